From an optimization exercise on the open Yosys and OpenROAD flow, aimed at small area, a short achievable clock period and few clock cycles per item; shortcuts taken in it are not production practice. At most, simulation tests tie the RTL to the original design; equivalence was not proved. The runs stand in the order in which they began. Some may have run side by side, so a run need not build on the results above it, and the first need not be the original design. The series may have gaps, and a smaller design here may also do less where the tests do not look. Function not checked in runs 2 to 4, 7 to 9, 12, 14 to 16 and 23: the RTL went through the layout flow alone. Power and IR drop assume default switching activity.

### design/flow/run.sh
#!/bin/bash
# synth_recipe.tcl (not shown) runs the flow's synth.tcl, then flattens the netlist and writes it again
# the make line also repeats each setting of config.mk as NAME=value (left out here)
make -C /OpenROAD-flow-scripts/flow DESIGN_CONFIG=/design/flow/config.mk WORK_HOME=/design/flow/orfs CLKGATE_MAP_FILE= SYNTH_SCRIPT=/design/flow/synth_recipe.tcl finish
### design/flow/config.mk
export PLATFORM = sky130hd
export DESIGN_NAME = iir_orde1_axis_wrapper
export DESIGN_NICKNAME = iir_orde1_axis_wrapper
export VERILOG_FILES = /design/flow/design.v
export SDC_FILE = /design/flow/constraint.sdc
export NUM_CORES = 4
export LEC_CHECK = 0
export CAP_MARGIN = 20
export CORE_MARGIN = 2
export CORE_UTILIZATION = 40
export SLEW_MARGIN = 20
### design/flow/constraint.sdc
create_clock -name core_clock -period 15.0 [get_ports {aclk}]
set_input_delay 3.0000 -clock core_clock [delete_from_list [all_inputs] [get_ports {aclk}]]
set_output_delay 3.0000 -clock core_clock [all_outputs]
set_load 0.01 [all_outputs]
### design/flow/design.v
`timescale 1ns / 1ps
module iir_orde1_core #(
    parameter integer ACC_W = 64   
)(
    input  wire clk,
    input  wire rst,          
    input  wire en,           
    input  wire clear_state,  
    input  wire signed [15:0] x_in,   
    output reg  signed [15:0] y_out,  
    input  wire signed [15:0] a0,     
    input  wire signed [15:0] a1,     
    input  wire signed [15:0] b1      
);
    reg signed [15:0] x1;   
    reg signed [15:0] y1;   
    reg signed [ACC_W-1:0] acc_comb;  
    reg signed [15:0]      y_next;    
    always @(posedge clk) begin
        if (rst) begin
            x1    <= 0;
            y1    <= 0;
            y_out <= 0;
        end else if (en) begin
            if (clear_state) begin
                x1    <= 0;
                y1    <= 0;
                y_out <= 0;
            end else begin
                acc_comb = $signed(x_in) * a0 +
                           $signed(x1)   * a1 +
                           $signed(y1)   * b1;
                if ((acc_comb >>> 15) > 32767)
                    y_next = 16'sd32767;
                else if ((acc_comb >>> 15) < -32768)
                    y_next = -16'sd32768;
                else
                    y_next = acc_comb[30:15];
                y_out <= y_next;
                x1    <= x_in;
                y1    <= y_next;
            end
        end
    end
endmodule
`timescale 1ns / 1ps
module iir_orde1_axis_wrapper #(
    parameter integer C_S_AXI_DATA_WIDTH = 32,
    parameter integer C_S_AXI_ADDR_WIDTH = 4,
    parameter integer DATA_WIDTH         = 32   
)(
    input  wire aclk,
    input  wire aresetn,   
    input  wire [DATA_WIDTH-1:0] s_axis_tdata,
    input  wire                  s_axis_tvalid,
    output wire                  s_axis_tready,
    input  wire                  s_axis_tlast,
    output wire [DATA_WIDTH-1:0] m_axis_tdata,
    output reg                   m_axis_tvalid,
    input  wire                  m_axis_tready,
    output reg                   m_axis_tlast,
    input  wire [C_S_AXI_ADDR_WIDTH-1:0] s_axi_awaddr,
    input  wire                          s_axi_awvalid,
    output wire                          s_axi_awready,
    input  wire [C_S_AXI_DATA_WIDTH-1:0] s_axi_wdata,
    input  wire [C_S_AXI_DATA_WIDTH/8-1:0] s_axi_wstrb,
    input  wire                          s_axi_wvalid,
    output wire                          s_axi_wready,
    output wire [1:0]                    s_axi_bresp,
    output wire                          s_axi_bvalid,
    input  wire                          s_axi_bready,
    input  wire [C_S_AXI_ADDR_WIDTH-1:0] s_axi_araddr,
    input  wire                          s_axi_arvalid,
    output wire                          s_axi_arready,
    output wire [C_S_AXI_DATA_WIDTH-1:0] s_axi_rdata,
    output wire [1:0]                    s_axi_rresp,
    output wire                          s_axi_rvalid,
    input  wire                          s_axi_rready
);
    reg [C_S_AXI_DATA_WIDTH-1:0] reg_ctrl;
    reg [C_S_AXI_DATA_WIDTH-1:0] reg_a0;
    reg [C_S_AXI_DATA_WIDTH-1:0] reg_a1;
    reg [C_S_AXI_DATA_WIDTH-1:0] reg_b1;
    reg axi_awready;
    reg axi_wready;
    reg [1:0] axi_bresp;
    reg axi_bvalid;
    reg axi_arready;
    reg [C_S_AXI_DATA_WIDTH-1:0] axi_rdata;
    reg axi_rvalid;
    reg aw_en;   
    assign s_axi_awready = axi_awready;
    assign s_axi_wready  = axi_wready;
    assign s_axi_bresp   = axi_bresp;
    assign s_axi_bvalid  = axi_bvalid;
    assign s_axi_arready = axi_arready;
    assign s_axi_rdata   = axi_rdata;
    assign s_axi_rresp   = 2'b00;   
    assign s_axi_rvalid  = axi_rvalid;
    always @(posedge aclk) begin
        if (!aresetn) begin
            axi_awready <= 1'b0;
            axi_wready  <= 1'b0;
            axi_bvalid  <= 1'b0;
            axi_bresp   <= 2'b0;
            aw_en       <= 1'b1;
            reg_ctrl    <= 32'h0000_0001;  
            reg_a0      <= 32'd0;
            reg_a1      <= 32'd0;
            reg_b1      <= 32'd0;
        end else begin
            if (~axi_awready && s_axi_awvalid && aw_en) begin
                axi_awready <= 1'b1;
                aw_en       <= 1'b0;
            end else begin
                axi_awready <= 1'b0;
            end
            if (~axi_wready && s_axi_wvalid) begin
                axi_wready <= 1'b1;
            end else begin
                axi_wready <= 1'b0;
            end
            if (axi_awready && s_axi_awvalid &&
                axi_wready  && s_axi_wvalid &&
                ~axi_bvalid) begin
                axi_bvalid <= 1'b1;
                axi_bresp  <= 2'b00;
                case (s_axi_awaddr[3:2])
                    2'h0: reg_ctrl <= s_axi_wdata;
                    2'h1: reg_a0   <= s_axi_wdata;
                    2'h2: reg_a1   <= s_axi_wdata;
                    2'h3: reg_b1   <= s_axi_wdata;
                    default: ;
                endcase
            end else if (s_axi_bready && axi_bvalid) begin
                axi_bvalid <= 1'b0;
                aw_en      <= 1'b1;
            end
        end
    end
    always @(posedge aclk) begin
        if (!aresetn) begin
            axi_arready <= 1'b0;
            axi_rvalid  <= 1'b0;
            axi_rdata   <= 32'd0;
        end else begin
            if (~axi_arready && s_axi_arvalid)
                axi_arready <= 1'b1;
            else
                axi_arready <= 1'b0;
            if (axi_arready && s_axi_arvalid && ~axi_rvalid) begin
                axi_rvalid <= 1'b1;
                case (s_axi_araddr[3:2])
                    2'h0: axi_rdata <= reg_ctrl;
                    2'h1: axi_rdata <= reg_a0;
                    2'h2: axi_rdata <= reg_a1;
                    2'h3: axi_rdata <= reg_b1;
                    default: axi_rdata <= 32'd0;
                endcase
            end else if (axi_rvalid && s_axi_rready) begin
                axi_rvalid <= 1'b0;
            end
        end
    end
    wire soft_enable_bit = reg_ctrl[0];
    wire soft_clear      = reg_ctrl[1];
    wire core_reset      = ~aresetn;
    wire axis_handshake_ok =
        s_axis_tvalid && (m_axis_tready || !m_axis_tvalid);
    wire core_enable_signal =
        axis_handshake_ok && soft_enable_bit;
    assign s_axis_tready =
        (m_axis_tready || !m_axis_tvalid) && soft_enable_bit;
    wire signed [15:0] data_in_L = s_axis_tdata[31:16];
    wire signed [15:0] data_in_R = s_axis_tdata[15:0];
    wire signed [15:0] data_out_L;
    wire signed [15:0] data_out_R;
    iir_orde1_core #(.ACC_W(64)) core_left (
        .clk        (aclk),
        .rst        (core_reset),
        .en         (core_enable_signal),
        .clear_state(soft_clear),
        .x_in       (data_in_L),
        .y_out      (data_out_L),
        .a0         (reg_a0[15:0]),
        .a1         (reg_a1[15:0]),
        .b1         (reg_b1[15:0])
    );
    iir_orde1_core #(.ACC_W(64)) core_right (
        .clk        (aclk),
        .rst        (core_reset),
        .en         (core_enable_signal),
        .clear_state(soft_clear),
        .x_in       (data_in_R),
        .y_out      (data_out_R),
        .a0         (reg_a0[15:0]),
        .a1         (reg_a1[15:0]),
        .b1         (reg_b1[15:0])
    );
    always @(posedge aclk) begin
        if (!aresetn) begin
            m_axis_tvalid <= 1'b0;
            m_axis_tlast  <= 1'b0;
        end else if (m_axis_tready || !m_axis_tvalid) begin
            m_axis_tvalid <= s_axis_tvalid && soft_enable_bit;
            m_axis_tlast  <= s_axis_tlast;
        end
    end
    assign m_axis_tdata = {data_out_L, data_out_R};
endmodule
==> results.txt, run 1 <==
The final layout contains 10460 nets. The placement row count is 156. The startpoint identified for the worst register-to-register timing path is reg_a1[7]$_SDFFE_PN0P_. Internal power comes to 1.180 mW. The number of CTS-inserted buffers came out at 31.

CTS built an H-tree with a depth of 1. The buffer type at the clock tree root is sky130_fd_sc_hd__clkbuf_16. The number of flops mapped to enable cells by yosys came out at 0.

The flip-flop and latch count after synthesis is 232. 162 I/O pins were placed. The worst setup skew after layout is 0.03534 ns. The final-report hold violation count came to 0.

Registers take 4649 um^2. The post-place setup slack came out at -0.5928 ns. The first global-routing pass estimated 328.4 mm of wire. The cell count after synthesis is 7893. The achievable clock frequency came out at 0.06800 GHz. The TritonCTS clock tree is done. The die outline height came out at 429.1 um. The final critical path takes up 98.04% of the cycle. The static leakage is 39.58 nW. The path with the worst hold slack has its endpoint at axi_arready$_SDFF_PN0_.

At the pin with the least slew margin, the transition time is 1.215 ns. Buffers placed on the I/O ports in this run total 149. The endpoint required time on the critical path is 15.53 ns. The share of the yosys chip area belonging to registers came out at 6.425%. The path depth of the worst reg2reg path is 43. The weighted congestion reported at the end of routability-driven placement is 0.9218.

The share of total power in the clock network is 46.6%. Entering global routing, the biggest net connects 128 pins. Once detail routing completed, the nets flagged for antenna violations numbered 0. The total power divided by cell area is 21.26 nW/um^2. No sink is reached through more buffers than the 3 on the longest clock path. The routed wire length is 203.3 mm. The smallest setup slack after layout is 0.2946 ns. The flow ran to the end and the layout has no timing, DRC or antenna violations. The cell area that synthesis handed to floorplanning was 72290 um^2. Per report_power, the sequential group accounts for 40.0% of the total. The overall power after layout came out at 1.700 mW. The clock net in this run drives a total of 232 sinks. The repair_antennas step left the layout with diodes totalling 0.

The end of the worst register-to-register path is core_left.y1[9]$_SDFFE_PN0P_. Yosys printed 2 warnings. The full die area came out at 184100 um^2. In this design, the largest share of critical-path delay is due to adder cells. The fraction of layout instances using a drive strength above 1 came out at 6.874%. In this run, distinct cell masters in the synthesized netlist total 83. The delay of the slowest cell on the worst path came out at 0.58 ns. The count of buffering cells on the critical path with inverters included came out at 13.

The highest ir drop seen on vdd is 0.0001020 V. The worst setup path is of the in2reg kind. The worst setup path is launched from a primary input. Summing all multi-input logic gate instances after layout gives 59600 um^2. The launching instance or port of the critical path is s_axis_tdata[29]. The number of DRC markers after the initial detailed-route iteration came out at 3305.

After global routing the overflow that remains totals 0. The internal reg-to-reg setup slack is 1.81 ns. The cell that appears most often on the critical path is sky130_fd_sc_hd__fa_1.

Once detailed placement completed, the half-perimeter wirelength came to 164.6 mm. At the later pin of the worst-skew pair, clock insertion delay measures 0.66 ns. The total count of max-transition violations in the final report came out at 0. The register clock-pin slew on the reported worst setup and hold paths is 0.06 ns. After detailed routing, the average wire length per cell comes to 19.36 um. The path class of the tightest hold or removal check is reg2reg. The worst-case headroom to the max-slew limit is 18.91%. The critical-path maximum fanout is 7.

The hold buffer count at CTS is 0. The initial cell density of the core is 40.13%. After detailed routing, the number of vias per cell comes to 5.057. The setup violation total in the final timing report is 0. The max-capacitance violation count came out at 0. The mean post-synth cell area is 9.159 um^2.

The slowest stage of the critical path is the sky130_fd_sc_hd__fa_1 cell. The number of antenna violations at the first check in global routing is 15. Along the worst hold path, the cell count comes to 1.

The worst hold-check slack is 0.4377 ns. For this run, asynchronously set or reset flops after synthesis account for 0%. The origin of the worst min-delay path is axi_arready$_SDFF_PN0_. Relative to the synthesized area, the layout overhead comes to 10.61%. The routed layout has 53110 vias. The worst setup path is captured at a flop.

The count of filler cells inserted in the layout came out at 17360. The arrival time of data at the critical path endpoint came out at 15.24 ns. From left edge to right edge, the die measures 429.1 um. Global routing consumed, over all layers together, 22.70% of the routing resources. The remaining design rule violation count is 0. The floorplan step defined a core boundary enclosing 180200 um^2. The part of the power in combinational logic is 13.4%. The number of detailed-routing iterations run before antenna repair is 5. The reported net switching power is 0.5197 mW. The number of global-route vias before repair is 58500.

In the synthesized netlist the dominant register cell turns out to be sky130_fd_sc_hd__dfxtp_1. The proportion of total power due to net switching came out at 30.58%. The minimum clock period after layout is 14.71 ns.
==> state kept, by name, indices dropped and copies added, names as in the netlist <==
register,count
core_right.x1,16
axi_rdata,32
reg_a0,32
m_axis_tlast,1
reg_a1,32
core_right.y1,16
reg_b1,32
core_left.y1,16
reg_ctrl,32
axi_wready,1
core_left.x1,16
aw_en,1
axi_bvalid,1
m_axis_tvalid,1
axi_rvalid,1
axi_awready,1
axi_arready,1
==> cell families after synthesis <==
group           Yosys count  synth area share [%]
compound gates          683                 6.513
flops                   232                 6.425
mux                      36                 1.052
other cells               1              0.005187
fa+ha+maj              2266                 57.21
buf+inv                2220                 11.57
simple gates           2288                 15.21
xor+xnor                167                 2.023
==> cells in the mapped netlist, types with 4 or more instances <==
| cell | number | area (um^2) |
|---|---|---|
| sky130_fd_sc_hd__a211oi_1 | 27 | 202.7 |
| sky130_fd_sc_hd__a21boi_0 | 171 | 1284 |
| sky130_fd_sc_hd__a21o_1 | 66 | 495.5 |
| sky130_fd_sc_hd__a21oi_1 | 172 | 860.8 |
| sky130_fd_sc_hd__a221o_1 | 13 | 130.1 |
| sky130_fd_sc_hd__a22oi_1 | 17 | 127.6 |
| sky130_fd_sc_hd__a311oi_1 | 5 | 43.79 |
| sky130_fd_sc_hd__a31o_2 | 7 | 61.31 |
| sky130_fd_sc_hd__a31oi_1 | 13 | 81.33 |
| sky130_fd_sc_hd__and2_1 | 652 | 4079 |
| sky130_fd_sc_hd__and3_1 | 20 | 125.1 |
| sky130_fd_sc_hd__and4_1 | 4 | 35.03 |
| sky130_fd_sc_hd__buf_1 | 7 | 26.28 |
| sky130_fd_sc_hd__buf_4 | 5 | 37.54 |
| sky130_fd_sc_hd__clkbuf_1 | 341 | 1280 |
| sky130_fd_sc_hd__dfxtp_1 | 232 | 4644 |
| sky130_fd_sc_hd__fa_1 | 1732 | 34670 |
| sky130_fd_sc_hd__ha_1 | 534 | 6681 |
| sky130_fd_sc_hd__inv_1 | 1863 | 6993 |
| sky130_fd_sc_hd__mux2i_1 | 4 | 40.04 |
| sky130_fd_sc_hd__mux4_2 | 32 | 720.7 |
| sky130_fd_sc_hd__nand2_1 | 1199 | 4501 |
| sky130_fd_sc_hd__nand2b_1 | 69 | 431.7 |
| sky130_fd_sc_hd__nand3_1 | 27 | 135.1 |
| sky130_fd_sc_hd__nand4_1 | 14 | 87.58 |
| sky130_fd_sc_hd__nor2_1 | 139 | 521.8 |
| sky130_fd_sc_hd__nor2b_1 | 54 | 337.8 |
| sky130_fd_sc_hd__nor3_1 | 31 | 155.2 |
| sky130_fd_sc_hd__nor3b_1 | 35 | 262.8 |
| sky130_fd_sc_hd__nor4_1 | 7 | 43.79 |
| sky130_fd_sc_hd__o2111ai_1 | 5 | 43.79 |
| sky130_fd_sc_hd__o211a_1 | 7 | 70.07 |
| sky130_fd_sc_hd__o211ai_1 | 4 | 30.03 |
| sky130_fd_sc_hd__o21a_1 | 25 | 187.7 |
| sky130_fd_sc_hd__o21ai_0 | 72 | 360.4 |
| sky130_fd_sc_hd__o21ai_1 | 7 | 35.03 |
| sky130_fd_sc_hd__o21bai_1 | 17 | 127.6 |
| sky130_fd_sc_hd__o31ai_1 | 9 | 67.56 |
| sky130_fd_sc_hd__o41ai_1 | 5 | 43.79 |
| sky130_fd_sc_hd__or2_2 | 5 | 31.28 |
| sky130_fd_sc_hd__or3_1 | 14 | 87.58 |
| sky130_fd_sc_hd__or4_1 | 4 | 30.03 |
| sky130_fd_sc_hd__xnor2_1 | 122 | 1069 |
| sky130_fd_sc_hd__xor2_1 | 45 | 394.1 |
==> per-stage QoR <==
step           cell area, um^2  instances  util (%)  setup TNS, ns
6_report                 79960      10500     44.38              0
5_1_grt                  79960      10500     44.38         -1.088
4_1_cts                  79440      10490     44.09              0
3_5_place_dp             78370      10430     43.50         -12.76
3_3_place_gp             78370      10430     43.50         -7.643
2_1_floorplan            72300       7896         -              0
==> worst max-delay path by stage <==
stage | end | slack (ns) | cells past startpoint
after global routing | core_left.y1[8]$_SDFFE_PN0P_ | -0.08 | 44
after detailed placement | core_left.y1[4]$_SDFFE_PN0P_ | -0.59 | 43
after global placement | core_left.y1[1]$_SDFFE_PN0P_ | -0.40 | 44
after CTS | core_left.y1[2]$_SDFFE_PN0P_ | 0.09 | 43
final | core_left.y1[9]$_SDFFE_PN0P_ | 0.29 | 44
after floorplan | core_left.y1[0]$_SDFFE_PN0P_ | 0.79 | 42
==> worst reg2reg max path: cells and delay by family, from the launching register on <==
kind | cells | cell delay, ns
adder cells (fa/ha/maj) | 14 | 6.24
AO/OA/AOI/OAI | 11 | 3.18
flip-flops | 1 | 1.03
buffers and inverters | 12 | 1.39
XOR/XNOR | 2 | 0.35
AND/OR/NAND/NOR | 4 | 0.86
==> final cells by class <==
class                   instances  share of cell area (%)
inverters                    1863                   8.746
clock inverters                17                  0.2206
well taps                    2370                   3.709
flip-flops and latches        232                   5.815
repair buffers                535                   5.860
clock buffers                  41                   1.117
multi-input cells            5444                   74.53
==> cell usage in the layout, fill, tap and decap left out, types with 66 or more instances in the layout <==
cell type                         Yosys  routed
sky130_fd_sc_hd__inv_1             1863    1860
sky130_fd_sc_hd__fa_1              1732    1723
sky130_fd_sc_hd__nand2_1           1199    1196
sky130_fd_sc_hd__and2_1             652     651
sky130_fd_sc_hd__ha_1               534     526
sky130_fd_sc_hd__buf_4                5     364
sky130_fd_sc_hd__dfxtp_1            232     228
sky130_fd_sc_hd__a21boi_0           171     171
sky130_fd_sc_hd__a21oi_1            172     170
sky130_fd_sc_hd__nor2_1             139     136
sky130_fd_sc_hd__clkdlybuf4s50_1      0     136
sky130_fd_sc_hd__xnor2_1            122     120
sky130_fd_sc_hd__o21ai_0             72      71
sky130_fd_sc_hd__nand2b_1            69      69
sky130_fd_sc_hd__a21o_1              66      66
==> repair_timing <==
action,CTS,global route
resized for setup,0,61
endpoints found under the setup margin,0,30
hold endpoints to repair,0,0
buffers inserted,0,13
==> routing by layer <==
metal  share of wire, %  track usage, %  vias up
li1                   -               -    23750
met1                 43           30.22    27450
met2                 47           38.12     1591
met3                7.3           3.972      306
met4                3.2           6.100       16
met5              0.055               0        -
==> power by group through the flow <==
stage	combinational (mW)	clock [mW]	sequential (mW)
floorplan	0.112	0	0.652
global placement	0.217	0	0.692
detailed placement	0.219	0	0.692
CTS	0.220	0.813	0.679
global route	0.244	0.830	0.682
finish	0.227	0.792	0.680
Testbench counts, summed over its fixed seeds: cycles 4,128, items 4,096.
==> run 2: too many edits to list; what changed since run 1 <==
design/flow/design.v: 210 -> 1462 lines; modules unchanged: 0
  iir_orde1_core: edited, 44 -> 1262 lines, shown in part
  iir_orde1_axis_wrapper: edited, 164 -> 198 lines
==> module iir_orde1_core, changes in run 2, first 48 of 1301 lines <==
@@ -1,44 +1,1262 @@
-module iir_orde1_core #(
-    parameter integer ACC_W = 64   
-)(
-    input  wire clk,
-    input  wire rst,          
-    input  wire en,           
-    input  wire clear_state,  
-    input  wire signed [15:0] x_in,   
-    output reg  signed [15:0] y_out,  
-    input  wire signed [15:0] a0,     
-    input  wire signed [15:0] a1,     
-    input  wire signed [15:0] b1      
+module iir_orde1_core (
+    input  wire               clk,
+    input  wire               rst,       
+    input  wire               go,        
+    input  wire               xv,        
+    input  wire               xclr,      
+    input  wire               pv,        
+    input  wire               pclr,      
+    input  wire        [15:0] x_in,      
+    input  wire        [15:0] a0,
+    input  wire        [15:0] a1,
+    input  wire        [15:0] b1,
+    output reg         [15:0] y_out      
 );
-    reg signed [15:0] x1;   
-    reg signed [15:0] y1;   
-    reg signed [ACC_W-1:0] acc_comb;  
-    reg signed [15:0]      y_next;    
+    localparam W = 33;
+    reg  [15:0]  x1;
+    reg  [W-1:0] p;
+    wire a0_neg0 = a0[1];
+    wire a0_one0 = a0[0] ^ 1'b0;
+    wire a0_two0 = (a0[1] & ~a0[0] & ~1'b0) | (~a0[1] & a0[0] & 1'b0);
+    wire a0_neg1 = a0[3];
+    wire a0_one1 = a0[2] ^ a0[1];
+    wire a0_two1 = (a0[3] & ~a0[2] & ~a0[1]) | (~a0[3] & a0[2] & a0[1]);
+    wire a0_neg2 = a0[5];
+    wire a0_one2 = a0[4] ^ a0[3];
+    wire a0_two2 = (a0[5] & ~a0[4] & ~a0[3]) | (~a0[5] & a0[4] & a0[3]);
+    wire a0_neg3 = a0[7];
+    wire a0_one3 = a0[6] ^ a0[5];
+    wire a0_two3 = (a0[7] & ~a0[6] & ~a0[5]) | (~a0[7] & a0[6] & a0[5]);
+    wire a0_neg4 = a0[9];
+    wire a0_one4 = a0[8] ^ a0[7];
==> module iir_orde1_axis_wrapper as of run 2 <==
module iir_orde1_axis_wrapper #(
    parameter integer C_S_AXI_DATA_WIDTH = 32,
    parameter integer C_S_AXI_ADDR_WIDTH = 4,
    parameter integer DATA_WIDTH         = 32   
)(
    input  wire aclk,
    input  wire aresetn,   
    input  wire [DATA_WIDTH-1:0] s_axis_tdata,
    input  wire                  s_axis_tvalid,
    output wire                  s_axis_tready,
    input  wire                  s_axis_tlast,
    output wire [DATA_WIDTH-1:0] m_axis_tdata,
    output reg                   m_axis_tvalid,
    input  wire                  m_axis_tready,
    output reg                   m_axis_tlast,
    input  wire [C_S_AXI_ADDR_WIDTH-1:0] s_axi_awaddr,
    input  wire                          s_axi_awvalid,
    output wire                          s_axi_awready,
    input  wire [C_S_AXI_DATA_WIDTH-1:0] s_axi_wdata,
    input  wire [C_S_AXI_DATA_WIDTH/8-1:0] s_axi_wstrb,
    input  wire                          s_axi_wvalid,
    output wire                          s_axi_wready,
    output wire [1:0]                    s_axi_bresp,
    output wire                          s_axi_bvalid,
    input  wire                          s_axi_bready,
    input  wire [C_S_AXI_ADDR_WIDTH-1:0] s_axi_araddr,
    input  wire                          s_axi_arvalid,
    output wire                          s_axi_arready,
    output wire [C_S_AXI_DATA_WIDTH-1:0] s_axi_rdata,
    output wire [1:0]                    s_axi_rresp,
    output wire                          s_axi_rvalid,
    input  wire                          s_axi_rready
);
    reg [C_S_AXI_DATA_WIDTH-1:0] reg_ctrl;
    reg [C_S_AXI_DATA_WIDTH-1:0] reg_a0;
    reg [C_S_AXI_DATA_WIDTH-1:0] reg_a1;
    reg [C_S_AXI_DATA_WIDTH-1:0] reg_b1;
    reg axi_awready;
    reg axi_wready;
    reg axi_bvalid;
    reg axi_arready;
    reg [C_S_AXI_DATA_WIDTH-1:0] axi_rdata;
    reg axi_rvalid;
    reg aw_en;   
    assign s_axi_awready = axi_awready;
    assign s_axi_wready  = axi_wready;
    assign s_axi_bresp   = 2'b00;   
    assign s_axi_bvalid  = axi_bvalid;
    assign s_axi_arready = axi_arready;
    assign s_axi_rdata   = axi_rdata;
    assign s_axi_rresp   = 2'b00;   
    assign s_axi_rvalid  = axi_rvalid;
    wire reg_write = axi_awready && s_axi_awvalid &&
                     axi_wready  && s_axi_wvalid && ~axi_bvalid;
    always @(posedge aclk) begin
        if (!aresetn) begin
            axi_awready <= 1'b0;
            axi_wready  <= 1'b0;
            axi_bvalid  <= 1'b0;
            aw_en       <= 1'b1;
            reg_ctrl    <= 32'h0000_0001;  
            reg_a0      <= 32'd0;
            reg_a1      <= 32'd0;
            reg_b1      <= 32'd0;
        end else begin
            if (~axi_awready && s_axi_awvalid && aw_en) begin
                axi_awready <= 1'b1;
                aw_en       <= 1'b0;
            end else begin
                axi_awready <= 1'b0;
            end
            if (~axi_wready && s_axi_wvalid) begin
                axi_wready <= 1'b1;
            end else begin
                axi_wready <= 1'b0;
            end
            if (reg_write) begin
                axi_bvalid <= 1'b1;
                case (s_axi_awaddr[3:2])
                    2'h0: reg_ctrl <= s_axi_wdata;
                    2'h1: reg_a0   <= s_axi_wdata;
                    2'h2: reg_a1   <= s_axi_wdata;
                    2'h3: reg_b1   <= s_axi_wdata;
                    default: ;
                endcase
            end else if (s_axi_bready && axi_bvalid) begin
                axi_bvalid <= 1'b0;
                aw_en      <= 1'b1;
            end
        end
    end
    always @(posedge aclk) begin
        if (!aresetn) begin
            axi_arready <= 1'b0;
            axi_rvalid  <= 1'b0;
            axi_rdata   <= 32'd0;
        end else begin
            if (~axi_arready && s_axi_arvalid)
                axi_arready <= 1'b1;
            else
                axi_arready <= 1'b0;
            if (axi_arready && s_axi_arvalid && ~axi_rvalid) begin
                axi_rvalid <= 1'b1;
                case (s_axi_araddr[3:2])
                    2'h0: axi_rdata <= reg_ctrl;
                    2'h1: axi_rdata <= reg_a0;
                    2'h2: axi_rdata <= reg_a1;
                    2'h3: axi_rdata <= reg_b1;
                    default: axi_rdata <= 32'd0;
                endcase
            end else if (axi_rvalid && s_axi_rready) begin
                axi_rvalid <= 1'b0;
            end
        end
    end
    wire go = ~m_axis_tvalid | m_axis_tready;
    reg        rdy;                  
    reg        sk_v, sk_last, sk_clr;
    reg [31:0] sk_d;                 
    reg        x_v, x_last, x_clr;
    reg [31:0] x_d;                  
    reg        p_v, p_last, p_clr;   
    assign s_axis_tready = rdy;
    wire accept = s_axis_tvalid & rdy;
    wire ctrl0_next = (reg_write && s_axi_awaddr[3:2] == 2'h0) ?
                      s_axi_wdata[0] : reg_ctrl[0];
    wire sk_v_next  = ~go & (sk_v | accept);
    always @(posedge aclk) begin
        if (!aresetn) begin
            rdy           <= 1'b1;
            sk_v          <= 1'b0;
            x_v           <= 1'b0;
            p_v           <= 1'b0;
            m_axis_tvalid <= 1'b0;
        end else begin
            rdy  <= ctrl0_next & ~sk_v_next;
            sk_v <= sk_v_next;
            if (go) begin
                x_v           <= sk_v | accept;
                p_v           <= x_v;
                m_axis_tvalid <= p_v;
            end
        end
    end
    always @(posedge aclk) begin
        if (~go & accept) begin
            sk_d    <= s_axis_tdata;
            sk_last <= s_axis_tlast;
            sk_clr  <= reg_ctrl[1];
        end
        if (go) begin
            if (sk_v) begin
                x_d    <= sk_d;
                x_last <= sk_last;
                x_clr  <= sk_clr;
            end else begin
                x_d    <= s_axis_tdata;
                x_last <= s_axis_tlast;
                x_clr  <= reg_ctrl[1];
            end
            p_last       <= x_last;
            p_clr        <= x_clr;
            m_axis_tlast <= p_last;
        end
    end
    wire core_reset = ~aresetn;
    wire [15:0] data_out_L;
    wire [15:0] data_out_R;
    iir_orde1_core core_left (
        .clk   (aclk),
        .rst   (core_reset),
        .go    (go),
        .xv    (x_v),
        .xclr  (x_clr),
        .pv    (p_v),
        .pclr  (p_clr),
        .x_in  (x_d[31:16]),
        .a0    (reg_a0[15:0]),
        .a1    (reg_a1[15:0]),
        .b1    (reg_b1[15:0]),
        .y_out (data_out_L)
    );
    iir_orde1_core core_right (
        .clk   (aclk),
        .rst   (core_reset),
        .go    (go),
        .xv    (x_v),
        .xclr  (x_clr),
        .pv    (p_v),
        .pclr  (p_clr),
        .x_in  (x_d[15:0]),
        .a0    (reg_a0[15:0]),
        .a1    (reg_a1[15:0]),
        .b1    (reg_b1[15:0]),
        .y_out (data_out_R)
    );
    assign m_axis_tdata = {data_out_L, data_out_R};
endmodule
==> run 2 against run 1 <==
  * Still clean
  * Worst setup slack better by 5.3 ns
  * Die area fell by 13%
  * Final area down 17%
  * Core utilization decreased by 1.6 points
  * Clock power is 48% higher
  * Combinational power increased to 3.8 times the previous value
  * Non-clock buffer count fell by 166
==> results.txt, run 2 <==
The proportion of synthesized flip-flops having asynchronous set or reset came out at 0% (unchanged). Status: no timing/DRC/antenna violations (unchanged). The average wire per cell in the routed design was 22.57 um (was 19.36 um).

The worst setup skew after layout was 0.03388 ns (was 0.03534 ns). The hold buffer count at CTS came out at 0 (unchanged). The number of DRC markers after the initial detailed-route iteration is 7473 (was 3305).

The startpoint of the lowest-slack register-to-register path is reg_a0[1]$_SDFFE_PN0P_ (was reg_a1[7]$_SDFFE_PN0P_). The critical setup path kind is reg2reg (was in2reg). The clock latency at the later pin of the worst-skew pair came out at 0.65 ns (was 0.66 ns). The overall overflow remaining after global route came to 0 (unchanged). The layout net count is 9216 (was 10460). The hold-critical path endpoint is m_axis_tlast$_DFFE_PN_ (was axi_arready$_SDFF_PN0_). The dominant cell by count in the synthesized netlist is sky130_fd_sc_hd__nand2_1 (was sky130_fd_sc_hd__inv_1). The non-filler instance count after layout is 10380 (was 10500).

The TritonCTS clock tree was done (unchanged). The total power divided by cell area came to 47.74 nW/um^2 (was 21.26 nW/um^2). The weighted congestion reported at the end of routability-driven placement is 0.9550 (was 0.9218).

The die outline height came out at 399.9 um (was 429.1 um). The end of the worst register-to-register path was core_right.p[31]$_DFFE_PN_ (was core_left.y1[9]$_SDFFE_PN0P_). The initial cell density of the core came out at 40.23% (was 40.13%). The post-synthesis to final-layout area growth came to 6.354% (was 10.61%). The fraction of layout instances using a drive strength above 1 came out at 5.582% (was 6.874%). The area share of the leading cell type in the synthesized netlist came out at 21.07% (was 47.96%). The maximum count of clock buffers along a single path came to 3 (unchanged). The total count of max-transition violations in the final report came to 0 (unchanged).

The number of detailed-routing iterations run before antenna repair is 7 (was 5). The part of the cycle the worst path needs came out at 62.71% (was 98.04%). The endpoint required time on the critical path is 15.36 ns (was 15.53 ns). The origin of the worst min-delay path is p_last$_DFFE_PN_ (was axi_arready$_SDFF_PN0_). The static leakage is 26.18 nW (was 39.58 nW). The flip-flop and latch count after synthesis is 372 (was 232).

The path depth of the worst reg2reg path is 27 (was 43). The worst hold-check slack is 0.4279 ns (was 0.4377 ns). The number of gates resized after cts came out at 0 (unchanged).

Most common library cells after synthesis: sky130_fd_sc_hd__nand2_1, sky130_fd_sc_hd__a21oi_1, sky130_fd_sc_hd__clkbuf_1 (was sky130_fd_sc_hd__inv_1, sky130_fd_sc_hd__fa_1, sky130_fd_sc_hd__nand2_1). The setup violation total in the final timing report came out at 0 (unchanged). The remaining design rule violation count is 0 (unchanged). The total of warnings raised by yosys is 2 (unchanged). The netlist area before placement came out at 62690 um^2 (was 72290 um^2). The minimum clock period after layout is 9.407 ns (was 14.71 ns). The cell taking the most area after synthesis is sky130_fd_sc_hd__fa_1 (unchanged). The count of filler cells inserted in the layout was 15840 (was 17360). The full die area came out at 159900 um^2 (was 184100 um^2).

The final sum of negative setup slack is 0 ns (unchanged). Leading cell types in the layout, fill and taps excluded: sky130_fd_sc_hd__nand2_1, sky130_fd_sc_hd__a21oi_1, sky130_fd_sc_hd__inv_1, sky130_fd_sc_hd__nor2_1, sky130_fd_sc_hd__fa_1 (was sky130_fd_sc_hd__inv_1, sky130_fd_sc_hd__fa_1, sky130_fd_sc_hd__nand2_1, sky130_fd_sc_hd__and2_1, sky130_fd_sc_hd__ha_1). The total I/O pin count was 162 (unchanged). The library cell appearing most often on the critical path is sky130_fd_sc_hd__fa_1 (unchanged). The clock sink count is 372 (was 232). The remaining number of nets flagged by the antenna check after routing came out at 0 (unchanged). The achievable clock frequency came to 0.1063 GHz (was 0.06800 GHz). The global-route usage over all layers is 28.77% (was 22.70%). The overall die width is 399.9 um (was 429.1 um).

The launching instance or port of the critical path was reg_a0[1]$_SDFFE_PN0P_ (was s_axis_tdata[29]). The delay of the slowest cell on the worst path is 0.88 ns (was 0.58 ns). The mean post-synth cell area came out at 7.119 um^2 (was 9.159 um^2). The cell count after synthesis came out at 8806 (was 7893). The number of antenna violations at the first check in global routing is 8 (was 15).

The transition time at the pin with the least slew margin came to 1.149 ns (was 1.215 ns). The critical-path maximum fanout came out at 44 (was 7). The post-CTS setup repair buffer count is 0 (unchanged). The global-route wire length before repair is 355.6 mm (was 328.4 mm). The type of element capturing the critical path is a flop (unchanged). The number of CTS-inserted buffers is 45 (was 31). The average vias per placed instance is 5.990 (was 5.057). The internal reg-to-reg setup slack came out at 5.59 ns (was 1.81 ns). The number of global-route vias before repair came to 58060 (was 58500).

The largest registers in the layout are core_left.p (33), core_right.p (33). The pin count of the biggest net entering global routing came to 141 (was 128). The standard cell with the maximum stage delay on the critical path is sky130_fd_sc_hd__a2111oi_0 (was sky130_fd_sc_hd__fa_1). The highest ir drop seen on vdd is 0.00009108 V (was 0.0001020 V). The number of flops mapped to enable cells by yosys is 137 (was 0). The detailed placer's ending HPWL is 160.9 mm (was 164.6 mm). The count of vias placed by the detailed router is 62160 (was 53110).

The buffer type at the clock tree root is sky130_fd_sc_hd__clkbuf_16 (unchanged). The main flop type after synthesis was sky130_fd_sc_hd__dfxtp_1 (unchanged). The register clock-pin slew on the reported worst setup and hold paths is 0.06 ns (about the same). The final-report hold violation count came to 0 (unchanged).

The worst-case headroom to the max-slew limit came out at 22.60% (was 18.91%). The arrival time of data at the critical path endpoint is 9.77 ns (was 15.24 ns). The routed wire length is 234.2 mm (was 203.3 mm).

The count of different cell masters after synthesis is 82 (was 83). The H-tree depth came out at 2 (was 1). The cell depth of the worst hold path is 0 (was 1).

The startpoint kind of the worst setup timing path is a flop (was primary input). The count of input and output buffers is 149 (unchanged). Cell types occupying the most area after synthesis: sky130_fd_sc_hd__fa_1, sky130_fd_sc_hd__nand2_1, sky130_fd_sc_hd__a21oi_1 (was sky130_fd_sc_hd__fa_1, sky130_fd_sc_hd__inv_1, sky130_fd_sc_hd__ha_1).

The most frequent standard cell in the layout excluding fill and tap cells is sky130_fd_sc_hd__nand2_1 (was sky130_fd_sc_hd__inv_1). The class of the tightest hold or removal check is reg2reg (unchanged). The share of the yosys chip area belonging to registers is 14.07% (was 6.425%). Setup repair after global routing left no endpoint under its margin. The max-capacitance violation count is 0 (unchanged). The number of placed cells counting well taps is 10290 (was 10430).

The placeable core region came to 155800 um^2 (was 180200 um^2). The placement row count came out at 145 (was 156).
[run 2: changes by cell type after synthesis, moves of 165 or more]
cell / change
sky130_fd_sc_hd__maj3_1: +201
sky130_fd_sc_hd__a21oi_1: +831
sky130_fd_sc_hd__inv_1: -1055
sky130_fd_sc_hd__ha_1: -340
sky130_fd_sc_hd__o21ai_0: +535
sky130_fd_sc_hd__and2_1: -619
sky130_fd_sc_hd__fa_1: -1072
sky130_fd_sc_hd__a221oi_1: +298
sky130_fd_sc_hd__a21boi_0: -165
sky130_fd_sc_hd__nor2_1: +551
sky130_fd_sc_hd__nand2_1: +668
sky130_fd_sc_hd__clkbuf_1: +481
[run 2: power by group]
part           switching, mW  internal (mW)
registers             0.0636           1.08
logic                  0.569          0.298
clock network          0.508          0.666
[run 2: worst max path at each step]
| stage | end |
|---|---|
| finish | core_right.p[31]$_DFFE_PN_ |
| global route | core_right.p[31]$_DFFE_PN_ |
| CTS | core_right.p[31]$_DFFE_PN_ |
| detailed placement | core_right.p[31]$_DFFE_PN_ |
| global placement | core_right.p[31]$_DFFE_PN_ |
| floorplan | core_left.y_out[10]$_SDFFE_PN0P_ |
[run 2: through the flow]
step | area, um^2 | util (%) | worst slack, ns | total power, mW
after floorplan | 62710 | - | 7.485 | 1.722
after global placement | 65050 | 41.74 | 5.843 | 1.989
after detailed placement | 65050 | 41.74 | 5.833 | 2.009
after CTS | 66620 | 42.75 | 5.792 | 3.189
after global routing | 66670 | 42.78 | 5.260 | 3.324
final | 66680 | 42.79 | 5.593 | 3.183
[run 2: cell families after synthesis]
group / count (synthesis) / share of synthesized area [%]
and+or+nand+nor: 2786 / 17.59
AOI/OAI and AO/OA: 2513 / 24.22
buffers and inverters: 1761 / 10.60
adders and majority gates: 1055 / 28.16
DFF: 372 / 14.07
xor gates and xnor gates: 217 / 3.032
muxes: 101 / 2.329
other: 1 / 0.005981
[run 2: cell type report]
cell class | instances | area [um^2] | share of cell area [%]
Multi-Input combinational cell | 6676 | 47400 | 71.08
Clock inverter | 27 | 334.1 | 0.5010
Clock buffer | 56 | 1232 | 1.848
Antenna cell | 7 | 17.52 | 0.02627
Timing Repair Buffer | 369 | 3166 | 4.748
Sequential cell | 372 | 8899 | 13.35
Tap cell | 2058 | 2575 | 3.862
Inverter | 812 | 3058 | 4.586
[run 2: worst max-delay path, delay by kind of cell, from the launching register on]
kind	cells	cell delay [ns]
adder cells (fa/ha/maj)	7	3.48
AO/OA/AOI/OAI	8	2.45
buffers and inverters	7	1.22
flip-flops	1	0.69
XOR/XNOR	1	0.51
AND/OR/NAND/NOR	3	0.48
multiplexers	1	0.19
[run 2: layer usage]
metal	vias up	GRT usage, %	wire length (um)
met4	4	15.51	14310
met2	3143	44.90	103300
met5	-	0	30
met1	30110	38.00	94990
li1	28310	-	-
met3	589	4.855	21580
==> run 3: too many edits to list; what changed since run 2 <==
design/flow/design.v: 1462 -> 1449 lines; modules unchanged: 1
  iir_orde1_core: edited, 1262 -> 1249 lines, shown in part
==> module iir_orde1_core, changes in run 3, first 32 of 1799 lines <==
@@ -14,7 +14,9 @@
 );
     localparam W = 33;
     reg  [15:0]  x1;
+    reg  [W-1:0] r;
     reg  [W-1:0] p;
+    wire [15:0]  xm = xv ? (xclr ? 16'd0 : x_in) : x1;
     wire a0_neg0 = a0[1];
     wire a0_one0 = a0[0] ^ 1'b0;
     wire a0_two0 = (a0[1] & ~a0[0] & ~1'b0) | (~a0[1] & a0[0] & 1'b0);
@@ -87,6 +89,363 @@
     wire b1_neg7 = b1[15];
     wire b1_one7 = b1[14] ^ b1[13];
     wire b1_two7 = (b1[15] & ~b1[14] & ~b1[13]) | (~b1[15] & b1[14] & b1[13]);
+    wire nsum14 = a0[15] ^ a1[15] ^ b1[15];
+    wire ncar15 = (a0[15] & a1[15]) | (b1[15] & (a0[15] ^ a1[15]));
+    wire pr_r0_0 = (((a1_one0 & xm[0]) | (a1_two0 & 1'b0)) ^ a1_neg0);
+    wire pr_r0_1 = (((a1_one0 & xm[1]) | (a1_two0 & xm[0])) ^ a1_neg0);
+    wire pr_r0_2 = (((a1_one0 & xm[2]) | (a1_two0 & xm[1])) ^ a1_neg0);
+    wire pr_r0_3 = (((a1_one0 & xm[3]) | (a1_two0 & xm[2])) ^ a1_neg0);
+    wire pr_r0_4 = (((a1_one0 & xm[4]) | (a1_two0 & xm[3])) ^ a1_neg0);
+    wire pr_r0_5 = (((a1_one0 & xm[5]) | (a1_two0 & xm[4])) ^ a1_neg0);
+    wire pr_r0_6 = (((a1_one0 & xm[6]) | (a1_two0 & xm[5])) ^ a1_neg0);
+    wire pr_r0_7 = (((a1_one0 & xm[7]) | (a1_two0 & xm[6])) ^ a1_neg0);
+    wire pr_r0_8 = (((a1_one0 & xm[8]) | (a1_two0 & xm[7])) ^ a1_neg0);
+    wire pr_r0_9 = (((a1_one0 & xm[9]) | (a1_two0 & xm[8])) ^ a1_neg0);
+    wire pr_r0_10 = (((a1_one0 & xm[10]) | (a1_two0 & xm[9])) ^ a1_neg0);
+    wire pr_r0_11 = (((a1_one0 & xm[11]) | (a1_two0 & xm[10])) ^ a1_neg0);
+    wire pr_r0_12 = (((a1_one0 & xm[12]) | (a1_two0 & xm[11])) ^ a1_neg0);
+    wire pr_r0_13 = (((a1_one0 & xm[13]) | (a1_two0 & xm[12])) ^ a1_neg0);
+    wire pr_r0_14 = (((a1_one0 & xm[14]) | (a1_two0 & xm[13])) ^ a1_neg0);
+    wire pr_r0_15 = (((a1_one0 & xm[15]) | (a1_two0 & xm[14])) ^ a1_neg0);
removed: design/flow/run.sh
==> design/flow/flow/run.sh (new file) <==
#!/bin/bash
# Standard layout, with timing repair aimed well below the clock period.
set -o pipefail
export SETUP_SLACK_MARGIN=${SETUP_SLACK_MARGIN_OVERRIDE:-10}
bash standard.sh 2>&1 | tee standard.log
==> design/flow/standard.sh (new file) <==
#!/bin/bash
# synth_recipe.tcl (not shown) runs the flow's synth.tcl, then flattens the netlist and writes it again
# the make line also repeats each setting of config.mk as NAME=value (left out here)
make -C /OpenROAD-flow-scripts/flow DESIGN_CONFIG=/design/flow/config.mk WORK_HOME=/design/flow/orfs CLKGATE_MAP_FILE= SYNTH_SCRIPT=/design/flow/synth_recipe.tcl "${@:-finish}"
==> run 3 against run 2 <==
  * Final cell count is 11% higher
  * Largest power group is now combinational cells
  * Global-route usage is 5.7 points higher
  * Die area is 6.7% higher
  * Critical path type unchanged
  * Sequential share of layout area is 0.85 points lower
  * Clock-buffer cell count is 8 higher
  * First-iteration DRC count is 34% higher
  * Power is 31% higher
  * Critical endpoint is now core_right.r[31]$_DFFE_PP_
  * Combinational power is 63% higher
  * Fmax is 46% higher
==> results.txt, run 3 <==
The register clock-pin slew on the reported worst setup and hold paths is 0.06 ns (about the same). The maximum count of clock buffers along a single path came out at 3 (unchanged). The highest ir drop seen on vdd came out at 0.00007391 V (was 0.00009108 V). The mean post-synth cell area came to 7.443 um^2 (was 7.119 um^2). The netlist area before placement is 66910 um^2 (was 62690 um^2).

The count of different cell masters after synthesis came out at 85 (was 82). The weighted congestion reported at the end of routability-driven placement is 0.9505 (was 0.9550). The number of global-route vias before repair came out at 67930 (was 58060). The number of antenna violations at the first check in global routing came out at 26 (was 8).

The clock sink count was 436 (was 372). The critical setup path kind is reg2reg (unchanged). The worst setup skew after layout came out at 0.07641 ns (was 0.03388 ns). The class of the tightest hold or removal check is reg2reg (unchanged). The total of warnings raised by yosys is 2 (unchanged). The end of the worst register-to-register path is core_right.r[31]$_DFFE_PP_ (was core_right.p[31]$_DFFE_PN_). The count of input and output buffers is 149 (unchanged).

Most common library cells after synthesis: sky130_fd_sc_hd__nand2_1, sky130_fd_sc_hd__a21oi_1, sky130_fd_sc_hd__inv_1 (was sky130_fd_sc_hd__nand2_1, sky130_fd_sc_hd__a21oi_1, sky130_fd_sc_hd__clkbuf_1). The delay of the slowest cell on the worst path came out at 0.57 ns (was 0.88 ns). The die outline height came out at 413.0 um (was 399.9 um).

The part of the cycle the worst path needs came out at 43.01% (was 62.71%). The startpoint of the lowest-slack register-to-register path was x_clr$_DFFE_PN_ (was reg_a0[1]$_SDFFE_PN0P_). The clock latency at the later pin of the worst-skew pair is 0.71 ns (was 0.65 ns). The static leakage is 35.71 nW (was 26.18 nW). The cell count after synthesis is 8989 (was 8806). The number of flops mapped to enable cells by yosys came out at 201 (was 137). Unrepaired setup endpoints after global routing: true (was false).

The placeable core region is 166700 um^2 (was 155800 um^2). The share of total power in the clock network came out at 33.3% (was 36.9%). The count of buffering cells on the critical path with inverters included came out at 12 (was 7). The H-tree depth came out at 2 (unchanged). The total count of max-transition violations in the final report came to 0 (unchanged). The cell area after placement is 71190 um^2 (was 65050 um^2). The family of cells with the greatest summed delay on the critical path is adder cells (unchanged).

The achievable clock frequency came to 0.1550 GHz (was 0.1063 GHz). The proportion of total power due to net switching is 36.76% (was 35.86%). The count of vias placed by the detailed router is 72850 (was 62160).

The path depth of the worst reg2reg path is 30 (was 27). The proportion of synthesized flip-flops having asynchronous set or reset is 0% (unchanged). The routed wire length came out at 307.0 mm (was 234.2 mm). The cell taking the most area after synthesis is sky130_fd_sc_hd__fa_1 (unchanged). The standard cell with the maximum stage delay on the critical path is sky130_fd_sc_hd__fa_1 (was sky130_fd_sc_hd__a2111oi_0). The overall overflow remaining after global route came out at 0 (unchanged). The non-filler instance count after layout came out at 11500 (was 10380). The global-route wire length before repair is 443.9 mm (was 355.6 mm). The remaining number of nets flagged by the antenna check after routing came out at 0 (unchanged). The transition time at the pin with the least slew margin is 1.225 ns (was 1.149 ns). The placement row count is 150 (was 145).

Cell types occupying the most area after synthesis: sky130_fd_sc_hd__fa_1, sky130_fd_sc_hd__nand2_1, sky130_fd_sc_hd__edfxtp_1 (was sky130_fd_sc_hd__fa_1, sky130_fd_sc_hd__nand2_1, sky130_fd_sc_hd__a21oi_1). The TritonCTS clock tree is done (unchanged). The area share of the leading cell type in the synthesized netlist is 18.22% (was 21.07%). The arrival time of data at the critical path endpoint came out at 6.86 ns (was 9.77 ns). The max-capacitance violation count is 0 (unchanged).

The average wire per cell in the routed design came out at 26.70 um (was 22.57 um). The initial cell density of the core came out at 40.15% (was 40.23%). Leading cell types in the layout, fill and taps excluded: sky130_fd_sc_hd__nand2_1, sky130_fd_sc_hd__a21oi_1, sky130_fd_sc_hd__inv_1, sky130_fd_sc_hd__nor2_1, sky130_fd_sc_hd__fa_1 (unchanged).

The utilization after layout is 52.58% (was 42.79%). The setup violation total in the final timing report is 0 (unchanged). The share of total power in sequential cells is 32.9% (was 35.9%). The global-route usage over all layers is 34.47% (was 28.77%). The type of element capturing the critical path was a flop (unchanged). The number of detailed-routing iterations run before antenna repair came out at 13 (was 7). The internal reg-to-reg setup slack is 8.55 ns (was 5.59 ns).

Status: no timing/DRC/antenna violations (unchanged). The final-report hold violation count came out at 0 (unchanged). The flip-flop and latch count after synthesis is 436 (was 372). The total power divided by cell area is 47.72 nW/um^2 (was 47.74 nW/um^2). The share of the yosys chip area belonging to registers is 16.05% (was 14.07%). The detailed placer's ending HPWL was 176.9 mm (was 160.9 mm). The pin count of the biggest net entering global routing came out at 186 (was 141). The critical-path maximum fanout came to 8 (was 44). The number of CTS-inserted buffers came out at 53 (was 45).

The full die area came out at 170600 um^2 (was 159900 um^2). The main flop type after synthesis is sky130_fd_sc_hd__dfxtp_1 (unchanged). The endpoint required time on the critical path was 15.40 ns (was 15.36 ns). The number of DRC markers after the initial detailed-route iteration was 10030 (was 7473). The origin of the worst min-delay path is p_last$_DFFE_PN_ (unchanged).

The most frequent standard cell in the layout excluding fill and tap cells is sky130_fd_sc_hd__nand2_1 (unchanged). The minimum clock period after layout came out at 6.452 ns (was 9.407 ns). The worst hold-check slack is 0.4266 ns (was 0.4279 ns). The fraction of layout instances using a drive strength above 1 is 23.13% (was 5.582%). The post-place setup slack came out at 7.033 ns (was 5.833 ns).

The post-route cell area came to 87620 um^2 (was 66680 um^2). The overall power after layout came out at 4.181 mW (was 3.183 mW). The average vias per placed instance is 6.335 (was 5.990). The cell depth of the worst hold path came out at 0 (unchanged). The internal portion of total power came out at 2.644 mW (was 2.042 mW). The buffer type at the clock tree root is sky130_fd_sc_hd__clkbuf_16 (unchanged). The total I/O pin count is 162 (unchanged). The worst-case headroom to the max-slew limit is 18.34% (was 22.60%). The layout net count is 10240 (was 9216). The final sum of negative setup slack came out at 0 ns (unchanged). Registers with the highest flip-flop counts: core_left.p (33), core_right.p (33) (unchanged). The part of the power in combinational logic was 33.8% (was 27.2%). The smallest setup slack after layout is 8.548 ns (was 5.593 ns). The overall die width came to 413.0 um (was 399.9 um). The reported net switching power came out at 1.537 mW (was 1.141 mW).

The remaining design rule violation count came out at 0 (unchanged). The startpoint kind of the worst setup timing path is a flop (unchanged). The dominant cell by count in the synthesized netlist is sky130_fd_sc_hd__nand2_1 (unchanged).

The number of placed cells counting well taps is 10620 (was 10290). The post-synthesis to final-layout area growth came to 30.96% (was 6.354%). The hold-critical path endpoint is m_axis_tlast$_DFFE_PN_ (unchanged).
[run 3: cell count changes in the layout (fill, tap and decap cells not counted), moves of 91 or more]
| cell | delta |
|---|---|
| sky130_fd_sc_hd__buf_4 | +290 |
| sky130_fd_sc_hd__nand2_1 | -270 |
| sky130_fd_sc_hd__o21ai_0 | -269 |
| sky130_fd_sc_hd__a21oi_1 | -230 |
| sky130_fd_sc_hd__a21boi_0 | +188 |
| sky130_fd_sc_hd__buf_6 | +156 |
| sky130_fd_sc_hd__buf_12 | +127 |
| sky130_fd_sc_hd__a221oi_2 | +126 |
| sky130_fd_sc_hd__a21oi_2 | +91 |
[run 3: cells by family (layout without fill, tap and decap cells)]
group | after synthesis | in the layout | synth area share, %
AO/OA/AOI/OAI | 2588 | 2588 | 24.72
XOR/XNOR | 252 | 252 | 3.310
adder cells (fa/ha/maj) | 1067 | 1067 | 26.17
buffers and inverters | 1729 | 1965 | 9.751
flip-flops | 436 | 436 | 16.05
multiplexers | 166 | 202 | 3.213
other | 1 | 11 | 0.005605
AND/OR/NAND/NOR | 2750 | 2775 | 16.77
[run 3: how the worst max path moves through the flow]
stage	from	end	slack, ns	depth (start not counted)
final	x_clr$_DFFE_PN_	core_right.r[31]$_DFFE_PP_	8.55	30
after CTS	x_clr$_DFFE_PN_	core_left.r[30]$_DFFE_PP_	8.78	23
after global placement	reg_a0[2]$_SDFFE_PN0P_	core_left.p[30]$_DFFE_PN_	7.12	20
after global routing	x_clr$_DFFE_PN_	core_right.r[31]$_DFFE_PP_	8.41	30
after detailed placement	reg_a0[2]$_SDFFE_PN0P_	core_left.p[30]$_DFFE_PN_	7.03	20
after floorplan	x_d[30]$_DFFE_PN_	core_left.r[30]$_DFFE_PP_	9.26	22
[run 3: what timing repair did]
| item | CTS | global route |
|---|---|---|
| setup buffers | 523 | 130 |
| resized for setup | 1104 | 322 |
| pin swaps | 396 | 271 |
| hold buffers | 0 | 0 |
| cloned | 120 | 6 |
| setup endpoints to repair | 244 | 174 |
[run 3: cell type report]
| cell class | instances | area, um^2 |
|---|---|---|
| antenna | 7 | 17.52 |
| clock buffer | 64 | 1420 |
| clock inverter | 34 | 404.1 |
| fill | 15030 | 79040 |
| inverter | 808 | 3047 |
| multi-input combinational | 6888 | 56480 |
| sequential | 436 | 10950 |
| tap | 2204 | 2758 |
| timing repair buffer | 1059 | 12550 |
[run 3: metal layers]
layer / wire (um) / GRT usage, %
met5: 250 / 0
met4: 27580 / 24.05
met3: 38330 / 9.165
met2: 130200 / 51.96
met1: 110600 / 42.79
[run 3: power groups by stage]
stage | Combinational, mW | Sequential, mW | Clock (mW)
after floorplan | 0.755 | 1.35 | 0
after detailed placement | 1.05 | 1.39 | 0
after global placement | 1.03 | 1.39 | 0
after CTS | 1.32 | 1.37 | 1.41
final | 1.41 | 1.38 | 1.39
after global routing | 1.48 | 1.38 | 1.45
## Run 4: large edit since run 3, in outline
design/flow/design.v: 1449 -> 1560 lines; modules unchanged: 0
  iir_orde1_core: edited, 1249 -> 1345 lines, shown in part
  iir_orde1_axis_wrapper: edited, 198 -> 213 lines
==> module iir_orde1_core, changes in run 4, first 48 of 2183 lines <==
@@ -1,22 +1,24 @@
 module iir_orde1_core (
-    input  wire               clk,
-    input  wire               rst,       
-    input  wire               go,        
-    input  wire               xv,        
-    input  wire               xclr,      
-    input  wire               pv,        
-    input  wire               pclr,      
-    input  wire        [15:0] x_in,      
-    input  wire        [15:0] a0,
-    input  wire        [15:0] a1,
-    input  wire        [15:0] b1,
-    output reg         [15:0] y_out      
+    input  wire        clk,
+    input  wire        rst,       
+    input  wire        go,        
+    input  wire        fv,        
+    input  wire        fclr,      
+    input  wire        lbv,       
+    input  wire        lbclr,     
+    input  wire [15:0] x_in,      
+    input  wire [15:0] a0,
+    input  wire [15:0] a1,
+    input  wire [15:0] b1,
+    output wire [15:0] y_new,     
+    output reg  [15:0] ya         
 );
     localparam W = 33;
-    reg  [15:0]  x1;
-    reg  [W-1:0] r;
-    reg  [W-1:0] p;
-    wire [15:0]  xm = xv ? (xclr ? 16'd0 : x_in) : x1;
+    reg  [15:0]  xa, xb;          
+    reg  [15:0]  yb;              
+    reg  [W-1:0] ps, pc;          
+    reg  [17:0]  qs, qc;          
+    reg          qk;
     wire a0_neg0 = a0[1];
     wire a0_one0 = a0[0] ^ 1'b0;
     wire a0_two0 = (a0[1] & ~a0[0] & ~1'b0) | (~a0[1] & a0[0] & 1'b0);
@@ -89,363 +91,6 @@
     wire b1_neg7 = b1[15];
     wire b1_one7 = b1[14] ^ b1[13];
     wire b1_two7 = (b1[15] & ~b1[14] & ~b1[13]) | (~b1[15] & b1[14] & b1[13]);
-    wire nsum14 = a0[15] ^ a1[15] ^ b1[15];
-    wire ncar15 = (a0[15] & a1[15]) | (b1[15] & (a0[15] ^ a1[15]));
-    wire pr_r0_0 = (((a1_one0 & xm[0]) | (a1_two0 & 1'b0)) ^ a1_neg0);
==> module iir_orde1_axis_wrapper, changes in run 4 <==
@@ -114,85 +114,100 @@
         end
     end
     wire go = ~m_axis_tvalid | m_axis_tready;
-    reg        rdy;                  
-    reg        sk_v, sk_last, sk_clr;
-    reg [31:0] sk_d;                 
-    reg        x_v, x_last, x_clr;
-    reg [31:0] x_d;                  
-    reg        p_v, p_last, p_clr;   
+    reg        rdy;                   
+    reg [1:0]  cnt;                   
+    reg [15:0] e0_d, e1_d, e2_d;
+    reg        e0_l, e1_l, e2_l;      
+    reg        e0_c, e1_c, e2_c;      
+    reg        hc;                    
+    reg        ph;                    
     assign s_axis_tready = rdy;
     wire accept = s_axis_tvalid & rdy;
+    wire f_v = (cnt != 2'd0) & (hc == ph);
+    wire pop = go & f_v;
+    wire [1:0] cnt_kept = cnt - {1'b0, pop};
+    wire [1:0] cnt_next = cnt_kept + {accept, 1'b0};
     wire ctrl0_next = (reg_write && s_axi_awaddr[3:2] == 2'h0) ?
                       s_axi_wdata[0] : reg_ctrl[0];
-    wire sk_v_next  = ~go & (sk_v | accept);
-    always @(posedge aclk) begin
-        if (!aresetn) begin
-            rdy           <= 1'b1;
-            sk_v          <= 1'b0;
-            x_v           <= 1'b0;
+    always @(posedge aclk) begin
+        if (!aresetn) begin
+            rdy <= 1'b1;
+            cnt <= 2'd0;
+            hc  <= 1'b0;
+            ph  <= 1'b0;
+        end else begin
+            rdy <= ctrl0_next & (cnt_next <= 2'd1);
+            cnt <= cnt_next;
+            if (pop)
+                hc <= ~hc;
+            if (go)
+                ph <= ~ph;
+        end
+    end
+    always @(posedge aclk) begin
+        if (pop) begin
+            e0_d <= e1_d; e0_l <= e1_l; e0_c <= e1_c;
+            e1_d <= e2_d; e1_l <= e2_l; e1_c <= e2_c;
+        end
+        if (accept) begin
+            if (cnt_kept == 2'd0) begin
+                e0_d <= s_axis_tdata[31:16]; e0_l <= s_axis_tlast; e0_c <= reg_ctrl[1];
+                e1_d <= s_axis_tdata[15:0];  e1_l <= s_axis_tlast; e1_c <= reg_ctrl[1];
+            end else begin
+                e1_d <= s_axis_tdata[31:16]; e1_l <= s_axis_tlast; e1_c <= reg_ctrl[1];
+                e2_d <= s_axis_tdata[15:0];  e2_l <= s_axis_tlast; e2_c <= reg_ctrl[1];
+            end
+        end
+    end
+    reg p_v, p_l, p_c, p_ch;          
+    reg q_v, q_l, q_c, q_ch;          
+    reg [31:0] out_d;
+    wire [15:0] y_new;
+    wire [15:0] y_left;
+    always @(posedge aclk) begin
+        if (!aresetn) begin
             p_v           <= 1'b0;
+            q_v           <= 1'b0;
             m_axis_tvalid <= 1'b0;
         end else begin
-            rdy  <= ctrl0_next & ~sk_v_next;
-            sk_v <= sk_v_next;
             if (go) begin
-                x_v           <= sk_v | accept;
-                p_v           <= x_v;
-                m_axis_tvalid <= p_v;
-            end
-        end
-    end
-    always @(posedge aclk) begin
-        if (~go & accept) begin
-            sk_d    <= s_axis_tdata;
-            sk_last <= s_axis_tlast;
-            sk_clr  <= reg_ctrl[1];
-        end
+                p_v <= f_v;
+                q_v <= p_v;
+            end
+            if (go & q_v & q_ch)
+                m_axis_tvalid <= 1'b1;
+            else if (m_axis_tready)
+                m_axis_tvalid <= 1'b0;
+        end
+    end
+    always @(posedge aclk) begin
         if (go) begin
-            if (sk_v) begin
-                x_d    <= sk_d;
-                x_last <= sk_last;
-                x_clr  <= sk_clr;
-            end else begin
-                x_d    <= s_axis_tdata;
-                x_last <= s_axis_tlast;
-                x_clr  <= reg_ctrl[1];
-            end
-            p_last       <= x_last;
-            p_clr        <= x_clr;
-            m_axis_tlast <= p_last;
-        end
-    end
-    wire core_reset = ~aresetn;
-    wire [15:0] data_out_L;
-    wire [15:0] data_out_R;
-    iir_orde1_core core_left (
+            p_l  <= e0_l;
+            p_c  <= e0_c;
+            p_ch <= hc;
+            q_l  <= p_l;
+            q_c  <= p_c;
+            q_ch <= p_ch;
+        end
+        if (go & q_v & q_ch) begin
+            out_d        <= {y_left, y_new};
+            m_axis_tlast <= q_l;
+        end
+    end
+    assign m_axis_tdata = out_d;
+    iir_orde1_core core (
         .clk   (aclk),
-        .rst   (core_reset),
+        .rst   (~aresetn),
         .go    (go),
-        .xv    (x_v),
-        .xclr  (x_clr),
-        .pv    (p_v),
-        .pclr  (p_clr),
-        .x_in  (x_d[31:16]),
+        .fv    (f_v),
+        .fclr  (e0_c),
+        .lbv   (q_v),
+        .lbclr (q_c),
+        .x_in  (e0_d),
         .a0    (reg_a0[15:0]),
         .a1    (reg_a1[15:0]),
         .b1    (reg_b1[15:0]),
-        .y_out (data_out_L)
+        .y_new (y_new),
+        .ya    (y_left)
     );
-    iir_orde1_core core_right (
-        .clk   (aclk),
-        .rst   (core_reset),
-        .go    (go),
-        .xv    (x_v),
-        .xclr  (x_clr),
-        .pv    (p_v),
-        .pclr  (p_clr),
-        .x_in  (x_d[15:0]),
-        .a0    (reg_a0[15:0]),
-        .a1    (reg_a1[15:0]),
-        .b1    (reg_b1[15:0]),
-        .y_out (data_out_R)
-    );
-    assign m_axis_tdata = {data_out_L, data_out_R};
 endmodule
removed: design/flow/flow/run.sh
removed: design/flow/standard.sh
==> design/flow/run.sh (new file) <==
#!/bin/bash
# synth_recipe.tcl (not shown) runs the flow's synth.tcl, then flattens the netlist and writes it again
# the make line also repeats each setting of config.mk as NAME=value (left out here)
make -C /OpenROAD-flow-scripts/flow DESIGN_CONFIG=/design/flow/config.mk WORK_HOME=/design/flow/orfs CLKGATE_MAP_FILE= SYNTH_SCRIPT=/design/flow/synth_recipe.tcl finish
==> run 4 against run 3 <==
  * Sequential power increased by 4%
  * Still clean
  * Combinational power increased by 13%
  * Final cell count decreased by 41%
==> results.txt, run 4 <==
Status: no timing/DRC/antenna violations (unchanged). Unrepaired setup endpoints after global routing: false (was true). Cell types occupying the most area after synthesis: sky130_fd_sc_hd__fa_1, sky130_fd_sc_hd__edfxtp_1, sky130_fd_sc_hd__dfxtp_1 (was sky130_fd_sc_hd__fa_1, sky130_fd_sc_hd__nand2_1, sky130_fd_sc_hd__edfxtp_1). The total of warnings raised by yosys is 2 (unchanged). The critical-path maximum fanout came to 39 (was 8). The global-route usage over all layers is 24.20% (was 34.47%). The overall die width came out at 329.8 um (was 413.0 um).

The share of total power in the clock network came out at 29.8% (was 33.3%). The hold buffer count at CTS came out at 0 (unchanged). The flip-flop and latch count after synthesis came out at 430 (was 436). The total I/O pin count is 162 (unchanged). The utilization after layout was 43.80% (was 52.58%).

The placement row count came out at 119 (was 150). The part of the power in combinational logic is 36.9% (was 33.8%). The reported net switching power was 1.687 mW (was 1.537 mW).

The post-place setup slack came out at 8.397 ns (was 7.033 ns). The internal portion of total power is 2.641 mW (was 2.644 mW). The clock latency at the later pin of the worst-skew pair came out at 0.64 ns (was 0.71 ns). The number of gates resized after cts is 0 (was 1104). The initial cell density of the core is 40.33% (was 40.15%). The overall overflow remaining after global route came to 0 (unchanged).

The buffer type at the clock tree root is sky130_fd_sc_hd__clkbuf_16 (unchanged). The number of CTS-inserted buffers is 50 (was 53). The average vias per placed instance came out at 5.636 (was 6.335). The post-synthesis to final-layout area growth is 8.621% (was 30.96%). The total power divided by cell area is 93.87 nW/um^2 (was 47.72 nW/um^2). Leading cell types in the layout, fill and taps excluded: sky130_fd_sc_hd__nand2_1, sky130_fd_sc_hd__a21oi_1, sky130_fd_sc_hd__o21ai_0, sky130_fd_sc_hd__nor2_1, sky130_fd_sc_hd__inv_1 (was sky130_fd_sc_hd__nand2_1, sky130_fd_sc_hd__a21oi_1, sky130_fd_sc_hd__inv_1, sky130_fd_sc_hd__nor2_1, sky130_fd_sc_hd__fa_1). The number of flops mapped to enable cells by yosys was 174 (was 201). The share of the yosys chip area belonging to registers was 24.38% (was 16.05%). The weighted congestion reported at the end of routability-driven placement is 0.9095 (was 0.9505). The H-tree depth came out at 2 (unchanged). The global-route wire length before repair came out at 205.6 mm (was 443.9 mm).

The post-route cell area is 46110 um^2 (was 87620 um^2). The total count of max-transition violations in the final report is 0 (unchanged). The cell area after placement came out at 44400 um^2 (was 71190 um^2). The most frequent standard cell in the layout excluding fill and tap cells is sky130_fd_sc_hd__nand2_1 (unchanged). The smallest setup slack after layout came out at 9.072 ns (was 8.548 ns). The pin count of the biggest net entering global routing is 195 (was 186). The remaining number of nets flagged by the antenna check after routing is 0 (unchanged). The netlist area before placement is 42450 um^2 (was 66910 um^2). The number of global-route vias before repair came to 34790 (was 67930). The clock sink count came to 430 (was 436).

The detailed placer's ending HPWL came to 92.81 mm (was 176.9 mm). The proportion of total power due to net switching came out at 38.98% (was 36.76%). Most common library cells after synthesis: sky130_fd_sc_hd__nand2_1, sky130_fd_sc_hd__a21oi_1, sky130_fd_sc_hd__o21ai_0 (was sky130_fd_sc_hd__nand2_1, sky130_fd_sc_hd__a21oi_1, sky130_fd_sc_hd__inv_1). The path depth of the worst reg2reg path is 11 (was 30). The placeable core region is 105300 um^2 (was 166700 um^2).

The cell count after synthesis came out at 5685 (was 8989). The average wire per cell in the routed design came out at 19.58 um (was 26.70 um). The register clock-pin slew on the reported worst setup and hold paths came out at 0.06 ns (about the same). The TritonCTS clock tree was done (unchanged). The final-report hold violation count came out at 0 (unchanged). The number of antenna violations at the first check in global routing came to 0 (was 26). The mean post-synth cell area was 7.467 um^2 (was 7.443 um^2).

The class of the tightest hold or removal check was reg2reg (unchanged). The worst-case headroom to the max-slew limit came to 26.29% (was 18.34%). The die outline height is 329.8 um (was 413.0 um). The remaining design rule violation count is 0 (unchanged). The layout net count is 5921 (was 10240). The count of different cell masters after synthesis came out at 66 (was 85). The transition time at the pin with the least slew margin is 1.106 ns (was 1.225 ns).

The proportion of synthesized flip-flops having asynchronous set or reset is 0% (unchanged). The max-capacitance violation count is 0 (unchanged). The critical setup path kind is in2reg (was reg2reg). The minimum clock period after layout is 5.928 ns (was 6.452 ns). The area share of the leading cell type in the synthesized netlist came out at 17.26% (was 18.22%). The arrival time of data at the critical path endpoint is 6.30 ns (was 6.86 ns). The final sum of negative setup slack came out at 0 ns (unchanged).

The routed wire length came out at 133.8 mm (was 307.0 mm). The post-CTS setup repair buffer count came to 0 (was 523). The number of DRC markers after the initial detailed-route iteration came out at 4016 (was 10030). The endpoint required time on the critical path came out at 15.37 ns (was 15.40 ns). The internal reg-to-reg setup slack came out at 9.36 ns (was 8.55 ns). The achievable clock frequency came out at 0.1687 GHz (was 0.1550 GHz). The number of detailed-routing iterations run before antenna repair came to 6 (was 13). The share of total power in sequential cells is 33.3% (was 32.9%). The cell depth of the worst hold path is 0 (unchanged). The number of diodes is 0 (was 7).

The fraction of layout instances using a drive strength above 1 was 6.026% (was 23.13%). The setup violation total in the final timing report came to 0 (unchanged). The cell taking the most area after synthesis is sky130_fd_sc_hd__fa_1 (unchanged).

The startpoint kind of the worst setup timing path is a primary input (was flop). The full die area is 108700 um^2 (was 170600 um^2). The static leakage came out at 15.95 nW (was 35.71 nW). The highest ir drop seen on vdd is 0.0001254 V (was 0.00007391 V). The maximum count of clock buffers along a single path is 3 (unchanged). The worst setup skew after layout came out at 0.04269 ns (was 0.07641 ns). The part of the cycle the worst path needs is 39.52% (was 43.01%). The count of vias placed by the detailed router came out at 38520 (was 72850). The type of element capturing the critical path is a flop (unchanged). The dominant cell by count in the synthesized netlist was sky130_fd_sc_hd__nand2_1 (unchanged). The count of input and output buffers is 149 (unchanged). The main flop type after synthesis is sky130_fd_sc_hd__dfxtp_1 (unchanged). The overall power after layout came out at 4.329 mW (was 4.181 mW).
==> run 4: changes by cell type after synthesis, sizes merged, moves of 111 or more <==
cell,delta
nor2,-189
clkbuf,-275
o211ai,+125
a21boi,-198
a21oi,-155
fa,-243
o22ai,-184
a221oi,-335
nand2,-532
xnor2,-111
inv,-419
ha,-226
==> run 4: metal layers <==
metal,routed length (um),GRT usage (%),vias up
li1,-,-,18470
met1,58890,33.81,18390
met2,59080,37.55,1440
met3,10890,4.270,216
met4,4920,8.686,0
met5,0,0,-
==> run 4: per-stage QoR <==
step | hold slack [ns] | std cells
floorplan | 0.4003 | 5688
global placement | 0.4018 | 6740
detailed placement | 0.4056 | 6740
CTS | 0.4192 | 6834
global route | 0.4243 | 6834
finish | 0.4172 | 6834
==> run 4: final timing paths <==
| kind | endpoint | start |
|---|---|---|
| hold / removal | q_ch$_DFFE_PN_ | p_ch$_DFFE_PN_ |
| hold reg to reg | q_ch$_DFFE_PN_ | p_ch$_DFFE_PN_ |
| setup / recovery | e1_d[3]$_DFFE_PP_ | m_axis_tready |
| setup reg to reg | core.ps[20]$_DFFE_PN_ | reg_a0[3]$_SDFFE_PN0P_ |
==> run 4: cells by family after synthesis <==
family / after synthesis / share of synthesized area [%]
and+or+nand+nor: 1830 / 17.20
DFF: 430 / 24.38
muxes: 75 / 2.753
adders and majority gates: 535 / 21.65
xor gates and xnor gates: 108 / 2.228
other: 1 / 0.008834
buffers and inverters: 998 / 8.907
AOI/OAI and AO/OA: 1708 / 22.87
==> run 4: cell type report <==
cell class	count	area (um^2)
fillers	10500	59160
multi-input cells	4260	28390
flip-flops and latches	430	10400
repair buffers	270	2407
well taps	1391	1740
inverters	389	1470
clock buffers	62	1359
clock inverters	32	346.6
==> run 4: critical path, cell delays in order <==
cell and delay [ns]:
sky130_fd_sc_hd__clkdlybuf4s50_1 0.45, sky130_fd_sc_hd__nor2b_4 0.11, sky130_fd_sc_hd__buf_4 0.43, sky130_fd_sc_hd__nor2_2 0.08
sky130_fd_sc_hd__buf_4 0.29, sky130_fd_sc_hd__ha_1 0.26, sky130_fd_sc_hd__xnor2_1 0.42, sky130_fd_sc_hd__nand2_1 0.72
sky130_fd_sc_hd__mux2i_1 0.38, sky130_fd_sc_hd__o21ai_0 0.12
==> run 4: power by group through the flow <==
stage	Combinational, mW	Clock (mW)	Sequential (mW)
after global placement	1.55	0	1.47
after CTS	1.59	1.31	1.44
after global routing	1.76	1.35	1.46
final	1.60	1.29	1.44
after detailed placement	1.58	0	1.47
after floorplan	1.14	0	1.45
## Run 5: large edit since run 4, in outline
design/flow/design.v: 1560 -> 1570 lines; modules unchanged: 0
  iir_orde1_core: edited, 1345 -> 1354 lines, shown in part
  iir_orde1_axis_wrapper: edited, 213 -> 214 lines
==> module iir_orde1_core as of run 5, first 46 of 1354 lines <==
module iir_orde1_core (
    input  wire        clk,
    input  wire        rst,       
    input  wire        go,        
    input  wire        fv,        
    input  wire        fclr,      
    input  wire        lbv,       
    input  wire        lbclr,     
    input  wire [15:0] x_in,      
    input  wire [15:0] a0,
    input  wire [15:0] a1,
    input  wire [15:0] b1,
    output wire [15:0] y_new,     
    output reg  [15:0] ya         
);
    localparam W = 33;
    reg  [15:0]  xa, xb;          
    reg  [15:0]  yb;              
    reg  [W-1:0] ps, pc;          
    reg  [17:0]  qs, qc;          
    reg          qk;
    reg [7:0] a0_neg, a0_one, a0_two;
    always @(posedge clk) begin
        a0_neg[0] <= a0[1];
        a0_one[0] <= a0[0] ^ 1'b0;
        a0_two[0] <= (a0[1] & ~a0[0] & ~1'b0) | (~a0[1] & a0[0] & 1'b0);
        a0_neg[1] <= a0[3];
        a0_one[1] <= a0[2] ^ a0[1];
        a0_two[1] <= (a0[3] & ~a0[2] & ~a0[1]) | (~a0[3] & a0[2] & a0[1]);
        a0_neg[2] <= a0[5];
        a0_one[2] <= a0[4] ^ a0[3];
        a0_two[2] <= (a0[5] & ~a0[4] & ~a0[3]) | (~a0[5] & a0[4] & a0[3]);
        a0_neg[3] <= a0[7];
        a0_one[3] <= a0[6] ^ a0[5];
        a0_two[3] <= (a0[7] & ~a0[6] & ~a0[5]) | (~a0[7] & a0[6] & a0[5]);
        a0_neg[4] <= a0[9];
        a0_one[4] <= a0[8] ^ a0[7];
        a0_two[4] <= (a0[9] & ~a0[8] & ~a0[7]) | (~a0[9] & a0[8] & a0[7]);
        a0_neg[5] <= a0[11];
        a0_one[5] <= a0[10] ^ a0[9];
        a0_two[5] <= (a0[11] & ~a0[10] & ~a0[9]) | (~a0[11] & a0[10] & a0[9]);
        a0_neg[6] <= a0[13];
        a0_one[6] <= a0[12] ^ a0[11];
        a0_two[6] <= (a0[13] & ~a0[12] & ~a0[11]) | (~a0[13] & a0[12] & a0[11]);
        a0_neg[7] <= a0[15];
        a0_one[7] <= a0[14] ^ a0[13];
==> module iir_orde1_axis_wrapper, changes in run 5 <==
@@ -121,12 +121,14 @@
     reg        e0_c, e1_c, e2_c;      
     reg        hc;                    
     reg        ph;                    
+    reg        p_v, q_v;              
     assign s_axis_tready = rdy;
     wire accept = s_axis_tvalid & rdy;
+    wire idle = (cnt == 2'd0) & ~p_v & ~q_v;
+    wire adv  = go & ~(idle & ~ph);
     wire f_v = (cnt != 2'd0) & (hc == ph);
-    wire pop = go & f_v;
-    wire [1:0] cnt_kept = cnt - {1'b0, pop};
-    wire [1:0] cnt_next = cnt_kept + {accept, 1'b0};
+    wire pop = adv & f_v;
+    wire [1:0] cnt_next = cnt - {1'b0, pop} + {accept, 1'b0};
     wire ctrl0_next = (reg_write && s_axi_awaddr[3:2] == 2'h0) ?
                       s_axi_wdata[0] : reg_ctrl[0];
     always @(posedge aclk) begin
@@ -140,27 +142,26 @@
             cnt <= cnt_next;
             if (pop)
                 hc <= ~hc;
-            if (go)
+            if (adv)
                 ph <= ~ph;
         end
     end
-    always @(posedge aclk) begin
-        if (pop) begin
-            e0_d <= e1_d; e0_l <= e1_l; e0_c <= e1_c;
-            e1_d <= e2_d; e1_l <= e2_l; e1_c <= e2_c;
-        end
-        if (accept) begin
-            if (cnt_kept == 2'd0) begin
-                e0_d <= s_axis_tdata[31:16]; e0_l <= s_axis_tlast; e0_c <= reg_ctrl[1];
-                e1_d <= s_axis_tdata[15:0];  e1_l <= s_axis_tlast; e1_c <= reg_ctrl[1];
-            end else begin
-                e1_d <= s_axis_tdata[31:16]; e1_l <= s_axis_tlast; e1_c <= reg_ctrl[1];
-                e2_d <= s_axis_tdata[15:0];  e2_l <= s_axis_tlast; e2_c <= reg_ctrl[1];
-            end
-        end
-    end
-    reg p_v, p_l, p_c, p_ch;          
-    reg q_v, q_l, q_c, q_ch;          
+    reg [17:0] v0, v1, v2, v3;
+    wire [17:0] in_l = {s_axis_tlast, reg_ctrl[1], s_axis_tdata[31:16]};
+    wire [17:0] in_r = {s_axis_tlast, reg_ctrl[1], s_axis_tdata[15:0]};
+    always @* begin
+        v0 = (cnt == 2'd0) ? in_l : {e0_l, e0_c, e0_d};
+        v1 = (cnt == 2'd0) ? in_r : (cnt == 2'd1) ? in_l : {e1_l, e1_c, e1_d};
+        v2 = (cnt == 2'd1) ? in_r : (cnt == 2'd2) ? in_l : {e2_l, e2_c, e2_d};
+        v3 = in_r;
+    end
+    always @(posedge aclk) begin
+        {e0_l, e0_c, e0_d} <= pop ? v1 : v0;
+        {e1_l, e1_c, e1_d} <= pop ? v2 : v1;
+        {e2_l, e2_c, e2_d} <= pop ? v3 : v2;
+    end
+    reg p_l, p_c, p_ch;               
+    reg q_l, q_c, q_ch;               
     reg [31:0] out_d;
     wire [15:0] y_new;
     wire [15:0] y_left;
@@ -170,18 +171,18 @@
             q_v           <= 1'b0;
             m_axis_tvalid <= 1'b0;
         end else begin
-            if (go) begin
+            if (adv) begin
                 p_v <= f_v;
                 q_v <= p_v;
             end
-            if (go & q_v & q_ch)
+            if (adv & q_v & q_ch)
                 m_axis_tvalid <= 1'b1;
             else if (m_axis_tready)
                 m_axis_tvalid <= 1'b0;
         end
     end
     always @(posedge aclk) begin
-        if (go) begin
+        if (adv) begin
             p_l  <= e0_l;
             p_c  <= e0_c;
             p_ch <= hc;
@@ -189,7 +190,7 @@
             q_c  <= p_c;
             q_ch <= p_ch;
         end
-        if (go & q_v & q_ch) begin
+        if (adv & q_v & q_ch) begin
             out_d        <= {y_left, y_new};
             m_axis_tlast <= q_l;
         end
@@ -198,7 +199,7 @@
     iir_orde1_core core (
         .clk   (aclk),
         .rst   (~aresetn),
-        .go    (go),
+        .go    (adv),
         .fv    (f_v),
         .fclr  (e0_c),
         .lbv   (q_v),
==> run 5 against run 4 <==
  * Via count shrank 32%
  * Power rose by 27%
  * Fmax rose by 5.7%
  * Sequential cell count rose by 72
  * Non-clock buffer count shrank 68
  * Routed wire length shrank 26%
  * First-iteration DRC count down 50%
  * Synthesized cell count is 34% lower
  * Critical path depth shrank 1
  * Sequential power increased by 51%
  * Sequential share of layout area increased by 6.7 points
  * Largest cell class unchanged
==> results.txt, run 5 <==
The register clock-pin slew on the reported worst setup and hold paths is 0.06 ns (about the same). The initial cell density of the core is 40.50% (was 40.33%). The overall die width came out at 303.6 um (was 329.8 um). The endpoint required time on the critical path was 15.54 ns (was 15.37 ns).

The TritonCTS clock tree was done (unchanged). The internal reg-to-reg setup slack is 9.60 ns (was 9.36 ns). The dominant cell by count in the synthesized netlist was sky130_fd_sc_hd__nand2_1 (unchanged). The number of CTS-inserted buffers is 54 (was 50). The number of gates resized after cts was 0 (unchanged). The highest ir drop seen on vdd is 0.0001222 V (was 0.0001254 V).

The final-report hold violation count came to 0 (unchanged). The global-route wire length before repair is 153.7 mm (was 205.6 mm). The fraction of layout instances using a drive strength above 1 came to 5.739% (was 6.026%).

The transition time at the pin with the least slew margin came out at 1.083 ns (was 1.106 ns). The number of global-route vias before repair came to 25970 (was 34790). The number of DRC markers after the initial detailed-route iteration is 2013 (was 4016). The global-route usage over all layers came out at 21.42% (was 24.20%). The standard cell with the maximum stage delay on the critical path is sky130_fd_sc_hd__buf_4 (was sky130_fd_sc_hd__nand2_1). The count of buffering cells on the critical path with inverters included is 5 (was 3). CP cell instances: clkdlybuf4s50_1 > nand2b_1 > buf_4 > o41ai_4 > buf_4 > inv_6 > buf_4 > o21ai_0 > a311oi_2 (was clkdlybuf4s50_1 > nor2b_4 > buf_4 > nor2_2 > buf_4 > ha_1 > xnor2_1 > nand2_1 > mux2i_1 > o21ai_0). The H-tree depth came to 2 (unchanged). The cell area after placement was 38010 um^2 (was 44400 um^2). The origin of the worst min-delay path is reg_a0[0]$_SDFFE_PN0P_ (was p_ch$_DFFE_PN_).

The minimum clock period after layout came out at 5.609 ns (was 5.928 ns). The delay of the slowest cell on the worst path was 0.77 ns (was 0.72 ns). The average wire per cell in the routed design is 20.25 um (was 19.58 um). Most common library cells after synthesis: sky130_fd_sc_hd__nand2_1, sky130_fd_sc_hd__fa_1, sky130_fd_sc_hd__inv_1 (was sky130_fd_sc_hd__nand2_1, sky130_fd_sc_hd__a21oi_1, sky130_fd_sc_hd__o21ai_0). The total I/O pin count is 162 (unchanged). The overall power after layout came out at 5.496 mW (was 4.329 mW).

The part of the power in combinational logic is 36.2% (was 36.9%). The final sum of negative setup slack came to 0 ns (unchanged). The critical setup path kind is in2reg (unchanged). The full die area came to 92160 um^2 (was 108700 um^2). The detailed placer's ending HPWL is 69.07 mm (was 92.81 mm). The count of input and output buffers is 149 (unchanged). The main flop type after synthesis was sky130_fd_sc_hd__dfxtp_1 (unchanged).

The netlist area before placement came out at 35900 um^2 (was 42450 um^2). The routed wire length came out at 98.41 mm (was 133.8 mm). Unrepaired setup endpoints after global routing: false (unchanged). The count of filler cells inserted in the layout is 8537 (was 10500). The placement row count is 109 (was 119). The worst-case headroom to the max-slew limit came out at 27.81% (was 26.29%). The critical-path maximum fanout is 99 (was 39). The layout net count is 4170 (was 5921). The number of cells on the critical path came out at 9 (was 10). The number of antenna violations at the first check in global routing is 7 (was 0). The area share of the leading cell type in the synthesized netlist was 20.41% (was 17.26%). Leading cell types in the layout, fill and taps excluded: sky130_fd_sc_hd__nand2_1, sky130_fd_sc_hd__fa_1, sky130_fd_sc_hd__inv_1, sky130_fd_sc_hd__a22oi_1, sky130_fd_sc_hd__dfxtp_1 (was sky130_fd_sc_hd__nand2_1, sky130_fd_sc_hd__a21oi_1, sky130_fd_sc_hd__o21ai_0, sky130_fd_sc_hd__nor2_1, sky130_fd_sc_hd__inv_1). The weighted congestion reported at the end of routability-driven placement is 0.9043 (was 0.9095). The end of the worst register-to-register path is core.ps[16]$_DFFE_PP_ (was core.ps[20]$_DFFE_PN_). The max-capacitance violation count is 0 (unchanged).

The die outline height came out at 303.6 um (was 329.8 um). The post-CTS setup repair buffer count came out at 0 (unchanged). The clock latency at the later pin of the worst-skew pair is 0.64 ns (about the same). Cell types occupying the most area after synthesis: sky130_fd_sc_hd__fa_1, sky130_fd_sc_hd__dfxtp_1, sky130_fd_sc_hd__edfxtp_1 (was sky130_fd_sc_hd__fa_1, sky130_fd_sc_hd__edfxtp_1, sky130_fd_sc_hd__dfxtp_1). The launching instance or port of the critical path is m_axis_tready (unchanged). The proportion of synthesized flip-flops having asynchronous set or reset came to 0% (unchanged). The most frequent standard cell in the layout excluding fill and tap cells is sky130_fd_sc_hd__nand2_1 (unchanged).

The clock sink count is 502 (was 430). The total of warnings raised by yosys came out at 2 (unchanged). The type of element capturing the critical path is a flop (unchanged).

The total power divided by cell area came to 138.2 nW/um^2 (was 93.87 nW/um^2). The count of different cell masters after synthesis is 55 (was 66). The worst setup skew after layout was 0.03075 ns (was 0.04269 ns). Status: no timing/DRC/antenna violations (unchanged). The cell count after synthesis came out at 3727 (was 5685).

The buffer type at the clock tree root is sky130_fd_sc_hd__clkbuf_16 (unchanged). The count of vias placed by the detailed router is 26130 (was 38520). The mean post-synth cell area came out at 9.632 um^2 (was 7.467 um^2). The achievable clock frequency is 0.1783 GHz (was 0.1687 GHz). The reported net switching power came out at 2.238 mW (was 1.687 mW). The proportion of total power due to net switching came to 40.72% (was 38.98%). The share of total power in sequential cells came out at 39.5% (was 33.3%). The remaining number of nets flagged by the antenna check after routing came to 0 (unchanged). The path depth of the worst reg2reg path is 9 (was 11). The arrival time of data at the critical path endpoint is 6.15 ns (was 6.30 ns). The termination of the worst setup path is core.ya[12]$_SDFFE_PN0P_ (was e1_d[3]$_DFFE_PP_). The internal portion of total power came out at 3.258 mW (was 2.641 mW). The startpoint of the lowest-slack register-to-register path is core.a1_neg[1]$_DFF_P_ (was reg_a0[3]$_SDFFE_PN0P_). The share of total power in the clock network is 24.3% (was 29.8%). The family of cells with the greatest summed delay on the critical path was buffers and inverters (unchanged). The remaining design rule violation count came out at 0 (unchanged). The share of the yosys chip area belonging to registers came out at 32.34% (was 24.38%). The placeable core region came out at 88650 um^2 (was 105300 um^2). The number of flops mapped to enable cells by yosys is 156 (was 174). The maximum count of clock buffers along a single path is 3 (unchanged). The library cell appearing most often on the critical path is sky130_fd_sc_hd__buf_4 (unchanged). The cell taking the most area after synthesis is sky130_fd_sc_hd__fa_1 (unchanged). The post-route cell area is 39770 um^2 (was 46110 um^2). The overall overflow remaining after global route came out at 0 (unchanged). The post-synthesis to final-layout area growth came out at 10.79% (was 8.621%). The total count of max-transition violations in the final report is 0 (unchanged). The class of the tightest hold or removal check is reg2reg (unchanged).

The hold buffer count at CTS is 0 (unchanged). The pin count of the biggest net entering global routing is 105 (was 195). The startpoint kind of the worst setup timing path is a primary input (unchanged). The flip-flop and latch count after synthesis came to 502 (was 430). The average vias per placed instance is 5.376 (was 5.636). The static leakage is 14.57 nW (was 15.95 nW). The part of the cycle the worst path needs came out at 37.39% (was 39.52%). The setup violation total in the final timing report is 0 (unchanged). The number of detailed-routing iterations run before antenna repair came to 7 (was 6).
## run 5: cell types whose count changed in the layout (fill, tap and decap cells not counted), moves of 175 or more
cell	previous run	this run
sky130_fd_sc_hd__nand2_1	1109	561
sky130_fd_sc_hd__a21oi_1	728	269
sky130_fd_sc_hd__nor2_1	527	74
sky130_fd_sc_hd__o21ai_0	541	105
sky130_fd_sc_hd__a22oi_1	81	360
sky130_fd_sc_hd__xor2_1	60	235
## run 5: worst min-delay path by stage
stage / endpoint / slack [ns] / cells past startpoint
2_1_floorplan: core.a1_one[0]$_DFF_P_ / 0.36 / 0
3_3_place_gp: core.a0_one[0]$_DFF_P_ / 0.37 / 0
3_5_place_dp: core.a0_one[0]$_DFF_P_ / 0.38 / 0
4_1_cts: core.a0_one[0]$_DFF_P_ / 0.39 / 0
5_1_grt: core.a0_one[0]$_DFF_P_ / 0.41 / 0
6_report: core.a0_one[0]$_DFF_P_ / 0.39 / 0
## run 5: metrics by stage
stage,cells,util [%],setup slack (ns),hold WS [ns]
floorplan,3730,-,7.968,0.3612
global placement,4759,42.88,8.762,0.3747
detailed placement,4759,42.88,8.675,0.3800
CTS,4859,44.86,9.340,0.3906
global route,4859,44.86,9.122,0.4096
finish,4860,44.87,9.391,0.3921
## run 5: worst reg2reg max path, stage by stage (launching register included)
cell and delay [ns]:
sky130_fd_sc_hd__dfxtp_1 0.68, sky130_fd_sc_hd__clkinv_1 0.87, sky130_fd_sc_hd__xnor2_1 0.58, sky130_fd_sc_hd__fa_1 0.48, sky130_fd_sc_hd__fa_1 0.47, sky130_fd_sc_hd__fa_1 0.59, sky130_fd_sc_hd__fa_1 0.45, sky130_fd_sc_hd__fa_1 0.54
sky130_fd_sc_hd__inv_1 0.05, sky130_fd_sc_hd__fa_1 0.44
## run 5: area by class of cell
class / instances / area, um^2 / share of cell area (%)
Clock buffer: 79 / 1538 / 3.866
Clock inverter: 21 / 220.2 / 0.5537
Sequential cell: 502 / 11620 / 29.21
Antenna cell: 1 / 2.502 / 0.006292
Tap cell: 1165 / 1458 / 3.665
Timing Repair Buffer: 202 / 1884 / 4.738
Multi-Input combinational cell: 2520 / 21660 / 54.45
Inverter: 370 / 1399 / 3.517
## run 5: power groups by stage
stage          clock (mW)  combinational [mW]  sequential, mW
2_1_floorplan           0                1.63            1.94
3_5_place_dp            0                2.00            2.19
4_1_cts              1.37                2.00            2.16
5_1_grt              1.42                2.26            2.19
3_3_place_gp            0                1.97            2.18
6_report             1.34                1.99            2.17
## run 5: routing by layer
| metal | GRT usage [%] | vias up | wire (um) |
|---|---|---|---|
| li1 | - | 12130 | - |
| met4 | 6.816 | 12 | 2925 |
| met3 | 5.997 | 202 | 9471 |
| met2 | 33.87 | 1056 | 44240 |
| met1 | 28.46 | 12730 | 41700 |
| met5 | 0 | - | 71 |
## run 5: logic make-up (layout without fill, tap and decap cells)
logic type / after synthesis / after routing / share of synthesized area, %
XOR/XNOR: 447 / 447 / 10.91
multiplexers: 76 / 76 / 3.287
flip-flops: 502 / 502 / 32.34
buffers and inverters: 708 / 672 / 7.480
adder cells (fa/ha/maj): 434 / 434 / 22.78
AND/OR/NAND/NOR: 743 / 743 / 8.477
other: 1 / 5 / 0.01045
AO/OA/AOI/OAI: 816 / 816 / 14.72
Testbench counts for the RTL of run 5, summed over its fixed seeds: cycles 8,320, items 4,096.
==> run 6, diff against run 5 <==
==> design/flow/flow/run.sh (new file) <==
#!/bin/bash
# The standard layout (standard.sh, unchanged synthesis), with ORFS's
# timing repair aimed at a slack margin, so it works on the paths that set
# the achieved period. The SDC and every other setting stay as given.
set -o pipefail
export SETUP_SLACK_MARGIN=10.5
bash standard.sh > standard.log 2>&1
==> design/flow/standard.sh (new file) <==
#!/bin/bash
# synth_recipe.tcl (not shown) runs the flow's synth.tcl, then flattens the netlist and writes it again
# the make line also repeats each setting of config.mk as NAME=value (left out here)
make -C /OpenROAD-flow-scripts/flow DESIGN_CONFIG=/design/flow/config.mk WORK_HOME=/design/flow/orfs CLKGATE_MAP_FILE= SYNTH_SCRIPT=/design/flow/synth_recipe.tcl "${@:-finish}"
removed: design/flow/run.sh
==> run 6 against run 5 <==
  * Synthesized cell count is the same
  * Clock power is essentially flat
  * Routed wire length grew 3.8%
  * Sequential share of layout area shrank 0.48 points
  * Non-clock buffer count grew 55
  * First-iteration DRC count grew 12%
  * Clock skew shrank 0.0034 ns
  * Final area grew 2.4%
  * Largest power group is now combinational cells
  * Clock-buffer cell count is the same
  * Still clean
  * Combinational power grew 19%
  * Die area is the same
  * Register-to-register slack gained 0.93 ns
==> results.txt, run 6 <==
Status: no timing/DRC/antenna violations (unchanged). The part of the power in combinational logic came to 41.0% (was 36.2%). The maximum count of clock buffers along a single path came out at 3 (unchanged). The combinational family with the most area after synthesis is adder cells (unchanged).

The count of filler cells inserted in the layout is 8390 (was 8537). The die outline height came out at 303.6 um (unchanged). The initial cell density of the core is 40.50% (unchanged). CP cell instances: buf_4 > a22oi_1 > xnor2_1 > fa_1 > fa_1 > fa_1 > fa_1 > fa_1 > fa_1 > inv_1 (was clkdlybuf4s50_1 > nand2b_1 > buf_4 > o41ai_4 > buf_4 > inv_6 > buf_4 > o21ai_0 > a311oi_2). The type of element capturing the critical path is a flop (unchanged). The number of flops mapped to enable cells by yosys is 156 (unchanged). The setup violation total in the final timing report is 0 (unchanged).

The cell depth of the worst hold path is 0 (unchanged). Unrepaired setup endpoints after global routing: true (was false). The minimum clock period after layout is 4.467 ns (was 5.609 ns). The weighted congestion reported at the end of routability-driven placement came to 0.8901 (was 0.9043). The count of input and output buffers came out at 149 (unchanged). The footprint of the multi-input gates came to 21850 um^2 (was 21660 um^2). The end of the worst register-to-register path was core.ps[14]$_DFFE_PP_ (was core.ps[16]$_DFFE_PP_). The post-synthesis adder-cell area fraction came to 22.78% (unchanged).

The average vias per placed instance was 5.407 (was 5.376). The global-route wire length before repair was 157.1 mm (was 153.7 mm). The cell count after synthesis is 3727 (unchanged). The critical setup path kind was reg2reg (was in2reg). The placeable core region was 88650 um^2 (unchanged). The post-route cell area was 40750 um^2 (was 39770 um^2). The overall overflow remaining after global route came out at 0 (unchanged). The buffer type at the clock tree root is sky130_fd_sc_hd__clkbuf_16 (unchanged).

The share of total power in sequential cells was 35.5% (was 39.5%). The total of warnings raised by yosys was 2 (unchanged). Cell types occupying the most area after synthesis: sky130_fd_sc_hd__fa_1, sky130_fd_sc_hd__dfxtp_1, sky130_fd_sc_hd__edfxtp_1 (unchanged). The non-filler instance count after layout was 4921 (was 4860). The max-capacitance violation count came out at 0 (unchanged). The count of buffering cells on the critical path with inverters included is 2 (was 5). The static leakage is 15.46 nW (was 14.57 nW). The final sum of negative setup slack is 0 ns (unchanged). The main flop type after synthesis was sky130_fd_sc_hd__dfxtp_1 (unchanged). The total power divided by cell area came out at 142.0 nW/um^2 (was 138.2 nW/um^2).

The remaining design rule violation count came out at 0 (unchanged). The pin count of the biggest net entering global routing is 97 (was 105). The clock latency at the later pin of the worst-skew pair is 0.62 ns (was 0.64 ns). The mean post-synth cell area is 9.632 um^2 (unchanged). The post-synthesis to final-layout area growth came out at 13.50% (was 10.79%). The family of cells with the greatest summed delay on the critical path is adder cells (was buffers and inverters). The global-route usage over all layers is 21.96% (was 21.42%). The final-report hold violation count came to 0 (unchanged). The H-tree depth is 2 (unchanged). The TritonCTS clock tree was done (unchanged).

The fraction of layout instances using a drive strength above 1 is 9.481% (was 5.739%). The startpoint of the lowest-slack register-to-register path is core.xa[7]$_SDFFE_PN0P_ (was core.a1_neg[1]$_DFF_P_). The highest ir drop seen on vdd is 0.0001115 V (was 0.0001222 V). The number of CTS-inserted buffers was 54 (unchanged).

The total I/O pin count was 162 (unchanged). The cell area after placement is 38060 um^2 (was 38010 um^2). The number of DRC markers after the initial detailed-route iteration came out at 2260 (was 2013). The origin of the worst min-delay path is reg_a0[0]$_SDFFE_PN0P_ (unchanged). The number of detailed-routing iterations run before antenna repair came out at 6 (was 7).

The hold buffer count at CTS was 0 (unchanged). The number of placed cells counting well taps is 4765 (was 4759). The placement row count is 109 (unchanged). The reported net switching power is 2.348 mW (was 2.238 mW). The number of global-route vias before repair was 26500 (was 25970). The remaining number of nets flagged by the antenna check after routing was 0 (unchanged).

The library cell appearing most often on the critical path is sky130_fd_sc_hd__fa_1 (was sky130_fd_sc_hd__buf_4). The post-place setup slack is 8.416 ns (was 8.675 ns). The routed wire length was 102.2 mm (was 98.41 mm). The clock sink count is 502 (unchanged).

The post-synthesis simple-gate area fraction came out at 8.477% (unchanged). Most common library cells after synthesis: sky130_fd_sc_hd__nand2_1, sky130_fd_sc_hd__fa_1, sky130_fd_sc_hd__inv_1 (unchanged). The transition time at the pin with the least slew margin is 1.028 ns (was 1.083 ns).

The layout net count is 4232 (was 4170). The overall die width came out at 303.6 um (unchanged). The hold-critical path endpoint was core.a0_one[0]$_DFF_P_ (unchanged). The arrival time of data at the critical path endpoint came to 4.83 ns (was 6.15 ns). The startpoint kind of the worst setup timing path is a flop (was primary input). The full die area came to 92160 um^2 (unchanged). The multiplexer area fraction after synthesis was 3.287% (unchanged). The flip-flop and latch count after synthesis came out at 502 (unchanged). The proportion of synthesized flip-flops having asynchronous set or reset is 0% (unchanged). The part of the cycle the worst path needs came to 29.78% (was 37.39%). The proportion of total power due to net switching came to 40.58% (was 40.72%).

The average wire per cell in the routed design came out at 20.76 um (was 20.25 um). The smallest setup slack after layout came to 10.53 ns (was 9.391 ns). The dominant cell by count in the synthesized netlist is sky130_fd_sc_hd__nand2_1 (unchanged).

The cell taking the most area after synthesis is sky130_fd_sc_hd__fa_1 (unchanged). The share of the yosys chip area belonging to registers came out at 32.34% (unchanged). The class of the tightest hold or removal check is reg2reg (unchanged). The worst setup skew after layout came out at 0.02734 ns (was 0.03075 ns).

The number of antenna violations at the first check in global routing came out at 1 (was 7). The most frequent standard cell in the layout excluding fill and tap cells is sky130_fd_sc_hd__nand2_1 (unchanged). The count of vias placed by the detailed router was 26610 (was 26130). The worst hold-check slack is 0.3766 ns (was 0.3921 ns). The worst-case headroom to the max-slew limit came out at 31.37% (was 27.81%).

The overall power after layout came to 5.786 mW (was 5.496 mW). The area share of the leading cell type in the synthesized netlist came out at 20.41% (unchanged). The delay of the slowest cell on the worst path is 0.55 ns (was 0.77 ns).

The xor/xnor cell area share of the yosys netlist came to 10.91% (unchanged). The internal reg-to-reg setup slack came to 10.53 ns (was 9.60 ns). The internal portion of total power is 3.438 mW (was 3.258 mW). The post-synthesis compound-gate area fraction came out at 14.72% (unchanged). The standard cell with the maximum stage delay on the critical path is sky130_fd_sc_hd__dfxtp_1 (was sky130_fd_sc_hd__buf_4). The share of total power in the clock network is 23.6% (was 24.3%).

The utilization after layout came out at 45.96% (was 44.87%). The register clock-pin slew on the reported worst setup and hold paths came out at 0.06 ns (about the same). The area taken by flip-flops and latches came to 11710 um^2 (was 11620 um^2). The critical-path maximum fanout is 12 (was 99). Leading cell types in the layout, fill and taps excluded: sky130_fd_sc_hd__nand2_1, sky130_fd_sc_hd__fa_1, sky130_fd_sc_hd__inv_1, sky130_fd_sc_hd__a22oi_1, sky130_fd_sc_hd__dfxtp_1 (unchanged). The total count of max-transition violations in the final report came out at 0 (unchanged). The netlist area before placement was 35900 um^2 (unchanged).

The detailed placer's ending HPWL was 68.97 mm (was 69.07 mm). The path depth of the worst reg2reg path is 10 (was 9). The count of different cell masters after synthesis came to 55 (unchanged). The achievable clock frequency is 0.2239 GHz (was 0.1783 GHz). The endpoint required time on the critical path is 15.36 ns (was 15.54 ns).
run 6: cell counts after synthesis:
No cell type changed its count.
run 6: how the worst max path moves through the flow:
stage | start | to | slack, ns | depth (start not counted)
after detailed placement | m_axis_tready | core.ya[6]$_SDFFE_PN0P_ | 8.42 | 8
final | core.xa[7]$_SDFFE_PN0P_ | core.ps[14]$_DFFE_PP_ | 10.53 | 10
after floorplan | core.a0_neg[7]$_DFF_P_ | core.ps[14]$_DFFE_PP_ | 10.50 | 10
after global routing | core.ya[13]$_SDFFE_PN0P_ | core.qk$_DFFE_PP_ | 10.37 | 15
after global placement | m_axis_tready | core.ya[12]$_SDFFE_PN0P_ | 8.46 | 8
after CTS | s_axi_wvalid | reg_a0[15]$_SDFFE_PN0P_ | 10.47 | 7
run 6: cell type report:
| type | instances | area share, % |
|---|---|---|
| clock inverter | 20 | 0.5865 |
| antenna | 1 | 0.006142 |
| inverter | 370 | 3.544 |
| timing repair inverter | 2 | 0.04299 |
| timing repair buffer | 257 | 6.031 |
| sequential | 502 | 28.73 |
| tap | 1165 | 3.577 |
| clock buffer | 79 | 3.869 |
| multi-input combinational | 2525 | 53.62 |
run 6: logic make-up after synthesis:
logic type | Yosys count
mux | 76
buf+inv | 708
xor+xnor | 447
simple gates | 743
flops | 502
other cells | 1
fa+ha+maj | 434
compound gates | 816
run 6: routing by layer:
metal,GRT usage [%],wire (um)
met5,0,13
met4,7.120,3506
met3,5.554,9662
met2,34.70,46150
met1,29.52,42840
run 6: worst register-to-register path, stage by stage, from the launching register on:
cell and delay (ns):
sky130_fd_sc_hd__dfxtp_1 0.55, sky130_fd_sc_hd__buf_4 0.31, sky130_fd_sc_hd__a22oi_1 0.12, sky130_fd_sc_hd__xnor2_1 0.23, sky130_fd_sc_hd__fa_1 0.48, sky130_fd_sc_hd__fa_1 0.55
sky130_fd_sc_hd__fa_1 0.45, sky130_fd_sc_hd__fa_1 0.54, sky130_fd_sc_hd__fa_1 0.45, sky130_fd_sc_hd__fa_1 0.52, sky130_fd_sc_hd__inv_1 0.04
run 6: repair_timing:
| item | 4_1_cts | 5_1_grt |
|---|---|---|
| endpoints found under the setup margin | 441 | 215 |
| pin swaps | 7 | 38 |
| gates resized for setup | 132 | 69 |
| gates cloned | 6 | 4 |
| buffers inserted | 38 | 8 |
run 6: power groups by stage:
stage               logic (mW)  clock network (mW)  registers (mW)
floorplan                 1.64                   0            1.91
global placement          1.99                   0            2.16
detailed placement        2.02                   0            2.17
CTS                       2.29                1.40            2.05
global route              2.64                1.45            2.08
finish                    2.37                1.36            2.05
## Run 7: large edit since run 6, in outline
design/flow/design.v: 1570 -> 1609 lines; modules unchanged: 0
  iir_orde1_core: edited, 1354 -> 1379 lines, shown in part
  iir_orde1_axis_wrapper: edited, 214 -> 228 lines
==> module iir_orde1_core, changes in run 7, first 28 of 1807 lines <==
@@ -18,7 +18,7 @@
     reg  [15:0]  yb;              
     reg  [W-1:0] ps, pc;          
     reg  [17:0]  qs, qc;          
-    reg          qk;
+    reg          qa, qb;
     reg [7:0] a0_neg, a0_one, a0_two;
     always @(posedge clk) begin
         a0_neg[0] <= a0[1];
@@ -100,6 +100,9 @@
         b1_one[7] <= b1[14] ^ b1[13];
         b1_two[7] <= (b1[15] & ~b1[14] & ~b1[13]) | (~b1[15] & b1[14] & b1[13]);
     end
+    reg [15:0] ns;
+    always @(posedge clk)
+        ns <= {1'b0, a0[15], 1'b0, a0[13], 1'b0, a0[11], 1'b0, a0[9], 1'b0, a0[7], 1'b0, a0[5], 1'b0, a0[3], 1'b0, a0[1]} + {1'b0, a1[15], 1'b0, a1[13], 1'b0, a1[11], 1'b0, a1[9], 1'b0, a1[7], 1'b0, a1[5], 1'b0, a1[3], 1'b0, a1[1]} + {1'b0, b1[15], 1'b0, b1[13], 1'b0, b1[11], 1'b0, b1[9], 1'b0, b1[7], 1'b0, b1[5], 1'b0, b1[3], 1'b0, b1[1]};
     wire pa_r0_0 = (((a0_one[0] & x_in[0]) | (a0_two[0] & 1'b0)) ^ a0_neg[0]);
     wire pa_r0_1 = (((a0_one[0] & x_in[1]) | (a0_two[0] & x_in[0])) ^ a0_neg[0]);
     wire pa_r0_2 = (((a0_one[0] & x_in[2]) | (a0_two[0] & x_in[1])) ^ a0_neg[0]);
@@ -185,57 +188,6 @@
     wire pa_r4_14 = (((a0_one[4] & x_in[14]) | (a0_two[4] & x_in[13])) ^ a0_neg[4]);
     wire pa_r4_15 = (((a0_one[4] & x_in[15]) | (a0_two[4] & x_in[14])) ^ a0_neg[4]);
     wire pa_r4_16 = ~(((a0_one[4] & x_in[15]) | (a0_two[4] & x_in[15])) ^ a0_neg[4]);
-    wire pa_r5_0 = (((a0_one[5] & x_in[0]) | (a0_two[5] & 1'b0)) ^ a0_neg[5]);
-    wire pa_r5_1 = (((a0_one[5] & x_in[1]) | (a0_two[5] & x_in[0])) ^ a0_neg[5]);
-    wire pa_r5_2 = (((a0_one[5] & x_in[2]) | (a0_two[5] & x_in[1])) ^ a0_neg[5]);
-    wire pa_r5_3 = (((a0_one[5] & x_in[3]) | (a0_two[5] & x_in[2])) ^ a0_neg[5]);
-    wire pa_r5_4 = (((a0_one[5] & x_in[4]) | (a0_two[5] & x_in[3])) ^ a0_neg[5]);
==> module iir_orde1_axis_wrapper, changes in run 7 <==
@@ -113,7 +113,8 @@
             end
         end
     end
-    wire go = ~m_axis_tvalid | m_axis_tready;
+    reg  o2_v;
+    wire go = ~o2_v;
     reg        rdy;                   
     reg [1:0]  cnt;                   
     reg [15:0] e0_d, e1_d, e2_d;
@@ -165,20 +166,29 @@
     reg [31:0] out_d;
     wire [15:0] y_new;
     wire [15:0] y_left;
+    wire        beat   = adv & q_v & q_ch;
+    wire [31:0] beat_d = {y_left, y_new};
+    wire        take   = m_axis_tvalid & m_axis_tready;
+    wire        o_load = ~m_axis_tvalid | m_axis_tready;
+    reg  [31:0] o2_d;
+    reg         o2_l;
     always @(posedge aclk) begin
         if (!aresetn) begin
             p_v           <= 1'b0;
             q_v           <= 1'b0;
             m_axis_tvalid <= 1'b0;
+            o2_v          <= 1'b0;
         end else begin
             if (adv) begin
                 p_v <= f_v;
                 q_v <= p_v;
             end
-            if (adv & q_v & q_ch)
-                m_axis_tvalid <= 1'b1;
-            else if (m_axis_tready)
-                m_axis_tvalid <= 1'b0;
+            if (o_load)
+                m_axis_tvalid <= o2_v | beat;
+            if (o2_v)
+                o2_v <= ~take;
+            else
+                o2_v <= beat & ~o_load;
         end
     end
     always @(posedge aclk) begin
@@ -190,9 +200,13 @@
             q_c  <= p_c;
             q_ch <= p_ch;
         end
-        if (adv & q_v & q_ch) begin
-            out_d        <= {y_left, y_new};
-            m_axis_tlast <= q_l;
+        if (o_load) begin
+            out_d        <= o2_v ? o2_d : beat_d;
+            m_axis_tlast <= o2_v ? o2_l : q_l;
+        end
+        if (~o2_v) begin
+            o2_d <= beat_d;
+            o2_l <= q_l;
         end
     end
     assign m_axis_tdata = out_d;
==> design/flow/flow/run.sh (replaced) <==
#!/bin/bash
# The standard layout (standard.sh, unchanged synthesis), with ORFS's
# timing repair aimed at a slack margin, so it works on the paths that set
# the achieved period. The SDC and every other setting stay as given.
set -o pipefail
export SETUP_SLACK_MARGIN=11.0
bash standard.sh > standard.log 2>&1
==> run 7 against run 6 <==
  * Critical path depth up 6
  * Sequential cell count rose by 49
  * Worst setup slack got worse by 0.080 ns
  * Combinational power is 22% higher
  * Final cell count is 5.8% higher
  * Synthesized cell count rose by 3.6%
  * Non-clock buffer count is 43 higher
  * Register-to-register slack got worse by 0.08 ns
  * Synthesized area increased by 5.9%
==> results.txt, run 7 <==
The fraction of layout instances using a drive strength above 1 was 16.65% (was 9.481%). The die outline height is 312.4 um (was 303.6 um). The placeable core region was 94590 um^2 (was 88650 um^2). The placement row count came out at 113 (was 109). The share of total power in sequential cells is 34.5% (was 35.5%). The total count of max-transition violations in the final report is 0 (unchanged). CP cell instances: buf_12 > a22oi_2 > xnor2_2 > fa_1 > inv_2 > fa_1 > inv_1 > fa_1 > fa_1 > inv_2 > fa_1 > inv_1 > ha_1 > nor2b_1 > o31ai_2 > a21oi_2 (was buf_4 > a22oi_1 > xnor2_1 > fa_1 > fa_1 > fa_1 > fa_1 > fa_1 > fa_1 > inv_1). The worst-case headroom to the max-slew limit came to 33.87% (was 31.37%). The type of element capturing the critical path is a flop (unchanged). The origin of the worst min-delay path is reg_a0[0]$_SDFFE_PN0P_ (unchanged).

The end of the worst register-to-register path is core.qb$_DFFE_PP_ (was core.ps[14]$_DFFE_PP_). The overall overflow remaining after global route is 0 (unchanged). The dominant cell by count in the synthesized netlist is sky130_fd_sc_hd__nand2_1 (unchanged). The flip-flop and latch count after synthesis came out at 551 (was 502). Leading cell types in the layout, fill and taps excluded: sky130_fd_sc_hd__nand2_1, sky130_fd_sc_hd__inv_1, sky130_fd_sc_hd__fa_1, sky130_fd_sc_hd__a22oi_1, sky130_fd_sc_hd__xor2_1 (was sky130_fd_sc_hd__nand2_1, sky130_fd_sc_hd__fa_1, sky130_fd_sc_hd__inv_1, sky130_fd_sc_hd__a22oi_1, sky130_fd_sc_hd__dfxtp_1). The post-synthesis to final-layout area growth came out at 16.30% (was 13.50%). The average vias per placed instance is 5.310 (was 5.407).

The final-report hold violation count was 0 (unchanged). The hold buffer count at CTS is 0 (unchanged). The main flop type after synthesis is sky130_fd_sc_hd__dfxtp_1 (unchanged). The part of the power in combinational logic came to 43.1% (was 41.0%). The final sum of negative setup slack is 0 ns (unchanged). The internal portion of total power came out at 4.000 mW (was 3.438 mW). The standard cell with the maximum stage delay on the critical path is sky130_fd_sc_hd__fa_1 (was sky130_fd_sc_hd__dfxtp_1). The total I/O pin count was 162 (unchanged).

The overall die width is 312.4 um (was 303.6 um). The layout net count is 4426 (was 4232). The cell depth of the worst hold path is 0 (unchanged). The count of input and output buffers was 149 (unchanged). The utilization after layout came out at 46.77% (was 45.96%). The proportion of total power due to net switching is 40.44% (was 40.58%). The share of the yosys chip area belonging to registers is 33.08% (was 32.34%). The reported net switching power was 2.715 mW (was 2.348 mW). The minimum clock period after layout is 4.547 ns (was 4.467 ns).

The number of DRC markers after the initial detailed-route iteration is 2292 (was 2260). The startpoint kind of the worst setup timing path was a flop (unchanged). The global-route usage over all layers came out at 21.46% (was 21.96%).

The TritonCTS clock tree is done (unchanged). Unrepaired setup endpoints after global routing: true (unchanged). The setup violation total in the final timing report came out at 0 (unchanged). The cell count after synthesis is 3863 (was 3727). The critical setup path kind is reg2reg (unchanged). The library cell appearing most often on the critical path is sky130_fd_sc_hd__fa_1 (unchanged). The remaining design rule violation count is 0 (unchanged). The detailed placer's ending HPWL came to 72.81 mm (was 68.97 mm). The initial cell density of the core came to 40.21% (was 40.50%). The achievable clock frequency is 0.2199 GHz (was 0.2239 GHz). The maximum count of clock buffers along a single path is 3 (unchanged). The endpoint required time on the critical path came out at 15.36 ns (about the same). The startpoint of the lowest-slack register-to-register path is core.b1_one[0]$_DFF_P_ (was core.xa[7]$_SDFFE_PN0P_).

The static leakage came out at 16.91 nW (was 15.46 nW). Cell types occupying the most area after synthesis: sky130_fd_sc_hd__dfxtp_1, sky130_fd_sc_hd__fa_1, sky130_fd_sc_hd__edfxtp_1 (was sky130_fd_sc_hd__fa_1, sky130_fd_sc_hd__dfxtp_1, sky130_fd_sc_hd__edfxtp_1). The cell taking the most area after synthesis is sky130_fd_sc_hd__dfxtp_1 (was sky130_fd_sc_hd__fa_1). The arrival time of data at the critical path endpoint came out at 4.90 ns (was 4.83 ns). The register clock-pin slew on the reported worst setup and hold paths is 0.06 ns (about the same). The share of total power in the clock network was 22.4% (was 23.6%). The number of antenna violations at the first check in global routing is 2 (was 1). The remaining number of nets flagged by the antenna check after routing is 0 (unchanged). The area taken by flip-flops and latches came out at 12850 um^2 (was 11710 um^2).

The number of detailed-routing iterations run before antenna repair was 7 (was 6). The total of warnings raised by yosys is 2 (unchanged). The transition time at the pin with the least slew margin is 0.9919 ns (was 1.028 ns). The full die area came out at 97570 um^2 (was 92160 um^2). The count of vias placed by the detailed router came out at 27640 (was 26610).

The average wire per cell in the routed design is 20.46 um (was 20.76 um). The most frequent standard cell in the layout excluding fill and tap cells was sky130_fd_sc_hd__nand2_1 (unchanged). The delay of the slowest cell on the worst path came out at 0.52 ns (was 0.55 ns). The worst setup skew after layout is 0.04225 ns (was 0.02734 ns). The number of global-route vias before repair is 27360 (was 26500). The highest ir drop seen on vdd was 0.0001266 V (was 0.0001115 V). The footprint of the multi-input gates came out at 23380 um^2 (was 21850 um^2).

Most common library cells after synthesis: sky130_fd_sc_hd__nand2_1, sky130_fd_sc_hd__dfxtp_1, sky130_fd_sc_hd__inv_1 (was sky130_fd_sc_hd__nand2_1, sky130_fd_sc_hd__fa_1, sky130_fd_sc_hd__inv_1). The total power divided by cell area was 151.8 nW/um^2 (was 142.0 nW/um^2). The clock latency at the later pin of the worst-skew pair is 0.65 ns (was 0.62 ns).

The proportion of synthesized flip-flops having asynchronous set or reset is 0% (unchanged). The hold-critical path endpoint is core.a0_one[0]$_DFF_P_ (unchanged). The H-tree depth is 2 (unchanged). The area share of the leading cell type in the synthesized netlist came out at 20.84% (was 20.41%). The family of cells with the greatest summed delay on the critical path is adder cells (unchanged). Status: no timing/DRC/antenna violations (unchanged). The pin count of the biggest net entering global routing is 131 (was 97). The critical-path maximum fanout came out at 3 (was 12). The count of buffering cells on the critical path with inverters included came to 5 (was 2). The routed wire length came out at 106.5 mm (was 102.2 mm). The netlist area before placement came out at 38030 um^2 (was 35900 um^2). The path depth of the worst reg2reg path came out at 16 (was 10).

The count of different cell masters after synthesis is 66 (was 55). The count of filler cells inserted in the layout came out at 8753 (was 8390). The internal reg-to-reg setup slack came out at 10.45 ns (was 10.53 ns). The post-place setup slack is 9.637 ns (was 8.416 ns). The smallest setup slack after layout is 10.45 ns (was 10.53 ns). The global-route wire length before repair is 164.2 mm (was 157.1 mm). The weighted congestion reported at the end of routability-driven placement is 0.8622 (was 0.8901). The class of the tightest hold or removal check was reg2reg (unchanged).

The part of the cycle the worst path needs was 30.31% (was 29.78%). The max-capacitance violation count is 0 (unchanged). The number of CTS-inserted buffers is 58 (was 54).

The clock sink count is 551 (was 502). The buffer type at the clock tree root is sky130_fd_sc_hd__clkbuf_16 (unchanged). The mean post-synth cell area came out at 9.845 um^2 (was 9.632 um^2). The number of flops mapped to enable cells by yosys was 155 (was 156).
-- run 7: changes by cell type in the layout (fill, tap and decap cells not counted), moves of 36 or more --
| cell | change |
|---|---|
| sky130_fd_sc_hd__dlygate4sd2_1 | -42 |
| sky130_fd_sc_hd__a21boi_1 | +60 |
| sky130_fd_sc_hd__a21boi_0 | +137 |
| sky130_fd_sc_hd__buf_2 | +36 |
| sky130_fd_sc_hd__xor2_1 | +57 |
| sky130_fd_sc_hd__a22oi_1 | -54 |
| sky130_fd_sc_hd__xnor2_1 | -68 |
| sky130_fd_sc_hd__buf_6 | +50 |
| sky130_fd_sc_hd__a22oi_2 | +55 |
| sky130_fd_sc_hd__dfxtp_2 | +40 |
| sky130_fd_sc_hd__a21oi_1 | -214 |
-- run 7: how the worst max path moves through the flow --
| stage | to | depth (start not counted) | from | slack, ns |
|---|---|---|---|---|
| after floorplan | core.qb$_DFFE_PP_ | 18 | core.b1_one[2]$_DFF_P_ | 10.60 |
| after global placement | reg_a1[25]$_SDFFE_PN0P_ | 8 | s_axi_awvalid | 9.66 |
| after detailed placement | reg_a1[3]$_SDFFE_PN0P_ | 8 | s_axi_awvalid | 9.64 |
| after CTS | core.qb$_DFFE_PP_ | 17 | core.ya[12]$_SDFFE_PN0P_ | 10.51 |
| after global routing | core.qb$_DFFE_PP_ | 16 | core.b1_one[0]$_DFF_P_ | 10.33 |
| final | core.qb$_DFFE_PP_ | 16 | core.b1_one[0]$_DFF_P_ | 10.45 |
-- run 7: area by class of cell --
class	count	area share, %
Multi-Input combinational cell	2591	52.86
Timing Repair Buffer	300	6.684
Antenna cell	1	0.005657
Inverter	387	3.295
Clock inverter	30	0.8005
Tap cell	1265	3.578
Clock buffer	80	3.720
Sequential cell	551	29.06
-- run 7: worst reg2reg max path, delay by kind of cell (launching register included) --
kind / cells / cell delay [ns]
AOI/OAI and AO/OA: 3 / 0.60
xor gates and xnor gates: 1 / 0.09
adders and majority gates: 6 / 2.75
buffers and inverters: 5 / 0.32
DFF: 1 / 0.37
and+or+nand+nor: 1 / 0.15
-- run 7: timing repair --
item / in CTS / in global routing
setup endpoints to repair: 318 / 236
gates resized for setup: 569 / 163
buffers inserted: 68 / 39
pin swaps: 39 / 110
gates cloned: 4 / 3
-- run 7: cell families (layout without fill, tap and decap cells) --
logic type	after synthesis	in the layout	share of synthesized area [%]
AOI/OAI and AO/OA	820	820	15.28
xor gates and xnor gates	443	443	10.20
other	1	5	0.009860
and+or+nand+nor	782	786	8.521
DFF	551	551	33.08
buffers and inverters	729	797	7.359
adders and majority gates	451	451	22.12
muxes	86	87	3.421
-- run 7: metrics by stage --
stage                     power (mW)  instance area, um^2  cells  hold WS [ns]
final                          6.715                44230   5205        0.3753
after global routing           7.159                44230   5204        0.3990
after CTS                      6.530                43200   5162        0.3767
after detailed placement       4.895                40170   4980        0.3776
after global placement         4.855                40170   4980        0.3782
after floorplan                4.089                38520   3866        0.3612
-- run 7: power by group through the flow --
stage	logic [mW]	registers (mW)	clock network [mW]
2_1_floorplan	1.91	2.17	0
3_3_place_gp	2.44	2.42	0
3_5_place_dp	2.47	2.42	0
4_1_cts	2.68	2.32	1.53
5_1_grt	3.22	2.35	1.59
6_report	2.89	2.32	1.50
-- run 7: layer usage --
metal | wire (um) | track usage [%] | vias up
met4 | 3195 | 6.523 | 2
met2 | 47710 | 33.22 | 965
met1 | 47370 | 30.06 | 13700
li1 | - | - | 12800
met5 | 11 | 0 | -
met3 | 8195 | 4.658 | 174
==> run 8, diff against run 7 <==
==> design/flow/flow/run.sh (replaced) <==
#!/bin/bash
# The standard layout (standard.sh, unchanged synthesis), with ORFS's
# timing repair aimed at a slack margin, so it works on the paths that set
# the achieved period. The SDC and every other setting stay as given.
set -o pipefail
export SETUP_SLACK_MARGIN=10.5
bash standard.sh > standard.log 2>&1
==> run 8 against run 7 <==
  * Sequential cell count did not move
  * Routed wire length fell by 3.1%
  * First-iteration DRC count decreased by 0.61%
  * Largest cell class unchanged
  * Still clean
==> results.txt, run 8 <==
The count of different cell masters after synthesis came to 66 (unchanged). Leading cell types in the layout, fill and taps excluded: sky130_fd_sc_hd__nand2_1, sky130_fd_sc_hd__inv_1, sky130_fd_sc_hd__fa_1, sky130_fd_sc_hd__dfxtp_1, sky130_fd_sc_hd__a22oi_1 (was sky130_fd_sc_hd__nand2_1, sky130_fd_sc_hd__inv_1, sky130_fd_sc_hd__fa_1, sky130_fd_sc_hd__a22oi_1, sky130_fd_sc_hd__xor2_1). The pin count of the biggest net entering global routing was 95 (was 131). The critical setup path kind was reg2reg (unchanged). The main flop type after synthesis was sky130_fd_sc_hd__dfxtp_1 (unchanged). The overall overflow remaining after global route is 0 (unchanged). The number of global-route vias before repair is 27020 (was 27360). The global routing usage on met3 came out at 3.942% (was 4.658%). The number of cells on the critical path is 17 (was 16). The worst hold-check slack came out at 0.3884 ns (was 0.3753 ns). The class of the tightest hold or removal check was reg2reg (unchanged).

The placement row count came out at 113 (unchanged). The weighted congestion reported at the end of routability-driven placement was 0.8521 (was 0.8622). The endpoint required time on the critical path is 15.39 ns (was 15.36 ns).

The average vias per placed instance came out at 5.314 (was 5.310). The number of CTS-inserted buffers is 60 (was 58). CP cell instances: buf_12 > a22oi_2 > xnor2_2 > fa_1 > inv_2 > fa_1 > inv_1 > fa_1 > fa_1 > inv_1 > fa_1 > inv_1 > ha_1 > nand3_1 > nor3_1 > o31ai_2 > a21oi_1 (was buf_12 > a22oi_2 > xnor2_2 > fa_1 > inv_2 > fa_1 > inv_1 > fa_1 > fa_1 > inv_2 > fa_1 > inv_1 > ha_1 > nor2b_1 > o31ai_2 > a21oi_2). The most frequent standard cell in the layout excluding fill and tap cells is sky130_fd_sc_hd__nand2_1 (unchanged). The library cell appearing most often on the critical path is sky130_fd_sc_hd__fa_1 (unchanged). The cell taking the most area after synthesis is sky130_fd_sc_hd__dfxtp_1 (unchanged). The number of flops mapped to enable cells by yosys came out at 155 (unchanged).

The cell count after synthesis was 3863 (unchanged). The worst setup skew after layout came to 0.03566 ns (was 0.04225 ns). The part of the cycle the worst path needs came out at 30.50% (was 30.31%).

The minimum clock period after layout is 4.574 ns (was 4.547 ns). The layout net count came out at 4342 (was 4426). The transition time at the pin with the least slew margin is 1.073 ns (was 0.9919 ns). The global-route wire length before repair came out at 162.5 mm (was 164.2 mm).

The non-filler instance count after layout is 5122 (was 5205). The total count of max-transition violations in the final report came out at 0 (unchanged). The die outline height came out at 312.4 um (unchanged). The netlist area before placement came to 38030 um^2 (unchanged).

The register clock-pin slew on the reported worst setup and hold paths is 0.06 ns (about the same). The number of diodes came out at 0 (was 1). The max-capacitance violation count came to 0 (unchanged). Status: no timing/DRC/antenna violations (unchanged). The placeable core region was 94590 um^2 (unchanged).

The final sum of negative setup slack is 0 ns (unchanged). Unrepaired setup endpoints after global routing: true (unchanged). The delay of the slowest cell on the worst path is 0.56 ns (was 0.52 ns). Cell types occupying the most area after synthesis: sky130_fd_sc_hd__dfxtp_1, sky130_fd_sc_hd__fa_1, sky130_fd_sc_hd__edfxtp_1 (unchanged).

The fraction of layout instances using a drive strength above 1 came out at 7.804% (was 16.65%). The remaining number of nets flagged by the antenna check after routing came to 0 (unchanged). The mean post-synth cell area is 9.845 um^2 (unchanged).

The count of vias placed by the detailed router came out at 27220 (was 27640). The worst-case headroom to the max-slew limit was 28.36% (was 33.87%). The detailed placer's ending HPWL came out at 72.67 mm (was 72.81 mm). The static leakage is 16.46 nW (was 16.91 nW). The met2 track demand over resource was 32.38% (was 33.22%). The global-route usage over all layers is 21.13% (was 21.46%). The achievable clock frequency is 0.2186 GHz (was 0.2199 GHz). The standard cell with the maximum stage delay on the critical path is sky130_fd_sc_hd__fa_1 (unchanged). The total power divided by cell area was 152.1 nW/um^2 (was 151.8 nW/um^2). The critical-path maximum fanout came out at 2 (was 3). The global routing usage on met1 is 30.54% (was 30.06%). The area share of the leading cell type in the synthesized netlist is 20.84% (unchanged). The count of buffering cells on the critical path with inverters included is 5 (unchanged). The post-synthesis to final-layout area growth came to 11.97% (was 16.30%).

The path depth of the worst reg2reg path is 17 (was 16). The clock latency at the later pin of the worst-skew pair came out at 0.65 ns (about the same). The initial cell density of the core came out at 40.21% (unchanged). The share of the yosys chip area belonging to registers is 33.08% (unchanged).

The number of detailed-routing iterations run before antenna repair was 5 (was 7). The routed wire length came out at 103.1 mm (was 106.5 mm). The overall power after layout came out at 6.478 mW (was 6.715 mW). The number of placed cells counting well taps came out at 4982 (was 4980). The highest ir drop seen on vdd is 0.0001434 V (was 0.0001266 V). Most common library cells after synthesis: sky130_fd_sc_hd__nand2_1, sky130_fd_sc_hd__dfxtp_1, sky130_fd_sc_hd__inv_1 (unchanged). The maximum count of clock buffers along a single path came out at 3 (unchanged). The TritonCTS clock tree is done (unchanged). The setup violation total in the final timing report came to 0 (unchanged).

The most crowded layer after global routing is met2 (unchanged). The hold buffer count at CTS is 0 (unchanged). The average wire per cell in the routed design was 20.14 um (was 20.46 um).

The proportion of synthesized flip-flops having asynchronous set or reset is 0% (unchanged). The total I/O pin count is 162 (unchanged). The family of cells with the greatest summed delay on the critical path is adder cells (unchanged). The full die area is 97570 um^2 (unchanged).

The flip-flop and latch count after synthesis is 551 (unchanged). The dominant cell by count in the synthesized netlist is sky130_fd_sc_hd__nand2_1 (unchanged). The final-report hold violation count is 0 (unchanged). The H-tree depth is 2 (unchanged).

The count of input and output buffers is 149 (unchanged). The buffer type at the clock tree root is sky130_fd_sc_hd__clkbuf_16 (unchanged). The number of antenna violations at the first check in global routing is 0 (was 2). The number of DRC markers after the initial detailed-route iteration is 2278 (was 2292). The internal reg-to-reg setup slack is 10.43 ns (was 10.45 ns). The utilization after layout was 45.02% (was 46.77%).

The remaining design rule violation count came out at 0 (unchanged). The overall die width is 312.4 um (unchanged). The count of filler cells inserted in the layout came out at 8933 (was 8753).

The arrival time of data at the critical path endpoint was 4.96 ns (was 4.90 ns). The startpoint kind of the worst setup timing path is a flop (unchanged). The type of element capturing the critical path is a flop (unchanged). The clock sink count is 551 (unchanged). The cell depth of the worst hold path is 0 (unchanged). The total of warnings raised by yosys is 2 (unchanged).
-- run 8: cell types whose count changed in the layout (fill, tap and decap cells not counted), sizes merged, moves of 2 or more --
cell           before  now
clkdlybuf4s50      71   75
clkinv             18   20
buf               225   69
or2                 5    3
inv               390  392
dlygate4sd2         1   72
-- run 8: stage by stage --
stage          setup slack, ns  cell area [um^2]
3_3_place_gp             9.668             40130
6_report                 10.43             42580
4_1_cts                  10.34             42460
3_5_place_dp             9.669             40130
2_1_floorplan            10.44             38080
5_1_grt                  10.28             42580
-- run 8: kinds of logic (layout without fill, tap and decap cells) --
group,after synthesis,count (layout),share of synthesized area [%]
compound gates,820,820,15.28
simple gates,782,784,8.521
other cells,1,4,0.009860
xor+xnor,443,443,10.20
flops,551,551,33.08
fa+ha+maj,451,451,22.12
mux,86,87,3.421
buf+inv,729,717,7.359
-- run 8: metal layers --
metal | vias up | share of wire (%)
li1 | 12630 | -
met1 | 13460 | 45
met2 | 961 | 45
met3 | 168 | 7.6
met4 | 0 | 2.7
met5 | - | 0
-- run 8: power breakdown --
group | leakage [nW] | total [mW] | switching (mW) | internal (mW)
clock network | 1.03 | 1.55 | 0.647 | 0.907
logic | 10.6 | 2.56 | 1.66 | 0.900
registers | 4.85 | 2.36 | 0.326 | 2.03
-- run 8: path summary, 6_finish.rpt --
kind	startpoint	endpoint
worst max-delay path	core.b1_one[2]$_DFF_P_	core.qb$_DFFE_PP_
worst min-delay path	reg_a1[0]$_SDFFE_PN0P_	core.a1_one[0]$_DFF_P_
worst max register to register	core.b1_one[2]$_DFF_P_	core.qb$_DFFE_PP_
worst min register to register	reg_a1[0]$_SDFFE_PN0P_	core.a1_one[0]$_DFF_P_
-- run 8: worst register-to-register path, delay by kind of cell (launching register included) --
kind / cells / cell delay, ns
adder cells (fa/ha/maj): 6 / 2.80
AO/OA/AOI/OAI: 3 / 0.60
buffers and inverters: 5 / 0.33
flip-flops: 1 / 0.32
AND/OR/NAND/NOR: 2 / 0.15
XOR/XNOR: 1 / 0.11
-- run 8: repair_timing --
item / in CTS / in global routing
gates cloned: 0 / 3
setup endpoints to repair: 136 / 95
buffers inserted: 21 / 2
gates resized for setup: 133 / 23
pin swaps: 10 / 5
-- run 8: final cells by class --
type	count	area [um^2]	share of cell area (%)
repair buffers	216	1981	4.651
multi-input cells	2589	22820	53.59
clock inverters	33	385.4	0.9050
inverters	387	1458	3.423
well taps	1265	1583	3.717
clock buffers	81	1703	3.999
flip-flops and latches	551	12650	29.71
==> run 9, diff against run 8 <==
==> design/flow/flow/run.sh (replaced) <==
#!/bin/bash
# The standard layout (standard.sh, unchanged synthesis and SDC) with
# two changes to how ORFS builds it:
#  - the port buffers are plain buf_2 cells (ORFS otherwise picks a slow
#    delay-buffer cell for them); every port is still buffered;
#  - timing repair aims at a slack margin, so it works on the paths that
#    set the achieved period.
set -o pipefail
export SETUP_SLACK_MARGIN=10.5
export BUFFER_PORTS_ARGS="-inputs -outputs -buffer_cell sky130_fd_sc_hd__buf_2"
bash standard.sh > standard.log 2>&1
==> run 9 against run 8 <==
  * Synthesized cell count unchanged
  * Hold slack improved by 0.013 ns
  * Worst setup slack improved by 0.13 ns
==> results.txt, run 9 <==
The total I/O pin count came out at 162 (unchanged). The routed wire length was 102.5 mm (was 103.1 mm). The TritonCTS clock tree is done (unchanged). The highest ir drop seen on vdd came out at 0.0001491 V (was 0.0001434 V). CP cell instances: buf_12 > buf_4 > a22oi_1 > xor2_1 > fa_1 > inv_1 > fa_1 > inv_1 > fa_1 > fa_1 > fa_1 > fa_1 > a21oi_2 (was buf_12 > a22oi_2 > xnor2_2 > fa_1 > inv_2 > fa_1 > inv_1 > fa_1 > fa_1 > inv_1 > fa_1 > inv_1 > ha_1 > nand3_1 > nor3_1 > o31ai_2 > a21oi_1). The number of diodes came out at 0 (unchanged). The met2 track demand over resource came out at 31.96% (was 32.38%). The number of detailed-routing iterations run before antenna repair is 5 (unchanged). The fraction of layout instances using a drive strength above 1 came out at 12.14% (was 7.804%). The arrival time of data at the critical path endpoint is 4.82 ns (was 4.96 ns). The static leakage was 16.26 nW (was 16.46 nW). The flip-flop and latch count after synthesis is 551 (unchanged). The final-report hold violation count was 0 (unchanged). Status: no timing/DRC/antenna violations (unchanged). The most frequent standard cell in the layout excluding fill and tap cells was sky130_fd_sc_hd__nand2_1 (unchanged). The proportion of total power due to net switching was 41.04% (was 40.71%). The number of CTS-inserted buffers came out at 57 (was 60).

Cell types occupying the most area after synthesis: sky130_fd_sc_hd__dfxtp_1, sky130_fd_sc_hd__fa_1, sky130_fd_sc_hd__edfxtp_1 (unchanged). The library cell appearing most often on the critical path is sky130_fd_sc_hd__fa_1 (unchanged). The type of element capturing the critical path was a flop (unchanged).

The share of total power in sequential cells is 36.9% (was 36.4%). The part of the power in combinational logic came out at 39.8% (was 39.6%). The cell count after synthesis came out at 3863 (unchanged). The count of different cell masters after synthesis came to 66 (unchanged). The standard cell with the maximum stage delay on the critical path is sky130_fd_sc_hd__fa_1 (unchanged). The transition time at the pin with the least slew margin came out at 1.093 ns (was 1.073 ns).

The worst-case headroom to the max-slew limit came out at 27.05% (was 28.36%). The internal portion of total power is 3.784 mW (was 3.841 mW). The remaining design rule violation count came out at 0 (unchanged). The number of placed cells counting well taps came out at 4977 (was 4982). The placement row count came to 113 (unchanged). The max-capacitance violation count is 0 (unchanged). The count of input and output buffers is 149 (unchanged).

The critical-path maximum fanout is 7 (was 2). The number of antenna violations at the first check in global routing came to 1 (was 0). The proportion of synthesized flip-flops having asynchronous set or reset came out at 0% (unchanged). The cell taking the most area after synthesis is sky130_fd_sc_hd__dfxtp_1 (unchanged). The main flop type after synthesis is sky130_fd_sc_hd__dfxtp_1 (unchanged). The number of DRC markers after the initial detailed-route iteration came to 2232 (was 2278).

The global routing usage on met3 is 3.928% (was 3.942%). The clock sink count is 551 (unchanged). The worst setup skew after layout is 0.01818 ns (was 0.03566 ns). The global-route usage over all layers came out at 20.99% (was 21.13%). The critical setup path kind is reg2reg (unchanged). The family of cells with the greatest summed delay on the critical path is adder cells (unchanged). The initial cell density of the core came out at 40.21% (unchanged). The maximum count of clock buffers along a single path is 3 (unchanged). The global routing usage on met1 is 30.49% (was 30.54%). The area share of the leading cell type in the synthesized netlist was 20.84% (unchanged). The setup violation total in the final timing report came to 0 (unchanged). The remaining number of nets flagged by the antenna check after routing is 0 (unchanged). The mean post-synth cell area came out at 9.845 um^2 (unchanged). The achievable clock frequency is 0.2250 GHz (was 0.2186 GHz). The average wire per cell in the routed design came out at 20.04 um (was 20.14 um). The reported net switching power is 2.635 mW (was 2.637 mW). The total count of max-transition violations in the final report was 0 (unchanged). The dominant cell by count in the synthesized netlist is sky130_fd_sc_hd__nand2_1 (unchanged). The number of flops mapped to enable cells by yosys was 155 (unchanged).

The total power divided by cell area came to 152.9 nW/um^2 (was 152.1 nW/um^2). The share of the yosys chip area belonging to registers came out at 33.08% (unchanged). The non-filler instance count after layout was 5113 (was 5122). The pin count of the biggest net entering global routing is 155 (was 95). The H-tree depth is 2 (unchanged). The die outline height came out at 312.4 um (unchanged). The clock latency at the later pin of the worst-skew pair came out at 0.64 ns (was 0.65 ns). Leading cell types in the layout, fill and taps excluded: sky130_fd_sc_hd__nand2_1, sky130_fd_sc_hd__inv_1, sky130_fd_sc_hd__fa_1, sky130_fd_sc_hd__dfxtp_1, sky130_fd_sc_hd__a22oi_1 (unchanged). The class of the tightest hold or removal check is reg2reg (unchanged). The overall die width came to 312.4 um (unchanged).

The layout net count is 4337 (was 4342). The most crowded layer after global routing was met2 (unchanged). The netlist area before placement came out at 38030 um^2 (unchanged).

The startpoint kind of the worst setup timing path is a flop (unchanged). The part of the cycle the worst path needs was 29.64% (was 30.50%). The startpoint of the lowest-slack register-to-register path was core.ya[11]$_SDFFE_PN0P_ (was core.b1_one[2]$_DFF_P_). Unrepaired setup endpoints after global routing: true (unchanged). The register clock-pin slew on the reported worst setup and hold paths came out at 0.06 ns (about the same). The origin of the worst min-delay path is reg_a1[0]$_SDFFE_PN0P_ (unchanged). The detailed placer's ending HPWL was 72.38 mm (was 72.67 mm). The full die area is 97570 um^2 (unchanged).

The count of buffering cells on the critical path with inverters included came out at 4 (was 5). The share of total power in the clock network is 23.4% (was 24.0%). The minimum clock period after layout came out at 4.445 ns (was 4.574 ns).

The launching instance or port of the critical path was core.ya[11]$_SDFFE_PN0P_ (was core.b1_one[2]$_DFF_P_). The final sum of negative setup slack is 0 ns (unchanged). The hold buffer count at CTS is 0 (unchanged). The post-synthesis to final-layout area growth is 10.35% (was 11.97%). The average vias per placed instance is 5.265 (was 5.314). The number of global-route vias before repair is 26910 (was 27020).

The delay of the slowest cell on the worst path came out at 0.58 ns (was 0.56 ns). Most common library cells after synthesis: sky130_fd_sc_hd__nand2_1, sky130_fd_sc_hd__dfxtp_1, sky130_fd_sc_hd__inv_1 (unchanged). The buffer type at the clock tree root is sky130_fd_sc_hd__clkbuf_16 (unchanged).

The weighted congestion reported at the end of routability-driven placement is 0.8677 (was 0.8521). The count of vias placed by the detailed router is 26920 (was 27220). The global-route wire length before repair is 161.8 mm (was 162.5 mm).

The placeable core region is 94590 um^2 (unchanged). The overall overflow remaining after global route is 0 (unchanged). The endpoint required time on the critical path is 15.37 ns (was 15.39 ns). The total of warnings raised by yosys came out at 2 (unchanged).
## run 9: changes by cell type in the layout (fill, tap and decap cells not counted), sizes merged, moves of 2 or more
cell / delta
clkdlybuf4s50: -75
clkbuf: -6
dlygate4sd2: -72
buf: +148
clkinvlp: +2
clkinv: -5
inv: +3
## run 9: layout make-up
type / count / area (um^2)
clock inverters: 32 / 359.1
clock buffers: 75 / 1618
multi-input cells: 2586 / 22900
well taps: 1265 / 1583
flip-flops and latches: 551 / 12670
fillers: 8989 / 52620
inverters: 387 / 1458
repair buffers: 217 / 1376
## run 9: kinds of logic after synthesis
family / Yosys count / synth area share [%]
buffers and inverters: 729 / 7.359
adders and majority gates: 451 / 22.12
other: 1 / 0.009860
xor gates and xnor gates: 443 / 10.20
AOI/OAI and AO/OA: 820 / 15.28
DFF: 551 / 33.08
muxes: 86 / 3.421
and+or+nand+nor: 782 / 8.521
## run 9: path summary, 6_finish.rpt
| kind | to | slack [ns] | cells after the start |
|---|---|---|---|
| worst max register to register | core.qb$_DFFE_PP_ | 10.55 | 13 |
| worst max-delay path | core.qb$_DFFE_PP_ | 10.55 | 13 |
| worst min-delay path | core.a1_one[0]$_DFF_P_ | 0.40 | 0 |
| worst min register to register | core.a1_one[0]$_DFF_P_ | 0.40 | 0 |
## run 9: layer usage
metal / vias up / wire length (um)
met1: 13250 / 46330
met3: 140 / 7629
met2: 912 / 45780
met4: 0 / 2728
li1: 12620 / -
met5: - / 0
## run 9: power groups by stage
stage / sequential (mW) / combinational [mW] / clock, mW
after detailed placement: 2.40 / 2.45 / 0
after global placement: 2.39 / 2.41 / 0
final: 2.37 / 2.55 / 1.50
after floorplan: 2.19 / 1.90 / 0
after global routing: 2.40 / 2.88 / 1.59
after CTS: 2.36 / 2.50 / 1.53
## run 9: per-stage QoR
stage	setup WS, ns	instance area, um^2	total power, mW	util, %	hold WS (ns)
2_1_floorplan	10.44	38080	4.093	-	0.3612
3_3_place_gp	9.690	39360	4.807	41.61	0.3716
3_5_place_dp	9.678	39360	4.853	41.61	0.3819
4_1_cts	10.36	41610	6.392	43.99	0.3796
5_1_grt	10.40	41970	6.866	44.37	0.4022
6_report	10.55	41970	6.419	44.37	0.4016
## run 9: what timing repair did
item                       CTS  global route
gates resized for setup     57            60
setup endpoints to repair   17            29
pin swaps                    8            27
setup buffers               19            10
==> run 10, diff against run 9 <==
==> design/flow/design.v: back to that of run 5 <==
==> run 10 against run 9 <==
  * Sequential cell count shrank 49
  * Power shrank 11%
  * Clock-buffer cell count grew 5
  * Hold slack lost 0.021 ns
  * Combinational power shrank 9.4%
  * Clock skew grew 0.0030 ns
  * Sequential share of layout area shrank 0.81 points
  * First-iteration DRC count shrank 6.5%
  * Non-clock buffer count grew 29
  * Final cell count shrank 4.1%
  * Routed wire length shrank 2.8%
  * Critical endpoint is now core.ps[13]$_DFFE_PP_
  * Largest cell class unchanged
==> results.txt, run 10 <==
The startpoint kind of the worst setup timing path is a flop (unchanged). The arrival time of data at the critical path endpoint was 4.84 ns (was 4.82 ns). The overall overflow remaining after global route came out at 0 (unchanged). The cell count after synthesis came out at 3727 (was 3863). The remaining number of nets flagged by the antenna check after routing came to 0 (unchanged). The overall die width is 303.6 um (was 312.4 um). The netlist area before placement came out at 35900 um^2 (was 38030 um^2).

The detailed placer's ending HPWL came out at 68.39 mm (was 72.38 mm). The worst-case headroom to the max-slew limit is 32.18% (was 27.05%). The part of the cycle the worst path needs is 29.69% (was 29.64%).

The met2 wire length is 44.81 mm (was 45.78 mm). The non-filler instance count after layout came to 4902 (was 5113). The cell taking the most area after synthesis is sky130_fd_sc_hd__fa_1 (was sky130_fd_sc_hd__dfxtp_1).

The setup violation total in the final timing report came out at 0 (unchanged). The library cell appearing most often on the critical path is sky130_fd_sc_hd__fa_1 (unchanged). The total count of max-transition violations in the final report came out at 0 (unchanged).

The weighted congestion reported at the end of routability-driven placement is 0.8889 (was 0.8677). The class of the tightest hold or removal check is reg2reg (unchanged). The type of element capturing the critical path is a flop (unchanged). The count of vias placed by the detailed router is 26640 (was 26920). The clock sink count is 502 (was 551). The placement row count is 109 (was 113). CP cell instances: buf_4 > a22oi_1 > xnor2_1 > fa_1 > fa_2 > fa_1 > fa_1 > inv_1 > fa_1 > inv_1 > fa_1 > inv_1 (was buf_12 > buf_4 > a22oi_1 > xor2_1 > fa_1 > inv_1 > fa_1 > inv_1 > fa_1 > fa_1 > fa_1 > fa_1 > a21oi_2).

The static leakage came out at 15.03 nW (was 16.26 nW). The post-route cell area came to 39900 um^2 (was 41970 um^2). The transition time at the pin with the least slew margin was 1.017 ns (was 1.093 ns). The count of different cell masters after synthesis came to 55 (was 66). The full die area came to 92160 um^2 (was 97570 um^2). The number of flops mapped to enable cells by yosys came out at 156 (was 155). The post-place setup slack came out at 9.057 ns (was 9.678 ns). The max-capacitance violation count came out at 0 (unchanged).

The area share of the leading cell type in the synthesized netlist is 20.41% (was 20.84%). The layout net count is 4214 (was 4337). The mean post-synth cell area came out at 9.632 um^2 (was 9.845 um^2). The main flop type after synthesis is sky130_fd_sc_hd__dfxtp_1 (unchanged). The number of CTS-inserted buffers came to 54 (was 57).

The hold buffer count at CTS came out at 0 (unchanged). The critical setup path kind was reg2reg (unchanged). The buffer type at the clock tree root was sky130_fd_sc_hd__clkbuf_16 (unchanged). The worst setup skew after layout is 0.02113 ns (was 0.01818 ns). The utilization after layout is 45.00% (was 44.37%). The H-tree depth is 2 (unchanged). The placeable core region is 88650 um^2 (was 94590 um^2). Unrepaired setup endpoints after global routing: true (unchanged). The total met3 wirelength after detailed routing is 9.245 mm (was 7.629 mm). The standard cell with the maximum stage delay on the critical path is sky130_fd_sc_hd__fa_2 (was sky130_fd_sc_hd__fa_1). The pin count of the biggest net entering global routing was 103 (was 155). Cell types occupying the most area after synthesis: sky130_fd_sc_hd__fa_1, sky130_fd_sc_hd__dfxtp_1, sky130_fd_sc_hd__edfxtp_1 (was sky130_fd_sc_hd__dfxtp_1, sky130_fd_sc_hd__fa_1, sky130_fd_sc_hd__edfxtp_1). The total power divided by cell area was 143.5 nW/um^2 (was 152.9 nW/um^2).

The number of detailed-routing iterations run before antenna repair came out at 6 (was 5). The register clock-pin slew on the reported worst setup and hold paths came to 0.06 ns (about the same). Most common library cells after synthesis: sky130_fd_sc_hd__nand2_1, sky130_fd_sc_hd__fa_1, sky130_fd_sc_hd__inv_1 (was sky130_fd_sc_hd__nand2_1, sky130_fd_sc_hd__dfxtp_1, sky130_fd_sc_hd__inv_1). The critical-path maximum fanout came to 4 (was 7). The delay of the slowest cell on the worst path is 0.59 ns (was 0.58 ns). The total I/O pin count came to 162 (unchanged). The fraction of layout instances using a drive strength above 1 came to 13.57% (was 12.14%).

The global-route usage over all layers is 21.37% (was 20.99%). The total of warnings raised by yosys is 2 (unchanged). The number of global-route vias before repair came out at 26130 (was 26910). The number of diodes came out at 0 (unchanged). The most frequent standard cell in the layout excluding fill and tap cells is sky130_fd_sc_hd__nand2_1 (unchanged). The flip-flop and latch count after synthesis came out at 502 (was 551). The count of input and output buffers is 149 (unchanged). The achievable clock frequency is 0.2245 GHz (was 0.2250 GHz). The smallest setup slack after layout is 10.55 ns (about the same).

The clock latency at the later pin of the worst-skew pair is 0.63 ns (was 0.64 ns). The cell area after placement was 37260 um^2 (was 39360 um^2). The initial cell density of the core is 40.50% (was 40.21%).

The final sum of negative setup slack is 0 ns (unchanged). The average wire per cell in the routed design was 20.32 um (was 20.04 um). The post-synthesis to final-layout area growth came to 11.14% (was 10.35%). The die outline height is 303.6 um (was 312.4 um). The number of antenna violations at the first check in global routing came out at 9 (was 1). Leading cell types in the layout, fill and taps excluded: sky130_fd_sc_hd__nand2_1, sky130_fd_sc_hd__fa_1, sky130_fd_sc_hd__inv_1, sky130_fd_sc_hd__a22oi_1, sky130_fd_sc_hd__dfxtp_1 (was sky130_fd_sc_hd__nand2_1, sky130_fd_sc_hd__inv_1, sky130_fd_sc_hd__fa_1, sky130_fd_sc_hd__dfxtp_1, sky130_fd_sc_hd__a22oi_1). The uppermost layer routed is met5 (was met4). The final-report hold violation count came out at 0 (unchanged). The share of the yosys chip area belonging to registers is 32.34% (was 33.08%). The proportion of synthesized flip-flops having asynchronous set or reset is 0% (unchanged). The TritonCTS clock tree is done (unchanged). The endpoint required time on the critical path is 15.38 ns (was 15.37 ns). The minimum clock period after layout is 4.454 ns (was 4.445 ns).

The average vias per placed instance is 5.434 (was 5.265). The dominant cell by count in the synthesized netlist was sky130_fd_sc_hd__nand2_1 (unchanged). The routed wire length is 99.61 mm (was 102.5 mm).

The number of DRC markers after the initial detailed-route iteration is 2086 (was 2232). The remaining design rule violation count is 0 (unchanged). The number of placed cells counting well taps is 4757 (was 4977).

Status: no timing/DRC/antenna violations (unchanged). The global-route wire length before repair is 153.9 mm (was 161.8 mm). The maximum count of clock buffers along a single path came out at 3 (unchanged). The highest ir drop seen on vdd is 0.0001431 V (was 0.0001491 V). The sum of routed wire segments on met1 came out at 42.49 mm (was 46.33 mm).
## run 10: cell count changes after synthesis, sizes merged, moves of 14 or more
cell and change:
inv -22, a211oi +16, nor3b +16, dfxtp -50, mux2 -17, a21boi -197, o311ai -17, xnor2 +66
a21oi +211, o211a -16, xor2 -62, nand2 -18, ha -14
## run 10: where the power goes
group	switching, mW	internal (mW)
combinational	1.52	0.786
sequential	0.230	1.82
clock	0.576	0.796
## run 10: worst max-delay path, delay by kind of cell, from the launching register on
kind                     cells  cell delay, ns
buffers and inverters        4            0.34
flip-flops                   1            0.51
AO/OA/AOI/OAI                1            0.19
adder cells (fa/ha/maj)      6            3.01
XOR/XNOR                     1            0.16
## run 10: logic make-up after synthesis
group | share of synthesized area (%)
buffers and inverters | 7.480
multiplexers | 3.287
AND/OR/NAND/NOR | 8.477
AO/OA/AOI/OAI | 14.72
adder cells (fa/ha/maj) | 22.78
flip-flops | 32.34
XOR/XNOR | 10.91
other | 0.01045
## run 10: stage by stage
stage	hold WS [ns]	power, mW
detailed placement	0.3793	4.158
global placement	0.3744	4.124
finish	0.3809	5.725
CTS	0.3790	5.646
floorplan	0.3612	3.550
global route	0.3963	6.090
## run 10: layer usage
metal / track usage, % / up-vias
li1: - / 12210
met1: 29.06 / 13050
met4: 6.548 / 18
met2: 33.49 / 1125
met3: 5.454 / 235
met5: 0 / -
## run 10: worst paths after layout
path	startpoint	to	slack, ns	depth (start not counted)
worst min register to register	reg_a0[0]$_SDFFE_PN0P_	core.a0_one[0]$_DFF_P_	0.38	0
worst max-delay path	e0_d[11]$_DFFE_PP_	core.ps[13]$_DFFE_PP_	10.55	12
worst min-delay path	reg_a0[0]$_SDFFE_PN0P_	core.a0_one[0]$_DFF_P_	0.38	0
worst max register to register	e0_d[11]$_DFFE_PP_	core.ps[13]$_DFFE_PP_	10.55	12
## run 10: what timing repair did
item                                    in CTS  in global routing
endpoints found under the setup margin     194                129
gates resized for setup                     66                 79
buffers inserted                            36                  8
pin swaps                                    2                 28
cloned                                       0                  2
## run 10: layout make-up
type | count | area, um^2
timing repair buffer | 246 | 1613
fill | 8438 | 48750
multi-input combinational | 2520 | 21830
inverter | 370 | 1443
sequential | 502 | 11720
tap | 1165 | 1458
clock buffer | 80 | 1609
clock inverter | 19 | 215.2
Testbench counts for the RTL of run 10, summed over its fixed seeds: cycles 8,320, items 4,096.
==> run 11, diff against run 10 <==
--- a/design/flow/flow/run.sh
+++ b/design/flow/flow/run.sh
@@ -6,6 +6,6 @@
 #  - timing repair aims at a slack margin, so it works on the paths that
 #    set the achieved period.
 set -o pipefail
-export SETUP_SLACK_MARGIN=10.5
+export SETUP_SLACK_MARGIN=11.0
 export BUFFER_PORTS_ARGS="-inputs -outputs -buffer_cell sky130_fd_sc_hd__buf_2"
 bash standard.sh > standard.log 2>&1
==> run 11 against run 10 <==
  * Core utilization is 1.4 points higher
  * Worst setup slack improved by 0.050 ns
  * Largest cell class unchanged
  * Routed wire length is 7.3% higher
==> results.txt, run 11 <==
The buffer type at the clock tree root was sky130_fd_sc_hd__clkbuf_16 (unchanged). The number of flops mapped to enable cells by yosys is 156 (unchanged). The worst setup skew after layout came out at 0.04188 ns (was 0.02113 ns). The number of DRC markers after the initial detailed-route iteration is 2461 (was 2086).

The total count of max-transition violations in the final report came out at 0 (unchanged). The overall die width is 303.6 um (unchanged). The area taken by flip-flops and latches is 11810 um^2 (was 11720 um^2). The critical-path maximum fanout came to 4 (unchanged). The utilization after layout is 46.45% (was 45.00%). Most common library cells after synthesis: sky130_fd_sc_hd__nand2_1, sky130_fd_sc_hd__fa_1, sky130_fd_sc_hd__inv_1 (unchanged). The final-report hold violation count was 0 (unchanged). The die outline height came out at 303.6 um (unchanged). The clock latency at the later pin of the worst-skew pair came out at 0.62 ns (was 0.63 ns).

The number of global-route vias before repair came out at 27280 (was 26130). The hold-critical path endpoint is core.a0_neg[7]$_DFF_P_ (was core.a0_one[0]$_DFF_P_). The clock sink count is 502 (unchanged). Leading cell types in the layout, fill and taps excluded: sky130_fd_sc_hd__nand2_1, sky130_fd_sc_hd__inv_1, sky130_fd_sc_hd__fa_1, sky130_fd_sc_hd__a22oi_1, sky130_fd_sc_hd__a21oi_1 (was sky130_fd_sc_hd__nand2_1, sky130_fd_sc_hd__fa_1, sky130_fd_sc_hd__inv_1, sky130_fd_sc_hd__a22oi_1, sky130_fd_sc_hd__dfxtp_1).

Unrepaired setup endpoints after global routing: true (unchanged). The sum of routed wire segments on met1 is 44.12 mm (was 42.49 mm). The remaining number of nets flagged by the antenna check after routing came out at 0 (unchanged). The footprint of the multi-input gates came out at 22210 um^2 (was 21830 um^2). The startpoint kind of the worst setup timing path is a flop (unchanged). The post-place setup slack was 9.290 ns (was 9.057 ns). The number of antenna violations at the first check in global routing is 3 (was 9). The TritonCTS clock tree is done (unchanged).

The proportion of total power due to net switching is 40.92% (was 40.66%). Status: no timing/DRC/antenna violations (unchanged). The count of vias placed by the detailed router came out at 27240 (was 26640). The internal reg-to-reg setup slack is 10.60 ns (was 10.55 ns). The endpoint required time on the critical path came out at 15.33 ns (was 15.38 ns). The initial cell density of the core is 40.50% (unchanged). The cell depth of the worst hold path is 0 (unchanged).

The global-route usage over all layers was 22.98% (was 21.37%). The startpoint of the lowest-slack register-to-register path is e0_d[7]$_DFFE_PP_ (was e0_d[11]$_DFFE_PP_). The static leakage is 15.35 nW (was 15.03 nW). The area share of the leading cell type in the synthesized netlist is 20.41% (unchanged). The minimum clock period after layout is 4.403 ns (was 4.454 ns). The mean post-synth cell area came out at 9.632 um^2 (unchanged). The remaining design rule violation count is 0 (unchanged). The share of total power in the clock network came to 22.6% (was 24.0%). The register clock-pin slew on the reported worst setup and hold paths was 0.06 ns (about the same). The netlist area before placement is 35900 um^2 (unchanged). The most frequent standard cell in the layout excluding fill and tap cells is sky130_fd_sc_hd__nand2_1 (unchanged). The total power divided by cell area is 141.3 nW/um^2 (was 143.5 nW/um^2). The average vias per placed instance is 5.511 (was 5.434).

The total met3 wirelength after detailed routing came to 11.12 mm (was 9.245 mm). The max-capacitance violation count is 0 (unchanged). The full die area is 92160 um^2 (unchanged). The cell count after synthesis is 3727 (unchanged). The proportion of synthesized flip-flops having asynchronous set or reset came out at 0% (unchanged). The total of warnings raised by yosys is 2 (unchanged). The routed wire length is 106.9 mm (was 99.61 mm). The maximum count of clock buffers along a single path was 3 (unchanged). The placement row count is 109 (unchanged). The reported net switching power came out at 2.381 mW (was 2.328 mW). Cell types occupying the most area after synthesis: sky130_fd_sc_hd__fa_1, sky130_fd_sc_hd__dfxtp_1, sky130_fd_sc_hd__edfxtp_1 (unchanged).

The H-tree depth is 2 (unchanged). The share of total power in sequential cells came to 34.1% (was 35.7%). The origin of the worst min-delay path is reg_a0[15]$_SDFFE_PN0P_ (was reg_a0[0]$_SDFFE_PN0P_). The weighted congestion reported at the end of routability-driven placement is 0.8949 (was 0.8889). The final sum of negative setup slack is 0 ns (unchanged).

The smallest setup slack after layout is 10.60 ns (was 10.55 ns). The count of input and output buffers is 149 (unchanged). The global-route wire length before repair was 163.4 mm (was 153.9 mm).

The setup violation total in the final timing report came out at 0 (unchanged). The pin count of the biggest net entering global routing is 91 (was 103). The transition time at the pin with the least slew margin was 1.055 ns (was 1.017 ns). The class of the tightest hold or removal check is reg2reg (unchanged).

The share of the yosys chip area belonging to registers came to 32.34% (unchanged). The achievable clock frequency is 0.2271 GHz (was 0.2245 GHz). The uppermost layer routed is met5 (unchanged).

The arrival time of data at the critical path endpoint came out at 4.73 ns (was 4.84 ns). The post-synthesis to final-layout area growth came out at 14.71% (was 11.14%). The path depth of the worst reg2reg path is 10 (was 12). The detailed placer's ending HPWL is 68.69 mm (was 68.39 mm). The worst-case headroom to the max-slew limit is 28.27% (was 32.18%). The average wire per cell in the routed design came out at 21.63 um (was 20.32 um).

The critical setup path kind is reg2reg (unchanged). The fraction of layout instances using a drive strength above 1 is 17.53% (was 13.57%). The flip-flop and latch count after synthesis came out at 502 (unchanged). The met2 wire length came out at 48.08 mm (was 44.81 mm). The cell taking the most area after synthesis was sky130_fd_sc_hd__fa_1 (unchanged). The placeable core region is 88650 um^2 (unchanged). The number of CTS-inserted buffers came out at 54 (unchanged). The layout net count came out at 4252 (was 4214). The count of filler cells inserted in the layout is 8318 (was 8438).

The overall overflow remaining after global route is 0 (unchanged). The part of the cycle the worst path needs came to 29.36% (was 29.69%). The part of the power in combinational logic came out at 43.4% (was 40.3%).

The number of detailed-routing iterations run before antenna repair came out at 10 (was 6). The type of element capturing the critical path is a flop (unchanged). The dominant cell by count in the synthesized netlist is sky130_fd_sc_hd__nand2_1 (unchanged). The internal portion of total power is 3.438 mW (was 3.397 mW). The highest ir drop seen on vdd is 0.0001792 V (was 0.0001431 V). The total I/O pin count is 162 (unchanged). The count of different cell masters after synthesis came to 55 (unchanged). The end of the worst register-to-register path is core.ps[18]$_DFFE_PP_ (was core.ps[13]$_DFFE_PP_).

The main flop type after synthesis is sky130_fd_sc_hd__dfxtp_1 (unchanged).
==> run 11: cell counts after synthesis <==
Identical to the previous run, type by type.
==> run 11: through the flow <==
step           cells  hold WS [ns]  cell area [um^2]  power [mW]
2_1_floorplan   3730        0.3612             36950       3.689
3_3_place_gp    4782        0.3921             37710       4.207
3_5_place_dp    4782        0.3943             37710       4.246
4_1_cts         4926        0.4055             40760       5.735
5_1_grt         4941        0.4187             41180       6.194
6_report        4942        0.4023             41180       5.819
==> run 11: power by group through the flow <==
stage	sequential [mW]	combinational [mW]	clock, mW
finish	1.98	2.52	1.31
global route	2.00	2.80	1.39
CTS	1.98	2.42	1.34
detailed placement	2.06	2.18	0
global placement	2.06	2.15	0
floorplan	1.91	1.77	0
==> run 11: cell families (layout without fill, tap and decap cells) <==
| logic type | count (synthesis) | after routing | synth area share, % |
|---|---|---|---|
| compound gates | 816 | 816 | 14.72 |
| xor+xnor | 447 | 447 | 10.91 |
| simple gates | 743 | 744 | 8.477 |
| fa+ha+maj | 434 | 434 | 22.78 |
| buf+inv | 708 | 752 | 7.480 |
| mux | 76 | 77 | 3.287 |
| other cells | 1 | 5 | 0.01045 |
| flops | 502 | 502 | 32.34 |
==> run 11: worst max path at each step <==
stage,from,to,slack (ns)
after floorplan,m_axis_tready,rdy$_SDFF_PN1_,10.73
after global placement,aresetn,core.xb[2]$_SDFFE_PN0P_,9.27
after detailed placement,aresetn,core.xb[5]$_SDFFE_PN0P_,9.29
after CTS,e0_d[7]$_DFFE_PP_,core.ps[18]$_DFFE_PP_,10.63
after global routing,e0_d[7]$_DFFE_PP_,core.ps[13]$_DFFE_PP_,10.49
final,e0_d[7]$_DFFE_PP_,core.ps[18]$_DFFE_PP_,10.60
==> run 11: critical path, cell delays in order, from the launching register on <==
cell and delay [ns]:
sky130_fd_sc_hd__edfxtp_1 0.52, sky130_fd_sc_hd__buf_6 0.18, sky130_fd_sc_hd__a22oi_1 0.18, sky130_fd_sc_hd__xor2_1 0.20
sky130_fd_sc_hd__fa_1 0.46, sky130_fd_sc_hd__fa_2 0.56, sky130_fd_sc_hd__fa_1 0.44, sky130_fd_sc_hd__fa_2 0.45
sky130_fd_sc_hd__fa_2 0.59, sky130_fd_sc_hd__inv_1 0.06, sky130_fd_sc_hd__fa_1 0.46
==> run 11: cell type report <==
| type | instances | share of cell area [%] |
|---|---|---|
| Multi-Input combinational cell | 2522 | 53.94 |
| Clock inverter | 21 | 0.4740 |
| Clock buffer | 79 | 3.755 |
| Timing Repair Buffer | 280 | 5.983 |
| Antenna cell | 1 | 0.006077 |
| Sequential cell | 502 | 28.67 |
| Tap cell | 1165 | 3.540 |
| Timing Repair inverter | 2 | 0.04254 |
| Inverter | 370 | 3.588 |
==> run 11: what timing repair did <==
action,CTS,global route
buffers inserted,40,11
endpoints found under the setup margin,326,257
hold buffers,0,0
resized for setup,278,66
pin swaps,67,40
hold endpoints to repair,0,0
gates cloned,4,4
==> run 11: layer usage <==
| metal | vias to the layer above | global-route usage [%] |
|---|---|---|
| met2 | 1305 | 35.98 |
| li1 | 12290 | - |
| met1 | 13370 | 31.02 |
| met4 | 6 | 7.306 |
| met5 | - | 0.1553 |
| met3 | 269 | 6.097 |
==> run 12, diff against run 11 <==
--- a/design/flow/design.v
+++ b/design/flow/design.v
@@ -20,84 +20,63 @@
     reg  [W-1:0] ps, pc;          
     reg  [17:0]  qs, qc;          
     reg          qk;
-    reg [7:0] a0_neg, a0_one, a0_two;
+    reg [7:0] a0_one, a0_two;
+    wire [7:0] a0_neg = {a0[15], a0[13], a0[11], a0[9], a0[7], a0[5], a0[3], a0[1]};
     always @(posedge clk) begin
-        a0_neg[0] <= a0[1];
         a0_one[0] <= a0[0] ^ 1'b0;
         a0_two[0] <= (a0[1] & ~a0[0] & ~1'b0) | (~a0[1] & a0[0] & 1'b0);
-        a0_neg[1] <= a0[3];
         a0_one[1] <= a0[2] ^ a0[1];
         a0_two[1] <= (a0[3] & ~a0[2] & ~a0[1]) | (~a0[3] & a0[2] & a0[1]);
-        a0_neg[2] <= a0[5];
         a0_one[2] <= a0[4] ^ a0[3];
         a0_two[2] <= (a0[5] & ~a0[4] & ~a0[3]) | (~a0[5] & a0[4] & a0[3]);
-        a0_neg[3] <= a0[7];
         a0_one[3] <= a0[6] ^ a0[5];
         a0_two[3] <= (a0[7] & ~a0[6] & ~a0[5]) | (~a0[7] & a0[6] & a0[5]);
-        a0_neg[4] <= a0[9];
         a0_one[4] <= a0[8] ^ a0[7];
         a0_two[4] <= (a0[9] & ~a0[8] & ~a0[7]) | (~a0[9] & a0[8] & a0[7]);
-        a0_neg[5] <= a0[11];
         a0_one[5] <= a0[10] ^ a0[9];
         a0_two[5] <= (a0[11] & ~a0[10] & ~a0[9]) | (~a0[11] & a0[10] & a0[9]);
-        a0_neg[6] <= a0[13];
         a0_one[6] <= a0[12] ^ a0[11];
         a0_two[6] <= (a0[13] & ~a0[12] & ~a0[11]) | (~a0[13] & a0[12] & a0[11]);
-        a0_neg[7] <= a0[15];
         a0_one[7] <= a0[14] ^ a0[13];
         a0_two[7] <= (a0[15] & ~a0[14] & ~a0[13]) | (~a0[15] & a0[14] & a0[13]);
     end
-    reg [7:0] a1_neg, a1_one, a1_two;
+    reg [7:0] a1_one, a1_two;
+    wire [7:0] a1_neg = {a1[15], a1[13], a1[11], a1[9], a1[7], a1[5], a1[3], a1[1]};
     always @(posedge clk) begin
-        a1_neg[0] <= a1[1];
         a1_one[0] <= a1[0] ^ 1'b0;
         a1_two[0] <= (a1[1] & ~a1[0] & ~1'b0) | (~a1[1] & a1[0] & 1'b0);
-        a1_neg[1] <= a1[3];
         a1_one[1] <= a1[2] ^ a1[1];
         a1_two[1] <= (a1[3] & ~a1[2] & ~a1[1]) | (~a1[3] & a1[2] & a1[1]);
-        a1_neg[2] <= a1[5];
         a1_one[2] <= a1[4] ^ a1[3];
         a1_two[2] <= (a1[5] & ~a1[4] & ~a1[3]) | (~a1[5] & a1[4] & a1[3]);
-        a1_neg[3] <= a1[7];
         a1_one[3] <= a1[6] ^ a1[5];
         a1_two[3] <= (a1[7] & ~a1[6] & ~a1[5]) | (~a1[7] & a1[6] & a1[5]);
-        a1_neg[4] <= a1[9];
         a1_one[4] <= a1[8] ^ a1[7];
         a1_two[4] <= (a1[9] & ~a1[8] & ~a1[7]) | (~a1[9] & a1[8] & a1[7]);
-        a1_neg[5] <= a1[11];
         a1_one[5] <= a1[10] ^ a1[9];
         a1_two[5] <= (a1[11] & ~a1[10] & ~a1[9]) | (~a1[11] & a1[10] & a1[9]);
-        a1_neg[6] <= a1[13];
         a1_one[6] <= a1[12] ^ a1[11];
         a1_two[6] <= (a1[13] & ~a1[12] & ~a1[11]) | (~a1[13] & a1[12] & a1[11]);
-        a1_neg[7] <= a1[15];
         a1_one[7] <= a1[14] ^ a1[13];
         a1_two[7] <= (a1[15] & ~a1[14] & ~a1[13]) | (~a1[15] & a1[14] & a1[13]);
     end
-    reg [7:0] b1_neg, b1_one, b1_two;
+    reg [7:0] b1_one, b1_two;
+    wire [7:0] b1_neg = {b1[15], b1[13], b1[11], b1[9], b1[7], b1[5], b1[3], b1[1]};
     always @(posedge clk) begin
-        b1_neg[0] <= b1[1];
         b1_one[0] <= b1[0] ^ 1'b0;
         b1_two[0] <= (b1[1] & ~b1[0] & ~1'b0) | (~b1[1] & b1[0] & 1'b0);
-        b1_neg[1] <= b1[3];
         b1_one[1] <= b1[2] ^ b1[1];
         b1_two[1] <= (b1[3] & ~b1[2] & ~b1[1]) | (~b1[3] & b1[2] & b1[1]);
-        b1_neg[2] <= b1[5];
         b1_one[2] <= b1[4] ^ b1[3];
         b1_two[2] <= (b1[5] & ~b1[4] & ~b1[3]) | (~b1[5] & b1[4] & b1[3]);
-        b1_neg[3] <= b1[7];
         b1_one[3] <= b1[6] ^ b1[5];
         b1_two[3] <= (b1[7] & ~b1[6] & ~b1[5]) | (~b1[7] & b1[6] & b1[5]);
-        b1_neg[4] <= b1[9];
         b1_one[4] <= b1[8] ^ b1[7];
         b1_two[4] <= (b1[9] & ~b1[8] & ~b1[7]) | (~b1[9] & b1[8] & b1[7]);
-        b1_neg[5] <= b1[11];
         b1_one[5] <= b1[10] ^ b1[9];
         b1_two[5] <= (b1[11] & ~b1[10] & ~b1[9]) | (~b1[11] & b1[10] & b1[9]);
-        b1_neg[6] <= b1[13];
         b1_one[6] <= b1[12] ^ b1[11];
         b1_two[6] <= (b1[13] & ~b1[12] & ~b1[11]) | (~b1[13] & b1[12] & b1[11]);
-        b1_neg[7] <= b1[15];
         b1_one[7] <= b1[14] ^ b1[13];
         b1_two[7] <= (b1[15] & ~b1[14] & ~b1[13]) | (~b1[15] & b1[14] & b1[13]);
     end
--- a/design/flow/flow/run.sh
+++ b/design/flow/flow/run.sh
@@ -6,6 +6,6 @@
 #  - timing repair aims at a slack margin, so it works on the paths that
 #    set the achieved period.
 set -o pipefail
-export SETUP_SLACK_MARGIN=11.0
+export SETUP_SLACK_MARGIN=10.5
 export BUFFER_PORTS_ARGS="-inputs -outputs -buffer_cell sky130_fd_sc_hd__buf_2"
 bash standard.sh > standard.log 2>&1
==> run 12 against run 11 <==
  * Still clean on timing, DRC and antenna
  * Sequential power about the same
  * Clock power about the same
  * Non-clock buffer count down 17
  * Worst setup slack worse by 0.056 ns
  * Sequential share of layout area down 0.29 points
  * Synthesized area down 0.99%
  * Power down 3.3%
  * Combinational power down 8%
  * Largest cell class unchanged
  * Highest routed layer unchanged
==> results.txt, run 12 <==
The count of different cell masters after synthesis came to 67 (was 55). Unrepaired setup endpoints after global routing: true (unchanged). The die outline height came out at 302.1 um (was 303.6 um). CP cell instances: a22oi_2 > xor2_1 > fa_1 > inv_1 > fa_1 > inv_1 > fa_1 > fa_1 > fa_1 > fa_1 > inv_1 (was buf_6 > a22oi_1 > xor2_1 > fa_1 > fa_2 > fa_1 > fa_2 > fa_2 > inv_1 > fa_1). The arrival time of data at the critical path endpoint came out at 4.84 ns (was 4.73 ns). The average wire per cell in the routed design is 19.92 um (was 21.63 um). The routed wire length came out at 97.49 mm (was 106.9 mm). Counting stages on the worst path, the most repeated cell is sky130_fd_sc_hd__fa_1.

The final-report hold violation count is 0 (unchanged). The cell count after synthesis was 3719 (was 3727). The worst setup skew after layout is 0.05321 ns (was 0.04188 ns). Cell types occupying the most area after synthesis: sky130_fd_sc_hd__fa_1, sky130_fd_sc_hd__dfxtp_1, sky130_fd_sc_hd__edfxtp_1 (unchanged). The utilization after layout was 44.88% (was 46.45%). Most common library cells after synthesis: sky130_fd_sc_hd__nand2_1, sky130_fd_sc_hd__inv_1, sky130_fd_sc_hd__fa_1 (was sky130_fd_sc_hd__nand2_1, sky130_fd_sc_hd__fa_1, sky130_fd_sc_hd__inv_1). The placement row count is 109 (unchanged).

The average vias per placed instance was 5.371 (was 5.511). The flip-flop and latch count after synthesis came to 478 (was 502). The number of global-route vias before repair was 26160 (was 27280). The final sum of negative setup slack is 0 ns (unchanged). The global-route wire length before repair is 153.8 mm (was 163.4 mm). The placeable core region came to 88240 um^2 (was 88650 um^2). The critical setup path kind is reg2reg (unchanged).

The netlist area before placement came out at 35540 um^2 (was 35900 um^2). The total power divided by cell area came out at 142.1 nW/um^2 (was 141.3 nW/um^2). The share of total power in the clock network was 23.8% (was 22.6%).

The part of the cycle the worst path needs is 29.73% (was 29.36%). The post-synthesis to final-layout area growth is 11.42% (was 14.71%). The full die area came out at 91260 um^2 (was 92160 um^2). Leading cell types in the layout, fill and taps excluded: sky130_fd_sc_hd__nand2_1, sky130_fd_sc_hd__inv_1, sky130_fd_sc_hd__fa_1, sky130_fd_sc_hd__a22oi_1, sky130_fd_sc_hd__dfxtp_1 (was sky130_fd_sc_hd__nand2_1, sky130_fd_sc_hd__inv_1, sky130_fd_sc_hd__fa_1, sky130_fd_sc_hd__a22oi_1, sky130_fd_sc_hd__a21oi_1).

The H-tree depth was 2 (unchanged). The layout net count came out at 4204 (was 4252). The static leakage came out at 15.03 nW (was 15.35 nW). The standard cell with the maximum stage delay on the critical path is sky130_fd_sc_hd__fa_1 (was sky130_fd_sc_hd__fa_2). The cell taking the most area after synthesis is sky130_fd_sc_hd__fa_1 (unchanged). The part of the power in combinational logic came out at 41.5% (was 43.4%). The number of detailed-routing iterations run before antenna repair is 6 (was 10). The clock latency at the later pin of the worst-skew pair is 0.65 ns (was 0.62 ns). The total count of max-transition violations in the final report is 0 (unchanged). The initial cell density of the core is 40.28% (was 40.50%). The main flop type after synthesis is sky130_fd_sc_hd__dfxtp_1 (unchanged). The most frequent standard cell in the layout excluding fill and tap cells is sky130_fd_sc_hd__nand2_1 (unchanged).

The remaining design rule violation count came to 0 (unchanged). The class of the tightest hold or removal check is reg2reg (unchanged). The path depth of the worst reg2reg path is 11 (was 10). The total of warnings raised by yosys came to 2 (unchanged). Status: no timing/DRC/antenna violations (unchanged).

The buffer type at the clock tree root is sky130_fd_sc_hd__clkbuf_16 (unchanged). The highest ir drop seen on vdd came out at 0.0001315 V (was 0.0001792 V). The number of flops mapped to enable cells by yosys came out at 156 (unchanged). The non-filler instance count after layout came out at 4893 (was 4942). The number of antenna violations at the first check in global routing is 3 (unchanged). The overall overflow remaining after global route is 0 (unchanged). The count of input and output buffers came out at 149 (unchanged). The register clock-pin slew on the reported worst setup and hold paths is 0.06 ns (about the same). The minimum clock period after layout is 4.460 ns (was 4.403 ns). The share of total power in sequential cells is 34.8% (was 34.1%). The post-place setup slack was 9.623 ns (was 9.290 ns).

The type of element capturing the critical path is a flop (unchanged). The worst-case headroom to the max-slew limit is 32.27% (was 28.27%). The smallest setup slack after layout came out at 10.54 ns (was 10.60 ns). The clock sink count is 478 (was 502).

The reported net switching power came out at 2.271 mW (was 2.381 mW). The global-route usage over all layers is 21.47% (was 22.98%). The proportion of total power due to net switching was 40.36% (was 40.92%).

The max-capacitance violation count came out at 0 (unchanged). The startpoint kind of the worst setup timing path is a flop (unchanged). The critical-path maximum fanout came out at 5 (was 4). The setup violation total in the final timing report came out at 0 (unchanged). The delay of the slowest cell on the worst path was 0.59 ns (about the same).

The number of DRC markers after the initial detailed-route iteration is 2240 (was 2461). The maximum count of clock buffers along a single path is 3 (unchanged). The mean post-synth cell area is 9.557 um^2 (was 9.632 um^2). The transition time at the pin with the least slew margin was 1.016 ns (was 1.055 ns). The dominant cell by count in the synthesized netlist is sky130_fd_sc_hd__nand2_1 (unchanged).

The TritonCTS clock tree is done (unchanged). The overall die width is 302.1 um (was 303.6 um). The proportion of synthesized flip-flops having asynchronous set or reset is 0% (unchanged). The weighted congestion reported at the end of routability-driven placement is 0.9124 (was 0.8949). The area share of the leading cell type in the synthesized netlist came out at 20.61% (was 20.41%). The share of the yosys chip area belonging to registers came to 31.32% (was 32.34%). The number of placed cells counting well taps came out at 4746 (was 4782). The total I/O pin count came out at 162 (unchanged). The pin count of the biggest net entering global routing came out at 112 (was 91). The internal portion of total power came to 3.355 mW (was 3.438 mW). The detailed placer's ending HPWL came out at 67.77 mm (was 68.69 mm). The endpoint required time on the critical path came to 15.38 ns (was 15.33 ns). The count of vias placed by the detailed router is 26280 (was 27240). The fraction of layout instances using a drive strength above 1 came out at 13.37% (was 17.53%). The number of CTS-inserted buffers came out at 54 (unchanged).

The achievable clock frequency came to 0.2242 GHz (was 0.2271 GHz). The remaining number of nets flagged by the antenna check after routing is 0 (unchanged). The cell depth of the worst hold path came out at 0 (unchanged).
[run 12: cell count changes after synthesis, moves of 7 or more]
cell,before,now
sky130_fd_sc_hd__a311oi_2,9,2
sky130_fd_sc_hd__a21oi_1,269,255
sky130_fd_sc_hd__nand2_1,563,549
sky130_fd_sc_hd__clkbuf_1,285,297
sky130_fd_sc_hd__or3_1,16,23
sky130_fd_sc_hd__dfxtp_1,346,322
sky130_fd_sc_hd__nor2_1,76,62
sky130_fd_sc_hd__a21boi_0,0,12
[run 12: power groups by stage]
| stage | sequential [mW] | combinational [mW] | clock (mW) |
|---|---|---|---|
| finish | 1.96 | 2.33 | 1.34 |
| detailed placement | 2.09 | 2.05 | 0 |
| CTS | 1.96 | 2.30 | 1.37 |
| global placement | 2.08 | 2.02 | 0 |
| global route | 1.99 | 2.63 | 1.42 |
| floorplan | 1.85 | 1.71 | 0 |
[run 12: metal layers]
metal / GRT usage [%] / share of wire, %
met1: 30.24 / 45
met5: 0 / 0.011
met4: 6.377 / 2.5
met3: 3.620 / 7.4
met2: 33.94 / 45
[run 12: what timing repair did]
item / CTS / global route
buffers inserted: 39 / 8
pin swaps: 0 / 25
hold buffers: 0 / 0
gates resized for setup: 57 / 69
cloned: 0 / 0
endpoints found under the setup margin: 87 / 75
[run 12: per-stage QoR]
stage | hold WS, ns | power (mW) | instance area, um^2
after detailed placement | 0.3964 | 4.147 | 36930
after global placement | 0.3965 | 4.109 | 36930
after global routing | 0.4108 | 6.037 | 39600
after floorplan | 0.3612 | 3.560 | 35630
after CTS | 0.3955 | 5.636 | 39300
final | 0.3956 | 5.626 | 39600
[run 12: layout make-up]
cell class | count | area [um^2]
Fill cell | 8449 | 48640
Multi-Input combinational cell | 2511 | 21790
Sequential cell | 478 | 11240
Timing Repair Buffer | 263 | 1805
Clock buffer | 71 | 1548
Inverter | 376 | 1471
Tap cell | 1165 | 1458
Clock inverter | 26 | 287.8
Antenna cell | 3 | 7.507
[run 12: critical path, delay by kind of cell (launching register included)]
kind | cells | cell delay, ns
AO/OA/AOI/OAI | 1 | 0.23
flip-flops | 1 | 0.55
adder cells (fa/ha/maj) | 6 | 3.19
buffers and inverters | 3 | 0.15
XOR/XNOR | 1 | 0.11
[run 12: worst paths after layout]
kind	startpoint	to	slack (ns)
worst max-delay path	e0_d[14]$_DFFE_PP_	core.ps[14]$_DFFE_PP_	10.54
worst min-delay path	reg_a0[0]$_SDFFE_PN0P_	core.a0_one[0]$_DFF_P_	0.40
worst max register to register	e0_d[14]$_DFFE_PP_	core.ps[14]$_DFFE_PP_	10.54
worst min register to register	reg_a0[0]$_SDFFE_PN0P_	core.a0_one[0]$_DFF_P_	0.40
[run 12: kinds of logic after synthesis]
| kind of cell | after synthesis | share of synthesized area, % |
|---|---|---|
| fa+ha+maj | 434 | 23.01 |
| xor+xnor | 445 | 10.99 |
| simple gates | 732 | 8.597 |
| buf+inv | 733 | 7.854 |
| compound gates | 821 | 14.97 |
| other cells | 1 | 0.01055 |
| flops | 478 | 31.32 |
| mux | 75 | 3.256 |
==> run 13, diff against run 12 <==
==> design/flow/design.v: back to that of run 5 <==
--- a/design/flow/config.mk
+++ b/design/flow/config.mk
@@ -7,5 +7,7 @@
 export LEC_CHECK = 0
 export CAP_MARGIN = 20
 export CORE_MARGIN = 2
-export CORE_UTILIZATION = 40
+export CORE_UTILIZATION = 55
+export CTS_CLUSTER_DIAMETER = 60
+export CTS_CLUSTER_SIZE = 30
 export SLEW_MARGIN = 20
==> run 13 against run 12 <==
  * Core utilization grew 16 points
  * Largest power group unchanged
  * First-iteration DRC count grew 20%
  * Sequential cell count grew 24
  * Critical endpoint is now core.ps[13]$_DFFE_PP_
  * Largest cell class unchanged
  * Via count grew 3.5%
  * Global-route usage grew 9.9 points
  * Register-to-register slack is essentially flat
  * Routed wire length grew 8.0%
  * Critical path depth shrank 1
  * Still clean on timing, DRC and antenna
  * Synthesized area grew 1.0%
  * Clock power shrank 9%
==> results.txt, run 13 <==
The count of input and output buffers is 149 (unchanged). The placement row count is 93 (was 109). The detailed placer's ending HPWL is 72.09 mm (was 67.77 mm). The total I/O pin count was 162 (unchanged). The full die area came out at 67330 um^2 (was 91260 um^2). The class of the tightest hold or removal check is reg2reg (unchanged).

The number of detailed-routing iterations run before antenna repair came out at 6 (unchanged). The clock sink count is 502 (was 478). The initial cell density of the core is 55.69% (was 40.28%). The startpoint kind of the worst setup timing path is a flop (unchanged).

The critical setup path kind is reg2reg (unchanged). The final-report hold violation count came to 0 (unchanged). The arrival time of data at the critical path endpoint came out at 4.81 ns (was 4.84 ns).

The remaining design rule violation count was 0 (unchanged). The max-capacitance violation count is 0 (unchanged). The library cell appearing most often on the critical path is sky130_fd_sc_hd__fa_1 (unchanged). The total count of max-transition violations in the final report is 0 (unchanged). Unrepaired setup endpoints after global routing: true (unchanged). The number of CTS-inserted buffers is 41 (was 54).

The non-filler instance count after layout is 4577 (was 4893). The count of different cell masters after synthesis came to 55 (was 67). Status: no timing/DRC/antenna violations (unchanged).

The mean post-synth cell area is 9.632 um^2 (was 9.557 um^2). The total power divided by cell area is 143.1 nW/um^2 (was 142.1 nW/um^2). The buffer type at the clock tree root is sky130_fd_sc_hd__clkbuf_16 (unchanged). The count of buffering cells on the critical path with inverters included is 4 (was 3). The average vias per placed instance is 5.942 (was 5.371). The average wire per cell in the routed design came out at 23.01 um (was 19.92 um). The netlist area before placement is 35900 um^2 (was 35540 um^2). The cell taking the most area after synthesis is sky130_fd_sc_hd__fa_1 (unchanged). The standard cell with the maximum stage delay on the critical path is sky130_fd_sc_hd__dfxtp_1 (was sky130_fd_sc_hd__fa_1). The static leakage came out at 14.97 nW (was 15.03 nW). The register clock-pin slew on the reported worst setup and hold paths came out at 0.10 ns (was 0.06 ns). The hold-critical path endpoint was core.a0_one[0]$_DFF_P_ (unchanged). The share of the yosys chip area belonging to registers was 32.34% (was 31.32%). Most common library cells after synthesis: sky130_fd_sc_hd__nand2_1, sky130_fd_sc_hd__fa_1, sky130_fd_sc_hd__inv_1 (was sky130_fd_sc_hd__nand2_1, sky130_fd_sc_hd__inv_1, sky130_fd_sc_hd__fa_1). The family of cells with the greatest summed delay on the critical path was adder cells (unchanged). The number of DRC markers after the initial detailed-route iteration was 2683 (was 2240). The global-route usage over all layers is 31.34% (was 21.47%). The achievable clock frequency came out at 0.2237 GHz (was 0.2242 GHz). The overall overflow remaining after global route came out at 0 (unchanged).

The minimum clock period after layout is 4.471 ns (was 4.460 ns). The maximum count of clock buffers along a single path came out at 3 (unchanged). The area share of the leading cell type in the synthesized netlist is 20.41% (was 20.61%). The layout net count came out at 4209 (was 4204). The cell depth of the worst hold path came out at 0 (unchanged). The count of vias placed by the detailed router came to 27200 (was 26280). The routed wire length is 105.3 mm (was 97.49 mm). The main flop type after synthesis is sky130_fd_sc_hd__dfxtp_1 (unchanged).

The most frequent standard cell in the layout excluding fill and tap cells is sky130_fd_sc_hd__nand2_1 (unchanged). The number of flops mapped to enable cells by yosys came out at 156 (unchanged). The startpoint of the lowest-slack register-to-register path is core.a1_neg[6]$_DFF_P_ (was e0_d[14]$_DFFE_PP_). The fraction of layout instances using a drive strength above 1 is 13.57% (was 13.37%). The global-route wire length before repair came to 162.0 mm (was 153.8 mm). The hold buffer count at CTS came out at 0 (unchanged).

The origin of the worst min-delay path is reg_a0[0]$_SDFFE_PN0P_ (unchanged). The TritonCTS clock tree is done (unchanged). The end of the worst register-to-register path is core.ps[13]$_DFFE_PP_ (was core.ps[14]$_DFFE_PP_). The count of filler cells inserted in the layout came out at 5513 (was 8449). The placeable core region came out at 64460 um^2 (was 88240 um^2). The critical-path maximum fanout came out at 14 (was 5).

The die outline height is 259.5 um (was 302.1 um). The type of element capturing the critical path is a flop (unchanged). The post-synthesis to final-layout area growth is 9.916% (was 11.42%). The pin count of the biggest net entering global routing is 111 (was 112).

The clock latency at the later pin of the worst-skew pair is 0.61 ns (was 0.65 ns). The internal reg-to-reg setup slack came out at 10.53 ns (was 10.54 ns). The utilization after layout came out at 61.21% (was 44.88%). The number of placed cells counting well taps came out at 4455 (was 4746).

The transition time at the pin with the least slew margin is 1.005 ns (was 1.016 ns). The worst setup skew after layout is 0.04180 ns (was 0.05321 ns). The weighted congestion reported at the end of routability-driven placement came out at 0.9303 (was 0.9124). The proportion of synthesized flip-flops having asynchronous set or reset came out at 0% (unchanged). The number of global-route vias before repair is 27670 (was 26160). The endpoint required time on the critical path came out at 15.34 ns (was 15.38 ns). The cell count after synthesis came out at 3727 (was 3719). The number of antenna violations at the first check in global routing is 7 (was 3). The setup violation total in the final timing report was 0 (unchanged). The launching instance or port of the critical path is core.a1_neg[6]$_DFF_P_ (was e0_d[14]$_DFFE_PP_). The overall die width is 259.5 um (was 302.1 um). The worst-case headroom to the max-slew limit came to 32.89% (was 32.27%).

The flip-flop and latch count after synthesis is 502 (was 478). The total of warnings raised by yosys is 2 (unchanged). The H-tree depth came out at 2 (unchanged).

Leading cell types in the layout, fill and taps excluded: sky130_fd_sc_hd__nand2_1, sky130_fd_sc_hd__inv_1, sky130_fd_sc_hd__fa_1, sky130_fd_sc_hd__a22oi_1, sky130_fd_sc_hd__dfxtp_1 (unchanged). The delay of the slowest cell on the worst path came to 0.80 ns (was 0.59 ns). The path depth of the worst reg2reg path was 10 (was 11). The part of the cycle the worst path needs came out at 29.81% (was 29.73%).

The final sum of negative setup slack came to 0 ns (unchanged). CP cell instances: clkinv_4 > xnor2_1 > fa_1 > fa_1 > fa_1 > inv_1 > fa_1 > inv_1 > fa_1 > inv_1 (was a22oi_2 > xor2_1 > fa_1 > inv_1 > fa_1 > inv_1 > fa_1 > fa_1 > fa_1 > fa_1 > inv_1). The overall power after layout is 5.648 mW (was 5.626 mW). The highest ir drop seen on vdd came out at 0.0001429 V (was 0.0001315 V). The dominant cell by count in the synthesized netlist is sky130_fd_sc_hd__nand2_1 (unchanged). The remaining number of nets flagged by the antenna check after routing came out at 0 (unchanged). Cell types occupying the most area after synthesis: sky130_fd_sc_hd__fa_1, sky130_fd_sc_hd__dfxtp_1, sky130_fd_sc_hd__edfxtp_1 (unchanged).
## run 13: cell types whose count changed in the layout (fill, tap and decap cells not counted), moves of 12 or more
cell                        previous run  this run
sky130_fd_sc_hd__a21boi_0             12         0
sky130_fd_sc_hd__buf_4                92        76
sky130_fd_sc_hd__clkinv_2             14         1
sky130_fd_sc_hd__a21oi_1             254       269
sky130_fd_sc_hd__nor2_1               60        74
sky130_fd_sc_hd__clkbuf_16            56        43
sky130_fd_sc_hd__nand2_1             548       560
sky130_fd_sc_hd__dfxtp_1             276       291
## run 13: report_power, final
group          switching (mW)  total [mW]  internal [mW]
Combinational            1.62        2.44          0.816
Sequential              0.180        1.99           1.81
Clock                   0.628        1.22          0.591
Total                    2.43        5.65           3.22
## run 13: cell families (layout without fill, tap and decap cells)
logic type	Yosys count	in the layout	synth area share (%)
buffers and inverters	708	697	7.480
other	1	5	0.01045
multiplexers	76	76	3.287
flip-flops	502	502	32.34
XOR/XNOR	447	447	10.91
adder cells (fa/ha/maj)	434	434	22.78
AO/OA/AOI/OAI	816	816	14.72
AND/OR/NAND/NOR	743	745	8.477
## run 13: worst max path at each step
stage                                  endpoint  cells past startpoint  slack, ns
final                     core.ps[13]$_DFFE_PP_                     10      10.53
after global routing          core.qk$_DFFE_PP_                     15      10.37
after CTS                     core.qk$_DFFE_PP_                     13      10.47
after detailed placement         rdy$_SDFF_PN1_                      9       8.77
after global placement           rdy$_SDFF_PN1_                      9       8.89
after floorplan           core.ps[14]$_DFFE_PP_                     10      10.50
## run 13: area by class of cell
class | instances | area, um^2 | share of cell area (%)
clock inverters | 30 | 469.2 | 1.189
inverters | 370 | 1460 | 3.701
flip-flops and latches | 502 | 11740 | 29.76
multi-input cells | 2522 | 21890 | 55.48
well taps | 855 | 1070 | 2.711
clock buffers | 45 | 1085 | 2.749
repair buffers | 252 | 1738 | 4.405
diodes | 1 | 2.502 | 0.006342
## run 13: stage by stage
step                      instance area [um^2]  hold slack [ns]  setup WS, ns
final                                    39460           0.3741         10.53
after global placement                   36930           0.3832         8.891
after floorplan                          35960           0.3612         10.50
after global routing                     39460           0.3961         10.37
after CTS                                39020           0.3869         10.47
after detailed placement                 36930           0.3870         8.772
## run 13: per-layer routing
metal / track usage (%) / vias up / part of all wire (%)
li1: - / 12200 / -
met1: 41.33 / 13380 / 41
met2: 50.71 / 1282 / 46
met3: 6.815 / 319 / 8.8
met4: 11.96 / 8 / 4.1
met5: 0 / - / 0.047
## run 13: what timing repair did
item | in CTS | in global routing
setup buffers | 36 | 8
setup endpoints to repair | 271 | 50
pin swaps | 9 | 47
gates resized for setup | 71 | 103
gates cloned | 2 | 0
Testbench counts for the RTL of run 13, summed over its fixed seeds: cycles 8,320, items 4,096.
==> run 14, diff against run 13 <==
==> design/flow/design.v: back to that of run 12 <==
--- a/design/flow/flow/run.sh
+++ b/design/flow/flow/run.sh
@@ -6,6 +6,6 @@
 #  - timing repair aims at a slack margin, so it works on the paths that
 #    set the achieved period.
 set -o pipefail
-export SETUP_SLACK_MARGIN=10.5
+export SETUP_SLACK_MARGIN=10.0
 export BUFFER_PORTS_ARGS="-inputs -outputs -buffer_cell sky130_fd_sc_hd__buf_2"
 bash standard.sh > standard.log 2>&1
--- a/design/flow/config.mk
+++ b/design/flow/config.mk
@@ -7,7 +7,5 @@
 export LEC_CHECK = 0
 export CAP_MARGIN = 20
 export CORE_MARGIN = 2
-export CORE_UTILIZATION = 55
-export CTS_CLUSTER_DIAMETER = 60
-export CTS_CLUSTER_SIZE = 30
+export CORE_UTILIZATION = 40
 export SLEW_MARGIN = 20
==> run 14 against run 13 <==
  * Core utilization decreased by 17 points
  * Routed wire length decreased by 8.2%
  * Still clean
  * Critical path depth increased by 1
  * Final cell count increased by 6.1%
  * Largest power group unchanged
  * Synthesized area decreased by 0.99%
  * Power decreased by 1.2%
  * Fmax decreased by 9.7%
  * Clock-buffer cell count increased by 26
==> results.txt, run 14 <==
The cell count after synthesis came out at 3719 (was 3727). The met2 track demand over resource is 32.96% (was 50.71%). The number of detailed-routing iterations run before antenna repair is 8 (was 6). The hold buffer count at CTS came out at 0 (unchanged).

The end of the worst register-to-register path is core.ps[14]$_DFFE_PP_ (was core.ps[13]$_DFFE_PP_). The global routing usage on met1 came out at 29.88% (was 41.33%). The remaining design rule violation count came out at 0 (unchanged). The maximum count of clock buffers along a single path came out at 3 (unchanged). The type of element capturing the critical path is a flop (unchanged). The path depth of the worst reg2reg path came out at 11 (was 10). The proportion of synthesized flip-flops having asynchronous set or reset is 0% (unchanged). The clock latency at the later pin of the worst-skew pair is 0.66 ns (was 0.61 ns). The count of input and output buffers came out at 149 (unchanged). The count of different cell masters after synthesis was 67 (was 55).

The post-synthesis adder-cell area fraction came out at 23.01% (was 22.78%). The number of DRC markers after the initial detailed-route iteration is 2420 (was 2683). The weighted congestion reported at the end of routability-driven placement came to 0.8881 (was 0.9303). The transition time at the pin with the least slew margin is 1.084 ns (was 1.005 ns). The cell taking the most area after synthesis is sky130_fd_sc_hd__fa_1 (unchanged). The H-tree depth is 2 (unchanged). The pin count of the biggest net entering global routing was 116 (was 111). The total count of max-transition violations in the final report came out at 0 (unchanged). The post-synthesis to final-layout area growth came out at 9.695% (was 9.916%). The multiplexer area fraction after synthesis is 3.256% (was 3.287%).

The achievable clock frequency came out at 0.2019 GHz (was 0.2237 GHz). The startpoint of the lowest-slack register-to-register path is e0_d[7]$_DFFE_PP_ (was core.a1_neg[6]$_DFF_P_). The xor/xnor cell area share of the yosys netlist is 10.99% (was 10.91%).

The die outline height came to 302.1 um (was 259.5 um). The netlist area before placement is 35540 um^2 (was 35900 um^2). The count of vias placed by the detailed router came out at 26230 (was 27200). The detailed placer's ending HPWL came to 67.54 mm (was 72.09 mm).

The average wire per cell in the routed design is 19.91 um (was 23.01 um). The area share of the leading cell type in the synthesized netlist is 20.61% (was 20.41%). The max-capacitance violation count is 0 (unchanged). The clock sink count is 478 (was 502).

Leading cell types in the layout, fill and taps excluded: sky130_fd_sc_hd__nand2_1, sky130_fd_sc_hd__inv_1, sky130_fd_sc_hd__fa_1, sky130_fd_sc_hd__a22oi_1, sky130_fd_sc_hd__dfxtp_1 (unchanged). The remaining number of nets flagged by the antenna check after routing came out at 0 (unchanged). The full die area came out at 91260 um^2 (was 67330 um^2). The dominant cell by count in the synthesized netlist was sky130_fd_sc_hd__nand2_1 (unchanged).

The register clock-pin slew on the reported worst setup and hold paths was 0.06 ns (was 0.10 ns). The main flop type after synthesis is sky130_fd_sc_hd__dfxtp_1 (unchanged). The fraction of layout instances using a drive strength above 1 is 10.65% (was 13.57%). The placeable core region is 88240 um^2 (was 64460 um^2). The layout net count is 4162 (was 4209). Unrepaired setup endpoints after global routing: true (unchanged).

The launching instance or port of the critical path is e0_d[7]$_DFFE_PP_ (was core.a1_neg[6]$_DFF_P_). The class of the tightest hold or removal check is reg2reg (unchanged). The mean post-synth cell area is 9.557 um^2 (was 9.632 um^2). Most common library cells after synthesis: sky130_fd_sc_hd__nand2_1, sky130_fd_sc_hd__inv_1, sky130_fd_sc_hd__fa_1 (was sky130_fd_sc_hd__nand2_1, sky130_fd_sc_hd__fa_1, sky130_fd_sc_hd__inv_1). The number of flops mapped to enable cells by yosys is 156 (unchanged). The static leakage is 14.78 nW (was 14.97 nW).

The most crowded layer after global routing is met2 (unchanged). The worst-case headroom to the max-slew limit came out at 27.66% (was 32.89%). The buffer type at the clock tree root is sky130_fd_sc_hd__clkbuf_16 (unchanged). The post-synthesis compound-gate area fraction came out at 14.97% (was 14.72%).

The global routing usage on met3 is 4.015% (was 6.815%). The post-synthesis simple-gate area fraction is 8.596% (was 8.477%). The flip-flop and latch count after synthesis is 478 (was 502).

The critical setup path kind is reg2reg (unchanged). The placement row count is 109 (was 93). The TritonCTS clock tree is done (unchanged). The total power divided by cell area is 143.1 nW/um^2 (about the same). The internal reg-to-reg setup slack is 10.05 ns (was 10.53 ns). The overall die width was 302.1 um (was 259.5 um).

Status: no timing/DRC/antenna violations (unchanged). The worst setup skew after layout came out at 0.06581 ns (was 0.04180 ns). The number of CTS-inserted buffers was 55 (was 41). The critical-path maximum fanout is 17 (was 14). The average vias per placed instance is 5.402 (was 5.942). The routed wire length came to 96.67 mm (was 105.3 mm). The number of global-route vias before repair came to 26130 (was 27670). The overall overflow remaining after global route is 0 (unchanged). The total of warnings raised by yosys was 2 (unchanged). The utilization after layout came to 44.19% (was 61.21%). The share of the yosys chip area belonging to registers is 31.32% (was 32.34%). The termination of the worst setup path was core.ps[14]$_DFFE_PP_ (was core.ps[13]$_DFFE_PP_). The overall power after layout is 5.581 mW (was 5.648 mW). The final-report hold violation count came to 0 (unchanged). Cell types occupying the most area after synthesis: sky130_fd_sc_hd__fa_1, sky130_fd_sc_hd__dfxtp_1, sky130_fd_sc_hd__edfxtp_1 (unchanged). The total I/O pin count came to 162 (unchanged). The startpoint kind of the worst setup timing path was a flop (unchanged). The minimum clock period after layout came out at 4.953 ns (was 4.471 ns).

The number of antenna violations at the first check in global routing is 4 (was 7). The combinational family with the most area after synthesis is adder cells (unchanged). The initial cell density of the core came out at 40.28% (was 55.69%). The arrival time of data at the critical path endpoint is 5.31 ns (was 4.81 ns). The cell area after placement came to 36890 um^2 (was 36930 um^2). The count of filler cells inserted in the layout is 8479 (was 5513). The final sum of negative setup slack is 0 ns (unchanged).

The endpoint required time on the critical path came out at 15.36 ns (was 15.34 ns). The highest ir drop seen on vdd came out at 0.0001758 V (was 0.0001429 V). The global-route usage over all layers is 21.24% (was 31.34%). The setup violation total in the final timing report came out at 0 (unchanged). The post-route cell area is 38990 um^2 (was 39460 um^2). The part of the cycle the worst path needs was 33.02% (was 29.81%). The global-route wire length before repair is 152.5 mm (was 162.0 mm).

The most frequent standard cell in the layout excluding fill and tap cells is sky130_fd_sc_hd__nand2_1 (unchanged).
-- run 14: cell types whose count changed after synthesis, moves of 12 or more --
cell	change
sky130_fd_sc_hd__a21boi_0	+12
sky130_fd_sc_hd__a21oi_1	-14
sky130_fd_sc_hd__clkbuf_1	+12
sky130_fd_sc_hd__dfxtp_1	-24
sky130_fd_sc_hd__nand2_1	-14
sky130_fd_sc_hd__nor2_1	-14
-- run 14: timing repair --
| action | CTS | global route |
|---|---|---|
| gates cloned | 0 | 0 |
| pin swaps | 0 | 0 |
| resized for setup | 8 | 4 |
| setup buffers | 0 | 9 |
| setup endpoints to repair | 50 | 128 |
-- run 14: per-stage QoR --
stage / worst slack (ns) / hold WS (ns) / cells
after floorplan: 10.02 / 0.3612 / 3722
after global placement: 9.370 / 0.3851 / 4740
after detailed placement: 9.355 / 0.3911 / 4740
after CTS: 10.05 / 0.4067 / 4844
after global routing: 9.931 / 0.4292 / 4855
final: 10.05 / 0.4062 / 4855
-- run 14: cell type report --
type                       instances  area, um^2  share of cell area, %
sequential                       478       11140                  28.57
antenna                            1       2.502               0.006418
tap                             1165        1458                  3.739
inverter                         376        1441                  3.697
multi-input combinational       2511       21670                  55.57
timing repair buffer             220        1331                  3.415
clock buffer                      71        1538                  3.944
clock inverter                    33       410.4                  1.053
-- run 14: kinds of logic after synthesis --
| family | Yosys count |
|---|---|
| other | 1 |
| adders and majority gates | 434 |
| xor gates and xnor gates | 445 |
| muxes | 75 |
| buffers and inverters | 733 |
| AOI/OAI and AO/OA | 821 |
| and+or+nand+nor | 732 |
| DFF | 478 |
-- run 14: worst min path at each step --
stage | from | endpoint | slack [ns] | cells after the start
after floorplan | reg_a1[0]$_SDFFE_PN0P_ | core.a1_one[0]$_DFF_P_ | 0.36 | 0
after global placement | reg_a0[0]$_SDFFE_PN0P_ | core.a0_one[0]$_DFF_P_ | 0.39 | 0
after detailed placement | reg_a0[0]$_SDFFE_PN0P_ | core.a0_one[0]$_DFF_P_ | 0.39 | 0
after CTS | reg_a0[0]$_SDFFE_PN0P_ | core.a0_one[0]$_DFF_P_ | 0.41 | 0
after global routing | reg_a0[0]$_SDFFE_PN0P_ | core.a0_one[0]$_DFF_P_ | 0.43 | 0
final | reg_a0[0]$_SDFFE_PN0P_ | core.a0_one[0]$_DFF_P_ | 0.41 | 0
-- run 14: worst max-delay path, stage by stage (launching register included) --
cell and delay [ns]:
sky130_fd_sc_hd__edfxtp_1 0.91, sky130_fd_sc_hd__a22oi_1 0.18, sky130_fd_sc_hd__xor2_1 0.21, sky130_fd_sc_hd__fa_1 0.58, sky130_fd_sc_hd__inv_1 0.06, sky130_fd_sc_hd__fa_1 0.50
sky130_fd_sc_hd__inv_1 0.06, sky130_fd_sc_hd__fa_1 0.62, sky130_fd_sc_hd__fa_1 0.46, sky130_fd_sc_hd__fa_1 0.52, sky130_fd_sc_hd__fa_1 0.51, sky130_fd_sc_hd__inv_1 0.04
-- run 14: routing by layer --
| layer | up-vias | wire length, um |
|---|---|---|
| li1 | 12090 | - |
| met1 | 12950 | 42770 |
| met2 | 995 | 43260 |
| met3 | 193 | 7520 |
| met4 | 4 | 3102 |
| met5 | - | 21 |
-- run 14: power by group --
group / total [mW] / switching [mW] / internal (mW) / leakage, nW
sequential: 2.03 / 0.268 / 1.76 / 4.19
clock: 1.42 / 0.579 / 0.837 / 0.950
combinational: 2.13 / 1.40 / 0.737 / 9.65
==> run 15, diff against run 14 <==
--- a/design/flow/flow/run.sh
+++ b/design/flow/flow/run.sh
@@ -6,6 +6,6 @@
 #  - timing repair aims at a slack margin, so it works on the paths that
 #    set the achieved period.
 set -o pipefail
-export SETUP_SLACK_MARGIN=10.0
+export SETUP_SLACK_MARGIN=10.3
 export BUFFER_PORTS_ARGS="-inputs -outputs -buffer_cell sky130_fd_sc_hd__buf_2"
 bash standard.sh > standard.log 2>&1
==> run 15 against run 14 <==
  * Sequential power is 5% lower
  * Non-clock buffer count rose by 43
  * Still clean
  * Global-route usage grew 0.24 points
  * Register-to-register slack gained 0.37 ns
  * Critical path depth is the same
==> results.txt, run 15 <==
The sum of routed wire segments on met1 was 42.82 mm (was 42.77 mm). The TritonCTS clock tree is done (unchanged). Status: no timing/DRC/antenna violations (unchanged).

The full die area came out at 91260 um^2 (unchanged). The final sum of negative setup slack was 0 ns (unchanged). The number of placed cells counting well taps is 4742 (was 4740).

The mean post-synth cell area is 9.557 um^2 (unchanged). The number of CTS-inserted buffers came out at 54 (was 55). The area taken by flip-flops and latches came out at 11190 um^2 (was 11140 um^2). The launching instance or port of the critical path is reg_a0[3]$_SDFFE_PN0P_ (was e0_d[7]$_DFFE_PP_).

The met2 wire length came out at 43.36 mm (was 43.26 mm). The total power divided by cell area is 145.2 nW/um^2 (was 143.1 nW/um^2). The post-synthesis simple-gate area fraction came out at 8.596% (unchanged). The final-report hold violation count came out at 0 (unchanged). The worst setup skew after layout is 0.06300 ns (was 0.06581 ns). The origin of the worst min-delay path is reg_a0[0]$_SDFFE_PN0P_ (unchanged). The weighted congestion reported at the end of routability-driven placement is 0.9014 (was 0.8881). The placeable core region came out at 88240 um^2 (unchanged). The type of element capturing the critical path is a flop (unchanged). The flip-flop and latch count after synthesis is 478 (unchanged).

The startpoint of the lowest-slack register-to-register path is reg_a0[3]$_SDFFE_PN0P_ (was e0_d[7]$_DFFE_PP_). The arrival time of data at the critical path endpoint came out at 4.94 ns (was 5.31 ns). The netlist area before placement came out at 35540 um^2 (unchanged). The footprint of the multi-input gates is 21670 um^2 (about the same). The smallest setup slack after layout came out at 10.42 ns (was 10.05 ns). The end of the worst register-to-register path is core.ps[13]$_DFFE_PP_ (was core.ps[14]$_DFFE_PP_). The class of the tightest hold or removal check is reg2reg (unchanged).

The cell count after synthesis came out at 3719 (unchanged). The buffer type at the clock tree root is sky130_fd_sc_hd__clkbuf_16 (unchanged). The routed wire length came out at 97.27 mm (was 96.67 mm). Unrepaired setup endpoints after global routing: true (unchanged). CP cell instances: clkinv_4 > xnor2_1 > fa_1 > fa_1 > fa_1 > fa_1 > inv_1 > fa_1 > inv_1 > fa_1 > inv_1 (was a22oi_1 > xor2_1 > fa_1 > inv_1 > fa_1 > inv_1 > fa_1 > fa_1 > fa_1 > fa_1 > inv_1).

The hold-critical path endpoint was core.a0_one[0]$_DFF_P_ (unchanged). The most frequent standard cell in the layout excluding fill and tap cells is sky130_fd_sc_hd__nand2_1 (unchanged). The post-synthesis compound-gate area fraction is 14.97% (unchanged). The area share of the leading cell type in the synthesized netlist is 20.61% (unchanged).

The number of detailed-routing iterations run before antenna repair came out at 5 (was 8). The overall power after layout is 5.737 mW (was 5.581 mW). The count of filler cells inserted in the layout is 8341 (was 8479). The combinational family with the most area after synthesis is adder cells (unchanged).

The total I/O pin count came to 162 (unchanged). The post-synthesis adder-cell area fraction came out at 23.01% (unchanged). The utilization after layout is 44.78% (was 44.19%).

The pin count of the biggest net entering global routing came to 115 (was 116). The post-place setup slack is 9.367 ns (was 9.355 ns). The global-route wire length before repair came to 154.1 mm (was 152.5 mm). The internal reg-to-reg setup slack is 10.42 ns (was 10.05 ns).

The critical-path maximum fanout came out at 15 (was 17). The part of the cycle the worst path needs is 30.53% (was 33.02%). The number of DRC markers after the initial detailed-route iteration was 2329 (was 2420). The count of vias placed by the detailed router is 26400 (was 26230).

The count of input and output buffers came out at 149 (unchanged). The xor/xnor cell area share of the yosys netlist came out at 10.99% (unchanged). The detailed placer's ending HPWL is 66.73 mm (was 67.54 mm). The non-filler instance count after layout came to 4897 (was 4855). The clock latency at the later pin of the worst-skew pair came out at 0.65 ns (was 0.66 ns). Most common library cells after synthesis: sky130_fd_sc_hd__nand2_1, sky130_fd_sc_hd__inv_1, sky130_fd_sc_hd__fa_1 (unchanged).

The setup violation total in the final timing report came to 0 (unchanged). The number of global-route vias before repair is 26660 (was 26130). The max-capacitance violation count is 0 (unchanged). The register clock-pin slew on the reported worst setup and hold paths came out at 0.07 ns (was 0.06 ns). The remaining number of nets flagged by the antenna check after routing came out at 0 (unchanged).

The average vias per placed instance is 5.390 (was 5.402). The total of warnings raised by yosys was 2 (unchanged). The average wire per cell in the routed design came to 19.86 um (was 19.91 um). The uppermost layer routed is met5 (unchanged). The worst-case headroom to the max-slew limit is 30.47% (was 27.66%). The layout net count is 4204 (was 4162).

The startpoint kind of the worst setup timing path was a flop (unchanged). The overall overflow remaining after global route was 0 (unchanged). Cell types occupying the most area after synthesis: sky130_fd_sc_hd__fa_1, sky130_fd_sc_hd__dfxtp_1, sky130_fd_sc_hd__edfxtp_1 (unchanged). The achievable clock frequency is 0.2184 GHz (was 0.2019 GHz). The share of the yosys chip area belonging to registers came out at 31.32% (unchanged). The dominant cell by count in the synthesized netlist is sky130_fd_sc_hd__nand2_1 (unchanged). The count of different cell masters after synthesis came out at 67 (unchanged).

The maximum count of clock buffers along a single path is 3 (unchanged). The main flop type after synthesis is sky130_fd_sc_hd__dfxtp_1 (unchanged). The remaining design rule violation count came out at 0 (unchanged). The critical setup path kind is reg2reg (unchanged).

The standard cell with the maximum stage delay on the critical path is sky130_fd_sc_hd__fa_1 (was sky130_fd_sc_hd__edfxtp_1). The highest ir drop seen on vdd came out at 0.0001538 V (was 0.0001758 V). The clock sink count came out at 478 (unchanged). The total count of max-transition violations in the final report is 0 (unchanged). The post-synthesis to final-layout area growth is 11.16% (was 9.695%).

The proportion of synthesized flip-flops having asynchronous set or reset is 0% (unchanged). The delay of the slowest cell on the worst path is 0.61 ns (was 0.91 ns). Leading cell types in the layout, fill and taps excluded: sky130_fd_sc_hd__nand2_1, sky130_fd_sc_hd__inv_1, sky130_fd_sc_hd__fa_1, sky130_fd_sc_hd__a22oi_1, sky130_fd_sc_hd__dfxtp_1 (unchanged). The static leakage came out at 15.07 nW (was 14.78 nW). The placement row count came to 109 (unchanged). The number of flops mapped to enable cells by yosys came out at 156 (unchanged).

The cell depth of the worst hold path came out at 0 (unchanged). The initial cell density of the core is 40.28% (unchanged). The endpoint required time on the critical path is 15.36 ns (about the same). The die outline height came to 302.1 um (unchanged). The library cell appearing most often on the critical path is sky130_fd_sc_hd__fa_1 (unchanged). The path depth of the worst reg2reg path came out at 11 (unchanged). The overall die width is 302.1 um (unchanged). The multiplexer area fraction after synthesis is 3.256% (unchanged). The cell taking the most area after synthesis was sky130_fd_sc_hd__fa_1 (unchanged). The hold buffer count at CTS came out at 0 (unchanged). The number of antenna violations at the first check in global routing came out at 5 (was 4). The minimum clock period after layout is 4.579 ns (was 4.953 ns). The global-route usage over all layers is 21.48% (was 21.24%). The fraction of layout instances using a drive strength above 1 was 12.65% (was 10.65%). The H-tree depth came out at 2 (unchanged). The transition time at the pin with the least slew margin came out at 1.043 ns (was 1.084 ns). The total met3 wirelength after detailed routing is 7.315 mm (was 7.520 mm).
==> run 15: cell count changes in the layout (fill, tap and decap cells not counted), sizes merged <==
cell,delta
buf,+43
clkinv,-8
inv,+5
clkbuf,+2
clkinvlp,-1
diode,+1
==> run 15: worst max path at each step <==
stage / end / cells past startpoint
6_report: core.ps[13]$_DFFE_PP_ / 11
5_1_grt: core.ps[13]$_DFFE_PP_ / 12
4_1_cts: core.ps[13]$_DFFE_PP_ / 11
3_5_place_dp: reg_a0[8]$_SDFFE_PN0P_ / 6
3_3_place_gp: reg_b1[3]$_SDFFE_PN0P_ / 6
2_1_floorplan: core.pc[0]$_DFFE_PP_ / 6
==> run 15: cell type report <==
class / count / area share (%)
Timing Repair Buffer: 263 / 4.424
Clock buffer: 73 / 4.072
Clock inverter: 29 / 0.9659
Inverter: 376 / 3.658
Tap cell: 1165 / 3.689
Sequential cell: 478 / 28.32
Antenna cell: 2 / 0.01267
Multi-Input combinational cell: 2511 / 54.86
==> run 15: critical path: cells and delay by family (launching register included) <==
kind                     cells  cell delay, ns
adder cells (fa/ha/maj)      6            3.13
XOR/XNOR                     1            0.29
flip-flops                   1            0.48
buffers and inverters        4            0.38
==> run 15: metal layers <==
| metal | up-vias | GRT usage [%] |
|---|---|---|
| met5 | - | 0 |
| met4 | 6 | 8.369 |
| met3 | 246 | 4.353 |
| met2 | 1031 | 33.27 |
| met1 | 12930 | 29.58 |
| li1 | 12190 | - |
==> run 15: logic make-up (layout without fill, tap and decap cells) <==
logic type | Yosys count | in the layout
AO/OA/AOI/OAI | 821 | 821
buffers and inverters | 733 | 741
other | 1 | 6
adder cells (fa/ha/maj) | 434 | 434
AND/OR/NAND/NOR | 732 | 732
flip-flops | 478 | 478
multiplexers | 75 | 75
XOR/XNOR | 445 | 445
==> run 15: timing repair <==
item / in CTS / in global routing
pin swaps: 0 / 2
gates cloned: 0 / 0
setup buffers: 49 / 1
endpoints found under the setup margin: 103 / 71
resized for setup: 26 / 37
==> run 15: through the flow <==
step | cell area, um^2 | hold WS [ns]
2_1_floorplan | 35570 | 0.3612
6_report | 39510 | 0.3896
3_3_place_gp | 36900 | 0.3886
4_1_cts | 39400 | 0.3945
5_1_grt | 39510 | 0.3985
3_5_place_dp | 36900 | 0.3915
==> run 15: where the power goes <==
| group | internal [mW] | switching, mW | total (mW) |
|---|---|---|---|
| Clock | 0.867 | 0.591 | 1.46 |
| Combinational | 0.825 | 1.52 | 2.35 |
| Sequential | 1.76 | 0.173 | 1.93 |
| Total | 3.45 | 2.28 | 5.74 |
==> run 16, diff against run 15 <==
--- a/design/flow/design.v
+++ b/design/flow/design.v
@@ -20,66 +20,81 @@
     reg  [W-1:0] ps, pc;          
     reg  [17:0]  qs, qc;          
     reg          qk;
-    reg [7:0] a0_one, a0_two;
-    wire [7:0] a0_neg = {a0[15], a0[13], a0[11], a0[9], a0[7], a0[5], a0[3], a0[1]};
-    always @(posedge clk) begin
-        a0_one[0] <= a0[0] ^ 1'b0;
-        a0_two[0] <= (a0[1] & ~a0[0] & ~1'b0) | (~a0[1] & a0[0] & 1'b0);
-        a0_one[1] <= a0[2] ^ a0[1];
-        a0_two[1] <= (a0[3] & ~a0[2] & ~a0[1]) | (~a0[3] & a0[2] & a0[1]);
-        a0_one[2] <= a0[4] ^ a0[3];
-        a0_two[2] <= (a0[5] & ~a0[4] & ~a0[3]) | (~a0[5] & a0[4] & a0[3]);
-        a0_one[3] <= a0[6] ^ a0[5];
-        a0_two[3] <= (a0[7] & ~a0[6] & ~a0[5]) | (~a0[7] & a0[6] & a0[5]);
-        a0_one[4] <= a0[8] ^ a0[7];
-        a0_two[4] <= (a0[9] & ~a0[8] & ~a0[7]) | (~a0[9] & a0[8] & a0[7]);
-        a0_one[5] <= a0[10] ^ a0[9];
-        a0_two[5] <= (a0[11] & ~a0[10] & ~a0[9]) | (~a0[11] & a0[10] & a0[9]);
-        a0_one[6] <= a0[12] ^ a0[11];
-        a0_two[6] <= (a0[13] & ~a0[12] & ~a0[11]) | (~a0[13] & a0[12] & a0[11]);
-        a0_one[7] <= a0[14] ^ a0[13];
-        a0_two[7] <= (a0[15] & ~a0[14] & ~a0[13]) | (~a0[15] & a0[14] & a0[13]);
-    end
-    reg [7:0] a1_one, a1_two;
-    wire [7:0] a1_neg = {a1[15], a1[13], a1[11], a1[9], a1[7], a1[5], a1[3], a1[1]};
-    always @(posedge clk) begin
-        a1_one[0] <= a1[0] ^ 1'b0;
-        a1_two[0] <= (a1[1] & ~a1[0] & ~1'b0) | (~a1[1] & a1[0] & 1'b0);
-        a1_one[1] <= a1[2] ^ a1[1];
-        a1_two[1] <= (a1[3] & ~a1[2] & ~a1[1]) | (~a1[3] & a1[2] & a1[1]);
-        a1_one[2] <= a1[4] ^ a1[3];
-        a1_two[2] <= (a1[5] & ~a1[4] & ~a1[3]) | (~a1[5] & a1[4] & a1[3]);
-        a1_one[3] <= a1[6] ^ a1[5];
-        a1_two[3] <= (a1[7] & ~a1[6] & ~a1[5]) | (~a1[7] & a1[6] & a1[5]);
-        a1_one[4] <= a1[8] ^ a1[7];
-        a1_two[4] <= (a1[9] & ~a1[8] & ~a1[7]) | (~a1[9] & a1[8] & a1[7]);
-        a1_one[5] <= a1[10] ^ a1[9];
-        a1_two[5] <= (a1[11] & ~a1[10] & ~a1[9]) | (~a1[11] & a1[10] & a1[9]);
-        a1_one[6] <= a1[12] ^ a1[11];
-        a1_two[6] <= (a1[13] & ~a1[12] & ~a1[11]) | (~a1[13] & a1[12] & a1[11]);
-        a1_one[7] <= a1[14] ^ a1[13];
-        a1_two[7] <= (a1[15] & ~a1[14] & ~a1[13]) | (~a1[15] & a1[14] & a1[13]);
-    end
-    reg [7:0] b1_one, b1_two;
-    wire [7:0] b1_neg = {b1[15], b1[13], b1[11], b1[9], b1[7], b1[5], b1[3], b1[1]};
-    always @(posedge clk) begin
-        b1_one[0] <= b1[0] ^ 1'b0;
-        b1_two[0] <= (b1[1] & ~b1[0] & ~1'b0) | (~b1[1] & b1[0] & 1'b0);
-        b1_one[1] <= b1[2] ^ b1[1];
-        b1_two[1] <= (b1[3] & ~b1[2] & ~b1[1]) | (~b1[3] & b1[2] & b1[1]);
-        b1_one[2] <= b1[4] ^ b1[3];
-        b1_two[2] <= (b1[5] & ~b1[4] & ~b1[3]) | (~b1[5] & b1[4] & b1[3]);
-        b1_one[3] <= b1[6] ^ b1[5];
-        b1_two[3] <= (b1[7] & ~b1[6] & ~b1[5]) | (~b1[7] & b1[6] & b1[5]);
-        b1_one[4] <= b1[8] ^ b1[7];
-        b1_two[4] <= (b1[9] & ~b1[8] & ~b1[7]) | (~b1[9] & b1[8] & b1[7]);
-        b1_one[5] <= b1[10] ^ b1[9];
-        b1_two[5] <= (b1[11] & ~b1[10] & ~b1[9]) | (~b1[11] & b1[10] & b1[9]);
-        b1_one[6] <= b1[12] ^ b1[11];
-        b1_two[6] <= (b1[13] & ~b1[12] & ~b1[11]) | (~b1[13] & b1[12] & b1[11]);
-        b1_one[7] <= b1[14] ^ b1[13];
-        b1_two[7] <= (b1[15] & ~b1[14] & ~b1[13]) | (~b1[15] & b1[14] & b1[13]);
-    end
+    wire [7:0] a0_neg, a0_one, a0_two;
+    assign a0_neg[0] = a0[1];
+    assign a0_one[0] = a0[0] ^ 1'b0;
+    assign a0_two[0] = (a0[1] & ~a0[0] & ~1'b0) | (~a0[1] & a0[0] & 1'b0);
+    assign a0_neg[1] = a0[3];
+    assign a0_one[1] = a0[2] ^ a0[1];
+    assign a0_two[1] = (a0[3] & ~a0[2] & ~a0[1]) | (~a0[3] & a0[2] & a0[1]);
+    assign a0_neg[2] = a0[5];
+    assign a0_one[2] = a0[4] ^ a0[3];
+    assign a0_two[2] = (a0[5] & ~a0[4] & ~a0[3]) | (~a0[5] & a0[4] & a0[3]);
+    assign a0_neg[3] = a0[7];
+    assign a0_one[3] = a0[6] ^ a0[5];
+    assign a0_two[3] = (a0[7] & ~a0[6] & ~a0[5]) | (~a0[7] & a0[6] & a0[5]);
+    assign a0_neg[4] = a0[9];
+    assign a0_one[4] = a0[8] ^ a0[7];
+    assign a0_two[4] = (a0[9] & ~a0[8] & ~a0[7]) | (~a0[9] & a0[8] & a0[7]);
+    assign a0_neg[5] = a0[11];
+    assign a0_one[5] = a0[10] ^ a0[9];
+    assign a0_two[5] = (a0[11] & ~a0[10] & ~a0[9]) | (~a0[11] & a0[10] & a0[9]);
+    assign a0_neg[6] = a0[13];
+    assign a0_one[6] = a0[12] ^ a0[11];
+    assign a0_two[6] = (a0[13] & ~a0[12] & ~a0[11]) | (~a0[13] & a0[12] & a0[11]);
+    assign a0_neg[7] = a0[15];
+    assign a0_one[7] = a0[14] ^ a0[13];
+    assign a0_two[7] = (a0[15] & ~a0[14] & ~a0[13]) | (~a0[15] & a0[14] & a0[13]);
+    wire [7:0] a1_neg, a1_one, a1_two;
+    assign a1_neg[0] = a1[1];
+    assign a1_one[0] = a1[0] ^ 1'b0;
+    assign a1_two[0] = (a1[1] & ~a1[0] & ~1'b0) | (~a1[1] & a1[0] & 1'b0);
+    assign a1_neg[1] = a1[3];
+    assign a1_one[1] = a1[2] ^ a1[1];
+    assign a1_two[1] = (a1[3] & ~a1[2] & ~a1[1]) | (~a1[3] & a1[2] & a1[1]);
+    assign a1_neg[2] = a1[5];
+    assign a1_one[2] = a1[4] ^ a1[3];
+    assign a1_two[2] = (a1[5] & ~a1[4] & ~a1[3]) | (~a1[5] & a1[4] & a1[3]);
+    assign a1_neg[3] = a1[7];
+    assign a1_one[3] = a1[6] ^ a1[5];
+    assign a1_two[3] = (a1[7] & ~a1[6] & ~a1[5]) | (~a1[7] & a1[6] & a1[5]);
+    assign a1_neg[4] = a1[9];
+    assign a1_one[4] = a1[8] ^ a1[7];
+    assign a1_two[4] = (a1[9] & ~a1[8] & ~a1[7]) | (~a1[9] & a1[8] & a1[7]);
+    assign a1_neg[5] = a1[11];
+    assign a1_one[5] = a1[10] ^ a1[9];
+    assign a1_two[5] = (a1[11] & ~a1[10] & ~a1[9]) | (~a1[11] & a1[10] & a1[9]);
+    assign a1_neg[6] = a1[13];
+    assign a1_one[6] = a1[12] ^ a1[11];
+    assign a1_two[6] = (a1[13] & ~a1[12] & ~a1[11]) | (~a1[13] & a1[12] & a1[11]);
+    assign a1_neg[7] = a1[15];
+    assign a1_one[7] = a1[14] ^ a1[13];
+    assign a1_two[7] = (a1[15] & ~a1[14] & ~a1[13]) | (~a1[15] & a1[14] & a1[13]);
+    wire [7:0] b1_neg, b1_one, b1_two;
+    assign b1_neg[0] = b1[1];
+    assign b1_one[0] = b1[0] ^ 1'b0;
+    assign b1_two[0] = (b1[1] & ~b1[0] & ~1'b0) | (~b1[1] & b1[0] & 1'b0);
+    assign b1_neg[1] = b1[3];
+    assign b1_one[1] = b1[2] ^ b1[1];
+    assign b1_two[1] = (b1[3] & ~b1[2] & ~b1[1]) | (~b1[3] & b1[2] & b1[1]);
+    assign b1_neg[2] = b1[5];
+    assign b1_one[2] = b1[4] ^ b1[3];
+    assign b1_two[2] = (b1[5] & ~b1[4] & ~b1[3]) | (~b1[5] & b1[4] & b1[3]);
+    assign b1_neg[3] = b1[7];
+    assign b1_one[3] = b1[6] ^ b1[5];
+    assign b1_two[3] = (b1[7] & ~b1[6] & ~b1[5]) | (~b1[7] & b1[6] & b1[5]);
+    assign b1_neg[4] = b1[9];
+    assign b1_one[4] = b1[8] ^ b1[7];
+    assign b1_two[4] = (b1[9] & ~b1[8] & ~b1[7]) | (~b1[9] & b1[8] & b1[7]);
+    assign b1_neg[5] = b1[11];
+    assign b1_one[5] = b1[10] ^ b1[9];
+    assign b1_two[5] = (b1[11] & ~b1[10] & ~b1[9]) | (~b1[11] & b1[10] & b1[9]);
+    assign b1_neg[6] = b1[13];
+    assign b1_one[6] = b1[12] ^ b1[11];
+    assign b1_two[6] = (b1[13] & ~b1[12] & ~b1[11]) | (~b1[13] & b1[12] & b1[11]);
+    assign b1_neg[7] = b1[15];
+    assign b1_one[7] = b1[14] ^ b1[13];
+    assign b1_two[7] = (b1[15] & ~b1[14] & ~b1[13]) | (~b1[15] & b1[14] & b1[13]);
     wire pa_r0_0 = (((a0_one[0] & x_in[0]) | (a0_two[0] & 1'b0)) ^ a0_neg[0]);
     wire pa_r0_1 = (((a0_one[0] & x_in[1]) | (a0_two[0] & x_in[0])) ^ a0_neg[0]);
     wire pa_r0_2 = (((a0_one[0] & x_in[2]) | (a0_two[0] & x_in[1])) ^ a0_neg[0]);
@@ -1451,9 +1466,9 @@
     wire go = ~m_axis_tvalid | m_axis_tready;
     reg        rdy;                   
     reg [1:0]  cnt;                   
-    reg [15:0] e0_d, e1_d, e2_d;
-    reg        e0_l, e1_l, e2_l;      
-    reg        e0_c, e1_c, e2_c;      
+    reg [15:0] e0_d, e1_d;
+    reg        e0_l, e1_l;            
+    reg        e0_c, e1_c;            
     reg        hc;                    
     reg        ph;                    
     reg        p_v, q_v;              
@@ -1464,6 +1479,9 @@
     wire f_v = (cnt != 2'd0) & (hc == ph);
     wire pop = adv & f_v;
     wire [1:0] cnt_next = cnt - {1'b0, pop} + {accept, 1'b0};
+    wire tvalid_next = (adv & q_v & q_ch) | (m_axis_tvalid & ~m_axis_tready);
+    wire ph_next     = ph ^ adv;
+    wire hc_next     = hc ^ pop;
     wire ctrl0_next = (reg_write && s_axi_awaddr[3:2] == 2'h0) ?
                       s_axi_wdata[0] : reg_ctrl[0];
     always @(posedge aclk) begin
@@ -1473,7 +1491,9 @@
             hc  <= 1'b0;
             ph  <= 1'b0;
         end else begin
-            rdy <= ctrl0_next & (cnt_next <= 2'd1);
+            rdy <= ctrl0_next & ~tvalid_next &
+                   ((cnt_next == 2'd0) |
+                    ((cnt_next == 2'd1) & (ph_next == hc_next)));
             cnt <= cnt_next;
             if (pop)
                 hc <= ~hc;
@@ -1481,19 +1501,13 @@
                 ph <= ~ph;
         end
     end
-    reg [17:0] v0, v1, v2, v3;
-    wire [17:0] in_l = {s_axis_tlast, reg_ctrl[1], s_axis_tdata[31:16]};
-    wire [17:0] in_r = {s_axis_tlast, reg_ctrl[1], s_axis_tdata[15:0]};
-    always @* begin
-        v0 = (cnt == 2'd0) ? in_l : {e0_l, e0_c, e0_d};
-        v1 = (cnt == 2'd0) ? in_r : (cnt == 2'd1) ? in_l : {e1_l, e1_c, e1_d};
-        v2 = (cnt == 2'd1) ? in_r : (cnt == 2'd2) ? in_l : {e2_l, e2_c, e2_d};
-        v3 = in_r;
-    end
     always @(posedge aclk) begin
-        {e0_l, e0_c, e0_d} <= pop ? v1 : v0;
-        {e1_l, e1_c, e1_d} <= pop ? v2 : v1;
-        {e2_l, e2_c, e2_d} <= pop ? v3 : v2;
+        if (accept) begin
+            {e0_l, e0_c, e0_d} <= {s_axis_tlast, reg_ctrl[1], s_axis_tdata[31:16]};
+            {e1_l, e1_c, e1_d} <= {s_axis_tlast, reg_ctrl[1], s_axis_tdata[15:0]};
+        end else if (pop) begin
+            {e0_l, e0_c, e0_d} <= {e1_l, e1_c, e1_d};
+        end
     end
     reg p_l, p_c, p_ch;               
     reg q_l, q_c, q_ch;               
--- a/design/flow/flow/run.sh
+++ b/design/flow/flow/run.sh
@@ -6,6 +6,6 @@
 #  - timing repair aims at a slack margin, so it works on the paths that
 #    set the achieved period.
 set -o pipefail
-export SETUP_SLACK_MARGIN=10.3
+export SETUP_SLACK_MARGIN=10.5
 export BUFFER_PORTS_ARGS="-inputs -outputs -buffer_cell sky130_fd_sc_hd__buf_2"
 bash standard.sh > standard.log 2>&1
==> run 16 against run 15 <==
  * Sequential share of layout area shrank 6.0 points
  * Clock-buffer cell count is 10 lower
  * Clock power is 23% lower
  * Final cell count is 29% higher
  * Sequential power is 16% lower
  * Highest routed layer unchanged
  * Largest cell class unchanged
  * Critical endpoint is now core.ps[14]$_DFFE_PP_
  * Power fell by 4.9%
==> results.txt, run 16 <==
The proportion of total power due to net switching came out at 42.91% (was 39.82%). The overall overflow remaining after global route came to 0 (unchanged). The internal reg-to-reg setup slack came to 10.39 ns (was 10.42 ns). The highest ir drop seen on vdd came out at 0.0001628 V (was 0.0001538 V). The total I/O pin count came out at 162 (unchanged). The post-place setup slack came out at 9.355 ns (was 9.367 ns). The achievable clock frequency is 0.2167 GHz (was 0.2184 GHz).

The global-route usage over all layers came to 25.76% (was 21.48%). The cell area after placement came out at 40350 um^2 (was 36900 um^2). The count of input and output buffers was 149 (unchanged). The number of placed cells counting well taps came to 6080 (was 4742). The maximum count of clock buffers along a single path came to 3 (unchanged).

The transition time at the pin with the least slew margin is 1.145 ns (was 1.043 ns). The number of detailed-routing iterations run before antenna repair is 6 (was 5). The count of different cell masters after synthesis came out at 68 (was 67). Status: no timing/DRC/antenna violations (unchanged). The part of the cycle the worst path needs is 30.76% (was 30.53%). The area taken by flip-flops and latches came out at 10110 um^2 (was 11190 um^2). The H-tree depth was 2 (unchanged). The worst-case headroom to the max-slew limit came to 23.57% (was 30.47%). The main flop type after synthesis is sky130_fd_sc_hd__dfxtp_1 (unchanged). The type of element capturing the critical path is a flop (unchanged). The flip-flop and latch count after synthesis was 412 (was 478). The critical-path maximum fanout came out at 7 (was 15). The footprint of the multi-input gates is 26420 um^2 (was 21670 um^2). The overall power after layout came to 5.455 mW (was 5.737 mW). The register clock-pin slew on the reported worst setup and hold paths is 0.06 ns (was 0.07 ns). The die outline height was 316.8 um (was 302.1 um).

The reported net switching power came to 2.341 mW (was 2.284 mW). The dominant cell by count in the synthesized netlist was sky130_fd_sc_hd__nand2_1 (unchanged). The setup violation total in the final timing report came out at 0 (unchanged). The internal portion of total power came out at 3.114 mW (was 3.452 mW). The cell taking the most area after synthesis is sky130_fd_sc_hd__fa_1 (unchanged). The number of CTS-inserted buffers came to 46 (was 54). The share of total power in sequential cells is 29.8% (was 33.7%). Unrepaired setup endpoints after global routing: true (unchanged). The startpoint kind of the worst setup timing path was a flop (unchanged).

The average vias per placed instance came to 5.744 (was 5.390). The critical setup path kind is reg2reg (unchanged). Cell types occupying the most area after synthesis: sky130_fd_sc_hd__fa_1, sky130_fd_sc_hd__edfxtp_1, sky130_fd_sc_hd__dfxtp_1 (was sky130_fd_sc_hd__fa_1, sky130_fd_sc_hd__dfxtp_1, sky130_fd_sc_hd__edfxtp_1). The routed wire length is 134.2 mm (was 97.27 mm). The share of the yosys chip area belonging to registers came out at 25.52% (was 31.32%). The number of antenna violations at the first check in global routing is 5 (unchanged). The max-capacitance violation count came out at 0 (unchanged).

The mean post-synth cell area is 7.681 um^2 (was 9.557 um^2). The smallest setup slack after layout came out at 10.39 ns (was 10.42 ns). The final sum of negative setup slack is 0 ns (unchanged). The clock latency at the later pin of the worst-skew pair is 0.62 ns (was 0.65 ns). The initial cell density of the core came to 40.41% (was 40.28%).

The post-synthesis to final-layout area growth was 15.65% (was 11.16%). The TritonCTS clock tree is done (unchanged). The utilization after layout is 46.74% (was 44.78%). The netlist area before placement came out at 39140 um^2 (was 35540 um^2).

The hold buffer count at CTS is 0 (unchanged). The minimum clock period after layout is 4.614 ns (was 4.579 ns). The non-filler instance count after layout is 6312 (was 4897).

The worst hold-check slack came to 0.4224 ns (was 0.3896 ns). Leading cell types in the layout, fill and taps excluded: sky130_fd_sc_hd__nand2_1, sky130_fd_sc_hd__a21oi_1, sky130_fd_sc_hd__inv_1, sky130_fd_sc_hd__nor2_1, sky130_fd_sc_hd__fa_1 (was sky130_fd_sc_hd__nand2_1, sky130_fd_sc_hd__inv_1, sky130_fd_sc_hd__fa_1, sky130_fd_sc_hd__a22oi_1, sky130_fd_sc_hd__dfxtp_1). The placeable core region is 96850 um^2 (was 88240 um^2). The number of DRC markers after the initial detailed-route iteration is 4540 (was 2329).

The number of flops mapped to enable cells by yosys is 174 (was 156). The remaining design rule violation count came out at 0 (unchanged). The layout net count came out at 5517 (was 4204). The share of total power in the clock network came out at 20.7% (was 25.4%). The final-report hold violation count is 0 (unchanged).

The total count of max-transition violations in the final report is 0 (unchanged). The placement row count came to 114 (was 109). The static leakage came out at 16.33 nW (was 15.07 nW).

The class of the tightest hold or removal check was reg2reg (unchanged). The pin count of the biggest net entering global routing came out at 94 (was 115). The remaining number of nets flagged by the antenna check after routing came out at 0 (unchanged). The proportion of synthesized flip-flops having asynchronous set or reset is 0% (unchanged).

The overall die width is 316.8 um (was 302.1 um). The total power divided by cell area is 120.5 nW/um^2 (was 145.2 nW/um^2). The part of the power in combinational logic came out at 49.5% (was 40.9%). The weighted congestion reported at the end of routability-driven placement came out at 0.8993 (was 0.9014). The fraction of layout instances using a drive strength above 1 is 15.61% (was 12.65%). The full die area is 100400 um^2 (was 91260 um^2).

The post-route cell area came out at 45270 um^2 (was 39510 um^2). The endpoint required time on the critical path came out at 15.37 ns (was 15.36 ns). The count of vias placed by the detailed router came out at 36260 (was 26400). The buffer type at the clock tree root is sky130_fd_sc_hd__clkbuf_16 (unchanged). The number of global-route vias before repair is 32880 (was 26660). The area share of the leading cell type in the synthesized netlist came out at 18.72% (was 20.61%).

Most common library cells after synthesis: sky130_fd_sc_hd__nand2_1, sky130_fd_sc_hd__a21oi_1, sky130_fd_sc_hd__clkbuf_1 (was sky130_fd_sc_hd__nand2_1, sky130_fd_sc_hd__inv_1, sky130_fd_sc_hd__fa_1). The worst setup skew after layout was 0.04374 ns (was 0.06300 ns). The global-route wire length before repair is 200.9 mm (was 154.1 mm). The arrival time of data at the critical path endpoint was 4.98 ns (was 4.94 ns). The most frequent standard cell in the layout excluding fill and tap cells was sky130_fd_sc_hd__nand2_1 (unchanged). The total of warnings raised by yosys came out at 2 (unchanged). The detailed placer's ending HPWL came to 84.57 mm (was 66.73 mm).

The clock sink count is 412 (was 478). The count of filler cells inserted in the layout is 9363 (was 8341). The average wire per cell in the routed design came out at 21.27 um (was 19.86 um). The cell count after synthesis is 5096 (was 3719).
-- run 16: worst paths after layout --
| path | from | end | cells past startpoint |
|---|---|---|---|
| setup / recovery | e0_d[10]$_DFFE_PP_ | core.ps[14]$_DFFE_PP_ | 14 |
| hold / removal | p_ch$_DFFE_PP_ | q_ch$_DFFE_PP_ | 0 |
| setup reg to reg | e0_d[10]$_DFFE_PP_ | core.ps[14]$_DFFE_PP_ | 14 |
| hold reg to reg | p_ch$_DFFE_PP_ | q_ch$_DFFE_PP_ | 0 |
-- run 16: area by class of cell --
| cell class | instances | area share [%] |
|---|---|---|
| inverters | 387 | 3.264 |
| repair buffers | 395 | 9.213 |
| multi-input cells | 3755 | 58.36 |
| diodes | 2 | 0.01106 |
| well taps | 1276 | 3.527 |
| flip-flops and latches | 412 | 22.33 |
| clock buffers | 63 | 2.825 |
| clock inverters | 22 | 0.4699 |
-- run 16: cell families after synthesis --
| group | synth area share, % |
|---|---|
| AOI/OAI and AO/OA | 21.63 |
| xor gates and xnor gates | 2.436 |
| adders and majority gates | 22.15 |
| buffers and inverters | 9.037 |
| DFF | 25.52 |
| muxes | 2.839 |
| other | 0.009581 |
| and+or+nand+nor | 16.38 |
-- run 16: power groups by stage --
stage | clock (mW) | sequential (mW) | combinational, mW
floorplan | 0 | 1.62 | 1.66
global placement | 0 | 1.63 | 2.30
detailed placement | 0 | 1.64 | 2.34
CTS | 1.15 | 1.62 | 2.55
global route | 1.19 | 1.65 | 2.98
finish | 1.13 | 1.63 | 2.70
-- run 16: critical path, stage by stage (launching register included) --
cell and delay, ns:
sky130_fd_sc_hd__edfxtp_1 0.44, sky130_fd_sc_hd__buf_12 0.15, sky130_fd_sc_hd__buf_16 0.14, sky130_fd_sc_hd__a21oi_1 0.07, sky130_fd_sc_hd__nor2_1 0.15, sky130_fd_sc_hd__o21ai_2 0.09
sky130_fd_sc_hd__fa_1 0.51, sky130_fd_sc_hd__inv_2 0.06, sky130_fd_sc_hd__fa_1 0.52, sky130_fd_sc_hd__inv_1 0.05, sky130_fd_sc_hd__fa_1 0.48, sky130_fd_sc_hd__fa_1 0.58
sky130_fd_sc_hd__fa_1 0.46, sky130_fd_sc_hd__fa_2 0.62, sky130_fd_sc_hd__inv_2 0.04
-- run 16: repair_timing --
| action | CTS | global route |
|---|---|---|
| pin swaps | 76 | 67 |
| endpoints found under the setup margin | 217 | 60 |
| gates cloned | 26 | 14 |
| setup buffers | 77 | 28 |
| gates resized for setup | 334 | 161 |
| endpoints found under the hold margin | 0 | 0 |
-- run 16: routing by layer --
layer	wire, um	GRT usage, %	vias to the layer above	share of wire (%)
met5	13	0	-	0.0097
met4	5211	9.230	2	3.9
met3	12120	4.141	251	9.0
met2	58790	39.15	1665	44
met1	58110	37.01	17560	43
li1	-	-	16780	-
==> run 17, diff against run 16 <==
--- a/design/flow/design.v
+++ b/design/flow/design.v
@@ -20,81 +20,66 @@
     reg  [W-1:0] ps, pc;          
     reg  [17:0]  qs, qc;          
     reg          qk;
-    wire [7:0] a0_neg, a0_one, a0_two;
-    assign a0_neg[0] = a0[1];
-    assign a0_one[0] = a0[0] ^ 1'b0;
-    assign a0_two[0] = (a0[1] & ~a0[0] & ~1'b0) | (~a0[1] & a0[0] & 1'b0);
-    assign a0_neg[1] = a0[3];
-    assign a0_one[1] = a0[2] ^ a0[1];
-    assign a0_two[1] = (a0[3] & ~a0[2] & ~a0[1]) | (~a0[3] & a0[2] & a0[1]);
-    assign a0_neg[2] = a0[5];
-    assign a0_one[2] = a0[4] ^ a0[3];
-    assign a0_two[2] = (a0[5] & ~a0[4] & ~a0[3]) | (~a0[5] & a0[4] & a0[3]);
-    assign a0_neg[3] = a0[7];
-    assign a0_one[3] = a0[6] ^ a0[5];
-    assign a0_two[3] = (a0[7] & ~a0[6] & ~a0[5]) | (~a0[7] & a0[6] & a0[5]);
-    assign a0_neg[4] = a0[9];
-    assign a0_one[4] = a0[8] ^ a0[7];
-    assign a0_two[4] = (a0[9] & ~a0[8] & ~a0[7]) | (~a0[9] & a0[8] & a0[7]);
-    assign a0_neg[5] = a0[11];
-    assign a0_one[5] = a0[10] ^ a0[9];
-    assign a0_two[5] = (a0[11] & ~a0[10] & ~a0[9]) | (~a0[11] & a0[10] & a0[9]);
-    assign a0_neg[6] = a0[13];
-    assign a0_one[6] = a0[12] ^ a0[11];
-    assign a0_two[6] = (a0[13] & ~a0[12] & ~a0[11]) | (~a0[13] & a0[12] & a0[11]);
-    assign a0_neg[7] = a0[15];
-    assign a0_one[7] = a0[14] ^ a0[13];
-    assign a0_two[7] = (a0[15] & ~a0[14] & ~a0[13]) | (~a0[15] & a0[14] & a0[13]);
-    wire [7:0] a1_neg, a1_one, a1_two;
-    assign a1_neg[0] = a1[1];
-    assign a1_one[0] = a1[0] ^ 1'b0;
-    assign a1_two[0] = (a1[1] & ~a1[0] & ~1'b0) | (~a1[1] & a1[0] & 1'b0);
-    assign a1_neg[1] = a1[3];
-    assign a1_one[1] = a1[2] ^ a1[1];
-    assign a1_two[1] = (a1[3] & ~a1[2] & ~a1[1]) | (~a1[3] & a1[2] & a1[1]);
-    assign a1_neg[2] = a1[5];
-    assign a1_one[2] = a1[4] ^ a1[3];
-    assign a1_two[2] = (a1[5] & ~a1[4] & ~a1[3]) | (~a1[5] & a1[4] & a1[3]);
-    assign a1_neg[3] = a1[7];
-    assign a1_one[3] = a1[6] ^ a1[5];
-    assign a1_two[3] = (a1[7] & ~a1[6] & ~a1[5]) | (~a1[7] & a1[6] & a1[5]);
-    assign a1_neg[4] = a1[9];
-    assign a1_one[4] = a1[8] ^ a1[7];
-    assign a1_two[4] = (a1[9] & ~a1[8] & ~a1[7]) | (~a1[9] & a1[8] & a1[7]);
-    assign a1_neg[5] = a1[11];
-    assign a1_one[5] = a1[10] ^ a1[9];
-    assign a1_two[5] = (a1[11] & ~a1[10] & ~a1[9]) | (~a1[11] & a1[10] & a1[9]);
-    assign a1_neg[6] = a1[13];
-    assign a1_one[6] = a1[12] ^ a1[11];
-    assign a1_two[6] = (a1[13] & ~a1[12] & ~a1[11]) | (~a1[13] & a1[12] & a1[11]);
-    assign a1_neg[7] = a1[15];
-    assign a1_one[7] = a1[14] ^ a1[13];
-    assign a1_two[7] = (a1[15] & ~a1[14] & ~a1[13]) | (~a1[15] & a1[14] & a1[13]);
-    wire [7:0] b1_neg, b1_one, b1_two;
-    assign b1_neg[0] = b1[1];
-    assign b1_one[0] = b1[0] ^ 1'b0;
-    assign b1_two[0] = (b1[1] & ~b1[0] & ~1'b0) | (~b1[1] & b1[0] & 1'b0);
-    assign b1_neg[1] = b1[3];
-    assign b1_one[1] = b1[2] ^ b1[1];
-    assign b1_two[1] = (b1[3] & ~b1[2] & ~b1[1]) | (~b1[3] & b1[2] & b1[1]);
-    assign b1_neg[2] = b1[5];
-    assign b1_one[2] = b1[4] ^ b1[3];
-    assign b1_two[2] = (b1[5] & ~b1[4] & ~b1[3]) | (~b1[5] & b1[4] & b1[3]);
-    assign b1_neg[3] = b1[7];
-    assign b1_one[3] = b1[6] ^ b1[5];
-    assign b1_two[3] = (b1[7] & ~b1[6] & ~b1[5]) | (~b1[7] & b1[6] & b1[5]);
-    assign b1_neg[4] = b1[9];
-    assign b1_one[4] = b1[8] ^ b1[7];
-    assign b1_two[4] = (b1[9] & ~b1[8] & ~b1[7]) | (~b1[9] & b1[8] & b1[7]);
-    assign b1_neg[5] = b1[11];
-    assign b1_one[5] = b1[10] ^ b1[9];
-    assign b1_two[5] = (b1[11] & ~b1[10] & ~b1[9]) | (~b1[11] & b1[10] & b1[9]);
-    assign b1_neg[6] = b1[13];
-    assign b1_one[6] = b1[12] ^ b1[11];
-    assign b1_two[6] = (b1[13] & ~b1[12] & ~b1[11]) | (~b1[13] & b1[12] & b1[11]);
-    assign b1_neg[7] = b1[15];
-    assign b1_one[7] = b1[14] ^ b1[13];
-    assign b1_two[7] = (b1[15] & ~b1[14] & ~b1[13]) | (~b1[15] & b1[14] & b1[13]);
+    reg [7:0] a0_one, a0_two;
+    wire [7:0] a0_neg = {a0[15], a0[13], a0[11], a0[9], a0[7], a0[5], a0[3], a0[1]};
+    always @(posedge clk) begin
+        a0_one[0] <= a0[0] ^ 1'b0;
+        a0_two[0] <= (a0[1] & ~a0[0] & ~1'b0) | (~a0[1] & a0[0] & 1'b0);
+        a0_one[1] <= a0[2] ^ a0[1];
+        a0_two[1] <= (a0[3] & ~a0[2] & ~a0[1]) | (~a0[3] & a0[2] & a0[1]);
+        a0_one[2] <= a0[4] ^ a0[3];
+        a0_two[2] <= (a0[5] & ~a0[4] & ~a0[3]) | (~a0[5] & a0[4] & a0[3]);
+        a0_one[3] <= a0[6] ^ a0[5];
+        a0_two[3] <= (a0[7] & ~a0[6] & ~a0[5]) | (~a0[7] & a0[6] & a0[5]);
+        a0_one[4] <= a0[8] ^ a0[7];
+        a0_two[4] <= (a0[9] & ~a0[8] & ~a0[7]) | (~a0[9] & a0[8] & a0[7]);
+        a0_one[5] <= a0[10] ^ a0[9];
+        a0_two[5] <= (a0[11] & ~a0[10] & ~a0[9]) | (~a0[11] & a0[10] & a0[9]);
+        a0_one[6] <= a0[12] ^ a0[11];
+        a0_two[6] <= (a0[13] & ~a0[12] & ~a0[11]) | (~a0[13] & a0[12] & a0[11]);
+        a0_one[7] <= a0[14] ^ a0[13];
+        a0_two[7] <= (a0[15] & ~a0[14] & ~a0[13]) | (~a0[15] & a0[14] & a0[13]);
+    end
+    reg [7:0] a1_one, a1_two;
+    wire [7:0] a1_neg = {a1[15], a1[13], a1[11], a1[9], a1[7], a1[5], a1[3], a1[1]};
+    always @(posedge clk) begin
+        a1_one[0] <= a1[0] ^ 1'b0;
+        a1_two[0] <= (a1[1] & ~a1[0] & ~1'b0) | (~a1[1] & a1[0] & 1'b0);
+        a1_one[1] <= a1[2] ^ a1[1];
+        a1_two[1] <= (a1[3] & ~a1[2] & ~a1[1]) | (~a1[3] & a1[2] & a1[1]);
+        a1_one[2] <= a1[4] ^ a1[3];
+        a1_two[2] <= (a1[5] & ~a1[4] & ~a1[3]) | (~a1[5] & a1[4] & a1[3]);
+        a1_one[3] <= a1[6] ^ a1[5];
+        a1_two[3] <= (a1[7] & ~a1[6] & ~a1[5]) | (~a1[7] & a1[6] & a1[5]);
+        a1_one[4] <= a1[8] ^ a1[7];
+        a1_two[4] <= (a1[9] & ~a1[8] & ~a1[7]) | (~a1[9] & a1[8] & a1[7]);
+        a1_one[5] <= a1[10] ^ a1[9];
+        a1_two[5] <= (a1[11] & ~a1[10] & ~a1[9]) | (~a1[11] & a1[10] & a1[9]);
+        a1_one[6] <= a1[12] ^ a1[11];
+        a1_two[6] <= (a1[13] & ~a1[12] & ~a1[11]) | (~a1[13] & a1[12] & a1[11]);
+        a1_one[7] <= a1[14] ^ a1[13];
+        a1_two[7] <= (a1[15] & ~a1[14] & ~a1[13]) | (~a1[15] & a1[14] & a1[13]);
+    end
+    reg [7:0] b1_one, b1_two;
+    wire [7:0] b1_neg = {b1[15], b1[13], b1[11], b1[9], b1[7], b1[5], b1[3], b1[1]};
+    always @(posedge clk) begin
+        b1_one[0] <= b1[0] ^ 1'b0;
+        b1_two[0] <= (b1[1] & ~b1[0] & ~1'b0) | (~b1[1] & b1[0] & 1'b0);
+        b1_one[1] <= b1[2] ^ b1[1];
+        b1_two[1] <= (b1[3] & ~b1[2] & ~b1[1]) | (~b1[3] & b1[2] & b1[1]);
+        b1_one[2] <= b1[4] ^ b1[3];
+        b1_two[2] <= (b1[5] & ~b1[4] & ~b1[3]) | (~b1[5] & b1[4] & b1[3]);
+        b1_one[3] <= b1[6] ^ b1[5];
+        b1_two[3] <= (b1[7] & ~b1[6] & ~b1[5]) | (~b1[7] & b1[6] & b1[5]);
+        b1_one[4] <= b1[8] ^ b1[7];
+        b1_two[4] <= (b1[9] & ~b1[8] & ~b1[7]) | (~b1[9] & b1[8] & b1[7]);
+        b1_one[5] <= b1[10] ^ b1[9];
+        b1_two[5] <= (b1[11] & ~b1[10] & ~b1[9]) | (~b1[11] & b1[10] & b1[9]);
+        b1_one[6] <= b1[12] ^ b1[11];
+        b1_two[6] <= (b1[13] & ~b1[12] & ~b1[11]) | (~b1[13] & b1[12] & b1[11]);
+        b1_one[7] <= b1[14] ^ b1[13];
+        b1_two[7] <= (b1[15] & ~b1[14] & ~b1[13]) | (~b1[15] & b1[14] & b1[13]);
+    end
     wire pa_r0_0 = (((a0_one[0] & x_in[0]) | (a0_two[0] & 1'b0)) ^ a0_neg[0]);
     wire pa_r0_1 = (((a0_one[0] & x_in[1]) | (a0_two[0] & x_in[0])) ^ a0_neg[0]);
     wire pa_r0_2 = (((a0_one[0] & x_in[2]) | (a0_two[0] & x_in[1])) ^ a0_neg[0]);
==> run 17 against run 16 <==
  * Sequential power grew about 10%
  * Final area shrank 14%
  * Via count shrank 31%
  * Highest routed layer is now met4
  * Core utilization shrank 1.6 points
  * First-iteration DRC count shrank 50%
==> results.txt, run 17 <==
Status: no timing/DRC/antenna violations (unchanged). The buffer type at the clock tree root is sky130_fd_sc_hd__clkbuf_16 (unchanged). The count of input and output buffers came out at 149 (unchanged).

The cell taking the most area after synthesis is sky130_fd_sc_hd__fa_1 (unchanged). The routed wire length came to 99.27 mm (was 134.2 mm). The main flop type after synthesis is sky130_fd_sc_hd__dfxtp_1 (unchanged). The endpoint required time on the critical path is 15.32 ns (was 15.37 ns). The global-route wire length before repair is 154.5 mm (was 200.9 mm). The area share of the leading cell type in the synthesized netlist is 21.05% (was 18.72%).

The highest ir drop seen on vdd came to 0.0001429 V (was 0.0001628 V). The number of DRC markers after the initial detailed-route iteration came out at 2261 (was 4540). The placeable core region came out at 86480 um^2 (was 96850 um^2). The mean post-synth cell area is 10.02 um^2 (was 7.681 um^2).

The maximum count of clock buffers along a single path came to 3 (unchanged). The most frequent standard cell in the layout excluding fill and tap cells was sky130_fd_sc_hd__nand2_1 (unchanged). The share of the yosys chip area belonging to registers came out at 31.46% (was 25.52%).

The number of global-route vias before repair came to 25780 (was 32880). The startpoint of the lowest-slack register-to-register path is core.a0_two[2]$_DFF_P_ (was e0_d[10]$_DFFE_PP_). The origin of the worst min-delay path is reg_a1[0]$_SDFFE_PN0P_ (was p_ch$_DFFE_PP_). The global-route usage over all layers is 22.22% (was 25.76%).

Most common library cells after synthesis: sky130_fd_sc_hd__nand2_1, sky130_fd_sc_hd__inv_1, sky130_fd_sc_hd__fa_1 (was sky130_fd_sc_hd__nand2_1, sky130_fd_sc_hd__a21oi_1, sky130_fd_sc_hd__clkbuf_1). The netlist area before placement came out at 34810 um^2 (was 39140 um^2). The minimum clock period after layout is 4.444 ns (was 4.614 ns).

Leading cell types in the layout, fill and taps excluded: sky130_fd_sc_hd__nand2_1, sky130_fd_sc_hd__inv_1, sky130_fd_sc_hd__fa_1, sky130_fd_sc_hd__a22oi_1, sky130_fd_sc_hd__dfxtp_1 (was sky130_fd_sc_hd__nand2_1, sky130_fd_sc_hd__a21oi_1, sky130_fd_sc_hd__inv_1, sky130_fd_sc_hd__nor2_1, sky130_fd_sc_hd__fa_1). The number of CTS-inserted buffers is 54 (was 46). The remaining design rule violation count is 0 (unchanged). The path depth of the worst reg2reg path is 10 (was 14). The met2 track demand over resource came out at 35.71% (was 39.15%). The clock latency at the later pin of the worst-skew pair came out at 0.65 ns (was 0.62 ns).

The number of antenna violations at the first check in global routing is 3 (was 5). The count of filler cells inserted in the layout came out at 8216 (was 9363). The achievable clock frequency came to 0.2250 GHz (was 0.2167 GHz). Cell types occupying the most area after synthesis: sky130_fd_sc_hd__fa_1, sky130_fd_sc_hd__dfxtp_1, sky130_fd_sc_hd__edfxtp_1 (was sky130_fd_sc_hd__fa_1, sky130_fd_sc_hd__edfxtp_1, sky130_fd_sc_hd__dfxtp_1). The internal reg-to-reg setup slack was 10.56 ns (was 10.39 ns). The type of element capturing the critical path is a flop (unchanged). The total I/O pin count is 162 (unchanged).

The die outline height came to 299.0 um (was 316.8 um). The post-synthesis to final-layout area growth came out at 12.02% (was 15.65%). The pin count of the biggest net entering global routing was 117 (was 94). The worst setup skew after layout came out at 0.06345 ns (was 0.04374 ns). The H-tree depth came out at 2 (unchanged). The delay of the slowest cell on the worst path came out at 0.58 ns (was 0.62 ns). The weighted congestion reported at the end of routability-driven placement is 0.8971 (was 0.8993).

The average wire per cell in the routed design is 21.31 um (was 21.27 um). The count of different cell masters after synthesis is 71 (was 68). The worst hold-check slack came out at 0.3893 ns (was 0.4224 ns). The static leakage was 14.75 nW (was 16.33 nW). The setup violation total in the final timing report is 0 (unchanged). The flip-flop and latch count after synthesis came to 460 (was 412).

The non-filler instance count after layout was 4659 (was 6312). The register clock-pin slew on the reported worst setup and hold paths was 0.07 ns (was 0.06 ns). The total of warnings raised by yosys was 2 (unchanged). The standard cell with the maximum stage delay on the critical path was sky130_fd_sc_hd__dfxtp_2 (was sky130_fd_sc_hd__fa_2). The clock sink count came out at 460 (was 412).

The global routing usage on met3 came out at 5.016% (was 4.141%). The critical setup path kind is reg2reg (unchanged). The arrival time of data at the critical path endpoint came out at 4.76 ns (was 4.98 ns). The TritonCTS clock tree is done (unchanged). The final-report hold violation count came out at 0 (unchanged). The overall die width came out at 299.0 um (was 316.8 um). The cell depth of the worst hold path came out at 0 (unchanged). The fraction of layout instances using a drive strength above 1 is 14.67% (was 15.61%). The transition time at the pin with the least slew margin is 1.108 ns (was 1.145 ns). The most crowded layer after global routing was met2 (unchanged). The final sum of negative setup slack is 0 ns (unchanged).

The detailed placer's ending HPWL came out at 66.79 mm (was 84.57 mm). The proportion of synthesized flip-flops having asynchronous set or reset is 0% (unchanged). The worst-case headroom to the max-slew limit is 24.21% (was 23.57%). The remaining number of nets flagged by the antenna check after routing came out at 0 (unchanged).

The class of the tightest hold or removal check is reg2reg (unchanged). Unrepaired setup endpoints after global routing: true (unchanged). CP cell instances: a22oi_1 > xnor2_1 > ha_1 > inv_1 > fa_1 > fa_1 > fa_1 > fa_1 > inv_1 > fa_1 (was buf_12 > buf_16 > a21oi_1 > nor2_1 > o21ai_2 > fa_1 > inv_2 > fa_1 > inv_1 > fa_1 > fa_1 > fa_1 > fa_2 > inv_2). The hold-critical path endpoint is core.a1_one[0]$_DFF_P_ (was q_ch$_DFFE_PP_). The layout net count is 3979 (was 5517). The startpoint kind of the worst setup timing path is a flop (unchanged). The end of the worst register-to-register path is core.ps[19]$_DFFE_PP_ (was core.ps[14]$_DFFE_PP_).

The initial cell density of the core came out at 40.25% (was 40.41%). The global routing usage on met1 was 29.53% (was 37.01%). The dominant cell by count in the synthesized netlist is sky130_fd_sc_hd__nand2_1 (unchanged).

The cell count after synthesis is 3475 (was 5096). The total power divided by cell area came out at 134.6 nW/um^2 (was 120.5 nW/um^2). The total count of max-transition violations in the final report was 0 (unchanged). The part of the cycle the worst path needs came out at 29.63% (was 30.76%). The number of placed cells counting well taps is 4529 (was 6080). The placement row count is 108 (was 114). The overall overflow remaining after global route came out at 0 (unchanged).

The max-capacitance violation count is 0 (unchanged). The number of flops mapped to enable cells by yosys is 174 (unchanged). The critical-path maximum fanout came out at 16 (was 7). The full die area was 89400 um^2 (was 100400 um^2). The library cell appearing most often on the critical path is sky130_fd_sc_hd__fa_1 (unchanged).

The count of vias placed by the detailed router came out at 25130 (was 36260). The average vias per placed instance came out at 5.395 (was 5.744). The number of detailed-routing iterations run before antenna repair was 6 (unchanged).
[run 17: critical path: cells and delay by family (launching register included)]
family / cells / cell delay (ns)
fa+ha+maj: 6 / 2.82
flops: 1 / 0.58
xor+xnor: 1 / 0.40
compound gates: 1 / 0.18
buf+inv: 2 / 0.13
[run 17: repair_timing]
| item | 4_1_cts | 5_1_grt |
|---|---|---|
| pin swaps | 3 | 36 |
| buffers inserted | 27 | 0 |
| hold buffers | 0 | 0 |
| resized for setup | 61 | 75 |
| setup endpoints to repair | 114 | 26 |
| gates cloned | 1 | 0 |
[run 17: layer usage]
| layer | share of wire (%) | up-vias |
|---|---|---|
| met1 | 41 | 12350 |
| li1 | - | 11410 |
| met4 | 3.5 | 0 |
| met2 | 46 | 1148 |
| met3 | 9.1 | 222 |
| met5 | 0 | - |
[run 17: layout make-up]
| class | count | area, um^2 | share of cell area (%) |
|---|---|---|---|
| diodes | 1 | 2.502 | 0.006417 |
| clock buffers | 73 | 1577 | 4.043 |
| clock inverters | 27 | 342.8 | 0.8791 |
| inverters | 392 | 1503 | 3.853 |
| multi-input cells | 2295 | 21280 | 54.57 |
| flip-flops and latches | 460 | 11070 | 28.38 |
| well taps | 1155 | 1445 | 3.706 |
| repair buffers | 255 | 1769 | 4.537 |
| repair inverters | 1 | 8.758 | 0.02246 |
[run 17: worst max path at each step]
stage,startpoint,end,slack [ns],cells after the start
2_1_floorplan,e0_d[10]$_DFFE_PP_,core.ps[13]$_DFFE_PP_,10.51,13
3_3_place_gp,m_axis_tready,core.xb[3]$_SDFFE_PN0P_,8.86,8
3_5_place_dp,m_axis_tready,core.xb[8]$_SDFFE_PN0P_,8.71,8
4_1_cts,e0_d[11]$_DFFE_PP_,core.ps[18]$_DFFE_PP_,10.50,11
5_1_grt,core.ya[5]$_SDFFE_PN0P_,core.qk$_DFFE_PP_,10.43,15
6_report,core.a0_two[2]$_DFF_P_,core.ps[19]$_DFFE_PP_,10.56,10
[run 17: through the flow]
| stage | area [um^2] | total power [mW] | worst slack, ns | utilization (%) |
|---|---|---|---|---|
| finish | 39000 | 5.248 | 10.56 | 45.09 |
| global route | 38990 | 5.591 | 10.43 | 45.09 |
| CTS | 38730 | 5.262 | 10.50 | 44.78 |
| detailed placement | 36370 | 3.763 | 8.712 | 42.06 |
| global placement | 36370 | 3.733 | 8.860 | 42.06 |
| floorplan | 34870 | 3.173 | 10.51 | - |
[run 17: logic make-up after synthesis]
family,synth area share (%)
xor+xnor,11.12
mux,2.922
buf+inv,7.918
flops,31.46
other cells,0.01077
fa+ha+maj,23.49
compound gates,16.04
simple gates,7.034
[run 17: power breakdown]
| part | switching, mW | internal, mW | total [mW] |
|---|---|---|---|
| Combinational | 1.36 | 0.699 | 2.06 |
| Clock | 0.561 | 0.832 | 1.39 |
| Sequential | 0.135 | 1.66 | 1.80 |
| Total | 2.06 | 3.19 | 5.25 |
Testbench counts for the RTL of run 17, summed over its fixed seeds: cycles 8,320, items 4,096.
==> run 18, diff against run 17 <==
--- a/design/flow/config.mk
+++ b/design/flow/config.mk
@@ -8,4 +8,5 @@
 export CAP_MARGIN = 20
 export CORE_MARGIN = 2
 export CORE_UTILIZATION = 40
+export CTS_BUF_LIST = sky130_fd_sc_hd__clkbuf_8
 export SLEW_MARGIN = 20
==> run 18 against run 17 <==
  * Die area stayed put
  * Worst setup slack improved by 0.018 ns
  * Fmax grew 0.41%
  * Sequential cell count is the same
  * Power decreased by 1.9%
  * Synthesized area is the same
  * Critical path depth decreased by 1
  * Critical path type unchanged
  * Highest routed layer is now met5
==> results.txt, run 18 <==
Status: no timing/DRC/antenna violations (unchanged). Most common library cells after synthesis: sky130_fd_sc_hd__nand2_1, sky130_fd_sc_hd__inv_1, sky130_fd_sc_hd__fa_1 (unchanged). The proportion of synthesized flip-flops having asynchronous set or reset is 0% (unchanged).

The count of different cell masters after synthesis came to 71 (unchanged). The endpoint required time on the critical path is 15.41 ns (was 15.32 ns). The hold buffer count at CTS is 0 (unchanged). The layout net count is 4021 (was 3979). The startpoint kind of the worst setup timing path is a flop (unchanged).

The post-synthesis adder-cell area fraction came out at 23.49% (unchanged). The critical setup path kind is reg2reg (unchanged). The worst-case headroom to the max-slew limit came out at 22.13% (was 24.21%). The non-filler instance count after layout came out at 4726 (was 4659).

The most frequent standard cell in the layout excluding fill and tap cells was sky130_fd_sc_hd__nand2_1 (unchanged). The number of CTS-inserted buffers came out at 85 (was 54). The static leakage came out at 14.89 nW (was 14.75 nW). Cell types occupying the most area after synthesis: sky130_fd_sc_hd__fa_1, sky130_fd_sc_hd__dfxtp_1, sky130_fd_sc_hd__edfxtp_1 (unchanged).

The area share of the leading cell type in the synthesized netlist came out at 21.05% (unchanged). The multiplexer area fraction after synthesis came out at 2.922% (unchanged). The dominant cell by count in the synthesized netlist is sky130_fd_sc_hd__nand2_1 (unchanged).

The H-tree depth came out at 3 (was 2). The xor/xnor cell area share of the yosys netlist came to 11.12% (unchanged). The pin count of the biggest net entering global routing was 117 (unchanged). The arrival time of data at the critical path endpoint came to 4.84 ns (was 4.76 ns).

The global-route wire length before repair was 154.8 mm (was 154.5 mm). The cell count after synthesis is 3475 (unchanged). The remaining number of nets flagged by the antenna check after routing is 0 (unchanged). The total I/O pin count is 162 (unchanged). The post-place setup slack came to 8.712 ns (unchanged). The TritonCTS clock tree was done (unchanged). The smallest setup slack after layout is 10.57 ns (was 10.56 ns). The placement row count came out at 108 (unchanged). The clock sink count came out at 460 (unchanged).

The remaining design rule violation count is 0 (unchanged). The cell taking the most area after synthesis is sky130_fd_sc_hd__fa_1 (unchanged). The netlist area before placement came to 34810 um^2 (unchanged). The max-capacitance violation count came out at 0 (unchanged). Leading cell types in the layout, fill and taps excluded: sky130_fd_sc_hd__nand2_1, sky130_fd_sc_hd__inv_1, sky130_fd_sc_hd__fa_1, sky130_fd_sc_hd__a22oi_1, sky130_fd_sc_hd__dfxtp_1 (unchanged). The number of antenna violations at the first check in global routing is 4 (was 3). The routed wire length came out at 100.2 mm (was 99.27 mm).

The register clock-pin slew on the reported worst setup and hold paths came out at 0.06 ns (was 0.07 ns). The count of vias placed by the detailed router was 25490 (was 25130). The class of the tightest hold or removal check is reg2reg (unchanged). The maximum count of clock buffers along a single path came out at 3 (unchanged).

The total power divided by cell area is 131.9 nW/um^2 (was 134.6 nW/um^2). The critical-path maximum fanout is 16 (unchanged). The number of flops mapped to enable cells by yosys came out at 174 (unchanged). The highest ir drop seen on vdd is 0.0001460 V (was 0.0001429 V). The final sum of negative setup slack came out at 0 ns (unchanged). The global-route usage over all layers is 22.32% (was 22.22%). The worst setup skew after layout is 0.07219 ns (was 0.06345 ns). The count of input and output buffers came to 149 (unchanged).

The average wire per cell in the routed design is 21.21 um (was 21.31 um). The full die area is 89400 um^2 (unchanged). The main flop type after synthesis was sky130_fd_sc_hd__dfxtp_1 (unchanged). The setup violation total in the final timing report was 0 (unchanged). The worst hold-check slack was 0.3884 ns (was 0.3893 ns).

The placeable core region is 86480 um^2 (unchanged). The number of placed cells counting well taps is 4529 (unchanged). The number of DRC markers after the initial detailed-route iteration came to 2120 (was 2261). The average vias per placed instance came out at 5.393 (was 5.395).

Unrepaired setup endpoints after global routing: true (unchanged). The die outline height is 299.0 um (unchanged). The buffer type at the clock tree root is sky130_fd_sc_hd__clkbuf_8 (was sky130_fd_sc_hd__clkbuf_16). The minimum clock period after layout was 4.426 ns (was 4.444 ns). The final-report hold violation count was 0 (unchanged). The overall power after layout came to 5.151 mW (was 5.248 mW). The number of detailed-routing iterations run before antenna repair is 6 (unchanged). The post-synthesis to final-layout area growth is 12.18% (was 12.02%). The fraction of layout instances using a drive strength above 1 came out at 15.66% (was 14.67%). The cell area after placement came out at 36370 um^2 (unchanged). The type of element capturing the critical path is a flop (unchanged).

The part of the cycle the worst path needs was 29.51% (was 29.63%). The post-route cell area came out at 39050 um^2 (was 39000 um^2). The flip-flop and latch count after synthesis came out at 460 (unchanged). The detailed placer's ending HPWL is 66.79 mm (unchanged). The combinational family with the most area after synthesis was adder cells (unchanged). The post-synthesis compound-gate area fraction is 16.04% (unchanged).

The overall overflow remaining after global route came out at 0 (unchanged). The number of global-route vias before repair came to 26010 (was 25780). The post-synthesis simple-gate area fraction is 7.034% (unchanged).

The achievable clock frequency came out at 0.2259 GHz (was 0.2250 GHz). The count of filler cells inserted in the layout is 8270 (was 8216). The clock latency at the later pin of the worst-skew pair is 0.71 ns (was 0.65 ns).

The total count of max-transition violations in the final report came out at 0 (unchanged). The share of the yosys chip area belonging to registers came to 31.46% (unchanged). The total of warnings raised by yosys came out at 2 (unchanged). The transition time at the pin with the least slew margin is 1.139 ns (was 1.108 ns).

The utilization after layout came out at 45.15% (was 45.09%). The overall die width came out at 299.0 um (unchanged). The initial cell density of the core is 40.25% (unchanged).

The mean post-synth cell area is 10.02 um^2 (unchanged). The weighted congestion reported at the end of routability-driven placement is 0.8971 (unchanged).
-- run 18: cell counts after synthesis --
No cell type changed its count.
-- run 18: layout make-up --
cell class	instances	area [um^2]	share of cell area, %
diodes	1	2.502	0.006408
well taps	1155	1445	3.701
multi-input cells	2295	21300	54.53
clock inverters	51	375.4	0.9612
clock buffers	105	1445	3.701
inverters	392	1500	3.842
flip-flops and latches	460	11060	28.33
repair buffers	267	1926	4.931
-- run 18: worst max-delay path: stages, from the launching register on --
cell and delay [ns]:
sky130_fd_sc_hd__dfxtp_2 0.63, sky130_fd_sc_hd__a22oi_1 0.15, sky130_fd_sc_hd__xor2_1 0.19, sky130_fd_sc_hd__fa_1 0.57, sky130_fd_sc_hd__fa_1 0.47, sky130_fd_sc_hd__fa_1 0.60
sky130_fd_sc_hd__fa_1 0.48, sky130_fd_sc_hd__fa_1 0.55, sky130_fd_sc_hd__inv_1 0.05, sky130_fd_sc_hd__fa_1 0.43
-- run 18: repair_timing --
action                     in CTS  in global routing
pin swaps                       4                 34
setup endpoints to repair     105                 34
cloned                          0                  2
hold endpoints to repair        0                  0
gates resized for setup        55                 85
setup buffers                  29                  8
-- run 18: logic make-up (layout without fill, tap and decap cells) --
family,after synthesis,in the layout
xor+xnor,442,442
simple gates,595,595
mux,59,59
buf+inv,723,815
other cells,1,5
flops,460,460
fa+ha+maj,434,434
compound gates,761,761
-- run 18: worst paths after layout --
check	cells after the start	to	slack [ns]	start
hold / removal	0	core.a1_one[0]$_DFF_P_	0.39	reg_a1[0]$_SDFFE_PN0P_
hold reg to reg	0	core.a1_one[0]$_DFF_P_	0.39	reg_a1[0]$_SDFFE_PN0P_
setup reg to reg	9	core.ps[15]$_DFFE_PP_	10.57	core.a0_two[6]$_DFF_P_
setup / recovery	9	core.ps[15]$_DFFE_PP_	10.57	core.a0_two[6]$_DFF_P_
-- run 18: per-layer routing --
metal,global-route usage (%),wire length (um)
met3,5.205,8946
met1,29.57,41790
met5,0,7
met2,35.38,45810
met4,8.833,3679
-- run 18: report_power, final --
part / leakage [nW] / switching [mW] / internal [mW]
registers: 4.03 / 0.136 / 1.66
logic: 9.85 / 1.36 / 0.716
clock network: 1.01 / 0.567 / 0.709
==> run 19, diff against run 18 <==
--- a/design/flow/flow/run.sh
+++ b/design/flow/flow/run.sh
@@ -6,6 +6,6 @@
 #  - timing repair aims at a slack margin, so it works on the paths that
 #    set the achieved period.
 set -o pipefail
-export SETUP_SLACK_MARGIN=10.5
+export SETUP_SLACK_MARGIN=10.6
 export BUFFER_PORTS_ARGS="-inputs -outputs -buffer_cell sky130_fd_sc_hd__buf_2"
 bash standard.sh > standard.log 2>&1
--- a/design/flow/config.mk
+++ b/design/flow/config.mk
@@ -8,5 +8,4 @@
 export CAP_MARGIN = 20
 export CORE_MARGIN = 2
 export CORE_UTILIZATION = 40
-export CTS_BUF_LIST = sky130_fd_sc_hd__clkbuf_8
 export SLEW_MARGIN = 20
==> run 19 against run 18 <==
  * Die area is the same
  * Clock power about the same
  * Sequential power hardly changed
  * Non-clock buffer count shrank 5
  * Final cell count shrank 1.4%
  * Fmax is 0.23% lower
  * Power rose by 1.4%
  * Register-to-register slack about the same
  * Final area shrank 0.13%
  * Highest routed layer unchanged
==> results.txt, run 19 <==
Status: no timing/DRC/antenna violations (unchanged). The area taken by flip-flops and latches came out at 11040 um^2 (was 11060 um^2). The number of antenna violations at the first check in global routing came out at 6 (was 4). The minimum clock period after layout was 4.437 ns (was 4.426 ns). The remaining design rule violation count is 0 (unchanged). The overall die width is 299.0 um (unchanged). The part of the cycle the worst path needs came to 29.58% (was 29.51%). The H-tree depth is 2 (was 3).

The final-report hold violation count is 0 (unchanged). The count of vias placed by the detailed router came out at 25240 (was 25490). The achievable clock frequency is 0.2254 GHz (was 0.2259 GHz). The detailed placer's ending HPWL was 65.42 mm (was 66.79 mm). The arrival time of data at the critical path endpoint is 4.79 ns (was 4.84 ns). The non-filler instance count after layout is 4661 (was 4726).

The initial cell density of the core is 40.25% (unchanged). The total power divided by cell area is 134.0 nW/um^2 (was 131.9 nW/um^2). The remaining number of nets flagged by the antenna check after routing came out at 0 (unchanged). The die outline height came out at 299.0 um (unchanged). The mean post-synth cell area came out at 10.02 um^2 (unchanged). The overall power after layout came out at 5.224 mW (was 5.151 mW).

The number of placed cells counting well taps is 4528 (was 4529). The total of warnings raised by yosys is 2 (unchanged). The placeable core region is 86480 um^2 (unchanged).

The main flop type after synthesis was sky130_fd_sc_hd__dfxtp_1 (unchanged). The placement row count is 108 (unchanged). Cell types occupying the most area after synthesis: sky130_fd_sc_hd__fa_1, sky130_fd_sc_hd__dfxtp_1, sky130_fd_sc_hd__edfxtp_1 (unchanged). The transition time at the pin with the least slew margin came out at 0.9951 ns (was 1.139 ns).

The startpoint kind of the worst setup timing path is a flop (unchanged). The share of the yosys chip area belonging to registers came out at 31.46% (unchanged). The count of input and output buffers is 149 (unchanged). The type of element capturing the critical path was a flop (unchanged). The max-capacitance violation count is 0 (unchanged). The worst-case headroom to the max-slew limit is 33.66% (was 22.13%). The total I/O pin count came out at 162 (unchanged). The average wire per cell in the routed design came to 21.30 um (was 21.21 um).

The footprint of the multi-input gates is 21380 um^2 (was 21300 um^2). The TritonCTS clock tree is done (unchanged). The static leakage is 14.70 nW (was 14.89 nW). The class of the tightest hold or removal check is reg2reg (unchanged). The clock latency at the later pin of the worst-skew pair came out at 0.63 ns (was 0.71 ns). The count of filler cells inserted in the layout is 8226 (was 8270). The clock sink count came out at 460 (unchanged). The critical setup path kind is reg2reg (unchanged).

The post-synthesis to final-layout area growth came out at 12.03% (was 12.18%). The overall overflow remaining after global route came out at 0 (unchanged). The count of different cell masters after synthesis came to 71 (unchanged). The number of CTS-inserted buffers is 52 (was 85). The reported net switching power came out at 2.081 mW (was 2.064 mW). The most frequent standard cell in the layout excluding fill and tap cells is sky130_fd_sc_hd__nand2_1 (unchanged). The layout net count is 3983 (was 4021).

The post-route cell area came out at 39000 um^2 (was 39050 um^2). The number of DRC markers after the initial detailed-route iteration came out at 2327 (was 2120). The global-route usage over all layers came out at 22.02% (was 22.32%).

The cell taking the most area after synthesis is sky130_fd_sc_hd__fa_1 (unchanged). The maximum count of clock buffers along a single path is 3 (unchanged). The share of total power in sequential cells is 34.5% (was 34.9%). Most common library cells after synthesis: sky130_fd_sc_hd__nand2_1, sky130_fd_sc_hd__inv_1, sky130_fd_sc_hd__fa_1 (unchanged). The setup violation total in the final timing report came out at 0 (unchanged). The number of flops mapped to enable cells by yosys is 174 (unchanged). The critical-path maximum fanout came to 7 (was 16). The part of the power in combinational logic came out at 41.0% (was 40.3%).

The highest ir drop seen on vdd is 0.0001214 V (was 0.0001460 V). The number of detailed-routing iterations run before antenna repair is 6 (unchanged). The netlist area before placement is 34810 um^2 (unchanged). The number of global-route vias before repair came out at 25650 (was 26010). The final sum of negative setup slack came out at 0 ns (unchanged). The fraction of layout instances using a drive strength above 1 is 15.29% (was 15.66%). Unrepaired setup endpoints after global routing: true (unchanged). Leading cell types in the layout, fill and taps excluded: sky130_fd_sc_hd__nand2_1, sky130_fd_sc_hd__inv_1, sky130_fd_sc_hd__fa_1, sky130_fd_sc_hd__a22oi_1, sky130_fd_sc_hd__dfxtp_1 (unchanged). The proportion of total power due to net switching is 39.84% (was 40.07%). The average vias per placed instance came to 5.415 (was 5.393). The cell count after synthesis was 3475 (unchanged). The full die area was 89400 um^2 (unchanged). The area share of the leading cell type in the synthesized netlist is 21.05% (unchanged). The register clock-pin slew on the reported worst setup and hold paths came out at 0.06 ns (about the same). The proportion of synthesized flip-flops having asynchronous set or reset was 0% (unchanged). The routed wire length came to 99.27 mm (was 100.2 mm). The worst setup skew after layout is 0.04307 ns (was 0.07219 ns).

The cell area after placement was 36380 um^2 (was 36370 um^2). The global-route wire length before repair is 153.2 mm (was 154.8 mm). The weighted congestion reported at the end of routability-driven placement came out at 0.8945 (was 0.8971). The utilization after layout is 45.10% (was 45.15%).

The share of total power in the clock network is 24.5% (was 24.8%). The internal portion of total power is 3.143 mW (was 3.087 mW). The buffer type at the clock tree root is sky130_fd_sc_hd__clkbuf_16 (was sky130_fd_sc_hd__clkbuf_8). The flip-flop and latch count after synthesis came to 460 (unchanged). The pin count of the biggest net entering global routing is 136 (was 117). The dominant cell by count in the synthesized netlist is sky130_fd_sc_hd__nand2_1 (unchanged). The endpoint required time on the critical path is 15.35 ns (was 15.41 ns). The hold buffer count at CTS is 0 (unchanged). The total count of max-transition violations in the final report came out at 0 (unchanged).
[run 19: critical path, cell delays in order (launching register included)]
cell and delay, ns:
sky130_fd_sc_hd__edfxtp_1 0.41, sky130_fd_sc_hd__buf_12 0.16, sky130_fd_sc_hd__buf_4 0.13, sky130_fd_sc_hd__a22oi_2 0.15
sky130_fd_sc_hd__xor2_1 0.20, sky130_fd_sc_hd__fa_1 0.48, sky130_fd_sc_hd__fa_1 0.60, sky130_fd_sc_hd__fa_1 0.45
sky130_fd_sc_hd__fa_1 0.51, sky130_fd_sc_hd__inv_2 0.04, sky130_fd_sc_hd__fa_1 0.47, sky130_fd_sc_hd__inv_1 0.05
sky130_fd_sc_hd__fa_1 0.47, sky130_fd_sc_hd__inv_1 0.03
[run 19: per-stage QoR]
step | hold WS [ns] | setup WS, ns
after CTS | 0.3864 | 10.57
after global placement | 0.3819 | 9.442
final | 0.3852 | 10.56
after detailed placement | 0.3840 | 9.441
after global routing | 0.3982 | 10.46
after floorplan | 0.3612 | 10.60
[run 19: per-layer routing]
layer	routed length, um	part of all wire, %	vias up	track usage, %
li1	-	-	11410	-
met1	41930	42	12470	29.59
met2	44910	45	1144	34.67
met3	9160	9.2	206	5.169
met4	3212	3.2	10	8.048
met5	57	0.057	-	0.1587
[run 19: cell type report]
type	count	share of cell area (%)
Clock inverter	28	0.8053
Inverter	392	3.853
Antenna cell	1	0.006416
Tap cell	1155	3.705
Sequential cell	460	28.31
Clock buffer	68	3.645
Multi-Input combinational cell	2295	54.82
Timing Repair Buffer	262	4.860
[run 19: kinds of logic after synthesis]
family,after synthesis,synth area share (%)
multiplexers,59,2.922
buffers and inverters,723,7.918
XOR/XNOR,442,11.12
adder cells (fa/ha/maj),434,23.49
flip-flops,460,31.46
other,1,0.01077
AND/OR/NAND/NOR,595,7.034
AO/OA/AOI/OAI,761,16.04
[run 19: power by group through the flow]
stage | clock [mW] | combinational (mW) | sequential, mW
after floorplan | 0 | 1.43 | 1.75
after global placement | 0 | 1.87 | 1.88
after detailed placement | 0 | 1.89 | 1.89
after CTS | 1.32 | 2.05 | 1.80
after global routing | 1.37 | 2.38 | 1.82
final | 1.28 | 2.14 | 1.80
[run 19: path summary, 6_finish.rpt]
kind	startpoint	end	slack (ns)	cells past startpoint
worst max-delay path	e0_d[12]$_DFFE_PP_	core.ps[13]$_DFFE_PP_	10.56	13
worst min-delay path	reg_a0[0]$_SDFFE_PN0P_	core.a0_one[0]$_DFF_P_	0.39	0
worst max register to register	e0_d[12]$_DFFE_PP_	core.ps[13]$_DFFE_PP_	10.56	13
worst min register to register	reg_a0[0]$_SDFFE_PN0P_	core.a0_one[0]$_DFF_P_	0.39	0
[run 19: timing repair]
| item | in CTS | in global routing |
|---|---|---|
| pin swaps | 31 | 38 |
| endpoints found under the setup margin | 135 | 59 |
| gates cloned | 0 | 2 |
| setup buffers | 29 | 5 |
| resized for setup | 79 | 79 |
==> run 20, diff against run 19 <==
--- a/design/flow/design.v
+++ b/design/flow/design.v
@@ -1428,24 +1428,25 @@
         if (!aresetn) begin
             axi_arready <= 1'b0;
             axi_rvalid  <= 1'b0;
-            axi_rdata   <= 32'd0;
         end else begin
             if (~axi_arready && s_axi_arvalid)
                 axi_arready <= 1'b1;
             else
                 axi_arready <= 1'b0;
-            if (axi_arready && s_axi_arvalid && ~axi_rvalid) begin
+            if (axi_arready && s_axi_arvalid && ~axi_rvalid)
                 axi_rvalid <= 1'b1;
-                case (s_axi_araddr[3:2])
-                    2'h0: axi_rdata <= reg_ctrl;
-                    2'h1: axi_rdata <= reg_a0;
-                    2'h2: axi_rdata <= reg_a1;
-                    2'h3: axi_rdata <= reg_b1;
-                    default: axi_rdata <= 32'd0;
-                endcase
-            end else if (axi_rvalid && s_axi_rready) begin
+            else if (axi_rvalid && s_axi_rready)
                 axi_rvalid <= 1'b0;
-            end
+        end
+    end
+    always @(posedge aclk) begin
+        if (~axi_rvalid) begin
+            case (s_axi_araddr[3:2])
+                2'h0: axi_rdata <= reg_ctrl;
+                2'h1: axi_rdata <= reg_a0;
+                2'h2: axi_rdata <= reg_a1;
+                default: axi_rdata <= reg_b1;
+            endcase
         end
     end
     wire go = ~m_axis_tvalid | m_axis_tready;
--- a/design/flow/flow/run.sh
+++ b/design/flow/flow/run.sh
@@ -6,6 +6,7 @@
 #  - timing repair aims at a slack margin, so it works on the paths that
 #    set the achieved period.
 set -o pipefail
-export SETUP_SLACK_MARGIN=10.6
+export SETUP_SLACK_MARGIN=10.5
+export MATCH_CELL_FOOTPRINT=0
 export BUFFER_PORTS_ARGS="-inputs -outputs -buffer_cell sky130_fd_sc_hd__buf_2"
 bash standard.sh > standard.log 2>&1
==> run 20 against run 19 <==
  * Clock-buffer cell count rose by 7
  * Routed wire length decreased by 3.4%
  * Via count decreased by 3.1%
  * Sequential power barely moved
  * Largest power group unchanged
  * Fmax is essentially flat
  * Core utilization grew 0.36 points
  * Highest routed layer is now met4
  * Final cell count down 2.2%
  * Final area decreased by 0.45%
  * Critical path depth fell by 4
  * Sequential cell count unchanged
==> results.txt, run 20 <==
The average vias per placed instance came to 5.365 (was 5.415). The average wire per cell in the routed design was 21.03 um (was 21.30 um). Status: no timing/DRC/antenna violations (unchanged). The weighted congestion reported at the end of routability-driven placement came out at 0.8833 (was 0.8945). The worst-case headroom to the max-slew limit came out at 32.51% (was 33.66%). The launching instance or port of the critical path was reg_a1[7]$_SDFFE_PN0P_ (was e0_d[12]$_DFFE_PP_).

The final-report hold violation count is 0 (unchanged). The routed wire length came out at 95.89 mm (was 99.27 mm). The startpoint kind of the worst setup timing path is a flop (unchanged). The minimum clock period after layout came out at 4.435 ns (was 4.437 ns). The overall die width is 298.1 um (was 299.0 um). The setup violation total in the final timing report is 0 (unchanged). The remaining design rule violation count is 0 (unchanged). The part of the cycle the worst path needs is 29.57% (was 29.58%). CP cell instances: inv_4 > xnor2_1 > fa_1 > fa_1 > fa_1 > fa_1 > fa_1 > inv_1 > fa_1 (was buf_12 > buf_4 > a22oi_2 > xor2_1 > fa_1 > fa_1 > fa_1 > fa_1 > inv_2 > fa_1 > inv_1 > fa_1 > inv_1).

The global-route usage over all layers is 21.30% (was 22.02%). The number of CTS-inserted buffers is 53 (was 52). The part of the power in combinational logic is 39.7% (was 41.0%).

The fraction of layout instances using a drive strength above 1 came out at 15.34% (was 15.29%). The final sum of negative setup slack is 0 ns (unchanged). The buffer type at the clock tree root is sky130_fd_sc_hd__clkbuf_16 (unchanged). The static leakage is 14.77 nW (was 14.70 nW).

The placement row count was 107 (was 108). The critical-path maximum fanout is 16 (was 7). The count of vias placed by the detailed router came out at 24460 (was 25240). The proportion of synthesized flip-flops having asynchronous set or reset was 0% (unchanged).

The dominant cell by count in the synthesized netlist was sky130_fd_sc_hd__nand2_1 (unchanged). The class of the tightest hold or removal check is reg2reg (unchanged). The netlist area before placement came out at 34610 um^2 (was 34810 um^2).

The total count of max-transition violations in the final report came out at 0 (unchanged). The number of cells on the critical path is 9 (was 13). The die outline height was 298.1 um (was 299.0 um). The origin of the worst min-delay path is reg_a1[0]$_SDFFE_PN0P_ (was reg_a0[0]$_SDFFE_PN0P_).

The area share of the leading cell type in the synthesized netlist came out at 21.17% (was 21.05%). The internal portion of total power came to 3.183 mW (was 3.143 mW). Unrepaired setup endpoints after global routing: true (unchanged). The TritonCTS clock tree is done (unchanged).

The non-filler instance count after layout came out at 4560 (was 4661). The global routing usage on met1 is 30.03% (was 29.59%). The number of global-route vias before repair came out at 24510 (was 25650). The H-tree depth is 2 (unchanged). The reported net switching power is 2.041 mW (was 2.081 mW). The endpoint required time on the critical path came to 15.33 ns (was 15.35 ns).

The layout net count came out at 3890 (was 3983). The full die area is 88890 um^2 (was 89400 um^2). The library cell appearing most often on the critical path is sky130_fd_sc_hd__fa_1 (unchanged).

The startpoint of the lowest-slack register-to-register path is reg_a1[7]$_SDFFE_PN0P_ (was e0_d[12]$_DFFE_PP_). The total I/O pin count came out at 162 (unchanged). The register clock-pin slew on the reported worst setup and hold paths came out at 0.06 ns (about the same). The global routing usage on met3 is 4.463% (was 5.169%). The count of buffering cells on the critical path with inverters included is 2 (was 5). The flip-flop and latch count after synthesis came out at 460 (unchanged). Leading cell types in the layout, fill and taps excluded: sky130_fd_sc_hd__nand2_1, sky130_fd_sc_hd__inv_1, sky130_fd_sc_hd__fa_1, sky130_fd_sc_hd__a22oi_1, sky130_fd_sc_hd__xor2_1 (was sky130_fd_sc_hd__nand2_1, sky130_fd_sc_hd__inv_1, sky130_fd_sc_hd__fa_1, sky130_fd_sc_hd__a22oi_1, sky130_fd_sc_hd__dfxtp_1).

The most crowded layer after global routing was met2 (unchanged). The end of the worst register-to-register path is core.ps[16]$_DFFE_PP_ (was core.ps[13]$_DFFE_PP_). The placeable core region is 85410 um^2 (was 86480 um^2). The worst hold-check slack is 0.3924 ns (was 0.3852 ns). The met2 track demand over resource came out at 32.84% (was 34.67%). The detailed placer's ending HPWL was 64.59 mm (was 65.42 mm). The share of total power in the clock network is 25.4% (was 24.5%). The overall overflow remaining after global route came to 0 (unchanged).

The utilization after layout came out at 45.45% (was 45.10%). The cell taking the most area after synthesis is sky130_fd_sc_hd__fa_1 (unchanged). The transition time at the pin with the least slew margin came out at 0.9868 ns (was 0.9951 ns).

The number of detailed-routing iterations run before antenna repair is 5 (was 6). The standard cell with the maximum stage delay on the critical path is sky130_fd_sc_hd__fa_1 (unchanged). The clock latency at the later pin of the worst-skew pair is 0.65 ns (was 0.63 ns).

The share of the yosys chip area belonging to registers was 32.57% (was 31.46%). The clock sink count is 460 (unchanged). The initial cell density of the core is 40.52% (was 40.25%).

The maximum count of clock buffers along a single path came out at 3 (unchanged). The delay of the slowest cell on the worst path is 0.58 ns (was 0.60 ns). The number of flops mapped to enable cells by yosys is 206 (was 174).

The arrival time of data at the critical path endpoint is 4.76 ns (was 4.79 ns). The cell area after placement is 36120 um^2 (was 36380 um^2). The family of cells with the greatest summed delay on the critical path is adder cells (unchanged).

The global-route wire length before repair is 148.0 mm (was 153.2 mm). The critical setup path kind is reg2reg (unchanged). The number of antenna violations at the first check in global routing is 2 (was 6). The post-synthesis to final-layout area growth is 12.18% (was 12.03%). The mean post-synth cell area came out at 10.28 um^2 (was 10.02 um^2). The share of total power in sequential cells came out at 34.9% (was 34.5%). The termination of the worst setup path is core.ps[16]$_DFFE_PP_ (was core.ps[13]$_DFFE_PP_). The most frequent standard cell in the layout excluding fill and tap cells was sky130_fd_sc_hd__nand2_1 (unchanged). The hold buffer count at CTS came out at 0 (unchanged).

The number of DRC markers after the initial detailed-route iteration is 2066 (was 2327). The internal reg-to-reg setup slack came out at 10.57 ns (was 10.56 ns). The max-capacitance violation count is 0 (unchanged). The total of warnings raised by yosys came out at 2 (unchanged). Cell types occupying the most area after synthesis: sky130_fd_sc_hd__fa_1, sky130_fd_sc_hd__edfxtp_1, sky130_fd_sc_hd__dfxtp_1 (was sky130_fd_sc_hd__fa_1, sky130_fd_sc_hd__dfxtp_1, sky130_fd_sc_hd__edfxtp_1). The remaining number of nets flagged by the antenna check after routing came out at 0 (unchanged). Most common library cells after synthesis: sky130_fd_sc_hd__nand2_1, sky130_fd_sc_hd__inv_1, sky130_fd_sc_hd__fa_1 (unchanged). The post-route cell area was 38820 um^2 (was 39000 um^2). The proportion of total power due to net switching came out at 39.07% (was 39.84%). The achievable clock frequency was 0.2255 GHz (was 0.2254 GHz).

The pin count of the biggest net entering global routing came to 129 (was 136). The number of placed cells counting well taps came out at 4410 (was 4528). The worst setup skew after layout came out at 0.06147 ns (was 0.04307 ns). The type of element capturing the critical path is a flop (unchanged).

The path depth of the worst reg2reg path came out at 9 (was 13). The main flop type after synthesis is sky130_fd_sc_hd__dfxtp_1 (unchanged). The count of input and output buffers is 149 (unchanged). The cell count after synthesis came to 3367 (was 3475).

The total power divided by cell area is 134.5 nW/um^2 (was 134.0 nW/um^2). The highest ir drop seen on vdd is 0.0001407 V (was 0.0001214 V). The count of different cell masters after synthesis is 70 (was 71).
## run 20: cell types whose count changed after synthesis, sizes merged, moves of 3 or more
cell,delta
a21boi,-33
buf,-9
dfxtp,-32
edfxtp,+32
nand2,-66
nor2b,+3
## run 20: area by class of cell
type,count,area [um^2]
repair inverters,1,11.26
diodes,1,2.502
well taps,1144,1431
fillers,8194,46590
inverters,393,1518
flip-flops and latches,460,11360
repair buffers,264,1807
clock buffers,75,1521
multi-input cells,2197,20880
clock inverters,25,295.3
## run 20: worst reg2reg max path, stage by stage (launching register included)
cell and delay (ns):
sky130_fd_sc_hd__dfxtp_2 0.52, sky130_fd_sc_hd__inv_4 0.22, sky130_fd_sc_hd__xnor2_1 0.29, sky130_fd_sc_hd__fa_1 0.47, sky130_fd_sc_hd__fa_1 0.54, sky130_fd_sc_hd__fa_1 0.58
sky130_fd_sc_hd__fa_1 0.46, sky130_fd_sc_hd__fa_1 0.54, sky130_fd_sc_hd__inv_1 0.05, sky130_fd_sc_hd__fa_1 0.45
## run 20: per-stage QoR
stage	power [mW]	setup slack [ns]
5_1_grt	5.568	10.44
3_5_place_dp	3.763	9.007
6_report	5.223	10.57
3_3_place_gp	3.738	9.019
2_1_floorplan	3.184	10.43
4_1_cts	5.196	10.51
## run 20: power groups by stage
| stage | combinational [mW] | sequential [mW] | clock (mW) |
|---|---|---|---|
| floorplan | 1.41 | 1.78 | 0 |
| detailed placement | 1.83 | 1.94 | 0 |
| global placement | 1.81 | 1.93 | 0 |
| finish | 2.07 | 1.82 | 1.33 |
| CTS | 2.01 | 1.82 | 1.36 |
| global route | 2.31 | 1.85 | 1.41 |
## run 20: cells by family (layout without fill, tap and decap cells)
family          count (synthesis)  in the layout  synth area share, %
buf+inv                       713            758                7.831
xor+xnor                      442            442                11.19
flops                         460            460                32.57
other cells                     1              5              0.01084
compound gates                728            728                15.46
fa+ha+maj                     434            434                23.63
mux                            59             59                2.939
simple gates                  530            530                6.374
## run 20: worst min-delay path by stage
| stage | end | cells past startpoint |
|---|---|---|
| floorplan | core.a1_one[0]$_DFF_P_ | 0 |
| global placement | core.a0_one[0]$_DFF_P_ | 0 |
| detailed placement | core.a0_one[0]$_DFF_P_ | 0 |
| CTS | core.a0_one[0]$_DFF_P_ | 0 |
| global route | core.a1_one[0]$_DFF_P_ | 0 |
| finish | core.a1_one[0]$_DFF_P_ | 0 |
## run 20: repair_timing
item,CTS,global route
setup endpoints to repair,113,19
pin swaps,6,50
cloned,0,2
resized for setup,48,86
setup buffers,41,6
## run 20: routing by layer
| layer | vias up | share of wire, % | wire [um] |
|---|---|---|---|
| met2 | 1042 | 44 | 42490 |
| met4 | 0 | 2.9 | 2812 |
| met3 | 178 | 8.4 | 8052 |
| li1 | 11120 | - | - |
| met5 | - | 0 | 0 |
| met1 | 12120 | 44 | 42530 |
Testbench counts for the RTL of run 20, summed over its fixed seeds: cycles 8,320, items 4,096.
==> run 21, diff against run 20 <==
--- a/design/flow/flow/run.sh
+++ b/design/flow/flow/run.sh
@@ -6,7 +6,7 @@
 #  - timing repair aims at a slack margin, so it works on the paths that
 #    set the achieved period.
 set -o pipefail
-export SETUP_SLACK_MARGIN=10.5
+export SETUP_SLACK_MARGIN=10.8
 export MATCH_CELL_FOOTPRINT=0
 export BUFFER_PORTS_ARGS="-inputs -outputs -buffer_cell sky130_fd_sc_hd__buf_2"
 bash standard.sh > standard.log 2>&1
==> run 21 against run 20 <==
  * Critical path depth increased by 2
  * Final area is 2.4% higher
  * Via count grew 1.5%
  * Routed wire length up 4.2%
  * Fmax grew 1.3%
  * Hold slack improved by 0.0079 ns
  * Power rose by 3.7%
  * Register-to-register slack gained 0.06 ns
  * Die area unchanged
  * Combinational power up 11%
  * Sequential cell count unchanged
  * Clock-buffer cell count up 4
  * Largest power group unchanged
==> results.txt, run 21 <==
The most frequent standard cell in the layout excluding fill and tap cells is sky130_fd_sc_hd__nand2_1 (unchanged). The cell count after synthesis is 3367 (unchanged). The global-route usage over all layers came out at 22.04% (was 21.30%).

The number of detailed-routing iterations run before antenna repair came out at 6 (was 5). The cell taking the most area after synthesis is sky130_fd_sc_hd__fa_1 (unchanged). The layout net count came to 3926 (was 3890). The buffer type at the clock tree root is sky130_fd_sc_hd__clkbuf_16 (unchanged). The number of antenna violations at the first check in global routing came out at 4 (was 2). The end of the worst register-to-register path is core.ps[12]$_DFFE_PP_ (was core.ps[16]$_DFFE_PP_). Unrepaired setup endpoints after global routing: true (unchanged). The remaining design rule violation count is 0 (unchanged).

Status: no timing/DRC/antenna violations (unchanged). The termination of the worst setup path is core.ps[12]$_DFFE_PP_ (was core.ps[16]$_DFFE_PP_). The count of input and output buffers came to 149 (unchanged). The number of DRC markers after the initial detailed-route iteration came out at 2134 (was 2066). The share of total power in the clock network is 23.8% (was 25.4%). The startpoint of the lowest-slack register-to-register path is e0_d[10]$_DFFE_PP_ (was reg_a1[7]$_SDFFE_PN0P_). The weighted congestion reported at the end of routability-driven placement is 0.8740 (was 0.8833).

The die outline height is 298.1 um (unchanged). The part of the power in combinational logic came to 42.2% (was 39.7%). The startpoint kind of the worst setup timing path was a flop (unchanged).

The launching instance or port of the critical path was e0_d[10]$_DFFE_PP_ (was reg_a1[7]$_SDFFE_PN0P_). The total count of max-transition violations in the final report is 0 (unchanged). The worst-case headroom to the max-slew limit is 33.16% (was 32.51%).

The internal portion of total power came out at 3.304 mW (was 3.183 mW). The clock sink count came out at 460 (unchanged). The detailed placer's ending HPWL came out at 66.09 mm (was 64.59 mm). The area share of the leading cell type in the synthesized netlist was 21.17% (unchanged). The proportion of total power due to net switching is 39.03% (was 39.07%). The total power divided by cell area came out at 136.3 nW/um^2 (was 134.5 nW/um^2). The mean post-synth cell area is 10.28 um^2 (unchanged). The final sum of negative setup slack is 0 ns (unchanged). The footprint of the multi-input gates is 21140 um^2 (was 20880 um^2).

The count of filler cells inserted in the layout came out at 8045 (was 8194). The area taken by flip-flops and latches came out at 11410 um^2 (was 11360 um^2). The total I/O pin count came to 162 (unchanged). Cell types occupying the most area after synthesis: sky130_fd_sc_hd__fa_1, sky130_fd_sc_hd__edfxtp_1, sky130_fd_sc_hd__dfxtp_1 (unchanged). The number of CTS-inserted buffers is 51 (was 53).

The worst hold-check slack is 0.4003 ns (was 0.3924 ns). The flip-flop and latch count after synthesis came out at 460 (unchanged). The share of total power in sequential cells came out at 33.9% (was 34.9%). The highest ir drop seen on vdd is 0.0001405 V (was 0.0001407 V). The final-report hold violation count came to 0 (unchanged). The transition time at the pin with the least slew margin is 0.9773 ns (was 0.9868 ns). The placeable core region is 85410 um^2 (unchanged).

The maximum count of clock buffers along a single path is 3 (unchanged). The overall overflow remaining after global route is 0 (unchanged). The non-filler instance count after layout came out at 4593 (was 4560). The minimum clock period after layout is 4.380 ns (was 4.435 ns). The static leakage was 15.09 nW (was 14.77 nW). The post-synthesis to final-layout area growth is 14.87% (was 12.18%). The reported net switching power was 2.115 mW (was 2.041 mW). The share of the yosys chip area belonging to registers is 32.57% (unchanged). The arrival time of data at the critical path endpoint is 4.76 ns (about the same). The routed wire length came to 99.93 mm (was 95.89 mm). The main flop type after synthesis is sky130_fd_sc_hd__dfxtp_1 (unchanged). The TritonCTS clock tree is done (unchanged).

The critical setup path kind is reg2reg (unchanged). The number of flops mapped to enable cells by yosys is 206 (unchanged). The endpoint required time on the critical path is 15.38 ns (was 15.33 ns).

The average vias per placed instance came to 5.406 (was 5.365). The part of the cycle the worst path needs was 29.20% (was 29.57%). The internal reg-to-reg setup slack came out at 10.62 ns (was 10.57 ns). The H-tree depth was 2 (unchanged). The dominant cell by count in the synthesized netlist is sky130_fd_sc_hd__nand2_1 (unchanged). The fraction of layout instances using a drive strength above 1 came out at 18.39% (was 15.34%). The number of placed cells counting well taps is 4417 (was 4410). The register clock-pin slew on the reported worst setup and hold paths was 0.07 ns (was 0.06 ns).

The achievable clock frequency is 0.2283 GHz (was 0.2255 GHz). The number of global-route vias before repair came out at 25140 (was 24510). The placement row count is 107 (unchanged).

Leading cell types in the layout, fill and taps excluded: sky130_fd_sc_hd__nand2_1, sky130_fd_sc_hd__inv_1, sky130_fd_sc_hd__fa_1, sky130_fd_sc_hd__a22oi_1, sky130_fd_sc_hd__xor2_1 (unchanged). The smallest setup slack after layout came out at 10.62 ns (was 10.57 ns). The path depth of the worst reg2reg path came out at 11 (was 9). The max-capacitance violation count came to 0 (unchanged). The average wire per cell in the routed design is 21.76 um (was 21.03 um). The pin count of the biggest net entering global routing is 96 (was 129).

The post-place setup slack is 9.220 ns (was 9.007 ns). The full die area came out at 88890 um^2 (unchanged). The count of different cell masters after synthesis came out at 70 (unchanged). The proportion of synthesized flip-flops having asynchronous set or reset came to 0% (unchanged). The count of vias placed by the detailed router is 24830 (was 24460). The cell depth of the worst hold path is 0 (unchanged).

The worst setup skew after layout came out at 0.03862 ns (was 0.06147 ns). The utilization after layout is 46.54% (was 45.45%). The remaining number of nets flagged by the antenna check after routing is 0 (unchanged).

The class of the tightest hold or removal check is reg2reg (unchanged). The initial cell density of the core came to 40.52% (unchanged). The netlist area before placement came to 34610 um^2 (unchanged). The type of element capturing the critical path is a flop (unchanged). The clock latency at the later pin of the worst-skew pair is 0.63 ns (was 0.65 ns). The critical-path maximum fanout is 8 (was 16).

The global-route wire length before repair came out at 153.1 mm (was 148.0 mm). The overall die width came out at 298.1 um (unchanged). Most common library cells after synthesis: sky130_fd_sc_hd__nand2_1, sky130_fd_sc_hd__inv_1, sky130_fd_sc_hd__fa_1 (unchanged). The total of warnings raised by yosys is 2 (unchanged). The setup violation total in the final timing report is 0 (unchanged).
-- run 21: worst min-delay path by stage --
stage	startpoint	end	slack, ns
after floorplan	reg_a1[0]$_SDFFE_PN0P_	core.a1_one[0]$_DFF_P_	0.36
after global placement	reg_a0[0]$_SDFFE_PN0P_	core.a0_one[0]$_DFF_P_	0.40
after detailed placement	reg_a0[0]$_SDFFE_PN0P_	core.a0_one[0]$_DFF_P_	0.39
after CTS	reg_a0[0]$_SDFFE_PN0P_	core.a0_one[0]$_DFF_P_	0.40
after global routing	reg_a0[0]$_SDFFE_PN0P_	core.a0_one[0]$_DFF_P_	0.41
final	reg_a0[0]$_SDFFE_PN0P_	core.a0_one[0]$_DFF_P_	0.40
-- run 21: cell families after synthesis --
| group | share of synthesized area (%) |
|---|---|
| AOI/OAI and AO/OA | 15.46 |
| and+or+nand+nor | 6.374 |
| other | 0.01084 |
| muxes | 2.939 |
| DFF | 32.57 |
| xor gates and xnor gates | 11.19 |
| adders and majority gates | 23.63 |
| buffers and inverters | 7.831 |
-- run 21: timing repair --
action,CTS,global route
pin swaps,22,54
gates cloned,1,6
hold buffers,0,0
resized for setup,128,138
setup endpoints to repair,139,60
buffers inserted,50,23
-- run 21: area by class of cell --
class	count	share of cell area, %
clock inverters	16	0.5665
diodes	1	0.006295
multi-input cells	2197	53.17
well taps	1144	3.601
repair buffers	301	6.226
inverters	393	3.827
flip-flops and latches	460	28.70
repair inverters	2	0.04406
clock buffers	79	3.862
-- run 21: critical path: stages, from the launching register on --
cell,delay [ns]
sky130_fd_sc_hd__edfxtp_1,0.42
sky130_fd_sc_hd__buf_12,0.17
sky130_fd_sc_hd__buf_6,0.12
sky130_fd_sc_hd__a22oi_2,0.22
sky130_fd_sc_hd__xnor2_2,0.15
sky130_fd_sc_hd__fa_2,0.51
sky130_fd_sc_hd__fa_2,0.56
sky130_fd_sc_hd__fa_2,0.44
sky130_fd_sc_hd__fa_1,0.53
sky130_fd_sc_hd__inv_2,0.04
sky130_fd_sc_hd__fa_1,0.56
sky130_fd_sc_hd__fa_2,0.43
-- run 21: through the flow --
step / area, um^2 / power [mW]
after floorplan: 35120 / 3.248
after global placement: 36280 / 3.752
after detailed placement: 36280 / 3.790
after CTS: 38910 / 5.264
after global routing: 39750 / 5.776
final: 39750 / 5.419
-- run 21: power by group through the flow --
stage	clock network, mW	logic, mW	registers, mW
2_1_floorplan	0	1.47	1.78
3_3_place_gp	0	1.80	1.95
3_5_place_dp	0	1.84	1.95
4_1_cts	1.32	2.11	1.83
5_1_grt	1.37	2.54	1.86
6_report	1.29	2.29	1.84
-- run 21: per-layer routing --
| metal | track usage [%] | up-vias | routed length (um) |
|---|---|---|---|
| met3 | 5.039 | 200 | 9210 |
| li1 | - | 11210 | - |
| met1 | 30.77 | 12240 | 43230 |
| met4 | 6.329 | 2 | 2868 |
| met2 | 34.21 | 1173 | 44610 |
| met5 | 0 | - | 11 |
==> run 22, diff against run 21 <==
--- a/design/flow/flow/run.sh
+++ b/design/flow/flow/run.sh
@@ -6,7 +6,6 @@
 #  - timing repair aims at a slack margin, so it works on the paths that
 #    set the achieved period.
 set -o pipefail
-export SETUP_SLACK_MARGIN=10.8
-export MATCH_CELL_FOOTPRINT=0
+export SETUP_SLACK_MARGIN=10.5
 export BUFFER_PORTS_ARGS="-inputs -outputs -buffer_cell sky130_fd_sc_hd__buf_2"
 bash standard.sh > standard.log 2>&1
==> run 22 against run 21 <==
  * Power down 3.6%
  * Register-to-register slack worse by 0.06 ns
  * Highest routed layer is now met4
  * Final cell count is 0.72% lower
  * Critical path type unchanged
  * Sequential cell count did not move
  * Fmax is 1.2% lower
  * Synthesized cell count is the same
  * Critical path depth decreased by 2
  * Sequential power about the same
  * Core utilization fell by 1.1 points
==> results.txt, run 22 <==
Status: no timing/DRC/antenna violations (unchanged). The worst hold-check slack is 0.3924 ns (was 0.4003 ns). The overall power after layout is 5.223 mW (was 5.419 mW).

The cell taking the most area after synthesis is sky130_fd_sc_hd__fa_1 (unchanged). The average vias per placed instance is 5.365 (was 5.406). The internal portion of total power came to 3.183 mW (was 3.304 mW). The placement row count is 107 (unchanged). The weighted congestion reported at the end of routability-driven placement came to 0.8833 (was 0.8740). The maximum count of clock buffers along a single path came out at 3 (unchanged).

The global-route wire length before repair is 148.0 mm (was 153.1 mm). The number of DRC markers after the initial detailed-route iteration came to 2066 (was 2134). The worst setup skew after layout came to 0.06147 ns (was 0.03862 ns). The transition time at the pin with the least slew margin is 0.9868 ns (was 0.9773 ns). The critical-path maximum fanout came to 16 (was 8). The reported net switching power came out at 2.041 mW (was 2.115 mW). The layout net count came out at 3890 (was 3926). The pin count of the biggest net entering global routing is 129 (was 96). The flip-flop and latch count after synthesis is 460 (unchanged). The total I/O pin count came out at 162 (unchanged).

The class of the tightest hold or removal check was reg2reg (unchanged). The arrival time of data at the critical path endpoint came out at 4.76 ns (about the same). The smallest setup slack after layout came out at 10.57 ns (was 10.62 ns). The post-place setup slack came out at 9.007 ns (was 9.220 ns). Unrepaired setup endpoints after global routing: true (unchanged). The global-route usage over all layers came out at 21.30% (was 22.04%). The static leakage is 14.77 nW (was 15.09 nW). The number of CTS-inserted buffers came out at 53 (was 51). The cell area after placement is 36120 um^2 (was 36280 um^2). The TritonCTS clock tree is done (unchanged). The non-filler instance count after layout is 4560 (was 4593). The area share of the leading cell type in the synthesized netlist came to 21.17% (unchanged). The H-tree depth came out at 2 (unchanged). The average wire per cell in the routed design came to 21.03 um (was 21.76 um).

The total power divided by cell area came to 134.5 nW/um^2 (was 136.3 nW/um^2). The number of flops mapped to enable cells by yosys came out at 206 (unchanged). The part of the power in combinational logic was 39.7% (was 42.2%). The number of global-route vias before repair came to 24510 (was 25140). The library cell appearing most often on the critical path is sky130_fd_sc_hd__fa_1 (was sky130_fd_sc_hd__fa_2). The die outline height is 298.1 um (unchanged).

The part of the cycle the worst path needs came out at 29.57% (was 29.20%). The count of vias placed by the detailed router came out at 24460 (was 24830). The cell count after synthesis is 3367 (unchanged).

The number of placed cells counting well taps came to 4410 (was 4417). The main flop type after synthesis is sky130_fd_sc_hd__dfxtp_1 (unchanged). The total of warnings raised by yosys is 2 (unchanged). The proportion of total power due to net switching came out at 39.07% (was 39.03%).

The mean post-synth cell area came out at 10.28 um^2 (unchanged). The share of the yosys chip area belonging to registers came out at 32.57% (unchanged). The post-route cell area is 38820 um^2 (was 39750 um^2). The number of detailed-routing iterations run before antenna repair came to 5 (was 6).

The final-report hold violation count came out at 0 (unchanged). The setup violation total in the final timing report is 0 (unchanged). The share of total power in sequential cells is 34.9% (was 33.9%). The placeable core region came to 85410 um^2 (unchanged).

The worst-case headroom to the max-slew limit came to 32.51% (was 33.16%). The hold buffer count at CTS is 0 (unchanged). The endpoint required time on the critical path came out at 15.33 ns (was 15.38 ns). The count of input and output buffers came to 149 (unchanged). The clock latency at the later pin of the worst-skew pair is 0.65 ns (was 0.63 ns). The clock sink count is 460 (unchanged). The netlist area before placement came to 34610 um^2 (unchanged). Most common library cells after synthesis: sky130_fd_sc_hd__nand2_1, sky130_fd_sc_hd__inv_1, sky130_fd_sc_hd__fa_1 (unchanged). The detailed placer's ending HPWL came out at 64.59 mm (was 66.09 mm). The routed wire length came out at 95.89 mm (was 99.93 mm). The register clock-pin slew on the reported worst setup and hold paths was 0.06 ns (was 0.07 ns). The critical setup path kind was reg2reg (unchanged). The overall die width is 298.1 um (unchanged). The proportion of synthesized flip-flops having asynchronous set or reset was 0% (unchanged).

The total count of max-transition violations in the final report is 0 (unchanged). The count of buffering cells on the critical path with inverters included is 2 (was 3). The full die area is 88890 um^2 (unchanged). The startpoint kind of the worst setup timing path is a flop (unchanged). The utilization after layout is 45.45% (was 46.54%). The initial cell density of the core came out at 40.52% (unchanged). The remaining number of nets flagged by the antenna check after routing is 0 (unchanged).

The number of antenna violations at the first check in global routing came out at 2 (was 4). The buffer type at the clock tree root is sky130_fd_sc_hd__clkbuf_16 (unchanged). The overall overflow remaining after global route came to 0 (unchanged). The delay of the slowest cell on the worst path is 0.58 ns (was 0.56 ns). CP cell instances: inv_4 > xnor2_1 > fa_1 > fa_1 > fa_1 > fa_1 > fa_1 > inv_1 > fa_1 (was buf_12 > buf_6 > a22oi_2 > xnor2_2 > fa_2 > fa_2 > fa_2 > fa_1 > inv_2 > fa_1 > fa_2). The final sum of negative setup slack was 0 ns (unchanged). The achievable clock frequency came out at 0.2255 GHz (was 0.2283 GHz). The post-synthesis to final-layout area growth came out at 12.18% (was 14.87%). The count of different cell masters after synthesis was 70 (unchanged). The share of total power in the clock network came out at 25.4% (was 23.8%). The dominant cell by count in the synthesized netlist is sky130_fd_sc_hd__nand2_1 (unchanged). The minimum clock period after layout came out at 4.435 ns (was 4.380 ns). The highest ir drop seen on vdd is 0.0001407 V (was 0.0001405 V). The remaining design rule violation count is 0 (unchanged). The max-capacitance violation count came to 0 (unchanged). Cell types occupying the most area after synthesis: sky130_fd_sc_hd__fa_1, sky130_fd_sc_hd__edfxtp_1, sky130_fd_sc_hd__dfxtp_1 (unchanged). Leading cell types in the layout, fill and taps excluded: sky130_fd_sc_hd__nand2_1, sky130_fd_sc_hd__inv_1, sky130_fd_sc_hd__fa_1, sky130_fd_sc_hd__a22oi_1, sky130_fd_sc_hd__xor2_1 (unchanged). The type of element capturing the critical path is a flop (unchanged). The family of cells with the greatest summed delay on the critical path was adder cells (unchanged).

The fraction of layout instances using a drive strength above 1 came out at 15.34% (was 18.39%). The standard cell with the maximum stage delay on the critical path is sky130_fd_sc_hd__fa_1 (was sky130_fd_sc_hd__fa_2). The most frequent standard cell in the layout excluding fill and tap cells is sky130_fd_sc_hd__nand2_1 (unchanged).
-- run 22: cell counts after synthesis --
No cell type changed its count.
-- run 22: repair_timing --
| item | CTS | global route |
|---|---|---|
| resized for setup | 48 | 86 |
| buffers inserted | 41 | 6 |
| cloned | 0 | 2 |
| pin swaps | 6 | 50 |
| endpoints found under the setup margin | 113 | 19 |
-- run 22: worst register-to-register path, delay by kind of cell (launching register included) --
kind	cells	cell delay [ns]
adder cells (fa/ha/maj)	6	3.04
flip-flops	1	0.52
XOR/XNOR	1	0.29
buffers and inverters	2	0.27
-- run 22: final cells by class --
type	instances	area, um^2
tap	1144	1431
clock buffer	75	1521
fill	8194	46590
inverter	393	1518
clock inverter	25	295.3
antenna	1	2.502
timing repair buffer	264	1807
timing repair inverter	1	11.26
sequential	460	11360
multi-input combinational	2197	20880
-- run 22: final timing paths --
kind                          startpoint                      to  slack, ns  depth (start not counted)
hold reg to reg   reg_a1[0]$_SDFFE_PN0P_  core.a1_one[0]$_DFF_P_       0.39                          0
setup reg to reg  reg_a1[7]$_SDFFE_PN0P_   core.ps[16]$_DFFE_PP_      10.57                          9
hold / removal    reg_a1[0]$_SDFFE_PN0P_  core.a1_one[0]$_DFF_P_       0.39                          0
setup / recovery  reg_a1[7]$_SDFFE_PN0P_   core.ps[16]$_DFFE_PP_      10.57                          9
-- run 22: cell families (layout without fill, tap and decap cells) --
group / count (synthesis) / after routing / share of synthesized area, %
buffers and inverters: 713 / 758 / 7.831
other: 1 / 5 / 0.01084
adder cells (fa/ha/maj): 434 / 434 / 23.63
flip-flops: 460 / 460 / 32.57
multiplexers: 59 / 59 / 2.939
XOR/XNOR: 442 / 442 / 11.19
AO/OA/AOI/OAI: 728 / 728 / 15.46
AND/OR/NAND/NOR: 530 / 530 / 6.374
-- run 22: routing by layer --
| layer | vias to the layer above | wire length, um | share of wire (%) | track usage (%) |
|---|---|---|---|---|
| li1 | 11120 | - | - | - |
| met1 | 12120 | 42530 | 44 | 30.03 |
| met2 | 1042 | 42490 | 44 | 32.84 |
| met3 | 178 | 8052 | 8.4 | 4.463 |
| met4 | 0 | 2812 | 2.9 | 6.497 |
| met5 | - | 0 | 0 | 0 |
-- run 22: power by group through the flow --
stage	Combinational (mW)	Sequential, mW	Clock, mW
floorplan	1.41	1.78	0
global placement	1.81	1.93	0
detailed placement	1.83	1.94	0
CTS	2.01	1.82	1.36
global route	2.31	1.85	1.41
finish	2.07	1.82	1.33
==> run 23, diff against run 22 <==
--- a/design/flow/design.v
+++ b/design/flow/design.v
@@ -1453,8 +1453,8 @@
     reg        rdy;                   
     reg [1:0]  cnt;                   
     reg [15:0] e0_d, e1_d;
-    reg        e0_l, e1_l;            
-    reg        e0_c, e1_c;            
+    reg        e_l;                   
+    reg        e_c;                   
     reg        hc;                    
     reg        ph;                    
     reg        p_v, q_v;              
@@ -1489,14 +1489,17 @@
     end
     always @(posedge aclk) begin
         if (accept) begin
-            {e0_l, e0_c, e0_d} <= {s_axis_tlast, reg_ctrl[1], s_axis_tdata[31:16]};
-            {e1_l, e1_c, e1_d} <= {s_axis_tlast, reg_ctrl[1], s_axis_tdata[15:0]};
+            e_l  <= s_axis_tlast;
+            e_c  <= reg_ctrl[1];
+            e0_d <= s_axis_tdata[31:16];
+            e1_d <= s_axis_tdata[15:0];
         end else if (pop) begin
-            {e0_l, e0_c, e0_d} <= {e1_l, e1_c, e1_d};
+            e0_d <= e1_d;
         end
     end
-    reg p_l, p_c, p_ch;               
-    reg q_l, q_c, q_ch;               
+    reg p_l, p_c;                     
+    reg q_l, q_c;                     
+    wire q_ch = ph;
     reg [31:0] out_d;
     wire [15:0] y_new;
     wire [15:0] y_left;
@@ -1518,12 +1521,10 @@
     end
     always @(posedge aclk) begin
         if (adv) begin
-            p_l  <= e0_l;
-            p_c  <= e0_c;
-            p_ch <= hc;
+            p_l  <= e_l;
+            p_c  <= e_c;
             q_l  <= p_l;
             q_c  <= p_c;
-            q_ch <= p_ch;
         end
         if (adv & q_v & q_ch) begin
             out_d        <= {y_left, y_new};
@@ -1536,7 +1537,7 @@
         .rst   (~aresetn),
         .go    (adv),
         .fv    (f_v),
-        .fclr  (e0_c),
+        .fclr  (e_c),
         .lbv   (q_v),
         .lbclr (q_c),
         .x_in  (e0_d),
==> run 23 against run 22 <==
  * Still clean on timing, DRC and antenna
  * Non-clock buffer count is 4 higher
  * Register-to-register slack worse by 0.07 ns
  * Core utilization decreased by 0.30 points
  * Combinational power decreased by 9%
  * Clock skew shrank 0.040 ns
  * Power decreased by 3.4%
  * Hold slack worse by 0.016 ns
  * Die area fell by 0.83%
  * Final cell count is 0.57% lower
  * First-iteration DRC count down 4.0%
  * Routed wire length is 0.45% lower
  * Sequential power fell by 2%
  * Critical endpoint is now core.ps[14]$_DFFE_PP_
==> results.txt, run 23 <==
The cell taking the most area after synthesis is sky130_fd_sc_hd__fa_1 (unchanged). The register clock-pin slew on the reported worst setup and hold paths is 0.06 ns (about the same). The main flop type after synthesis is sky130_fd_sc_hd__dfxtp_1 (unchanged).

The type of element capturing the critical path was a flop (unchanged). The startpoint kind of the worst setup timing path is a flop (unchanged). The total I/O pin count is 162 (unchanged). The placement row count came out at 107 (unchanged).

The die outline height came out at 296.9 um (was 298.1 um). The overall die width came out at 296.9 um (was 298.1 um). The worst-case headroom to the max-slew limit came to 30.55% (was 32.51%). The global-route usage over all layers came to 21.54% (was 21.30%).

The initial cell density of the core came out at 40.30% (was 40.52%). The full die area is 88150 um^2 (was 88890 um^2). Cell types occupying the most area after synthesis: sky130_fd_sc_hd__fa_1, sky130_fd_sc_hd__edfxtp_1, sky130_fd_sc_hd__dfxtp_1 (unchanged). The part of the cycle the worst path needs came out at 30.06% (was 29.57%). The share of the yosys chip area belonging to registers came to 32.49% (was 32.57%). The H-tree depth is 2 (unchanged).

Status: no timing/DRC/antenna violations (unchanged). The highest ir drop seen on vdd is 0.0001219 V (was 0.0001407 V). The placeable core region is 85150 um^2 (was 85410 um^2). The achievable clock frequency is 0.2218 GHz (was 0.2255 GHz). The overall power after layout is 5.048 mW (was 5.223 mW). The post-synthesis to final-layout area growth came out at 12.04% (was 12.18%). The detailed placer's ending HPWL was 64.84 mm (was 64.59 mm).

The path depth of the worst reg2reg path is 12 (was 9). The clock latency at the later pin of the worst-skew pair is 0.62 ns (was 0.65 ns). The launching instance or port of the critical path is e0_d[14]$_DFFE_PP_ (was reg_a1[7]$_SDFFE_PN0P_). The mean post-synth cell area came to 10.28 um^2 (about the same). The buffer type at the clock tree root is sky130_fd_sc_hd__clkbuf_16 (unchanged). The number of global-route vias before repair is 24620 (was 24510). The area share of the leading cell type in the synthesized netlist came out at 21.35% (was 21.17%). The maximum count of clock buffers along a single path is 3 (unchanged).

The overall overflow remaining after global route is 0 (unchanged). The final-report hold violation count came out at 0 (unchanged). The total count of max-transition violations in the final report came to 0 (unchanged).

The minimum clock period after layout came out at 4.509 ns (was 4.435 ns). The number of CTS-inserted buffers came to 52 (was 53). The number of flops mapped to enable cells by yosys is 202 (was 206). The weighted congestion reported at the end of routability-driven placement came out at 0.9081 (was 0.8833). The layout net count is 3865 (was 3890). The static leakage is 14.67 nW (was 14.77 nW). The total power divided by cell area came to 131.3 nW/um^2 (was 134.5 nW/um^2). The netlist area before placement came to 34320 um^2 (was 34610 um^2). The worst setup skew after layout came to 0.02196 ns (was 0.06147 ns). The pin count of the biggest net entering global routing is 113 (was 129). The count of filler cells inserted in the layout came out at 8105 (was 8194). The critical setup path kind is reg2reg (unchanged). Unrepaired setup endpoints after global routing: true (unchanged). The transition time at the pin with the least slew margin was 1.042 ns (was 0.9868 ns). The cell count after synthesis is 3339 (was 3367). The flip-flop and latch count after synthesis is 456 (was 460). The remaining design rule violation count is 0 (unchanged). The count of vias placed by the detailed router is 24220 (was 24460). The count of different cell masters after synthesis is 64 (was 70). The critical-path maximum fanout came to 4 (was 16). The dominant cell by count in the synthesized netlist was sky130_fd_sc_hd__nand2_1 (unchanged).

The most frequent standard cell in the layout excluding fill and tap cells is sky130_fd_sc_hd__nand2_1 (unchanged). The average vias per placed instance came out at 5.341 (was 5.365). The endpoint required time on the critical path was 15.37 ns (was 15.33 ns). The clock sink count is 456 (was 460). The TritonCTS clock tree is done (unchanged). The max-capacitance violation count came to 0 (unchanged).

The startpoint of the lowest-slack register-to-register path is e0_d[14]$_DFFE_PP_ (was reg_a1[7]$_SDFFE_PN0P_). The number of detailed-routing iterations run before antenna repair is 6 (was 5). Most common library cells after synthesis: sky130_fd_sc_hd__nand2_1, sky130_fd_sc_hd__inv_1, sky130_fd_sc_hd__fa_1 (unchanged). The number of antenna violations at the first check in global routing was 3 (was 2). The routed wire length came out at 95.46 mm (was 95.89 mm).

The internal reg-to-reg setup slack came out at 10.49 ns (was 10.57 ns). The remaining number of nets flagged by the antenna check after routing came out at 0 (unchanged). The fraction of layout instances using a drive strength above 1 came to 15.02% (was 15.34%). The termination of the worst setup path was core.ps[14]$_DFFE_PP_ (was core.ps[16]$_DFFE_PP_). The final sum of negative setup slack came out at 0 ns (unchanged).

The total of warnings raised by yosys came out at 2 (unchanged). The number of DRC markers after the initial detailed-route iteration came out at 1984 (was 2066). Leading cell types in the layout, fill and taps excluded: sky130_fd_sc_hd__nand2_1, sky130_fd_sc_hd__inv_1, sky130_fd_sc_hd__fa_1, sky130_fd_sc_hd__a22oi_1, sky130_fd_sc_hd__xor2_1 (unchanged). The global-route wire length before repair was 149.0 mm (was 148.0 mm). The end of the worst register-to-register path was core.ps[14]$_DFFE_PP_ (was core.ps[16]$_DFFE_PP_). The count of input and output buffers came out at 149 (unchanged).

The arrival time of data at the critical path endpoint is 4.88 ns (was 4.76 ns). The class of the tightest hold or removal check was reg2reg (unchanged). The setup violation total in the final timing report came out at 0 (unchanged).

The average wire per cell in the routed design came out at 21.05 um (was 21.03 um). The proportion of synthesized flip-flops having asynchronous set or reset is 0% (unchanged).
-- run 23: how the worst min path moves through the flow --
stage,from,endpoint,slack (ns),cells past startpoint
floorplan,reg_a1[0]$_SDFFE_PN0P_,core.a1_one[0]$_DFF_P_,0.36,0
global placement,reg_a1[0]$_SDFFE_PN0P_,core.a1_one[0]$_DFF_P_,0.37,0
detailed placement,reg_a0[0]$_SDFFE_PN0P_,core.a0_one[0]$_DFF_P_,0.38,0
CTS,reg_a1[0]$_SDFFE_PN0P_,core.a1_one[0]$_DFF_P_,0.38,0
global route,reg_a1[0]$_SDFFE_PN0P_,core.a1_one[0]$_DFF_P_,0.39,0
finish,reg_a1[0]$_SDFFE_PN0P_,core.a1_one[0]$_DFF_P_,0.38,0
-- run 23: cell type report --
class | instances | area (um^2) | area share, %
inverter | 387 | 1491 | 3.879
clock inverter | 18 | 280.3 | 0.7289
tap | 1144 | 1431 | 3.723
antenna | 2 | 5.005 | 0.01302
multi-input combinational | 2180 | 20630 | 53.66
clock buffer | 79 | 1599 | 4.159
timing repair buffer | 268 | 1787 | 4.647
sequential | 456 | 11220 | 29.19
-- run 23: routing by layer --
metal	vias up	wire (um)	GRT usage, %
met1	12010	42020	29.99
met5	-	13	0
li1	11030	-	-
met4	2	2545	6.277
met2	1014	42830	33.65
met3	159	8049	4.791
-- run 23: cells by family after synthesis --
| logic type | after synthesis | synth area share [%] |
|---|---|---|
| AOI/OAI and AO/OA | 724 | 15.39 |
| xor gates and xnor gates | 447 | 11.41 |
| adders and majority gates | 434 | 23.83 |
| buffers and inverters | 706 | 7.872 |
| DFF | 456 | 32.49 |
| muxes | 53 | 2.775 |
| other | 1 | 0.01093 |
| and+or+nand+nor | 518 | 6.220 |
-- run 23: repair_timing --
item	CTS	global route
cloned	0	1
hold buffers	0	0
endpoints found under the setup margin	100	28
gates resized for setup	50	53
setup buffers	40	8
pin swaps	1	38
-- run 23: power by group --
part | switching [mW] | internal, mW | total (mW) | leakage (nW)
registers | 0.137 | 1.64 | 1.78 | 4.12
clock network | 0.545 | 0.843 | 1.39 | 0.926
logic | 1.23 | 0.654 | 1.88 | 9.63
-- run 23: stage by stage --
| stage | setup slack [ns] | hold slack (ns) | std cells | util, % | cell area, um^2 |
|---|---|---|---|---|---|
| 6_report | 10.49 | 0.3765 | 4534 | 45.16 | 38450 |
| 5_1_grt | 10.36 | 0.3911 | 4534 | 45.16 | 38450 |
| 4_1_cts | 10.47 | 0.3795 | 4523 | 44.83 | 38170 |
| 3_5_place_dp | 9.141 | 0.3759 | 4386 | 42.08 | 35830 |
| 3_3_place_gp | 9.211 | 0.3744 | 4386 | 42.08 | 35830 |
| 2_1_floorplan | 10.50 | 0.3612 | 3342 | - | 34380 |
-- run 23: critical path, cell delays in order (launching register included) --
cell,delay (ns)
sky130_fd_sc_hd__edfxtp_1,0.53
sky130_fd_sc_hd__buf_4,0.20
sky130_fd_sc_hd__a22oi_2,0.15
sky130_fd_sc_hd__xor2_1,0.11
sky130_fd_sc_hd__fa_1,0.56
sky130_fd_sc_hd__inv_1,0.06
sky130_fd_sc_hd__fa_1,0.55
sky130_fd_sc_hd__inv_1,0.06
sky130_fd_sc_hd__fa_2,0.56
sky130_fd_sc_hd__fa_2,0.44
sky130_fd_sc_hd__fa_1,0.49
sky130_fd_sc_hd__fa_1,0.51
sky130_fd_sc_hd__inv_1,0.03
==> run 24, diff against run 23 <==
--- a/design/flow/design.v
+++ b/design/flow/design.v
@@ -1453,8 +1453,8 @@
     reg        rdy;                   
     reg [1:0]  cnt;                   
     reg [15:0] e0_d, e1_d;
-    reg        e_l;                   
-    reg        e_c;                   
+    reg        e0_l, e1_l;            
+    reg        e0_c, e1_c;            
     reg        hc;                    
     reg        ph;                    
     reg        p_v, q_v;              
@@ -1489,17 +1489,14 @@
     end
     always @(posedge aclk) begin
         if (accept) begin
-            e_l  <= s_axis_tlast;
-            e_c  <= reg_ctrl[1];
-            e0_d <= s_axis_tdata[31:16];
-            e1_d <= s_axis_tdata[15:0];
+            {e0_l, e0_c, e0_d} <= {s_axis_tlast, reg_ctrl[1], s_axis_tdata[31:16]};
+            {e1_l, e1_c, e1_d} <= {s_axis_tlast, reg_ctrl[1], s_axis_tdata[15:0]};
         end else if (pop) begin
-            e0_d <= e1_d;
+            {e0_l, e0_c, e0_d} <= {e1_l, e1_c, e1_d};
         end
     end
-    reg p_l, p_c;                     
-    reg q_l, q_c;                     
-    wire q_ch = ph;
+    reg p_l, p_c, p_ch;               
+    reg q_l, q_c, q_ch;               
     reg [31:0] out_d;
     wire [15:0] y_new;
     wire [15:0] y_left;
@@ -1521,10 +1518,12 @@
     end
     always @(posedge aclk) begin
         if (adv) begin
-            p_l  <= e_l;
-            p_c  <= e_c;
+            p_l  <= e0_l;
+            p_c  <= e0_c;
+            p_ch <= hc;
             q_l  <= p_l;
             q_c  <= p_c;
+            q_ch <= p_ch;
         end
         if (adv & q_v & q_ch) begin
             out_d        <= {y_left, y_new};
@@ -1537,7 +1536,7 @@
         .rst   (~aresetn),
         .go    (adv),
         .fv    (f_v),
-        .fclr  (e_c),
+        .fclr  (e0_c),
         .lbv   (q_v),
         .lbclr (q_c),
         .x_in  (e0_d),
--- a/design/flow/config.mk
+++ b/design/flow/config.mk
@@ -5,6 +5,7 @@
 export SDC_FILE = /design/flow/constraint.sdc
 export NUM_CORES = 4
 export LEC_CHECK = 0
+export ABC_CLOCK_PERIOD_IN_PS = 4400
 export CAP_MARGIN = 20
 export CORE_MARGIN = 2
 export CORE_UTILIZATION = 40
==> run 24 against run 23 <==
  * Core utilization up 0.30 points
  * Power up 3.5%
  * Register-to-register slack better by 0.07 ns
  * Clock skew up 0.040 ns
  * Hold slack better by 0.016 ns
  * Die area up 0.83%
==> results.txt, run 24 <==
The overall die width is 298.1 um (was 296.9 um). The origin of the worst min-delay path is reg_a1[0]$_SDFFE_PN0P_ (unchanged). The TritonCTS clock tree was done (unchanged). The part of the cycle the worst path needs is 29.57% (was 30.06%).

The share of total power in sequential cells is 34.9% (was 35.2%). The total power divided by cell area is 134.5 nW/um^2 (was 131.3 nW/um^2). The internal portion of total power is 3.183 mW (was 3.138 mW). The average wire per cell in the routed design is 21.03 um (was 21.05 um). The flip-flop and latch count after synthesis was 460 (was 456). The total I/O pin count came out at 162 (unchanged). The post-synthesis to final-layout area growth is 12.18% (was 12.04%). The full die area came out at 88890 um^2 (was 88150 um^2). The number of detailed-routing iterations run before antenna repair came out at 5 (was 6). The non-filler instance count after layout is 4560 (was 4534). The global-route usage over all layers came out at 21.30% (was 21.54%). The count of filler cells inserted in the layout came out at 8194 (was 8105). The initial cell density of the core was 40.52% (was 40.30%). The final-report hold violation count came out at 0 (unchanged). The footprint of the multi-input gates came to 20880 um^2 (was 20630 um^2). The startpoint kind of the worst setup timing path is a flop (unchanged).

The placement row count is 107 (unchanged). The worst-case headroom to the max-slew limit was 32.51% (was 30.55%). The highest ir drop seen on vdd is 0.0001407 V (was 0.0001219 V). The arrival time of data at the critical path endpoint is 4.76 ns (was 4.88 ns). The H-tree depth was 2 (unchanged). The count of input and output buffers came out at 149 (unchanged). The remaining design rule violation count was 0 (unchanged). The max-capacitance violation count came out at 0 (unchanged). The share of total power in the clock network was 25.4% (was 27.5%). The part of the power in combinational logic came out at 39.7% (was 37.3%).

The cell count after synthesis is 3367 (was 3339). Status: no timing/DRC/antenna violations (unchanged). The internal reg-to-reg setup slack was 10.57 ns (was 10.49 ns).

The average vias per placed instance came out at 5.365 (was 5.341). The number of antenna violations at the first check in global routing came to 2 (was 3). The path depth of the worst reg2reg path was 9 (was 12). The critical setup path kind is reg2reg (unchanged).

The end of the worst register-to-register path is core.ps[16]$_DFFE_PP_ (was core.ps[14]$_DFFE_PP_). The clock sink count came out at 460 (was 456). The weighted congestion reported at the end of routability-driven placement came out at 0.8833 (was 0.9081). The dominant cell by count in the synthesized netlist is sky130_fd_sc_hd__nand2_1 (unchanged).

The transition time at the pin with the least slew margin came out at 0.9868 ns (was 1.042 ns). The global-route wire length before repair came out at 148.0 mm (was 149.0 mm). The register clock-pin slew on the reported worst setup and hold paths is 0.06 ns (about the same). The achievable clock frequency is 0.2255 GHz (was 0.2218 GHz).

The cell depth of the worst hold path came to 0 (unchanged). The routed wire length is 95.89 mm (was 95.46 mm). The share of the yosys chip area belonging to registers is 32.57% (was 32.49%). The overall overflow remaining after global route is 0 (unchanged). The number of CTS-inserted buffers is 53 (was 52). The number of global-route vias before repair came out at 24510 (was 24620).

The main flop type after synthesis is sky130_fd_sc_hd__dfxtp_1 (unchanged). Unrepaired setup endpoints after global routing: true (unchanged). The pin count of the biggest net entering global routing was 129 (was 113).

The minimum clock period after layout came out at 4.435 ns (was 4.509 ns). The most frequent standard cell in the layout excluding fill and tap cells is sky130_fd_sc_hd__nand2_1 (unchanged). The setup violation total in the final timing report came to 0 (unchanged). The proportion of total power due to net switching came out at 39.07% (was 37.84%). The critical-path maximum fanout came out at 16 (was 4). The area taken by flip-flops and latches came out at 11360 um^2 (was 11220 um^2). The startpoint of the lowest-slack register-to-register path is reg_a1[7]$_SDFFE_PN0P_ (was e0_d[14]$_DFFE_PP_). The total of warnings raised by yosys is 2 (unchanged). The detailed placer's ending HPWL came out at 64.59 mm (was 64.84 mm).

The buffer type at the clock tree root is sky130_fd_sc_hd__clkbuf_16 (unchanged). The proportion of synthesized flip-flops having asynchronous set or reset came out at 0% (unchanged). The cell taking the most area after synthesis was sky130_fd_sc_hd__fa_1 (unchanged). The remaining number of nets flagged by the antenna check after routing came to 0 (unchanged). Most common library cells after synthesis: sky130_fd_sc_hd__nand2_1, sky130_fd_sc_hd__inv_1, sky130_fd_sc_hd__fa_1 (unchanged). The static leakage is 14.77 nW (was 14.67 nW). The endpoint required time on the critical path is 15.33 ns (was 15.37 ns). The mean post-synth cell area came out at 10.28 um^2 (about the same). The number of flops mapped to enable cells by yosys came out at 206 (was 202). The number of DRC markers after the initial detailed-route iteration was 2066 (was 1984).

The die outline height was 298.1 um (was 296.9 um). Leading cell types in the layout, fill and taps excluded: sky130_fd_sc_hd__nand2_1, sky130_fd_sc_hd__inv_1, sky130_fd_sc_hd__fa_1, sky130_fd_sc_hd__a22oi_1, sky130_fd_sc_hd__xor2_1 (unchanged). The placeable core region is 85410 um^2 (was 85150 um^2). The count of vias placed by the detailed router is 24460 (was 24220). The maximum count of clock buffers along a single path was 3 (unchanged). The netlist area before placement was 34610 um^2 (was 34320 um^2).

The hold-critical path endpoint was core.a1_one[0]$_DFF_P_ (unchanged). The type of element capturing the critical path was a flop (unchanged). The area share of the leading cell type in the synthesized netlist is 21.17% (was 21.35%).

The final sum of negative setup slack came out at 0 ns (unchanged). The worst setup skew after layout came out at 0.06147 ns (was 0.02196 ns). The clock latency at the later pin of the worst-skew pair is 0.65 ns (was 0.62 ns). The class of the tightest hold or removal check is reg2reg (unchanged). The total count of max-transition violations in the final report is 0 (unchanged). The number of placed cells counting well taps is 4410 (was 4386). The count of different cell masters after synthesis is 70 (was 64). The fraction of layout instances using a drive strength above 1 came out at 15.34% (was 15.02%). The reported net switching power came to 2.041 mW (was 1.910 mW).

The layout net count is 3890 (was 3865). Cell types occupying the most area after synthesis: sky130_fd_sc_hd__fa_1, sky130_fd_sc_hd__edfxtp_1, sky130_fd_sc_hd__dfxtp_1 (unchanged).
[run 24: cell types whose count changed after synthesis, sizes merged, moves of 5 or more]
cell	previous run	this run
a21oi	39	34
buf	55	50
clkbuf	264	270
inv	383	389
nand2	417	423
nand2b	9	3
nand3	12	7
nor2	32	38
nor2b	7	14
[run 24: worst max path at each step]
stage                                      start                       to  depth (start not counted)
after floorplan                  s_axi_araddr[2]  axi_rdata[10]$_DFFE_PN_                          3
after global placement             m_axis_tready  core.ya[0]$_SDFFE_PN0P_                          9
after detailed placement           m_axis_tready  core.ya[0]$_SDFFE_PN0P_                          9
after CTS                     e0_d[13]$_DFFE_PP_    core.ps[13]$_DFFE_PP_                         12
after global routing      reg_b1[3]$_SDFFE_PN0P_        core.qk$_DFFE_PP_                         15
final                     reg_a1[7]$_SDFFE_PN0P_    core.ps[16]$_DFFE_PP_                          9
[run 24: power by group through the flow]
| stage | clock, mW | sequential [mW] | combinational [mW] |
|---|---|---|---|
| CTS | 1.36 | 1.82 | 2.01 |
| global route | 1.41 | 1.85 | 2.31 |
| floorplan | 0 | 1.78 | 1.41 |
| finish | 1.33 | 1.82 | 2.07 |
| detailed placement | 0 | 1.94 | 1.83 |
| global placement | 0 | 1.93 | 1.81 |
[run 24: layout make-up]
| class | instances | share of cell area, % |
|---|---|---|
| multi-input combinational | 2197 | 53.77 |
| tap | 1144 | 3.687 |
| timing repair buffer | 264 | 4.654 |
| timing repair inverter | 1 | 0.02901 |
| antenna | 1 | 0.006446 |
| sequential | 460 | 29.27 |
| inverter | 393 | 3.909 |
| clock buffer | 75 | 3.919 |
| clock inverter | 25 | 0.7606 |
[run 24: per-stage QoR]
stage	setup slack, ns	power, mW	hold slack, ns	cell area [um^2]	util, %
after floorplan	10.43	3.184	0.3612	34660	-
after CTS	10.51	5.196	0.3923	38440	45.00
after global routing	10.44	5.568	0.4066	38820	45.45
after global placement	9.019	3.738	0.3796	36120	42.29
final	10.57	5.223	0.3924	38820	45.45
after detailed placement	9.007	3.763	0.3815	36120	42.29
[run 24: kinds of logic after synthesis]
kind of cell,count (synthesis),synth area share [%]
compound gates,728,15.46
mux,59,2.939
xor+xnor,442,11.19
simple gates,530,6.374
buf+inv,713,7.831
flops,460,32.57
fa+ha+maj,434,23.63
other cells,1,0.01084
[run 24: layer usage]
metal / vias to the layer above / wire, um / GRT usage (%)
li1: 11120 / - / -
met1: 12120 / 42530 / 30.03
met2: 1042 / 42490 / 32.84
met3: 178 / 8052 / 4.463
met4: 0 / 2812 / 6.497
met5: - / 0 / 0
[run 24: worst max-delay path, stage by stage, from the launching register on]
cell and delay [ns]:
sky130_fd_sc_hd__dfxtp_2 0.52, sky130_fd_sc_hd__inv_4 0.22, sky130_fd_sc_hd__xnor2_1 0.27, sky130_fd_sc_hd__fa_1 0.47, sky130_fd_sc_hd__fa_1 0.54, sky130_fd_sc_hd__fa_1 0.58, sky130_fd_sc_hd__fa_1 0.46, sky130_fd_sc_hd__fa_1 0.54
sky130_fd_sc_hd__inv_1 0.05, sky130_fd_sc_hd__fa_1 0.45
[run 24: what timing repair did]
action,CTS,global route
pin swaps,6,50
resized for setup,48,86
hold buffers,0,0
gates cloned,0,2
setup buffers,41,6
setup endpoints to repair,113,19
Testbench counts for the RTL of run 24, summed over its fixed seeds: cycles 8,320, items 4,096.
==> run 25, diff against run 24 <==
--- a/design/flow/config.mk
+++ b/design/flow/config.mk
@@ -5,7 +5,7 @@
 export SDC_FILE = /design/flow/constraint.sdc
 export NUM_CORES = 4
 export LEC_CHECK = 0
-export ABC_CLOCK_PERIOD_IN_PS = 4400
+export ABC_AREA = 1
 export CAP_MARGIN = 20
 export CORE_MARGIN = 2
 export CORE_UTILIZATION = 40
==> run 25 against run 24 <==
  * Via count rose by 7.9%
  * Critical path depth rose by 3
  * Clock skew fell by 0.037 ns
  * Non-clock buffer count rose by 116
  * Worst setup slack got worse by 0.11 ns
  * Sequential share of layout area fell by 0.45 points
  * Clock power fell by 5%
  * Routed wire length rose by 4.5%
  * Clock-buffer cell count fell by 9
  * Core utilization rose by 1.6 points
  * Fmax fell by 2.4%
  * Die area fell by 2.2%
==> results.txt, run 25 <==
The count of filler cells inserted in the layout came out at 7902 (was 8194). The count of different cell masters after synthesis is 51 (was 70). The setup violation total in the final timing report came out at 0 (unchanged). The number of antenna violations at the first check in global routing is 2 (unchanged).

The critical setup path kind is reg2reg (unchanged). The buffer type at the clock tree root is sky130_fd_sc_hd__clkbuf_16 (unchanged). The type of element capturing the critical path is a flop (unchanged).

The post-synthesis to final-layout area growth came out at 16.30% (was 12.18%). The fraction of layout instances using a drive strength above 1 is 18.19% (was 15.34%). The remaining number of nets flagged by the antenna check after routing is 0 (unchanged). The placeable core region came out at 83690 um^2 (was 85410 um^2). The share of the yosys chip area belonging to registers came out at 33.31% (was 32.57%).

The clock latency at the later pin of the worst-skew pair was 0.62 ns (was 0.65 ns). The overall overflow remaining after global route came out at 0 (unchanged). The flip-flop and latch count after synthesis is 460 (unchanged). The netlist area before placement is 33840 um^2 (was 34610 um^2). The final sum of negative setup slack was 0 ns (unchanged).

The average vias per placed instance came out at 5.284 (was 5.365). The hold buffer count at CTS is 0 (unchanged). The smallest setup slack after layout was 10.46 ns (was 10.57 ns).

The weighted congestion reported at the end of routability-driven placement is 0.9680 (was 0.8833). The post-place setup slack came out at 9.348 ns (was 9.007 ns). The H-tree depth came out at 2 (unchanged).

The worst setup skew after layout came out at 0.02437 ns (was 0.06147 ns). The number of CTS-inserted buffers came out at 49 (was 53). The cell taking the most area after synthesis was sky130_fd_sc_hd__fa_1 (unchanged).

The number of diodes is 0 (was 1). The number of DRC markers after the initial detailed-route iteration was 2642 (was 2066). The final-report hold violation count is 0 (unchanged). The highest ir drop seen on vdd came out at 0.0001301 V (was 0.0001407 V). The minimum clock period after layout came out at 4.544 ns (was 4.435 ns).

The main flop type after synthesis is sky130_fd_sc_hd__dfxtp_1 (unchanged). The layout net count came out at 4339 (was 3890). The number of global-route vias before repair was 25010 (was 24510). The number of flops mapped to enable cells by yosys was 206 (unchanged). The class of the tightest hold or removal check was reg2reg (unchanged). The part of the cycle the worst path needs came to 30.30% (was 29.57%). The startpoint kind of the worst setup timing path is a flop (unchanged). The total of warnings raised by yosys came out at 2 (unchanged). Cell types occupying the most area after synthesis: sky130_fd_sc_hd__fa_1, sky130_fd_sc_hd__edfxtp_1, sky130_fd_sc_hd__dfxtp_1 (unchanged). The post-route cell area is 39350 um^2 (was 38820 um^2). The initial cell density of the core came out at 40.43% (was 40.52%). The static leakage came out at 16.15 nW (was 14.77 nW). Most common library cells after synthesis: sky130_fd_sc_hd__inv_1, sky130_fd_sc_hd__xor2_1, sky130_fd_sc_hd__o22ai_1 (was sky130_fd_sc_hd__nand2_1, sky130_fd_sc_hd__inv_1, sky130_fd_sc_hd__fa_1). The die outline height came to 294.9 um (was 298.1 um). Leading cell types in the layout, fill and taps excluded: sky130_fd_sc_hd__inv_1, sky130_fd_sc_hd__xor2_1, sky130_fd_sc_hd__o22ai_1, sky130_fd_sc_hd__fa_1, sky130_fd_sc_hd__a21oi_1 (was sky130_fd_sc_hd__nand2_1, sky130_fd_sc_hd__inv_1, sky130_fd_sc_hd__fa_1, sky130_fd_sc_hd__a22oi_1, sky130_fd_sc_hd__xor2_1). The count of vias placed by the detailed router is 26390 (was 24460). The dominant cell by count in the synthesized netlist is sky130_fd_sc_hd__inv_1 (was sky130_fd_sc_hd__nand2_1). The proportion of synthesized flip-flops having asynchronous set or reset came out at 0% (unchanged). The routed wire length came out at 100.2 mm (was 95.89 mm).

The number of detailed-routing iterations run before antenna repair is 8 (was 5). The overall die width is 294.9 um (was 298.1 um). The achievable clock frequency is 0.2201 GHz (was 0.2255 GHz). The mean post-synth cell area was 9.350 um^2 (was 10.28 um^2).

The detailed placer's ending HPWL came out at 69.71 mm (was 64.59 mm). The clock sink count is 460 (unchanged). The total I/O pin count was 162 (unchanged). The worst hold-check slack came to 0.3691 ns (was 0.3924 ns). The area taken by flip-flops and latches is 11340 um^2 (was 11360 um^2). The worst-case headroom to the max-slew limit is 35.70% (was 32.51%). The pin count of the biggest net entering global routing was 103 (was 129). The global-route wire length before repair is 150.1 mm (was 148.0 mm). The remaining design rule violation count came out at 0 (unchanged). The transition time at the pin with the least slew margin came out at 0.9622 ns (was 0.9868 ns). The critical-path maximum fanout came to 8 (was 16). The placement row count came to 106 (was 107). Status: no timing/DRC/antenna violations (unchanged).

The total power divided by cell area came out at 141.3 nW/um^2 (was 134.5 nW/um^2). The cell area after placement is 35290 um^2 (was 36120 um^2). The global-route usage over all layers came out at 22.49% (was 21.30%).

The most frequent standard cell in the layout excluding fill and tap cells is sky130_fd_sc_hd__inv_1 (was sky130_fd_sc_hd__nand2_1). The endpoint required time on the critical path was 15.34 ns (was 15.33 ns). The area share of the leading cell type in the synthesized netlist came to 21.65% (was 21.17%).

The register clock-pin slew on the reported worst setup and hold paths came out at 0.06 ns (about the same). The max-capacitance violation count came out at 0 (unchanged). The TritonCTS clock tree is done (unchanged). The average wire per cell in the routed design is 20.07 um (was 21.03 um). The arrival time of data at the critical path endpoint is 4.89 ns (was 4.76 ns).

The cell count after synthesis is 3619 (was 3367). The maximum count of clock buffers along a single path came out at 3 (unchanged). The full die area came out at 86940 um^2 (was 88890 um^2). The count of input and output buffers was 149 (unchanged). Unrepaired setup endpoints after global routing: true (unchanged). The total count of max-transition violations in the final report was 0 (unchanged). The footprint of the multi-input gates is 19370 um^2 (was 20880 um^2).
==> run 25: cells by family (layout without fill, tap and decap cells) <==
kind of cell / count (synthesis) / count (layout) / share of synthesized area, %
fa+ha+maj: 434 / 434 / 24.17
buf+inv: 930 / 1168 / 10.58
compound gates: 930 / 930 / 15.65
flops: 460 / 460 / 33.31
other cells: 1 / 4 / 0.01108
xor+xnor: 419 / 419 / 10.85
mux: 1 / 1 / 0.02958
simple gates: 444 / 444 / 5.402
==> run 25: worst paths after layout <==
| check | from | end | slack, ns | cells past startpoint |
|---|---|---|---|---|
| max reg2reg | core.a0_one[2]$_DFF_P_ | core.ps[15]$_DFFE_PP_ | 10.46 | 12 |
| min reg2reg | reg_a0[0]$_SDFFE_PN0P_ | core.a0_one[0]$_DFF_P_ | 0.37 | 0 |
| max | core.a0_one[2]$_DFF_P_ | core.ps[15]$_DFFE_PP_ | 10.46 | 12 |
| min | reg_a0[0]$_SDFFE_PN0P_ | core.a0_one[0]$_DFF_P_ | 0.37 | 0 |
==> run 25: area by class of cell <==
| class | count | area share, % |
|---|---|---|
| multi-input cells | 2232 | 49.23 |
| flip-flops and latches | 460 | 28.82 |
| inverters | 695 | 7.501 |
| repair buffers | 380 | 6.598 |
| well taps | 1134 | 3.606 |
| clock buffers | 66 | 3.408 |
| clock inverters | 26 | 0.8330 |
| repair inverters | 1 | 0.01272 |
==> run 25: what timing repair did <==
action,CTS,global route
gates cloned,0,2
buffers inserted,64,140
gates resized for setup,110,134
setup endpoints to repair,107,118
pin swaps,3,51
==> run 25: stage by stage <==
step                      std cells  power [mW]  utilization, %
after CTS                      4852       5.409           45.10
after global routing           4994       5.930           47.02
after floorplan                3622       3.437               -
after detailed placement       4696       4.069           42.17
final                          4994       5.561           47.02
after global placement         4696       4.038           42.17
==> run 25: power by group <==
group	switching, mW	internal [mW]	total, mW
registers	0.148	1.71	1.86
clock network	0.523	0.737	1.26
logic	1.64	0.801	2.44
total	2.31	3.25	5.56
==> run 25: metal layers <==
layer | share of wire (%) | vias up | track usage (%) | wire length [um]
met3 | 10 | 320 | 5.422 | 10430
met2 | 44 | 1428 | 34.01 | 43660
met1 | 41 | 12520 | 30.72 | 41250
li1 | - | 12120 | - | -
met5 | 0.013 | - | 0 | 13
met4 | 4.9 | 2 | 9.557 | 4869
==> run 25: critical path, cell delays in order, from the launching register on <==
cell	delay (ns)
sky130_fd_sc_hd__dfxtp_2	0.36
sky130_fd_sc_hd__clkinvlp_4	0.20
sky130_fd_sc_hd__buf_6	0.18
sky130_fd_sc_hd__buf_6	0.11
sky130_fd_sc_hd__o22ai_4	0.16
sky130_fd_sc_hd__xor2_2	0.18
sky130_fd_sc_hd__fa_2	0.50
sky130_fd_sc_hd__fa_2	0.63
sky130_fd_sc_hd__fa_1	0.44
sky130_fd_sc_hd__fa_1	0.51
sky130_fd_sc_hd__fa_1	0.52
sky130_fd_sc_hd__inv_1	0.05
sky130_fd_sc_hd__fa_1	0.42
==> run 26, diff against run 25 <==
--- a/design/flow/design.v
+++ b/design/flow/design.v
@@ -796,70 +796,11 @@
     wire tf_442 = (pb_r7_14 & tf_383) | (tf_380 & (pb_r7_14 ^ tf_383));
     wire tf_443 = pa_r7_15 ^ pb_r7_15;
     wire tf_444 = pa_r7_15 & pb_r7_15;
-    wire tf_445 = b1_neg[0] ^ tf_281;
-    wire tf_446 = b1_neg[0] & tf_281;
-    wire tf_447 = tf_282 ^ tf_387 ^ tf_386;
-    wire tf_448 = (tf_282 & tf_387) | (tf_386 & (tf_282 ^ tf_387));
-    wire tf_449 = tf_283 ^ tf_389 ^ tf_388;
-    wire tf_450 = (tf_283 & tf_389) | (tf_388 & (tf_283 ^ tf_389));
-    wire tf_451 = tf_284 ^ tf_391 ^ tf_390;
-    wire tf_452 = (tf_284 & tf_391) | (tf_390 & (tf_284 ^ tf_391));
-    wire tf_453 = tf_286 ^ tf_393 ^ tf_392;
-    wire tf_454 = (tf_286 & tf_393) | (tf_392 & (tf_286 ^ tf_393));
-    wire tf_455 = tf_290 ^ tf_395 ^ tf_394;
-    wire tf_456 = (tf_290 & tf_395) | (tf_394 & (tf_290 ^ tf_395));
-    wire tf_457 = tf_294 ^ tf_397 ^ tf_396;
-    wire tf_458 = (tf_294 & tf_397) | (tf_396 & (tf_294 ^ tf_397));
-    wire tf_459 = tf_298 ^ tf_399 ^ tf_398;
-    wire tf_460 = (tf_298 & tf_399) | (tf_398 & (tf_298 ^ tf_399));
-    wire tf_461 = tf_302 ^ tf_401 ^ tf_400;
-    wire tf_462 = (tf_302 & tf_401) | (tf_400 & (tf_302 ^ tf_401));
-    wire tf_463 = tf_306 ^ tf_403 ^ tf_402;
-    wire tf_464 = (tf_306 & tf_403) | (tf_402 & (tf_306 ^ tf_403));
-    wire tf_465 = tf_310 ^ tf_405 ^ tf_404;
-    wire tf_466 = (tf_310 & tf_405) | (tf_404 & (tf_310 ^ tf_405));
-    wire tf_467 = tf_314 ^ tf_407 ^ tf_406;
-    wire tf_468 = (tf_314 & tf_407) | (tf_406 & (tf_314 ^ tf_407));
-    wire tf_469 = tf_318 ^ tf_409 ^ tf_408;
-    wire tf_470 = (tf_318 & tf_409) | (tf_408 & (tf_318 ^ tf_409));
-    wire tf_471 = tf_322 ^ tf_411 ^ tf_410;
-    wire tf_472 = (tf_322 & tf_411) | (tf_410 & (tf_322 ^ tf_411));
-    wire tf_473 = tf_326 ^ tf_413 ^ tf_412;
-    wire tf_474 = (tf_326 & tf_413) | (tf_412 & (tf_326 ^ tf_413));
-    wire tf_475 = tf_330 ^ tf_415 ^ tf_414;
-    wire tf_476 = (tf_330 & tf_415) | (tf_414 & (tf_330 ^ tf_415));
-    wire tf_477 = tf_334 ^ tf_417 ^ tf_416;
-    wire tf_478 = (tf_334 & tf_417) | (tf_416 & (tf_334 ^ tf_417));
-    wire tf_479 = tf_338 ^ tf_419 ^ tf_418;
-    wire tf_480 = (tf_338 & tf_419) | (tf_418 & (tf_338 ^ tf_419));
-    wire tf_481 = tf_342 ^ tf_421 ^ tf_420;
-    wire tf_482 = (tf_342 & tf_421) | (tf_420 & (tf_342 ^ tf_421));
-    wire tf_483 = tf_346 ^ tf_423 ^ tf_422;
-    wire tf_484 = (tf_346 & tf_423) | (tf_422 & (tf_346 ^ tf_423));
-    wire tf_485 = tf_350 ^ tf_425 ^ tf_424;
-    wire tf_486 = (tf_350 & tf_425) | (tf_424 & (tf_350 ^ tf_425));
-    wire tf_487 = tf_354 ^ tf_427 ^ tf_426;
-    wire tf_488 = (tf_354 & tf_427) | (tf_426 & (tf_354 ^ tf_427));
-    wire tf_489 = tf_358 ^ tf_429 ^ tf_428;
-    wire tf_490 = (tf_358 & tf_429) | (tf_428 & (tf_358 ^ tf_429));
-    wire tf_491 = tf_362 ^ tf_431 ^ tf_430;
-    wire tf_492 = (tf_362 & tf_431) | (tf_430 & (tf_362 ^ tf_431));
-    wire tf_493 = tf_366 ^ tf_433 ^ tf_432;
-    wire tf_494 = (tf_366 & tf_433) | (tf_432 & (tf_366 ^ tf_433));
-    wire tf_495 = tf_370 ^ tf_435 ^ tf_434;
-    wire tf_496 = (tf_370 & tf_435) | (tf_434 & (tf_370 ^ tf_435));
-    wire tf_497 = tf_374 ^ tf_437 ^ tf_436;
-    wire tf_498 = (tf_374 & tf_437) | (tf_436 & (tf_374 ^ tf_437));
-    wire tf_499 = tf_378 ^ tf_439 ^ tf_438;
-    wire tf_500 = (tf_378 & tf_439) | (tf_438 & (tf_378 ^ tf_439));
-    wire tf_501 = tf_382 ^ tf_441 ^ tf_440;
-    wire tf_502 = (tf_382 & tf_441) | (tf_440 & (tf_382 ^ tf_441));
-    wire tf_503 = tf_384 ^ tf_443 ^ tf_442;
-    wire tf_504 = (tf_384 & tf_443) | (tf_442 & (tf_384 ^ tf_443));
-    wire tf_505 = pa_r7_16 ^ pb_r7_16 ^ tf_444;
-    wire tf_506 = (pa_r7_16 & pb_r7_16) | (tf_444 & (pa_r7_16 ^ pb_r7_16));
-    wire [W-1:0] ps_next = {1'b1, tf_506, tf_505, tf_503, tf_501, tf_499, tf_497, tf_495, tf_493, tf_491, tf_489, tf_487, tf_485, tf_483, tf_481, tf_479, tf_477, tf_475, tf_473, tf_471, tf_469, tf_467, tf_465, tf_463, tf_461, tf_459, tf_457, tf_455, tf_453, tf_451, tf_449, tf_447, tf_385};
-    wire [W-1:0] pc_next = {1'b0, 1'b0, tf_504, tf_502, tf_500, tf_498, tf_496, tf_494, tf_492, tf_490, tf_488, tf_486, tf_484, tf_482, tf_480, tf_478, tf_476, tf_474, tf_472, tf_470, tf_468, tf_466, tf_464, tf_462, tf_460, tf_458, tf_456, tf_454, tf_452, tf_450, tf_448, tf_446, tf_445};
+    wire [W-1:0] ps_next = {1'b1, 1'b0, pa_r7_16, tf_384, tf_382, tf_378, tf_374, tf_370, tf_366, tf_362, tf_358, tf_354, tf_350, tf_346, tf_342, tf_338, tf_334, tf_330, tf_326, tf_322, tf_318, tf_314, tf_310, tf_306, tf_302, tf_298, tf_294, tf_290, tf_286, tf_284, tf_283, tf_282, b1_neg[0]};
+    wire [W-1:0] pc_next = {1'b0, 1'b0, pb_r7_16, tf_443, tf_441, tf_439, tf_437, tf_435, tf_433, tf_431, tf_429, tf_427, tf_425, tf_423, tf_421, tf_419, tf_417, tf_415, tf_413, tf_411, tf_409, tf_407, tf_405, tf_403, tf_401, tf_399, tf_397, tf_395, tf_393, tf_391, tf_389, tf_387, tf_281};
+    wire [30:0] pd_next = {tf_444, tf_442, tf_440, tf_438, tf_436, tf_434, tf_432, tf_430, tf_428, tf_426, tf_424, tf_422, tf_420, tf_418, tf_416, tf_414, tf_412, tf_410, tf_408, tf_406, tf_404, tf_402, tf_400, tf_398, tf_396, tf_394, tf_392, tf_390, tf_388, tf_386, tf_385};
+    reg  [30:0] pd;
+    always @(posedge clk) if (go) pd <= pd_next;
     wire pc_r0_0 = (((b1_one[0] & ya[0]) | (b1_two[0] & 1'b0)) ^ b1_neg[0]);
     wire pc_r0_1 = (((b1_one[0] & ya[1]) | (b1_two[0] & ya[0])) ^ b1_neg[0]);
     wire pc_r0_2 = (((b1_one[0] & ya[2]) | (b1_two[0] & ya[1])) ^ b1_neg[0]);
@@ -996,313 +937,377 @@
     wire pc_r7_14 = (((b1_one[7] & ya[14]) | (b1_two[7] & ya[13])) ^ b1_neg[7]);
     wire pc_r7_15 = (((b1_one[7] & ya[15]) | (b1_two[7] & ya[14])) ^ b1_neg[7]);
     wire pc_r7_16 = ~(((b1_one[7] & ya[15]) | (b1_two[7] & ya[15])) ^ b1_neg[7]);
-    wire tl_1 = pc_r0_14 ^ pc_r1_12;
-    wire tl_2 = pc_r0_14 & pc_r1_12;
-    wire tl_3 = pc_r0_15 ^ pc_r1_13 ^ pc_r2_11;
-    wire tl_4 = (pc_r0_15 & pc_r1_13) | (pc_r2_11 & (pc_r0_15 ^ pc_r1_13));
-    wire tl_5 = pc_r0_16 ^ pc_r1_14 ^ pc_r2_12;
-    wire tl_6 = (pc_r0_16 & pc_r1_14) | (pc_r2_12 & (pc_r0_16 ^ pc_r1_14));
-    wire tl_7 = pc_r1_15 ^ pc_r2_13;
-    wire tl_8 = pc_r1_15 & pc_r2_13;
-    wire tl_9 = pc_r1_16 ^ pc_r2_14;
-    wire tl_10 = pc_r1_16 & pc_r2_14;
-    wire tl_11 = pc_r0_8 ^ pc_r1_6;
-    wire tl_12 = pc_r0_8 & pc_r1_6;
-    wire tl_13 = pc_r0_9 ^ pc_r1_7 ^ pc_r2_5;
-    wire tl_14 = (pc_r0_9 & pc_r1_7) | (pc_r2_5 & (pc_r0_9 ^ pc_r1_7));
-    wire tl_15 = pc_r0_10 ^ pc_r1_8 ^ pc_r2_6;
-    wire tl_16 = (pc_r0_10 & pc_r1_8) | (pc_r2_6 & (pc_r0_10 ^ pc_r1_8));
-    wire tl_17 = pc_r3_4 ^ pc_r4_2;
-    wire tl_18 = pc_r3_4 & pc_r4_2;
-    wire tl_19 = pc_r0_11 ^ pc_r1_9 ^ pc_r2_7;
-    wire tl_20 = (pc_r0_11 & pc_r1_9) | (pc_r2_7 & (pc_r0_11 ^ pc_r1_9));
-    wire tl_21 = pc_r3_5 ^ pc_r4_3 ^ pc_r5_1;
-    wire tl_22 = (pc_r3_5 & pc_r4_3) | (pc_r5_1 & (pc_r3_5 ^ pc_r4_3));
-    wire tl_23 = pc_r0_12 ^ pc_r1_10 ^ pc_r2_8;
-    wire tl_24 = (pc_r0_12 & pc_r1_10) | (pc_r2_8 & (pc_r0_12 ^ pc_r1_10));
-    wire tl_25 = pc_r3_6 ^ pc_r4_4 ^ pc_r5_2;
-    wire tl_26 = (pc_r3_6 & pc_r4_4) | (pc_r5_2 & (pc_r3_6 ^ pc_r4_4));
-    wire tl_27 = pc_r6_0 ^ ps[12];
-    wire tl_28 = pc_r6_0 & ps[12];
-    wire tl_29 = pc_r0_13 ^ pc_r1_11 ^ pc_r2_9;
-    wire tl_30 = (pc_r0_13 & pc_r1_11) | (pc_r2_9 & (pc_r0_13 ^ pc_r1_11));
-    wire tl_31 = pc_r3_7 ^ pc_r4_5 ^ pc_r5_3;
-    wire tl_32 = (pc_r3_7 & pc_r4_5) | (pc_r5_3 & (pc_r3_7 ^ pc_r4_5));
-    wire tl_33 = pc_r6_1 ^ ps[13] ^ pc[13];
-    wire tl_34 = (pc_r6_1 & ps[13]) | (pc[13] & (pc_r6_1 ^ ps[13]));
-    wire tl_35 = pc_r2_10 ^ pc_r3_8 ^ pc_r4_6;
-    wire tl_36 = (pc_r2_10 & pc_r3_8) | (pc_r4_6 & (pc_r2_10 ^ pc_r3_8));
-    wire tl_37 = pc_r5_4 ^ pc_r6_2 ^ pc_r7_0;
-    wire tl_38 = (pc_r5_4 & pc_r6_2) | (pc_r7_0 & (pc_r5_4 ^ pc_r6_2));
-    wire tl_39 = ps[14] ^ pc[14] ^ tl_1;
-    wire tl_40 = (ps[14] & pc[14]) | (tl_1 & (ps[14] ^ pc[14]));
-    wire tl_41 = pc_r3_9 ^ pc_r4_7 ^ pc_r5_5;
-    wire tl_42 = (pc_r3_9 & pc_r4_7) | (pc_r5_5 & (pc_r3_9 ^ pc_r4_7));
-    wire tl_43 = pc_r6_3 ^ pc_r7_1 ^ ps[15];
-    wire tl_44 = (pc_r6_3 & pc_r7_1) | (ps[15] & (pc_r6_3 ^ pc_r7_1));
-    wire tl_45 = pc[15] ^ tl_3 ^ tl_2;
-    wire tl_46 = (pc[15] & tl_3) | (tl_2 & (pc[15] ^ tl_3));
-    wire tl_47 = pc_r3_10 ^ pc_r4_8 ^ pc_r5_6;
-    wire tl_48 = (pc_r3_10 & pc_r4_8) | (pc_r5_6 & (pc_r3_10 ^ pc_r4_8));
-    wire tl_49 = pc_r6_4 ^ pc_r7_2 ^ ps[16];
-    wire tl_50 = (pc_r6_4 & pc_r7_2) | (ps[16] & (pc_r6_4 ^ pc_r7_2));
-    wire tl_51 = pc[16] ^ tl_5 ^ tl_4;
-    wire tl_52 = (pc[16] & tl_5) | (tl_4 & (pc[16] ^ tl_5));
-    wire tl_53 = pc_r3_11 ^ pc_r4_9 ^ pc_r5_7;
-    wire tl_54 = (pc_r3_11 & pc_r4_9) | (pc_r5_7 & (pc_r3_11 ^ pc_r4_9));
-    wire tl_55 = pc_r6_5 ^ pc_r7_3 ^ ps[17];
-    wire tl_56 = (pc_r6_5 & pc_r7_3) | (ps[17] & (pc_r6_5 ^ pc_r7_3));
-    wire tl_57 = pc[17] ^ tl_7 ^ tl_6;
-    wire tl_58 = (pc[17] & tl_7) | (tl_6 & (pc[17] ^ tl_7));
-    wire tl_59 = pc_r3_12 ^ pc_r4_10 ^ pc_r5_8;
-    wire tl_60 = (pc_r3_12 & pc_r4_10) | (pc_r5_8 & (pc_r3_12 ^ pc_r4_10));
-    wire tl_61 = pc_r6_6 ^ pc_r7_4 ^ ps[18];
-    wire tl_62 = (pc_r6_6 & pc_r7_4) | (ps[18] & (pc_r6_6 ^ pc_r7_4));
-    wire tl_63 = pc[18] ^ tl_9 ^ tl_8;
-    wire tl_64 = (pc[18] & tl_9) | (tl_8 & (pc[18] ^ tl_9));
-    wire tl_65 = pc_r2_15 ^ pc_r3_13 ^ pc_r4_11;
-    wire tl_66 = (pc_r2_15 & pc_r3_13) | (pc_r4_11 & (pc_r2_15 ^ pc_r3_13));
-    wire tl_67 = pc_r5_9 ^ pc_r6_7 ^ pc_r7_5;
-    wire tl_68 = (pc_r5_9 & pc_r6_7) | (pc_r7_5 & (pc_r5_9 ^ pc_r6_7));
-    wire tl_69 = ps[19] ^ pc[19] ^ tl_10;
-    wire tl_70 = (ps[19] & pc[19]) | (tl_10 & (ps[19] ^ pc[19]));
-    wire tl_71 = pc_r2_16 ^ pc_r3_14 ^ pc_r4_12;
-    wire tl_72 = (pc_r2_16 & pc_r3_14) | (pc_r4_12 & (pc_r2_16 ^ pc_r3_14));
-    wire tl_73 = pc_r5_10 ^ pc_r6_8 ^ pc_r7_6;
-    wire tl_74 = (pc_r5_10 & pc_r6_8) | (pc_r7_6 & (pc_r5_10 ^ pc_r6_8));
-    wire tl_75 = ps[20] ^ pc[20];
-    wire tl_76 = ps[20] & pc[20];
-    wire tl_77 = pc_r3_15 ^ pc_r4_13 ^ pc_r5_11;
-    wire tl_78 = (pc_r3_15 & pc_r4_13) | (pc_r5_11 & (pc_r3_15 ^ pc_r4_13));
-    wire tl_79 = pc_r6_9 ^ pc_r7_7 ^ ps[21];
-    wire tl_80 = (pc_r6_9 & pc_r7_7) | (ps[21] & (pc_r6_9 ^ pc_r7_7));
-    wire tl_81 = pc_r3_16 ^ pc_r4_14 ^ pc_r5_12;
-    wire tl_82 = (pc_r3_16 & pc_r4_14) | (pc_r5_12 & (pc_r3_16 ^ pc_r4_14));
-    wire tl_83 = pc_r6_10 ^ pc_r7_8;
-    wire tl_84 = pc_r6_10 & pc_r7_8;
-    wire tl_85 = pc_r4_15 ^ pc_r5_13 ^ pc_r6_11;
-    wire tl_86 = (pc_r4_15 & pc_r5_13) | (pc_r6_11 & (pc_r4_15 ^ pc_r5_13));
-    wire tl_87 = pc_r4_16 ^ pc_r5_14;
-    wire tl_88 = pc_r4_16 & pc_r5_14;
-    wire tl_89 = pc_r0_4 ^ pc_r1_2;
-    wire tl_90 = pc_r0_4 & pc_r1_2;
-    wire tl_91 = pc_r0_5 ^ pc_r1_3 ^ pc_r2_1;
-    wire tl_92 = (pc_r0_5 & pc_r1_3) | (pc_r2_1 & (pc_r0_5 ^ pc_r1_3));
-    wire tl_93 = pc_r0_6 ^ pc_r1_4 ^ pc_r2_2;
-    wire tl_94 = (pc_r0_6 & pc_r1_4) | (pc_r2_2 & (pc_r0_6 ^ pc_r1_4));
-    wire tl_95 = pc_r3_0 ^ ps[6];
-    wire tl_96 = pc_r3_0 & ps[6];
-    wire tl_97 = pc_r0_7 ^ pc_r1_5 ^ pc_r2_3;
-    wire tl_98 = (pc_r0_7 & pc_r1_5) | (pc_r2_3 & (pc_r0_7 ^ pc_r1_5));
-    wire tl_99 = pc_r3_1 ^ ps[7] ^ pc[7];
-    wire tl_100 = (pc_r3_1 & ps[7]) | (pc[7] & (pc_r3_1 ^ ps[7]));
-    wire tl_101 = pc_r2_4 ^ pc_r3_2 ^ pc_r4_0;
-    wire tl_102 = (pc_r2_4 & pc_r3_2) | (pc_r4_0 & (pc_r2_4 ^ pc_r3_2));
-    wire tl_103 = ps[8] ^ pc[8] ^ tl_11;
-    wire tl_104 = (ps[8] & pc[8]) | (tl_11 & (ps[8] ^ pc[8]));
-    wire tl_105 = pc_r3_3 ^ pc_r4_1 ^ ps[9];
-    wire tl_106 = (pc_r3_3 & pc_r4_1) | (ps[9] & (pc_r3_3 ^ pc_r4_1));
-    wire tl_107 = pc[9] ^ tl_13 ^ tl_12;
-    wire tl_108 = (pc[9] & tl_13) | (tl_12 & (pc[9] ^ tl_13));
-    wire tl_109 = pc_r5_0 ^ ps[10] ^ pc[10];
-    wire tl_110 = (pc_r5_0 & ps[10]) | (pc[10] & (pc_r5_0 ^ ps[10]));
-    wire tl_111 = tl_15 ^ tl_17 ^ tl_14;
-    wire tl_112 = (tl_15 & tl_17) | (tl_14 & (tl_15 ^ tl_17));
-    wire tl_113 = ps[11] ^ pc[11] ^ tl_19;
-    wire tl_114 = (ps[11] & pc[11]) | (tl_19 & (ps[11] ^ pc[11]));
-    wire tl_115 = tl_21 ^ tl_16 ^ tl_18;
-    wire tl_116 = (tl_21 & tl_16) | (tl_18 & (tl_21 ^ tl_16));
-    wire tl_117 = pc[12] ^ tl_23 ^ tl_25;
-    wire tl_118 = (pc[12] & tl_23) | (tl_25 & (pc[12] ^ tl_23));
-    wire tl_119 = tl_27 ^ tl_20 ^ tl_22;
-    wire tl_120 = (tl_27 & tl_20) | (tl_22 & (tl_27 ^ tl_20));
-    wire tl_121 = tl_29 ^ tl_31 ^ tl_33;
-    wire tl_122 = (tl_29 & tl_31) | (tl_33 & (tl_29 ^ tl_31));
-    wire tl_123 = tl_24 ^ tl_26 ^ tl_28;
-    wire tl_124 = (tl_24 & tl_26) | (tl_28 & (tl_24 ^ tl_26));
-    wire tl_125 = tl_35 ^ tl_37 ^ tl_39;
-    wire tl_126 = (tl_35 & tl_37) | (tl_39 & (tl_35 ^ tl_37));
-    wire tl_127 = tl_30 ^ tl_32 ^ tl_34;
-    wire tl_128 = (tl_30 & tl_32) | (tl_34 & (tl_30 ^ tl_32));
-    wire tl_129 = tl_41 ^ tl_43 ^ tl_45;
-    wire tl_130 = (tl_41 & tl_43) | (tl_45 & (tl_41 ^ tl_43));
-    wire tl_131 = tl_36 ^ tl_38 ^ tl_40;
-    wire tl_132 = (tl_36 & tl_38) | (tl_40 & (tl_36 ^ tl_38));
-    wire tl_133 = tl_47 ^ tl_49 ^ tl_51;
-    wire tl_134 = (tl_47 & tl_49) | (tl_51 & (tl_47 ^ tl_49));
-    wire tl_135 = tl_42 ^ tl_44 ^ tl_46;
-    wire tl_136 = (tl_42 & tl_44) | (tl_46 & (tl_42 ^ tl_44));
-    wire tl_137 = tl_53 ^ tl_55 ^ tl_57;
-    wire tl_138 = (tl_53 & tl_55) | (tl_57 & (tl_53 ^ tl_55));
-    wire tl_139 = tl_48 ^ tl_50 ^ tl_52;
-    wire tl_140 = (tl_48 & tl_50) | (tl_52 & (tl_48 ^ tl_50));
-    wire tl_141 = tl_59 ^ tl_61 ^ tl_63;
-    wire tl_142 = (tl_59 & tl_61) | (tl_63 & (tl_59 ^ tl_61));
-    wire tl_143 = tl_54 ^ tl_56 ^ tl_58;
-    wire tl_144 = (tl_54 & tl_56) | (tl_58 & (tl_54 ^ tl_56));
-    wire tl_145 = tl_65 ^ tl_67 ^ tl_69;
-    wire tl_146 = (tl_65 & tl_67) | (tl_69 & (tl_65 ^ tl_67));
-    wire tl_147 = tl_60 ^ tl_62 ^ tl_64;
-    wire tl_148 = (tl_60 & tl_62) | (tl_64 & (tl_60 ^ tl_62));
-    wire tl_149 = tl_71 ^ tl_73 ^ tl_75;
-    wire tl_150 = (tl_71 & tl_73) | (tl_75 & (tl_71 ^ tl_73));
-    wire tl_151 = tl_66 ^ tl_68 ^ tl_70;
-    wire tl_152 = (tl_66 & tl_68) | (tl_70 & (tl_66 ^ tl_68));
-    wire tl_153 = pc[21] ^ tl_77 ^ tl_79;
-    wire tl_154 = (pc[21] & tl_77) | (tl_79 & (pc[21] ^ tl_77));
-    wire tl_155 = tl_72 ^ tl_74 ^ tl_76;
-    wire tl_156 = (tl_72 & tl_74) | (tl_76 & (tl_72 ^ tl_74));
-    wire tl_157 = ps[22] ^ pc[22] ^ tl_81;
-    wire tl_158 = (ps[22] & pc[22]) | (tl_81 & (ps[22] ^ pc[22]));
-    wire tl_159 = tl_83 ^ tl_78 ^ tl_80;
-    wire tl_160 = (tl_83 & tl_78) | (tl_80 & (tl_83 ^ tl_78));
-    wire tl_161 = pc_r7_9 ^ ps[23] ^ pc[23];
-    wire tl_162 = (pc_r7_9 & ps[23]) | (pc[23] & (pc_r7_9 ^ ps[23]));
-    wire tl_163 = tl_85 ^ tl_82 ^ tl_84;
-    wire tl_164 = (tl_85 & tl_82) | (tl_84 & (tl_85 ^ tl_82));
-    wire tl_165 = pc_r6_12 ^ pc_r7_10 ^ ps[24];
-    wire tl_166 = (pc_r6_12 & pc_r7_10) | (ps[24] & (pc_r6_12 ^ pc_r7_10));
-    wire tl_167 = pc[24] ^ tl_87 ^ tl_86;
-    wire tl_168 = (pc[24] & tl_87) | (tl_86 & (pc[24] ^ tl_87));
-    wire tl_169 = pc_r5_15 ^ pc_r6_13 ^ pc_r7_11;
-    wire tl_170 = (pc_r5_15 & pc_r6_13) | (pc_r7_11 & (pc_r5_15 ^ pc_r6_13));
-    wire tl_171 = ps[25] ^ pc[25] ^ tl_88;
-    wire tl_172 = (ps[25] & pc[25]) | (tl_88 & (ps[25] ^ pc[25]));
-    wire tl_173 = pc_r5_16 ^ pc_r6_14 ^ pc_r7_12;
-    wire tl_174 = (pc_r5_16 & pc_r6_14) | (pc_r7_12 & (pc_r5_16 ^ pc_r6_14));
-    wire tl_175 = ps[26] ^ pc[26];
-    wire tl_176 = ps[26] & pc[26];
-    wire tl_177 = pc_r6_15 ^ pc_r7_13 ^ ps[27];
-    wire tl_178 = (pc_r6_15 & pc_r7_13) | (ps[27] & (pc_r6_15 ^ pc_r7_13));
-    wire tl_179 = pc_r6_16 ^ pc_r7_14;
-    wire tl_180 = pc_r6_16 & pc_r7_14;
-    wire tl_181 = pc_r0_2 ^ pc_r1_0;
-    wire tl_182 = pc_r0_2 & pc_r1_0;
-    wire tl_183 = pc_r0_3 ^ pc_r1_1 ^ ps[3];
-    wire tl_184 = (pc_r0_3 & pc_r1_1) | (ps[3] & (pc_r0_3 ^ pc_r1_1));
-    wire tl_185 = pc_r2_0 ^ ps[4] ^ pc[4];
-    wire tl_186 = (pc_r2_0 & ps[4]) | (pc[4] & (pc_r2_0 ^ ps[4]));
-    wire tl_187 = ps[5] ^ pc[5] ^ tl_91;
-    wire tl_188 = (ps[5] & pc[5]) | (tl_91 & (ps[5] ^ pc[5]));
-    wire tl_189 = pc[6] ^ tl_93 ^ tl_95;
-    wire tl_190 = (pc[6] & tl_93) | (tl_95 & (pc[6] ^ tl_93));
-    wire tl_191 = tl_97 ^ tl_99 ^ tl_94;
-    wire tl_192 = (tl_97 & tl_99) | (tl_94 & (tl_97 ^ tl_99));
-    wire tl_193 = tl_101 ^ tl_103 ^ tl_98;
-    wire tl_194 = (tl_101 & tl_103) | (tl_98 & (tl_101 ^ tl_103));
-    wire tl_195 = tl_105 ^ tl_107 ^ tl_102;
-    wire tl_196 = (tl_105 & tl_107) | (tl_102 & (tl_105 ^ tl_107));
-    wire tl_197 = tl_109 ^ tl_111 ^ tl_106;
-    wire tl_198 = (tl_109 & tl_111) | (tl_106 & (tl_109 ^ tl_111));
-    wire tl_199 = tl_113 ^ tl_115 ^ tl_110;
-    wire tl_200 = (tl_113 & tl_115) | (tl_110 & (tl_113 ^ tl_115));
-    wire tl_201 = tl_117 ^ tl_119 ^ tl_114;
-    wire tl_202 = (tl_117 & tl_119) | (tl_114 & (tl_117 ^ tl_119));
-    wire tl_203 = tl_121 ^ tl_123 ^ tl_118;
-    wire tl_204 = (tl_121 & tl_123) | (tl_118 & (tl_121 ^ tl_123));
-    wire tl_205 = tl_125 ^ tl_127 ^ tl_122;
-    wire tl_206 = (tl_125 & tl_127) | (tl_122 & (tl_125 ^ tl_127));
-    wire tl_207 = tl_129 ^ tl_131 ^ tl_126;
-    wire tl_208 = (tl_129 & tl_131) | (tl_126 & (tl_129 ^ tl_131));
-    wire tl_209 = tl_133 ^ tl_135 ^ tl_130;
-    wire tl_210 = (tl_133 & tl_135) | (tl_130 & (tl_133 ^ tl_135));
-    wire tl_211 = tl_137 ^ tl_139 ^ tl_134;
-    wire tl_212 = (tl_137 & tl_139) | (tl_134 & (tl_137 ^ tl_139));
-    wire tl_213 = tl_141 ^ tl_143 ^ tl_138;
-    wire tl_214 = (tl_141 & tl_143) | (tl_138 & (tl_141 ^ tl_143));
-    wire tl_215 = tl_145 ^ tl_147 ^ tl_142;
-    wire tl_216 = (tl_145 & tl_147) | (tl_142 & (tl_145 ^ tl_147));
-    wire tl_217 = tl_149 ^ tl_151 ^ tl_146;
-    wire tl_218 = (tl_149 & tl_151) | (tl_146 & (tl_149 ^ tl_151));
-    wire tl_219 = tl_153 ^ tl_155 ^ tl_150;
-    wire tl_220 = (tl_153 & tl_155) | (tl_150 & (tl_153 ^ tl_155));
-    wire tl_221 = tl_157 ^ tl_159 ^ tl_154;
-    wire tl_222 = (tl_157 & tl_159) | (tl_154 & (tl_157 ^ tl_159));
-    wire tl_223 = tl_161 ^ tl_163 ^ tl_158;
-    wire tl_224 = (tl_161 & tl_163) | (tl_158 & (tl_161 ^ tl_163));
-    wire tl_225 = tl_165 ^ tl_167 ^ tl_162;
-    wire tl_226 = (tl_165 & tl_167) | (tl_162 & (tl_165 ^ tl_167));
-    wire tl_227 = tl_169 ^ tl_171 ^ tl_166;
-    wire tl_228 = (tl_169 & tl_171) | (tl_166 & (tl_169 ^ tl_171));
-    wire tl_229 = tl_173 ^ tl_175 ^ tl_170;
-    wire tl_230 = (tl_173 & tl_175) | (tl_170 & (tl_173 ^ tl_175));
-    wire tl_231 = pc[27] ^ tl_177 ^ tl_174;
-    wire tl_232 = (pc[27] & tl_177) | (tl_174 & (pc[27] ^ tl_177));
-    wire tl_233 = ps[28] ^ pc[28] ^ tl_179;
-    wire tl_234 = (ps[28] & pc[28]) | (tl_179 & (ps[28] ^ pc[28]));
-    wire tl_235 = pc_r7_15 ^ ps[29] ^ pc[29];
-    wire tl_236 = (pc_r7_15 & ps[29]) | (pc[29] & (pc_r7_15 ^ ps[29]));
+    wire tl_1 = pc_r0_12 ^ pc_r1_10;
+    wire tl_2 = pc_r0_12 & pc_r1_10;
+    wire tl_3 = pc_r0_13 ^ pc_r1_11 ^ pc_r2_9;
+    wire tl_4 = (pc_r0_13 & pc_r1_11) | (pc_r2_9 & (pc_r0_13 ^ pc_r1_11));
+    wire tl_5 = pc_r0_14 ^ pc_r1_12 ^ pc_r2_10;
+    wire tl_6 = (pc_r0_14 & pc_r1_12) | (pc_r2_10 & (pc_r0_14 ^ pc_r1_12));
+    wire tl_7 = pc_r3_8 ^ pc_r4_6;
+    wire tl_8 = pc_r3_8 & pc_r4_6;
+    wire tl_9 = pc_r0_15 ^ pc_r1_13 ^ pc_r2_11;
+    wire tl_10 = (pc_r0_15 & pc_r1_13) | (pc_r2_11 & (pc_r0_15 ^ pc_r1_13));
+    wire tl_11 = pc_r3_9 ^ pc_r4_7 ^ pc_r5_5;
+    wire tl_12 = (pc_r3_9 & pc_r4_7) | (pc_r5_5 & (pc_r3_9 ^ pc_r4_7));
+    wire tl_13 = pc_r0_16 ^ pc_r1_14 ^ pc_r2_12;
+    wire tl_14 = (pc_r0_16 & pc_r1_14) | (pc_r2_12 & (pc_r0_16 ^ pc_r1_14));
+    wire tl_15 = pc_r3_10 ^ pc_r4_8 ^ pc_r5_6;
+    wire tl_16 = (pc_r3_10 & pc_r4_8) | (pc_r5_6 & (pc_r3_10 ^ pc_r4_8));
+    wire tl_17 = pc_r1_15 ^ pc_r2_13 ^ pc_r3_11;
+    wire tl_18 = (pc_r1_15 & pc_r2_13) | (pc_r3_11 & (pc_r1_15 ^ pc_r2_13));
+    wire tl_19 = pc_r4_9 ^ pc_r5_7;
+    wire tl_20 = pc_r4_9 & pc_r5_7;
+    wire tl_21 = pc_r1_16 ^ pc_r2_14 ^ pc_r3_12;
+    wire tl_22 = (pc_r1_16 & pc_r2_14) | (pc_r3_12 & (pc_r1_16 ^ pc_r2_14));
+    wire tl_23 = pc_r4_10 ^ pc_r5_8;
+    wire tl_24 = pc_r4_10 & pc_r5_8;
+    wire tl_25 = pc_r2_15 ^ pc_r3_13 ^ pc_r4_11;
+    wire tl_26 = (pc_r2_15 & pc_r3_13) | (pc_r4_11 & (pc_r2_15 ^ pc_r3_13));
+    wire tl_27 = pc_r2_16 ^ pc_r3_14;
+    wire tl_28 = pc_r2_16 & pc_r3_14;
+    wire tl_29 = pc_r0_6 ^ pc_r1_4;
+    wire tl_30 = pc_r0_6 & pc_r1_4;
+    wire tl_31 = pc_r0_7 ^ pc_r1_5 ^ pc_r2_3;
+    wire tl_32 = (pc_r0_7 & pc_r1_5) | (pc_r2_3 & (pc_r0_7 ^ pc_r1_5));
+    wire tl_33 = pc_r0_8 ^ pc_r1_6 ^ pc_r2_4;
+    wire tl_34 = (pc_r0_8 & pc_r1_6) | (pc_r2_4 & (pc_r0_8 ^ pc_r1_6));
+    wire tl_35 = pc_r3_2 ^ pc_r4_0;
+    wire tl_36 = pc_r3_2 & pc_r4_0;
+    wire tl_37 = pc_r0_9 ^ pc_r1_7 ^ pc_r2_5;
+    wire tl_38 = (pc_r0_9 & pc_r1_7) | (pc_r2_5 & (pc_r0_9 ^ pc_r1_7));
+    wire tl_39 = pc_r3_3 ^ pc_r4_1 ^ ps[9];
+    wire tl_40 = (pc_r3_3 & pc_r4_1) | (ps[9] & (pc_r3_3 ^ pc_r4_1));
+    wire tl_41 = pc_r0_10 ^ pc_r1_8 ^ pc_r2_6;
+    wire tl_42 = (pc_r0_10 & pc_r1_8) | (pc_r2_6 & (pc_r0_10 ^ pc_r1_8));
+    wire tl_43 = pc_r3_4 ^ pc_r4_2 ^ pc_r5_0;
+    wire tl_44 = (pc_r3_4 & pc_r4_2) | (pc_r5_0 & (pc_r3_4 ^ pc_r4_2));
+    wire tl_45 = ps[10] ^ pd[10];
+    wire tl_46 = ps[10] & pd[10];
+    wire tl_47 = pc_r0_11 ^ pc_r1_9 ^ pc_r2_7;
+    wire tl_48 = (pc_r0_11 & pc_r1_9) | (pc_r2_7 & (pc_r0_11 ^ pc_r1_9));
+    wire tl_49 = pc_r3_5 ^ pc_r4_3 ^ pc_r5_1;
+    wire tl_50 = (pc_r3_5 & pc_r4_3) | (pc_r5_1 & (pc_r3_5 ^ pc_r4_3));
+    wire tl_51 = ps[11] ^ pd[11] ^ pc[11];
+    wire tl_52 = (ps[11] & pd[11]) | (pc[11] & (ps[11] ^ pd[11]));
+    wire tl_53 = pc_r2_8 ^ pc_r3_6 ^ pc_r4_4;
+    wire tl_54 = (pc_r2_8 & pc_r3_6) | (pc_r4_4 & (pc_r2_8 ^ pc_r3_6));
+    wire tl_55 = pc_r5_2 ^ pc_r6_0 ^ ps[12];
+    wire tl_56 = (pc_r5_2 & pc_r6_0) | (ps[12] & (pc_r5_2 ^ pc_r6_0));
+    wire tl_57 = pd[12] ^ pc[12] ^ tl_1;
+    wire tl_58 = (pd[12] & pc[12]) | (tl_1 & (pd[12] ^ pc[12]));
+    wire tl_59 = pc_r3_7 ^ pc_r4_5 ^ pc_r5_3;
+    wire tl_60 = (pc_r3_7 & pc_r4_5) | (pc_r5_3 & (pc_r3_7 ^ pc_r4_5));
+    wire tl_61 = pc_r6_1 ^ ps[13] ^ pd[13];
+    wire tl_62 = (pc_r6_1 & ps[13]) | (pd[13] & (pc_r6_1 ^ ps[13]));
+    wire tl_63 = pc[13] ^ tl_3 ^ tl_2;
+    wire tl_64 = (pc[13] & tl_3) | (tl_2 & (pc[13] ^ tl_3));
+    wire tl_65 = pc_r5_4 ^ pc_r6_2 ^ pc_r7_0;
+    wire tl_66 = (pc_r5_4 & pc_r6_2) | (pc_r7_0 & (pc_r5_4 ^ pc_r6_2));
+    wire tl_67 = ps[14] ^ pd[14] ^ pc[14];
+    wire tl_68 = (ps[14] & pd[14]) | (pc[14] & (ps[14] ^ pd[14]));
+    wire tl_69 = tl_5 ^ tl_7 ^ tl_4;
+    wire tl_70 = (tl_5 & tl_7) | (tl_4 & (tl_5 ^ tl_7));
+    wire tl_71 = pc_r6_3 ^ pc_r7_1 ^ ps[15];
+    wire tl_72 = (pc_r6_3 & pc_r7_1) | (ps[15] & (pc_r6_3 ^ pc_r7_1));
+    wire tl_73 = pd[15] ^ pc[15] ^ tl_9;
+    wire tl_74 = (pd[15] & pc[15]) | (tl_9 & (pd[15] ^ pc[15]));
+    wire tl_75 = tl_11 ^ tl_6 ^ tl_8;
+    wire tl_76 = (tl_11 & tl_6) | (tl_8 & (tl_11 ^ tl_6));
+    wire tl_77 = pc_r6_4 ^ pc_r7_2 ^ ps[16];
+    wire tl_78 = (pc_r6_4 & pc_r7_2) | (ps[16] & (pc_r6_4 ^ pc_r7_2));
+    wire tl_79 = pd[16] ^ pc[16] ^ tl_13;
+    wire tl_80 = (pd[16] & pc[16]) | (tl_13 & (pd[16] ^ pc[16]));
+    wire tl_81 = tl_15 ^ tl_10 ^ tl_12;
+    wire tl_82 = (tl_15 & tl_10) | (tl_12 & (tl_15 ^ tl_10));
+    wire tl_83 = pc_r6_5 ^ pc_r7_3 ^ ps[17];
+    wire tl_84 = (pc_r6_5 & pc_r7_3) | (ps[17] & (pc_r6_5 ^ pc_r7_3));
+    wire tl_85 = pd[17] ^ pc[17] ^ tl_17;
+    wire tl_86 = (pd[17] & pc[17]) | (tl_17 & (pd[17] ^ pc[17]));
+    wire tl_87 = tl_19 ^ tl_14 ^ tl_16;
+    wire tl_88 = (tl_19 & tl_14) | (tl_16 & (tl_19 ^ tl_14));
+    wire tl_89 = pc_r6_6 ^ pc_r7_4 ^ ps[18];
+    wire tl_90 = (pc_r6_6 & pc_r7_4) | (ps[18] & (pc_r6_6 ^ pc_r7_4));
+    wire tl_91 = pd[18] ^ pc[18] ^ tl_21;
+    wire tl_92 = (pd[18] & pc[18]) | (tl_21 & (pd[18] ^ pc[18]));
+    wire tl_93 = tl_23 ^ tl_18 ^ tl_20;
+    wire tl_94 = (tl_23 & tl_18) | (tl_20 & (tl_23 ^ tl_18));
+    wire tl_95 = pc_r5_9 ^ pc_r6_7 ^ pc_r7_5;
+    wire tl_96 = (pc_r5_9 & pc_r6_7) | (pc_r7_5 & (pc_r5_9 ^ pc_r6_7));
+    wire tl_97 = ps[19] ^ pd[19] ^ pc[19];
+    wire tl_98 = (ps[19] & pd[19]) | (pc[19] & (ps[19] ^ pd[19]));
+    wire tl_99 = tl_25 ^ tl_22 ^ tl_24;
+    wire tl_100 = (tl_25 & tl_22) | (tl_24 & (tl_25 ^ tl_22));
+    wire tl_101 = pc_r4_12 ^ pc_r5_10 ^ pc_r6_8;
+    wire tl_102 = (pc_r4_12 & pc_r5_10) | (pc_r6_8 & (pc_r4_12 ^ pc_r5_10));
+    wire tl_103 = pc_r7_6 ^ ps[20] ^ pd[20];
+    wire tl_104 = (pc_r7_6 & ps[20]) | (pd[20] & (pc_r7_6 ^ ps[20]));
+    wire tl_105 = pc[20] ^ tl_27 ^ tl_26;
+    wire tl_106 = (pc[20] & tl_27) | (tl_26 & (pc[20] ^ tl_27));
+    wire tl_107 = pc_r3_15 ^ pc_r4_13 ^ pc_r5_11;
+    wire tl_108 = (pc_r3_15 & pc_r4_13) | (pc_r5_11 & (pc_r3_15 ^ pc_r4_13));
+    wire tl_109 = pc_r6_9 ^ pc_r7_7 ^ ps[21];
+    wire tl_110 = (pc_r6_9 & pc_r7_7) | (ps[21] & (pc_r6_9 ^ pc_r7_7));
+    wire tl_111 = pd[21] ^ pc[21] ^ tl_28;
+    wire tl_112 = (pd[21] & pc[21]) | (tl_28 & (pd[21] ^ pc[21]));
+    wire tl_113 = pc_r3_16 ^ pc_r4_14 ^ pc_r5_12;
+    wire tl_114 = (pc_r3_16 & pc_r4_14) | (pc_r5_12 & (pc_r3_16 ^ pc_r4_14));
+    wire tl_115 = pc_r6_10 ^ pc_r7_8 ^ ps[22];
+    wire tl_116 = (pc_r6_10 & pc_r7_8) | (ps[22] & (pc_r6_10 ^ pc_r7_8));
+    wire tl_117 = pd[22] ^ pc[22];
+    wire tl_118 = pd[22] & pc[22];
+    wire tl_119 = pc_r4_15 ^ pc_r5_13 ^ pc_r6_11;
+    wire tl_120 = (pc_r4_15 & pc_r5_13) | (pc_r6_11 & (pc_r4_15 ^ pc_r5_13));
+    wire tl_121 = pc_r7_9 ^ ps[23] ^ pd[23];
+    wire tl_122 = (pc_r7_9 & ps[23]) | (pd[23] & (pc_r7_9 ^ ps[23]));
+    wire tl_123 = pc_r4_16 ^ pc_r5_14 ^ pc_r6_12;
+    wire tl_124 = (pc_r4_16 & pc_r5_14) | (pc_r6_12 & (pc_r4_16 ^ pc_r5_14));
+    wire tl_125 = pc_r7_10 ^ ps[24];
+    wire tl_126 = pc_r7_10 & ps[24];
+    wire tl_127 = pc_r5_15 ^ pc_r6_13 ^ pc_r7_11;
+    wire tl_128 = (pc_r5_15 & pc_r6_13) | (pc_r7_11 & (pc_r5_15 ^ pc_r6_13));
+    wire tl_129 = pc_r5_16 ^ pc_r6_14;
+    wire tl_130 = pc_r5_16 & pc_r6_14;
+    wire tl_131 = pc_r0_2 ^ pc_r1_0;
+    wire tl_132 = pc_r0_2 & pc_r1_0;
+    wire tl_133 = pc_r0_3 ^ pc_r1_1 ^ ps[3];
+    wire tl_134 = (pc_r0_3 & pc_r1_1) | (ps[3] & (pc_r0_3 ^ pc_r1_1));
+    wire tl_135 = pc_r0_4 ^ pc_r1_2 ^ pc_r2_0;
+    wire tl_136 = (pc_r0_4 & pc_r1_2) | (pc_r2_0 & (pc_r0_4 ^ pc_r1_2));
+    wire tl_137 = ps[4] ^ pd[4];
+    wire tl_138 = ps[4] & pd[4];
+    wire tl_139 = pc_r0_5 ^ pc_r1_3 ^ pc_r2_1;
+    wire tl_140 = (pc_r0_5 & pc_r1_3) | (pc_r2_1 & (pc_r0_5 ^ pc_r1_3));
+    wire tl_141 = ps[5] ^ pd[5] ^ pc[5];
+    wire tl_142 = (ps[5] & pd[5]) | (pc[5] & (ps[5] ^ pd[5]));
+    wire tl_143 = pc_r2_2 ^ pc_r3_0 ^ ps[6];
+    wire tl_144 = (pc_r2_2 & pc_r3_0) | (ps[6] & (pc_r2_2 ^ pc_r3_0));
+    wire tl_145 = pd[6] ^ pc[6] ^ tl_29;
+    wire tl_146 = (pd[6] & pc[6]) | (tl_29 & (pd[6] ^ pc[6]));
+    wire tl_147 = pc_r3_1 ^ ps[7] ^ pd[7];
+    wire tl_148 = (pc_r3_1 & ps[7]) | (pd[7] & (pc_r3_1 ^ ps[7]));
+    wire tl_149 = pc[7] ^ tl_31 ^ tl_30;
+    wire tl_150 = (pc[7] & tl_31) | (tl_30 & (pc[7] ^ tl_31));
+    wire tl_151 = ps[8] ^ pd[8] ^ pc[8];
+    wire tl_152 = (ps[8] & pd[8]) | (pc[8] & (ps[8] ^ pd[8]));
+    wire tl_153 = tl_33 ^ tl_35 ^ tl_32;
+    wire tl_154 = (tl_33 & tl_35) | (tl_32 & (tl_33 ^ tl_35));
+    wire tl_155 = pd[9] ^ pc[9] ^ tl_37;
+    wire tl_156 = (pd[9] & pc[9]) | (tl_37 & (pd[9] ^ pc[9]));
+    wire tl_157 = tl_39 ^ tl_34 ^ tl_36;
+    wire tl_158 = (tl_39 & tl_34) | (tl_36 & (tl_39 ^ tl_34));
+    wire tl_159 = pc[10] ^ tl_41 ^ tl_43;
+    wire tl_160 = (pc[10] & tl_41) | (tl_43 & (pc[10] ^ tl_41));
+    wire tl_161 = tl_45 ^ tl_38 ^ tl_40;
+    wire tl_162 = (tl_45 & tl_38) | (tl_40 & (tl_45 ^ tl_38));
+    wire tl_163 = tl_47 ^ tl_49 ^ tl_51;
+    wire tl_164 = (tl_47 & tl_49) | (tl_51 & (tl_47 ^ tl_49));
+    wire tl_165 = tl_42 ^ tl_44 ^ tl_46;
+    wire tl_166 = (tl_42 & tl_44) | (tl_46 & (tl_42 ^ tl_44));
+    wire tl_167 = tl_53 ^ tl_55 ^ tl_57;
+    wire tl_168 = (tl_53 & tl_55) | (tl_57 & (tl_53 ^ tl_55));
+    wire tl_169 = tl_48 ^ tl_50 ^ tl_52;
+    wire tl_170 = (tl_48 & tl_50) | (tl_52 & (tl_48 ^ tl_50));
+    wire tl_171 = tl_59 ^ tl_61 ^ tl_63;
+    wire tl_172 = (tl_59 & tl_61) | (tl_63 & (tl_59 ^ tl_61));
+    wire tl_173 = tl_54 ^ tl_56 ^ tl_58;
+    wire tl_174 = (tl_54 & tl_56) | (tl_58 & (tl_54 ^ tl_56));
+    wire tl_175 = tl_65 ^ tl_67 ^ tl_69;
+    wire tl_176 = (tl_65 & tl_67) | (tl_69 & (tl_65 ^ tl_67));
+    wire tl_177 = tl_60 ^ tl_62 ^ tl_64;
+    wire tl_178 = (tl_60 & tl_62) | (tl_64 & (tl_60 ^ tl_62));
+    wire tl_179 = tl_71 ^ tl_73 ^ tl_75;
+    wire tl_180 = (tl_71 & tl_73) | (tl_75 & (tl_71 ^ tl_73));
+    wire tl_181 = tl_66 ^ tl_68 ^ tl_70;
+    wire tl_182 = (tl_66 & tl_68) | (tl_70 & (tl_66 ^ tl_68));
+    wire tl_183 = tl_77 ^ tl_79 ^ tl_81;
+    wire tl_184 = (tl_77 & tl_79) | (tl_81 & (tl_77 ^ tl_79));
+    wire tl_185 = tl_72 ^ tl_74 ^ tl_76;
+    wire tl_186 = (tl_72 & tl_74) | (tl_76 & (tl_72 ^ tl_74));
+    wire tl_187 = tl_83 ^ tl_85 ^ tl_87;
+    wire tl_188 = (tl_83 & tl_85) | (tl_87 & (tl_83 ^ tl_85));
+    wire tl_189 = tl_78 ^ tl_80 ^ tl_82;
+    wire tl_190 = (tl_78 & tl_80) | (tl_82 & (tl_78 ^ tl_80));
+    wire tl_191 = tl_89 ^ tl_91 ^ tl_93;
+    wire tl_192 = (tl_89 & tl_91) | (tl_93 & (tl_89 ^ tl_91));
+    wire tl_193 = tl_84 ^ tl_86 ^ tl_88;
+    wire tl_194 = (tl_84 & tl_86) | (tl_88 & (tl_84 ^ tl_86));
+    wire tl_195 = tl_95 ^ tl_97 ^ tl_99;
+    wire tl_196 = (tl_95 & tl_97) | (tl_99 & (tl_95 ^ tl_97));
+    wire tl_197 = tl_90 ^ tl_92 ^ tl_94;
+    wire tl_198 = (tl_90 & tl_92) | (tl_94 & (tl_90 ^ tl_92));
+    wire tl_199 = tl_101 ^ tl_103 ^ tl_105;
+    wire tl_200 = (tl_101 & tl_103) | (tl_105 & (tl_101 ^ tl_103));
+    wire tl_201 = tl_96 ^ tl_98 ^ tl_100;
+    wire tl_202 = (tl_96 & tl_98) | (tl_100 & (tl_96 ^ tl_98));
+    wire tl_203 = tl_107 ^ tl_109 ^ tl_111;
+    wire tl_204 = (tl_107 & tl_109) | (tl_111 & (tl_107 ^ tl_109));
+    wire tl_205 = tl_102 ^ tl_104 ^ tl_106;
+    wire tl_206 = (tl_102 & tl_104) | (tl_106 & (tl_102 ^ tl_104));
+    wire tl_207 = tl_113 ^ tl_115 ^ tl_117;
+    wire tl_208 = (tl_113 & tl_115) | (tl_117 & (tl_113 ^ tl_115));
+    wire tl_209 = tl_108 ^ tl_110 ^ tl_112;
+    wire tl_210 = (tl_108 & tl_110) | (tl_112 & (tl_108 ^ tl_110));
+    wire tl_211 = pc[23] ^ tl_119 ^ tl_121;
+    wire tl_212 = (pc[23] & tl_119) | (tl_121 & (pc[23] ^ tl_119));
+    wire tl_213 = tl_114 ^ tl_116 ^ tl_118;
+    wire tl_214 = (tl_114 & tl_116) | (tl_118 & (tl_114 ^ tl_116));
+    wire tl_215 = pd[24] ^ pc[24] ^ tl_123;
+    wire tl_216 = (pd[24] & pc[24]) | (tl_123 & (pd[24] ^ pc[24]));
+    wire tl_217 = tl_125 ^ tl_120 ^ tl_122;
+    wire tl_218 = (tl_125 & tl_120) | (tl_122 & (tl_125 ^ tl_120));
+    wire tl_219 = ps[25] ^ pd[25] ^ pc[25];
+    wire tl_220 = (ps[25] & pd[25]) | (pc[25] & (ps[25] ^ pd[25]));
+    wire tl_221 = tl_127 ^ tl_124 ^ tl_126;
+    wire tl_222 = (tl_127 & tl_124) | (tl_126 & (tl_127 ^ tl_124));
+    wire tl_223 = pc_r7_12 ^ ps[26] ^ pd[26];
+    wire tl_224 = (pc_r7_12 & ps[26]) | (pd[26] & (pc_r7_12 ^ ps[26]));
+    wire tl_225 = pc[26] ^ tl_129 ^ tl_128;
+    wire tl_226 = (pc[26] & tl_129) | (tl_128 & (pc[26] ^ tl_129));
+    wire tl_227 = pc_r6_15 ^ pc_r7_13 ^ ps[27];
+    wire tl_228 = (pc_r6_15 & pc_r7_13) | (ps[27] & (pc_r6_15 ^ pc_r7_13));
+    wire tl_229 = pd[27] ^ pc[27] ^ tl_130;
+    wire tl_230 = (pd[27] & pc[27]) | (tl_130 & (pd[27] ^ pc[27]));
+    wire tl_231 = pc_r6_16 ^ pc_r7_14 ^ ps[28];
+    wire tl_232 = (pc_r6_16 & pc_r7_14) | (ps[28] & (pc_r6_16 ^ pc_r7_14));
+    wire tl_233 = pd[28] ^ pc[28];
+    wire tl_234 = pd[28] & pc[28];
+    wire tl_235 = pc_r7_15 ^ ps[29] ^ pd[29];
+    wire tl_236 = (pc_r7_15 & ps[29]) | (pd[29] & (pc_r7_15 ^ ps[29]));
     wire tl_237 = pc_r7_16 ^ ps[30];
     wire tl_238 = pc_r7_16 & ps[30];
     wire tl_239 = pc_r0_0 ^ ps[0];
     wire tl_240 = pc_r0_0 & ps[0];
-    wire tl_241 = pc_r0_1 ^ ps[1] ^ pc[1];
-    wire tl_242 = (pc_r0_1 & ps[1]) | (pc[1] & (pc_r0_1 ^ ps[1]));
-    wire tl_243 = ps[2] ^ pc[2] ^ tl_181;
-    wire tl_244 = (ps[2] & pc[2]) | (tl_181 & (ps[2] ^ pc[2]));
-    wire tl_245 = pc[3] ^ tl_183 ^ tl_182;
-    wire tl_246 = (pc[3] & tl_183) | (tl_182 & (pc[3] ^ tl_183));
-    wire tl_247 = tl_89 ^ tl_185 ^ tl_184;
-    wire tl_248 = (tl_89 & tl_185) | (tl_184 & (tl_89 ^ tl_185));
-    wire tl_249 = tl_90 ^ tl_187 ^ tl_186;
-    wire tl_250 = (tl_90 & tl_187) | (tl_186 & (tl_90 ^ tl_187));
-    wire tl_251 = tl_92 ^ tl_189 ^ tl_188;
-    wire tl_252 = (tl_92 & tl_189) | (tl_188 & (tl_92 ^ tl_189));
-    wire tl_253 = tl_96 ^ tl_191 ^ tl_190;
-    wire tl_254 = (tl_96 & tl_191) | (tl_190 & (tl_96 ^ tl_191));
-    wire tl_255 = tl_100 ^ tl_193 ^ tl_192;
-    wire tl_256 = (tl_100 & tl_193) | (tl_192 & (tl_100 ^ tl_193));
-    wire tl_257 = tl_104 ^ tl_195 ^ tl_194;
-    wire tl_258 = (tl_104 & tl_195) | (tl_194 & (tl_104 ^ tl_195));
-    wire tl_259 = tl_108 ^ tl_197 ^ tl_196;
-    wire tl_260 = (tl_108 & tl_197) | (tl_196 & (tl_108 ^ tl_197));
-    wire tl_261 = tl_112 ^ tl_199 ^ tl_198;
-    wire tl_262 = (tl_112 & tl_199) | (tl_198 & (tl_112 ^ tl_199));
-    wire tl_263 = tl_116 ^ tl_201 ^ tl_200;
-    wire tl_264 = (tl_116 & tl_201) | (tl_200 & (tl_116 ^ tl_201));
-    wire tl_265 = tl_120 ^ tl_203 ^ tl_202;
-    wire tl_266 = (tl_120 & tl_203) | (tl_202 & (tl_120 ^ tl_203));
-    wire tl_267 = tl_124 ^ tl_205 ^ tl_204;
-    wire tl_268 = (tl_124 & tl_205) | (tl_204 & (tl_124 ^ tl_205));
-    wire tl_269 = tl_128 ^ tl_207 ^ tl_206;
-    wire tl_270 = (tl_128 & tl_207) | (tl_206 & (tl_128 ^ tl_207));
-    wire tl_271 = tl_132 ^ tl_209 ^ tl_208;
-    wire tl_272 = (tl_132 & tl_209) | (tl_208 & (tl_132 ^ tl_209));
-    wire tl_273 = tl_136 ^ tl_211 ^ tl_210;
-    wire tl_274 = (tl_136 & tl_211) | (tl_210 & (tl_136 ^ tl_211));
-    wire tl_275 = tl_140 ^ tl_213 ^ tl_212;
-    wire tl_276 = (tl_140 & tl_213) | (tl_212 & (tl_140 ^ tl_213));
-    wire tl_277 = tl_144 ^ tl_215 ^ tl_214;
-    wire tl_278 = (tl_144 & tl_215) | (tl_214 & (tl_144 ^ tl_215));
-    wire tl_279 = tl_148 ^ tl_217 ^ tl_216;
-    wire tl_280 = (tl_148 & tl_217) | (tl_216 & (tl_148 ^ tl_217));
-    wire tl_281 = tl_152 ^ tl_219 ^ tl_218;
-    wire tl_282 = (tl_152 & tl_219) | (tl_218 & (tl_152 ^ tl_219));
-    wire tl_283 = tl_156 ^ tl_221 ^ tl_220;
-    wire tl_284 = (tl_156 & tl_221) | (tl_220 & (tl_156 ^ tl_221));
-    wire tl_285 = tl_160 ^ tl_223 ^ tl_222;
-    wire tl_286 = (tl_160 & tl_223) | (tl_222 & (tl_160 ^ tl_223));
-    wire tl_287 = tl_164 ^ tl_225 ^ tl_224;
-    wire tl_288 = (tl_164 & tl_225) | (tl_224 & (tl_164 ^ tl_225));
-    wire tl_289 = tl_168 ^ tl_227 ^ tl_226;
-    wire tl_290 = (tl_168 & tl_227) | (tl_226 & (tl_168 ^ tl_227));
-    wire tl_291 = tl_172 ^ tl_229 ^ tl_228;
-    wire tl_292 = (tl_172 & tl_229) | (tl_228 & (tl_172 ^ tl_229));
-    wire tl_293 = tl_176 ^ tl_231 ^ tl_230;
-    wire tl_294 = (tl_176 & tl_231) | (tl_230 & (tl_176 ^ tl_231));
-    wire tl_295 = tl_178 ^ tl_233 ^ tl_232;
-    wire tl_296 = (tl_178 & tl_233) | (tl_232 & (tl_178 ^ tl_233));
-    wire tl_297 = tl_180 ^ tl_235 ^ tl_234;
-    wire tl_298 = (tl_180 & tl_235) | (tl_234 & (tl_180 ^ tl_235));
-    wire tl_299 = pc[30] ^ tl_237 ^ tl_236;
-    wire tl_300 = (pc[30] & tl_237) | (tl_236 & (pc[30] ^ tl_237));
-    wire tl_301 = ps[31] ^ pc[31] ^ tl_238;
-    wire tl_302 = (ps[31] & pc[31]) | (tl_238 & (ps[31] ^ pc[31]));
-    wire tl_303 = ps[32] ^ pc[32];
-    wire tl_304 = ps[32] & pc[32];
-    wire [15:0] lo_sum = {1'b0, {tl_267, tl_265, tl_263, tl_261, tl_259, tl_257, tl_255, tl_253, tl_251, tl_249, tl_247, tl_245, tl_243, tl_241, pc[0]}} + {1'b0, {tl_266, tl_264, tl_262, tl_260, tl_258, tl_256, tl_254, tl_252, tl_250, tl_248, tl_246, tl_244, tl_242, tl_240, tl_239}};
-    wire [17:0] qs_next = {tl_303, tl_301, tl_299, tl_297, tl_295, tl_293, tl_291, tl_289, tl_287, tl_285, tl_283, tl_281, tl_279, tl_277, tl_275, tl_273, tl_271, tl_269};
-    wire [17:0] qc_next = {tl_302, tl_300, tl_298, tl_296, tl_294, tl_292, tl_290, tl_288, tl_286, tl_284, tl_282, tl_280, tl_278, tl_276, tl_274, tl_272, tl_270, tl_268};
+    wire tl_241 = pc_r0_1 ^ ps[1] ^ pd[1];
+    wire tl_242 = (pc_r0_1 & ps[1]) | (pd[1] & (pc_r0_1 ^ ps[1]));
+    wire tl_243 = ps[2] ^ pd[2] ^ pc[2];
+    wire tl_244 = (ps[2] & pd[2]) | (pc[2] & (ps[2] ^ pd[2]));
+    wire tl_245 = pd[3] ^ pc[3] ^ tl_133;
+    wire tl_246 = (pd[3] & pc[3]) | (tl_133 & (pd[3] ^ pc[3]));
+    wire tl_247 = pc[4] ^ tl_135 ^ tl_137;
+    wire tl_248 = (pc[4] & tl_135) | (tl_137 & (pc[4] ^ tl_135));
+    wire tl_249 = tl_139 ^ tl_141 ^ tl_136;
+    wire tl_250 = (tl_139 & tl_141) | (tl_136 & (tl_139 ^ tl_141));
+    wire tl_251 = tl_143 ^ tl_145 ^ tl_140;
+    wire tl_252 = (tl_143 & tl_145) | (tl_140 & (tl_143 ^ tl_145));
+    wire tl_253 = tl_147 ^ tl_149 ^ tl_144;
+    wire tl_254 = (tl_147 & tl_149) | (tl_144 & (tl_147 ^ tl_149));
+    wire tl_255 = tl_151 ^ tl_153 ^ tl_148;
+    wire tl_256 = (tl_151 & tl_153) | (tl_148 & (tl_151 ^ tl_153));
+    wire tl_257 = tl_155 ^ tl_157 ^ tl_152;
+    wire tl_258 = (tl_155 & tl_157) | (tl_152 & (tl_155 ^ tl_157));
+    wire tl_259 = tl_159 ^ tl_161 ^ tl_156;
+    wire tl_260 = (tl_159 & tl_161) | (tl_156 & (tl_159 ^ tl_161));
+    wire tl_261 = tl_163 ^ tl_165 ^ tl_160;
+    wire tl_262 = (tl_163 & tl_165) | (tl_160 & (tl_163 ^ tl_165));
+    wire tl_263 = tl_167 ^ tl_169 ^ tl_164;
+    wire tl_264 = (tl_167 & tl_169) | (tl_164 & (tl_167 ^ tl_169));
+    wire tl_265 = tl_171 ^ tl_173 ^ tl_168;
+    wire tl_266 = (tl_171 & tl_173) | (tl_168 & (tl_171 ^ tl_173));
+    wire tl_267 = tl_175 ^ tl_177 ^ tl_172;
+    wire tl_268 = (tl_175 & tl_177) | (tl_172 & (tl_175 ^ tl_177));
+    wire tl_269 = tl_179 ^ tl_181 ^ tl_176;
+    wire tl_270 = (tl_179 & tl_181) | (tl_176 & (tl_179 ^ tl_181));
+    wire tl_271 = tl_183 ^ tl_185 ^ tl_180;
+    wire tl_272 = (tl_183 & tl_185) | (tl_180 & (tl_183 ^ tl_185));
+    wire tl_273 = tl_187 ^ tl_189 ^ tl_184;
+    wire tl_274 = (tl_187 & tl_189) | (tl_184 & (tl_187 ^ tl_189));
+    wire tl_275 = tl_191 ^ tl_193 ^ tl_188;
+    wire tl_276 = (tl_191 & tl_193) | (tl_188 & (tl_191 ^ tl_193));
+    wire tl_277 = tl_195 ^ tl_197 ^ tl_192;
+    wire tl_278 = (tl_195 & tl_197) | (tl_192 & (tl_195 ^ tl_197));
+    wire tl_279 = tl_199 ^ tl_201 ^ tl_196;
+    wire tl_280 = (tl_199 & tl_201) | (tl_196 & (tl_199 ^ tl_201));
+    wire tl_281 = tl_203 ^ tl_205 ^ tl_200;
+    wire tl_282 = (tl_203 & tl_205) | (tl_200 & (tl_203 ^ tl_205));
+    wire tl_283 = tl_207 ^ tl_209 ^ tl_204;
+    wire tl_284 = (tl_207 & tl_209) | (tl_204 & (tl_207 ^ tl_209));
+    wire tl_285 = tl_211 ^ tl_213 ^ tl_208;
+    wire tl_286 = (tl_211 & tl_213) | (tl_208 & (tl_211 ^ tl_213));
+    wire tl_287 = tl_215 ^ tl_217 ^ tl_212;
+    wire tl_288 = (tl_215 & tl_217) | (tl_212 & (tl_215 ^ tl_217));
+    wire tl_289 = tl_219 ^ tl_221 ^ tl_216;
+    wire tl_290 = (tl_219 & tl_221) | (tl_216 & (tl_219 ^ tl_221));
+    wire tl_291 = tl_223 ^ tl_225 ^ tl_220;
+    wire tl_292 = (tl_223 & tl_225) | (tl_220 & (tl_223 ^ tl_225));
+    wire tl_293 = tl_227 ^ tl_229 ^ tl_224;
+    wire tl_294 = (tl_227 & tl_229) | (tl_224 & (tl_227 ^ tl_229));
+    wire tl_295 = tl_231 ^ tl_233 ^ tl_228;
+    wire tl_296 = (tl_231 & tl_233) | (tl_228 & (tl_231 ^ tl_233));
+    wire tl_297 = pc[29] ^ tl_235 ^ tl_232;
+    wire tl_298 = (pc[29] & tl_235) | (tl_232 & (pc[29] ^ tl_235));
+    wire tl_299 = pd[30] ^ pc[30] ^ tl_237;
+    wire tl_300 = (pd[30] & pc[30]) | (tl_237 & (pd[30] ^ pc[30]));
+    wire tl_301 = ps[31] ^ pc[31];
+    wire tl_302 = ps[31] & pc[31];
+    wire tl_303 = pd[0] ^ pc[0];
+    wire tl_304 = pd[0] & pc[0];
+    wire tl_305 = pc[1] ^ tl_241 ^ tl_240;
+    wire tl_306 = (pc[1] & tl_241) | (tl_240 & (pc[1] ^ tl_241));
+    wire tl_307 = tl_131 ^ tl_243 ^ tl_242;
+    wire tl_308 = (tl_131 & tl_243) | (tl_242 & (tl_131 ^ tl_243));
+    wire tl_309 = tl_132 ^ tl_245 ^ tl_244;
+    wire tl_310 = (tl_132 & tl_245) | (tl_244 & (tl_132 ^ tl_245));
+    wire tl_311 = tl_134 ^ tl_247 ^ tl_246;
+    wire tl_312 = (tl_134 & tl_247) | (tl_246 & (tl_134 ^ tl_247));
+    wire tl_313 = tl_138 ^ tl_249 ^ tl_248;
+    wire tl_314 = (tl_138 & tl_249) | (tl_248 & (tl_138 ^ tl_249));
+    wire tl_315 = tl_142 ^ tl_251 ^ tl_250;
+    wire tl_316 = (tl_142 & tl_251) | (tl_250 & (tl_142 ^ tl_251));
+    wire tl_317 = tl_146 ^ tl_253 ^ tl_252;
+    wire tl_318 = (tl_146 & tl_253) | (tl_252 & (tl_146 ^ tl_253));
+    wire tl_319 = tl_150 ^ tl_255 ^ tl_254;
+    wire tl_320 = (tl_150 & tl_255) | (tl_254 & (tl_150 ^ tl_255));
+    wire tl_321 = tl_154 ^ tl_257 ^ tl_256;
+    wire tl_322 = (tl_154 & tl_257) | (tl_256 & (tl_154 ^ tl_257));
+    wire tl_323 = tl_158 ^ tl_259 ^ tl_258;
+    wire tl_324 = (tl_158 & tl_259) | (tl_258 & (tl_158 ^ tl_259));
+    wire tl_325 = tl_162 ^ tl_261 ^ tl_260;
+    wire tl_326 = (tl_162 & tl_261) | (tl_260 & (tl_162 ^ tl_261));
+    wire tl_327 = tl_166 ^ tl_263 ^ tl_262;
+    wire tl_328 = (tl_166 & tl_263) | (tl_262 & (tl_166 ^ tl_263));
+    wire tl_329 = tl_170 ^ tl_265 ^ tl_264;
+    wire tl_330 = (tl_170 & tl_265) | (tl_264 & (tl_170 ^ tl_265));
+    wire tl_331 = tl_174 ^ tl_267 ^ tl_266;
+    wire tl_332 = (tl_174 & tl_267) | (tl_266 & (tl_174 ^ tl_267));
+    wire tl_333 = tl_178 ^ tl_269 ^ tl_268;
+    wire tl_334 = (tl_178 & tl_269) | (tl_268 & (tl_178 ^ tl_269));
+    wire tl_335 = tl_182 ^ tl_271 ^ tl_270;
+    wire tl_336 = (tl_182 & tl_271) | (tl_270 & (tl_182 ^ tl_271));
+    wire tl_337 = tl_186 ^ tl_273 ^ tl_272;
+    wire tl_338 = (tl_186 & tl_273) | (tl_272 & (tl_186 ^ tl_273));
+    wire tl_339 = tl_190 ^ tl_275 ^ tl_274;
+    wire tl_340 = (tl_190 & tl_275) | (tl_274 & (tl_190 ^ tl_275));
+    wire tl_341 = tl_194 ^ tl_277 ^ tl_276;
+    wire tl_342 = (tl_194 & tl_277) | (tl_276 & (tl_194 ^ tl_277));
+    wire tl_343 = tl_198 ^ tl_279 ^ tl_278;
+    wire tl_344 = (tl_198 & tl_279) | (tl_278 & (tl_198 ^ tl_279));
+    wire tl_345 = tl_202 ^ tl_281 ^ tl_280;
+    wire tl_346 = (tl_202 & tl_281) | (tl_280 & (tl_202 ^ tl_281));
+    wire tl_347 = tl_206 ^ tl_283 ^ tl_282;
+    wire tl_348 = (tl_206 & tl_283) | (tl_282 & (tl_206 ^ tl_283));
+    wire tl_349 = tl_210 ^ tl_285 ^ tl_284;
+    wire tl_350 = (tl_210 & tl_285) | (tl_284 & (tl_210 ^ tl_285));
+    wire tl_351 = tl_214 ^ tl_287 ^ tl_286;
+    wire tl_352 = (tl_214 & tl_287) | (tl_286 & (tl_214 ^ tl_287));
+    wire tl_353 = tl_218 ^ tl_289 ^ tl_288;
+    wire tl_354 = (tl_218 & tl_289) | (tl_288 & (tl_218 ^ tl_289));
+    wire tl_355 = tl_222 ^ tl_291 ^ tl_290;
+    wire tl_356 = (tl_222 & tl_291) | (tl_290 & (tl_222 ^ tl_291));
+    wire tl_357 = tl_226 ^ tl_293 ^ tl_292;
+    wire tl_358 = (tl_226 & tl_293) | (tl_292 & (tl_226 ^ tl_293));
+    wire tl_359 = tl_230 ^ tl_295 ^ tl_294;
+    wire tl_360 = (tl_230 & tl_295) | (tl_294 & (tl_230 ^ tl_295));
+    wire tl_361 = tl_234 ^ tl_297 ^ tl_296;
+    wire tl_362 = (tl_234 & tl_297) | (tl_296 & (tl_234 ^ tl_297));
+    wire tl_363 = tl_236 ^ tl_299 ^ tl_298;
+    wire tl_364 = (tl_236 & tl_299) | (tl_298 & (tl_236 ^ tl_299));
+    wire tl_365 = tl_238 ^ tl_301 ^ tl_300;
+    wire tl_366 = (tl_238 & tl_301) | (tl_300 & (tl_238 ^ tl_301));
+    wire tl_367 = ps[32] ^ pc[32] ^ tl_302;
+    wire tl_368 = (ps[32] & pc[32]) | (tl_302 & (ps[32] ^ pc[32]));
+    wire [15:0] lo_sum = {1'b0, {tl_331, tl_329, tl_327, tl_325, tl_323, tl_321, tl_319, tl_317, tl_315, tl_313, tl_311, tl_309, tl_307, tl_305, tl_239}} + {1'b0, {tl_330, tl_328, tl_326, tl_324, tl_322, tl_320, tl_318, tl_316, tl_314, tl_312, tl_310, tl_308, tl_306, tl_304, tl_303}};
+    wire [17:0] qs_next = {tl_367, tl_365, tl_363, tl_361, tl_359, tl_357, tl_355, tl_353, tl_351, tl_349, tl_347, tl_345, tl_343, tl_341, tl_339, tl_337, tl_335, tl_333};
+    wire [17:0] qc_next = {tl_366, tl_364, tl_362, tl_360, tl_358, tl_356, tl_354, tl_352, tl_350, tl_348, tl_346, tl_344, tl_342, tl_340, tl_338, tl_336, tl_334, tl_332};
     wire        qk_next = lo_sum[15];
     wire [17:0] t = qs + qc + {17'd0, qk};
     wire [15:0] y_sat =
--- a/design/flow/config.mk
+++ b/design/flow/config.mk
@@ -5,7 +5,6 @@
 export SDC_FILE = /design/flow/constraint.sdc
 export NUM_CORES = 4
 export LEC_CHECK = 0
-export ABC_AREA = 1
 export CAP_MARGIN = 20
 export CORE_MARGIN = 2
 export CORE_UTILIZATION = 40
==> run 26 against run 25 <==
  * Still clean on timing, DRC and antenna
  * Fmax grew 1.5%
  * Worst setup slack improved by 0.067 ns
  * Sequential share of layout area grew 2.7 points
  * Clock-buffer cell count rose by 14
  * Register-to-register slack gained 0.07 ns
  * Die area increased by 3.9%
  * Final area fell by 1.5%
  * Critical path type unchanged
  * Largest cell class unchanged
==> results.txt, run 26 <==
The number of detailed-routing iterations run before antenna repair is 6 (was 8). The overall overflow remaining after global route is 0 (unchanged). The total power divided by cell area is 149.0 nW/um^2 (was 141.3 nW/um^2). The pin count of the biggest net entering global routing was 145 (was 103). The total of warnings raised by yosys came out at 2 (unchanged). The detailed placer's ending HPWL came out at 66.96 mm (was 69.71 mm). The register clock-pin slew on the reported worst setup and hold paths is 0.06 ns (about the same).

The number of flops mapped to enable cells by yosys is 236 (was 206). The critical-path maximum fanout is 19 (was 8). The final-report hold violation count came out at 0 (unchanged). The proportion of total power due to net switching came out at 40.20% (was 41.51%). The TritonCTS clock tree is done (unchanged). The worst setup skew after layout came to 0.06819 ns (was 0.02437 ns). The total count of max-transition violations in the final report came out at 0 (unchanged).

The static leakage came out at 15.31 nW (was 16.15 nW). The clock sink count is 490 (was 460). The clock latency at the later pin of the worst-skew pair came to 0.63 ns (was 0.62 ns). The maximum count of clock buffers along a single path came out at 3 (unchanged).

The H-tree depth is 2 (unchanged). The part of the power in combinational logic came out at 40.7% (was 43.8%). The full die area came to 90300 um^2 (was 86940 um^2).

The startpoint kind of the worst setup timing path is a flop (unchanged). The overall die width came out at 300.5 um (was 294.9 um). The global-route wire length before repair was 150.7 mm (was 150.1 mm). The type of element capturing the critical path was a flop (unchanged).

The mean post-synth cell area is 10.58 um^2 (was 9.350 um^2). The reported net switching power came out at 2.320 mW (was 2.308 mW). The smallest setup slack after layout is 10.52 ns (was 10.46 ns). The placeable core region came out at 86890 um^2 (was 83690 um^2).

The post-place setup slack is 9.686 ns (was 9.348 ns). The routed wire length is 97.38 mm (was 100.2 mm). The transition time at the pin with the least slew margin came to 1.175 ns (was 0.9622 ns). The dominant cell by count in the synthesized netlist is sky130_fd_sc_hd__nand2_1 (was sky130_fd_sc_hd__inv_1). The cell count after synthesis is 3325 (was 3619).

The fraction of layout instances using a drive strength above 1 came to 12.58% (was 18.19%). The number of CTS-inserted buffers came out at 54 (was 49). The part of the cycle the worst path needs came out at 29.85% (was 30.30%). The netlist area before placement came out at 35160 um^2 (was 33840 um^2).

The minimum clock period after layout was 4.478 ns (was 4.544 ns). The remaining design rule violation count is 0 (unchanged). The max-capacitance violation count came out at 0 (unchanged). The count of different cell masters after synthesis came out at 63 (was 51). The initial cell density of the core came to 40.47% (was 40.43%).

Leading cell types in the layout, fill and taps excluded: sky130_fd_sc_hd__nand2_1, sky130_fd_sc_hd__fa_1, sky130_fd_sc_hd__a22oi_1, sky130_fd_sc_hd__inv_1, sky130_fd_sc_hd__xnor2_1 (was sky130_fd_sc_hd__inv_1, sky130_fd_sc_hd__xor2_1, sky130_fd_sc_hd__o22ai_1, sky130_fd_sc_hd__fa_1, sky130_fd_sc_hd__a21oi_1). The final sum of negative setup slack came out at 0 ns (unchanged). The critical setup path kind is reg2reg (unchanged). The achievable clock frequency is 0.2233 GHz (was 0.2201 GHz). The highest ir drop seen on vdd came out at 0.0001360 V (was 0.0001301 V).

Most common library cells after synthesis: sky130_fd_sc_hd__nand2_1, sky130_fd_sc_hd__fa_1, sky130_fd_sc_hd__a22oi_1 (was sky130_fd_sc_hd__inv_1, sky130_fd_sc_hd__xor2_1, sky130_fd_sc_hd__o22ai_1). Status: no timing/DRC/antenna violations (unchanged). The total I/O pin count came out at 162 (unchanged). The worst hold-check slack is 0.4034 ns (was 0.3691 ns). The setup violation total in the final timing report was 0 (unchanged). The share of total power in sequential cells came out at 36.9% (was 33.5%). The number of antenna violations at the first check in global routing is 8 (was 2). The arrival time of data at the critical path endpoint was 4.79 ns (was 4.89 ns). The global-route usage over all layers came out at 21.64% (was 22.49%). The weighted congestion reported at the end of routability-driven placement is 0.9631 (was 0.9680).

The buffer type at the clock tree root is sky130_fd_sc_hd__clkbuf_16 (unchanged). The main flop type after synthesis is sky130_fd_sc_hd__dfxtp_1 (unchanged). Unrepaired setup endpoints after global routing: true (unchanged).

The proportion of synthesized flip-flops having asynchronous set or reset is 0% (unchanged). The area share of the leading cell type in the synthesized netlist came out at 20.84% (was 21.65%). The most frequent standard cell in the layout excluding fill and tap cells is sky130_fd_sc_hd__nand2_1 (was sky130_fd_sc_hd__inv_1). The die outline height came to 300.5 um (was 294.9 um). The placement row count is 108 (was 106).

Cell types occupying the most area after synthesis: sky130_fd_sc_hd__fa_1, sky130_fd_sc_hd__edfxtp_1, sky130_fd_sc_hd__dfxtp_1 (unchanged). The flip-flop and latch count after synthesis is 490 (was 460). The internal portion of total power is 3.452 mW (was 3.252 mW).

The number of DRC markers after the initial detailed-route iteration is 2034 (was 2642). The post-synthesis to final-layout area growth is 10.19% (was 16.30%). The worst-case headroom to the max-slew limit came out at 21.59% (was 35.70%). The share of the yosys chip area belonging to registers is 34.61% (was 33.31%). The number of global-route vias before repair came to 24850 (was 25010). The count of vias placed by the detailed router came to 24470 (was 26390).

The endpoint required time on the critical path came out at 15.31 ns (was 15.34 ns). The layout net count came out at 3806 (was 4339). The cell taking the most area after synthesis is sky130_fd_sc_hd__fa_1 (unchanged). The average vias per placed instance is 5.449 (was 5.284). The class of the tightest hold or removal check is reg2reg (unchanged). The count of input and output buffers was 149 (unchanged). The remaining number of nets flagged by the antenna check after routing came to 0 (unchanged). The share of total power in the clock network is 22.4% (was 22.7%).

The average wire per cell in the routed design is 21.68 um (was 20.07 um).
[run 26: cell types whose count changed in the layout (fill, tap and decap cells not counted), moves of 170 or more]
| cell | before | now |
|---|---|---|
| sky130_fd_sc_hd__xnor2_1 | 7 | 284 |
| sky130_fd_sc_hd__a22oi_1 | 0 | 357 |
| sky130_fd_sc_hd__inv_1 | 587 | 315 |
| sky130_fd_sc_hd__xor2_1 | 402 | 162 |
| sky130_fd_sc_hd__o22ai_1 | 358 | 0 |
| sky130_fd_sc_hd__a21oi_1 | 259 | 31 |
| sky130_fd_sc_hd__nand2_1 | 255 | 425 |
[run 26: worst max-delay path: stages, from the launching register on]
cell and delay, ns:
sky130_fd_sc_hd__dfxtp_1 0.31, sky130_fd_sc_hd__buf_4 0.29, sky130_fd_sc_hd__a22oi_1 0.13, sky130_fd_sc_hd__xnor2_1 0.16
sky130_fd_sc_hd__ha_1 0.32, sky130_fd_sc_hd__fa_1 0.53, sky130_fd_sc_hd__inv_1 0.05, sky130_fd_sc_hd__fa_1 0.48
sky130_fd_sc_hd__inv_1 0.08, sky130_fd_sc_hd__fa_1 0.56, sky130_fd_sc_hd__fa_1 0.44, sky130_fd_sc_hd__ha_1 0.32
sky130_fd_sc_hd__a21o_1 0.17, sky130_fd_sc_hd__a31oi_2 0.19, sky130_fd_sc_hd__o21ai_1 0.11
[run 26: final cells by class]
| cell class | count | area, um^2 |
|---|---|---|
| inverters | 322 | 1225 |
| multi-input cells | 2193 | 20640 |
| clock buffers | 80 | 1544 |
| clock inverters | 22 | 192.7 |
| fillers | 8178 | 48140 |
| diodes | 4 | 10.01 |
| well taps | 1155 | 1445 |
| repair buffers | 225 | 1480 |
| flip-flops and latches | 490 | 12210 |
[run 26: worst paths after layout]
| check | startpoint | to | slack [ns] | cells past startpoint |
|---|---|---|---|---|
| max reg2reg | core.ya[12]$_SDFFE_PN0P_ | core.qk$_DFFE_PP_ | 10.52 | 14 |
| max | core.ya[12]$_SDFFE_PN0P_ | core.qk$_DFFE_PP_ | 10.52 | 14 |
| min reg2reg | reg_a0[0]$_SDFFE_PN0P_ | core.a0_one[0]$_DFF_P_ | 0.40 | 0 |
| min | reg_a0[0]$_SDFFE_PN0P_ | core.a0_one[0]$_DFF_P_ | 0.40 | 0 |
[run 26: cell families (layout without fill, tap and decap cells)]
logic type	Yosys count	in the layout	synth area share [%]
xor+xnor	447	447	11.13
buf+inv	645	649	6.992
compound gates	719	719	14.98
mux	55	55	2.790
fa+ha+maj	434	434	23.26
flops	490	490	34.61
simple gates	534	534	6.223
other cells	1	8	0.01066
[run 26: through the flow]
step	total power [mW]	std cells	area, um^2	util (%)
CTS	5.769	4482	38480	44.29
detailed placement	4.442	4375	36670	42.20
global placement	4.402	4375	36670	42.20
global route	6.216	4490	38740	44.59
floorplan	3.740	3328	35210	-
finish	5.772	4491	38750	44.59
[run 26: timing repair]
item / CTS / global route
hold buffers: 0 / 0
pin swaps: 0 / 5
buffers inserted: 5 / 5
endpoints found under the hold margin: 0 / 0
resized for setup: 19 / 58
setup endpoints to repair: 178 / 160
[run 26: layer usage]
| layer | share of wire (%) | global-route usage, % | wire length (um) | up-vias |
|---|---|---|---|---|
| met2 | 45 | 33.87 | 43990 | 1120 |
| li1 | - | - | - | 11010 |
| met4 | 3.6 | 8.131 | 3509 | 6 |
| met3 | 9.0 | 5.173 | 8756 | 225 |
| met1 | 42 | 29.14 | 41100 | 12110 |
| met5 | 0.029 | 0 | 28 | - |
[run 26: power groups by stage]
stage	logic, mW	registers (mW)	clock network [mW]
2_1_floorplan	1.77	1.97	0
5_1_grt	2.67	2.16	1.38
4_1_cts	2.32	2.12	1.33
6_report	2.35	2.13	1.29
3_5_place_dp	2.29	2.15	0
3_3_place_gp	2.26	2.14	0
Testbench counts for the RTL of run 26, summed over its fixed seeds: cycles 8,320, items 4,096.
==> run 27, diff against run 26 <==
--- a/design/flow/flow/run.sh
+++ b/design/flow/flow/run.sh
@@ -6,6 +6,6 @@
 #  - timing repair aims at a slack margin, so it works on the paths that
 #    set the achieved period.
 set -o pipefail
-export SETUP_SLACK_MARGIN=10.5
+export SETUP_SLACK_MARGIN=10.9
 export BUFFER_PORTS_ARGS="-inputs -outputs -buffer_cell sky130_fd_sc_hd__buf_2"
 bash standard.sh > standard.log 2>&1
==> run 27 against run 26 <==
  * Highest routed layer is now met4
  * Hold slack lost 0.023 ns
  * Clock-buffer cell count shrank 9
  * Power grew 7.8%
  * Critical endpoint unchanged
  * Largest cell class unchanged
  * Sequential share of layout area decreased by 1.2 points
==> results.txt, run 27 <==
Status: no timing/DRC/antenna violations (unchanged). The die outline height came out at 300.5 um (unchanged). The overall power after layout was 6.222 mW (was 5.772 mW). Most common library cells after synthesis: sky130_fd_sc_hd__nand2_1, sky130_fd_sc_hd__fa_1, sky130_fd_sc_hd__a22oi_1 (unchanged). The global-route usage over all layers came to 22.64% (was 21.64%). The smallest setup slack after layout came out at 10.77 ns (was 10.52 ns). The register clock-pin slew on the reported worst setup and hold paths came out at 0.06 ns (about the same). Unrepaired setup endpoints after global routing: true (unchanged). The pin count of the biggest net entering global routing is 134 (was 145).

The multiplexer area fraction after synthesis was 2.790% (unchanged). The clock latency at the later pin of the worst-skew pair is 0.64 ns (was 0.63 ns). The main flop type after synthesis was sky130_fd_sc_hd__dfxtp_1 (unchanged). The part of the power in combinational logic is 45.2% (was 40.7%). The number of detailed-routing iterations run before antenna repair is 6 (unchanged). The remaining design rule violation count came out at 0 (unchanged).

The total of warnings raised by yosys came out at 2 (unchanged). The footprint of the multi-input gates came out at 20890 um^2 (was 20640 um^2). The most frequent standard cell in the layout excluding fill and tap cells was sky130_fd_sc_hd__nand2_1 (unchanged).

The count of input and output buffers is 149 (unchanged). The proportion of synthesized flip-flops having asynchronous set or reset came out at 0% (unchanged). The count of filler cells inserted in the layout is 8006 (was 8178).

The library cell appearing most often on the critical path is sky130_fd_sc_hd__fa_1 (unchanged). The critical setup path kind was reg2reg (unchanged). The standard cell with the maximum stage delay on the critical path is sky130_fd_sc_hd__fa_1 (unchanged).

The final sum of negative setup slack came to 0 ns (unchanged). The fraction of layout instances using a drive strength above 1 is 17.22% (was 12.58%). The xor/xnor cell area share of the yosys netlist is 11.13% (unchanged). The number of cells on the critical path came out at 15 (was 14). The total I/O pin count came out at 162 (unchanged).

The uppermost layer routed is met4 (was met5). The number of DRC markers after the initial detailed-route iteration was 2591 (was 2034). The H-tree depth is 2 (unchanged). The reported net switching power was 2.472 mW (was 2.320 mW). The remaining number of nets flagged by the antenna check after routing was 0 (unchanged). The post-synthesis adder-cell area fraction is 23.26% (unchanged). The average vias per placed instance is 5.436 (was 5.449). The final-report hold violation count came out at 0 (unchanged). The highest ir drop seen on vdd came out at 0.0001434 V (was 0.0001360 V). The post-synthesis compound-gate area fraction came to 14.98% (unchanged). The setup violation total in the final timing report is 0 (unchanged). The worst-case headroom to the max-slew limit is 31.32% (was 21.59%). The proportion of total power due to net switching is 39.72% (was 40.20%).

The worst setup skew after layout was 0.05240 ns (was 0.06819 ns). The count of different cell masters after synthesis is 63 (unchanged). The overall overflow remaining after global route is 0 (unchanged). The post-place setup slack came out at 9.739 ns (was 9.686 ns). The placement row count is 108 (unchanged).

The delay of the slowest cell on the worst path is 0.57 ns (was 0.56 ns). The endpoint required time on the critical path came to 15.38 ns (was 15.31 ns). The internal portion of total power came out at 3.750 mW (was 3.452 mW). The utilization after layout came out at 46.55% (was 44.59%). The area taken by flip-flops and latches was 12280 um^2 (was 12210 um^2). The type of element capturing the critical path is a flop (unchanged). The non-filler instance count after layout came out at 4589 (was 4491). The total met3 wirelength after detailed routing was 7.922 mm (was 8.756 mm). The count of vias placed by the detailed router was 24950 (was 24470). The overall die width came out at 300.5 um (unchanged).

The TritonCTS clock tree was done (unchanged). The achievable clock frequency was 0.2365 GHz (was 0.2233 GHz). The max-capacitance violation count came out at 0 (unchanged). The number of flops mapped to enable cells by yosys came to 236 (unchanged). The total count of max-transition violations in the final report is 0 (unchanged). The post-synthesis to final-layout area growth is 15.02% (was 10.19%). The minimum clock period after layout was 4.229 ns (was 4.478 ns).

Leading cell types in the layout, fill and taps excluded: sky130_fd_sc_hd__nand2_1, sky130_fd_sc_hd__fa_1, sky130_fd_sc_hd__a22oi_1, sky130_fd_sc_hd__inv_1, sky130_fd_sc_hd__xnor2_1 (unchanged). The flip-flop and latch count after synthesis came to 490 (unchanged). Cell types occupying the most area after synthesis: sky130_fd_sc_hd__fa_1, sky130_fd_sc_hd__edfxtp_1, sky130_fd_sc_hd__dfxtp_1 (unchanged). The share of total power in sequential cells is 32.6% (was 36.9%).

The hold buffer count at CTS was 0 (unchanged). The count of buffering cells on the critical path with inverters included came out at 5 (was 3). The initial cell density of the core came out at 40.47% (unchanged). The combinational family with the most area after synthesis is adder cells (unchanged). The total power divided by cell area was 153.8 nW/um^2 (was 149.0 nW/um^2). The cell count after synthesis is 3325 (unchanged).

The path depth of the worst reg2reg path is 15 (was 14). The part of the cycle the worst path needs is 28.19% (was 29.85%). The critical-path maximum fanout is 5 (was 19). The cell area after placement is 36770 um^2 (was 36670 um^2). The number of placed cells counting well taps came to 4376 (was 4375). The arrival time of data at the critical path endpoint is 4.61 ns (was 4.79 ns). The number of CTS-inserted buffers is 55 (was 54). The placeable core region came to 86890 um^2 (unchanged). The routed wire length is 102.5 mm (was 97.38 mm).

CP cell instances: buf_12 > buf_6 > a22oi_2 > xor2_1 > fa_1 > inv_2 > fa_2 > inv_2 > fa_2 > fa_1 > fa_1 > inv_1 > ha_4 > a21oi_2 > o21ai_2 (was buf_4 > a22oi_1 > xnor2_1 > ha_1 > fa_1 > inv_1 > fa_1 > inv_1 > fa_1 > fa_1 > ha_1 > a21o_1 > a31oi_2 > o21ai_1). The startpoint kind of the worst setup timing path is a flop (unchanged). The layout net count was 3905 (was 3806). The maximum count of clock buffers along a single path came out at 3 (unchanged). The share of total power in the clock network is 22.3% (was 22.4%). The cell depth of the worst hold path is 0 (unchanged).

The met2 wire length is 46.75 mm (was 43.99 mm). The mean post-synth cell area is 10.58 um^2 (unchanged). The post-synthesis simple-gate area fraction is 6.223% (unchanged). The full die area is 90300 um^2 (unchanged). The worst hold-check slack came to 0.3805 ns (was 0.4034 ns).

The weighted congestion reported at the end of routability-driven placement is 0.8710 (was 0.9631). The post-route cell area came out at 40440 um^2 (was 38750 um^2). The dominant cell by count in the synthesized netlist was sky130_fd_sc_hd__nand2_1 (unchanged). The transition time at the pin with the least slew margin is 1.029 ns (was 1.175 ns). The share of the yosys chip area belonging to registers came out at 34.61% (unchanged). The number of global-route vias before repair was 24850 (unchanged). The area share of the leading cell type in the synthesized netlist is 20.84% (unchanged). The class of the tightest hold or removal check is reg2reg (unchanged). The detailed placer's ending HPWL came out at 68.00 mm (was 66.96 mm). The global-route wire length before repair came out at 156.2 mm (was 150.7 mm). The average wire per cell in the routed design is 22.33 um (was 21.68 um). The family of cells with the greatest summed delay on the critical path is adder cells (unchanged).

The number of antenna violations at the first check in global routing came out at 3 (was 8). The static leakage is 16.08 nW (was 15.31 nW). The buffer type at the clock tree root was sky130_fd_sc_hd__clkbuf_16 (unchanged).

The netlist area before placement was 35160 um^2 (unchanged). The sum of routed wire segments on met1 was 44.64 mm (was 41.10 mm). The clock sink count was 490 (unchanged). The cell taking the most area after synthesis is sky130_fd_sc_hd__fa_1 (unchanged).
## run 27: cell types whose count changed in the layout (fill, tap and decap cells not counted), moves of 7 or more
cell	delta
sky130_fd_sc_hd__buf_2	-7
sky130_fd_sc_hd__dfxtp_4	+11
sky130_fd_sc_hd__a22oi_1	-21
sky130_fd_sc_hd__buf_4	+63
sky130_fd_sc_hd__a21boi_0	-60
sky130_fd_sc_hd__a21boi_1	+60
sky130_fd_sc_hd__clkinv_1	+7
sky130_fd_sc_hd__buf_6	+10
sky130_fd_sc_hd__a22oi_2	+21
sky130_fd_sc_hd__dfxtp_2	+20
sky130_fd_sc_hd__buf_12	+26
sky130_fd_sc_hd__dfxtp_1	-31
## run 27: power groups by stage
stage               logic [mW]  registers, mW  clock network [mW]
floorplan                 1.81           1.97                   0
global placement          2.26           2.14                   0
detailed placement        2.30           2.15                   0
CTS                       2.70           2.03                1.42
global route              3.14           2.06                1.47
finish                    2.81           2.03                1.38
## run 27: worst paths after layout
kind                            slack (ns)                    start                endpoint
worst max-delay path                 10.77  core.ya[9]$_SDFFE_PN0P_       core.qk$_DFFE_PP_
worst min-delay path                  0.38   reg_a0[0]$_SDFFE_PN0P_  core.a0_one[0]$_DFF_P_
worst max register to register       10.77  core.ya[9]$_SDFFE_PN0P_       core.qk$_DFFE_PP_
worst min register to register        0.38   reg_a0[0]$_SDFFE_PN0P_  core.a0_one[0]$_DFF_P_
## run 27: cell families (layout without fill, tap and decap cells)
| kind of cell | after synthesis | after routing |
|---|---|---|
| AO/OA/AOI/OAI | 719 | 719 |
| XOR/XNOR | 447 | 447 |
| adder cells (fa/ha/maj) | 434 | 434 |
| buffers and inverters | 645 | 749 |
| flip-flops | 490 | 490 |
| multiplexers | 55 | 55 |
| other | 1 | 6 |
| AND/OR/NAND/NOR | 534 | 534 |
## run 27: metal layers
metal | GRT usage [%] | vias up
li1 | - | 11220
met1 | 32.09 | 12410
met2 | 35.48 | 1111
met3 | 3.867 | 202
met4 | 6.905 | 0
met5 | 0 | -
## run 27: cell type report
type                            count  share of cell area [%]
Clock buffer                       71                   3.700
Sequential cell                   490                   30.36
Clock inverter                     33                  0.9250
Tap cell                         1155                   3.573
Antenna cell                        2                 0.01237
Timing Repair Buffer              323                   6.760
Multi-Input combinational cell   2193                   51.64
Inverter                          322                   3.035
## run 27: repair_timing
item,in CTS,in global routing
endpoints found under the hold margin,0,0
pin swaps,36,14
gates cloned,4,1
gates resized for setup,144,44
buffers inserted,92,10
endpoints found under the setup margin,319,119
==> run 28, diff against run 27 <==
--- a/design/flow/flow/run.sh
+++ b/design/flow/flow/run.sh
@@ -6,6 +6,6 @@
 #  - timing repair aims at a slack margin, so it works on the paths that
 #    set the achieved period.
 set -o pipefail
-export SETUP_SLACK_MARGIN=10.9
+export SETUP_SLACK_MARGIN=10.8
 export BUFFER_PORTS_ARGS="-inputs -outputs -buffer_cell sky130_fd_sc_hd__buf_2"
 bash standard.sh > standard.log 2>&1
==> run 28 against run 27 <==
  * Still clean
  * Core utilization decreased by 0.28 points
  * Die area unchanged
  * Sequential share of layout area increased by 0.17 points
  * Critical path depth unchanged
  * Critical path type unchanged
  * Critical endpoint unchanged
==> results.txt, run 28 <==
The overall overflow remaining after global route came to 0 (unchanged). The transition time at the pin with the least slew margin was 1.057 ns (was 1.029 ns). The family of cells with the greatest summed delay on the critical path is adder cells (unchanged). Unrepaired setup endpoints after global routing: true (unchanged).

The final sum of negative setup slack came out at 0 ns (unchanged). The number of DRC markers after the initial detailed-route iteration came out at 2499 (was 2591). The total count of max-transition violations in the final report is 0 (unchanged).

The pin count of the biggest net entering global routing is 142 (was 134). The launching instance or port of the critical path is core.ya[4]$_SDFFE_PN0P_ (was core.ya[9]$_SDFFE_PN0P_). Leading cell types in the layout, fill and taps excluded: sky130_fd_sc_hd__nand2_1, sky130_fd_sc_hd__fa_1, sky130_fd_sc_hd__a22oi_1, sky130_fd_sc_hd__inv_1, sky130_fd_sc_hd__xnor2_1 (unchanged).

The global-route wire length before repair was 155.9 mm (was 156.2 mm). The origin of the worst min-delay path is reg_a1[0]$_SDFFE_PN0P_ (was reg_a0[0]$_SDFFE_PN0P_). The placement row count is 108 (unchanged). The TritonCTS clock tree is done (unchanged). The share of the yosys chip area belonging to registers came out at 34.61% (unchanged). The achievable clock frequency is 0.2362 GHz (was 0.2365 GHz). The total I/O pin count came to 162 (unchanged).

The buffer type at the clock tree root was sky130_fd_sc_hd__clkbuf_16 (unchanged). The critical setup path kind was reg2reg (unchanged). The share of total power in the clock network is 22.0% (was 22.3%). The average wire per cell in the routed design is 22.35 um (was 22.33 um). Most common library cells after synthesis: sky130_fd_sc_hd__nand2_1, sky130_fd_sc_hd__fa_1, sky130_fd_sc_hd__a22oi_1 (unchanged). The cell taking the most area after synthesis is sky130_fd_sc_hd__fa_1 (unchanged). The setup violation total in the final timing report came out at 0 (unchanged). The cell count after synthesis is 3325 (unchanged).

The worst-case headroom to the max-slew limit is 29.46% (was 31.32%). The internal portion of total power came out at 3.709 mW (was 3.750 mW). The startpoint kind of the worst setup timing path is a flop (unchanged).

The worst hold-check slack came out at 0.3986 ns (was 0.3805 ns). The post-route cell area was 40200 um^2 (was 40440 um^2). The initial cell density of the core is 40.47% (unchanged).

The clock sink count came to 490 (unchanged). The die outline height is 300.5 um (unchanged). The area share of the leading cell type in the synthesized netlist is 20.84% (unchanged). The main flop type after synthesis is sky130_fd_sc_hd__dfxtp_1 (unchanged). The max-capacitance violation count is 0 (unchanged). The class of the tightest hold or removal check is reg2reg (unchanged). The arrival time of data at the critical path endpoint came out at 4.60 ns (was 4.61 ns). The cell area after placement is 36700 um^2 (was 36770 um^2). The static leakage was 15.96 nW (was 16.08 nW). The dominant cell by count in the synthesized netlist was sky130_fd_sc_hd__nand2_1 (unchanged). The average vias per placed instance is 5.489 (was 5.436). The post-synthesis to final-layout area growth is 14.33% (was 15.02%). The fraction of layout instances using a drive strength above 1 was 16.91% (was 17.22%). The mean post-synth cell area is 10.58 um^2 (unchanged).

The reported net switching power was 2.475 mW (was 2.472 mW). The global-route usage over all layers came out at 22.39% (was 22.64%). The H-tree depth is 2 (unchanged). The layout net count is 3892 (was 3905).

The placeable core region came to 86890 um^2 (unchanged). The maximum count of clock buffers along a single path is 3 (unchanged). The standard cell with the maximum stage delay on the critical path is sky130_fd_sc_hd__fa_2 (was sky130_fd_sc_hd__fa_1). The netlist area before placement is 35160 um^2 (unchanged). The overall die width came out at 300.5 um (unchanged). The number of global-route vias before repair came out at 25200 (was 24850). The part of the power in combinational logic came out at 45.0% (was 45.2%). The number of detailed-routing iterations run before antenna repair came out at 6 (unchanged). The total power divided by cell area is 153.8 nW/um^2 (about the same). The type of element capturing the critical path is a flop (unchanged).

The register clock-pin slew on the reported worst setup and hold paths is 0.07 ns (was 0.06 ns). The detailed placer's ending HPWL came out at 67.26 mm (was 68.00 mm). The count of different cell masters after synthesis is 63 (unchanged).

The most frequent standard cell in the layout excluding fill and tap cells is sky130_fd_sc_hd__nand2_1 (unchanged). Status: no timing/DRC/antenna violations (unchanged). The hold buffer count at CTS is 0 (unchanged).

The startpoint of the lowest-slack register-to-register path was core.ya[4]$_SDFFE_PN0P_ (was core.ya[9]$_SDFFE_PN0P_). CP cell instances: buf_12 > buf_4 > a22oi_1 > xor2_1 > fa_1 > inv_1 > fa_1 > fa_2 > fa_2 > ha_1 > a21o_1 > a21oi_2 > o21ai_2 > a31oi_4 > o21ai_2 (was buf_12 > buf_6 > a22oi_2 > xor2_1 > fa_1 > inv_2 > fa_2 > inv_2 > fa_2 > fa_1 > fa_1 > inv_1 > ha_4 > a21oi_2 > o21ai_2). The worst setup skew after layout came out at 0.04019 ns (was 0.05240 ns). The critical-path maximum fanout came out at 18 (was 5). The count of filler cells inserted in the layout is 8011 (was 8006). The number of flops mapped to enable cells by yosys is 236 (unchanged).

The remaining number of nets flagged by the antenna check after routing was 0 (unchanged). The remaining design rule violation count came to 0 (unchanged). The share of total power in sequential cells came out at 32.9% (was 32.6%). The clock latency at the later pin of the worst-skew pair is 0.62 ns (was 0.64 ns). The proportion of synthesized flip-flops having asynchronous set or reset was 0% (unchanged). The delay of the slowest cell on the worst path came to 0.56 ns (was 0.57 ns). The count of input and output buffers came out at 149 (unchanged). The number of CTS-inserted buffers is 56 (was 55). The flip-flop and latch count after synthesis came out at 490 (unchanged). The minimum clock period after layout came out at 4.234 ns (was 4.229 ns). The overall power after layout came to 6.184 mW (was 6.222 mW).

Cell types occupying the most area after synthesis: sky130_fd_sc_hd__fa_1, sky130_fd_sc_hd__edfxtp_1, sky130_fd_sc_hd__dfxtp_1 (unchanged). The final-report hold violation count is 0 (unchanged). The full die area came out at 90300 um^2 (unchanged). The total of warnings raised by yosys came to 2 (unchanged). The count of vias placed by the detailed router came to 25110 (was 24950).

The endpoint required time on the critical path came to 15.37 ns (was 15.38 ns). The part of the cycle the worst path needs came out at 28.23% (was 28.19%). The count of buffering cells on the critical path with inverters included came out at 3 (was 5). The number of antenna violations at the first check in global routing came to 3 (unchanged).

The proportion of total power due to net switching was 40.02% (was 39.72%). The highest ir drop seen on vdd was 0.0001365 V (was 0.0001434 V). The routed wire length came to 102.2 mm (was 102.5 mm). The weighted congestion reported at the end of routability-driven placement is 0.9145 (was 0.8710).
run 28: metrics by stage:
| stage | std cells | setup slack, ns | util [%] |
|---|---|---|---|
| after floorplan | 3328 | 10.62 | - |
| after global placement | 4376 | 9.699 | 42.24 |
| after detailed placement | 4376 | 9.689 | 42.24 |
| after CTS | 4538 | 10.73 | 45.52 |
| after global routing | 4574 | 10.64 | 46.27 |
| final | 4574 | 10.77 | 46.27 |
run 28: cells by family (layout without fill, tap and decap cells):
family          Yosys count  in the layout  share of synthesized area, %
mux                      55             55                         2.790
buf+inv                 645            735                         6.992
xor+xnor                447            447                         11.13
flops                   490            490                         34.61
simple gates            534            534                         6.223
fa+ha+maj               434            434                         23.26
other cells               1              5                       0.01066
compound gates          719            719                         14.98
run 28: repair_timing:
action,CTS,global route
gates resized for setup,107,85
cloned,3,2
endpoints found under the hold margin,0,0
setup endpoints to repair,227,210
setup buffers,55,33
pin swaps,14,48
run 28: worst paths after layout:
check                           endpoint  slack (ns)  depth (start not counted)
setup / recovery       core.qk$_DFFE_PP_       10.77                         15
hold / removal    core.a1_one[0]$_DFF_P_        0.40                          0
setup reg to reg       core.qk$_DFFE_PP_       10.77                         15
hold reg to reg   core.a1_one[0]$_DFF_P_        0.40                          0
run 28: layout make-up:
| class | count | area (um^2) | area share [%] |
|---|---|---|---|
| clock inverter | 21 | 178.9 | 0.4451 |
| tap | 1155 | 1445 | 3.595 |
| multi-input combinational | 2193 | 20910 | 52.00 |
| timing repair buffer | 309 | 2506 | 6.234 |
| antenna | 1 | 2.502 | 0.006225 |
| clock buffer | 83 | 1658 | 4.124 |
| sequential | 490 | 12270 | 30.52 |
| inverter | 322 | 1234 | 3.069 |
run 28: worst reg2reg max path: stages, from the launching register on:
cell and delay [ns]:
sky130_fd_sc_hd__dfxtp_1 0.32, sky130_fd_sc_hd__buf_12 0.16, sky130_fd_sc_hd__buf_4 0.16, sky130_fd_sc_hd__a22oi_1 0.18, sky130_fd_sc_hd__xor2_1 0.22, sky130_fd_sc_hd__fa_1 0.47
sky130_fd_sc_hd__inv_1 0.10, sky130_fd_sc_hd__fa_1 0.46, sky130_fd_sc_hd__fa_2 0.56, sky130_fd_sc_hd__fa_2 0.43, sky130_fd_sc_hd__ha_1 0.19, sky130_fd_sc_hd__a21o_1 0.19
sky130_fd_sc_hd__a21oi_2 0.17, sky130_fd_sc_hd__o21ai_2 0.10, sky130_fd_sc_hd__a31oi_4 0.19, sky130_fd_sc_hd__o21ai_2 0.08
run 28: power groups by stage:
| stage | registers, mW | logic, mW | clock network [mW] |
|---|---|---|---|
| 2_1_floorplan | 1.97 | 1.80 | 0 |
| 3_3_place_gp | 2.12 | 2.28 | 0 |
| 3_5_place_dp | 2.13 | 2.33 | 0 |
| 4_1_cts | 2.04 | 2.64 | 1.40 |
| 5_1_grt | 2.06 | 3.12 | 1.45 |
| 6_report | 2.04 | 2.78 | 1.36 |
run 28: per-layer routing:
metal	vias up	wire length [um]	global-route usage, %
met5	-	13	0
met4	2	3228	6.702
met3	202	7910	3.716
met2	1120	47140	36.03
met1	12590	43940	31.06
li1	11200	-	-
==> run 29, diff against run 28 <==
--- a/design/flow/flow/run.sh
+++ b/design/flow/flow/run.sh
@@ -6,6 +6,6 @@
 #  - timing repair aims at a slack margin, so it works on the paths that
 #    set the achieved period.
 set -o pipefail
-export SETUP_SLACK_MARGIN=10.8
+export SETUP_SLACK_MARGIN=10.7
 export BUFFER_PORTS_ARGS="-inputs -outputs -buffer_cell sky130_fd_sc_hd__buf_2"
 bash standard.sh > standard.log 2>&1
==> run 29 against run 28 <==
  * Final cell count fell by 0.20%
  * Non-clock buffer count fell by 12
  * Register-to-register slack barely moved
  * Fmax rose by 0.24%
  * Clock power barely moved
  * Sequential share of layout area rose by 0.13 points
  * Combinational power barely moved
  * Core utilization fell by 0.27 points
  * Final area fell by 0.58%
  * Largest power group unchanged
  * Synthesized cell count did not move
  * Synthesized area did not move
  * Power fell by 0.45%
==> results.txt, run 29 <==
Status: no timing/DRC/antenna violations (unchanged). The end of the worst register-to-register path is core.pc[17]$_DFFE_PP_ (was core.qk$_DFFE_PP_). The setup violation total in the final timing report came out at 0 (unchanged). The dominant cell by count in the synthesized netlist is sky130_fd_sc_hd__nand2_1 (unchanged).

The maximum count of clock buffers along a single path is 3 (unchanged). The global-route usage over all layers was 21.72% (was 22.39%). The critical setup path kind was reg2out (was reg2reg). The main flop type after synthesis is sky130_fd_sc_hd__dfxtp_1 (unchanged). The cell taking the most area after synthesis was sky130_fd_sc_hd__fa_1 (unchanged). The average wire per cell in the routed design is 22.00 um (was 22.35 um).

The internal reg-to-reg setup slack was 10.78 ns (was 10.77 ns). Leading cell types in the layout, fill and taps excluded: sky130_fd_sc_hd__nand2_1, sky130_fd_sc_hd__fa_1, sky130_fd_sc_hd__a22oi_1, sky130_fd_sc_hd__inv_1, sky130_fd_sc_hd__xnor2_1 (unchanged). The average vias per placed instance is 5.436 (was 5.489).

The number of CTS-inserted buffers is 56 (unchanged). The buffer type at the clock tree root is sky130_fd_sc_hd__clkbuf_16 (unchanged). The initial cell density of the core is 40.47% (unchanged). The delay of the slowest cell on the worst path is 0.42 ns (was 0.56 ns). Unrepaired setup endpoints after global routing: true (unchanged). The routed wire length is 100.4 mm (was 102.2 mm). The transition time at the pin with the least slew margin is 1.128 ns (was 1.057 ns). The overall die width was 300.5 um (unchanged).

The proportion of synthesized flip-flops having asynchronous set or reset came out at 0% (unchanged). The multiplexer area fraction after synthesis came out at 2.790% (unchanged). The worst-case headroom to the max-slew limit came out at 24.73% (was 29.46%). The highest ir drop seen on vdd is 0.0002013 V (was 0.0001365 V).

The count of buffering cells on the critical path with inverters included came to 1 (was 3). The total count of max-transition violations in the final report was 0 (unchanged). The share of the yosys chip area belonging to registers is 34.61% (unchanged).

The pin count of the biggest net entering global routing is 147 (was 142). The layout net count came to 3880 (was 3892). The combinational family with the most area after synthesis is adder cells (unchanged). The post-synthesis simple-gate area fraction is 6.223% (unchanged). The final-report hold violation count was 0 (unchanged). The remaining design rule violation count came out at 0 (unchanged). The fraction of layout instances using a drive strength above 1 is 16.02% (was 16.91%). The number of flops mapped to enable cells by yosys came out at 236 (unchanged). The number of placed cells counting well taps is 4379 (was 4376).

The number of detailed-routing iterations run before antenna repair is 7 (was 6). The number of DRC markers after the initial detailed-route iteration was 2397 (was 2499). The hold buffer count at CTS came out at 0 (unchanged). The origin of the worst min-delay path is reg_a1[0]$_SDFFE_PN0P_ (unchanged).

The part of the cycle the worst path needs is 28.16% (was 28.23%). The mean post-synth cell area was 10.58 um^2 (unchanged). The startpoint kind of the worst setup timing path is a flop (unchanged). The smallest setup slack after layout is 10.78 ns (was 10.77 ns). The family of cells with the greatest summed delay on the critical path is flip-flops (was adder cells). The critical-path maximum fanout is 6 (was 18).

The count of different cell masters after synthesis is 63 (unchanged). The H-tree depth came out at 2 (unchanged). The worst setup skew after layout is 0.05703 ns (was 0.04019 ns). Cell types occupying the most area after synthesis: sky130_fd_sc_hd__fa_1, sky130_fd_sc_hd__edfxtp_1, sky130_fd_sc_hd__dfxtp_1 (unchanged). The post-synthesis compound-gate area fraction is 14.98% (unchanged). The flip-flop and latch count after synthesis is 490 (unchanged).

The netlist area before placement came out at 35160 um^2 (unchanged). The post-place setup slack was 9.706 ns (was 9.689 ns). The static leakage is 15.84 nW (was 15.96 nW). The xor/xnor cell area share of the yosys netlist is 11.13% (unchanged). The type of element capturing the critical path is an output port (was flop). The overall power after layout is 6.156 mW (was 6.184 mW). The register clock-pin slew on the reported worst setup and hold paths is 0.06 ns (was 0.07 ns). The total power divided by cell area was 154.0 nW/um^2 (was 153.8 nW/um^2). The path depth of the worst reg2reg path is 8 (was 15). The cell depth of the worst hold path is 0 (unchanged). The standard cell with the maximum stage delay on the critical path is sky130_fd_sc_hd__dfxtp_1 (was sky130_fd_sc_hd__fa_2).

The remaining number of nets flagged by the antenna check after routing came out at 0 (unchanged). The total of warnings raised by yosys came out at 2 (unchanged). The weighted congestion reported at the end of routability-driven placement came to 0.9392 (was 0.9145).

The placement row count is 108 (unchanged). The total I/O pin count is 162 (unchanged). The TritonCTS clock tree is done (unchanged). The number of antenna violations at the first check in global routing is 7 (was 3). The number of global-route vias before repair is 24860 (was 25200). The clock sink count is 490 (unchanged). The placeable core region came to 86890 um^2 (unchanged). The post-synthesis adder-cell area fraction is 23.26% (unchanged).

The cell count after synthesis is 3325 (unchanged). The area share of the leading cell type in the synthesized netlist is 20.84% (unchanged). The final sum of negative setup slack is 0 ns (unchanged). The count of input and output buffers came out at 149 (unchanged).

The count of vias placed by the detailed router came to 24820 (was 25110). The achievable clock frequency came out at 0.2367 GHz (was 0.2362 GHz). The die outline height came out at 300.5 um (unchanged).

The hold-critical path endpoint is core.a1_one[0]$_DFF_P_ (unchanged). The class of the tightest hold or removal check is reg2reg (unchanged). The utilization after layout came out at 46.00% (was 46.27%). The most frequent standard cell in the layout excluding fill and tap cells is sky130_fd_sc_hd__nand2_1 (unchanged). The startpoint of the lowest-slack register-to-register path was core.a0_one[2]$_DFF_P_ (was core.ya[4]$_SDFFE_PN0P_). The count of filler cells inserted in the layout came out at 8013 (was 8011). The endpoint required time on the critical path was 12.00 ns (was 15.37 ns).

The minimum clock period after layout is 4.224 ns (was 4.234 ns). CP cell instances: buf_2 (was buf_12 > buf_4 > a22oi_1 > xor2_1 > fa_1 > inv_1 > fa_1 > fa_2 > fa_2 > ha_1 > a21o_1 > a21oi_2 > o21ai_2 > a31oi_4 > o21ai_2). The clock latency at the later pin of the worst-skew pair came out at 0.64 ns (was 0.62 ns). The arrival time of data at the critical path endpoint came out at 1.22 ns (was 4.60 ns). The post-synthesis to final-layout area growth is 13.67% (was 14.33%). Most common library cells after synthesis: sky130_fd_sc_hd__nand2_1, sky130_fd_sc_hd__fa_1, sky130_fd_sc_hd__a22oi_1 (unchanged). The full die area came out at 90300 um^2 (unchanged). The detailed placer's ending HPWL came to 66.93 mm (was 67.26 mm).

The global-route wire length before repair is 151.2 mm (was 155.9 mm). The non-filler instance count after layout came out at 4565 (was 4574). The max-capacitance violation count was 0 (unchanged). The overall overflow remaining after global route came out at 0 (unchanged).
-- run 29: cell counts after synthesis --
Identical to the previous run, type by type.
-- run 29: cell families (layout without fill, tap and decap cells) --
group / after synthesis / in the layout
compound gates: 719 / 719
buf+inv: 645 / 725
simple gates: 534 / 534
flops: 490 / 490
xor+xnor: 447 / 447
fa+ha+maj: 434 / 434
mux: 55 / 55
other cells: 1 / 6
-- run 29: metrics by stage --
stage	instance area, um^2	hold WS (ns)
floorplan	35290	0.3612
global placement	36710	0.3845
detailed placement	36710	0.3853
CTS	39110	0.4037
global route	39970	0.4207
finish	39970	0.3955
-- run 29: report_power, final --
part	leakage (nW)	switching, mW	internal [mW]
Combinational	10.5	1.71	1.04
Sequential	4.45	0.166	1.87
Clock	0.905	0.581	0.797
-- run 29: timing repair --
item | 4_1_cts | 5_1_grt
pin swaps | 4 | 36
gates resized for setup | 61 | 99
setup buffers | 33 | 41
setup endpoints to repair | 172 | 89
hold endpoints to repair | 0 | 0
gates cloned | 0 | 4
-- run 29: cell type report --
| cell class | count | area (um^2) | area share, % |
|---|---|---|---|
| antenna | 2 | 5.005 | 0.01252 |
| timing repair buffer | 297 | 2338 | 5.851 |
| multi-input combinational | 2193 | 20810 | 52.07 |
| inverter | 322 | 1241 | 3.105 |
| sequential | 490 | 12250 | 30.65 |
| tap | 1155 | 1445 | 3.616 |
| clock inverter | 31 | 341.6 | 0.8546 |
| clock buffer | 75 | 1534 | 3.838 |
-- run 29: worst max-delay path by stage --
stage | from | endpoint | slack [ns] | depth (start not counted)
floorplan | m_axis_tready | rdy$_SDFF_PN1_ | 10.63 | 11
global placement | m_axis_tready | core.pc[1]$_DFFE_PP_ | 9.73 | 5
detailed placement | m_axis_tready | core.pc[1]$_DFFE_PP_ | 9.71 | 5
CTS | core.ya[8]$_SDFFE_PN0P_ | core.qk$_DFFE_PP_ | 10.58 | 16
global route | core.ya[0]$_SDFFE_PN0P_ | core.qk$_DFFE_PP_ | 10.60 | 16
finish | axi_bvalid$_SDFFE_PN0P_ | s_axi_bvalid | 10.78 | 1
-- run 29: metal layers --
metal	global-route usage, %	wire (um)	vias up
li1	-	-	11170
met1	29.68	42310	12290
met2	33.83	45680	1112
met3	4.697	8748	237
met4	8.274	3628	8
met5	0	49	-
==> run 30, diff against run 29 <==
--- a/design/flow/config.mk
+++ b/design/flow/config.mk
@@ -8,4 +8,5 @@
 export CAP_MARGIN = 20
 export CORE_MARGIN = 2
 export CORE_UTILIZATION = 40
+export PLACE_DENSITY = 0.75
 export SLEW_MARGIN = 20
==> run 30 against run 29 <==
  * Final cell count fell by 0.66%
  * Non-clock buffer count shrank 24
  * Via count grew 2.9%
  * Clock power is 3% higher
  * Clock skew is 0.011 ns lower
  * Critical endpoint is now core.qk$_DFFE_PP_
  * Largest power group unchanged
==> results.txt, run 30 <==
The clock sink count is 490 (unchanged). The final-report hold violation count is 0 (unchanged). The arrival time of data at the critical path endpoint is 4.65 ns (was 1.22 ns). The placement row count came out at 108 (unchanged). The global-route usage over all layers came to 21.59% (was 21.72%). The number of flops mapped to enable cells by yosys is 236 (unchanged). Most common library cells after synthesis: sky130_fd_sc_hd__nand2_1, sky130_fd_sc_hd__fa_1, sky130_fd_sc_hd__a22oi_1 (unchanged). The minimum clock period after layout came out at 4.299 ns (was 4.224 ns). The internal reg-to-reg setup slack is 10.70 ns (was 10.78 ns). The global-route wire length before repair is 150.7 mm (was 151.2 mm). The worst setup skew after layout came out at 0.04590 ns (was 0.05703 ns). The cell area after placement came to 36690 um^2 (was 36710 um^2). The number of global-route vias before repair came to 25590 (was 24860). The cell taking the most area after synthesis is sky130_fd_sc_hd__fa_1 (unchanged). The total of warnings raised by yosys came out at 2 (unchanged). Unrepaired setup endpoints after global routing: true (unchanged). The detailed placer's ending HPWL is 66.97 mm (was 66.93 mm). The part of the cycle the worst path needs was 28.66% (was 28.16%). The max-capacitance violation count is 0 (unchanged). The routed wire length is 100.9 mm (was 100.4 mm). The post-route cell area is 39750 um^2 (was 39970 um^2).

The share of the yosys chip area belonging to registers was 34.61% (unchanged). The transition time at the pin with the least slew margin is 1.052 ns (was 1.128 ns). The clock latency at the later pin of the worst-skew pair is 0.62 ns (was 0.64 ns). Leading cell types in the layout, fill and taps excluded: sky130_fd_sc_hd__nand2_1, sky130_fd_sc_hd__fa_1, sky130_fd_sc_hd__a22oi_1, sky130_fd_sc_hd__inv_1, sky130_fd_sc_hd__xnor2_1 (unchanged). The overall power after layout came to 6.230 mW (was 6.156 mW). The post-synthesis to final-layout area growth came out at 13.04% (was 13.67%).

The number of detailed-routing iterations run before antenna repair is 6 (was 7). The flip-flop and latch count after synthesis is 490 (unchanged). The total power divided by cell area came out at 156.7 nW/um^2 (was 154.0 nW/um^2). The layout net count came out at 3854 (was 3880).

The achievable clock frequency is 0.2326 GHz (was 0.2367 GHz). The type of element capturing the critical path is a flop (was output port). The weighted congestion reported at the end of routability-driven placement is 0.9839 (was 0.9392). The proportion of synthesized flip-flops having asynchronous set or reset came out at 0% (unchanged). The count of input and output buffers was 149 (unchanged).

The initial cell density of the core was 40.47% (unchanged). The fraction of layout instances using a drive strength above 1 is 15.06% (was 16.02%). The number of antenna violations at the first check in global routing came to 5 (was 7). The dominant cell by count in the synthesized netlist is sky130_fd_sc_hd__nand2_1 (unchanged).

The critical setup path kind was reg2reg (was reg2out). The class of the tightest hold or removal check is reg2reg (unchanged). The endpoint required time on the critical path came to 15.35 ns (was 12.00 ns). The static leakage is 15.77 nW (was 15.84 nW).

The H-tree depth was 2 (unchanged). The main flop type after synthesis is sky130_fd_sc_hd__dfxtp_1 (unchanged). The worst-case headroom to the max-slew limit came to 29.80% (was 24.73%). The die outline height is 300.5 um (unchanged).

The total count of max-transition violations in the final report came out at 0 (unchanged). The count of vias placed by the detailed router came out at 25540 (was 24820). Status: no timing/DRC/antenna violations (unchanged). The count of different cell masters after synthesis is 63 (unchanged). The register clock-pin slew on the reported worst setup and hold paths is 0.07 ns (was 0.06 ns). The post-place setup slack is 9.029 ns (was 9.706 ns). The smallest setup slack after layout was 10.70 ns (was 10.78 ns). The hold buffer count at CTS is 0 (unchanged). The remaining number of nets flagged by the antenna check after routing came out at 0 (unchanged). The total I/O pin count is 162 (unchanged).

The TritonCTS clock tree is done (unchanged). The overall overflow remaining after global route is 0 (unchanged). The cell count after synthesis came out at 3325 (unchanged). The final sum of negative setup slack is 0 ns (unchanged). The pin count of the biggest net entering global routing was 91 (was 147). The number of DRC markers after the initial detailed-route iteration is 3201 (was 2397). The average wire per cell in the routed design is 22.24 um (was 22.00 um). The netlist area before placement came out at 35160 um^2 (unchanged). The count of filler cells inserted in the layout came to 7898 (was 8013).

The critical-path maximum fanout came out at 18 (was 6). The area share of the leading cell type in the synthesized netlist is 20.84% (unchanged). The most frequent standard cell in the layout excluding fill and tap cells is sky130_fd_sc_hd__nand2_1 (unchanged).

The number of CTS-inserted buffers came out at 53 (was 56). The full die area is 90300 um^2 (unchanged). The buffer type at the clock tree root is sky130_fd_sc_hd__clkbuf_16 (unchanged). The startpoint kind of the worst setup timing path is a flop (unchanged). The highest ir drop seen on vdd is 0.0001658 V (was 0.0002013 V). The average vias per placed instance is 5.632 (was 5.436). The mean post-synth cell area was 10.58 um^2 (unchanged). The maximum count of clock buffers along a single path is 3 (unchanged). Cell types occupying the most area after synthesis: sky130_fd_sc_hd__fa_1, sky130_fd_sc_hd__edfxtp_1, sky130_fd_sc_hd__dfxtp_1 (unchanged). The remaining design rule violation count came out at 0 (unchanged). The setup violation total in the final timing report is 0 (unchanged).

The overall die width came to 300.5 um (unchanged). The placeable core region was 86890 um^2 (unchanged).
## run 30: cell counts after synthesis
Identical to the previous run, type by type.
## run 30: metal layers
layer  wire length, um  GRT usage (%)
met5               107              0
met4              3764          7.869
met3             11570          6.183
met2             45800          33.85
met1             39610          28.47
## run 30: worst paths after layout
check | start | to | depth (start not counted)
worst max-delay path | core.ya[10]$_SDFFE_PN0P_ | core.qk$_DFFE_PP_ | 14
worst min-delay path | reg_a1[0]$_SDFFE_PN0P_ | core.a1_one[0]$_DFF_P_ | 0
worst max register to register | core.ya[10]$_SDFFE_PN0P_ | core.qk$_DFFE_PP_ | 14
worst min register to register | reg_a1[0]$_SDFFE_PN0P_ | core.a1_one[0]$_DFF_P_ | 0
## run 30: kinds of logic (layout without fill, tap and decap cells)
group           count (synthesis)  in the layout  share of synthesized area (%)
other cells                     1              5                        0.01066
flops                         490            490                          34.61
compound gates                719            719                          14.98
buf+inv                       645            696                          6.992
fa+ha+maj                     434            434                          23.26
xor+xnor                      447            447                          11.13
mux                            55             55                          2.790
simple gates                  534            534                          6.223
## run 30: area by class of cell
cell class                      count  area, um^2  share of cell area (%)
Multi-Input combinational cell   2193       20730                   52.15
Sequential cell                   490       12260                   30.83
Timing Repair Buffer              273        2143                   5.392
Clock buffer                       70        1516                   3.815
Tap cell                         1155        1445                   3.636
Inverter                          322        1241                   3.123
Clock inverter                     30       405.4                   1.020
Timing Repair inverter              1       8.758                 0.02203
Antenna cell                        1       2.502                0.006296
## run 30: worst max-delay path, cell delays in order (launching register included)
cell                      delay (ns)
sky130_fd_sc_hd__dfxtp_1        0.37
sky130_fd_sc_hd__buf_8          0.21
sky130_fd_sc_hd__a22oi_2        0.09
sky130_fd_sc_hd__xnor2_1        0.14
sky130_fd_sc_hd__ha_1           0.32
sky130_fd_sc_hd__fa_1           0.56
sky130_fd_sc_hd__inv_1          0.05
sky130_fd_sc_hd__fa_1           0.47
sky130_fd_sc_hd__inv_1          0.06
sky130_fd_sc_hd__fa_1           0.56
sky130_fd_sc_hd__fa_1           0.43
sky130_fd_sc_hd__ha_1           0.32
sky130_fd_sc_hd__a21o_1         0.17
sky130_fd_sc_hd__a31oi_2        0.17
sky130_fd_sc_hd__o21ai_2        0.07
## run 30: report_power, final
group          total, mW  switching, mW  internal [mW]  leakage, nW
combinational       2.77           1.73           1.04         10.4
clock               1.42          0.566          0.857        0.939
sequential          2.04          0.176           1.86         4.45
## run 30: timing repair
action                     4_1_cts  5_1_grt
buffers inserted                34       18
gates cloned                     0        6
setup endpoints to repair      203       36
resized for setup               70       73
pin swaps                        3       13
## run 30: per-stage QoR
step | util (%) | instances | hold slack (ns)
after floorplan | - | 3328 | 0.3612
after global placement | 42.22 | 4376 | 0.3844
after detailed placement | 42.22 | 4376 | 0.3975
after CTS | 45.11 | 4510 | 0.4131
after global routing | 45.75 | 4535 | 0.4323
final | 45.75 | 4535 | 0.4063
==> run 31, diff against run 30 <==
--- a/design/flow/config.mk
+++ b/design/flow/config.mk
@@ -7,6 +7,5 @@
 export LEC_CHECK = 0
 export CAP_MARGIN = 20
 export CORE_MARGIN = 2
-export CORE_UTILIZATION = 40
-export PLACE_DENSITY = 0.75
+export CORE_UTILIZATION = 60
 export SLEW_MARGIN = 20
==> run 31 against run 30 <==
  * Sequential share of layout area is 0.15 points higher
  * Die area is 33% lower
  * Non-clock buffer count is 29 higher
  * Final cell count is 7.9% lower
  * First-iteration DRC count is 13% lower
  * Hold slack worse by 0.017 ns
==> results.txt, run 31 <==
The proportion of synthesized flip-flops having asynchronous set or reset is 0% (unchanged). The standard cell with the maximum stage delay on the critical path is sky130_fd_sc_hd__dfxtp_1 (was sky130_fd_sc_hd__fa_1). The reported net switching power came out at 2.487 mW (was 2.472 mW). The minimum clock period after layout is 4.286 ns (was 4.299 ns).

The H-tree depth is 2 (unchanged). The critical setup path kind is reg2reg (unchanged). The hold buffer count at CTS came to 0 (unchanged). Status: no timing/DRC/antenna violations (unchanged).

The buffer type at the clock tree root was sky130_fd_sc_hd__clkbuf_16 (unchanged). The maximum count of clock buffers along a single path came out at 3 (unchanged). The main flop type after synthesis is sky130_fd_sc_hd__dfxtp_1 (unchanged). The worst setup skew after layout came out at 0.03888 ns (was 0.04590 ns). The remaining number of nets flagged by the antenna check after routing is 0 (unchanged).

The placement row count is 88 (was 108). The highest ir drop seen on vdd came out at 0.0001702 V (was 0.0001658 V). The part of the power in combinational logic came out at 45.0% (was 44.4%).

The proportion of total power due to net switching came to 40.21% (was 39.68%). The achievable clock frequency was 0.2333 GHz (was 0.2326 GHz). Leading cell types in the layout, fill and taps excluded: sky130_fd_sc_hd__nand2_1, sky130_fd_sc_hd__fa_1, sky130_fd_sc_hd__a22oi_1, sky130_fd_sc_hd__inv_1, sky130_fd_sc_hd__xnor2_1 (unchanged). The area share of the leading cell type in the synthesized netlist came out at 20.84% (unchanged). The register clock-pin slew on the reported worst setup and hold paths is 0.06 ns (was 0.07 ns).

The total count of max-transition violations in the final report is 0 (unchanged). The layout net count came out at 3884 (was 3854). The full die area came to 60560 um^2 (was 90300 um^2).

The library cell appearing most often on the critical path is sky130_fd_sc_hd__fa_1 (unchanged). The global-route usage over all layers came out at 34.00% (was 21.59%). The number of placed cells counting well taps is 3976 (was 4376). The share of the yosys chip area belonging to registers is 34.61% (unchanged). The detailed placer's ending HPWL is 69.99 mm (was 66.97 mm). The share of total power in the clock network came out at 21.8% (was 22.8%). The number of global-route vias before repair is 25730 (was 25590).

The delay of the slowest cell on the worst path came to 0.92 ns (was 0.56 ns). The number of DRC markers after the initial detailed-route iteration came to 2800 (was 3201). The type of element capturing the critical path was a flop (unchanged). The average vias per placed instance is 6.160 (was 5.632). The global routing usage on met3 was 7.375% (was 6.183%). The final sum of negative setup slack came to 0 ns (unchanged).

Most common library cells after synthesis: sky130_fd_sc_hd__nand2_1, sky130_fd_sc_hd__fa_1, sky130_fd_sc_hd__a22oi_1 (unchanged). The class of the tightest hold or removal check is reg2reg (unchanged). The total power divided by cell area is 156.3 nW/um^2 (was 156.7 nW/um^2). The most crowded layer after global routing is met2 (unchanged). The count of vias placed by the detailed router is 25720 (was 25540). The static leakage is 15.89 nW (was 15.77 nW).

The met2 track demand over resource came out at 52.01% (was 33.85%). The post-synthesis to final-layout area growth came out at 12.55% (was 13.04%). The pin count of the biggest net entering global routing came out at 91 (unchanged).

The total of warnings raised by yosys is 2 (unchanged). The critical-path maximum fanout came out at 16 (was 18). The remaining design rule violation count was 0 (unchanged).

The cell taking the most area after synthesis is sky130_fd_sc_hd__fa_1 (unchanged). The mean post-synth cell area came out at 10.58 um^2 (unchanged). The most frequent standard cell in the layout excluding fill and tap cells is sky130_fd_sc_hd__nand2_1 (unchanged). The internal portion of total power is 3.698 mW (was 3.757 mW). The overall die width came out at 246.1 um (was 300.5 um). The TritonCTS clock tree is done (unchanged).

The part of the cycle the worst path needs is 28.57% (was 28.66%). The cell count after synthesis came out at 3325 (unchanged). The fraction of layout instances using a drive strength above 1 is 16.34% (was 15.06%). The flip-flop and latch count after synthesis is 490 (unchanged).

The non-filler instance count after layout is 4175 (was 4535). The number of CTS-inserted buffers is 53 (unchanged). The endpoint required time on the critical path is 15.35 ns (about the same). The placeable core region came out at 57810 um^2 (was 86890 um^2). Cell types occupying the most area after synthesis: sky130_fd_sc_hd__fa_1, sky130_fd_sc_hd__edfxtp_1, sky130_fd_sc_hd__dfxtp_1 (unchanged).

The setup violation total in the final timing report was 0 (unchanged). The total I/O pin count is 162 (unchanged). The average wire per cell in the routed design is 25.00 um (was 22.24 um).

The final-report hold violation count was 0 (unchanged). The initial cell density of the core is 60.83% (was 40.47%). The share of total power in sequential cells came out at 33.2% (was 32.7%). Unrepaired setup endpoints after global routing: true (unchanged).

The number of antenna violations at the first check in global routing is 3 (was 5). The global-route wire length before repair is 154.9 mm (was 150.7 mm). The weighted congestion reported at the end of routability-driven placement came to 0.9519 (was 0.9839). The clock sink count was 490 (unchanged). The transition time at the pin with the least slew margin came out at 1.108 ns (was 1.052 ns). The max-capacitance violation count is 0 (unchanged). The netlist area before placement came out at 35160 um^2 (unchanged). The number of detailed-routing iterations run before antenna repair is 6 (unchanged). The number of flops mapped to enable cells by yosys is 236 (unchanged).

CP cell instances: a22oi_1 > xnor2_1 > fa_1 > inv_1 > fa_1 > inv_1 > fa_1 > fa_1 > fa_1 (was buf_8 > a22oi_2 > xnor2_1 > ha_1 > fa_1 > inv_1 > fa_1 > inv_1 > fa_1 > fa_1 > ha_1 > a21o_1 > a31oi_2 > o21ai_2). The count of different cell masters after synthesis is 63 (unchanged). The count of input and output buffers came out at 149 (unchanged). The routed wire length came to 104.4 mm (was 100.9 mm). The overall overflow remaining after global route is 0 (unchanged). The worst-case headroom to the max-slew limit came to 26.01% (was 29.80%).

The dominant cell by count in the synthesized netlist was sky130_fd_sc_hd__nand2_1 (unchanged). The startpoint kind of the worst setup timing path is a flop (unchanged). The clock latency at the later pin of the worst-skew pair came to 0.63 ns (was 0.62 ns).

The die outline height was 246.1 um (was 300.5 um). The arrival time of data at the critical path endpoint is 4.63 ns (was 4.65 ns). The global routing usage on met1 is 47.58% (was 28.47%).
[run 31: through the flow]
stage	utilization [%]	total power [mW]	hold slack, ns	setup slack [ns]	instance area [um^2]
global placement	62.51	4.353	0.3699	9.207	36140
CTS	66.86	5.885	0.3894	10.70	38650
floorplan	-	3.760	0.3612	10.63	35290
detailed placement	62.51	4.443	0.3817	9.162	36140
global route	68.46	6.565	0.3947	10.62	39580
finish	68.46	6.185	0.3890	10.71	39580
[run 31: path summary, 6_finish.rpt]
path | end | cells past startpoint | startpoint | slack (ns)
hold reg to reg | core.a1_one[0]$_DFF_P_ | 0 | reg_a1[0]$_SDFFE_PN0P_ | 0.39
hold / removal | core.a1_one[0]$_DFF_P_ | 0 | reg_a1[0]$_SDFFE_PN0P_ | 0.39
setup reg to reg | core.pc[16]$_DFFE_PP_ | 9 | core.a1_two[3]$_DFF_P_ | 10.71
setup / recovery | core.pc[16]$_DFFE_PP_ | 9 | core.a1_two[3]$_DFF_P_ | 10.71
[run 31: per-layer routing]
layer / vias up / routed length [um]
met5: - / 25
met3: 251 / 10650
met1: 12920 / 42180
met4: 4 / 3688
met2: 1373 / 47840
li1: 11170 / -
[run 31: power groups by stage]
stage	sequential (mW)	combinational (mW)	clock [mW]
after detailed placement	2.16	2.28	0
final	2.05	2.78	1.35
after CTS	2.11	2.41	1.36
after floorplan	1.97	1.79	0
after global routing	2.08	3.07	1.42
after global placement	2.15	2.20	0
[run 31: cell families after synthesis]
| logic type | Yosys count | synth area share, % |
|---|---|---|
| muxes | 55 | 2.790 |
| DFF | 490 | 34.61 |
| and+or+nand+nor | 534 | 6.223 |
| xor gates and xnor gates | 447 | 11.13 |
| adders and majority gates | 434 | 23.26 |
| other | 1 | 0.01066 |
| buffers and inverters | 645 | 6.992 |
| AOI/OAI and AO/OA | 719 | 14.98 |
[run 31: area by class of cell]
cell class | count | area, um^2
clock buffer | 72 | 1480
clock inverter | 28 | 307.8
antenna | 1 | 2.502
multi-input combinational | 2195 | 20890
tap | 765 | 957.2
sequential | 490 | 12260
inverter | 322 | 1219
timing repair buffer | 302 | 2454
fill | 4374 | 18230
[run 31: critical path, delay by kind of cell, from the launching register on]
family / cells / cell delay [ns]
DFF: 1 / 0.92
adders and majority gates: 5 / 2.58
xor gates and xnor gates: 1 / 0.20
AOI/OAI and AO/OA: 1 / 0.18
buffers and inverters: 2 / 0.12
[run 31: repair_timing]
item / 4_1_cts / 5_1_grt
buffers inserted: 35 / 56
setup endpoints to repair: 246 / 186
cloned: 2 / 5
resized for setup: 109 / 62
pin swaps: 13 / 44

## afterwards: timing with drivers on the ports
The flow's constraints put no driver on any port. The routed layouts listed below were extracted and timed again, unchanged, in two steps.
Step 1 (the two cells are an assumption about what drives the block):
set clk [get_ports {aclk}]
set_driving_cell -lib_cell sky130_fd_sc_hd__clkbuf_16 $clk
set_driving_cell -lib_cell sky130_fd_sc_hd__buf_2 [delete_from_list [all_inputs] $clk]
Step 2 times the ports against the registers' clock, not the clock port: input delays grow and output delays shrink by t, the midpoint of the rising clock arrivals with the driver on.
Slacks: no drivers / after step 1 / after step 2; pairs: no drivers / after step 1.
| run | t, ns | setup WS [ns] | latest minus earliest clock arrival (ns) |
|---|---|---|---|
| run 1 | 0.717 | 0.295 / 0.332 / -0.385 | 0.036 / 0.036 |
| run 2 | 0.719 | 5.593 / 5.593 / 5.593 | 0.034 / 0.034 |
| run 3 | 0.754 | 8.548 / 8.548 / 8.548 | 0.076 / 0.077 |
| run 4 | 0.686 | 9.072 / 9.112 / 8.425 | 0.045 / 0.045 |
| run 5 | 0.690 | 9.391 / 9.435 / 8.745 | 0.034 / 0.034 |
| run 6 | 0.670 | 10.533 / 10.474 / 9.965 | 0.028 / 0.028 |
| run 7 | 0.701 | 10.453 / 10.453 / 10.402 | 0.042 / 0.042 |
| run 8 | 0.705 | 10.426 / 10.426 / 9.915 | 0.037 / 0.038 |
| run 9 | 0.699 | 10.555 / 10.555 / 10.035 | 0.020 / 0.020 |
| run 10 | 0.685 | 10.546 / 10.546 / 9.964 | 0.021 / 0.021 |
| run 11 | 0.668 | 10.597 / 10.597 / 10.408 | 0.044 / 0.043 |
| run 12 | 0.691 | 10.540 / 10.540 / 10.004 | 0.059 / 0.059 |
| run 13 | 0.659 | 10.529 / 10.529 / 10.006 | 0.043 / 0.043 |
| run 14 | 0.690 | 10.047 / 10.047 / 9.632 | 0.067 / 0.068 |
| run 15 | 0.686 | 10.421 / 10.421 / 9.801 | 0.069 / 0.068 |
| run 16 | 0.676 | 10.386 / 10.386 / 9.773 | 0.045 / 0.045 |
| run 17 | 0.683 | 10.556 / 10.556 / 10.012 | 0.063 / 0.063 |
| run 18 | 0.747 | 10.574 / 10.574 / 9.941 | 0.073 / 0.072 |
| run 19 | 0.675 | 10.563 / 10.563 / 10.083 | 0.043 / 0.043 |
| run 20 | 0.677 | 10.565 / 10.565 / 10.032 | 0.065 / 0.065 |
| run 21 | 0.678 | 10.620 / 10.620 / 10.275 | 0.039 / 0.039 |
| run 22 | 0.677 | 10.565 / 10.565 / 10.032 | 0.065 / 0.065 |
| run 23 | 0.667 | 10.491 / 10.491 / 9.973 | 0.023 / 0.022 |
| run 24 | 0.677 | 10.565 / 10.565 / 10.032 | 0.065 / 0.065 |
| run 25 | 0.675 | 10.456 / 10.456 / 10.000 | 0.030 / 0.030 |
| run 26 | 0.664 | 10.522 / 10.522 / 10.053 | 0.068 / 0.069 |
| run 27 | 0.684 | 10.771 / 10.730 / 10.378 | 0.053 / 0.052 |
| run 28 | 0.668 | 10.766 / 10.744 / 10.227 | 0.041 / 0.040 |
| run 29 | 0.675 | 10.776 / 10.710 / 10.165 | 0.057 / 0.058 |
| run 30 | 0.664 | 10.701 / 10.701 / 10.164 | 0.047 / 0.047 |
| run 31 | 0.681 | 10.714 / 10.696 / 10.104 | 0.039 / 0.039 |
Met with ideal ports but missed after step 2: setup timing in run 1. For run 1, which loses most, drivers alone change the setup slack by +0.037 ns; drivers and shift together by -0.680 ns.
